Context: an optimization exercise on an open-source flow, tuned for small area, a short achievable clock period and few clock cycles per item. The choices shown serve that exercise and are no tape-out recipe.
The RTL was checked by simulation tests, not by an equivalence proof against the original design.
Order is by start time. A run may have started before the one above it ended, and the first run may already hold edits.
Some runs may be left out. An edit can pass the tests and still lose a function that they never use.
Power figures rest on the tool's default switching activity, not on a simulated workload.

[design/flow/config.mk]
export PLATFORM = sky130hd
export DESIGN_NAME = multiplier32FP
export DESIGN_NICKNAME = multiplier32FP
export VERILOG_FILES = /design/flow/design.v
export SDC_FILE = /design/flow/constraint.sdc
export NUM_CORES = 4
export LEC_CHECK = 0
export CAP_MARGIN = 20
export CORE_MARGIN = 2
export CORE_UTILIZATION = 40
export PLACE_DENSITY = 0.6
export SLEW_MARGIN = 20
[design/flow/constraint.sdc]
create_clock -name core_clock -period 15.0 [get_ports {clk}]
set_input_delay 3.0000 -clock core_clock [delete_from_list [all_inputs] [get_ports {clk}]]
set_output_delay 3.0000 -clock core_clock [all_outputs]
set_load 0.01 [all_outputs]
[design/flow/design.v]
module multiplier32FP (
	input logic clk,		 
	input logic rst_n,		 
	input logic start_i,	 
	input logic [31:0] a_i,  
	input logic [31:0] b_i,  
	output logic done_o,			 
	output logic nan_o,				 
	output logic infinit_o,			 
	output logic overflow_o,		 
	output logic underflow_o,		 
	output logic [31:0] product_o	 
);	
	logic [31:0] a_i_ff, a_i_s;
	logic [31:0] b_i_ff, b_i_s;
	logic a_i_sign, b_i_sign, flagzero_a_ff, flagzero_b_ff, flagzero_a_s, flagzero_b_s, dirty_a, dirty_b, infinit_a, infinit_b;
	logic [7:0] a_i_exponent, b_i_exponent;
	logic signed [9:0] product_o_exponent_ff, product_o_exponent_s;
	logic [23:0] a_i_mantissa, b_i_mantissa;
	logic [47:0] product_o_mantissa_ff, product_o_mantissa_s;
	logic [31:0] product_o_ff;
	logic done_o_ff;
	logic nan_o_ff;
	logic infinit_o_ff;
	logic overflow_o_ff, underflow_o_ff;
	logic product_o_sign_ff, product_o_sign_s;
	logic norm_found;
	logic [4:0] norm_shift;
    typedef enum logic [2:0] {
    	IDLE,
    	EXPONENT,
        CHECK_INPUTS,
        MULTIPLY,
        CHECK_OVERFLOW_UNDERFLOW,
        DONE
    } state;
    state current_state, next_state;
    always_ff @(posedge clk or negedge rst_n) begin
        if (!rst_n) begin
            current_state <= IDLE;
        	product_o_exponent_s <= 9'h0;
        	product_o_mantissa_s <= 48'h0;
        	product_o_sign_s <= 1'b0;
        	product_o <= 32'h0;
        	overflow_o <= 1'b0;
        	done_o <= 1'b0;
        	nan_o <= 1'b0;
        	infinit_o <= 1'b0;
        	underflow_o <= 1'b0;
        	infinit_o <= 1'b0;
        	nan_o <= 1'b0;
        	done_o <= 1'b0;
        	product_o <= 32'h00000000;
        	flagzero_a_s <= 1'b0;
        	flagzero_b_s <= 1'b0;
        	a_i_s <= 32'b0;
        	b_i_s <= 32'b0;
        end else begin
            current_state <= next_state;
        	product_o_exponent_s <= product_o_exponent_ff;
        	product_o_mantissa_s <= product_o_mantissa_ff;
        	product_o_sign_s <= product_o_sign_ff;
        	flagzero_a_s <= flagzero_a_ff;
        	flagzero_b_s <= flagzero_b_ff;
        	product_o <= product_o_ff;
        	overflow_o <= overflow_o_ff;
        	underflow_o  <= underflow_o_ff;
        	done_o <= done_o_ff;
        	nan_o <= nan_o_ff;
        	infinit_o <= infinit_o_ff;  
        	a_i_s <= a_i_ff;
   			b_i_s <= b_i_ff;     	     	
        end
    end
    always_comb begin
        begin
        	next_state = current_state;
        	a_i_ff = a_i_s;
        	b_i_ff = b_i_s;
			a_i_sign = a_i_s[31];		 
			b_i_sign = b_i_s[31];		 
			a_i_exponent = a_i_ff[30:23];  
			b_i_exponent = b_i_ff[30:23];  
			a_i_mantissa = (a_i_exponent == 8'b0) ? {1'b0, a_i_s[22:0]} : {1'b1, a_i_s[22:0]};   
			b_i_mantissa = (b_i_exponent == 8'b0) ? {1'b0, b_i_s[22:0]} : {1'b1, b_i_s[22:0]};   
			done_o_ff = 1'b0;	
			product_o_exponent_ff = product_o_exponent_s;
        	product_o_mantissa_ff = product_o_mantissa_s;
        	product_o_sign_ff = product_o_sign_s ;
        	product_o_ff = product_o;
        	overflow_o_ff = overflow_o;
        	underflow_o_ff = underflow_o;
        	flagzero_a_ff = flagzero_a_s;
        	flagzero_b_ff = flagzero_b_s;
        	nan_o_ff = nan_o;
        	infinit_o_ff = infinit_o; 
        	dirty_a = 1'b0;
        	norm_found = 1'b0;
        	norm_shift = 5'd0;
        	dirty_b = 1'b0;
        	infinit_a = 1'b0;
        	infinit_b = 1'b0;
	        case (current_state)
	        	IDLE: begin
	        		if (start_i) begin
	                    next_state = EXPONENT;
	                    nan_o_ff = 1'b0;
	                    infinit_o_ff = 1'b0;
	                    overflow_o_ff = 1'b0;
	                    underflow_o_ff = 1'b0;
		                a_i_ff = a_i;
	        			b_i_ff = b_i;
	        		end
	            end
	            EXPONENT: begin
	            	dirty_a = (a_i_exponent == 8'b0000000) && (a_i_mantissa != 0);
	            	dirty_b = (b_i_exponent == 8'b0000000) && (b_i_mantissa != 0);
			 		flagzero_a_ff = (a_i_s[30:0] == 0);
			 		flagzero_b_ff = (b_i_s[30:0] == 0);
	            	if (!dirty_a && !dirty_b) begin
	            		product_o_exponent_ff = a_i_exponent + b_i_exponent - 127;  
	            		next_state = MULTIPLY;
	            	end else if (dirty_a && dirty_b) begin
	            		underflow_o_ff = 1'b1;
	            		product_o_ff = 32'h00000000;
	            		next_state = DONE;
	            	end else begin
	            		product_o_exponent_ff = a_i_exponent + b_i_exponent - 126;
	            		next_state = MULTIPLY;
	            	end
	            end
	            MULTIPLY: begin
	            	product_o_sign_ff = a_i_sign ^ b_i_sign;  
	                product_o_mantissa_ff = a_i_mantissa * b_i_mantissa;  
					product_o_exponent_ff = product_o_exponent_s + product_o_mantissa_ff[47];
					product_o_mantissa_ff = product_o_mantissa_ff >> product_o_mantissa_ff[47];
					if (product_o_mantissa_ff == 0) begin
						product_o_exponent_ff = 0;
						product_o_sign_ff = 0;
						next_state = CHECK_INPUTS;
					end else if (product_o_mantissa_ff[46] == '0 && product_o_exponent_ff > 0) begin
						 norm_found = 1'b0;
						 norm_shift = 5'd0;
						 for (int i = 24; i >= 1; i--) begin
			                if (product_o_mantissa_ff[46-i] == 1'b1) begin
			                  norm_found = 1'b1;
			                  norm_shift = i[4:0];
			                end
			             end
			             if (norm_found) begin
			               product_o_mantissa_ff = product_o_mantissa_ff << norm_shift ;
			               product_o_exponent_ff = product_o_exponent_ff - norm_shift ;
			             end
			        end
					if (product_o_exponent_ff >= -22 && product_o_exponent_ff <= 0) begin
						product_o_mantissa_ff = product_o_mantissa_ff >> (-product_o_exponent_ff + 1);
						product_o_exponent_ff = '0;
					end
	                next_state = CHECK_INPUTS;
	            end
	            CHECK_INPUTS: begin
	                nan_o_ff = ((a_i_exponent == 8'hFF && a_i_mantissa[22:0] != 0) ||
			 			(b_i_exponent == 8'hFF && b_i_mantissa[22:0] != 0));
             		infinit_o_ff = (product_o_exponent_s == 8'hFF && product_o_mantissa_s[45:23] == 0);
             		infinit_a = (a_i_exponent == 8'hFF && a_i_mantissa[22:0] == 0);
             		infinit_b = (b_i_exponent == 8'hFF && b_i_mantissa[22:0] == 0);
	                if (nan_o_ff) begin
	                	product_o_ff = 32'h00000000;
	                	next_state = DONE;
	                end else if ((infinit_a && flagzero_b_ff) || (flagzero_a_ff && infinit_b)) begin
	                	product_o_ff = 32'h00000000;
	                	next_state = DONE;
	                end else if ((infinit_a && !infinit_b) || (!infinit_a && infinit_b)) begin
	                	product_o_ff = {product_o_sign_s, 31'h7FFFFFFF};
	                	overflow_o_ff = 1'b1;
	                	next_state =DONE;
	                end else if (infinit_o_ff) begin
	                	product_o_exponent_ff = 8'hFF;
	                	product_o_mantissa_ff = 48'hFFFFFFFFFFFF;
	                	product_o_ff = {product_o_sign_s, product_o_exponent_ff[7:0], product_o_mantissa_ff[45:23]};
	                	next_state = DONE;
	                end else
	                	next_state = CHECK_OVERFLOW_UNDERFLOW;
	            end
	            CHECK_OVERFLOW_UNDERFLOW: begin
		                underflow_o_ff = ((product_o_exponent_s < 0) || ((product_o_exponent_s  == 0) && (product_o_mantissa_s[22:0] != 0) && (product_o_mantissa_s[45:23] == 0)));
		               	overflow_o_ff = ($signed(product_o_exponent_s) > 10'shFE);
		               	if (underflow_o_ff) begin
		               		if (product_o_mantissa_s[45:23] != 0 && product_o_exponent_s == 0) begin
								product_o_ff = {product_o_sign_s, product_o_exponent_s[7:0], product_o_mantissa_s[45:23]};
						 	end else begin
						 		product_o_ff = {product_o_sign_s, 31'h00000000};
		               		end
		               	end else if (overflow_o_ff) begin
		               		product_o_ff = {product_o_sign_s, 31'h7FFFFFFF};
		               	end	else begin
		               		product_o_ff = {product_o_sign_s, product_o_exponent_s[7:0], product_o_mantissa_s[45:23]};
		               	end
		               		next_state = DONE;
	            end            
	            DONE: begin
	                done_o_ff = 1'b1;
	                next_state = IDLE;
	            end
	        endcase
        end
    end
endmodule
[design/flow/run.sh]
#!/bin/bash
# synth_recipe.tcl (not shown) runs the flow's synth.tcl, then flattens the netlist and writes it again
# the make line also repeats each setting of config.mk as NAME=value (left out here)
make -C /OpenROAD-flow-scripts/flow DESIGN_CONFIG=/design/flow/config.mk WORK_HOME=/design/flow/orfs CLKGATE_MAP_FILE= SYNTH_SCRIPT=/design/flow/synth_recipe.tcl finish
==> impl_metrics.py, run 1 <==
metrics = {
    "clocking": {
        "cts-root-buf": "clkbuf_16",
        "cts_sinks": 163,
        "clkTransAtPathRegs_ns": 0.07,
        "cts_max_level": 4,
        "cts_buffers": 17,
        "clockBufferDepth": 2,
        "clock_latency_ns": 0.50,
        "cts_hold_buf": 0,
        "cts_tree": "done",
    },
    "global_route": {
        "grt_overflow": 0,
        "grt_max_degree": 86,
        "grt_pass1_vias": 36540,
        "grt_usage_pct": 31.52,
        "antenna_found_initial": 3,
        "grt_pass1_wl_um": 235400,
    },
    "sta": {
        "maxSlewViolCount": 0,
        "worstMarginPinSlew_ns": 1.226,
        "fin_skew_ns": 0.02039,
        "maxSlewHeadroom_pct": 16.12,
        "finalCritPeriodShare_pct": 95.55,
        "setup-violations-final": 0,
        "period_needed_ns": 14.33,
        "hold_ws_ns": 0.4870,
        "timing_hold_violations_final": 0,
        "rsz0062_at_grt": "yes",
        "fmax_mhz": 69.77,
    },
    "setup_path": {
        "endpoint_kind": "flip-flop",
        "crit_arrival_ns": 14.74,
        "cpMaxStageDelayCell": "fa_1",
        "path_max_fanout": 11,
        "worstSetupStartpointType": "flip-flop",
        "crit_top_cell": "fa_1",
        "crit_type": "reg2reg",
        "cp_num_buf_inv": 5,
        "path_delay_family": "simple AND/OR/NAND/NOR gates",
        "max_stage_delay_ns": 0.55,
        "r2r_slack_ns": 0.67,
        "cp.required_ns": 15.40,
    },
    "detailed_routing": {
        "first_iter_violations": 3901,
        "first_pass_iters": 6,
        "ant_nets": 0,
        "drc": 0,
        "wl_per_cell_um": 26.08,
        "wirelength_um": 154200,
        "num_vias": 36510,
        "via_per_inst": 6.176,
    },
    "floorplan": {
        "ioPinCount": 104,
        "floorplan.die.height_um": 311.9,
        "fp.dieArea_um2": 97250,
        "die_w_um": 311.9,
        "rows": 112,
        "initial_core_util_pct": 40.50,
        "core-area_um2": 93610,
    },
    "synth": {
        "synth_edf_count": 0,
        "yosysTopAreaCell": "fa_1",
        "yosys-top-cells-area": "fa_1 26%, dfrtp_1 11%, ha_1 6.6%",
        "syn_avg_cell_area_um2": 8.076,
        "syn-cell-area_um2": 37910,
        "synthCells": 4694,
        "synth_top_area_share_pct": 25.56,
        "ys_ff_latch": 163,
        "ys_seq_area_share_pct": 10.76,
        "yosysWarnings": 1,
        "yosysUniqueCellTypes": 122,
        "ys_async_sr_fraction_pct": 100.0,
        "synthFlopType": "dfrtp_1",
    },
    "final_layout": {
        "num-fill-cells": 9607,
        "area_delta_synth_final_pct": 8.324,
        "finalNetCount": 5396,
        "layout_common_cells": "635 x nand2_1, 547 x inv_1, 484 x fa_1, 259 x nor2_1, 237 x and2_1",
        "drive_above_1_share_pct": 10.09,
        "n_antenna_cell": 0,
        "final_common_cell": "nand2_1",
    },
    "placed_design": {
        "port_buffers": 103,
        "dpl.hpwl_um": 120800,
        "place.gp.congestion": 0.9986,
    },
    "worst_hold_path": {
        "hp-class": "reg2reg",
    },
    "status": {
        "status": "complete, no violations",
    },
    "job": {
        "maxCapViolations": 0,
    },
}
==> state kept, by name (all words and copies together), names as in the netlist, 3 cells and up <==
| signal | cells |
|---|---|
| product_o_mantissa_s | 46 |
| a_i_s | 32 |
| b_i_s | 32 |
| product_o | 32 |
| product_o_exponent_s | 10 |
| current_state | 3 |
==> through the flow <==
stage | setup slack (ns) | util (%) | TNS (ns) | std cells | instance area [µm²]
after global routing | -0.05635 | 43.87 | -0.07845 | 5912 | 41070
final | 0.6670 | 43.87 | 0 | 5912 | 41070
after detailed placement | 0.2917 | 43.02 | 0 | 5874 | 40270
after floorplan | 1.121 | - | 0 | 4694 | 37910
after global placement | 0.1931 | 43.02 | 0 | 5874 | 40270
after CTS | 0.2410 | 43.65 | 0 | 5906 | 40860
==> cells in the mapped netlist (16+ instances only) <==
library cell,count
o21ai_0,205
o22ai_1,34
buf_2,66
a21o_1,32
o211ai_1,59
and3_1,21
a311oi_1,17
nand3_1,105
clkbuf_1,222
buf_4,16
mux2i_1,67
inv_1,547
a211oi_1,41
a221oi_1,21
fa_1,484
a22oi_1,22
mux2_2,120
a31oi_1,43
o21a_1,32
o21ai_1,48
a21oi_1,232
or3_1,19
nand2_1,637
xnor2_1,51
nand2b_1,28
xor2_1,34
a2111oi_0,16
nor2_1,260
o31ai_1,21
nor3_1,103
nor4_1,50
o221ai_1,28
and2_1,237
o22a_1,16
ha_1,200
dfrtp_1,163
nand4_1,52
==> cell families after synthesis <==
kind of cell               Yosys count  share of synthesized area [%]
buffers and inverters              874                          9.132
muxes                              191                          5.548
adders and majority gates          684                          32.16
AOI/OAI and AO/OA                 1087                          19.89
xor gates and xnor gates            87                          2.086
DFF                                163                          10.76
and+or+nand+nor                   1608                          20.43
==> timing repair <==
| item | CTS | global route |
|---|---|---|
| setup buffers | 0 | 5 |
| endpoints found under the setup margin | 0 | 44 |
| hold endpoints to repair | 0 | 0 |
| resized for setup | 0 | 62 |
==> final timing paths <==
path	start	endpoint	depth (start not counted)
worst max-delay path	b_i_s[25]	product_o_mantissa_s[9]	51
worst min-delay path	nan_o	nan_o	1
worst max register to register	b_i_s[25]	product_o_mantissa_s[9]	51
worst min register to register	nan_o	nan_o	1
max in group asynchronous	rst_n	product_o_mantissa_s[38]	2
min in group asynchronous	rst_n	a_i_s[23]	1
==> area by class of cell <==
type	count	area [µm²]	area share, %
multi-input combinational	3657	30540	74.38
sequential	163	4121	10.04
timing repair buffer	252	2158	5.256
inverter	554	2079	5.064
tap	1254	1569	3.821
clock buffer	17	425.4	1.036
clock inverter	15	167.7	0.4083
==> per-layer routing <==
layer	global-route usage [%]	part of all wire, %	wire, µm	vias up
li1	-	-	-	16000
met1	43.14	42	65380	18300
met2	48.30	44	67870	1826
met3	6.469	8.8	13580	387
met4	13.30	4.8	7333	4
met5	0	0.018	27	-
Testbench counts, summed over its fixed seeds: cycles 19,200, ops 3,200.
Power of run 1 is not shown: default switching activity piles up to over one toggle a cycle in this logic, so the estimate is an artifact.
==> inputs of run 2 (changes only) <==
==> design/flow/design.v (replaced) <==
module multiplier32FP (
	input  logic        clk,
	input  logic        rst_n,
	input  logic        start_i,
	input  logic [31:0] a_i,
	input  logic [31:0] b_i,
	output logic        done_o,
	output logic        nan_o,
	output logic        infinit_o,
	output logic        overflow_o,
	output logic        underflow_o,
	output logic [31:0] product_o
);
	logic [7:0]  ea, eb;
	logic [22:0] fa, fb;
	logic        ea_nz, eb_nz, fa_nz, fb_nz, ea_max, eb_max;
	logic [23:0] ma, mb;
	logic        da, db;
	logic [22:0] fsub;
	logic [4:0]  t;
	logic signed [10:0] exp0, e0;
	logic [5:0]  v1;
	assign ea = a_i[30:23];
	assign eb = b_i[30:23];
	assign fa = a_i[22:0];
	assign fb = b_i[22:0];
	assign ea_nz = |ea;
	assign eb_nz = |eb;
	assign fa_nz = |fa;
	assign fb_nz = |fb;
	assign ea_max = &ea;
	assign eb_max = &eb;
	assign ma = {ea_nz, fa};
	assign mb = {eb_nz, fb};
	assign da = !ea_nz && fa_nz;
	assign db = !eb_nz && fb_nz;
	assign fsub = da ? fa : fb;
	always_comb begin
		t = 5'd0;
		if (da || db) begin
			t = 5'd23;
			for (int i = 0; i < 23; i++)
				if (fsub[i]) t = 5'(23 - i);
		end
	end
	assign exp0 = $signed({3'b0, ea}) + $signed({3'b0, eb}) - 11'sd127 + $signed({10'b0, da | db});
	assign e0   = exp0 - $signed({6'b0, t});
	logic low0;
	logic signed [10:0] vlow;
	assign low0 = (e0 <= 0);
	assign vlow = 11'sd24 - exp0;
	always_comb begin
		if (!low0)            v1 = 6'(5'd23 - t);
		else if (vlow > 11'sd63) v1 = 6'd63;
		else                  v1 = vlow[5:0];
	end
	logic [35:0] pl_r, ph_r;
	logic [5:0]  v_r;
	logic [7:0]  ef_r;
	logic        low0_r, sign_r, bd_r, nan_r, z_r, inf_op_r;
	logic        ge254_r, ge255_r, eq254_r, eq255_r;
	always_ff @(posedge clk) begin
		pl_r     <= ma * mb[11:0];
		ph_r     <= ma * mb[23:12];
		v_r      <= v1;
		low0_r   <= low0;
		ef_r     <= low0 ? 8'd0 : e0[7:0];
		sign_r   <= a_i[31] ^ b_i[31];
		bd_r     <= da && db;
		nan_r    <= (ea_max && fa_nz) || (eb_max && fb_nz);
		z_r      <= (!ea_nz && !fa_nz) || (!eb_nz && !fb_nz);
		inf_op_r <= (ea_max && !fa_nz) || (eb_max && !fb_nz);
		ge254_r  <= (e0 >= 11'sd254);
		ge255_r  <= (e0 >= 11'sd255);
		eq254_r  <= (e0 == 11'sd254);
		eq255_r  <= (e0 == 11'sd255);
	end
	always_ff @(posedge clk or negedge rst_n) begin
		if (!rst_n) done_o <= 1'b0;
		else        done_o <= start_i;
	end
	logic [47:0] p;
	logic [72:0] x;
	logic [24:0] q;
	logic        sel, wz, inf_f, ovf_n, unf_n;
	logic [22:0] w;
	logic [7:0]  e_field;
	assign p = {ph_r, 12'b0} + {12'b0, pl_r};
	assign x = {25'b0, p};
	assign q = 25'(x >> v_r);
	assign sel = q[24] && !low0_r;
	assign w = sel ? q[23:1] : q[22:0];
	assign e_field = low0_r ? {7'b0, q[23]} : ef_r + {7'b0, q[24]};
	assign wz = (w == 23'd0);
	assign inf_f = (q[24] ? eq254_r : eq255_r) && wz && !z_r;
	assign ovf_n = q[24] ? ge254_r : ge255_r;
	assign unf_n = low0_r && !q[23] && wz;
	always_comb begin
		product_o   = {sign_r, e_field, w};
		nan_o       = 1'b0;
		infinit_o   = 1'b0;
		overflow_o  = 1'b0;
		underflow_o = 1'b0;
		if (bd_r) begin
			product_o   = 32'h0;
			underflow_o = 1'b1;
		end else if (nan_r) begin
			product_o   = 32'h0;
			nan_o       = 1'b1;
			infinit_o   = inf_f;
		end else if (z_r) begin
			product_o   = 32'h0;
		end else if (inf_op_r || ovf_n) begin
			product_o   = {sign_r, 31'h7FFFFFFF};
			infinit_o   = inf_f;
			overflow_o  = inf_op_r || !inf_f;
		end else begin
			underflow_o = unf_n;
		end
	end
endmodule
==> impl_metrics.py, run 2 <==
metrics = {
    "status": {
        "status": "complete, no violations",
    },
    "global_route": {
        "grt_overflow": 0,
        "antenna_found_initial": 4,
        "grt_pass1_wl_um": 135400,
        "grt_max_degree": 62,
        "grt_usage_pct": 23.96,
        "grt_pass1_vias": 24520,
    },
    "placed_design": {
        "port_buffers": 103,
        "dpl.cell_count": 4314,
        "place.gp.congestion": 0.9241,
        "dpl.hpwl_um": 63800,
    },
    "detailed_routing": {
        "wl_per_cell_um": 19.08,
        "first_pass_iters": 5,
        "via_per_inst": 5.537,
        "drc": 0,
        "num_vias": 23990,
        "first_iter_violations": 1715,
        "wirelength_um": 82630,
        "ant_nets": 0,
    },
    "clocking": {
        "cts_tree": "done",
        "cts_buffers": 9,
        "cts_hold_buf": 0,
        "cts.repair.resized": 0,
        "cts_max_level": 3,
        "clkTransAtPathRegs_ns": 0.07,
        "cts-root-buf": "clkbuf_16",
        "clockBufferDepth": 2,
        "cts_sinks": 97,
        "cts_setup_buffers": 0,
    },
    "setup_path": {
        "path_delay_family": "compound AO/OA/AOI/OAI gates",
        "path_cells": "clkdlybuf4s50_1 > nand2_1 > fa_1 > inv_1 > ha_1 > fa_1 > inv_1 > fa_1 > fa_1 > inv_1 > ha_1 > o21ai_0 > a21boi_0 > o21ai_0 > a21oi_1 > o2111ai_1 > a21boi_0 > o21ai_0 > a311oi_1 > o31ai_1 > a31oi_1 > nand2_1 > o221ai_1 > xor2_1",
        "crit_type": "in2reg",
        "crit_arrival_ns": 10.10,
        "cp.required_ns": 15.31,
        "path_max_fanout": 26,
        "crit_top_cell": "fa_1",
        "cp_num_buf_inv": 4,
        "worstSetupStartpointType": "primary input",
        "cpMaxStageDelayCell": "clkdlybuf4s50_1",
        "max_stage_delay_ns": 1.17,
        "crit_start": "b_i[3]",
        "endpoint_kind": "flip-flop",
    },
    "job": {
        "maxCapViolations": 0,
    },
    "synth": {
        "synth-simple-area-share_pct": 20.41,
        "ys_ff_latch": 97,
        "synth_top_area_share_pct": 32.04,
        "syn-cell-area_um2": 27680,
        "synth_xor_xnor_area_share_pct": 3.286,
        "syn_avg_cell_area_um2": 8.080,
        "synthFlopType": "dfxtp_1",
        "ys_async_sr_fraction_pct": 1.031,
        "yosys.area_share.adder_pct": 41.03,
        "synthCells": 3426,
        "ys_seq_area_share_pct": 7.033,
        "muxShareOfSynthArea_pct": 3.087,
        "yosys-top-cells-area": "fa_1 32%, ha_1 9.0%, nand2_1 7.2%",
        "synth_top_family_by_area": "adder cells",
        "yosysTopAreaCell": "fa_1",
        "yosysMostFrequentCell": "nand2_1",
        "synth_compound_area_share_pct": 15.37,
        "synth_edf_count": 0,
        "yosysUniqueCellTypes": 106,
        "synthTopCellsByCount": "529 x nand2_1, 502 x inv_1, 443 x fa_1, 201 x and2_1, 199 x ha_1",
        "yosysWarnings": 1,
    },
    "floorplan": {
        "die_w_um": 267.1,
        "initial_core_util_pct": 40.36,
        "rows": 96,
        "floorplan.die.height_um": 267.1,
        "core-area_um2": 68590,
        "fp.dieArea_um2": 71330,
        "ioPinCount": 104,
    },
    "final_layout": {
        "area_delta_synth_final_pct": 7.792,
        "num-fill-cells": 6908,
        "finalNetCount": 4103,
        "drive_above_1_share_pct": 4.678,
        "post-route-util_pct": 43.51,
        "final_cells": 4332,
        "reg_top3": "ph_r: 36 flops, pl_r: 36 flops, ef_r: 8 flops",
        "layout_common_cells": "529 x nand2_1, 502 x inv_1, 443 x fa_1, 201 x and2_1, 199 x ha_1",
        "final_common_cell": "nand2_1",
    },
    "sta": {
        "finalCritPeriodShare_pct": 65.25,
        "timing_hold_violations_final": 0,
        "fmax_mhz": 102.2,
        "setup-violations-final": 0,
        "period_needed_ns": 9.788,
        "maxSlewViolCount": 0,
        "worstMarginPinSlew_ns": 1.063,
        "fin_setup_tns_ns": 0,
        "rsz0062_at_grt": "no",
        "hold_ws_ns": 2.749,
        "maxSlewHeadroom_pct": 28.92,
    },
    "worst_hold_path": {
        "hp-class": "in2async",
    },
}
-- run 2: per-stage QoR --
stage | setup WS, ns | area [µm²]
after global placement | 4.685 | 29510
final | 5.212 | 29840
after CTS | 5.274 | 29840
after detailed placement | 4.875 | 29520
after global routing | 4.699 | 29840
after floorplan | 6.186 | 27680
-- run 2: final cells by class --
type | count | area [µm²] | share of cell area (%)
repair buffers | 162 | 1466 | 4.914
inverters | 504 | 1892 | 6.340
clock buffers | 13 | 270.3 | 0.9057
well taps | 931 | 1165 | 3.904
multi-input cells | 2620 | 23040 | 77.23
flip-flops and latches | 97 | 1951 | 6.537
clock inverters | 3 | 46.29 | 0.1551
diodes | 2 | 5.005 | 0.01677
-- run 2: final timing paths --
kind / to / slack [ns] / depth (start not counted)
min in group core_clock: done_o / 3.06 / 1
max in group asynchronous: done_o / 12.15 / 1
min: done_o / 2.75 / 1
max: pl_r[34] / 5.21 / 24
-- run 2: kinds of logic after synthesis --
kind of cell / Yosys count
mux: 70
fa+ha+maj: 642
xor+xnor: 103
buf+inv: 709
flops: 97
compound gates: 622
simple gates: 1183
-- run 2: per-layer routing --
metal	GRT usage, %	wire (µm)	vias up
met1	32.08	36510	12020
met2	40.96	39790	714
met5	0	0	-
li1	-	-	11140
met3	2.197	3994	116
met4	7.455	2333	0
Testbench counts for the RTL of run 2, summed over its fixed seeds: cycles 3,200, ops 3,200.
Power of run 2 is not shown: the default activity estimate is doubtful for this run.
==> inputs of run 3 (changes only) <==
--- a/design/flow/config.mk
+++ b/design/flow/config.mk
@@ -5,6 +5,7 @@
 export SDC_FILE = /design/flow/constraint.sdc
 export NUM_CORES = 4
 export LEC_CHECK = 0
+export ABC_AREA = 1
 export CAP_MARGIN = 20
 export CORE_MARGIN = 2
 export CORE_UTILIZATION = 40
==> impl_metrics.py, run 3 <==
metrics = {
    "setup_path": {
        "cp.required_ns": 15.28,
        "crit_top_cell": "nand2_1",
        "crit_arrival_ns": 9.54,
        "endpoint_kind": "flip-flop",
        "path_max_fanout": 25,
        "cp_num_buf_inv": 5,
        "worstSetupPathDepth": 30,
        "critPathCapture": "pl_r[32]",
        "worstSetupStartpointType": "primary input",
        "crit_start": "b_i[4]",
        "max_stage_delay_ns": 1.23,
        "crit_type": "in2reg",
        "cpMaxStageDelayCell": "clkdlybuf4s50_1",
        "path_delay_family": "adder cells",
    },
    "sta": {
        "finalCritPeriodShare_pct": 61.73,
        "period_needed_ns": 9.259,
        "fin_setup_tns_ns": 0,
        "setup-violations-final": 0,
        "worstMarginPinSlew_ns": 1.144,
        "maxSlewViolCount": 0,
        "maxSlewHeadroom_pct": 23.50,
        "timing_hold_violations_final": 0,
        "fmax_mhz": 108.0,
        "rsz0062_at_grt": "no",
    },
    "synth": {
        "ys_ff_latch": 97,
        "yosysMostFrequentCell": "nand2_1",
        "synthTopCellsByCount": "1257 x nand2_1, 888 x inv_1, 443 x fa_1, 354 x nand3_1, 199 x ha_1",
        "yosys-top-cells-area": "fa_1 32%, nand2_1 17%, inv_1 12%",
        "ys_async_sr_fraction_pct": 1.031,
        "synthCells": 4097,
        "yosysUniqueCellTypes": 55,
        "syn_avg_cell_area_um2": 6.801,
        "synth_edf_count": 0,
        "synth_top_area_share_pct": 31.83,
        "yosysWarnings": 1,
        "syn-cell-area_um2": 27860,
        "ys_seq_area_share_pct": 6.987,
        "yosysTopAreaCell": "fa_1",
        "synthFlopType": "dfxtp_1",
    },
    "detailed_routing": {
        "wl_per_cell_um": 15.42,
        "drc": 0,
        "num_vias": 24660,
        "first_pass_iters": 6,
        "ant_nets": 0,
        "first_iter_violations": 1767,
        "wirelength_um": 77180,
        "via_per_inst": 4.928,
    },
    "clocking": {
        "cts_buffers": 9,
        "cts_setup_buffers": 0,
        "cts_max_level": 3,
        "clockBufferDepth": 2,
        "cts_sinks": 97,
        "clkTransAtPathRegs_ns": 0.08,
        "cts_tree": "done",
        "cts_hold_buf": 0,
        "cts-root-buf": "clkbuf_16",
        "cts.repair.resized": 0,
    },
    "placed_design": {
        "dpl_cell_area_um2": 29680,
        "port_buffers": 103,
        "dpl.hpwl_um": 61540,
        "place.gp.congestion": 0.9040,
    },
    "floorplan": {
        "core-area_um2": 68830,
        "floorplan.die.height_um": 267.9,
        "fp.dieArea_um2": 71780,
        "initial_core_util_pct": 40.48,
        "ioPinCount": 104,
        "rows": 96,
        "die_w_um": 267.9,
    },
    "global_route": {
        "grt_overflow": 0,
        "grt_pass1_wl_um": 129500,
        "grt_max_degree": 57,
        "grt_usage_pct": 22.57,
        "grt_pass1_vias": 24790,
        "antenna_found_initial": 1,
    },
    "final_layout": {
        "finalNetCount": 4776,
        "final_common_cell": "nand2_1",
        "reg_top3": "ph_r: 36 flops, pl_r: 36 flops, ef_r: 8 flops",
        "layout_common_cells": "1257 x nand2_1, 888 x inv_1, 443 x fa_1, 354 x nand3_1, 199 x ha_1",
        "area_delta_synth_final_pct": 7.544,
        "fin_area_um2": 29970,
        "drive_above_1_share_pct": 3.880,
    },
    "status": {
        "status": "complete, no violations",
    },
    "job": {
        "maxCapViolations": 0,
    },
    "worst_hold_path": {
        "hp-class": "in2async",
    },
}
==> run 3: cell types whose count changed in the layout (fill, tap and decap cells not counted), moves of 36 or more <==
cell,previous run,this run
inv_1,502,888
nand3_1,42,354
nand2_1,529,1257
mux2i_1,43,7
xnor2_1,70,31
and2_1,201,4
a21oi_1,159,122
nor3_1,55,11
==> run 3: worst min-delay path by stage <==
stage,startpoint,endpoint,depth (start not counted)
global route,rst_n,done_o,1
floorplan,rst_n,done_o,0
finish,rst_n,done_o,1
global placement,rst_n,done_o,1
detailed placement,rst_n,done_o,1
CTS,rst_n,done_o,1
==> run 3: area by class of cell <==
cell class	instances	area, µm²
fill	7208	38860
multi-input combinational	2901	21740
inverter	898	3371
sequential	97	1949
timing repair buffer	160	1449
tap	931	1165
clock buffer	11	252.7
clock inverter	5	38.79
antenna	1	2.502
==> run 3: kinds of logic after synthesis <==
kind of cell               count (synthesis)  share of synthesized area (%)
muxes                                      7                         0.2515
DFF                                       97                          6.987
AOI/OAI and AO/OA                        257                          5.025
xor gates and xnor gates                  92                          2.892
buffers and inverters                   1099                          15.00
and+or+nand+nor                         1903                          29.08
adders and majority gates                642                          40.77
==> run 3: routing by layer <==
metal	routed length (µm)	share of wire, %	up-vias	track usage [%]
li1	-	-	12190	-
met2	36530	47	563	38.43
met1	35130	46	11800	30.49
met3	3213	4.2	112	2.007
met4	2310	3.0	0	6.795
met5	0	0	-	0
==> run 3: through the flow <==
stage / std cells / worst slack (ns) / utilization (%) / hold slack, ns
2_1_floorplan: 4097 / 6.597 / - / 2.704
3_3_place_gp: 4987 / 5.451 / 43.12 / 3.149
3_5_place_dp: 4987 / 5.314 / 43.12 / 3.153
4_1_cts: 5003 / 5.749 / 43.54 / 2.714
5_1_grt: 5004 / 5.278 / 43.54 / 2.726
6_report: 5004 / 5.741 / 43.54 / 2.736
Power of run 3 is not shown: the default activity estimate is doubtful for this run.
## Run 4: large edit since run 3, in outline
design/flow/design.v: 121 -> 2802 lines; modules unchanged: 0
  multiplier32FP: edited, 121 -> 123 lines
  mul24_cs: new, 2679 lines, shown in part
==> module multiplier32FP as of run 4 <==
module multiplier32FP (
	input  logic        clk,
	input  logic        rst_n,
	input  logic        start_i,
	input  logic [31:0] a_i,
	input  logic [31:0] b_i,
	output logic        done_o,
	output logic        nan_o,
	output logic        infinit_o,
	output logic        overflow_o,
	output logic        underflow_o,
	output logic [31:0] product_o
);
	logic [7:0]  ea, eb;
	logic [22:0] fa, fb;
	logic        ea_nz, eb_nz, fa_nz, fb_nz, ea_max, eb_max;
	logic [23:0] ma, mb;
	logic        da, db;
	logic [22:0] fsub;
	logic [4:0]  t;
	logic signed [10:0] exp0;
	assign ea = a_i[30:23];
	assign eb = b_i[30:23];
	assign fa = a_i[22:0];
	assign fb = b_i[22:0];
	assign ea_nz = |ea;
	assign eb_nz = |eb;
	assign fa_nz = |fa;
	assign fb_nz = |fb;
	assign ea_max = &ea;
	assign eb_max = &eb;
	assign ma = {ea_nz, fa};
	assign mb = {eb_nz, fb};
	assign da = !ea_nz && fa_nz;
	assign db = !eb_nz && fb_nz;
	assign fsub = da ? fa : fb;
	always_comb begin
		t = 5'd0;
		if (da || db) begin
			t = 5'd23;
			for (int i = 0; i < 23; i++)
				if (fsub[i]) t = 5'(23 - i);
		end
	end
	assign exp0 = $signed({3'b0, ea}) + $signed({3'b0, eb}) - 11'sd127 + $signed({10'b0, da | db});
	logic [47:0] ms, mc, s_r, c_r;
	mul24_cs u_mul (.a(ma), .b(mb), .s(ms), .c(mc));
	logic signed [10:0] exp0_r;
	logic [4:0]  t_r;
	logic        sign_r, bd_r, nan_r, z_r, inf_op_r;
	always_ff @(posedge clk) begin
		s_r      <= ms;
		c_r      <= mc;
		exp0_r   <= exp0;
		t_r      <= t;
		sign_r   <= a_i[31] ^ b_i[31];
		bd_r     <= da && db;
		nan_r    <= (ea_max && fa_nz) || (eb_max && fb_nz);
		z_r      <= (!ea_nz && !fa_nz) || (!eb_nz && !fb_nz);
		inf_op_r <= (ea_max && !fa_nz) || (eb_max && !fb_nz);
	end
	always_ff @(posedge clk or negedge rst_n) begin
		if (!rst_n) done_o <= 1'b0;
		else        done_o <= start_i;
	end
	logic signed [10:0] e0, vlow;
	logic        low0;
	logic [5:0]  vsh;
	logic [7:0]  ef;
	logic        ge254, ge255, eq254, eq255;
	assign e0     = exp0_r - $signed({6'b0, t_r});
	assign low0   = (e0 <= 0);
	assign vlow   = 11'sd24 - exp0_r;
	always_comb begin
		if (!low0)               vsh = 6'(5'd23 - t_r);
		else if (vlow > 11'sd63) vsh = 6'd63;
		else                     vsh = vlow[5:0];
	end
	assign ef    = low0 ? 8'd0 : e0[7:0];
	assign ge254 = (e0 >= 11'sd254);
	assign ge255 = (e0 >= 11'sd255);
	assign eq254 = (e0 == 11'sd254);
	assign eq255 = (e0 == 11'sd255);
	logic [47:0] p;
	logic [72:0] x;
	logic [24:0] q;
	logic        sel, wz, inf_f, ovf_n, unf_n;
	logic [22:0] w;
	logic [7:0]  e_field;
	assign p = s_r + c_r;
	assign x = {25'b0, p};
	assign q = 25'(x >> vsh);
	assign sel = q[24] && !low0;
	assign w = sel ? q[23:1] : q[22:0];
	assign e_field = low0 ? {7'b0, q[23]} : ef + {7'b0, q[24]};
	assign wz = (w == 23'd0);
	assign inf_f = (q[24] ? eq254 : eq255) && wz && !z_r;
	assign ovf_n = q[24] ? ge254 : ge255;
	assign unf_n = low0 && !q[23] && wz;
	always_comb begin
		product_o   = {sign_r, e_field, w};
		nan_o       = 1'b0;
		infinit_o   = 1'b0;
		overflow_o  = 1'b0;
		underflow_o = 1'b0;
		if (bd_r) begin
			product_o   = 32'h0;
			underflow_o = 1'b1;
		end else if (nan_r) begin
			product_o   = 32'h0;
			nan_o       = 1'b1;
			infinit_o   = inf_f;
		end else if (z_r) begin
			product_o   = 32'h0;
		end else if (inf_op_r || ovf_n) begin
			product_o   = {sign_r, 31'h7FFFFFFF};
			infinit_o   = inf_f;
			overflow_o  = inf_op_r || !inf_f;
		end else begin
			underflow_o = unf_n;
		end
	end
endmodule
==> module mul24_cs as of run 4, first 133 of 2679 lines <==
module mul24_cs (
	input  logic [23:0] a,
	input  logic [23:0] b,
	output logic [47:0] s,
	output logic [47:0] c
);
	logic pp1;
	logic pp2;
	logic pp3;
	logic pp4;
	logic pp5;
	logic pp6;
	logic pp7;
	logic pp8;
	logic pp9;
	logic pp10;
	logic pp11;
	logic pp12;
	logic pp13;
	logic pp14;
	logic pp15;
	logic pp16;
	logic pp17;
	logic pp18;
	logic pp19;
	logic pp20;
	logic pp21;
	logic pp22;
	logic pp23;
	logic pp24;
	logic pp25;
	logic pp26;
	logic pp27;
	logic pp28;
	logic pp29;
	logic pp30;
	logic pp31;
	logic pp32;
	logic pp33;
	logic pp34;
	logic pp35;
	logic pp36;
	logic pp37;
	logic pp38;
	logic pp39;
	logic pp40;
	logic pp41;
	logic pp42;
	logic pp43;
	logic pp44;
	logic pp45;
	logic pp46;
	logic pp47;
	logic pp48;
	logic pp49;
	logic pp50;
	logic pp51;
	logic pp52;
	logic pp53;
	logic pp54;
	logic pp55;
	logic pp56;
	logic pp57;
	logic pp58;
	logic pp59;
	logic pp60;
	logic pp61;
	logic pp62;
	logic pp63;
	logic pp64;
	logic pp65;
	logic pp66;
	logic pp67;
	logic pp68;
	logic pp69;
	logic pp70;
	logic pp71;
	logic pp72;
	logic pp73;
	logic pp74;
	logic pp75;
	logic pp76;
	logic pp77;
	logic pp78;
	logic pp79;
	logic pp80;
	logic pp81;
	logic pp82;
	logic pp83;
	logic pp84;
	logic pp85;
	logic pp86;
	logic pp87;
	logic pp88;
	logic pp89;
	logic pp90;
	logic pp91;
	logic pp92;
	logic pp93;
	logic pp94;
	logic pp95;
	logic pp96;
	logic pp97;
	logic pp98;
	logic pp99;
	logic pp100;
	logic pp101;
	logic pp102;
	logic pp103;
	logic pp104;
	logic pp105;
	logic pp106;
	logic pp107;
	logic pp108;
	logic pp109;
	logic pp110;
	logic pp111;
	logic pp112;
	logic pp113;
	logic pp114;
	logic pp115;
	logic pp116;
	logic pp117;
	logic pp118;
	logic pp119;
	logic pp120;
	logic pp121;
	logic pp122;
	logic pp123;
	logic pp124;
	logic pp125;
	logic pp126;
	logic pp127;
--- a/design/flow/config.mk
+++ b/design/flow/config.mk
@@ -5,7 +5,6 @@
 export SDC_FILE = /design/flow/constraint.sdc
 export NUM_CORES = 4
 export LEC_CHECK = 0
-export ABC_AREA = 1
 export CAP_MARGIN = 20
 export CORE_MARGIN = 2
 export CORE_UTILIZATION = 40
==> impl_metrics.py, run 4 <==
metrics = {
    "status": {
        "status": "complete, no violations",
    },
    "clocking": {
        "cts_buffers": 17,
        "cts_setup_buffers": 0,
        "cts_max_level": 4,
        "cts_hold_buf": 0,
        "clkTransAtPathRegs_ns": 0.06,
        "clockBufferDepth": 2,
        "cts-root-buf": "clkbuf_16",
        "cts.repair.resized": 0,
        "cts_sinks": 115,
        "cts_tree": "done",
    },
    "synth": {
        "synthCells": 3176,
        "ys_ff_latch": 115,
        "yosysWarnings": 1,
        "synth_edf_count": 0,
        "ys_async_sr_fraction_pct": 0.8696,
        "ys_seq_area_share_pct": 8.586,
        "synthTopCellsByCount": "545 x inv_1, 536 x and2_1, 486 x fa_1, 235 x nand2_1, 153 x a21oi_1",
        "yosysMostFrequentCell": "inv_1",
        "yosysTopAreaCell": "fa_1",
        "yosysUniqueCellTypes": 96,
        "synth_top_area_share_pct": 36.20,
        "syn-cell-area_um2": 26870,
        "synthFlopType": "dfxtp_1",
        "syn_avg_cell_area_um2": 8.461,
        "yosys-top-cells-area": "fa_1 36%, and2_1 12%, dfxtp_1 8.5%",
    },
    "detailed_routing": {
        "first_pass_iters": 7,
        "wirelength_um": 87330,
        "num_vias": 22560,
        "via_per_inst": 5.536,
        "ant_nets": 0,
        "first_iter_violations": 1682,
        "drc": 0,
        "wl_per_cell_um": 21.43,
    },
    "final_layout": {
        "num-fill-cells": 6782,
        "top_register": "s_r",
        "largest_reg_flops": 47,
        "reg_top3": "s_r: 47 flops, c_r: 46 flops, exp0_r: 11 flops",
        "final_common_cell": "inv_1",
        "area_delta_synth_final_pct": 8.939,
        "finalNetCount": 3837,
        "drive_above_1_share_pct": 4.780,
        "layout_common_cells": "545 x inv_1, 536 x and2_1, 486 x fa_1, 235 x nand2_1, 153 x a21oi_1",
    },
    "sta": {
        "fmax_mhz": 96.68,
        "finalCritPeriodShare_pct": 68.95,
        "maxSlewHeadroom_pct": 24.15,
        "setup-violations-final": 0,
        "period_needed_ns": 10.34,
        "worstMarginPinSlew_ns": 1.123,
        "maxSlewViolCount": 0,
        "timing_hold_violations_final": 0,
        "fin_setup_tns_ns": 0,
        "rsz0062_at_grt": "no",
    },
    "global_route": {
        "antenna_found_initial": 4,
        "grt_overflow": 0,
        "grt_pass1_wl_um": 137500,
        "grt_pass1_vias": 23770,
        "grt_usage_pct": 25.64,
        "grt_max_degree": 62,
    },
    "setup_path": {
        "max_stage_delay_ns": 0.76,
        "crit_arrival_ns": 7.34,
        "path_cells": "inv_1 > ha_1 > fa_1 > nand2b_1 > a211oi_1 > nor3_1 > xnor2_1 > o21ai_2 > buf_4 > mux2_4 > nand3_1 > a21oi_1 > nor4_4 > nor4_1 > or3_1 > o21ai_0 > o22ai_2 > nand4_1 > nor4_1 > clkdlybuf4s50_1",
        "endpoint_kind": "primary output",
        "crit_type": "reg2out",
        "path_max_fanout": 61,
        "worstSetupStartpointType": "flip-flop",
        "cpMaxStageDelayCell": "mux2_4",
        "crit_top_cell": "nor4_1",
        "cp.required_ns": 12.00,
    },
    "job": {
        "maxCapViolations": 0,
    },
    "placed_design": {
        "dpl.hpwl_um": 62400,
        "port_buffers": 103,
        "place.gp.congestion": 1.015,
    },
    "worst_hold_path": {
        "hp-class": "in2async",
    },
    "floorplan": {
        "initial_core_util_pct": 40.23,
        "core-area_um2": 66800,
        "die_w_um": 263.2,
        "rows": 95,
        "fp.dieArea_um2": 69270,
        "floorplan.die.height_um": 263.2,
        "ioPinCount": 104,
    },
}
[run 4: critical path: cells and delay by family, from the launching register on]
kind            cells  cell delay, ns
compound gates      5            1.47
xor+xnor            1            0.49
fa+ha+maj           2            0.68
buf+inv             3            0.95
flops               1            0.42
mux                 1            0.76
simple gates        8            2.10
[run 4: area by class of cell]
type                            count  area, µm²  area share (%)
Antenna cell                        1      2.502        0.008548
Clock buffer                       18      439.2           1.500
Inverter                          545       2046           6.988
Timing Repair Buffer              156       1379           4.710
Multi-Input combinational cell   2353      21810           74.49
Sequential cell                   115       2307           7.881
Tap cell                          873       1092           3.731
Clock inverter                     14      201.4          0.6881
[run 4: logic make-up after synthesis]
logic type / share of synthesized area, %
simple gates: 23.45
fa+ha+maj: 40.67
xor+xnor: 2.021
buf+inv: 10.36
compound gates: 11.70
mux: 3.208
flops: 8.586
[run 4: worst paths after layout]
| path | startpoint | end | cells past startpoint |
|---|---|---|---|
| max in group asynchronous | rst_n | done_o | 1 |
| min in group core_clock | start_i | done_o | 1 |
| hold / removal | rst_n | done_o | 1 |
| setup / recovery | exp0_r[0] | infinit_o | 20 |
[run 4: layer usage]
layer	routed length (µm)	GRT usage [%]
met5	0	0
met4	3357	9.730
met3	5546	3.498
met2	41050	42.70
met1	37380	33.95
[run 4: per-stage QoR]
| step | cell area [µm²] | hold WS (ns) | instances | setup slack, ns | util, % |
|---|---|---|---|---|---|
| CTS | 29270 | 2.656 | 4074 | 4.688 | 43.82 |
| finish | 29280 | 2.690 | 4075 | 4.657 | 43.82 |
| global placement | 28630 | 3.149 | 4042 | 5.438 | 42.86 |
| detailed placement | 28630 | 3.151 | 4042 | 5.204 | 42.86 |
| floorplan | 26870 | 2.704 | 3176 | 7.230 | - |
| global route | 29280 | 2.683 | 4075 | 4.107 | 43.82 |
Testbench counts for the RTL of run 4, summed over its fixed seeds: cycles 3,200, ops 3,200.
Power of run 4 is not shown: the default activity estimate is doubtful for this run.
==> inputs of run 5 (changes only) <==
--- a/design/flow/config.mk
+++ b/design/flow/config.mk
@@ -5,6 +5,7 @@
 export SDC_FILE = /design/flow/constraint.sdc
 export NUM_CORES = 4
 export LEC_CHECK = 0
+export ABC_AREA = 1
 export CAP_MARGIN = 20
 export CORE_MARGIN = 2
 export CORE_UTILIZATION = 40
==> impl_metrics.py, run 5 <==
metrics = {
    "pwr": {
        "p_int_mw": 2.441,
        "p_clk_share_pct": 7.0,
        "p_leak_nw": 18.53,
        "combPwrFrac_pct": 83.8,
        "p_per_area_nw_per_um2": 184.8,
        "netSwitchingPower_mw": 3.199,
        "p_seq_share_pct": 9.2,
        "sw_frac_of_total_pct": 56.72,
        "max-vdd-ir-drop_mv": 0.1026,
    },
    "placed_design": {
        "dpl.hpwl_um": 66930,
        "port_buffers": 103,
        "post-place-ws_ns": 5.950,
        "dpl.cell_count": 5234,
        "place.gp.congestion": 0.9285,
    },
    "global_route": {
        "grt_usage_pct": 25.07,
        "grt_pass1_wl_um": 143000,
        "grt_overflow": 0,
        "grt_max_degree": 56,
        "antenna_found_initial": 6,
        "grt_pass1_vias": 26190,
    },
    "setup_path": {
        "crit_top_cell": "nand3_1",
        "endpoint_kind": "primary output",
        "crit_arrival_ns": 6.52,
        "cpMaxStageDelayCell": "clkdlybuf4s50_1",
        "worstSetupStartpointType": "flip-flop",
        "path_delay_family": "simple AND/OR/NAND/NOR gates",
        "worstSetupPathDepth": 33,
        "cp_num_buf_inv": 7,
        "max_stage_delay_ns": 0.58,
        "path_max_fanout": 55,
        "cp.required_ns": 12.00,
        "crit_type": "reg2out",
    },
    "floorplan": {
        "core-area_um2": 70030,
        "ioPinCount": 104,
        "initial_core_util_pct": 40.44,
        "die_w_um": 270.1,
        "rows": 97,
        "fp.dieArea_um2": 72950,
        "floorplan.die.height_um": 270.1,
    },
    "clocking": {
        "clkTransAtPathRegs_ns": 0.06,
        "cts.repair.resized": 0,
        "cts_sinks": 115,
        "cts_hold_buf": 0,
        "cts_tree": "done",
        "cts_max_level": 4,
        "cts_setup_buffers": 0,
        "cts-root-buf": "clkbuf_16",
        "cts_buffers": 17,
        "clockBufferDepth": 2,
    },
    "final_layout": {
        "reg_top3": "s_r: 47 flops, c_r: 46 flops, exp0_r: 11 flops",
        "final_common_cell": "nand2_1",
        "top_register": "s_r",
        "final_cells": 5268,
        "post-route-util_pct": 43.58,
        "drive_above_1_share_pct": 2.867,
        "num-fill-cells": 7407,
        "finalNetCount": 4962,
        "largest_reg_flops": 47,
        "area_delta_synth_final_pct": 7.749,
        "layout_common_cells": "1299 x nand2_1, 1258 x inv_1, 486 x fa_1, 365 x nand3_1, 198 x nor2_1",
    },
    "synth": {
        "synthTopCellsByCount": "1299 x nand2_1, 1258 x inv_1, 486 x fa_1, 365 x nand3_1, 200 x nor2_1",
        "ys_ff_latch": 115,
        "yosys-top-cells-area": "fa_1 34%, nand2_1 17%, inv_1 17%",
        "yosysMostFrequentCell": "nand2_1",
        "ys_seq_area_share_pct": 8.146,
        "yosysTopAreaCell": "fa_1",
        "synth_top_area_share_pct": 34.35,
        "syn-cell-area_um2": 28320,
        "ys_async_sr_fraction_pct": 0.8696,
        "yosysWarnings": 1,
        "synth_edf_count": 0,
        "synthCells": 4339,
        "synthFlopType": "dfxtp_1",
        "syn_avg_cell_area_um2": 6.527,
        "yosysUniqueCellTypes": 50,
    },
    "worst_hold_path": {
        "hp-class": "in2async",
    },
    "detailed_routing": {
        "first_pass_iters": 5,
        "drc": 0,
        "num_vias": 25660,
        "wirelength_um": 89280,
        "ant_nets": 0,
        "first_iter_violations": 1993,
        "via_per_inst": 4.871,
        "wl_per_cell_um": 16.95,
    },
    "sta": {
        "rsz0062_at_grt": "no",
        "period_needed_ns": 9.517,
        "worstMarginPinSlew_ns": 0.9763,
        "finalCritPeriodShare_pct": 63.44,
        "setup_slack_ns": 5.483,
        "setup-violations-final": 0,
        "fin_setup_tns_ns": 0,
        "maxSlewViolCount": 0,
        "fmax_mhz": 105.1,
        "timing_hold_violations_final": 0,
        "maxSlewHeadroom_pct": 34.91,
    },
    "job": {
        "maxCapViolations": 0,
    },
    "status": {
        "status": "complete, no violations",
    },
}
==> run 5: cell types whose count changed in the layout (fill, tap and decap cells not counted), moves of 71 or more <==
| cell | before | now |
|---|---|---|
| nand3_1 | 64 | 365 |
| nor2_1 | 127 | 198 |
| nand2_1 | 235 | 1299 |
| inv_1 | 545 | 1258 |
| and2_1 | 536 | 5 |
| a21oi_1 | 153 | 71 |
==> run 5: routing by layer <==
layer | GRT usage [%] | vias up | wire, µm
met4 | 7.880 | 2 | 2613
met5 | 0 | - | 19
met1 | 33.13 | 12300 | 38290
met3 | 3.192 | 157 | 6087
li1 | - | 12350 | -
met2 | 42.63 | 860 | 42270
==> run 5: logic make-up (layout without fill, tap and decap cells) <==
group / Yosys count / after routing / share of synthesized area (%)
AOI/OAI and AO/OA: 177 / 177 / 3.490
xor gates and xnor gates: 44 / 44 / 1.361
adders and majority gates: 582 / 582 / 38.59
buffers and inverters: 1453 / 1439 / 19.58
DFF: 115 / 115 / 8.146
other: 0 / 3 / 0
and+or+nand+nor: 1968 / 1968 / 28.83
==> run 5: worst max-delay path by stage <==
stage	start	slack, ns	endpoint
floorplan	a_i[24]	7.34	c_r[29]
global placement	exp0_r[0]	6.01	product_o[30]
detailed placement	exp0_r[0]	5.95	product_o[30]
CTS	exp0_r[0]	5.48	product_o[30]
global route	exp0_r[0]	4.90	product_o[30]
finish	exp0_r[0]	5.48	product_o[30]
==> run 5: metrics by stage <==
step                      instance area, µm²  hold slack (ns)  total power, mW
after global routing                   30510            2.679            6.302
after detailed placement               29940            3.151            5.188
after CTS                              30510            2.658            5.602
after global placement                 29940            3.148            5.166
final                                  30520            2.686            5.639
after floorplan                        28320            2.704            3.679
==> run 5: final cells by class <==
class / count / area [µm²] / area share (%)
clock buffer: 21 / 460.4 / 1.509
antenna: 3 / 7.507 / 0.02460
inverter: 1267 / 4756 / 15.58
timing repair buffer: 141 / 1226 / 4.018
clock inverter: 10 / 107.6 / 0.3526
multi-input combinational: 2771 / 20480 / 67.10
sequential: 115 / 2307 / 7.560
tap: 940 / 1176 / 3.854
==> run 5: power groups by stage <==
stage	Sequential, mW	Clock (mW)	Combinational [mW]
2_1_floorplan	0.509	0	3.17
3_3_place_gp	0.526	0	4.64
3_5_place_dp	0.528	0	4.66
4_1_cts	0.522	0.404	4.68
5_1_grt	0.531	0.413	5.36
6_report	0.520	0.395	4.72
==> inputs of run 6 (changes only) <==
==> design/flow/design.v (replaced) <==
module multiplier32FP (
	input  logic        clk,
	input  logic        rst_n,
	input  logic        start_i,
	input  logic [31:0] a_i,
	input  logic [31:0] b_i,
	output logic        done_o,
	output logic        nan_o,
	output logic        infinit_o,
	output logic        overflow_o,
	output logic        underflow_o,
	output logic [31:0] product_o
);
	logic [7:0]  ea, eb;
	logic [22:0] fa, fb;
	logic        ea_nz, eb_nz, fa_nz, fb_nz, ea_max, eb_max;
	logic [23:0] ma, mb;
	logic        da, db;
	logic [22:0] fsub;
	logic [4:0]  msb, k;
	logic [9:0]  sum3;
	logic [8:0]  esum;
	logic        low0;
	logic [5:0]  vsh;
	assign ea = a_i[30:23];
	assign eb = b_i[30:23];
	assign fa = a_i[22:0];
	assign fb = b_i[22:0];
	assign ea_nz = |ea;
	assign eb_nz = |eb;
	assign fa_nz = |fa;
	assign fb_nz = |fb;
	assign ea_max = &ea;
	assign eb_max = &eb;
	assign ma = {ea_nz, fa};
	assign mb = {eb_nz, fb};
	assign da = !ea_nz && fa_nz;
	assign db = !eb_nz && fb_nz;
	assign fsub = da ? fa : fb;
	always_comb begin
		msb = 5'd0;
		for (int i = 0; i < 23; i++)
			if (fsub[i]) msb = 5'(i);
	end
	assign k    = (da || db) ? msb : 5'd22;
	assign sum3 = {2'b0, ea} + {2'b0, eb} + {5'b0, k};
	assign low0 = (sum3 <= 10'd149);
	assign esum = {1'b0, ea} + {1'b0, eb} + {8'b0, da | db};
	always_comb begin
		if (!low0)              vsh = (da || db) ? {1'b0, msb} : 6'd23;
		else if (esum <= 9'd88) vsh = 6'd63;
		else                    vsh = 6'(9'd151 - esum);
	end
	logic [47:0] ms, mc, s_r, c_r;
	mul24_cs u_mul (.a(ma), .b(mb), .s(ms), .c(mc));
	logic [9:0]  sum3_r;
	logic [5:0]  vsh_r;
	logic        low0_r, sign_r, bd_r, nan_r, z_r, inf_op_r;
	always_ff @(posedge clk) begin
		s_r      <= ms;
		c_r      <= mc;
		sum3_r   <= sum3;
		vsh_r    <= vsh;
		low0_r   <= low0;
		sign_r   <= a_i[31] ^ b_i[31];
		bd_r     <= da && db;
		nan_r    <= (ea_max && fa_nz) || (eb_max && fb_nz);
		z_r      <= (!ea_nz && !fa_nz) || (!eb_nz && !fb_nz);
		inf_op_r <= (ea_max && !fa_nz) || (eb_max && !fb_nz);
	end
	always_ff @(posedge clk or negedge rst_n) begin
		if (!rst_n) done_o <= 1'b0;
		else        done_o <= start_i;
	end
	logic [7:0]  ef;
	logic        ge254, ge255, eq254, eq255;
	assign ef    = 8'(sum3_r - 10'd149);
	assign ge254 = (sum3_r >= 10'd403);
	assign ge255 = (sum3_r >= 10'd404);
	assign eq254 = (sum3_r == 10'd403);
	assign eq255 = (sum3_r == 10'd404);
	logic [47:0] p;
	logic [72:0] x;
	logic [24:0] q;
	logic        sel, wz, inf_f, ovf_n, unf_n;
	logic [22:0] w;
	logic [7:0]  e_field;
	assign p = s_r + c_r;
	assign x = {25'b0, p};
	assign q = 25'(x >> vsh_r);
	assign sel = q[24] && !low0_r;
	assign w = sel ? q[23:1] : q[22:0];
	assign e_field = low0_r ? {7'b0, q[23]} : ef + {7'b0, q[24]};
	assign wz = (w == 23'd0);
	assign inf_f = (q[24] ? eq254 : eq255) && wz && !z_r;
	assign ovf_n = q[24] ? ge254 : ge255;
	assign unf_n = low0_r && !q[23] && wz;
	always_comb begin
		product_o   = {sign_r, e_field, w};
		nan_o       = 1'b0;
		infinit_o   = 1'b0;
		overflow_o  = 1'b0;
		underflow_o = 1'b0;
		if (bd_r) begin
			product_o   = 32'h0;
			underflow_o = 1'b1;
		end else if (nan_r) begin
			product_o   = 32'h0;
			nan_o       = 1'b1;
			infinit_o   = inf_f;
		end else if (z_r) begin
			product_o   = 32'h0;
		end else if (inf_op_r || ovf_n) begin
			product_o   = {sign_r, 31'h7FFFFFFF};
			infinit_o   = inf_f;
			overflow_o  = inf_op_r || !inf_f;
		end else begin
			underflow_o = unf_n;
		end
	end
endmodule
module mul24_cs (
	input  logic [23:0] a,
	input  logic [23:0] b,
	output logic [47:0] s,
	output logic [47:0] c
);
	logic one1;
	logic two2;
	logic neg3;
	logic pp4;
	logic pp5;
	logic pp6;
	logic pp7;
	logic pp8;
	logic pp9;
	logic pp10;
	logic pp11;
	logic pp12;
	logic pp13;
	logic pp14;
	logic pp15;
	logic pp16;
	logic pp17;
	logic pp18;
	logic pp19;
	logic pp20;
	logic pp21;
	logic pp22;
	logic pp23;
	logic pp24;
	logic pp25;
	logic pp26;
	logic pp27;
	logic pp28;
	logic ns29;
	logic one30;
	logic two31;
	logic neg32;
	logic pp33;
	logic pp34;
	logic pp35;
	logic pp36;
	logic pp37;
	logic pp38;
	logic pp39;
	logic pp40;
	logic pp41;
	logic pp42;
	logic pp43;
	logic pp44;
	logic pp45;
	logic pp46;
	logic pp47;
	logic pp48;
	logic pp49;
	logic pp50;
	logic pp51;
	logic pp52;
	logic pp53;
	logic pp54;
	logic pp55;
	logic pp56;
	logic pp57;
	logic ns58;
	logic one59;
	logic two60;
	logic neg61;
	logic pp62;
	logic pp63;
	logic pp64;
	logic pp65;
	logic pp66;
	logic pp67;
	logic pp68;
	logic pp69;
	logic pp70;
	logic pp71;
	logic pp72;
	logic pp73;
	logic pp74;
	logic pp75;
	logic pp76;
	logic pp77;
	logic pp78;
	logic pp79;
	logic pp80;
	logic pp81;
	logic pp82;
	logic pp83;
	logic pp84;
	logic pp85;
	logic pp86;
	logic ns87;
	logic one88;
	logic two89;
	logic neg90;
	logic pp91;
	logic pp92;
	logic pp93;
	logic pp94;
	logic pp95;
	logic pp96;
	logic pp97;
	logic pp98;
	logic pp99;
	logic pp100;
	logic pp101;
	logic pp102;
	logic pp103;
	logic pp104;
	logic pp105;
	logic pp106;
	logic pp107;
	logic pp108;
	logic pp109;
	logic pp110;
	logic pp111;
	logic pp112;
	logic pp113;
	logic pp114;
	logic pp115;
	logic ns116;
	logic one117;
	logic two118;
	logic neg119;
	logic pp120;
	logic pp121;
	logic pp122;
	logic pp123;
	logic pp124;
	logic pp125;
	logic pp126;
	logic pp127;
	logic pp128;
	logic pp129;
	logic pp130;
	logic pp131;
	logic pp132;
	logic pp133;
	logic pp134;
	logic pp135;
	logic pp136;
	logic pp137;
	logic pp138;
	logic pp139;
	logic pp140;
	logic pp141;
	logic pp142;
	logic pp143;
	logic pp144;
	logic ns145;
	logic one146;
	logic two147;
	logic neg148;
	logic pp149;
	logic pp150;
	logic pp151;
	logic pp152;
	logic pp153;
	logic pp154;
	logic pp155;
	logic pp156;
	logic pp157;
	logic pp158;
	logic pp159;
	logic pp160;
	logic pp161;
	logic pp162;
	logic pp163;
	logic pp164;
	logic pp165;
	logic pp166;
	logic pp167;
	logic pp168;
	logic pp169;
	logic pp170;
	logic pp171;
	logic pp172;
	logic pp173;
	logic ns174;
	logic one175;
	logic two176;
	logic neg177;
	logic pp178;
	logic pp179;
	logic pp180;
	logic pp181;
	logic pp182;
	logic pp183;
	logic pp184;
	logic pp185;
	logic pp186;
	logic pp187;
	logic pp188;
	logic pp189;
	logic pp190;
	logic pp191;
	logic pp192;
	logic pp193;
	logic pp194;
	logic pp195;
	logic pp196;
	logic pp197;
	logic pp198;
	logic pp199;
	logic pp200;
	logic pp201;
	logic pp202;
	logic ns203;
	logic one204;
	logic two205;
	logic neg206;
	logic pp207;
	logic pp208;
	logic pp209;
	logic pp210;
	logic pp211;
	logic pp212;
	logic pp213;
	logic pp214;
	logic pp215;
	logic pp216;
	logic pp217;
	logic pp218;
	logic pp219;
	logic pp220;
	logic pp221;
	logic pp222;
	logic pp223;
	logic pp224;
	logic pp225;
	logic pp226;
	logic pp227;
	logic pp228;
	logic pp229;
	logic pp230;
	logic pp231;
	logic ns232;
	logic one233;
	logic two234;
	logic neg235;
	logic pp236;
	logic pp237;
	logic pp238;
	logic pp239;
	logic pp240;
	logic pp241;
	logic pp242;
	logic pp243;
	logic pp244;
	logic pp245;
	logic pp246;
	logic pp247;
	logic pp248;
	logic pp249;
	logic pp250;
	logic pp251;
	logic pp252;
	logic pp253;
	logic pp254;
	logic pp255;
	logic pp256;
	logic pp257;
	logic pp258;
	logic pp259;
	logic pp260;
	logic ns261;
	logic one262;
	logic two263;
	logic neg264;
	logic pp265;
	logic pp266;
	logic pp267;
	logic pp268;
	logic pp269;
	logic pp270;
	logic pp271;
	logic pp272;
	logic pp273;
	logic pp274;
	logic pp275;
	logic pp276;
	logic pp277;
	logic pp278;
	logic pp279;
	logic pp280;
	logic pp281;
	logic pp282;
	logic pp283;
	logic pp284;
	logic pp285;
	logic pp286;
	logic pp287;
	logic pp288;
	logic pp289;
	logic ns290;
	logic one291;
	logic two292;
	logic neg293;
	logic pp294;
	logic pp295;
	logic pp296;
	logic pp297;
	logic pp298;
	logic pp299;
	logic pp300;
	logic pp301;
	logic pp302;
	logic pp303;
	logic pp304;
	logic pp305;
	logic pp306;
	logic pp307;
	logic pp308;
	logic pp309;
	logic pp310;
	logic pp311;
	logic pp312;
	logic pp313;
	logic pp314;
	logic pp315;
	logic pp316;
	logic pp317;
	logic pp318;
	logic ns319;
	logic one320;
	logic two321;
	logic neg322;
	logic pp323;
	logic pp324;
	logic pp325;
	logic pp326;
	logic pp327;
	logic pp328;
	logic pp329;
	logic pp330;
	logic pp331;
	logic pp332;
	logic pp333;
	logic pp334;
	logic pp335;
	logic pp336;
	logic pp337;
	logic pp338;
	logic pp339;
	logic pp340;
	logic pp341;
	logic pp342;
	logic pp343;
	logic pp344;
	logic pp345;
	logic pp346;
	logic pp347;
	logic ns348;
	logic pp349;
	logic pp350;
	logic pp351;
	logic pp352;
	logic pp353;
	logic pp354;
	logic pp355;
	logic pp356;
	logic pp357;
	logic pp358;
	logic pp359;
	logic pp360;
	logic pp361;
	logic pp362;
	logic pp363;
	logic pp364;
	logic pp365;
	logic pp366;
	logic pp367;
	logic pp368;
	logic pp369;
	logic pp370;
	logic pp371;
	logic pp372;
	logic ci373;
	logic ci374;
	logic ci375;
	logic ci376;
	logic ci377;
	logic ci378;
	logic ci379;
	logic ci380;
	logic ci381;
	logic ci382;
	logic ci383;
	logic ci384;
	logic hs385;
	logic hc386;
	logic hs387;
	logic hc388;
	logic fs389;
	logic fc390;
	logic hs391;
	logic hc392;
	logic fs393;
	logic fc394;
	logic hs395;
	logic hc396;
	logic fs397;
	logic fc398;
	logic fs399;
	logic fc400;
	logic hs401;
	logic hc402;
	logic fs403;
	logic fc404;
	logic fs405;
	logic fc406;
	logic hs407;
	logic hc408;
	logic fs409;
	logic fc410;
	logic fs411;
	logic fc412;
	logic fs413;
	logic fc414;
	logic hs415;
	logic hc416;
	logic fs417;
	logic fc418;
	logic fs419;
	logic fc420;
	logic fs421;
	logic fc422;
	logic hs423;
	logic hc424;
	logic fs425;
	logic fc426;
	logic fs427;
	logic fc428;
	logic fs429;
	logic fc430;
	logic fs431;
	logic fc432;
	logic fs433;
	logic fc434;
	logic fs435;
	logic fc436;
	logic fs437;
	logic fc438;
	logic fs439;
	logic fc440;
	logic fs441;
	logic fc442;
	logic fs443;
	logic fc444;
	logic fs445;
	logic fc446;
	logic fs447;
	logic fc448;
	logic fs449;
	logic fc450;
	logic fs451;
	logic fc452;
	logic fs453;
	logic fc454;
	logic fs455;
	logic fc456;
	logic fs457;
	logic fc458;
	logic fs459;
	logic fc460;
	logic fs461;
	logic fc462;
	logic fs463;
	logic fc464;
	logic fs465;
	logic fc466;
	logic fs467;
	logic fc468;
	logic fs469;
	logic fc470;
	logic fs471;
	logic fc472;
	logic fs473;
	logic fc474;
	logic fs475;
	logic fc476;
	logic fs477;
	logic fc478;
	logic fs479;
	logic fc480;
	logic hs481;
	logic hc482;
	logic hs483;
	logic hc484;
	logic fs485;
	logic fc486;
	logic hs487;
	logic hc488;
	logic fs489;
	logic fc490;
	logic hs491;
	logic hc492;
	logic fs493;
	logic fc494;
	logic fs495;
	logic fc496;
	logic hs497;
	logic hc498;
	logic fs499;
	logic fc500;
	logic fs501;
	logic fc502;
	logic hs503;
	logic hc504;
	logic fs505;
	logic fc506;
	logic fs507;
	logic fc508;
	logic fs509;
	logic fc510;
	logic fs511;
	logic fc512;
	logic fs513;
	logic fc514;
	logic fs515;
	logic fc516;
	logic fs517;
	logic fc518;
	logic fs519;
	logic fc520;
	logic fs521;
	logic fc522;
	logic fs523;
	logic fc524;
	logic fs525;
	logic fc526;
	logic fs527;
	logic fc528;
	logic fs529;
	logic fc530;
	logic fs531;
	logic fc532;
	logic fs533;
	logic fc534;
	logic fs535;
	logic fc536;
	logic fs537;
	logic fc538;
	logic fs539;
	logic fc540;
	logic fs541;
	logic fc542;
	logic fs543;
	logic fc544;
	logic fs545;
	logic fc546;
	logic fs547;
	logic fc548;
	logic fs549;
	logic fc550;
	logic fs551;
	logic fc552;
	logic fs553;
	logic fc554;
	logic fs555;
	logic fc556;
	logic fs557;
	logic fc558;
	logic fs559;
	logic fc560;
	logic fs561;
	logic fc562;
	logic fs563;
	logic fc564;
	logic fs565;
	logic fc566;
	logic fs567;
	logic fc568;
	logic fs569;
	logic fc570;
	logic fs571;
	logic fc572;
	logic fs573;
	logic fc574;
	logic fs575;
	logic fc576;
	logic fs577;
	logic fc578;
	logic fs579;
	logic fc580;
	logic fs581;
	logic fc582;
	logic fs583;
	logic fc584;
	logic fs585;
	logic fc586;
	logic fs587;
	logic fc588;
	logic fs589;
	logic fc590;
	logic fs591;
	logic fc592;
	logic fs593;
	logic fc594;
	logic fs595;
	logic fc596;
	logic fs597;
	logic fc598;
	logic fs599;
	logic fc600;
	logic fs601;
	logic fc602;
	logic fs603;
	logic fc604;
	logic fs605;
	logic fc606;
	logic fs607;
	logic fc608;
	logic fs609;
	logic fc610;
	logic fs611;
	logic fc612;
	logic fs613;
	logic fc614;
	logic fs615;
	logic fc616;
	logic fs617;
	logic fc618;
	logic fs619;
	logic fc620;
	logic fs621;
	logic fc622;
	logic fs623;
	logic fc624;
	logic fs625;
	logic fc626;
	logic fs627;
	logic fc628;
	logic fs629;
	logic fc630;
	logic fs631;
	logic fc632;
	logic fs633;
	logic fc634;
	logic fs635;
	logic fc636;
	logic hs637;
	logic hc638;
	logic hs639;
	logic hc640;
	logic fs641;
	logic fc642;
	logic hs643;
	logic hc644;
	logic fs645;
	logic fc646;
	logic hs647;
	logic hc648;
	logic fs649;
	logic fc650;
	logic fs651;
	logic fc652;
	logic fs653;
	logic fc654;
	logic fs655;
	logic fc656;
	logic fs657;
	logic fc658;
	logic fs659;
	logic fc660;
	logic fs661;
	logic fc662;
	logic fs663;
	logic fc664;
	logic fs665;
	logic fc666;
	logic fs667;
	logic fc668;
	logic fs669;
	logic fc670;
	logic fs671;
	logic fc672;
	logic fs673;
	logic fc674;
	logic fs675;
	logic fc676;
	logic fs677;
	logic fc678;
	logic fs679;
	logic fc680;
	logic fs681;
	logic fc682;
	logic fs683;
	logic fc684;
	logic fs685;
	logic fc686;
	logic fs687;
	logic fc688;
	logic fs689;
	logic fc690;
	logic fs691;
	logic fc692;
	logic fs693;
	logic fc694;
	logic fs695;
	logic fc696;
	logic fs697;
	logic fc698;
	logic fs699;
	logic fc700;
	logic fs701;
	logic fc702;
	logic fs703;
	logic fc704;
	logic fs705;
	logic fc706;
	logic fs707;
	logic fc708;
	logic fs709;
	logic fc710;
	logic fs711;
	logic fc712;
	logic fs713;
	logic fc714;
	logic fs715;
	logic fc716;
	logic fs717;
	logic fc718;
	logic fs719;
	logic fc720;
	logic fs721;
	logic fc722;
	logic fs723;
	logic fc724;
	logic fs725;
	logic fc726;
	logic fs727;
	logic fc728;
	logic fs729;
	logic fc730;
	logic fs731;
	logic fc732;
	logic fs733;
	logic fc734;
	logic fs735;
	logic fc736;
	logic fs737;
	logic fc738;
	logic fs739;
	logic fc740;
	logic fs741;
	logic fc742;
	logic fs743;
	logic fc744;
	logic fs745;
	logic fc746;
	logic fs747;
	logic fc748;
	logic fs749;
	logic fc750;
	logic fs751;
	logic fc752;
	logic fs753;
	logic fc754;
	logic fs755;
	logic fc756;
	logic fs757;
	logic fc758;
	logic fs759;
	logic fc760;
	logic fs761;
	logic fc762;
	logic fs763;
	logic fc764;
	logic fs765;
	logic fc766;
	logic fs767;
	logic fc768;
	logic fs769;
	logic fc770;
	logic fs771;
	logic fc772;
	logic fs773;
	logic fc774;
	logic fs775;
	logic fc776;
	logic fs777;
	logic fc778;
	logic fs779;
	logic fc780;
	logic hs781;
	logic hc782;
	logic hs783;
	logic hc784;
	logic fs785;
	logic fc786;
	logic fs787;
	logic fc788;
	logic fs789;
	logic fc790;
	logic fs791;
	logic fc792;
	logic fs793;
	logic fc794;
	logic fs795;
	logic fc796;
	logic fs797;
	logic fc798;
	logic fs799;
	logic fc800;
	logic fs801;
	logic fc802;
	logic fs803;
	logic fc804;
	logic fs805;
	logic fc806;
	logic fs807;
	logic fc808;
	logic fs809;
	logic fc810;
	logic fs811;
	logic fc812;
	logic fs813;
	logic fc814;
	logic fs815;
	logic fc816;
	logic fs817;
	logic fc818;
	logic fs819;
	logic fc820;
	logic fs821;
	logic fc822;
	logic fs823;
	logic fc824;
	logic fs825;
	logic fc826;
	logic fs827;
	logic fc828;
	logic fs829;
	logic fc830;
	logic fs831;
	logic fc832;
	logic fs833;
	logic fc834;
	logic fs835;
	logic fc836;
	logic fs837;
	logic fc838;
	logic fs839;
	logic fc840;
	logic fs841;
	logic fc842;
	logic fs843;
	logic fc844;
	logic fs845;
	logic fc846;
	logic fs847;
	logic fc848;
	logic fs849;
	logic fc850;
	logic fs851;
	logic fc852;
	logic fs853;
	logic fc854;
	logic fs855;
	logic fc856;
	logic fs857;
	logic fc858;
	logic fs859;
	logic fc860;
	logic fs861;
	logic fc862;
	logic fs863;
	logic fc864;
	logic hs865;
	logic hc866;
	logic hs867;
	logic hc868;
	logic fs869;
	logic fc870;
	logic fs871;
	logic fc872;
	logic fs873;
	logic fc874;
	logic fs875;
	logic fc876;
	logic fs877;
	logic fc878;
	logic fs879;
	logic fc880;
	logic fs881;
	logic fc882;
	logic fs883;
	logic fc884;
	logic fs885;
	logic fc886;
	logic fs887;
	logic fc888;
	logic fs889;
	logic fc890;
	logic fs891;
	logic fc892;
	logic fs893;
	logic fc894;
	logic fs895;
	logic fc896;
	logic fs897;
	logic fc898;
	logic fs899;
	logic fc900;
	logic fs901;
	logic fc902;
	logic fs903;
	logic fc904;
	logic fs905;
	logic fc906;
	logic fs907;
	logic fc908;
	logic fs909;
	logic fc910;
	logic fs911;
	logic fc912;
	logic fs913;
	logic fc914;
	logic fs915;
	logic fc916;
	logic fs917;
	logic fc918;
	logic fs919;
	logic fc920;
	logic fs921;
	logic fc922;
	logic fs923;
	logic fc924;
	logic fs925;
	logic fc926;
	logic fs927;
	logic fc928;
	logic fs929;
	logic fc930;
	logic fs931;
	logic fc932;
	logic fs933;
	logic fc934;
	logic fs935;
	logic fc936;
	logic fs937;
	logic fc938;
	logic fs939;
	logic fc940;
	logic fs941;
	logic fc942;
	logic fs943;
	logic fc944;
	logic fs945;
	logic fc946;
	logic fs947;
	logic fc948;
	logic fs949;
	logic fc950;
	logic fs951;
	logic fc952;
	logic fs953;
	logic fc954;
	logic fs955;
	logic fc956;
	assign one1 = b[0] ^ 1'b0;
	assign two2 = (b[1] & ~b[0] & ~1'b0) | (~b[1] & b[0] & 1'b0);
	assign neg3 = b[1];
	booth_sel u_pp4 (.one(one1), .two(two2), .neg(neg3), .a0(a[0]), .a1(1'b0), .pp(pp4));
	booth_sel u_pp5 (.one(one1), .two(two2), .neg(neg3), .a0(a[1]), .a1(a[0]), .pp(pp5));
	booth_sel u_pp6 (.one(one1), .two(two2), .neg(neg3), .a0(a[2]), .a1(a[1]), .pp(pp6));
	booth_sel u_pp7 (.one(one1), .two(two2), .neg(neg3), .a0(a[3]), .a1(a[2]), .pp(pp7));
	booth_sel u_pp8 (.one(one1), .two(two2), .neg(neg3), .a0(a[4]), .a1(a[3]), .pp(pp8));
	booth_sel u_pp9 (.one(one1), .two(two2), .neg(neg3), .a0(a[5]), .a1(a[4]), .pp(pp9));
	booth_sel u_pp10 (.one(one1), .two(two2), .neg(neg3), .a0(a[6]), .a1(a[5]), .pp(pp10));
	booth_sel u_pp11 (.one(one1), .two(two2), .neg(neg3), .a0(a[7]), .a1(a[6]), .pp(pp11));
	booth_sel u_pp12 (.one(one1), .two(two2), .neg(neg3), .a0(a[8]), .a1(a[7]), .pp(pp12));
	booth_sel u_pp13 (.one(one1), .two(two2), .neg(neg3), .a0(a[9]), .a1(a[8]), .pp(pp13));
	booth_sel u_pp14 (.one(one1), .two(two2), .neg(neg3), .a0(a[10]), .a1(a[9]), .pp(pp14));
	booth_sel u_pp15 (.one(one1), .two(two2), .neg(neg3), .a0(a[11]), .a1(a[10]), .pp(pp15));
	booth_sel u_pp16 (.one(one1), .two(two2), .neg(neg3), .a0(a[12]), .a1(a[11]), .pp(pp16));
	booth_sel u_pp17 (.one(one1), .two(two2), .neg(neg3), .a0(a[13]), .a1(a[12]), .pp(pp17));
	booth_sel u_pp18 (.one(one1), .two(two2), .neg(neg3), .a0(a[14]), .a1(a[13]), .pp(pp18));
	booth_sel u_pp19 (.one(one1), .two(two2), .neg(neg3), .a0(a[15]), .a1(a[14]), .pp(pp19));
	booth_sel u_pp20 (.one(one1), .two(two2), .neg(neg3), .a0(a[16]), .a1(a[15]), .pp(pp20));
	booth_sel u_pp21 (.one(one1), .two(two2), .neg(neg3), .a0(a[17]), .a1(a[16]), .pp(pp21));
	booth_sel u_pp22 (.one(one1), .two(two2), .neg(neg3), .a0(a[18]), .a1(a[17]), .pp(pp22));
	booth_sel u_pp23 (.one(one1), .two(two2), .neg(neg3), .a0(a[19]), .a1(a[18]), .pp(pp23));
	booth_sel u_pp24 (.one(one1), .two(two2), .neg(neg3), .a0(a[20]), .a1(a[19]), .pp(pp24));
	booth_sel u_pp25 (.one(one1), .two(two2), .neg(neg3), .a0(a[21]), .a1(a[20]), .pp(pp25));
	booth_sel u_pp26 (.one(one1), .two(two2), .neg(neg3), .a0(a[22]), .a1(a[21]), .pp(pp26));
	booth_sel u_pp27 (.one(one1), .two(two2), .neg(neg3), .a0(a[23]), .a1(a[22]), .pp(pp27));
	booth_sel u_pp28 (.one(one1), .two(two2), .neg(neg3), .a0(1'b0), .a1(a[23]), .pp(pp28));
	assign ns29 = ~neg3;
	assign one30 = b[2] ^ b[1];
	assign two31 = (b[3] & ~b[2] & ~b[1]) | (~b[3] & b[2] & b[1]);
	assign neg32 = b[3];
	booth_sel u_pp33 (.one(one30), .two(two31), .neg(neg32), .a0(a[0]), .a1(1'b0), .pp(pp33));
	booth_sel u_pp34 (.one(one30), .two(two31), .neg(neg32), .a0(a[1]), .a1(a[0]), .pp(pp34));
	booth_sel u_pp35 (.one(one30), .two(two31), .neg(neg32), .a0(a[2]), .a1(a[1]), .pp(pp35));
	booth_sel u_pp36 (.one(one30), .two(two31), .neg(neg32), .a0(a[3]), .a1(a[2]), .pp(pp36));
	booth_sel u_pp37 (.one(one30), .two(two31), .neg(neg32), .a0(a[4]), .a1(a[3]), .pp(pp37));
	booth_sel u_pp38 (.one(one30), .two(two31), .neg(neg32), .a0(a[5]), .a1(a[4]), .pp(pp38));
	booth_sel u_pp39 (.one(one30), .two(two31), .neg(neg32), .a0(a[6]), .a1(a[5]), .pp(pp39));
	booth_sel u_pp40 (.one(one30), .two(two31), .neg(neg32), .a0(a[7]), .a1(a[6]), .pp(pp40));
	booth_sel u_pp41 (.one(one30), .two(two31), .neg(neg32), .a0(a[8]), .a1(a[7]), .pp(pp41));
	booth_sel u_pp42 (.one(one30), .two(two31), .neg(neg32), .a0(a[9]), .a1(a[8]), .pp(pp42));
	booth_sel u_pp43 (.one(one30), .two(two31), .neg(neg32), .a0(a[10]), .a1(a[9]), .pp(pp43));
	booth_sel u_pp44 (.one(one30), .two(two31), .neg(neg32), .a0(a[11]), .a1(a[10]), .pp(pp44));
	booth_sel u_pp45 (.one(one30), .two(two31), .neg(neg32), .a0(a[12]), .a1(a[11]), .pp(pp45));
	booth_sel u_pp46 (.one(one30), .two(two31), .neg(neg32), .a0(a[13]), .a1(a[12]), .pp(pp46));
	booth_sel u_pp47 (.one(one30), .two(two31), .neg(neg32), .a0(a[14]), .a1(a[13]), .pp(pp47));
	booth_sel u_pp48 (.one(one30), .two(two31), .neg(neg32), .a0(a[15]), .a1(a[14]), .pp(pp48));
	booth_sel u_pp49 (.one(one30), .two(two31), .neg(neg32), .a0(a[16]), .a1(a[15]), .pp(pp49));
	booth_sel u_pp50 (.one(one30), .two(two31), .neg(neg32), .a0(a[17]), .a1(a[16]), .pp(pp50));
	booth_sel u_pp51 (.one(one30), .two(two31), .neg(neg32), .a0(a[18]), .a1(a[17]), .pp(pp51));
	booth_sel u_pp52 (.one(one30), .two(two31), .neg(neg32), .a0(a[19]), .a1(a[18]), .pp(pp52));
	booth_sel u_pp53 (.one(one30), .two(two31), .neg(neg32), .a0(a[20]), .a1(a[19]), .pp(pp53));
	booth_sel u_pp54 (.one(one30), .two(two31), .neg(neg32), .a0(a[21]), .a1(a[20]), .pp(pp54));
	booth_sel u_pp55 (.one(one30), .two(two31), .neg(neg32), .a0(a[22]), .a1(a[21]), .pp(pp55));
	booth_sel u_pp56 (.one(one30), .two(two31), .neg(neg32), .a0(a[23]), .a1(a[22]), .pp(pp56));
	booth_sel u_pp57 (.one(one30), .two(two31), .neg(neg32), .a0(1'b0), .a1(a[23]), .pp(pp57));
	assign ns58 = ~neg32;
	assign one59 = b[4] ^ b[3];
	assign two60 = (b[5] & ~b[4] & ~b[3]) | (~b[5] & b[4] & b[3]);
	assign neg61 = b[5];
	booth_sel u_pp62 (.one(one59), .two(two60), .neg(neg61), .a0(a[0]), .a1(1'b0), .pp(pp62));
	booth_sel u_pp63 (.one(one59), .two(two60), .neg(neg61), .a0(a[1]), .a1(a[0]), .pp(pp63));
	booth_sel u_pp64 (.one(one59), .two(two60), .neg(neg61), .a0(a[2]), .a1(a[1]), .pp(pp64));
	booth_sel u_pp65 (.one(one59), .two(two60), .neg(neg61), .a0(a[3]), .a1(a[2]), .pp(pp65));
	booth_sel u_pp66 (.one(one59), .two(two60), .neg(neg61), .a0(a[4]), .a1(a[3]), .pp(pp66));
	booth_sel u_pp67 (.one(one59), .two(two60), .neg(neg61), .a0(a[5]), .a1(a[4]), .pp(pp67));
	booth_sel u_pp68 (.one(one59), .two(two60), .neg(neg61), .a0(a[6]), .a1(a[5]), .pp(pp68));
	booth_sel u_pp69 (.one(one59), .two(two60), .neg(neg61), .a0(a[7]), .a1(a[6]), .pp(pp69));
	booth_sel u_pp70 (.one(one59), .two(two60), .neg(neg61), .a0(a[8]), .a1(a[7]), .pp(pp70));
	booth_sel u_pp71 (.one(one59), .two(two60), .neg(neg61), .a0(a[9]), .a1(a[8]), .pp(pp71));
	booth_sel u_pp72 (.one(one59), .two(two60), .neg(neg61), .a0(a[10]), .a1(a[9]), .pp(pp72));
	booth_sel u_pp73 (.one(one59), .two(two60), .neg(neg61), .a0(a[11]), .a1(a[10]), .pp(pp73));
	booth_sel u_pp74 (.one(one59), .two(two60), .neg(neg61), .a0(a[12]), .a1(a[11]), .pp(pp74));
	booth_sel u_pp75 (.one(one59), .two(two60), .neg(neg61), .a0(a[13]), .a1(a[12]), .pp(pp75));
	booth_sel u_pp76 (.one(one59), .two(two60), .neg(neg61), .a0(a[14]), .a1(a[13]), .pp(pp76));
	booth_sel u_pp77 (.one(one59), .two(two60), .neg(neg61), .a0(a[15]), .a1(a[14]), .pp(pp77));
	booth_sel u_pp78 (.one(one59), .two(two60), .neg(neg61), .a0(a[16]), .a1(a[15]), .pp(pp78));
	booth_sel u_pp79 (.one(one59), .two(two60), .neg(neg61), .a0(a[17]), .a1(a[16]), .pp(pp79));
	booth_sel u_pp80 (.one(one59), .two(two60), .neg(neg61), .a0(a[18]), .a1(a[17]), .pp(pp80));
	booth_sel u_pp81 (.one(one59), .two(two60), .neg(neg61), .a0(a[19]), .a1(a[18]), .pp(pp81));
	booth_sel u_pp82 (.one(one59), .two(two60), .neg(neg61), .a0(a[20]), .a1(a[19]), .pp(pp82));
	booth_sel u_pp83 (.one(one59), .two(two60), .neg(neg61), .a0(a[21]), .a1(a[20]), .pp(pp83));
	booth_sel u_pp84 (.one(one59), .two(two60), .neg(neg61), .a0(a[22]), .a1(a[21]), .pp(pp84));
	booth_sel u_pp85 (.one(one59), .two(two60), .neg(neg61), .a0(a[23]), .a1(a[22]), .pp(pp85));
	booth_sel u_pp86 (.one(one59), .two(two60), .neg(neg61), .a0(1'b0), .a1(a[23]), .pp(pp86));
	assign ns87 = ~neg61;
	assign one88 = b[6] ^ b[5];
	assign two89 = (b[7] & ~b[6] & ~b[5]) | (~b[7] & b[6] & b[5]);
	assign neg90 = b[7];
	booth_sel u_pp91 (.one(one88), .two(two89), .neg(neg90), .a0(a[0]), .a1(1'b0), .pp(pp91));
	booth_sel u_pp92 (.one(one88), .two(two89), .neg(neg90), .a0(a[1]), .a1(a[0]), .pp(pp92));
	booth_sel u_pp93 (.one(one88), .two(two89), .neg(neg90), .a0(a[2]), .a1(a[1]), .pp(pp93));
	booth_sel u_pp94 (.one(one88), .two(two89), .neg(neg90), .a0(a[3]), .a1(a[2]), .pp(pp94));
	booth_sel u_pp95 (.one(one88), .two(two89), .neg(neg90), .a0(a[4]), .a1(a[3]), .pp(pp95));
	booth_sel u_pp96 (.one(one88), .two(two89), .neg(neg90), .a0(a[5]), .a1(a[4]), .pp(pp96));
	booth_sel u_pp97 (.one(one88), .two(two89), .neg(neg90), .a0(a[6]), .a1(a[5]), .pp(pp97));
	booth_sel u_pp98 (.one(one88), .two(two89), .neg(neg90), .a0(a[7]), .a1(a[6]), .pp(pp98));
	booth_sel u_pp99 (.one(one88), .two(two89), .neg(neg90), .a0(a[8]), .a1(a[7]), .pp(pp99));
	booth_sel u_pp100 (.one(one88), .two(two89), .neg(neg90), .a0(a[9]), .a1(a[8]), .pp(pp100));
	booth_sel u_pp101 (.one(one88), .two(two89), .neg(neg90), .a0(a[10]), .a1(a[9]), .pp(pp101));
	booth_sel u_pp102 (.one(one88), .two(two89), .neg(neg90), .a0(a[11]), .a1(a[10]), .pp(pp102));
	booth_sel u_pp103 (.one(one88), .two(two89), .neg(neg90), .a0(a[12]), .a1(a[11]), .pp(pp103));
	booth_sel u_pp104 (.one(one88), .two(two89), .neg(neg90), .a0(a[13]), .a1(a[12]), .pp(pp104));
	booth_sel u_pp105 (.one(one88), .two(two89), .neg(neg90), .a0(a[14]), .a1(a[13]), .pp(pp105));
	booth_sel u_pp106 (.one(one88), .two(two89), .neg(neg90), .a0(a[15]), .a1(a[14]), .pp(pp106));
	booth_sel u_pp107 (.one(one88), .two(two89), .neg(neg90), .a0(a[16]), .a1(a[15]), .pp(pp107));
	booth_sel u_pp108 (.one(one88), .two(two89), .neg(neg90), .a0(a[17]), .a1(a[16]), .pp(pp108));
	booth_sel u_pp109 (.one(one88), .two(two89), .neg(neg90), .a0(a[18]), .a1(a[17]), .pp(pp109));
	booth_sel u_pp110 (.one(one88), .two(two89), .neg(neg90), .a0(a[19]), .a1(a[18]), .pp(pp110));
	booth_sel u_pp111 (.one(one88), .two(two89), .neg(neg90), .a0(a[20]), .a1(a[19]), .pp(pp111));
	booth_sel u_pp112 (.one(one88), .two(two89), .neg(neg90), .a0(a[21]), .a1(a[20]), .pp(pp112));
	booth_sel u_pp113 (.one(one88), .two(two89), .neg(neg90), .a0(a[22]), .a1(a[21]), .pp(pp113));
	booth_sel u_pp114 (.one(one88), .two(two89), .neg(neg90), .a0(a[23]), .a1(a[22]), .pp(pp114));
	booth_sel u_pp115 (.one(one88), .two(two89), .neg(neg90), .a0(1'b0), .a1(a[23]), .pp(pp115));
	assign ns116 = ~neg90;
	assign one117 = b[8] ^ b[7];
	assign two118 = (b[9] & ~b[8] & ~b[7]) | (~b[9] & b[8] & b[7]);
	assign neg119 = b[9];
	booth_sel u_pp120 (.one(one117), .two(two118), .neg(neg119), .a0(a[0]), .a1(1'b0), .pp(pp120));
	booth_sel u_pp121 (.one(one117), .two(two118), .neg(neg119), .a0(a[1]), .a1(a[0]), .pp(pp121));
	booth_sel u_pp122 (.one(one117), .two(two118), .neg(neg119), .a0(a[2]), .a1(a[1]), .pp(pp122));
	booth_sel u_pp123 (.one(one117), .two(two118), .neg(neg119), .a0(a[3]), .a1(a[2]), .pp(pp123));
	booth_sel u_pp124 (.one(one117), .two(two118), .neg(neg119), .a0(a[4]), .a1(a[3]), .pp(pp124));
	booth_sel u_pp125 (.one(one117), .two(two118), .neg(neg119), .a0(a[5]), .a1(a[4]), .pp(pp125));
	booth_sel u_pp126 (.one(one117), .two(two118), .neg(neg119), .a0(a[6]), .a1(a[5]), .pp(pp126));
	booth_sel u_pp127 (.one(one117), .two(two118), .neg(neg119), .a0(a[7]), .a1(a[6]), .pp(pp127));
	booth_sel u_pp128 (.one(one117), .two(two118), .neg(neg119), .a0(a[8]), .a1(a[7]), .pp(pp128));
	booth_sel u_pp129 (.one(one117), .two(two118), .neg(neg119), .a0(a[9]), .a1(a[8]), .pp(pp129));
	booth_sel u_pp130 (.one(one117), .two(two118), .neg(neg119), .a0(a[10]), .a1(a[9]), .pp(pp130));
	booth_sel u_pp131 (.one(one117), .two(two118), .neg(neg119), .a0(a[11]), .a1(a[10]), .pp(pp131));
	booth_sel u_pp132 (.one(one117), .two(two118), .neg(neg119), .a0(a[12]), .a1(a[11]), .pp(pp132));
	booth_sel u_pp133 (.one(one117), .two(two118), .neg(neg119), .a0(a[13]), .a1(a[12]), .pp(pp133));
	booth_sel u_pp134 (.one(one117), .two(two118), .neg(neg119), .a0(a[14]), .a1(a[13]), .pp(pp134));
	booth_sel u_pp135 (.one(one117), .two(two118), .neg(neg119), .a0(a[15]), .a1(a[14]), .pp(pp135));
	booth_sel u_pp136 (.one(one117), .two(two118), .neg(neg119), .a0(a[16]), .a1(a[15]), .pp(pp136));
	booth_sel u_pp137 (.one(one117), .two(two118), .neg(neg119), .a0(a[17]), .a1(a[16]), .pp(pp137));
	booth_sel u_pp138 (.one(one117), .two(two118), .neg(neg119), .a0(a[18]), .a1(a[17]), .pp(pp138));
	booth_sel u_pp139 (.one(one117), .two(two118), .neg(neg119), .a0(a[19]), .a1(a[18]), .pp(pp139));
	booth_sel u_pp140 (.one(one117), .two(two118), .neg(neg119), .a0(a[20]), .a1(a[19]), .pp(pp140));
	booth_sel u_pp141 (.one(one117), .two(two118), .neg(neg119), .a0(a[21]), .a1(a[20]), .pp(pp141));
	booth_sel u_pp142 (.one(one117), .two(two118), .neg(neg119), .a0(a[22]), .a1(a[21]), .pp(pp142));
	booth_sel u_pp143 (.one(one117), .two(two118), .neg(neg119), .a0(a[23]), .a1(a[22]), .pp(pp143));
	booth_sel u_pp144 (.one(one117), .two(two118), .neg(neg119), .a0(1'b0), .a1(a[23]), .pp(pp144));
	assign ns145 = ~neg119;
	assign one146 = b[10] ^ b[9];
	assign two147 = (b[11] & ~b[10] & ~b[9]) | (~b[11] & b[10] & b[9]);
	assign neg148 = b[11];
	booth_sel u_pp149 (.one(one146), .two(two147), .neg(neg148), .a0(a[0]), .a1(1'b0), .pp(pp149));
	booth_sel u_pp150 (.one(one146), .two(two147), .neg(neg148), .a0(a[1]), .a1(a[0]), .pp(pp150));
	booth_sel u_pp151 (.one(one146), .two(two147), .neg(neg148), .a0(a[2]), .a1(a[1]), .pp(pp151));
	booth_sel u_pp152 (.one(one146), .two(two147), .neg(neg148), .a0(a[3]), .a1(a[2]), .pp(pp152));
	booth_sel u_pp153 (.one(one146), .two(two147), .neg(neg148), .a0(a[4]), .a1(a[3]), .pp(pp153));
	booth_sel u_pp154 (.one(one146), .two(two147), .neg(neg148), .a0(a[5]), .a1(a[4]), .pp(pp154));
	booth_sel u_pp155 (.one(one146), .two(two147), .neg(neg148), .a0(a[6]), .a1(a[5]), .pp(pp155));
	booth_sel u_pp156 (.one(one146), .two(two147), .neg(neg148), .a0(a[7]), .a1(a[6]), .pp(pp156));
	booth_sel u_pp157 (.one(one146), .two(two147), .neg(neg148), .a0(a[8]), .a1(a[7]), .pp(pp157));
	booth_sel u_pp158 (.one(one146), .two(two147), .neg(neg148), .a0(a[9]), .a1(a[8]), .pp(pp158));
	booth_sel u_pp159 (.one(one146), .two(two147), .neg(neg148), .a0(a[10]), .a1(a[9]), .pp(pp159));
	booth_sel u_pp160 (.one(one146), .two(two147), .neg(neg148), .a0(a[11]), .a1(a[10]), .pp(pp160));
	booth_sel u_pp161 (.one(one146), .two(two147), .neg(neg148), .a0(a[12]), .a1(a[11]), .pp(pp161));
	booth_sel u_pp162 (.one(one146), .two(two147), .neg(neg148), .a0(a[13]), .a1(a[12]), .pp(pp162));
	booth_sel u_pp163 (.one(one146), .two(two147), .neg(neg148), .a0(a[14]), .a1(a[13]), .pp(pp163));
	booth_sel u_pp164 (.one(one146), .two(two147), .neg(neg148), .a0(a[15]), .a1(a[14]), .pp(pp164));
	booth_sel u_pp165 (.one(one146), .two(two147), .neg(neg148), .a0(a[16]), .a1(a[15]), .pp(pp165));
	booth_sel u_pp166 (.one(one146), .two(two147), .neg(neg148), .a0(a[17]), .a1(a[16]), .pp(pp166));
	booth_sel u_pp167 (.one(one146), .two(two147), .neg(neg148), .a0(a[18]), .a1(a[17]), .pp(pp167));
	booth_sel u_pp168 (.one(one146), .two(two147), .neg(neg148), .a0(a[19]), .a1(a[18]), .pp(pp168));
	booth_sel u_pp169 (.one(one146), .two(two147), .neg(neg148), .a0(a[20]), .a1(a[19]), .pp(pp169));
	booth_sel u_pp170 (.one(one146), .two(two147), .neg(neg148), .a0(a[21]), .a1(a[20]), .pp(pp170));
	booth_sel u_pp171 (.one(one146), .two(two147), .neg(neg148), .a0(a[22]), .a1(a[21]), .pp(pp171));
	booth_sel u_pp172 (.one(one146), .two(two147), .neg(neg148), .a0(a[23]), .a1(a[22]), .pp(pp172));
	booth_sel u_pp173 (.one(one146), .two(two147), .neg(neg148), .a0(1'b0), .a1(a[23]), .pp(pp173));
	assign ns174 = ~neg148;
	assign one175 = b[12] ^ b[11];
	assign two176 = (b[13] & ~b[12] & ~b[11]) | (~b[13] & b[12] & b[11]);
	assign neg177 = b[13];
	booth_sel u_pp178 (.one(one175), .two(two176), .neg(neg177), .a0(a[0]), .a1(1'b0), .pp(pp178));
	booth_sel u_pp179 (.one(one175), .two(two176), .neg(neg177), .a0(a[1]), .a1(a[0]), .pp(pp179));
	booth_sel u_pp180 (.one(one175), .two(two176), .neg(neg177), .a0(a[2]), .a1(a[1]), .pp(pp180));
	booth_sel u_pp181 (.one(one175), .two(two176), .neg(neg177), .a0(a[3]), .a1(a[2]), .pp(pp181));
	booth_sel u_pp182 (.one(one175), .two(two176), .neg(neg177), .a0(a[4]), .a1(a[3]), .pp(pp182));
	booth_sel u_pp183 (.one(one175), .two(two176), .neg(neg177), .a0(a[5]), .a1(a[4]), .pp(pp183));
	booth_sel u_pp184 (.one(one175), .two(two176), .neg(neg177), .a0(a[6]), .a1(a[5]), .pp(pp184));
	booth_sel u_pp185 (.one(one175), .two(two176), .neg(neg177), .a0(a[7]), .a1(a[6]), .pp(pp185));
	booth_sel u_pp186 (.one(one175), .two(two176), .neg(neg177), .a0(a[8]), .a1(a[7]), .pp(pp186));
	booth_sel u_pp187 (.one(one175), .two(two176), .neg(neg177), .a0(a[9]), .a1(a[8]), .pp(pp187));
	booth_sel u_pp188 (.one(one175), .two(two176), .neg(neg177), .a0(a[10]), .a1(a[9]), .pp(pp188));
	booth_sel u_pp189 (.one(one175), .two(two176), .neg(neg177), .a0(a[11]), .a1(a[10]), .pp(pp189));
	booth_sel u_pp190 (.one(one175), .two(two176), .neg(neg177), .a0(a[12]), .a1(a[11]), .pp(pp190));
	booth_sel u_pp191 (.one(one175), .two(two176), .neg(neg177), .a0(a[13]), .a1(a[12]), .pp(pp191));
	booth_sel u_pp192 (.one(one175), .two(two176), .neg(neg177), .a0(a[14]), .a1(a[13]), .pp(pp192));
	booth_sel u_pp193 (.one(one175), .two(two176), .neg(neg177), .a0(a[15]), .a1(a[14]), .pp(pp193));
	booth_sel u_pp194 (.one(one175), .two(two176), .neg(neg177), .a0(a[16]), .a1(a[15]), .pp(pp194));
	booth_sel u_pp195 (.one(one175), .two(two176), .neg(neg177), .a0(a[17]), .a1(a[16]), .pp(pp195));
	booth_sel u_pp196 (.one(one175), .two(two176), .neg(neg177), .a0(a[18]), .a1(a[17]), .pp(pp196));
	booth_sel u_pp197 (.one(one175), .two(two176), .neg(neg177), .a0(a[19]), .a1(a[18]), .pp(pp197));
	booth_sel u_pp198 (.one(one175), .two(two176), .neg(neg177), .a0(a[20]), .a1(a[19]), .pp(pp198));
	booth_sel u_pp199 (.one(one175), .two(two176), .neg(neg177), .a0(a[21]), .a1(a[20]), .pp(pp199));
	booth_sel u_pp200 (.one(one175), .two(two176), .neg(neg177), .a0(a[22]), .a1(a[21]), .pp(pp200));
	booth_sel u_pp201 (.one(one175), .two(two176), .neg(neg177), .a0(a[23]), .a1(a[22]), .pp(pp201));
	booth_sel u_pp202 (.one(one175), .two(two176), .neg(neg177), .a0(1'b0), .a1(a[23]), .pp(pp202));
	assign ns203 = ~neg177;
	assign one204 = b[14] ^ b[13];
	assign two205 = (b[15] & ~b[14] & ~b[13]) | (~b[15] & b[14] & b[13]);
	assign neg206 = b[15];
	booth_sel u_pp207 (.one(one204), .two(two205), .neg(neg206), .a0(a[0]), .a1(1'b0), .pp(pp207));
	booth_sel u_pp208 (.one(one204), .two(two205), .neg(neg206), .a0(a[1]), .a1(a[0]), .pp(pp208));
	booth_sel u_pp209 (.one(one204), .two(two205), .neg(neg206), .a0(a[2]), .a1(a[1]), .pp(pp209));
	booth_sel u_pp210 (.one(one204), .two(two205), .neg(neg206), .a0(a[3]), .a1(a[2]), .pp(pp210));
	booth_sel u_pp211 (.one(one204), .two(two205), .neg(neg206), .a0(a[4]), .a1(a[3]), .pp(pp211));
	booth_sel u_pp212 (.one(one204), .two(two205), .neg(neg206), .a0(a[5]), .a1(a[4]), .pp(pp212));
	booth_sel u_pp213 (.one(one204), .two(two205), .neg(neg206), .a0(a[6]), .a1(a[5]), .pp(pp213));
	booth_sel u_pp214 (.one(one204), .two(two205), .neg(neg206), .a0(a[7]), .a1(a[6]), .pp(pp214));
	booth_sel u_pp215 (.one(one204), .two(two205), .neg(neg206), .a0(a[8]), .a1(a[7]), .pp(pp215));
	booth_sel u_pp216 (.one(one204), .two(two205), .neg(neg206), .a0(a[9]), .a1(a[8]), .pp(pp216));
	booth_sel u_pp217 (.one(one204), .two(two205), .neg(neg206), .a0(a[10]), .a1(a[9]), .pp(pp217));
	booth_sel u_pp218 (.one(one204), .two(two205), .neg(neg206), .a0(a[11]), .a1(a[10]), .pp(pp218));
	booth_sel u_pp219 (.one(one204), .two(two205), .neg(neg206), .a0(a[12]), .a1(a[11]), .pp(pp219));
	booth_sel u_pp220 (.one(one204), .two(two205), .neg(neg206), .a0(a[13]), .a1(a[12]), .pp(pp220));
	booth_sel u_pp221 (.one(one204), .two(two205), .neg(neg206), .a0(a[14]), .a1(a[13]), .pp(pp221));
	booth_sel u_pp222 (.one(one204), .two(two205), .neg(neg206), .a0(a[15]), .a1(a[14]), .pp(pp222));
	booth_sel u_pp223 (.one(one204), .two(two205), .neg(neg206), .a0(a[16]), .a1(a[15]), .pp(pp223));
	booth_sel u_pp224 (.one(one204), .two(two205), .neg(neg206), .a0(a[17]), .a1(a[16]), .pp(pp224));
	booth_sel u_pp225 (.one(one204), .two(two205), .neg(neg206), .a0(a[18]), .a1(a[17]), .pp(pp225));
	booth_sel u_pp226 (.one(one204), .two(two205), .neg(neg206), .a0(a[19]), .a1(a[18]), .pp(pp226));
	booth_sel u_pp227 (.one(one204), .two(two205), .neg(neg206), .a0(a[20]), .a1(a[19]), .pp(pp227));
	booth_sel u_pp228 (.one(one204), .two(two205), .neg(neg206), .a0(a[21]), .a1(a[20]), .pp(pp228));
	booth_sel u_pp229 (.one(one204), .two(two205), .neg(neg206), .a0(a[22]), .a1(a[21]), .pp(pp229));
	booth_sel u_pp230 (.one(one204), .two(two205), .neg(neg206), .a0(a[23]), .a1(a[22]), .pp(pp230));
	booth_sel u_pp231 (.one(one204), .two(two205), .neg(neg206), .a0(1'b0), .a1(a[23]), .pp(pp231));
	assign ns232 = ~neg206;
	assign one233 = b[16] ^ b[15];
	assign two234 = (b[17] & ~b[16] & ~b[15]) | (~b[17] & b[16] & b[15]);
	assign neg235 = b[17];
	booth_sel u_pp236 (.one(one233), .two(two234), .neg(neg235), .a0(a[0]), .a1(1'b0), .pp(pp236));
	booth_sel u_pp237 (.one(one233), .two(two234), .neg(neg235), .a0(a[1]), .a1(a[0]), .pp(pp237));
	booth_sel u_pp238 (.one(one233), .two(two234), .neg(neg235), .a0(a[2]), .a1(a[1]), .pp(pp238));
	booth_sel u_pp239 (.one(one233), .two(two234), .neg(neg235), .a0(a[3]), .a1(a[2]), .pp(pp239));
	booth_sel u_pp240 (.one(one233), .two(two234), .neg(neg235), .a0(a[4]), .a1(a[3]), .pp(pp240));
	booth_sel u_pp241 (.one(one233), .two(two234), .neg(neg235), .a0(a[5]), .a1(a[4]), .pp(pp241));
	booth_sel u_pp242 (.one(one233), .two(two234), .neg(neg235), .a0(a[6]), .a1(a[5]), .pp(pp242));
	booth_sel u_pp243 (.one(one233), .two(two234), .neg(neg235), .a0(a[7]), .a1(a[6]), .pp(pp243));
	booth_sel u_pp244 (.one(one233), .two(two234), .neg(neg235), .a0(a[8]), .a1(a[7]), .pp(pp244));
	booth_sel u_pp245 (.one(one233), .two(two234), .neg(neg235), .a0(a[9]), .a1(a[8]), .pp(pp245));
	booth_sel u_pp246 (.one(one233), .two(two234), .neg(neg235), .a0(a[10]), .a1(a[9]), .pp(pp246));
	booth_sel u_pp247 (.one(one233), .two(two234), .neg(neg235), .a0(a[11]), .a1(a[10]), .pp(pp247));
	booth_sel u_pp248 (.one(one233), .two(two234), .neg(neg235), .a0(a[12]), .a1(a[11]), .pp(pp248));
	booth_sel u_pp249 (.one(one233), .two(two234), .neg(neg235), .a0(a[13]), .a1(a[12]), .pp(pp249));
	booth_sel u_pp250 (.one(one233), .two(two234), .neg(neg235), .a0(a[14]), .a1(a[13]), .pp(pp250));
	booth_sel u_pp251 (.one(one233), .two(two234), .neg(neg235), .a0(a[15]), .a1(a[14]), .pp(pp251));
	booth_sel u_pp252 (.one(one233), .two(two234), .neg(neg235), .a0(a[16]), .a1(a[15]), .pp(pp252));
	booth_sel u_pp253 (.one(one233), .two(two234), .neg(neg235), .a0(a[17]), .a1(a[16]), .pp(pp253));
	booth_sel u_pp254 (.one(one233), .two(two234), .neg(neg235), .a0(a[18]), .a1(a[17]), .pp(pp254));
	booth_sel u_pp255 (.one(one233), .two(two234), .neg(neg235), .a0(a[19]), .a1(a[18]), .pp(pp255));
	booth_sel u_pp256 (.one(one233), .two(two234), .neg(neg235), .a0(a[20]), .a1(a[19]), .pp(pp256));
	booth_sel u_pp257 (.one(one233), .two(two234), .neg(neg235), .a0(a[21]), .a1(a[20]), .pp(pp257));
	booth_sel u_pp258 (.one(one233), .two(two234), .neg(neg235), .a0(a[22]), .a1(a[21]), .pp(pp258));
	booth_sel u_pp259 (.one(one233), .two(two234), .neg(neg235), .a0(a[23]), .a1(a[22]), .pp(pp259));
	booth_sel u_pp260 (.one(one233), .two(two234), .neg(neg235), .a0(1'b0), .a1(a[23]), .pp(pp260));
	assign ns261 = ~neg235;
	assign one262 = b[18] ^ b[17];
	assign two263 = (b[19] & ~b[18] & ~b[17]) | (~b[19] & b[18] & b[17]);
	assign neg264 = b[19];
	booth_sel u_pp265 (.one(one262), .two(two263), .neg(neg264), .a0(a[0]), .a1(1'b0), .pp(pp265));
	booth_sel u_pp266 (.one(one262), .two(two263), .neg(neg264), .a0(a[1]), .a1(a[0]), .pp(pp266));
	booth_sel u_pp267 (.one(one262), .two(two263), .neg(neg264), .a0(a[2]), .a1(a[1]), .pp(pp267));
	booth_sel u_pp268 (.one(one262), .two(two263), .neg(neg264), .a0(a[3]), .a1(a[2]), .pp(pp268));
	booth_sel u_pp269 (.one(one262), .two(two263), .neg(neg264), .a0(a[4]), .a1(a[3]), .pp(pp269));
	booth_sel u_pp270 (.one(one262), .two(two263), .neg(neg264), .a0(a[5]), .a1(a[4]), .pp(pp270));
	booth_sel u_pp271 (.one(one262), .two(two263), .neg(neg264), .a0(a[6]), .a1(a[5]), .pp(pp271));
	booth_sel u_pp272 (.one(one262), .two(two263), .neg(neg264), .a0(a[7]), .a1(a[6]), .pp(pp272));
	booth_sel u_pp273 (.one(one262), .two(two263), .neg(neg264), .a0(a[8]), .a1(a[7]), .pp(pp273));
	booth_sel u_pp274 (.one(one262), .two(two263), .neg(neg264), .a0(a[9]), .a1(a[8]), .pp(pp274));
	booth_sel u_pp275 (.one(one262), .two(two263), .neg(neg264), .a0(a[10]), .a1(a[9]), .pp(pp275));
	booth_sel u_pp276 (.one(one262), .two(two263), .neg(neg264), .a0(a[11]), .a1(a[10]), .pp(pp276));
	booth_sel u_pp277 (.one(one262), .two(two263), .neg(neg264), .a0(a[12]), .a1(a[11]), .pp(pp277));
	booth_sel u_pp278 (.one(one262), .two(two263), .neg(neg264), .a0(a[13]), .a1(a[12]), .pp(pp278));
	booth_sel u_pp279 (.one(one262), .two(two263), .neg(neg264), .a0(a[14]), .a1(a[13]), .pp(pp279));
	booth_sel u_pp280 (.one(one262), .two(two263), .neg(neg264), .a0(a[15]), .a1(a[14]), .pp(pp280));
	booth_sel u_pp281 (.one(one262), .two(two263), .neg(neg264), .a0(a[16]), .a1(a[15]), .pp(pp281));
	booth_sel u_pp282 (.one(one262), .two(two263), .neg(neg264), .a0(a[17]), .a1(a[16]), .pp(pp282));
	booth_sel u_pp283 (.one(one262), .two(two263), .neg(neg264), .a0(a[18]), .a1(a[17]), .pp(pp283));
	booth_sel u_pp284 (.one(one262), .two(two263), .neg(neg264), .a0(a[19]), .a1(a[18]), .pp(pp284));
	booth_sel u_pp285 (.one(one262), .two(two263), .neg(neg264), .a0(a[20]), .a1(a[19]), .pp(pp285));
	booth_sel u_pp286 (.one(one262), .two(two263), .neg(neg264), .a0(a[21]), .a1(a[20]), .pp(pp286));
	booth_sel u_pp287 (.one(one262), .two(two263), .neg(neg264), .a0(a[22]), .a1(a[21]), .pp(pp287));
	booth_sel u_pp288 (.one(one262), .two(two263), .neg(neg264), .a0(a[23]), .a1(a[22]), .pp(pp288));
	booth_sel u_pp289 (.one(one262), .two(two263), .neg(neg264), .a0(1'b0), .a1(a[23]), .pp(pp289));
	assign ns290 = ~neg264;
	assign one291 = b[20] ^ b[19];
	assign two292 = (b[21] & ~b[20] & ~b[19]) | (~b[21] & b[20] & b[19]);
	assign neg293 = b[21];
	booth_sel u_pp294 (.one(one291), .two(two292), .neg(neg293), .a0(a[0]), .a1(1'b0), .pp(pp294));
	booth_sel u_pp295 (.one(one291), .two(two292), .neg(neg293), .a0(a[1]), .a1(a[0]), .pp(pp295));
	booth_sel u_pp296 (.one(one291), .two(two292), .neg(neg293), .a0(a[2]), .a1(a[1]), .pp(pp296));
	booth_sel u_pp297 (.one(one291), .two(two292), .neg(neg293), .a0(a[3]), .a1(a[2]), .pp(pp297));
	booth_sel u_pp298 (.one(one291), .two(two292), .neg(neg293), .a0(a[4]), .a1(a[3]), .pp(pp298));
	booth_sel u_pp299 (.one(one291), .two(two292), .neg(neg293), .a0(a[5]), .a1(a[4]), .pp(pp299));
	booth_sel u_pp300 (.one(one291), .two(two292), .neg(neg293), .a0(a[6]), .a1(a[5]), .pp(pp300));
	booth_sel u_pp301 (.one(one291), .two(two292), .neg(neg293), .a0(a[7]), .a1(a[6]), .pp(pp301));
	booth_sel u_pp302 (.one(one291), .two(two292), .neg(neg293), .a0(a[8]), .a1(a[7]), .pp(pp302));
	booth_sel u_pp303 (.one(one291), .two(two292), .neg(neg293), .a0(a[9]), .a1(a[8]), .pp(pp303));
	booth_sel u_pp304 (.one(one291), .two(two292), .neg(neg293), .a0(a[10]), .a1(a[9]), .pp(pp304));
	booth_sel u_pp305 (.one(one291), .two(two292), .neg(neg293), .a0(a[11]), .a1(a[10]), .pp(pp305));
	booth_sel u_pp306 (.one(one291), .two(two292), .neg(neg293), .a0(a[12]), .a1(a[11]), .pp(pp306));
	booth_sel u_pp307 (.one(one291), .two(two292), .neg(neg293), .a0(a[13]), .a1(a[12]), .pp(pp307));
	booth_sel u_pp308 (.one(one291), .two(two292), .neg(neg293), .a0(a[14]), .a1(a[13]), .pp(pp308));
	booth_sel u_pp309 (.one(one291), .two(two292), .neg(neg293), .a0(a[15]), .a1(a[14]), .pp(pp309));
	booth_sel u_pp310 (.one(one291), .two(two292), .neg(neg293), .a0(a[16]), .a1(a[15]), .pp(pp310));
	booth_sel u_pp311 (.one(one291), .two(two292), .neg(neg293), .a0(a[17]), .a1(a[16]), .pp(pp311));
	booth_sel u_pp312 (.one(one291), .two(two292), .neg(neg293), .a0(a[18]), .a1(a[17]), .pp(pp312));
	booth_sel u_pp313 (.one(one291), .two(two292), .neg(neg293), .a0(a[19]), .a1(a[18]), .pp(pp313));
	booth_sel u_pp314 (.one(one291), .two(two292), .neg(neg293), .a0(a[20]), .a1(a[19]), .pp(pp314));
	booth_sel u_pp315 (.one(one291), .two(two292), .neg(neg293), .a0(a[21]), .a1(a[20]), .pp(pp315));
	booth_sel u_pp316 (.one(one291), .two(two292), .neg(neg293), .a0(a[22]), .a1(a[21]), .pp(pp316));
	booth_sel u_pp317 (.one(one291), .two(two292), .neg(neg293), .a0(a[23]), .a1(a[22]), .pp(pp317));
	booth_sel u_pp318 (.one(one291), .two(two292), .neg(neg293), .a0(1'b0), .a1(a[23]), .pp(pp318));
	assign ns319 = ~neg293;
	assign one320 = b[22] ^ b[21];
	assign two321 = (b[23] & ~b[22] & ~b[21]) | (~b[23] & b[22] & b[21]);
	assign neg322 = b[23];
	booth_sel u_pp323 (.one(one320), .two(two321), .neg(neg322), .a0(a[0]), .a1(1'b0), .pp(pp323));
	booth_sel u_pp324 (.one(one320), .two(two321), .neg(neg322), .a0(a[1]), .a1(a[0]), .pp(pp324));
	booth_sel u_pp325 (.one(one320), .two(two321), .neg(neg322), .a0(a[2]), .a1(a[1]), .pp(pp325));
	booth_sel u_pp326 (.one(one320), .two(two321), .neg(neg322), .a0(a[3]), .a1(a[2]), .pp(pp326));
	booth_sel u_pp327 (.one(one320), .two(two321), .neg(neg322), .a0(a[4]), .a1(a[3]), .pp(pp327));
	booth_sel u_pp328 (.one(one320), .two(two321), .neg(neg322), .a0(a[5]), .a1(a[4]), .pp(pp328));
	booth_sel u_pp329 (.one(one320), .two(two321), .neg(neg322), .a0(a[6]), .a1(a[5]), .pp(pp329));
	booth_sel u_pp330 (.one(one320), .two(two321), .neg(neg322), .a0(a[7]), .a1(a[6]), .pp(pp330));
	booth_sel u_pp331 (.one(one320), .two(two321), .neg(neg322), .a0(a[8]), .a1(a[7]), .pp(pp331));
	booth_sel u_pp332 (.one(one320), .two(two321), .neg(neg322), .a0(a[9]), .a1(a[8]), .pp(pp332));
	booth_sel u_pp333 (.one(one320), .two(two321), .neg(neg322), .a0(a[10]), .a1(a[9]), .pp(pp333));
	booth_sel u_pp334 (.one(one320), .two(two321), .neg(neg322), .a0(a[11]), .a1(a[10]), .pp(pp334));
	booth_sel u_pp335 (.one(one320), .two(two321), .neg(neg322), .a0(a[12]), .a1(a[11]), .pp(pp335));
	booth_sel u_pp336 (.one(one320), .two(two321), .neg(neg322), .a0(a[13]), .a1(a[12]), .pp(pp336));
	booth_sel u_pp337 (.one(one320), .two(two321), .neg(neg322), .a0(a[14]), .a1(a[13]), .pp(pp337));
	booth_sel u_pp338 (.one(one320), .two(two321), .neg(neg322), .a0(a[15]), .a1(a[14]), .pp(pp338));
	booth_sel u_pp339 (.one(one320), .two(two321), .neg(neg322), .a0(a[16]), .a1(a[15]), .pp(pp339));
	booth_sel u_pp340 (.one(one320), .two(two321), .neg(neg322), .a0(a[17]), .a1(a[16]), .pp(pp340));
	booth_sel u_pp341 (.one(one320), .two(two321), .neg(neg322), .a0(a[18]), .a1(a[17]), .pp(pp341));
	booth_sel u_pp342 (.one(one320), .two(two321), .neg(neg322), .a0(a[19]), .a1(a[18]), .pp(pp342));
	booth_sel u_pp343 (.one(one320), .two(two321), .neg(neg322), .a0(a[20]), .a1(a[19]), .pp(pp343));
	booth_sel u_pp344 (.one(one320), .two(two321), .neg(neg322), .a0(a[21]), .a1(a[20]), .pp(pp344));
	booth_sel u_pp345 (.one(one320), .two(two321), .neg(neg322), .a0(a[22]), .a1(a[21]), .pp(pp345));
	booth_sel u_pp346 (.one(one320), .two(two321), .neg(neg322), .a0(a[23]), .a1(a[22]), .pp(pp346));
	booth_sel u_pp347 (.one(one320), .two(two321), .neg(neg322), .a0(1'b0), .a1(a[23]), .pp(pp347));
	assign ns348 = ~neg322;
	assign pp349 = a[0] & b[23];
	assign pp350 = a[1] & b[23];
	assign pp351 = a[2] & b[23];
	assign pp352 = a[3] & b[23];
	assign pp353 = a[4] & b[23];
	assign pp354 = a[5] & b[23];
	assign pp355 = a[6] & b[23];
	assign pp356 = a[7] & b[23];
	assign pp357 = a[8] & b[23];
	assign pp358 = a[9] & b[23];
	assign pp359 = a[10] & b[23];
	assign pp360 = a[11] & b[23];
	assign pp361 = a[12] & b[23];
	assign pp362 = a[13] & b[23];
	assign pp363 = a[14] & b[23];
	assign pp364 = a[15] & b[23];
	assign pp365 = a[16] & b[23];
	assign pp366 = a[17] & b[23];
	assign pp367 = a[18] & b[23];
	assign pp368 = a[19] & b[23];
	assign pp369 = a[20] & b[23];
	assign pp370 = a[21] & b[23];
	assign pp371 = a[22] & b[23];
	assign pp372 = a[23] & b[23];
	assign ci373 = ~ns29;
	assign ci374 = ~pp57;
	assign ci375 = ~pp86;
	assign ci376 = ~pp115;
	assign ci377 = ~pp144;
	assign ci378 = ~pp173;
	assign ci379 = ~pp202;
	assign ci380 = ~pp231;
	assign ci381 = ~pp260;
	assign ci382 = ~pp289;
	assign ci383 = ~pp318;
	assign ci384 = ~pp347;
	ha_cell u_hs385 (.a(pp20), .b(pp47), .s(hs385), .co(hc386));
	ha_cell u_hs387 (.a(pp21), .b(pp48), .s(hs387), .co(hc388));
	fa_cell u_fs389 (.a(pp22), .b(pp49), .ci(pp76), .s(fs389), .co(fc390));
	ha_cell u_hs391 (.a(pp103), .b(pp130), .s(hs391), .co(hc392));
	fa_cell u_fs393 (.a(pp23), .b(pp50), .ci(pp77), .s(fs393), .co(fc394));
	ha_cell u_hs395 (.a(pp104), .b(pp131), .s(hs395), .co(hc396));
	fa_cell u_fs397 (.a(pp24), .b(pp51), .ci(pp78), .s(fs397), .co(fc398));
	fa_cell u_fs399 (.a(pp105), .b(pp132), .ci(pp159), .s(fs399), .co(fc400));
	ha_cell u_hs401 (.a(pp186), .b(pp213), .s(hs401), .co(hc402));
	fa_cell u_fs403 (.a(pp25), .b(pp52), .ci(pp79), .s(fs403), .co(fc404));
	fa_cell u_fs405 (.a(pp106), .b(pp133), .ci(pp160), .s(fs405), .co(fc406));
	ha_cell u_hs407 (.a(pp187), .b(pp214), .s(hs407), .co(hc408));
	fa_cell u_fs409 (.a(pp26), .b(pp53), .ci(pp80), .s(fs409), .co(fc410));
	fa_cell u_fs411 (.a(pp107), .b(pp134), .ci(pp161), .s(fs411), .co(fc412));
	fa_cell u_fs413 (.a(pp188), .b(pp215), .ci(pp242), .s(fs413), .co(fc414));
	ha_cell u_hs415 (.a(pp269), .b(pp296), .s(hs415), .co(hc416));
	fa_cell u_fs417 (.a(pp27), .b(pp54), .ci(pp81), .s(fs417), .co(fc418));
	fa_cell u_fs419 (.a(pp108), .b(pp135), .ci(pp162), .s(fs419), .co(fc420));
	fa_cell u_fs421 (.a(pp189), .b(pp216), .ci(pp243), .s(fs421), .co(fc422));
	ha_cell u_hs423 (.a(pp270), .b(pp297), .s(hs423), .co(hc424));
	fa_cell u_fs425 (.a(pp28), .b(pp55), .ci(pp82), .s(fs425), .co(fc426));
	fa_cell u_fs427 (.a(pp109), .b(pp136), .ci(pp163), .s(fs427), .co(fc428));
	fa_cell u_fs429 (.a(pp190), .b(pp217), .ci(pp244), .s(fs429), .co(fc430));
	fa_cell u_fs431 (.a(pp271), .b(pp298), .ci(pp325), .s(fs431), .co(fc432));
	fa_cell u_fs433 (.a(pp56), .b(pp83), .ci(pp110), .s(fs433), .co(fc434));
	fa_cell u_fs435 (.a(pp137), .b(pp164), .ci(pp191), .s(fs435), .co(fc436));
	fa_cell u_fs437 (.a(pp218), .b(pp245), .ci(pp272), .s(fs437), .co(fc438));
	fa_cell u_fs439 (.a(pp299), .b(pp326), .ci(pp350), .s(fs439), .co(fc440));
	fa_cell u_fs441 (.a(pp84), .b(pp111), .ci(pp138), .s(fs441), .co(fc442));
	fa_cell u_fs443 (.a(pp165), .b(pp192), .ci(pp219), .s(fs443), .co(fc444));
	fa_cell u_fs445 (.a(pp246), .b(pp273), .ci(pp300), .s(fs445), .co(fc446));
	fa_cell u_fs447 (.a(pp327), .b(pp351), .ci(ns29), .s(fs447), .co(fc448));
	fa_cell u_fs449 (.a(ns58), .b(pp85), .ci(pp112), .s(fs449), .co(fc450));
	fa_cell u_fs451 (.a(pp139), .b(pp166), .ci(pp193), .s(fs451), .co(fc452));
	fa_cell u_fs453 (.a(pp220), .b(pp247), .ci(pp274), .s(fs453), .co(fc454));
	fa_cell u_fs455 (.a(pp301), .b(pp328), .ci(pp352), .s(fs455), .co(fc456));
	fa_cell u_fs457 (.a(pp113), .b(pp140), .ci(pp167), .s(fs457), .co(fc458));
	fa_cell u_fs459 (.a(pp194), .b(pp221), .ci(pp248), .s(fs459), .co(fc460));
	fa_cell u_fs461 (.a(pp275), .b(pp302), .ci(pp329), .s(fs461), .co(fc462));
	fa_cell u_fs463 (.a(ns87), .b(pp114), .ci(pp141), .s(fs463), .co(fc464));
	fa_cell u_fs465 (.a(pp168), .b(pp195), .ci(pp222), .s(fs465), .co(fc466));
	fa_cell u_fs467 (.a(pp249), .b(pp276), .ci(pp303), .s(fs467), .co(fc468));
	fa_cell u_fs469 (.a(pp142), .b(pp169), .ci(pp196), .s(fs469), .co(fc470));
	fa_cell u_fs471 (.a(pp223), .b(pp250), .ci(pp277), .s(fs471), .co(fc472));
	fa_cell u_fs473 (.a(ns116), .b(pp143), .ci(pp170), .s(fs473), .co(fc474));
	fa_cell u_fs475 (.a(pp197), .b(pp224), .ci(pp251), .s(fs475), .co(fc476));
	fa_cell u_fs477 (.a(pp171), .b(pp198), .ci(pp225), .s(fs477), .co(fc478));
	fa_cell u_fs479 (.a(ns145), .b(pp172), .ci(pp199), .s(fs479), .co(fc480));
	ha_cell u_hs481 (.a(pp14), .b(pp41), .s(hs481), .co(hc482));
	ha_cell u_hs483 (.a(pp15), .b(pp42), .s(hs483), .co(hc484));
	fa_cell u_fs485 (.a(pp16), .b(pp43), .ci(pp70), .s(fs485), .co(fc486));
	ha_cell u_hs487 (.a(pp97), .b(pp124), .s(hs487), .co(hc488));
	fa_cell u_fs489 (.a(pp17), .b(pp44), .ci(pp71), .s(fs489), .co(fc490));
	ha_cell u_hs491 (.a(pp98), .b(pp125), .s(hs491), .co(hc492));
	fa_cell u_fs493 (.a(pp18), .b(pp45), .ci(pp72), .s(fs493), .co(fc494));
	fa_cell u_fs495 (.a(pp99), .b(pp126), .ci(pp153), .s(fs495), .co(fc496));
	ha_cell u_hs497 (.a(pp180), .b(pp207), .s(hs497), .co(hc498));
	fa_cell u_fs499 (.a(pp19), .b(pp46), .ci(pp73), .s(fs499), .co(fc500));
	fa_cell u_fs501 (.a(pp100), .b(pp127), .ci(pp154), .s(fs501), .co(fc502));
	ha_cell u_hs503 (.a(pp181), .b(pp208), .s(hs503), .co(hc504));
	fa_cell u_fs505 (.a(hs385), .b(pp74), .ci(pp101), .s(fs505), .co(fc506));
	fa_cell u_fs507 (.a(pp128), .b(pp155), .ci(pp182), .s(fs507), .co(fc508));
	fa_cell u_fs509 (.a(pp209), .b(pp236), .ci(neg235), .s(fs509), .co(fc510));
	fa_cell u_fs511 (.a(hc386), .b(hs387), .ci(pp75), .s(fs511), .co(fc512));
	fa_cell u_fs513 (.a(pp102), .b(pp129), .ci(pp156), .s(fs513), .co(fc514));
	fa_cell u_fs515 (.a(pp183), .b(pp210), .ci(pp237), .s(fs515), .co(fc516));
	fa_cell u_fs517 (.a(hc388), .b(fs389), .ci(hs391), .s(fs517), .co(fc518));
	fa_cell u_fs519 (.a(pp157), .b(pp184), .ci(pp211), .s(fs519), .co(fc520));
	fa_cell u_fs521 (.a(pp238), .b(pp265), .ci(neg264), .s(fs521), .co(fc522));
	fa_cell u_fs523 (.a(fc390), .b(hc392), .ci(fs393), .s(fs523), .co(fc524));
	fa_cell u_fs525 (.a(hs395), .b(pp158), .ci(pp185), .s(fs525), .co(fc526));
	fa_cell u_fs527 (.a(pp212), .b(pp239), .ci(pp266), .s(fs527), .co(fc528));
	fa_cell u_fs529 (.a(fc394), .b(hc396), .ci(fs397), .s(fs529), .co(fc530));
	fa_cell u_fs531 (.a(fs399), .b(hs401), .ci(pp240), .s(fs531), .co(fc532));
	fa_cell u_fs533 (.a(pp267), .b(pp294), .ci(neg293), .s(fs533), .co(fc534));
	fa_cell u_fs535 (.a(fc398), .b(fc400), .ci(hc402), .s(fs535), .co(fc536));
	fa_cell u_fs537 (.a(fs403), .b(fs405), .ci(hs407), .s(fs537), .co(fc538));
	fa_cell u_fs539 (.a(pp241), .b(pp268), .ci(pp295), .s(fs539), .co(fc540));
	fa_cell u_fs541 (.a(fc404), .b(fc406), .ci(hc408), .s(fs541), .co(fc542));
	fa_cell u_fs543 (.a(fs409), .b(fs411), .ci(fs413), .s(fs543), .co(fc544));
	fa_cell u_fs545 (.a(hs415), .b(pp323), .ci(neg322), .s(fs545), .co(fc546));
	fa_cell u_fs547 (.a(fc410), .b(fc412), .ci(fc414), .s(fs547), .co(fc548));
	fa_cell u_fs549 (.a(hc416), .b(fs417), .ci(fs419), .s(fs549), .co(fc550));
	fa_cell u_fs551 (.a(fs421), .b(hs423), .ci(pp324), .s(fs551), .co(fc552));
	fa_cell u_fs553 (.a(fc418), .b(fc420), .ci(fc422), .s(fs553), .co(fc554));
	fa_cell u_fs555 (.a(hc424), .b(fs425), .ci(fs427), .s(fs555), .co(fc556));
	fa_cell u_fs557 (.a(fs429), .b(fs431), .ci(pp349), .s(fs557), .co(fc558));
	fa_cell u_fs559 (.a(fc426), .b(fc428), .ci(fc430), .s(fs559), .co(fc560));
	fa_cell u_fs561 (.a(fc432), .b(fs433), .ci(fs435), .s(fs561), .co(fc562));
	fa_cell u_fs563 (.a(fs437), .b(fs439), .ci(ci373), .s(fs563), .co(fc564));
	fa_cell u_fs565 (.a(fc434), .b(fc436), .ci(fc438), .s(fs565), .co(fc566));
	fa_cell u_fs567 (.a(fc440), .b(fs441), .ci(fs443), .s(fs567), .co(fc568));
	fa_cell u_fs569 (.a(fs445), .b(fs447), .ci(ci374), .s(fs569), .co(fc570));
	fa_cell u_fs571 (.a(fc442), .b(fc444), .ci(fc446), .s(fs571), .co(fc572));
	fa_cell u_fs573 (.a(fc448), .b(fs449), .ci(fs451), .s(fs573), .co(fc574));
	fa_cell u_fs575 (.a(fs453), .b(fs455), .ci(pp57), .s(fs575), .co(fc576));
	fa_cell u_fs577 (.a(fc450), .b(fc452), .ci(fc454), .s(fs577), .co(fc578));
	fa_cell u_fs579 (.a(fc456), .b(fs457), .ci(fs459), .s(fs579), .co(fc580));
	fa_cell u_fs581 (.a(fs461), .b(pp353), .ci(ci375), .s(fs581), .co(fc582));
	fa_cell u_fs583 (.a(fc458), .b(fc460), .ci(fc462), .s(fs583), .co(fc584));
	fa_cell u_fs585 (.a(fs463), .b(fs465), .ci(fs467), .s(fs585), .co(fc586));
	fa_cell u_fs587 (.a(pp330), .b(pp354), .ci(pp86), .s(fs587), .co(fc588));
	fa_cell u_fs589 (.a(fc464), .b(fc466), .ci(fc468), .s(fs589), .co(fc590));
	fa_cell u_fs591 (.a(fs469), .b(fs471), .ci(pp304), .s(fs591), .co(fc592));
	fa_cell u_fs593 (.a(pp331), .b(pp355), .ci(ci376), .s(fs593), .co(fc594));
	fa_cell u_fs595 (.a(fc470), .b(fc472), .ci(fs473), .s(fs595), .co(fc596));
	fa_cell u_fs597 (.a(fs475), .b(pp278), .ci(pp305), .s(fs597), .co(fc598));
	fa_cell u_fs599 (.a(pp332), .b(pp356), .ci(pp115), .s(fs599), .co(fc600));
	fa_cell u_fs601 (.a(fc474), .b(fc476), .ci(fs477), .s(fs601), .co(fc602));
	fa_cell u_fs603 (.a(pp252), .b(pp279), .ci(pp306), .s(fs603), .co(fc604));
	fa_cell u_fs605 (.a(pp333), .b(pp357), .ci(ci377), .s(fs605), .co(fc606));
	fa_cell u_fs607 (.a(fc478), .b(fs479), .ci(pp226), .s(fs607), .co(fc608));
	fa_cell u_fs609 (.a(pp253), .b(pp280), .ci(pp307), .s(fs609), .co(fc610));
	fa_cell u_fs611 (.a(pp334), .b(pp358), .ci(pp144), .s(fs611), .co(fc612));
	fa_cell u_fs613 (.a(fc480), .b(pp200), .ci(pp227), .s(fs613), .co(fc614));
	fa_cell u_fs615 (.a(pp254), .b(pp281), .ci(pp308), .s(fs615), .co(fc616));
	fa_cell u_fs617 (.a(pp335), .b(pp359), .ci(ci378), .s(fs617), .co(fc618));
	fa_cell u_fs619 (.a(ns174), .b(pp201), .ci(pp228), .s(fs619), .co(fc620));
	fa_cell u_fs621 (.a(pp255), .b(pp282), .ci(pp309), .s(fs621), .co(fc622));
	fa_cell u_fs623 (.a(pp336), .b(pp360), .ci(pp173), .s(fs623), .co(fc624));
	fa_cell u_fs625 (.a(pp229), .b(pp256), .ci(pp283), .s(fs625), .co(fc626));
	fa_cell u_fs627 (.a(pp310), .b(pp337), .ci(pp361), .s(fs627), .co(fc628));
	fa_cell u_fs629 (.a(ns203), .b(pp230), .ci(pp257), .s(fs629), .co(fc630));
	fa_cell u_fs631 (.a(pp284), .b(pp311), .ci(pp338), .s(fs631), .co(fc632));
	fa_cell u_fs633 (.a(pp258), .b(pp285), .ci(pp312), .s(fs633), .co(fc634));
	fa_cell u_fs635 (.a(ns232), .b(pp259), .ci(pp286), .s(fs635), .co(fc636));
	ha_cell u_hs637 (.a(pp10), .b(pp37), .s(hs637), .co(hc638));
	ha_cell u_hs639 (.a(pp11), .b(pp38), .s(hs639), .co(hc640));
	fa_cell u_fs641 (.a(pp12), .b(pp39), .ci(pp66), .s(fs641), .co(fc642));
	ha_cell u_hs643 (.a(pp93), .b(pp120), .s(hs643), .co(hc644));
	fa_cell u_fs645 (.a(pp13), .b(pp40), .ci(pp67), .s(fs645), .co(fc646));
	ha_cell u_hs647 (.a(pp94), .b(pp121), .s(hs647), .co(hc648));
	fa_cell u_fs649 (.a(hs481), .b(pp68), .ci(pp95), .s(fs649), .co(fc650));
	fa_cell u_fs651 (.a(pp122), .b(pp149), .ci(neg148), .s(fs651), .co(fc652));
	fa_cell u_fs653 (.a(hc482), .b(hs483), .ci(pp69), .s(fs653), .co(fc654));
	fa_cell u_fs655 (.a(pp96), .b(pp123), .ci(pp150), .s(fs655), .co(fc656));
	fa_cell u_fs657 (.a(hc484), .b(fs485), .ci(hs487), .s(fs657), .co(fc658));
	fa_cell u_fs659 (.a(pp151), .b(pp178), .ci(neg177), .s(fs659), .co(fc660));
	fa_cell u_fs661 (.a(fc486), .b(hc488), .ci(fs489), .s(fs661), .co(fc662));
	fa_cell u_fs663 (.a(hs491), .b(pp152), .ci(pp179), .s(fs663), .co(fc664));
	fa_cell u_fs665 (.a(fc490), .b(hc492), .ci(fs493), .s(fs665), .co(fc666));
	fa_cell u_fs667 (.a(fs495), .b(hs497), .ci(neg206), .s(fs667), .co(fc668));
	fa_cell u_fs669 (.a(fc494), .b(fc496), .ci(hc498), .s(fs669), .co(fc670));
	fa_cell u_fs671 (.a(fs499), .b(fs501), .ci(hs503), .s(fs671), .co(fc672));
	fa_cell u_fs673 (.a(fc500), .b(fc502), .ci(hc504), .s(fs673), .co(fc674));
	fa_cell u_fs675 (.a(fs505), .b(fs507), .ci(fs509), .s(fs675), .co(fc676));
	fa_cell u_fs677 (.a(fc506), .b(fc508), .ci(fc510), .s(fs677), .co(fc678));
	fa_cell u_fs679 (.a(fs511), .b(fs513), .ci(fs515), .s(fs679), .co(fc680));
	fa_cell u_fs681 (.a(fc512), .b(fc514), .ci(fc516), .s(fs681), .co(fc682));
	fa_cell u_fs683 (.a(fs517), .b(fs519), .ci(fs521), .s(fs683), .co(fc684));
	fa_cell u_fs685 (.a(fc518), .b(fc520), .ci(fc522), .s(fs685), .co(fc686));
	fa_cell u_fs687 (.a(fs523), .b(fs525), .ci(fs527), .s(fs687), .co(fc688));
	fa_cell u_fs689 (.a(fc524), .b(fc526), .ci(fc528), .s(fs689), .co(fc690));
	fa_cell u_fs691 (.a(fs529), .b(fs531), .ci(fs533), .s(fs691), .co(fc692));
	fa_cell u_fs693 (.a(fc530), .b(fc532), .ci(fc534), .s(fs693), .co(fc694));
	fa_cell u_fs695 (.a(fs535), .b(fs537), .ci(fs539), .s(fs695), .co(fc696));
	fa_cell u_fs697 (.a(fc536), .b(fc538), .ci(fc540), .s(fs697), .co(fc698));
	fa_cell u_fs699 (.a(fs541), .b(fs543), .ci(fs545), .s(fs699), .co(fc700));
	fa_cell u_fs701 (.a(fc542), .b(fc544), .ci(fc546), .s(fs701), .co(fc702));
	fa_cell u_fs703 (.a(fs547), .b(fs549), .ci(fs551), .s(fs703), .co(fc704));
	fa_cell u_fs705 (.a(fc548), .b(fc550), .ci(fc552), .s(fs705), .co(fc706));
	fa_cell u_fs707 (.a(fs553), .b(fs555), .ci(fs557), .s(fs707), .co(fc708));
	fa_cell u_fs709 (.a(fc554), .b(fc556), .ci(fc558), .s(fs709), .co(fc710));
	fa_cell u_fs711 (.a(fs559), .b(fs561), .ci(fs563), .s(fs711), .co(fc712));
	fa_cell u_fs713 (.a(fc560), .b(fc562), .ci(fc564), .s(fs713), .co(fc714));
	fa_cell u_fs715 (.a(fs565), .b(fs567), .ci(fs569), .s(fs715), .co(fc716));
	fa_cell u_fs717 (.a(fc566), .b(fc568), .ci(fc570), .s(fs717), .co(fc718));
	fa_cell u_fs719 (.a(fs571), .b(fs573), .ci(fs575), .s(fs719), .co(fc720));
	fa_cell u_fs721 (.a(fc572), .b(fc574), .ci(fc576), .s(fs721), .co(fc722));
	fa_cell u_fs723 (.a(fs577), .b(fs579), .ci(fs581), .s(fs723), .co(fc724));
	fa_cell u_fs725 (.a(fc578), .b(fc580), .ci(fc582), .s(fs725), .co(fc726));
	fa_cell u_fs727 (.a(fs583), .b(fs585), .ci(fs587), .s(fs727), .co(fc728));
	fa_cell u_fs729 (.a(fc584), .b(fc586), .ci(fc588), .s(fs729), .co(fc730));
	fa_cell u_fs731 (.a(fs589), .b(fs591), .ci(fs593), .s(fs731), .co(fc732));
	fa_cell u_fs733 (.a(fc590), .b(fc592), .ci(fc594), .s(fs733), .co(fc734));
	fa_cell u_fs735 (.a(fs595), .b(fs597), .ci(fs599), .s(fs735), .co(fc736));
	fa_cell u_fs737 (.a(fc596), .b(fc598), .ci(fc600), .s(fs737), .co(fc738));
	fa_cell u_fs739 (.a(fs601), .b(fs603), .ci(fs605), .s(fs739), .co(fc740));
	fa_cell u_fs741 (.a(fc602), .b(fc604), .ci(fc606), .s(fs741), .co(fc742));
	fa_cell u_fs743 (.a(fs607), .b(fs609), .ci(fs611), .s(fs743), .co(fc744));
	fa_cell u_fs745 (.a(fc608), .b(fc610), .ci(fc612), .s(fs745), .co(fc746));
	fa_cell u_fs747 (.a(fs613), .b(fs615), .ci(fs617), .s(fs747), .co(fc748));
	fa_cell u_fs749 (.a(fc614), .b(fc616), .ci(fc618), .s(fs749), .co(fc750));
	fa_cell u_fs751 (.a(fs619), .b(fs621), .ci(fs623), .s(fs751), .co(fc752));
	fa_cell u_fs753 (.a(fc620), .b(fc622), .ci(fc624), .s(fs753), .co(fc754));
	fa_cell u_fs755 (.a(fs625), .b(fs627), .ci(ci379), .s(fs755), .co(fc756));
	fa_cell u_fs757 (.a(fc626), .b(fc628), .ci(fs629), .s(fs757), .co(fc758));
	fa_cell u_fs759 (.a(fs631), .b(pp362), .ci(pp202), .s(fs759), .co(fc760));
	fa_cell u_fs761 (.a(fc630), .b(fc632), .ci(fs633), .s(fs761), .co(fc762));
	fa_cell u_fs763 (.a(pp339), .b(pp363), .ci(ci380), .s(fs763), .co(fc764));
	fa_cell u_fs765 (.a(fc634), .b(fs635), .ci(pp313), .s(fs765), .co(fc766));
	fa_cell u_fs767 (.a(pp340), .b(pp364), .ci(pp231), .s(fs767), .co(fc768));
	fa_cell u_fs769 (.a(fc636), .b(pp287), .ci(pp314), .s(fs769), .co(fc770));
	fa_cell u_fs771 (.a(pp341), .b(pp365), .ci(ci381), .s(fs771), .co(fc772));
	fa_cell u_fs773 (.a(ns261), .b(pp288), .ci(pp315), .s(fs773), .co(fc774));
	fa_cell u_fs775 (.a(pp342), .b(pp366), .ci(pp260), .s(fs775), .co(fc776));
	fa_cell u_fs777 (.a(pp316), .b(pp343), .ci(pp367), .s(fs777), .co(fc778));
	fa_cell u_fs779 (.a(ns290), .b(pp317), .ci(pp344), .s(fs779), .co(fc780));
	ha_cell u_hs781 (.a(pp8), .b(pp35), .s(hs781), .co(hc782));
	ha_cell u_hs783 (.a(pp9), .b(pp36), .s(hs783), .co(hc784));
	fa_cell u_fs785 (.a(hs637), .b(pp64), .ci(pp91), .s(fs785), .co(fc786));
	fa_cell u_fs787 (.a(hc638), .b(hs639), .ci(pp65), .s(fs787), .co(fc788));
	fa_cell u_fs789 (.a(hc640), .b(fs641), .ci(hs643), .s(fs789), .co(fc790));
	fa_cell u_fs791 (.a(fc642), .b(hc644), .ci(fs645), .s(fs791), .co(fc792));
	fa_cell u_fs793 (.a(fc646), .b(hc648), .ci(fs649), .s(fs793), .co(fc794));
	fa_cell u_fs795 (.a(fc650), .b(fc652), .ci(fs653), .s(fs795), .co(fc796));
	fa_cell u_fs797 (.a(fc654), .b(fc656), .ci(fs657), .s(fs797), .co(fc798));
	fa_cell u_fs799 (.a(fc658), .b(fc660), .ci(fs661), .s(fs799), .co(fc800));
	fa_cell u_fs801 (.a(fc662), .b(fc664), .ci(fs665), .s(fs801), .co(fc802));
	fa_cell u_fs803 (.a(fc666), .b(fc668), .ci(fs669), .s(fs803), .co(fc804));
	fa_cell u_fs805 (.a(fc670), .b(fc672), .ci(fs673), .s(fs805), .co(fc806));
	fa_cell u_fs807 (.a(fc674), .b(fc676), .ci(fs677), .s(fs807), .co(fc808));
	fa_cell u_fs809 (.a(fc678), .b(fc680), .ci(fs681), .s(fs809), .co(fc810));
	fa_cell u_fs811 (.a(fc682), .b(fc684), .ci(fs685), .s(fs811), .co(fc812));
	fa_cell u_fs813 (.a(fc686), .b(fc688), .ci(fs689), .s(fs813), .co(fc814));
	fa_cell u_fs815 (.a(fc690), .b(fc692), .ci(fs693), .s(fs815), .co(fc816));
	fa_cell u_fs817 (.a(fc694), .b(fc696), .ci(fs697), .s(fs817), .co(fc818));
	fa_cell u_fs819 (.a(fc698), .b(fc700), .ci(fs701), .s(fs819), .co(fc820));
	fa_cell u_fs821 (.a(fc702), .b(fc704), .ci(fs705), .s(fs821), .co(fc822));
	fa_cell u_fs823 (.a(fc706), .b(fc708), .ci(fs709), .s(fs823), .co(fc824));
	fa_cell u_fs825 (.a(fc710), .b(fc712), .ci(fs713), .s(fs825), .co(fc826));
	fa_cell u_fs827 (.a(fc714), .b(fc716), .ci(fs717), .s(fs827), .co(fc828));
	fa_cell u_fs829 (.a(fc718), .b(fc720), .ci(fs721), .s(fs829), .co(fc830));
	fa_cell u_fs831 (.a(fc722), .b(fc724), .ci(fs725), .s(fs831), .co(fc832));
	fa_cell u_fs833 (.a(fc726), .b(fc728), .ci(fs729), .s(fs833), .co(fc834));
	fa_cell u_fs835 (.a(fc730), .b(fc732), .ci(fs733), .s(fs835), .co(fc836));
	fa_cell u_fs837 (.a(fc734), .b(fc736), .ci(fs737), .s(fs837), .co(fc838));
	fa_cell u_fs839 (.a(fc738), .b(fc740), .ci(fs741), .s(fs839), .co(fc840));
	fa_cell u_fs841 (.a(fc742), .b(fc744), .ci(fs745), .s(fs841), .co(fc842));
	fa_cell u_fs843 (.a(fc746), .b(fc748), .ci(fs749), .s(fs843), .co(fc844));
	fa_cell u_fs845 (.a(fc750), .b(fc752), .ci(fs753), .s(fs845), .co(fc846));
	fa_cell u_fs847 (.a(fc754), .b(fc756), .ci(fs757), .s(fs847), .co(fc848));
	fa_cell u_fs849 (.a(fc758), .b(fc760), .ci(fs761), .s(fs849), .co(fc850));
	fa_cell u_fs851 (.a(fc762), .b(fc764), .ci(fs765), .s(fs851), .co(fc852));
	fa_cell u_fs853 (.a(fc766), .b(fc768), .ci(fs769), .s(fs853), .co(fc854));
	fa_cell u_fs855 (.a(fc770), .b(fc772), .ci(fs773), .s(fs855), .co(fc856));
	fa_cell u_fs857 (.a(fc774), .b(fc776), .ci(fs777), .s(fs857), .co(fc858));
	fa_cell u_fs859 (.a(fc778), .b(fs779), .ci(pp368), .s(fs859), .co(fc860));
	fa_cell u_fs861 (.a(fc780), .b(pp345), .ci(pp369), .s(fs861), .co(fc862));
	fa_cell u_fs863 (.a(ns319), .b(pp346), .ci(pp370), .s(fs863), .co(fc864));
	ha_cell u_hs865 (.a(pp6), .b(pp33), .s(hs865), .co(hc866));
	ha_cell u_hs867 (.a(pp7), .b(pp34), .s(hs867), .co(hc868));
	fa_cell u_fs869 (.a(hs781), .b(pp62), .ci(neg61), .s(fs869), .co(fc870));
	fa_cell u_fs871 (.a(hc782), .b(hs783), .ci(pp63), .s(fs871), .co(fc872));
	fa_cell u_fs873 (.a(hc784), .b(fs785), .ci(neg90), .s(fs873), .co(fc874));
	fa_cell u_fs875 (.a(fc786), .b(fs787), .ci(pp92), .s(fs875), .co(fc876));
	fa_cell u_fs877 (.a(fc788), .b(fs789), .ci(neg119), .s(fs877), .co(fc878));
	fa_cell u_fs879 (.a(fc790), .b(fs791), .ci(hs647), .s(fs879), .co(fc880));
	fa_cell u_fs881 (.a(fc792), .b(fs793), .ci(fs651), .s(fs881), .co(fc882));
	fa_cell u_fs883 (.a(fc794), .b(fs795), .ci(fs655), .s(fs883), .co(fc884));
	fa_cell u_fs885 (.a(fc796), .b(fs797), .ci(fs659), .s(fs885), .co(fc886));
	fa_cell u_fs887 (.a(fc798), .b(fs799), .ci(fs663), .s(fs887), .co(fc888));
	fa_cell u_fs889 (.a(fc800), .b(fs801), .ci(fs667), .s(fs889), .co(fc890));
	fa_cell u_fs891 (.a(fc802), .b(fs803), .ci(fs671), .s(fs891), .co(fc892));
	fa_cell u_fs893 (.a(fc804), .b(fs805), .ci(fs675), .s(fs893), .co(fc894));
	fa_cell u_fs895 (.a(fc806), .b(fs807), .ci(fs679), .s(fs895), .co(fc896));
	fa_cell u_fs897 (.a(fc808), .b(fs809), .ci(fs683), .s(fs897), .co(fc898));
	fa_cell u_fs899 (.a(fc810), .b(fs811), .ci(fs687), .s(fs899), .co(fc900));
	fa_cell u_fs901 (.a(fc812), .b(fs813), .ci(fs691), .s(fs901), .co(fc902));
	fa_cell u_fs903 (.a(fc814), .b(fs815), .ci(fs695), .s(fs903), .co(fc904));
	fa_cell u_fs905 (.a(fc816), .b(fs817), .ci(fs699), .s(fs905), .co(fc906));
	fa_cell u_fs907 (.a(fc818), .b(fs819), .ci(fs703), .s(fs907), .co(fc908));
	fa_cell u_fs909 (.a(fc820), .b(fs821), .ci(fs707), .s(fs909), .co(fc910));
	fa_cell u_fs911 (.a(fc822), .b(fs823), .ci(fs711), .s(fs911), .co(fc912));
	fa_cell u_fs913 (.a(fc824), .b(fs825), .ci(fs715), .s(fs913), .co(fc914));
	fa_cell u_fs915 (.a(fc826), .b(fs827), .ci(fs719), .s(fs915), .co(fc916));
	fa_cell u_fs917 (.a(fc828), .b(fs829), .ci(fs723), .s(fs917), .co(fc918));
	fa_cell u_fs919 (.a(fc830), .b(fs831), .ci(fs727), .s(fs919), .co(fc920));
	fa_cell u_fs921 (.a(fc832), .b(fs833), .ci(fs731), .s(fs921), .co(fc922));
	fa_cell u_fs923 (.a(fc834), .b(fs835), .ci(fs735), .s(fs923), .co(fc924));
	fa_cell u_fs925 (.a(fc836), .b(fs837), .ci(fs739), .s(fs925), .co(fc926));
	fa_cell u_fs927 (.a(fc838), .b(fs839), .ci(fs743), .s(fs927), .co(fc928));
	fa_cell u_fs929 (.a(fc840), .b(fs841), .ci(fs747), .s(fs929), .co(fc930));
	fa_cell u_fs931 (.a(fc842), .b(fs843), .ci(fs751), .s(fs931), .co(fc932));
	fa_cell u_fs933 (.a(fc844), .b(fs845), .ci(fs755), .s(fs933), .co(fc934));
	fa_cell u_fs935 (.a(fc846), .b(fs847), .ci(fs759), .s(fs935), .co(fc936));
	fa_cell u_fs937 (.a(fc848), .b(fs849), .ci(fs763), .s(fs937), .co(fc938));
	fa_cell u_fs939 (.a(fc850), .b(fs851), .ci(fs767), .s(fs939), .co(fc940));
	fa_cell u_fs941 (.a(fc852), .b(fs853), .ci(fs771), .s(fs941), .co(fc942));
	fa_cell u_fs943 (.a(fc854), .b(fs855), .ci(fs775), .s(fs943), .co(fc944));
	fa_cell u_fs945 (.a(fc856), .b(fs857), .ci(ci382), .s(fs945), .co(fc946));
	fa_cell u_fs947 (.a(fc858), .b(fs859), .ci(pp289), .s(fs947), .co(fc948));
	fa_cell u_fs949 (.a(fc860), .b(fs861), .ci(ci383), .s(fs949), .co(fc950));
	fa_cell u_fs951 (.a(fc862), .b(fs863), .ci(pp318), .s(fs951), .co(fc952));
	fa_cell u_fs953 (.a(fc864), .b(pp371), .ci(ci384), .s(fs953), .co(fc954));
	fa_cell u_fs955 (.a(ns348), .b(pp372), .ci(pp347), .s(fs955), .co(fc956));
	assign s = {fc954, fc952, fc950, fc948, fc946, fc944, fc942, fc940, fc938, fc936, fc934, fc932, fc930, fc928, fc926, fc924, fc922, fc920, fc918, fc916, fc914, fc912, fc910, fc908, fc906, fc904, fc902, fc900, fc898, fc896, fc894, fc892, fc890, fc888, fc886, fc884, fc882, fc880, fc878, fc876, fc874, fc872, fc870, hc868, hc866, hs865, pp5, pp4};
	assign c = {fs955, fs953, fs951, fs949, fs947, fs945, fs943, fs941, fs939, fs937, fs935, fs933, fs931, fs929, fs927, fs925, fs923, fs921, fs919, fs917, fs915, fs913, fs911, fs909, fs907, fs905, fs903, fs901, fs899, fs897, fs895, fs893, fs891, fs889, fs887, fs885, fs883, fs881, fs879, fs877, fs875, fs873, fs871, fs869, hs867, neg32, 1'b0, neg3};
endmodule
module fa_cell (input logic a, b, ci, output logic s, co);
	assign s  = a ^ b ^ ci;
	assign co = (a & b) | (a & ci) | (b & ci);
endmodule
module booth_sel (input logic one, two, neg, a0, a1, output logic pp);
	assign pp = ((one & a0) | (two & a1)) ^ neg;
endmodule
module ha_cell (input logic a, b, output logic s, co);
	assign s  = a ^ b;
	assign co = a & b;
endmodule
--- a/design/flow/config.mk
+++ b/design/flow/config.mk
@@ -5,9 +5,9 @@
 export SDC_FILE = /design/flow/constraint.sdc
 export NUM_CORES = 4
 export LEC_CHECK = 0
-export ABC_AREA = 1
 export CAP_MARGIN = 20
 export CORE_MARGIN = 2
 export CORE_UTILIZATION = 40
 export PLACE_DENSITY = 0.6
 export SLEW_MARGIN = 20
+export SYNTH_HIERARCHICAL = 1
==> impl_metrics.py, run 6 <==
metrics = {
    "status": {
        "status": "complete, no violations",
    },
    "global_route": {
        "grt_max_degree": 55,
        "grt_pass1_wl_um": 137400,
        "grt_overflow": 0,
        "grt_usage_pct": 26.54,
        "antenna_found_initial": 1,
        "grt_pass1_vias": 22750,
    },
    "detailed_routing": {
        "wl_per_cell_um": 24.77,
        "num_vias": 22410,
        "first_iter_violations": 2252,
        "first_pass_iters": 6,
        "drc": 0,
        "wirelength_um": 88630,
        "ant_nets": 0,
        "via_per_inst": 6.264,
    },
    "clocking": {
        "cts_sinks": 119,
        "cts_tree": "done",
        "cts.repair.resized": 0,
        "cts_max_level": 4,
        "clockBufferDepth": 2,
        "cts_setup_buffers": 0,
        "cts-root-buf": "clkbuf_16",
        "cts_buffers": 17,
        "clkTransAtPathRegs_ns": 0.07,
        "cts_hold_buf": 0,
    },
    "synth": {
        "synth_edf_count": 0,
        "syn-cell-area_um2": 25410,
        "synthCells": 2691,
        "synth_top_area_share_pct": 21.67,
        "yosysTopAreaCell": "fa_1",
        "ys_ff_latch": 119,
        "synthFlopType": "dfxtp_1",
        "ys_seq_area_share_pct": 9.396,
        "yosysMostFrequentCell": "xnor2_1",
        "synthTopCellsByCount": "328 x xnor2_1, 301 x a22oi_2, 275 x fa_1, 165 x nand2_1, 161 x a21oi_1",
        "yosys-top-cells-area": "fa_1 22%, a22oi_2 15%, xnor2_1 11%",
        "syn_avg_cell_area_um2": 9.441,
        "yosysWarnings": 7,
        "yosysUniqueCellTypes": 114,
        "ys_async_sr_fraction_pct": 0.8403,
    },
    "sta": {
        "worstMarginPinSlew_ns": 1.156,
        "maxSlewHeadroom_pct": 22.95,
        "rsz0062_at_grt": "no",
        "period_needed_ns": 9.641,
        "finalCritPeriodShare_pct": 64.27,
        "fmax_mhz": 103.7,
        "setup_slack_ns": 5.359,
        "timing_hold_violations_final": 0,
        "setup-violations-final": 0,
        "maxSlewViolCount": 0,
        "fin_setup_tns_ns": 0,
    },
    "floorplan": {
        "floorplan.die.height_um": 256.0,
        "die_w_um": 256.0,
        "initial_core_util_pct": 40.35,
        "ioPinCount": 104,
        "core-area_um2": 62970,
        "rows": 92,
        "fp.dieArea_um2": 65550,
    },
    "setup_path": {
        "crit_type": "in2reg",
        "worstSetupStartpointType": "primary input",
        "cp.required_ns": 15.27,
        "crit_arrival_ns": 9.91,
        "endpoint_kind": "flip-flop",
        "path_max_fanout": 28,
    },
    "final_layout": {
        "reg_top3": "c_r: 48 flops, s_r: 48 flops, sum3_r: 10 flops",
        "drive_above_1_share_pct": 19.52,
        "finalNetCount": 3148,
        "area_delta_synth_final_pct": 9.500,
        "final_cells": 3578,
        "final_common_cell": "xnor2_1",
        "layout_common_cells": "328 x xnor2_1, 301 x a22oi_2, 275 x fa_1, 164 x nand2_1, 161 x a21oi_1",
    },
    "placed_design": {
        "dpl.cell_count": 3543,
        "place.gp.congestion": 0.9625,
        "dpl.hpwl_um": 66690,
        "post-place-ws_ns": 4.861,
        "port_buffers": 103,
    },
    "worst_hold_path": {
        "hp-class": "in2async",
    },
    "job": {
        "maxCapViolations": 0,
    },
}
run 6: changes by cell type after synthesis, moves of 211 or more:
cell | before | now
nand2_1 | 1299 | 165
nand3_1 | 365 | 33
fa_1 | 486 | 275
inv_1 | 1258 | 79
xnor2_1 | 19 | 328
a22oi_2 | 0 | 301
run 6: final timing paths:
path,depth (start not counted),slack [ns],end,start
worst max-delay path,28,5.36,vsh_r[0],a_i[14]
max in group asynchronous,1,12.20,done_o,rst_n
worst min-delay path,1,2.70,done_o,rst_n
min in group core_clock,1,3.01,done_o,start_i
run 6: area by class of cell:
class / instances / area [µm²]
repair buffers: 180 / 1582
fillers: 6038 / 35150
inverters: 82 / 307.8
well taps: 846 / 1059
clock buffers: 17 / 425.4
clock inverters: 14 / 152.6
diodes: 1 / 2.502
flip-flops and latches: 119 / 2389
multi-input cells: 2319 / 21900
run 6: per-layer routing:
layer | up-vias | track usage (%) | wire [µm] | share of wire, %
li1 | 9931 | - | - | -
met1 | 11200 | 35.73 | 38210 | 43
met2 | 1123 | 43.31 | 41240 | 47
met3 | 163 | 3.892 | 6325 | 7.1
met4 | 0 | 9.519 | 2851 | 3.2
met5 | - | 0 | 0 | 0
run 6: stage by stage:
| stage | utilization, % | cell area (µm²) | hold slack [ns] |
|---|---|---|---|
| floorplan | - | 25500 | 2.704 |
| global placement | 43.12 | 27150 | 3.148 |
| detailed placement | 43.13 | 27160 | 3.153 |
| CTS | 44.05 | 27740 | 2.676 |
| global route | 44.18 | 27820 | 2.689 |
| finish | 44.18 | 27820 | 2.705 |
run 6: Yosys stat by module (local to each module, per instance):
| module | area [µm²] | cells inside | times used | flip-flops and latches |
|---|---|---|---|---|
| fa_cell | 20.02 | 1 | 264 | 0 |
| booth_sel | 21.27 | 2 | 300 | 0 |
| ha_cell | 12.51 | 1 | 22 | 0 |
| mul24_cs | 1304 | 191 | 1 | 0 |
| multiplier32FP | 12160 | 1614 | 1 | 119 |
run 6: cells by family after synthesis:
family                     Yosys count  synth area share, %
other                                1              0.01476
adders and majority gates          362                25.95
AOI/OAI and AO/OA                  900                31.26
DFF                                119                9.396
buffers and inverters              277                5.806
xor gates and xnor gates           361                12.50
and+or+nand+nor                    603                11.98
muxes                               68                3.088
run 6: worst max-delay path, stage by stage:
cell and delay [ns]:
clkdlybuf4s50_1 0.40, buf_4 0.27, nor4_1 0.33, nand4_1 0.23
o21bai_4 0.62, o311ai_0 0.23, a21oi_1 0.21, o21bai_1 0.09
a21oi_1 0.16, o21bai_1 0.08, a21oi_1 0.18, nor2_1 0.06
nor2_1 0.11, nor2_1 0.06, o32ai_1 0.70, nor2_1 0.15
fa_1 0.45, ha_1 0.23, fa_1 0.41, a21o_1 0.20
a21oi_1 0.24, o21bai_1 0.09, a21oi_1 0.21, nor2_1 0.07
o21a_1 0.19, nor3b_2 0.61, nand2b_1 0.19, o221ai_1 0.12
Testbench counts for the RTL of run 6, summed over its fixed seeds: cycles 3,200, ops 3,200.
Power of run 6 is not shown: the default activity estimate is doubtful for this run.
==> inputs of run 7 (changes only) <==
==> design/flow/flow/run.sh (new file) <==
#!/bin/bash
# Own layout flow: the standard ORFS flow (standard.sh), unchanged except
# that the input and output ports are buffered with buf_4 cells instead of the
# default port-buffer choice. Each make step writes its own log under
# orfs/logs; the make output as a whole goes to standard.log.
set -euo pipefail
export BUFFER_PORTS_ARGS="-buffer_cell sky130_fd_sc_hd__buf_4"
bash standard.sh > standard.log 2>&1
==> design/flow/standard.sh (new file) <==
#!/bin/bash
# synth_recipe.tcl (not shown) runs the flow's synth.tcl, then flattens the netlist and writes it again
# the make line also repeats each setting of config.mk as NAME=value (left out here)
make -C /OpenROAD-flow-scripts/flow DESIGN_CONFIG=/design/flow/config.mk WORK_HOME=/design/flow/orfs CLKGATE_MAP_FILE= SYNTH_SCRIPT=/design/flow/synth_recipe.tcl "${@:-finish}"
removed: design/flow/run.sh
==> impl_metrics.py, run 7 <==
metrics = {
    "sta": {
        "fin_setup_tns_ns": 0,
        "maxSlewHeadroom_pct": 27.25,
        "maxSlewViolCount": 0,
        "rsz0062_at_grt": "no",
        "period_needed_ns": 9.309,
        "timing_hold_violations_final": 0,
        "hold_ws_ns": 2.328,
        "worstMarginPinSlew_ns": 1.081,
        "setup-violations-final": 0,
        "fmax_mhz": 107.4,
        "finalCritPeriodShare_pct": 62.06,
    },
    "setup_path": {
        "path_max_fanout": 28,
        "crit_start": "a_i[14]",
        "crit_arrival_ns": 9.58,
        "endpoint_kind": "flip-flop",
        "critPathCapture": "vsh_r[0]",
        "worstSetupStartpointType": "primary input",
        "crit_type": "in2reg",
        "cp.required_ns": 15.28,
    },
    "floorplan": {
        "floorplan.die.height_um": 256.0,
        "fp.dieArea_um2": 65550,
        "ioPinCount": 104,
        "initial_core_util_pct": 40.35,
        "die_w_um": 256.0,
        "rows": 92,
        "core-area_um2": 62970,
    },
    "detailed_routing": {
        "drc": 0,
        "first_iter_violations": 2320,
        "first_pass_iters": 6,
        "via_per_inst": 6.301,
        "wl_per_cell_um": 25.19,
        "wirelength_um": 89290,
        "ant_nets": 0,
        "num_vias": 22330,
    },
    "clocking": {
        "clockBufferDepth": 2,
        "cts_max_level": 4,
        "cts_hold_buf": 0,
        "cts.repair.resized": 0,
        "cts_tree": "done",
        "cts-root-buf": "clkbuf_16",
        "cts_buffers": 17,
        "clkTransAtPathRegs_ns": 0.06,
        "cts_setup_buffers": 0,
        "cts_sinks": 119,
    },
    "job": {
        "maxCapViolations": 0,
    },
    "placed_design": {
        "place.gp.congestion": 0.9596,
        "dpl.hpwl_um": 67730,
        "port_buffers": 103,
    },
    "global_route": {
        "grt_overflow": 0,
        "antenna_found_initial": 0,
        "grt_pass1_vias": 22570,
        "grt_max_degree": 56,
        "grt_pass1_wl_um": 138100,
        "grt_usage_pct": 26.75,
    },
    "synth": {
        "synthTopCellsByCount": "328 x xnor2_1, 301 x a22oi_2, 275 x fa_1, 165 x nand2_1, 161 x a21oi_1",
        "synthFlopType": "dfxtp_1",
        "syn-cell-area_um2": 25410,
        "synth_edf_count": 0,
        "ys_async_sr_fraction_pct": 0.8403,
        "yosysWarnings": 7,
        "syn_avg_cell_area_um2": 9.441,
        "yosys-top-cells-area": "fa_1 22%, a22oi_2 15%, xnor2_1 11%",
        "synth_top_area_share_pct": 21.67,
        "ys_seq_area_share_pct": 9.396,
        "ys_ff_latch": 119,
        "yosysTopAreaCell": "fa_1",
        "yosysMostFrequentCell": "xnor2_1",
        "synthCells": 2691,
        "yosysUniqueCellTypes": 114,
    },
    "final_layout": {
        "post-route-util_pct": 43.51,
        "area_delta_synth_final_pct": 7.820,
        "reg_top3": "c_r: 48 flops, s_r: 48 flops, sum3_r: 10 flops",
        "num-fill-cells": 6105,
        "final_common_cell": "xnor2_1",
        "finalNetCount": 3114,
        "n_antenna_cell": 0,
        "layout_common_cells": "328 x xnor2_1, 301 x a22oi_2, 275 x fa_1, 164 x nand2_1, 161 x a21oi_1",
        "drive_above_1_share_pct": 21.76,
    },
    "status": {
        "status": "complete, no violations",
    },
    "worst_hold_path": {
        "hp-class": "in2async",
    },
}
[run 7: kinds of logic (layout without fill, tap and decap cells)]
logic type	after synthesis	after routing	share of synthesized area, %
xor+xnor	361	361	12.50
compound gates	900	900	31.26
fa+ha+maj	362	362	25.95
mux	68	68	3.088
buf+inv	277	260	5.806
other cells	1	25	0.01476
flops	119	119	9.396
simple gates	603	603	11.98
[run 7: worst min-delay path by stage]
stage / slack (ns) / endpoint / start
global placement: 2.77 / done_o / rst_n
finish: 2.33 / done_o / rst_n
global route: 2.31 / done_o / rst_n
CTS: 2.30 / done_o / rst_n
floorplan: 2.70 / done_o / rst_n
detailed placement: 2.78 / done_o / rst_n
[run 7: modules after synthesis (local to each module, per instance)]
| module | cells inside | times used | flops+latches |
|---|---|---|---|
| multiplier32FP | 1614 | 1 | 119 |
| ha_cell | 1 | 22 | 0 |
| booth_sel | 2 | 300 | 0 |
| mul24_cs | 191 | 1 | 0 |
| fa_cell | 1 | 264 | 0 |
[run 7: stage by stage]
step	cell area [µm²]	cells	worst slack, ns
3_3_place_gp	26720	3509	5.483
6_report	27390	3544	5.691
5_1_grt	27390	3544	5.332
2_1_floorplan	25500	2715	5.516
3_5_place_dp	26720	3509	5.450
4_1_cts	27320	3541	5.846
[run 7: final cells by class]
| cell class | instances | area (µm²) | share of cell area, % |
|---|---|---|---|
| inverters | 82 | 307.8 | 1.124 |
| repair buffers | 146 | 1140 | 4.161 |
| flip-flops and latches | 119 | 2389 | 8.719 |
| clock inverters | 15 | 176.4 | 0.6440 |
| multi-input cells | 2319 | 21900 | 79.94 |
| well taps | 846 | 1059 | 3.864 |
| clock buffers | 17 | 425.4 | 1.553 |
[run 7: worst max-delay path, stage by stage]
cell and delay (ns):
buf_4 0.26, nor4_1 0.39, nand4_1 0.20, o21bai_2 0.88, o311ai_0 0.25, a21oi_1 0.19
o21bai_1 0.08, a21oi_1 0.17, o21bai_1 0.09, a21oi_1 0.19, nor2_1 0.05, nor2_1 0.12
nor2_1 0.05, o32ai_1 0.70, nor2_1 0.17, fa_1 0.42, ha_1 0.22, fa_1 0.40
a21o_1 0.19, a21oi_1 0.21, o21bai_1 0.09, a21oi_1 0.25, nor2_1 0.07, o21a_1 0.19
nor3b_1 0.24, buf_4 0.24, nand2b_1 0.13, o221ai_1 0.12
[run 7: metal layers]
| layer | wire length [µm] | GRT usage (%) |
|---|---|---|
| met4 | 2844 | 8.106 |
| met3 | 5985 | 2.684 |
| met5 | 0 | 0 |
| met1 | 39360 | 37.30 |
| met2 | 41090 | 43.69 |
Power of run 7 is not shown: the default activity estimate is doubtful for this run.
==> run 8: too many edits to list; what changed since run 7 <==
design/flow/design.v: 1767 -> 2426 lines; modules unchanged: 2
  multiplier32FP: edited, 121 -> 177 lines
  mul24_cs: edited, 1635 -> 2235 lines, shown in part
  ao22_cell: new, 3 lines
  xor_cell: new, 3 lines
  removed: booth_sel
==> module multiplier32FP as of run 8 <==
module multiplier32FP (
	input  logic        clk,
	input  logic        rst_n,
	input  logic        start_i,
	input  logic [31:0] a_i,
	input  logic [31:0] b_i,
	output logic        done_o,
	output logic        nan_o,
	output logic        infinit_o,
	output logic        overflow_o,
	output logic        underflow_o,
	output logic [31:0] product_o
);
	logic [7:0]  ea, eb;
	logic [22:0] fa, fb;
	logic        ea_nz, eb_nz, fa_nz, fb_nz, ea_max, eb_max;
	logic [23:0] ma, mb;
	logic        da, db, z, nan, inf_op, bd, rare;
	logic [22:0] fsub;
	logic [4:0]  msb;
	logic [8:0]  esum;
	assign ea = a_i[30:23];
	assign eb = b_i[30:23];
	assign fa = a_i[22:0];
	assign fb = b_i[22:0];
	assign ea_nz = |ea;
	assign eb_nz = |eb;
	assign fa_nz = |fa;
	assign fb_nz = |fb;
	assign ea_max = &ea;
	assign eb_max = &eb;
	assign ma = {ea_nz, fa};
	assign mb = {eb_nz, fb};
	assign da = !ea_nz && fa_nz;
	assign db = !eb_nz && fb_nz;
	assign z      = (!ea_nz && !fa_nz) || (!eb_nz && !fb_nz);
	assign nan    = (ea_max && fa_nz) || (eb_max && fb_nz);
	assign inf_op = (ea_max && !fa_nz) || (eb_max && !fb_nz);
	assign bd     = da && db;
	assign esum   = {1'b0, ea} + {1'b0, eb};
	assign fsub = da ? fa : fb;
	always_comb begin
		msb = 5'd0;
		for (int i = 0; i < 23; i++)
			if (fsub[i]) msb = 5'(i);
	end
	assign rare = !z && !bd &&
	              ((((da || db) || esum <= 9'd127) && !nan && !inf_op) ||
	               esum == 9'd381 || esum == 9'd382);
	logic [47:0] ms, mc, s_r, c_r;
	mul24_cs u_mul (.a(ma), .b(mb), .s(ms), .c(mc));
	logic [8:0]  esum_r;
	logic [4:0]  msb_r;
	logic        d_r, sign_r, bd_r, nan_r, z_r, inf_op_r;
	always_ff @(posedge clk) begin
		s_r      <= ms;
		c_r      <= mc;
		esum_r   <= esum;
		msb_r    <= msb;
		d_r      <= da || db;
		sign_r   <= a_i[31] ^ b_i[31];
		bd_r     <= bd;
		nan_r    <= nan;
		z_r      <= z;
		inf_op_r <= inf_op;
	end
	logic pend, rsel;
	always_ff @(posedge clk or negedge rst_n) begin
		if (!rst_n) begin
			pend   <= 1'b0;
			done_o <= 1'b0;
		end else begin
			pend   <= !pend && start_i && rare;
			done_o <= (!pend && start_i && !rare) || pend;
		end
	end
	always_ff @(posedge clk) rsel <= pend;
	logic [47:0] p;
	assign p = s_r + c_r;
	logic [7:0]  fe;
	logic [22:0] fw;
	logic [31:0] f_prod;
	logic        f_nan, f_ovf, f_unf;
	assign fe = p[47] ? 8'(esum_r - 9'd126) : 8'(esum_r - 9'd127);
	assign fw = p[47] ? p[46:24] : p[45:23];
	always_comb begin
		f_prod = {sign_r, fe, fw};
		f_nan  = 1'b0;
		f_ovf  = 1'b0;
		f_unf  = 1'b0;
		if (bd_r) begin
			f_prod = 32'h0;
			f_unf  = 1'b1;
		end else if (nan_r) begin
			f_prod = 32'h0;
			f_nan  = 1'b1;
		end else if (z_r) begin
			f_prod = 32'h0;
		end else if (inf_op_r || esum_r >= 9'd383) begin
			f_prod = {sign_r, 31'h7FFFFFFF};
			f_ovf  = 1'b1;
		end
	end
	logic [4:0]  k;
	logic [9:0]  sum3, esum1;
	logic        low0;
	logic [5:0]  vsh;
	logic [7:0]  ef;
	logic        ge254, ge255, eq254, eq255;
	assign k     = d_r ? msb_r : 5'd22;
	assign sum3  = {1'b0, esum_r} + {5'b0, k};
	assign low0  = (sum3 <= 10'd149);
	assign esum1 = {1'b0, esum_r} + {9'b0, d_r};
	always_comb begin
		if (!low0)                vsh = d_r ? {1'b0, msb_r} : 6'd23;
		else if (esum1 <= 10'd88) vsh = 6'd63;
		else                      vsh = 6'(10'd151 - esum1);
	end
	assign ef    = 8'(sum3 - 10'd149);
	assign ge254 = (sum3 >= 10'd403);
	assign ge255 = (sum3 >= 10'd404);
	assign eq254 = (sum3 == 10'd403);
	assign eq255 = (sum3 == 10'd404);
	logic [72:0] x;
	logic [24:0] q;
	logic        sel, wz, inf_f, ovf_n, unf_n;
	logic [22:0] w;
	logic [7:0]  e_field;
	logic [31:0] g_prod;
	logic        g_nan, g_inf, g_ovf, g_unf;
	assign x = {25'b0, p};
	assign q = 25'(x >> vsh);
	assign sel = q[24] && !low0;
	assign w = sel ? q[23:1] : q[22:0];
	assign e_field = low0 ? {7'b0, q[23]} : ef + {7'b0, q[24]};
	assign wz = (w == 23'd0);
	assign inf_f = (q[24] ? eq254 : eq255) && wz && !z_r;
	assign ovf_n = q[24] ? ge254 : ge255;
	assign unf_n = low0 && !q[23] && wz;
	always_comb begin
		g_prod = {sign_r, e_field, w};
		g_nan  = 1'b0;
		g_inf  = 1'b0;
		g_ovf  = 1'b0;
		g_unf  = 1'b0;
		if (bd_r) begin
			g_prod = 32'h0;
			g_unf  = 1'b1;
		end else if (nan_r) begin
			g_prod = 32'h0;
			g_nan  = 1'b1;
			g_inf  = inf_f;
		end else if (z_r) begin
			g_prod = 32'h0;
		end else if (inf_op_r || ovf_n) begin
			g_prod = {sign_r, 31'h7FFFFFFF};
			g_inf  = inf_f;
			g_ovf  = inf_op_r || !inf_f;
		end else begin
			g_unf  = unf_n;
		end
	end
	logic [31:0] r_prod;
	logic        r_nan, r_inf, r_ovf, r_unf;
	always_ff @(posedge clk) begin
		r_prod <= g_prod;
		r_nan  <= g_nan;
		r_inf  <= g_inf;
		r_ovf  <= g_ovf;
		r_unf  <= g_unf;
	end
	assign product_o   = rsel ? r_prod : f_prod;
	assign nan_o       = rsel ? r_nan  : f_nan;
	assign infinit_o   = rsel && r_inf;
	assign overflow_o  = rsel ? r_ovf  : f_ovf;
	assign underflow_o = rsel ? r_unf  : f_unf;
endmodule
==> module mul24_cs, changes in run 8, first 128 of 3295 lines <==
@@ -8,726 +8,726 @@
 	logic two2;
 	logic neg3;
 	logic pp4;
-	logic pp5;
+	logic pm5;
 	logic pp6;
-	logic pp7;
+	logic pm7;
 	logic pp8;
-	logic pp9;
+	logic pm9;
 	logic pp10;
-	logic pp11;
+	logic pm11;
 	logic pp12;
-	logic pp13;
+	logic pm13;
 	logic pp14;
-	logic pp15;
+	logic pm15;
 	logic pp16;
-	logic pp17;
+	logic pm17;
 	logic pp18;
-	logic pp19;
+	logic pm19;
 	logic pp20;
-	logic pp21;
+	logic pm21;
 	logic pp22;
-	logic pp23;
+	logic pm23;
 	logic pp24;
-	logic pp25;
+	logic pm25;
 	logic pp26;
-	logic pp27;
+	logic pm27;
 	logic pp28;
-	logic ns29;
-	logic one30;
-	logic two31;
-	logic neg32;
-	logic pp33;
+	logic pm29;
+	logic pp30;
+	logic pm31;
+	logic pp32;
+	logic pm33;
 	logic pp34;
-	logic pp35;
+	logic pm35;
 	logic pp36;
-	logic pp37;
+	logic pm37;
 	logic pp38;
-	logic pp39;
+	logic pm39;
 	logic pp40;
-	logic pp41;
+	logic pm41;
 	logic pp42;
-	logic pp43;
+	logic pm43;
 	logic pp44;
-	logic pp45;
+	logic pm45;
 	logic pp46;
-	logic pp47;
+	logic pm47;
 	logic pp48;
-	logic pp49;
+	logic pm49;
 	logic pp50;
-	logic pp51;
+	logic pm51;
 	logic pp52;
-	logic pp53;
-	logic pp54;
-	logic pp55;
-	logic pp56;
-	logic pp57;
-	logic ns58;
-	logic one59;
-	logic two60;
-	logic neg61;
+	logic pm53;
+	logic ns54;
+	logic one55;
+	logic two56;
+	logic neg57;
+	logic pp58;
+	logic pm59;
+	logic pp60;
+	logic pm61;
 	logic pp62;
-	logic pp63;
+	logic pm63;
 	logic pp64;
-	logic pp65;
+	logic pm65;
 	logic pp66;
-	logic pp67;
+	logic pm67;
 	logic pp68;
-	logic pp69;
+	logic pm69;
 	logic pp70;
-	logic pp71;
+	logic pm71;
 	logic pp72;
-	logic pp73;
+	logic pm73;
 	logic pp74;
-	logic pp75;
+	logic pm75;
 	logic pp76;
-	logic pp77;
+	logic pm77;
 	logic pp78;
-	logic pp79;
+	logic pm79;
 	logic pp80;
-	logic pp81;
+	logic pm81;
 	logic pp82;
-	logic pp83;
==> module ao22_cell as of run 8 <==
module ao22_cell (input logic a, b, c, d, output logic y);
	assign y = (a & b) | (c & d);
endmodule
==> module xor_cell as of run 8 <==
module xor_cell (input logic a, b, output logic y);
	assign y = a ^ b;
endmodule
==> impl_metrics.py, run 8 <==
metrics = {
    "setup_path": {
        "endpoint_kind": "primary output",
        "crit_top_cell": "a21oi_1",
        "worstSetupPathDepth": 15,
        "cpMaxStageDelayCell": "buf_4",
        "cp_num_buf_inv": 2,
        "reg2regPathDepth": 20,
        "cp.required_ns": 12.00,
        "path_max_fanout": 49,
        "max_stage_delay_ns": 0.50,
        "path_cells": "ha_1 > a21oi_1 > o21ai_0 > a21oi_1 > o221ai_1 > nor2_1 > a21oi_1 > o311ai_4 > buf_4 > mux2i_1 > nor3b_1 > xnor2_1 > nand2_1 > a22o_1 > buf_4",
        "crit_arrival_ns": 4.76,
        "path_delay_family": "compound AO/OA/AOI/OAI gates",
        "worstSetupStartpointType": "flip-flop",
        "crit_type": "reg2out",
    },
    "synth": {
        "yosysWarnings": 7,
        "synth_top_area_share_pct": 20.99,
        "synth_compound_area_share_pct": 27.08,
        "syn-cell-area_um2": 25460,
        "yosys.area_share.adder_pct": 25.37,
        "yosysUniqueCellTypes": 103,
        "yosys-top-cells-area": "fa_1 21%, dfxtp_1 12%, xor2_1 11%",
        "yosysMostFrequentCell": "xor2_1",
        "muxShareOfSynthArea_pct": 3.352,
        "ys_seq_area_share_pct": 12.23,
        "ys_async_sr_fraction_pct": 1.290,
        "synthCells": 2893,
        "yosysTopAreaCell": "fa_1",
        "synthTopCellsByCount": "333 x xor2_1, 307 x a22o_1, 267 x fa_1, 210 x nand2_1, 187 x a21oi_1",
        "synth_xor_xnor_area_share_pct": 13.17,
        "syn_avg_cell_area_um2": 8.801,
        "synthFlopType": "dfxtp_1",
        "ys_ff_latch": 155,
        "synth_top_family_by_area": "compound AO/OA/AOI/OAI gates",
        "synth_edf_count": 0,
        "synth-simple-area-share_pct": 13.09,
    },
    "sta": {
        "period_needed_ns": 7.756,
        "fmax_mhz": 128.9,
        "fin_skew_ns": 0.01653,
        "fin_setup_tns_ns": 0,
        "maxSlewViolCount": 0,
        "setup_slack_ns": 7.244,
        "maxSlewHeadroom_pct": 24.87,
        "hold_ws_ns": 0.4073,
        "worstMarginPinSlew_ns": 1.119,
        "rsz0062_at_grt": "no",
        "timing_hold_violations_final": 0,
        "finalCritPeriodShare_pct": 51.71,
        "setup-violations-final": 0,
    },
    "global_route": {
        "antenna_found_initial": 0,
        "grt_usage_pct": 27.83,
        "grt_pass1_wl_um": 143200,
        "grt_overflow": 0,
        "grt_pass1_vias": 24000,
        "grt_max_degree": 68,
    },
    "clocking": {
        "cts_hold_buf": 0,
        "cts_buffers": 17,
        "cts_tree": "done",
        "clock_latency_ns": 0.47,
        "cts_max_level": 4,
        "clkTransAtPathRegs_ns": 0.06,
        "clockBufferDepth": 2,
        "cts_setup_buffers": 0,
        "cts-root-buf": "clkbuf_16",
        "cts_sinks": 155,
        "cts.repair.resized": 0,
    },
    "floorplan": {
        "fp.dieArea_um2": 65680,
        "initial_core_util_pct": 40.44,
        "rows": 92,
        "ioPinCount": 104,
        "core-area_um2": 62970,
        "floorplan.die.height_um": 256.3,
        "die_w_um": 256.3,
    },
    "detailed_routing": {
        "num_vias": 23710,
        "ant_nets": 0,
        "first_iter_violations": 2142,
        "drc": 0,
        "wl_per_cell_um": 24.98,
        "wirelength_um": 93450,
        "via_per_inst": 6.338,
        "first_pass_iters": 9,
    },
    "final_layout": {
        "layout_common_cells": "322 x xor2_1, 307 x a22o_1, 267 x fa_1, 209 x nand2_1, 187 x a21oi_1",
        "num-fill-cells": 6227,
        "finalNetCount": 3305,
        "reg_top3": "c_r: 48 flops, s_r: 48 flops, r_prod: 32 flops",
        "area_delta_synth_final_pct": 7.406,
        "drive_above_1_share_pct": 9.706,
        "n_antenna_cell": 0,
        "regArea_um2": 3114,
        "final_common_cell": "xor2_1",
        "multiInputGateArea_um2": 21140,
    },
    "placed_design": {
        "post-place-ws_ns": 7.407,
        "place.gp.congestion": 1.005,
        "port_buffers": 103,
        "dpl.hpwl_um": 67580,
    },
    "worst_hold_path": {
        "whs_path_depth": 0,
        "hp-class": "reg2reg",
    },
    "status": {
        "status": "complete, no violations",
    },
    "job": {
        "maxCapViolations": 0,
    },
}
-- run 8: cell types whose count changed in the layout (fill, tap and decap cells not counted), sizes merged, moves of 13 or more --
cell   previous run  this run
xor2             31       333
a22oi           316        17
a22o              9       307
xnor2           330        49
o21ai           107       168
nand2           167       212
dfxtp           118       153
nor2            155       176
a21oi           168       188
nor3             48        68
a31oi            27        11
inv              83        67
mux2             10        25
nand3            33        46
-- run 8: worst reg2reg max path, stage by stage (launching register included) --
cell and delay [ns]:
dfxtp_1 0.61, nor2b_1 0.28, inv_1 0.16, fa_1 0.46, a21o_1 0.27, a21o_1 0.33, xor2_1 0.31, a22oi_1 0.16
o2111a_2 0.39, nor3_1 0.48, or2_2 0.20, buf_4 0.52, a211oi_1 0.14, o21ai_0 0.74, nand4_1 0.24, and3_1 0.53
nor2_1 0.26, or4b_1 0.45, a21oi_1 0.13, nand4_1 0.21, o41ai_1 0.41
-- run 8: area by class of cell --
class                      count  area share [%]
timing repair buffer         152           4.173
multi-input combinational   2493           77.32
clock buffer                  21           1.720
inverter                      63          0.8648
tap                          846           3.871
clock inverter                11          0.6634
sequential                   155           11.39
-- run 8: path summary, 6_finish.rpt --
path,to,slack (ns),start
setup reg to reg,r_unf,7.61,d_r
setup / recovery,product_o[27],7.24,s_r[14]
hold reg to reg,rsel,0.41,pend
hold / removal,rsel,0.41,pend
max in group asynchronous,done_o,12.61,rst_n
min in group asynchronous,pend,2.31,rst_n
-- run 8: per-module statistics from Yosys (local to each module, per instance) --
module | cell area, µm² | flip-flops and latches | cells inside
multiplier32FP | 13340 | 155 | 1816
mul24_cs | 1304 | 0 | 191
fa_cell | 20.02 | 0 | 1
ha_cell | 12.51 | 0 | 1
ao22_cell | 8.758 | 0 | 1
xor_cell | 8.758 | 0 | 1
-- run 8: routing by layer --
layer / track usage (%) / vias to the layer above / routed length (µm)
met2: 45.02 / 1378 / 42690
met3: 4.577 / 272 / 7885
met4: 13.50 / 0 / 4208
li1: - / 10440 / -
met5: 0 / - / 0
met1: 36.09 / 11620 / 38670
-- run 8: metrics by stage --
step | util, % | std cells | cell area, µm²
floorplan | - | 2917 | 25550
global placement | 42.38 | 3709 | 26680
detailed placement | 42.38 | 3709 | 26680
CTS | 43.41 | 3741 | 27340
global route | 43.43 | 3741 | 27350
finish | 43.43 | 3741 | 27350
-- run 8: logic make-up after synthesis --
family | Yosys count
adders and majority gates | 356
AOI/OAI and AO/OA | 957
muxes | 78
DFF | 155
buffers and inverters | 269
other | 1
xor gates and xnor gates | 382
and+or+nand+nor | 695
Testbench counts for the RTL of run 8, summed over its fixed seeds: cycles 3,216, ops 3,200.
Power of run 8 is not shown: the default activity estimate is doubtful for this run.
==> inputs of run 9 (changes only) <==
==> design/flow/run.sh (new file) <==
#!/bin/bash
# synth_recipe.tcl (not shown) runs the flow's synth.tcl, then flattens the netlist and writes it again
# the make line also repeats each setting of config.mk as NAME=value (left out here)
make -C /OpenROAD-flow-scripts/flow DESIGN_CONFIG=/design/flow/config.mk WORK_HOME=/design/flow/orfs CLKGATE_MAP_FILE= SYNTH_SCRIPT=/design/flow/synth_recipe.tcl finish
removed: design/flow/flow/run.sh
removed: design/flow/standard.sh
==> impl_metrics.py, run 9 <==
metrics = {
    "status": {
        "status": "complete, no violations",
    },
    "setup_path": {
        "worstSetupStartpointType": "flip-flop",
        "cp.required_ns": 12.00,
        "endpoint_kind": "primary output",
        "path_max_fanout": 49,
        "crit_arrival_ns": 5.09,
        "crit_type": "reg2out",
        "crit-reg2reg-launch": "d_r",
        "crit_start": "s_r[14]",
    },
    "sta": {
        "fmax_mhz": 123.6,
        "rsz0062_at_grt": "no",
        "timing_hold_violations_final": 0,
        "period_needed_ns": 8.091,
        "fin_skew_ns": 0.02135,
        "worstMarginPinSlew_ns": 1.064,
        "maxSlewHeadroom_pct": 28.53,
        "maxSlewViolCount": 0,
        "fin_setup_tns_ns": 0,
        "setup-violations-final": 0,
        "finalCritPeriodShare_pct": 53.94,
    },
    "floorplan": {
        "ioPinCount": 104,
        "initial_core_util_pct": 40.44,
        "die_w_um": 256.3,
        "floorplan.die.height_um": 256.3,
        "core-area_um2": 62970,
        "rows": 92,
        "fp.dieArea_um2": 65680,
    },
    "worst_hold_path": {
        "hp-class": "reg2reg",
        "min_from": "pend",
    },
    "global_route": {
        "grt_pass1_wl_um": 145300,
        "grt_pass1_vias": 24410,
        "grt_usage_pct": 28.29,
        "antenna_found_initial": 1,
        "grt_overflow": 0,
        "grt_max_degree": 68,
    },
    "clocking": {
        "clock_latency_ns": 0.47,
        "clkTransAtPathRegs_ns": 0.06,
        "cts-root-buf": "clkbuf_16",
        "cts_buffers": 17,
        "cts_sinks": 155,
        "cts_hold_buf": 0,
        "cts_tree": "done",
        "cts_max_level": 4,
        "cts_setup_buffers": 0,
        "clockBufferDepth": 2,
        "cts.repair.resized": 0,
    },
    "detailed_routing": {
        "topRoutingLayerUsed": "met4",
        "drc": 0,
        "wl_met2_um": 43610,
        "wl_per_cell_um": 25.02,
        "wl_met1_um": 39340,
        "first_iter_violations": 2280,
        "first_pass_iters": 7,
        "wirelength_um": 94330,
        "num_vias": 23710,
        "via_per_inst": 6.288,
        "ant_nets": 0,
        "wl_met3_um": 7813,
    },
    "synth": {
        "ys_seq_area_share_pct": 12.23,
        "syn_avg_cell_area_um2": 8.801,
        "yosysUniqueCellTypes": 103,
        "ys_async_sr_fraction_pct": 1.290,
        "synth_edf_count": 0,
        "synth_top_area_share_pct": 20.99,
        "yosys-top-cells-area": "fa_1 21%, dfxtp_1 12%, xor2_1 11%",
        "yosysWarnings": 7,
        "ys_ff_latch": 155,
        "syn-cell-area_um2": 25460,
        "yosysTopAreaCell": "fa_1",
        "synthTopCellsByCount": "333 x xor2_1, 307 x a22o_1, 267 x fa_1, 210 x nand2_1, 187 x a21oi_1",
        "synthCells": 2893,
        "yosysMostFrequentCell": "xor2_1",
        "synthFlopType": "dfxtp_1",
    },
    "job": {
        "maxCapViolations": 0,
    },
    "placed_design": {
        "place.gp.congestion": 0.9948,
        "dpl_cell_area_um2": 27130,
        "dpl.hpwl_um": 68490,
        "port_buffers": 103,
        "dpl.cell_count": 3739,
    },
    "final_layout": {
        "area_delta_synth_final_pct": 8.713,
        "final_cells": 3770,
        "finalNetCount": 3335,
        "fin_area_um2": 27680,
        "layout_common_cells": "322 x xor2_1, 307 x a22o_1, 267 x fa_1, 209 x nand2_1, 187 x a21oi_1",
        "final_common_cell": "xor2_1",
        "reg_top3": "c_r: 48 flops, s_r: 48 flops, r_prod: 32 flops",
        "drive_above_1_share_pct": 7.527,
    },
}
## run 9: cell counts after synthesis
No cell type changed its count.
## run 9: per-stage QoR
stage	worst slack, ns	hold slack [ns]	util (%)
after detailed placement	7.061	0.3899	43.09
after global placement	7.181	0.3847	43.07
after global routing	6.648	0.4202	43.96
final	6.909	0.3985	43.96
after CTS	6.973	0.4041	43.95
after floorplan	6.555	0.3699	-
## run 9: logic make-up (layout without fill, tap and decap cells)
kind of cell               after synthesis  after routing  synth area share, %
other                                    1             26              0.01473
muxes                                   78             78                3.351
adders and majority gates              356            356                25.37
AOI/OAI and AO/OA                      957            957                27.08
buffers and inverters                  269            275                5.701
and+or+nand+nor                        695            695                13.09
xor gates and xnor gates               382            382                13.17
DFF                                    155            155                12.23
## run 9: cell type report
type | instances | area [µm²]
clock buffer | 19 | 442.9
timing repair buffer | 182 | 1569
clock inverter | 11 | 97.59
fill | 6229 | 35290
inverter | 63 | 236.5
multi-input combinational | 2493 | 21160
sequential | 155 | 3117
antenna | 1 | 2.502
tap | 846 | 1059
## run 9: worst paths after layout
path / slack (ns) / to / depth (start not counted)
setup / recovery: 6.91 / product_o[28] / 15
hold / removal: 0.40 / rsel / 0
setup reg to reg: 7.26 / r_ovf / 20
hold reg to reg: 0.40 / rsel / 0
max in group asynchronous: 12.19 / done_o / 1
min in group asynchronous: 2.70 / pend / 1
## run 9: critical path: stages, from the launching register on
cell	delay [ns]
dfxtp_1	0.31
ha_1	0.39
a21oi_1	0.29
o21ai_0	0.16
a21oi_1	0.49
o221ai_1	0.28
nor2_1	0.41
a21oi_1	0.18
o311ai_4	0.09
buf_4	0.52
o21ai_0	0.29
nor2_1	0.18
xor2_1	0.16
o21ai_0	0.10
o21ai_0	0.17
clkdlybuf4s50_1	0.56
## run 9: metal layers
| layer | global-route usage, % | vias up |
|---|---|---|
| met3 | 5.190 | 244 |
| met4 | 12.77 | 0 |
| met2 | 46.04 | 1275 |
| met5 | 0 | - |
| met1 | 36.52 | 11670 |
| li1 | - | 10520 |
## run 9: Yosys stat by module, one instance, submodules excluded
module / flops+latches / cells inside / copies in the design / area [µm²]
fa_cell: 0 / 1 / 264 / 20.02
xor_cell: 0 / 1 / 300 / 8.758
mul24_cs: 0 / 191 / 1 / 1304
ha_cell: 0 / 1 / 22 / 12.51
multiplier32FP: 155 / 1816 / 1 / 13340
ao22_cell: 0 / 1 / 300 / 8.758
Power of run 9 is not shown: the default activity estimate is doubtful for this run.
==> inputs of run 10 (changes only) <==
==> design/flow/flow/run.sh (new file) <==
#!/bin/bash
# Own layout flow: the standard ORFS flow (standard.sh) with two changes:
#  - the input and output ports are buffered with buf_4 cells instead of the
#    default port-buffer choice;
#  - timing repair aims for 8 ns of setup slack (the clock period and the
#    constraints are unchanged; this only makes repair work on paths that
#    already meet them).
# Each make step writes its own log under orfs/logs; the make output as a
# whole goes to standard.log.
set -euo pipefail
export BUFFER_PORTS_ARGS="-buffer_cell sky130_fd_sc_hd__buf_4"
export SETUP_SLACK_MARGIN=8
bash standard.sh > standard.log 2>&1
==> design/flow/standard.sh (new file) <==
#!/bin/bash
# synth_recipe.tcl (not shown) runs the flow's synth.tcl, then flattens the netlist and writes it again
# the make line also repeats each setting of config.mk as NAME=value (left out here)
make -C /OpenROAD-flow-scripts/flow DESIGN_CONFIG=/design/flow/config.mk WORK_HOME=/design/flow/orfs CLKGATE_MAP_FILE= SYNTH_SCRIPT=/design/flow/synth_recipe.tcl "${@:-finish}"
removed: design/flow/run.sh
==> impl_metrics.py, run 10 <==
metrics = {
    "setup_path": {
        "reg2reg_to": "r_unf",
        "cpMaxStageDelayCell": "ha_1",
        "max_stage_delay_ns": 0.39,
        "crit_top_cell": "a21oi_2",
        "crit_arrival_ns": 3.89,
        "cp.required_ns": 12.00,
        "r2r_slack_ns": 8.25,
        "crit-reg2reg-launch": "d_r",
        "endpoint_kind": "primary output",
        "path_cells": "ha_1 > a21oi_1 > o21ai_0 > a21oi_2 > o221ai_4 > nor2_4 > a21oi_2 > o311ai_4 > buf_12 > mux2i_1 > nor3b_1 > xnor2_1 > nand2_1 > a22o_1 > buf_4",
        "crit_type": "reg2out",
        "worstSetupStartpointType": "flip-flop",
        "path_max_fanout": 25,
        "reg2regPathDepth": 21,
    },
    "floorplan": {
        "ioPinCount": 104,
        "die_w_um": 256.3,
        "floorplan.die.height_um": 256.3,
        "fp.dieArea_um2": 65680,
        "rows": 92,
        "core-area_um2": 62970,
        "initial_core_util_pct": 40.44,
    },
    "final_layout": {
        "area_delta_synth_final_pct": 9.219,
        "finalNetCount": 3325,
        "final_common_cell": "xor2_1",
        "layout_common_cells": "320 x xor2_1, 307 x a22o_1, 265 x fa_1, 209 x nand2_1, 184 x a21oi_1",
        "reg_top3": "c_r: 48 flops, s_r: 48 flops, r_prod: 32 flops",
        "drive_above_1_share_pct": 12.42,
    },
    "detailed_routing": {
        "ant_nets": 0,
        "wl_per_cell_um": 25.96,
        "drc": 0,
        "first_iter_violations": 2188,
        "first_pass_iters": 7,
        "wirelength_um": 97700,
        "via_per_inst": 6.354,
        "num_vias": 23910,
    },
    "worst_hold_path": {
        "hp-class": "reg2reg",
        "min_from": "pend",
        "whs_path_depth": 0,
        "hold_end": "rsel",
    },
    "synth": {
        "muxShareOfSynthArea_pct": 3.352,
        "yosysMostFrequentCell": "xor2_1",
        "ys_async_sr_fraction_pct": 1.290,
        "yosysUniqueCellTypes": 103,
        "synthFlopType": "dfxtp_1",
        "synth-simple-area-share_pct": 13.09,
        "syn_avg_cell_area_um2": 8.801,
        "ys_ff_latch": 155,
        "synth_compound_area_share_pct": 27.08,
        "synth_edf_count": 0,
        "yosysWarnings": 7,
        "syn-cell-area_um2": 25460,
        "yosys.area_share.adder_pct": 25.37,
        "synthTopCellsByCount": "333 x xor2_1, 307 x a22o_1, 267 x fa_1, 210 x nand2_1, 187 x a21oi_1",
        "synthCells": 2893,
        "synth_xor_xnor_area_share_pct": 13.17,
        "ys_seq_area_share_pct": 12.23,
        "synth_top_area_share_pct": 20.99,
        "yosys-top-cells-area": "fa_1 21%, dfxtp_1 12%, xor2_1 11%",
        "yosysTopAreaCell": "fa_1",
        "synth_top_family_by_area": "compound AO/OA/AOI/OAI gates",
    },
    "job": {
        "maxCapViolations": 0,
    },
    "clocking": {
        "cts_tree": "done",
        "clock_latency_ns": 0.47,
        "cts_sinks": 155,
        "clkTransAtPathRegs_ns": 0.07,
        "cts-root-buf": "clkbuf_16",
        "cts_hold_buf": 0,
        "cts_max_level": 4,
        "cts_buffers": 17,
        "clockBufferDepth": 2,
    },
    "sta": {
        "hold_ws_ns": 0.4081,
        "rsz0062_at_grt": "yes",
        "period_needed_ns": 6.890,
        "timing_hold_violations_final": 0,
        "maxSlewViolCount": 0,
        "fin_setup_tns_ns": 0,
        "finalCritPeriodShare_pct": 45.94,
        "setup-violations-final": 0,
        "fin_skew_ns": 0.02263,
        "fmax_mhz": 145.1,
        "worstMarginPinSlew_ns": 0.9904,
        "maxSlewHeadroom_pct": 33.73,
    },
    "global_route": {
        "grt_max_degree": 68,
        "grt_pass1_wl_um": 148800,
        "grt_pass1_vias": 24270,
        "grt_overflow": 0,
        "grt_usage_pct": 29.03,
        "antenna_found_initial": 3,
    },
    "status": {
        "status": "complete, no violations",
    },
    "placed_design": {
        "port_buffers": 103,
        "dpl.hpwl_um": 69200,
        "place.gp.congestion": 0.9584,
    },
}
-- run 10: cell counts after synthesis --
No cell type changed its count.
-- run 10: timing repair --
| action | in CTS | in global routing |
|---|---|---|
| setup endpoints to repair | 39 | 40 |
| gates resized for setup | 43 | 32 |
| pin swaps | 8 | 12 |
| cloned | 3 | 1 |
| setup buffers | 8 | 14 |
-- run 10: metrics by stage --
| stage | area, µm² | setup WS (ns) | utilization (%) | cells |
|---|---|---|---|---|
| 3_3_place_gp | 26700 | 7.569 | 42.41 | 3703 |
| 4_1_cts | 27550 | 7.966 | 43.76 | 3746 |
| 6_report | 27810 | 8.110 | 44.16 | 3763 |
| 2_1_floorplan | 25650 | 7.983 | - | 2917 |
| 5_1_grt | 27800 | 7.911 | 44.16 | 3761 |
| 3_5_place_dp | 26700 | 7.439 | 42.41 | 3703 |
-- run 10: logic make-up (layout without fill, tap and decap cells) --
| family | count (synthesis) | in the layout |
|---|---|---|
| buffers and inverters | 269 | 264 |
| flip-flops | 155 | 155 |
| AO/OA/AOI/OAI | 957 | 958 |
| adder cells (fa/ha/maj) | 356 | 356 |
| AND/OR/NAND/NOR | 695 | 697 |
| other | 1 | 27 |
| multiplexers | 78 | 78 |
| XOR/XNOR | 382 | 382 |
-- run 10: metal layers --
layer,track usage (%),routed length (µm),vias up
met5,0,11,-
met4,11.47,3611,2
met3,5.733,7819,249
met2,48.24,46250,1292
met1,37.00,40010,11870
li1,-,-,10500
-- run 10: area by class of cell --
cell class | count | area [µm²]
Antenna cell | 2 | 5.005
Clock buffer | 18 | 439.2
Clock inverter | 14 | 107.6
Fill cell | 6226 | 35160
Inverter | 63 | 236.5
Multi-Input combinational cell | 2496 | 21530
Sequential cell | 155 | 3115
Tap cell | 846 | 1059
Timing Repair Buffer | 169 | 1314
-- run 10: critical path: cells and delay by family, from the launching register on --
family,cells,cell delay [ns]
AO/OA/AOI/OAI,7,1.46
AND/OR/NAND/NOR,3,0.61
adder cells (fa/ha/maj),1,0.39
buffers and inverters,2,0.36
flip-flops,1,0.30
XOR/XNOR,1,0.16
multiplexers,1,0.14
-- run 10: per-module statistics from Yosys, one instance, submodules excluded --
module / cells inside / cell area (µm²) / copies in the design / flops+latches
ha_cell: 1 / 12.51 / 22 / 0
fa_cell: 1 / 20.02 / 264 / 0
mul24_cs: 191 / 1304 / 1 / 0
xor_cell: 1 / 8.758 / 300 / 0
multiplier32FP: 1816 / 13340 / 1 / 155
ao22_cell: 1 / 8.758 / 300 / 0
-- run 10: worst max-delay path by stage --
| stage | start | to | slack (ns) | depth (start not counted) |
|---|---|---|---|---|
| floorplan | b_i[26] | c_r[26] | 7.98 | 12 |
| global placement | b_i[28] | c_r[26] | 7.57 | 12 |
| detailed placement | b_i[26] | c_r[28] | 7.44 | 12 |
| CTS | s_r[28] | product_o[27] | 7.97 | 14 |
| global route | s_r[0] | product_o[4] | 7.91 | 13 |
| finish | s_r[14] | product_o[27] | 8.11 | 15 |
Power of run 10 is not shown: the default activity estimate is doubtful for this run.
==> inputs of run 11 (changes only) <==
==> design/flow/flow/run.sh (replaced) <==
#!/bin/bash
# Own layout flow: the standard ORFS flow (standard.sh) with two changes:
#  - the input and output ports are buffered with buf_4 cells instead of the
#    default port-buffer choice;
#  - timing repair aims for 9 ns of setup slack (the clock period and the
#    constraints are unchanged; this only makes repair work on paths that
#    already meet them).
# Each make step writes its own log under orfs/logs; the make output as a
# whole goes to standard.log.
set -euo pipefail
export BUFFER_PORTS_ARGS="-buffer_cell sky130_fd_sc_hd__buf_4"
export SETUP_SLACK_MARGIN=9
bash standard.sh > standard.log 2>&1
==> impl_metrics.py, run 11 <==
metrics = {
    "setup_path": {
        "crit_type": "reg2out",
        "max_stage_delay_ns": 0.56,
        "worstSetupStartpointType": "flip-flop",
        "endpoint_kind": "primary output",
        "r2r_slack_ns": 9.05,
        "cpMaxStageDelayCell": "or4_4",
        "path_max_fanout": 6,
        "path_cells": "ha_4 > nand4_1 > or4_4 > a211oi_4 > buf_6 > nor2_4 > a21oi_2 > o311ai_4 > buf_4 > buf_12 > buf_12 > buf_4 > o21ai_2 > a211oi_1 > a21o_1 > buf_4",
        "crit_top_cell": "buf_4",
        "crit_arrival_ns": 3.75,
        "cp.required_ns": 12.00,
    },
    "detailed_routing": {
        "drc": 0,
        "first_pass_iters": 8,
        "wirelength_um": 114800,
        "wl_per_cell_um": 28.64,
        "ant_nets": 0,
        "first_iter_violations": 2727,
        "num_vias": 25790,
        "via_per_inst": 6.434,
    },
    "global_route": {
        "grt_max_degree": 68,
        "antenna_found_initial": 3,
        "grt_overflow": 0,
        "grt_pass1_vias": 25260,
        "grt_pass1_wl_um": 165700,
        "grt_usage_pct": 33.46,
    },
    "synth": {
        "synth_edf_count": 0,
        "yosysTopAreaCell": "fa_1",
        "yosysWarnings": 7,
        "synth_top_area_share_pct": 20.99,
        "syn_avg_cell_area_um2": 8.801,
        "yosys-top-cells-area": "fa_1 21%, dfxtp_1 12%, xor2_1 11%",
        "synthTopCellsByCount": "333 x xor2_1, 307 x a22o_1, 267 x fa_1, 210 x nand2_1, 187 x a21oi_1",
        "synthFlopType": "dfxtp_1",
        "yosysMostFrequentCell": "xor2_1",
        "ys_seq_area_share_pct": 12.23,
        "ys_async_sr_fraction_pct": 1.290,
        "syn-cell-area_um2": 25460,
        "yosysUniqueCellTypes": 103,
        "ys_ff_latch": 155,
        "synthCells": 2893,
    },
    "floorplan": {
        "die_w_um": 256.3,
        "fp.dieArea_um2": 65680,
        "ioPinCount": 104,
        "initial_core_util_pct": 40.44,
        "floorplan.die.height_um": 256.3,
        "rows": 92,
        "core-area_um2": 62970,
    },
    "clocking": {
        "cts_tree": "done",
        "cts_buffers": 17,
        "cts-root-buf": "clkbuf_16",
        "clockBufferDepth": 2,
        "cts_sinks": 155,
        "clock_latency_ns": 0.51,
        "clkTransAtPathRegs_ns": 0.07,
        "cts_hold_buf": 0,
        "cts_max_level": 4,
    },
    "sta": {
        "fin_skew_ns": 0.02967,
        "maxSlewHeadroom_pct": 32.26,
        "setup_slack_ns": 8.248,
        "maxSlewViolCount": 0,
        "worstMarginPinSlew_ns": 1.016,
        "rsz0062_at_grt": "yes",
        "fmax_mhz": 148.1,
        "fin_setup_tns_ns": 0,
        "finalCritPeriodShare_pct": 45.01,
        "period_needed_ns": 6.752,
        "timing_hold_violations_final": 0,
        "setup-violations-final": 0,
    },
    "placed_design": {
        "port_buffers": 103,
        "post-place-ws_ns": 7.558,
        "place.gp.congestion": 0.9609,
        "dpl.hpwl_um": 70000,
    },
    "job": {
        "maxCapViolations": 0,
    },
    "worst_hold_path": {
        "hp-class": "reg2reg",
    },
    "final_layout": {
        "final_common_cell": "a22o_1",
        "reg_top3": "c_r: 48 flops, s_r: 48 flops, r_prod: 32 flops",
        "finalNetCount": 3570,
        "post-route-util_pct": 52.73,
        "area_delta_synth_final_pct": 30.40,
        "drive_above_1_share_pct": 30.41,
        "layout_common_cells": "304 x a22o_1, 299 x xor2_1, 282 x buf_4, 197 x nand2_1, 161 x nor2_1",
    },
    "status": {
        "status": "complete, no violations",
    },
}
-- run 11: cell types whose count changed in the layout (fill, tap and decap cells not counted), sizes merged, moves of 2 or more --
cell      delta
buf        +204
clkinv       -4
bufbuf       +9
clkbuf       +3
xor2        +10
clkinvlp     +2
o21ai       +13
nand2        +3
-- run 11: critical path, delay by kind of cell (launching register included) --
kind / cells / cell delay (ns)
flops: 1 / 0.33
buf+inv: 6 / 0.85
compound gates: 6 / 1.02
fa+ha+maj: 1 / 0.26
simple gates: 3 / 0.76
-- run 11: final timing paths --
| kind | start | to | depth (start not counted) |
|---|---|---|---|
| hold / removal | pend | rsel | 0 |
| hold reg to reg | pend | rsel | 0 |
| max in group asynchronous | rst_n | pend | 1 |
| setup reg to reg | msb_r[0] | r_ovf | 21 |
| setup / recovery | c_r[27] | product_o[2] | 16 |
| min in group asynchronous | rst_n | done_o | 1 |
-- run 11: cell families (layout without fill, tap and decap cells) --
family	Yosys count	in the layout	synth area share, %
adder cells (fa/ha/maj)	356	356	25.37
AND/OR/NAND/NOR	695	703	13.09
XOR/XNOR	382	392	13.17
buffers and inverters	269	480	5.701
other	1	27	0.01473
flip-flops	155	155	12.23
AO/OA/AOI/OAI	957	971	27.08
multiplexers	78	78	3.351
-- run 11: metrics by stage --
stage          std cells  instance area, µm²  hold WS [ns]
6_report            4008               33200        0.3931
4_1_cts             3932               31670        0.3970
3_3_place_gp        3687               27090        0.3861
2_1_floorplan       2917               26340        0.3699
5_1_grt             4006               33200        0.4202
3_5_place_dp        3687               27090        0.3885
-- run 11: modules after synthesis, one instance, submodules excluded --
module	area (µm²)	times used	flip-flops and latches	cells inside
ao22_cell	8.758	300	0	1
fa_cell	20.02	264	0	1
ha_cell	12.51	22	0	1
mul24_cs	1304	1	0	191
multiplier32FP	13340	1	155	1816
xor_cell	8.758	300	0	1
-- run 11: metal layers --
metal	GRT usage [%]	up-vias	share of wire [%]
met1	41.20	12660	38
met2	54.53	1653	46
li1	-	11050	-
met5	0	-	0.011
met3	7.177	424	9.3
met4	18.39	2	6.6
-- run 11: final cells by class --
cell class | instances | area, µm²
multi-input cells | 2525 | 24070
clock buffers | 18 | 429.2
well taps | 846 | 1059
clock inverters | 14 | 153.9
diodes | 2 | 5.005
inverters | 63 | 240.2
fillers | 5704 | 29760
repair buffers | 385 | 4104
flip-flops and latches | 155 | 3137
-- run 11: timing repair --
item | CTS | global route
pin swaps | 182 | 118
setup endpoints to repair | 133 | 107
gates resized for setup | 402 | 198
setup buffers | 169 | 67
cloned | 44 | 7
Power of run 11 is not shown: the default activity estimate is doubtful for this run.
==> inputs of run 12 (changes only) <==
--- a/design/flow/design.v
+++ b/design/flow/design.v
@@ -64,25 +64,16 @@
 		z_r      <= z;
 		inf_op_r <= inf_op;
 	end
-	logic pend, rsel;
-	always_ff @(posedge clk or negedge rst_n) begin
-		if (!rst_n) begin
-			pend   <= 1'b0;
-			done_o <= 1'b0;
-		end else begin
-			pend   <= !pend && start_i && rare;
-			done_o <= (!pend && start_i && !rare) || pend;
-		end
-	end
-	always_ff @(posedge clk) rsel <= pend;
 	logic [47:0] p;
 	assign p = s_r + c_r;
 	logic [7:0]  fe;
 	logic [22:0] fw;
 	logic [31:0] f_prod;
 	logic        f_nan, f_ovf, f_unf;
-	assign fe = p[47] ? 8'(esum_r - 9'd126) : 8'(esum_r - 9'd127);
-	assign fw = p[47] ? p[46:24] : p[45:23];
+	sel2 #(.N(31)) u_fsel (.s(p[47]),
+	                       .a({8'(esum_r - 9'd126), p[46:24]}),
+	                       .b({8'(esum_r - 9'd127), p[45:23]}),
+	                       .y({fe, fw}));
 	always_comb begin
 		f_prod = {sign_r, fe, fw};
 		f_nan  = 1'b0;
@@ -105,8 +96,6 @@
 	logic [9:0]  sum3, esum1;
 	logic        low0;
 	logic [5:0]  vsh;
-	logic [7:0]  ef;
-	logic        ge254, ge255, eq254, eq255;
 	assign k     = d_r ? msb_r : 5'd22;
 	assign sum3  = {1'b0, esum_r} + {5'b0, k};
 	assign low0  = (sum3 <= 10'd149);
@@ -116,64 +105,101 @@
 		else if (esum1 <= 10'd88) vsh = 6'd63;
 		else                      vsh = 6'(10'd151 - esum1);
 	end
-	assign ef    = 8'(sum3 - 10'd149);
-	assign ge254 = (sum3 >= 10'd403);
-	assign ge255 = (sum3 >= 10'd404);
-	assign eq254 = (sum3 == 10'd403);
-	assign eq255 = (sum3 == 10'd404);
-	logic [72:0] x;
+	logic [46:0] sh_load, sh_r;
+	logic [4:0]  cnt_load, cnt_r;
+	always_comb begin
+		if (vsh >= 6'd48) begin
+			sh_load  = 47'd0;
+			cnt_load = 5'd0;
+		end else if (vsh >= 6'd23) begin
+			sh_load  = {22'd0, p[47:23]};
+			cnt_load = 5'(vsh - 6'd23);
+		end else begin
+			sh_load  = p[46:0];
+			cnt_load = vsh[4:0];
+		end
+	end
+	logic pend, shifting, idle, gsel, gdone;
+	assign idle  = !pend && !shifting;
+	assign gdone = (pend && cnt_load == 5'd0) || (shifting && cnt_r == 5'd1);
+	always_ff @(posedge clk or negedge rst_n) begin
+		if (!rst_n) begin
+			pend     <= 1'b0;
+			shifting <= 1'b0;
+			done_o   <= 1'b0;
+		end else begin
+			pend     <= idle && start_i && rare;
+			shifting <= (pend && cnt_load != 5'd0) || (shifting && cnt_r != 5'd1);
+			done_o   <= (idle && start_i && !rare) || gdone;
+		end
+	end
+	logic [9:0]  g_sum3;
+	logic        g_sign, g_nan, g_inf_op;
+	always_ff @(posedge clk) begin
+		gsel  <= gdone;
+		sh_r  <= pend ? sh_load : {1'b0, sh_r[46:1]};
+		cnt_r <= pend ? cnt_load : cnt_r - 5'd1;
+		if (pend) begin
+			g_sum3   <= sum3;
+			g_sign   <= sign_r;
+			g_nan    <= nan_r;
+			g_inf_op <= inf_op_r;
+		end
+	end
+	logic        g_low0;
+	logic [7:0]  ef;
+	logic        ge254, ge255, eq254, eq255;
+	assign g_low0 = (g_sum3 <= 10'd149);
+	assign ef    = 8'(g_sum3 - 10'd149);
+	assign ge254 = (g_sum3 >= 10'd403);
+	assign ge255 = (g_sum3 >= 10'd404);
+	assign eq254 = (g_sum3 == 10'd403);
+	assign eq255 = (g_sum3 == 10'd404);
 	logic [24:0] q;
 	logic        sel, wz, inf_f, ovf_n, unf_n;
 	logic [22:0] w;
 	logic [7:0]  e_field;
 	logic [31:0] g_prod;
-	logic        g_nan, g_inf, g_ovf, g_unf;
-	assign x = {25'b0, p};
-	assign q = 25'(x >> vsh);
-	assign sel = q[24] && !low0;
+	logic        g_nan_o, g_inf, g_ovf, g_unf;
+	assign q = sh_r[24:0];
+	assign sel = q[24] && !g_low0;
 	assign w = sel ? q[23:1] : q[22:0];
-	assign e_field = low0 ? {7'b0, q[23]} : ef + {7'b0, q[24]};
+	assign e_field = g_low0 ? {7'b0, q[23]} : ef + {7'b0, q[24]};
 	assign wz = (w == 23'd0);
-	assign inf_f = (q[24] ? eq254 : eq255) && wz && !z_r;
+	assign inf_f = (q[24] ? eq254 : eq255) && wz;
 	assign ovf_n = q[24] ? ge254 : ge255;
-	assign unf_n = low0 && !q[23] && wz;
+	assign unf_n = g_low0 && !q[23] && wz;
 	always_comb begin
-		g_prod = {sign_r, e_field, w};
-		g_nan  = 1'b0;
-		g_inf  = 1'b0;
-		g_ovf  = 1'b0;
-		g_unf  = 1'b0;
-		if (bd_r) begin
-			g_prod = 32'h0;
-			g_unf  = 1'b1;
-		end else if (nan_r) begin
-			g_prod = 32'h0;
-			g_nan  = 1'b1;
-			g_inf  = inf_f;
-		end else if (z_r) begin
-			g_prod = 32'h0;
-		end else if (inf_op_r || ovf_n) begin
-			g_prod = {sign_r, 31'h7FFFFFFF};
-			g_inf  = inf_f;
-			g_ovf  = inf_op_r || !inf_f;
+		g_prod  = {g_sign, e_field, w};
+		g_nan_o = 1'b0;
+		g_inf   = 1'b0;
+		g_ovf   = 1'b0;
+		g_unf   = 1'b0;
+		if (g_nan) begin
+			g_prod  = 32'h0;
+			g_nan_o = 1'b1;
+			g_inf   = inf_f;
+		end else if (g_inf_op || ovf_n) begin
+			g_prod  = {g_sign, 31'h7FFFFFFF};
+			g_inf   = inf_f;
+			g_ovf   = g_inf_op || !inf_f;
 		end else begin
-			g_unf  = unf_n;
+			g_unf   = unf_n;
 		end
 	end
-	logic [31:0] r_prod;
-	logic        r_nan, r_inf, r_ovf, r_unf;
-	always_ff @(posedge clk) begin
-		r_prod <= g_prod;
-		r_nan  <= g_nan;
-		r_inf  <= g_inf;
-		r_ovf  <= g_ovf;
-		r_unf  <= g_unf;
-	end
-	assign product_o   = rsel ? r_prod : f_prod;
-	assign nan_o       = rsel ? r_nan  : f_nan;
-	assign infinit_o   = rsel && r_inf;
-	assign overflow_o  = rsel ? r_ovf  : f_ovf;
-	assign underflow_o = rsel ? r_unf  : f_unf;
+	assign product_o   = gsel ? g_prod  : f_prod;
+	assign nan_o       = gsel ? g_nan_o : f_nan;
+	assign infinit_o   = gsel && g_inf;
+	assign overflow_o  = gsel ? g_ovf   : f_ovf;
+	assign underflow_o = gsel ? g_unf   : f_unf;
+endmodule
+module sel2 #(parameter int N = 1) (
+	input  logic         s,
+	input  logic [N-1:0] a,
+	input  logic [N-1:0] b,
+	output logic [N-1:0] y
+);
+	assign y = s ? a : b;
 endmodule
 module mul24_cs (
 	input  logic [23:0] a,
@@ -2121,294 +2147,294 @@
 	assign ci682 = ~pp538;
 	assign ci683 = ~pp592;
 	assign ci684 = ~pp646;
-	ha_cell u_hs685 (.a(pp36), .b(pp86), .s(hs685), .co(hc686));
+	ha_cell u_hs685 (.a(neg435), .b(pp36), .s(hs685), .co(hc686));
 	ha_cell u_hs687 (.a(pp38), .b(pp88), .s(hs687), .co(hc688));
-	fa_cell u_fs689 (.a(pp40), .b(pp90), .ci(pp140), .s(fs689), .co(fc690));
-	ha_cell u_hs691 (.a(pp190), .b(pp240), .s(hs691), .co(hc692));
+	fa_cell u_fs689 (.a(neg489), .b(pp40), .ci(pp90), .s(fs689), .co(fc690));
+	ha_cell u_hs691 (.a(pp140), .b(pp190), .s(hs691), .co(hc692));
 	fa_cell u_fs693 (.a(pp42), .b(pp92), .ci(pp142), .s(fs693), .co(fc694));
 	ha_cell u_hs695 (.a(pp192), .b(pp242), .s(hs695), .co(hc696));
-	fa_cell u_fs697 (.a(pp44), .b(pp94), .ci(pp144), .s(fs697), .co(fc698));
-	fa_cell u_fs699 (.a(pp194), .b(pp244), .ci(pp294), .s(fs699), .co(fc700));
-	ha_cell u_hs701 (.a(pp344), .b(pp394), .s(hs701), .co(hc702));
+	fa_cell u_fs697 (.a(neg543), .b(pp44), .ci(pp94), .s(fs697), .co(fc698));
+	fa_cell u_fs699 (.a(pp144), .b(pp194), .ci(pp244), .s(fs699), .co(fc700));
+	ha_cell u_hs701 (.a(pp294), .b(pp344), .s(hs701), .co(hc702));
 	fa_cell u_fs703 (.a(pp46), .b(pp96), .ci(pp146), .s(fs703), .co(fc704));
 	fa_cell u_fs705 (.a(pp196), .b(pp246), .ci(pp296), .s(fs705), .co(fc706));
 	ha_cell u_hs707 (.a(pp346), .b(pp396), .s(hs707), .co(hc708));
-	fa_cell u_fs709 (.a(pp48), .b(pp98), .ci(pp148), .s(fs709), .co(fc710));
-	fa_cell u_fs711 (.a(pp198), .b(pp248), .ci(pp298), .s(fs711), .co(fc712));
-	fa_cell u_fs713 (.a(pp348), .b(pp398), .ci(pp448), .s(fs713), .co(fc714));
-	ha_cell u_hs715 (.a(pp498), .b(pp548), .s(hs715), .co(hc716));
+	fa_cell u_fs709 (.a(neg597), .b(pp48), .ci(pp98), .s(fs709), .co(fc710));
+	fa_cell u_fs711 (.a(pp148), .b(pp198), .ci(pp248), .s(fs711), .co(fc712));
+	fa_cell u_fs713 (.a(pp298), .b(pp348), .ci(pp398), .s(fs713), .co(fc714));
+	ha_cell u_hs715 (.a(pp448), .b(pp498), .s(hs715), .co(hc716));
 	fa_cell u_fs717 (.a(pp50), .b(pp100), .ci(pp150), .s(fs717), .co(fc718));
 	fa_cell u_fs719 (.a(pp200), .b(pp250), .ci(pp300), .s(fs719), .co(fc720));
 	fa_cell u_fs721 (.a(pp350), .b(pp400), .ci(pp450), .s(fs721), .co(fc722));
 	ha_cell u_hs723 (.a(pp500), .b(pp550), .s(hs723), .co(hc724));
-	fa_cell u_fs725 (.a(pp52), .b(pp102), .ci(pp152), .s(fs725), .co(fc726));
-	fa_cell u_fs727 (.a(pp202), .b(pp252), .ci(pp302), .s(fs727), .co(fc728));
-	fa_cell u_fs729 (.a(pp352), .b(pp402), .ci(pp452), .s(fs729), .co(fc730));
-	fa_cell u_fs731 (.a(pp502), .b(pp552), .ci(pp602), .s(fs731), .co(fc732));
-	fa_cell u_fs733 (.a(pp104), .b(pp154), .ci(pp204), .s(fs733), .co(fc734));
-	fa_cell u_fs735 (.a(pp254), .b(pp304), .ci(pp354), .s(fs735), .co(fc736));
-	fa_cell u_fs737 (.a(pp404), .b(pp454), .ci(pp504), .s(fs737), .co(fc738));
-	fa_cell u_fs739 (.a(pp554), .b(pp604), .ci(pp650), .s(fs739), .co(fc740));
-	fa_cell u_fs741 (.a(pp156), .b(pp206), .ci(pp256), .s(fs741), .co(fc742));
-	fa_cell u_fs743 (.a(pp306), .b(pp356), .ci(pp406), .s(fs743), .co(fc744));
-	fa_cell u_fs745 (.a(pp456), .b(pp506), .ci(pp556), .s(fs745), .co(fc746));
-	fa_cell u_fs747 (.a(pp606), .b(pp651), .ci(ns54), .s(fs747), .co(fc748));
-	fa_cell u_fs749 (.a(ns108), .b(pp158), .ci(pp208), .s(fs749), .co(fc750));
-	fa_cell u_fs751 (.a(pp258), .b(pp308), .ci(pp358), .s(fs751), .co(fc752));
-	fa_cell u_fs753 (.a(pp408), .b(pp458), .ci(pp508), .s(fs753), .co(fc754));
-	fa_cell u_fs755 (.a(pp558), .b(pp608), .ci(pp652), .s(fs755), .co(fc756));
-	fa_cell u_fs757 (.a(pp210), .b(pp260), .ci(pp310), .s(fs757), .co(fc758));
-	fa_cell u_fs759 (.a(pp360), .b(pp410), .ci(pp460), .s(fs759), .co(fc760));
-	fa_cell u_fs761 (.a(pp510), .b(pp560), .ci(pp610), .s(fs761), .co(fc762));
-	fa_cell u_fs763 (.a(ns162), .b(pp212), .ci(pp262), .s(fs763), .co(fc764));
-	fa_cell u_fs765 (.a(pp312), .b(pp362), .ci(pp412), .s(fs765), .co(fc766));
-	fa_cell u_fs767 (.a(pp462), .b(pp512), .ci(pp562), .s(fs767), .co(fc768));
-	fa_cell u_fs769 (.a(pp264), .b(pp314), .ci(pp364), .s(fs769), .co(fc770));
-	fa_cell u_fs771 (.a(pp414), .b(pp464), .ci(pp514), .s(fs771), .co(fc772));
-	fa_cell u_fs773 (.a(ns216), .b(pp266), .ci(pp316), .s(fs773), .co(fc774));
-	fa_cell u_fs775 (.a(pp366), .b(pp416), .ci(pp466), .s(fs775), .co(fc776));
-	fa_cell u_fs777 (.a(pp318), .b(pp368), .ci(pp418), .s(fs777), .co(fc778));
-	fa_cell u_fs779 (.a(ns270), .b(pp320), .ci(pp370), .s(fs779), .co(fc780));
-	ha_cell u_hs781 (.a(pp24), .b(pp74), .s(hs781), .co(hc782));
+	fa_cell u_fs725 (.a(pp649), .b(pp52), .ci(pp102), .s(fs725), .co(fc726));
+	fa_cell u_fs727 (.a(pp152), .b(pp202), .ci(pp252), .s(fs727), .co(fc728));
+	fa_cell u_fs729 (.a(pp302), .b(pp352), .ci(pp402), .s(fs729), .co(fc730));
+	fa_cell u_fs731 (.a(pp452), .b(pp502), .ci(pp552), .s(fs731), .co(fc732));
+	fa_cell u_fs733 (.a(pp650), .b(ci673), .ci(pp104), .s(fs733), .co(fc734));
+	fa_cell u_fs735 (.a(pp154), .b(pp204), .ci(pp254), .s(fs735), .co(fc736));
+	fa_cell u_fs737 (.a(pp304), .b(pp354), .ci(pp404), .s(fs737), .co(fc738));
+	fa_cell u_fs739 (.a(pp454), .b(pp504), .ci(pp554), .s(fs739), .co(fc740));
+	fa_cell u_fs741 (.a(pp651), .b(ns54), .ci(pp156), .s(fs741), .co(fc742));
+	fa_cell u_fs743 (.a(pp206), .b(pp256), .ci(pp306), .s(fs743), .co(fc744));
+	fa_cell u_fs745 (.a(pp356), .b(pp406), .ci(pp456), .s(fs745), .co(fc746));
+	fa_cell u_fs747 (.a(pp506), .b(pp556), .ci(ci674), .s(fs747), .co(fc748));
+	fa_cell u_fs749 (.a(pp652), .b(ns108), .ci(pp158), .s(fs749), .co(fc750));
+	fa_cell u_fs751 (.a(pp208), .b(pp258), .ci(pp308), .s(fs751), .co(fc752));
+	fa_cell u_fs753 (.a(pp358), .b(pp408), .ci(pp458), .s(fs753), .co(fc754));
+	fa_cell u_fs755 (.a(pp508), .b(pp558), .ci(pp106), .s(fs755), .co(fc756));
+	fa_cell u_fs757 (.a(pp653), .b(pp210), .ci(pp260), .s(fs757), .co(fc758));
+	fa_cell u_fs759 (.a(pp310), .b(pp360), .ci(pp410), .s(fs759), .co(fc760));
+	fa_cell u_fs761 (.a(pp460), .b(pp510), .ci(pp560), .s(fs761), .co(fc762));
+	fa_cell u_fs763 (.a(pp654), .b(ns162), .ci(pp212), .s(fs763), .co(fc764));
+	fa_cell u_fs765 (.a(pp262), .b(pp312), .ci(pp362), .s(fs765), .co(fc766));
+	fa_cell u_fs767 (.a(pp412), .b(pp462), .ci(pp512), .s(fs767), .co(fc768));
+	fa_cell u_fs769 (.a(pp655), .b(pp264), .ci(pp314), .s(fs769), .co(fc770));
+	fa_cell u_fs771 (.a(pp364), .b(pp414), .ci(pp464), .s(fs771), .co(fc772));
+	fa_cell u_fs773 (.a(pp656), .b(ns216), .ci(pp266), .s(fs773), .co(fc774));
+	fa_cell u_fs775 (.a(pp316), .b(pp366), .ci(pp416), .s(fs775), .co(fc776));
+	fa_cell u_fs777 (.a(pp657), .b(pp318), .ci(pp368), .s(fs777), .co(fc778));
+	fa_cell u_fs779 (.a(pp658), .b(ns270), .ci(pp320), .s(fs779), .co(fc780));
+	ha_cell u_hs781 (.a(neg273), .b(pp24), .s(hs781), .co(hc782));
 	ha_cell u_hs783 (.a(pp26), .b(pp76), .s(hs783), .co(hc784));
-	fa_cell u_fs785 (.a(pp28), .b(pp78), .ci(pp128), .s(fs785), .co(fc786));
-	ha_cell u_hs787 (.a(pp178), .b(pp228), .s(hs787), .co(hc788));
+	fa_cell u_fs785 (.a(neg327), .b(pp28), .ci(pp78), .s(fs785), .co(fc786));
+	ha_cell u_hs787 (.a(pp128), .b(pp178), .s(hs787), .co(hc788));
 	fa_cell u_fs789 (.a(pp30), .b(pp80), .ci(pp130), .s(fs789), .co(fc790));
 	ha_cell u_hs791 (.a(pp180), .b(pp230), .s(hs791), .co(hc792));
-	fa_cell u_fs793 (.a(pp32), .b(pp82), .ci(pp132), .s(fs793), .co(fc794));
-	fa_cell u_fs795 (.a(pp182), .b(pp232), .ci(pp282), .s(fs795), .co(fc796));
-	ha_cell u_hs797 (.a(pp332), .b(pp382), .s(hs797), .co(hc798));
+	fa_cell u_fs793 (.a(neg381), .b(pp32), .ci(pp82), .s(fs793), .co(fc794));
+	fa_cell u_fs795 (.a(pp132), .b(pp182), .ci(pp232), .s(fs795), .co(fc796));
+	ha_cell u_hs797 (.a(pp282), .b(pp332), .s(hs797), .co(hc798));
 	fa_cell u_fs799 (.a(pp34), .b(pp84), .ci(pp134), .s(fs799), .co(fc800));
 	fa_cell u_fs801 (.a(pp184), .b(pp234), .ci(pp284), .s(fs801), .co(fc802));
 	ha_cell u_hs803 (.a(pp334), .b(pp384), .s(hs803), .co(hc804));
-	fa_cell u_fs805 (.a(hs685), .b(pp136), .ci(pp186), .s(fs805), .co(fc806));
+	fa_cell u_fs805 (.a(pp86), .b(pp136), .ci(pp186), .s(fs805), .co(fc806));
 	fa_cell u_fs807 (.a(pp236), .b(pp286), .ci(pp336), .s(fs807), .co(fc808));
-	fa_cell u_fs809 (.a(pp386), .b(pp436), .ci(neg435), .s(fs809), .co(fc810));
-	fa_cell u_fs811 (.a(hc686), .b(hs687), .ci(pp138), .s(fs811), .co(fc812));
-	fa_cell u_fs813 (.a(pp188), .b(pp238), .ci(pp288), .s(fs813), .co(fc814));
-	fa_cell u_fs815 (.a(pp338), .b(pp388), .ci(pp438), .s(fs815), .co(fc816));
-	fa_cell u_fs817 (.a(hc688), .b(fs689), .ci(hs691), .s(fs817), .co(fc818));
-	fa_cell u_fs819 (.a(pp290), .b(pp340), .ci(pp390), .s(fs819), .co(fc820));
-	fa_cell u_fs821 (.a(pp440), .b(pp490), .ci(neg489), .s(fs821), .co(fc822));
-	fa_cell u_fs823 (.a(fc690), .b(hc692), .ci(fs693), .s(fs823), .co(fc824));
-	fa_cell u_fs825 (.a(hs695), .b(pp292), .ci(pp342), .s(fs825), .co(fc826));
-	fa_cell u_fs827 (.a(pp392), .b(pp442), .ci(pp492), .s(fs827), .co(fc828));
-	fa_cell u_fs829 (.a(fc694), .b(hc696), .ci(fs697), .s(fs829), .co(fc830));
-	fa_cell u_fs831 (.a(fs699), .b(hs701), .ci(pp444), .s(fs831), .co(fc832));
-	fa_cell u_fs833 (.a(pp494), .b(pp544), .ci(neg543), .s(fs833), .co(fc834));
-	fa_cell u_fs835 (.a(fc698), .b(fc700), .ci(hc702), .s(fs835), .co(fc836));
-	fa_cell u_fs837 (.a(fs703), .b(fs705), .ci(hs707), .s(fs837), .co(fc838));
-	fa_cell u_fs839 (.a(pp446), .b(pp496), .ci(pp546), .s(fs839), .co(fc840));
-	fa_cell u_fs841 (.a(fc704), .b(fc706), .ci(hc708), .s(fs841), .co(fc842));
-	fa_cell u_fs843 (.a(fs709), .b(fs711), .ci(fs713), .s(fs843), .co(fc844));
-	fa_cell u_fs845 (.a(hs715), .b(pp598), .ci(neg597), .s(fs845), .co(fc846));
-	fa_cell u_fs847 (.a(fc710), .b(fc712), .ci(fc714), .s(fs847), .co(fc848));
-	fa_cell u_fs849 (.a(hc716), .b(fs717), .ci(fs719), .s(fs849), .co(fc850));
-	fa_cell u_fs851 (.a(fs721), .b(hs723), .ci(pp600), .s(fs851), .co(fc852));
-	fa_cell u_fs853 (.a(fc718), .b(fc720), .ci(fc722), .s(fs853), .co(fc854));
-	fa_cell u_fs855 (.a(hc724), .b(fs725), .ci(fs727), .s(fs855), .co(fc856));
-	fa_cell u_fs857 (.a(fs729), .b(fs731), .ci(pp649), .s(fs857), .co(fc858));
+	fa_cell u_fs809 (.a(pp386), .b(pp436), .ci(hs685), .s(fs809), .co(fc810));
+	fa_cell u_fs811 (.a(pp138), .b(pp188), .ci(pp238), .s(fs811), .co(fc812));
+	fa_cell u_fs813 (.a(pp288), .b(pp338), .ci(pp388), .s(fs813), .co(fc814));
+	fa_cell u_fs815 (.a(pp438), .b(hc686), .ci(hs687), .s(fs815), .co(fc816));
+	fa_cell u_fs817 (.a(pp240), .b(pp290), .ci(pp340), .s(fs817), .co(fc818));
+	fa_cell u_fs819 (.a(pp390), .b(pp440), .ci(pp490), .s(fs819), .co(fc820));
+	fa_cell u_fs821 (.a(hc688), .b(hs691), .ci(fs689), .s(fs821), .co(fc822));
+	fa_cell u_fs823 (.a(pp292), .b(pp342), .ci(pp392), .s(fs823), .co(fc824));
+	fa_cell u_fs825 (.a(pp442), .b(pp492), .ci(hc692), .s(fs825), .co(fc826));
+	fa_cell u_fs827 (.a(hs695), .b(fc690), .ci(fs693), .s(fs827), .co(fc828));
+	fa_cell u_fs829 (.a(pp394), .b(pp444), .ci(pp494), .s(fs829), .co(fc830));
+	fa_cell u_fs831 (.a(pp544), .b(hc696), .ci(hs701), .s(fs831), .co(fc832));
+	fa_cell u_fs833 (.a(fc694), .b(fs697), .ci(fs699), .s(fs833), .co(fc834));
+	fa_cell u_fs835 (.a(pp446), .b(pp496), .ci(pp546), .s(fs835), .co(fc836));
+	fa_cell u_fs837 (.a(hc702), .b(hs707), .ci(fc698), .s(fs837), .co(fc838));
+	fa_cell u_fs839 (.a(fc700), .b(fs703), .ci(fs705), .s(fs839), .co(fc840));
+	fa_cell u_fs841 (.a(pp548), .b(hc708), .ci(hs715), .s(fs841), .co(fc842));
+	fa_cell u_fs843 (.a(fc704), .b(fc706), .ci(fs709), .s(fs843), .co(fc844));
+	fa_cell u_fs845 (.a(fs711), .b(fs713), .ci(pp598), .s(fs845), .co(fc846));
+	fa_cell u_fs847 (.a(hc716), .b(hs723), .ci(fc710), .s(fs847), .co(fc848));
+	fa_cell u_fs849 (.a(fc712), .b(fc714), .ci(fs717), .s(fs849), .co(fc850));
+	fa_cell u_fs851 (.a(fs719), .b(fs721), .ci(pp600), .s(fs851), .co(fc852));
+	fa_cell u_fs853 (.a(hc724), .b(fc718), .ci(fc720), .s(fs853), .co(fc854));
+	fa_cell u_fs855 (.a(fc722), .b(fs725), .ci(fs727), .s(fs855), .co(fc856));
+	fa_cell u_fs857 (.a(fs729), .b(fs731), .ci(pp602), .s(fs857), .co(fc858));
 	fa_cell u_fs859 (.a(fc726), .b(fc728), .ci(fc730), .s(fs859), .co(fc860));
 	fa_cell u_fs861 (.a(fc732), .b(fs733), .ci(fs735), .s(fs861), .co(fc862));
-	fa_cell u_fs863 (.a(fs737), .b(fs739), .ci(ci673), .s(fs863), .co(fc864));
+	fa_cell u_fs863 (.a(fs737), .b(fs739), .ci(pp604), .s(fs863), .co(fc864));
 	fa_cell u_fs865 (.a(fc734), .b(fc736), .ci(fc738), .s(fs865), .co(fc866));
 	fa_cell u_fs867 (.a(fc740), .b(fs741), .ci(fs743), .s(fs867), .co(fc868));
-	fa_cell u_fs869 (.a(fs745), .b(fs747), .ci(ci674), .s(fs869), .co(fc870));
+	fa_cell u_fs869 (.a(fs745), .b(pp606), .ci(fs747), .s(fs869), .co(fc870));
 	fa_cell u_fs871 (.a(fc742), .b(fc744), .ci(fc746), .s(fs871), .co(fc872));
-	fa_cell u_fs873 (.a(fc748), .b(fs749), .ci(fs751), .s(fs873), .co(fc874));
-	fa_cell u_fs875 (.a(fs753), .b(fs755), .ci(pp106), .s(fs875), .co(fc876));
-	fa_cell u_fs877 (.a(fc750), .b(fc752), .ci(fc754), .s(fs877), .co(fc878));
-	fa_cell u_fs879 (.a(fc756), .b(fs757), .ci(fs759), .s(fs879), .co(fc880));
-	fa_cell u_fs881 (.a(fs761), .b(pp653), .ci(ci675), .s(fs881), .co(fc882));
-	fa_cell u_fs883 (.a(fc758), .b(fc760), .ci(fc762), .s(fs883), .co(fc884));
-	fa_cell u_fs885 (.a(fs763), .b(fs765), .ci(fs767), .s(fs885), .co(fc886));
-	fa_cell u_fs887 (.a(pp612), .b(pp654), .ci(pp160), .s(fs887), .co(fc888));
-	fa_cell u_fs889 (.a(fc764), .b(fc766), .ci(fc768), .s(fs889), .co(fc890));
-	fa_cell u_fs891 (.a(fs769), .b(fs771), .ci(pp564), .s(fs891), .co(fc892));
-	fa_cell u_fs893 (.a(pp614), .b(pp655), .ci(ci676), .s(fs893), .co(fc894));
-	fa_cell u_fs895 (.a(fc770), .b(fc772), .ci(fs773), .s(fs895), .co(fc896));
-	fa_cell u_fs897 (.a(fs775), .b(pp516), .ci(pp566), .s(fs897), .co(fc898));
-	fa_cell u_fs899 (.a(pp616), .b(pp656), .ci(pp214), .s(fs899), .co(fc900));
-	fa_cell u_fs901 (.a(fc774), .b(fc776), .ci(fs777), .s(fs901), .co(fc902));
-	fa_cell u_fs903 (.a(pp468), .b(pp518), .ci(pp568), .s(fs903), .co(fc904));
-	fa_cell u_fs905 (.a(pp618), .b(pp657), .ci(ci677), .s(fs905), .co(fc906));
-	fa_cell u_fs907 (.a(fc778), .b(fs779), .ci(pp420), .s(fs907), .co(fc908));
-	fa_cell u_fs909 (.a(pp470), .b(pp520), .ci(pp570), .s(fs909), .co(fc910));
-	fa_cell u_fs911 (.a(pp620), .b(pp658), .ci(pp268), .s(fs911), .co(fc912));
-	fa_cell u_fs913 (.a(fc780), .b(pp372), .ci(pp422), .s(fs913), .co(fc914));
+	fa_cell u_fs873 (.a(fs749), .b(fs751), .ci(fs753), .s(fs873), .co(fc874));
+	fa_cell u_fs875 (.a(fs755), .b(pp608), .ci(fc748), .s(fs875), .co(fc876));
+	fa_cell u_fs877 (.a(ci675), .b(fc750), .ci(fc752), .s(fs877), .co(fc878));
+	fa_cell u_fs879 (.a(fc754), .b(fc756), .ci(fs757), .s(fs879), .co(fc880));
+	fa_cell u_fs881 (.a(fs759), .b(fs761), .ci(pp610), .s(fs881), .co(fc882));
+	fa_cell u_fs883 (.a(pp562), .b(pp160), .ci(fc758), .s(fs883), .co(fc884));
+	fa_cell u_fs885 (.a(fc760), .b(fc762), .ci(fs763), .s(fs885), .co(fc886));
+	fa_cell u_fs887 (.a(fs765), .b(fs767), .ci(pp612), .s(fs887), .co(fc888));
+	fa_cell u_fs889 (.a(pp514), .b(pp564), .ci(ci676), .s(fs889), .co(fc890));
+	fa_cell u_fs891 (.a(fc764), .b(fc766), .ci(fc768), .s(fs891), .co(fc892));
+	fa_cell u_fs893 (.a(fs769), .b(fs771), .ci(pp614), .s(fs893), .co(fc894));
+	fa_cell u_fs895 (.a(pp466), .b(pp516), .ci(pp566), .s(fs895), .co(fc896));
+	fa_cell u_fs897 (.a(pp214), .b(fc770), .ci(fc772), .s(fs897), .co(fc898));
+	fa_cell u_fs899 (.a(fs773), .b(fs775), .ci(pp616), .s(fs899), .co(fc900));
+	fa_cell u_fs901 (.a(pp418), .b(pp468), .ci(pp518), .s(fs901), .co(fc902));
+	fa_cell u_fs903 (.a(pp568), .b(ci677), .ci(fc774), .s(fs903), .co(fc904));
+	fa_cell u_fs905 (.a(fc776), .b(fs777), .ci(pp618), .s(fs905), .co(fc906));
+	fa_cell u_fs907 (.a(pp370), .b(pp420), .ci(pp470), .s(fs907), .co(fc908));
+	fa_cell u_fs909 (.a(pp520), .b(pp570), .ci(pp268), .s(fs909), .co(fc910));
+	fa_cell u_fs911 (.a(fc778), .b(fs779), .ci(pp620), .s(fs911), .co(fc912));
+	fa_cell u_fs913 (.a(pp659), .b(pp372), .ci(pp422), .s(fs913), .co(fc914));
 	fa_cell u_fs915 (.a(pp472), .b(pp522), .ci(pp572), .s(fs915), .co(fc916));
-	fa_cell u_fs917 (.a(pp622), .b(pp659), .ci(ci678), .s(fs917), .co(fc918));
-	fa_cell u_fs919 (.a(ns324), .b(pp374), .ci(pp424), .s(fs919), .co(fc920));
-	fa_cell u_fs921 (.a(pp474), .b(pp524), .ci(pp574), .s(fs921), .co(fc922));
-	fa_cell u_fs923 (.a(pp624), .b(pp660), .ci(pp322), .s(fs923), .co(fc924));
-	fa_cell u_fs925 (.a(pp426), .b(pp476), .ci(pp526), .s(fs925), .co(fc926));
-	fa_cell u_fs927 (.a(pp576), .b(pp626), .ci(pp661), .s(fs927), .co(fc928));
-	fa_cell u_fs929 (.a(ns378), .b(pp428), .ci(pp478), .s(fs929), .co(fc930));
-	fa_cell u_fs931 (.a(pp528), .b(pp578), .ci(pp628), .s(fs931), .co(fc932));
-	fa_cell u_fs933 (.a(pp480), .b(pp530), .ci(pp580), .s(fs933), .co(fc934));
-	fa_cell u_fs935 (.a(ns432), .b(pp482), .ci(pp532), .s(fs935), .co(fc936));
-	ha_cell u_hs937 (.a(pp16), .b(pp66), .s(hs937), .co(hc938));
+	fa_cell u_fs917 (.a(ci678), .b(fc780), .ci(pp622), .s(fs917), .co(fc918));
+	fa_cell u_fs919 (.a(pp660), .b(ns324), .ci(pp374), .s(fs919), .co(fc920));
+	fa_cell u_fs921 (.a(pp424), .b(pp474), .ci(pp524), .s(fs921), .co(fc922));
+	fa_cell u_fs923 (.a(pp574), .b(pp322), .ci(pp624), .s(fs923), .co(fc924));
+	fa_cell u_fs925 (.a(pp661), .b(pp426), .ci(pp476), .s(fs925), .co(fc926));
+	fa_cell u_fs927 (.a(pp526), .b(pp576), .ci(ci679), .s(fs927), .co(fc928));
+	fa_cell u_fs929 (.a(pp662), .b(ns378), .ci(pp428), .s(fs929), .co(fc930));
+	fa_cell u_fs931 (.a(pp478), .b(pp528), .ci(pp578), .s(fs931), .co(fc932));
+	fa_cell u_fs933 (.a(pp663), .b(pp480), .ci(pp530), .s(fs933), .co(fc934));
+	fa_cell u_fs935 (.a(pp664), .b(ns432), .ci(pp482), .s(fs935), .co(fc936));
+	ha_cell u_hs937 (.a(neg165), .b(pp16), .s(hs937), .co(hc938));
 	ha_cell u_hs939 (.a(pp18), .b(pp68), .s(hs939), .co(hc940));
-	fa_cell u_fs941 (.a(pp20), .b(pp70), .ci(pp120), .s(fs941), .co(fc942));
-	ha_cell u_hs943 (.a(pp170), .b(pp220), .s(hs943), .co(hc944));
+	fa_cell u_fs941 (.a(neg219), .b(pp20), .ci(pp70), .s(fs941), .co(fc942));
+	ha_cell u_hs943 (.a(pp120), .b(pp170), .s(hs943), .co(hc944));
 	fa_cell u_fs945 (.a(pp22), .b(pp72), .ci(pp122), .s(fs945), .co(fc946));
 	ha_cell u_hs947 (.a(pp172), .b(pp222), .s(hs947), .co(hc948));
-	fa_cell u_fs949 (.a(hs781), .b(pp124), .ci(pp174), .s(fs949), .co(fc950));
-	fa_cell u_fs951 (.a(pp224), .b(pp274), .ci(neg273), .s(fs951), .co(fc952));
-	fa_cell u_fs953 (.a(hc782), .b(hs783), .ci(pp126), .s(fs953), .co(fc954));
-	fa_cell u_fs955 (.a(pp176), .b(pp226), .ci(pp276), .s(fs955), .co(fc956));
-	fa_cell u_fs957 (.a(hc784), .b(fs785), .ci(hs787), .s(fs957), .co(fc958));
-	fa_cell u_fs959 (.a(pp278), .b(pp328), .ci(neg327), .s(fs959), .co(fc960));
-	fa_cell u_fs961 (.a(fc786), .b(hc788), .ci(fs789), .s(fs961), .co(fc962));
-	fa_cell u_fs963 (.a(hs791), .b(pp280), .ci(pp330), .s(fs963), .co(fc964));
-	fa_cell u_fs965 (.a(fc790), .b(hc792), .ci(fs793), .s(fs965), .co(fc966));
-	fa_cell u_fs967 (.a(fs795), .b(hs797), .ci(neg381), .s(fs967), .co(fc968));
-	fa_cell u_fs969 (.a(fc794), .b(fc796), .ci(hc798), .s(fs969), .co(fc970));
-	fa_cell u_fs971 (.a(fs799), .b(fs801), .ci(hs803), .s(fs971), .co(fc972));
-	fa_cell u_fs973 (.a(fc800), .b(fc802), .ci(hc804), .s(fs973), .co(fc974));
+	fa_cell u_fs949 (.a(pp74), .b(pp124), .ci(pp174), .s(fs949), .co(fc950));
+	fa_cell u_fs951 (.a(pp224), .b(pp274), .ci(hs781), .s(fs951), .co(fc952));
+	fa_cell u_fs953 (.a(pp126), .b(pp176), .ci(pp226), .s(fs953), .co(fc954));
+	fa_cell u_fs955 (.a(pp276), .b(hc782), .ci(hs783), .s(fs955), .co(fc956));
+	fa_cell u_fs957 (.a(pp228), .b(pp278), .ci(pp328), .s(fs957), .co(fc958));
+	fa_cell u_fs959 (.a(hc784), .b(hs787), .ci(fs785), .s(fs959), .co(fc960));
+	fa_cell u_fs961 (.a(pp280), .b(pp330), .ci(hc788), .s(fs961), .co(fc962));
+	fa_cell u_fs963 (.a(hs791), .b(fc786), .ci(fs789), .s(fs963), .co(fc964));
+	fa_cell u_fs965 (.a(pp382), .b(hc792), .ci(hs797), .s(fs965), .co(fc966));
+	fa_cell u_fs967 (.a(fc790), .b(fs793), .ci(fs795), .s(fs967), .co(fc968));
+	fa_cell u_fs969 (.a(hc798), .b(hs803), .ci(fc794), .s(fs969), .co(fc970));
+	fa_cell u_fs971 (.a(fc796), .b(fs799), .ci(fs801), .s(fs971), .co(fc972));
+	fa_cell u_fs973 (.a(hc804), .b(fc800), .ci(fc802), .s(fs973), .co(fc974));
 	fa_cell u_fs975 (.a(fs805), .b(fs807), .ci(fs809), .s(fs975), .co(fc976));
-	fa_cell u_fs977 (.a(fc806), .b(fc808), .ci(fc810), .s(fs977), .co(fc978));
-	fa_cell u_fs979 (.a(fs811), .b(fs813), .ci(fs815), .s(fs979), .co(fc980));
-	fa_cell u_fs981 (.a(fc812), .b(fc814), .ci(fc816), .s(fs981), .co(fc982));
-	fa_cell u_fs983 (.a(fs817), .b(fs819), .ci(fs821), .s(fs983), .co(fc984));
-	fa_cell u_fs985 (.a(fc818), .b(fc820), .ci(fc822), .s(fs985), .co(fc986));
-	fa_cell u_fs987 (.a(fs823), .b(fs825), .ci(fs827), .s(fs987), .co(fc988));
-	fa_cell u_fs989 (.a(fc824), .b(fc826), .ci(fc828), .s(fs989), .co(fc990));
-	fa_cell u_fs991 (.a(fs829), .b(fs831), .ci(fs833), .s(fs991), .co(fc992));
-	fa_cell u_fs993 (.a(fc830), .b(fc832), .ci(fc834), .s(fs993), .co(fc994));
-	fa_cell u_fs995 (.a(fs835), .b(fs837), .ci(fs839), .s(fs995), .co(fc996));
-	fa_cell u_fs997 (.a(fc836), .b(fc838), .ci(fc840), .s(fs997), .co(fc998));
-	fa_cell u_fs999 (.a(fs841), .b(fs843), .ci(fs845), .s(fs999), .co(fc1000));
-	fa_cell u_fs1001 (.a(fc842), .b(fc844), .ci(fc846), .s(fs1001), .co(fc1002));
-	fa_cell u_fs1003 (.a(fs847), .b(fs849), .ci(fs851), .s(fs1003), .co(fc1004));
-	fa_cell u_fs1005 (.a(fc848), .b(fc850), .ci(fc852), .s(fs1005), .co(fc1006));
-	fa_cell u_fs1007 (.a(fs853), .b(fs855), .ci(fs857), .s(fs1007), .co(fc1008));
-	fa_cell u_fs1009 (.a(fc854), .b(fc856), .ci(fc858), .s(fs1009), .co(fc1010));
-	fa_cell u_fs1011 (.a(fs859), .b(fs861), .ci(fs863), .s(fs1011), .co(fc1012));
-	fa_cell u_fs1013 (.a(fc860), .b(fc862), .ci(fc864), .s(fs1013), .co(fc1014));
-	fa_cell u_fs1015 (.a(fs865), .b(fs867), .ci(fs869), .s(fs1015), .co(fc1016));
-	fa_cell u_fs1017 (.a(fc866), .b(fc868), .ci(fc870), .s(fs1017), .co(fc1018));
-	fa_cell u_fs1019 (.a(fs871), .b(fs873), .ci(fs875), .s(fs1019), .co(fc1020));
-	fa_cell u_fs1021 (.a(fc872), .b(fc874), .ci(fc876), .s(fs1021), .co(fc1022));
-	fa_cell u_fs1023 (.a(fs877), .b(fs879), .ci(fs881), .s(fs1023), .co(fc1024));
-	fa_cell u_fs1025 (.a(fc878), .b(fc880), .ci(fc882), .s(fs1025), .co(fc1026));
-	fa_cell u_fs1027 (.a(fs883), .b(fs885), .ci(fs887), .s(fs1027), .co(fc1028));
-	fa_cell u_fs1029 (.a(fc884), .b(fc886), .ci(fc888), .s(fs1029), .co(fc1030));
-	fa_cell u_fs1031 (.a(fs889), .b(fs891), .ci(fs893), .s(fs1031), .co(fc1032));
-	fa_cell u_fs1033 (.a(fc890), .b(fc892), .ci(fc894), .s(fs1033), .co(fc1034));
-	fa_cell u_fs1035 (.a(fs895), .b(fs897), .ci(fs899), .s(fs1035), .co(fc1036));
-	fa_cell u_fs1037 (.a(fc896), .b(fc898), .ci(fc900), .s(fs1037), .co(fc1038));
-	fa_cell u_fs1039 (.a(fs901), .b(fs903), .ci(fs905), .s(fs1039), .co(fc1040));
-	fa_cell u_fs1041 (.a(fc902), .b(fc904), .ci(fc906), .s(fs1041), .co(fc1042));
-	fa_cell u_fs1043 (.a(fs907), .b(fs909), .ci(fs911), .s(fs1043), .co(fc1044));
-	fa_cell u_fs1045 (.a(fc908), .b(fc910), .ci(fc912), .s(fs1045), .co(fc1046));
-	fa_cell u_fs1047 (.a(fs913), .b(fs915), .ci(fs917), .s(fs1047), .co(fc1048));
-	fa_cell u_fs1049 (.a(fc914), .b(fc916), .ci(fc918), .s(fs1049), .co(fc1050));
-	fa_cell u_fs1051 (.a(fs919), .b(fs921), .ci(fs923), .s(fs1051), .co(fc1052));
-	fa_cell u_fs1053 (.a(fc920), .b(fc922), .ci(fc924), .s(fs1053), .co(fc1054));
-	fa_cell u_fs1055 (.a(fs925), .b(fs927), .ci(ci679), .s(fs1055), .co(fc1056));
-	fa_cell u_fs1057 (.a(fc926), .b(fc928), .ci(fs929), .s(fs1057), .co(fc1058));
-	fa_cell u_fs1059 (.a(fs931), .b(pp662), .ci(pp376), .s(fs1059), .co(fc1060));
-	fa_cell u_fs1061 (.a(fc930), .b(fc932), .ci(fs933), .s(fs1061), .co(fc1062));
-	fa_cell u_fs1063 (.a(pp630), .b(pp663), .ci(ci680), .s(fs1063), .co(fc1064));
-	fa_cell u_fs1065 (.a(fc934), .b(fs935), .ci(pp582), .s(fs1065), .co(fc1066));
-	fa_cell u_fs1067 (.a(pp632), .b(pp664), .ci(pp430), .s(fs1067), .co(fc1068));
-	fa_cell u_fs1069 (.a(fc936), .b(pp534), .ci(pp584), .s(fs1069), .co(fc1070));
-	fa_cell u_fs1071 (.a(pp634), .b(pp665), .ci(ci681), .s(fs1071), .co(fc1072));
-	fa_cell u_fs1073 (.a(ns486), .b(pp536), .ci(pp586), .s(fs1073), .co(fc1074));
-	fa_cell u_fs1075 (.a(pp636), .b(pp666), .ci(pp484), .s(fs1075), .co(fc1076));
-	fa_cell u_fs1077 (.a(pp588), .b(pp638), .ci(pp667), .s(fs1077), .co(fc1078));
-	fa_cell u_fs1079 (.a(ns540), .b(pp590), .ci(pp640), .s(fs1079), .co(fc1080));
-	ha_cell u_hs1081 (.a(pp12), .b(pp62), .s(hs1081), .co(hc1082));
+	fa_cell u_fs977 (.a(fc806), .b(fc808), .ci(fs811), .s(fs977), .co(fc978));
+	fa_cell u_fs979 (.a(fs813), .b(fc810), .ci(fs815), .s(fs979), .co(fc980));
+	fa_cell u_fs981 (.a(fc812), .b(fc814), .ci(fs817), .s(fs981), .co(fc982));
+	fa_cell u_fs983 (.a(fs819), .b(fc816), .ci(fs821), .s(fs983), .co(fc984));
+	fa_cell u_fs985 (.a(fc818), .b(fc820), .ci(fs823), .s(fs985), .co(fc986));
+	fa_cell u_fs987 (.a(fs825), .b(fc822), .ci(fs827), .s(fs987), .co(fc988));
+	fa_cell u_fs989 (.a(fc824), .b(fs829), .ci(fc826), .s(fs989), .co(fc990));
+	fa_cell u_fs991 (.a(fs831), .b(fc828), .ci(fs833), .s(fs991), .co(fc992));
+	fa_cell u_fs993 (.a(fc830), .b(fs835), .ci(fc832), .s(fs993), .co(fc994));
+	fa_cell u_fs995 (.a(fs837), .b(fc834), .ci(fs839), .s(fs995), .co(fc996));
+	fa_cell u_fs997 (.a(fc836), .b(fs841), .ci(fc838), .s(fs997), .co(fc998));
+	fa_cell u_fs999 (.a(fc840), .b(fs843), .ci(fs845), .s(fs999), .co(fc1000));
+	fa_cell u_fs1001 (.a(fc842), .b(fs847), .ci(fc844), .s(fs1001), .co(fc1002));
+	fa_cell u_fs1003 (.a(fc846), .b(fs849), .ci(fs851), .s(fs1003), .co(fc1004));
+	fa_cell u_fs1005 (.a(fc848), .b(fs853), .ci(fc850), .s(fs1005), .co(fc1006));
+	fa_cell u_fs1007 (.a(fc852), .b(fs855), .ci(fs857), .s(fs1007), .co(fc1008));
+	fa_cell u_fs1009 (.a(fc854), .b(fs859), .ci(fc856), .s(fs1009), .co(fc1010));
+	fa_cell u_fs1011 (.a(fc858), .b(fs861), .ci(fs863), .s(fs1011), .co(fc1012));
+	fa_cell u_fs1013 (.a(fc860), .b(fs865), .ci(fc862), .s(fs1013), .co(fc1014));
+	fa_cell u_fs1015 (.a(fc864), .b(fs867), .ci(fs869), .s(fs1015), .co(fc1016));
+	fa_cell u_fs1017 (.a(fc866), .b(fs871), .ci(fc868), .s(fs1017), .co(fc1018));
+	fa_cell u_fs1019 (.a(fs873), .b(fc870), .ci(fs875), .s(fs1019), .co(fc1020));
+	fa_cell u_fs1021 (.a(fc872), .b(fs877), .ci(fc874), .s(fs1021), .co(fc1022));
+	fa_cell u_fs1023 (.a(fc876), .b(fs879), .ci(fs881), .s(fs1023), .co(fc1024));
+	fa_cell u_fs1025 (.a(fc878), .b(fs883), .ci(fc880), .s(fs1025), .co(fc1026));
+	fa_cell u_fs1027 (.a(fc882), .b(fs885), .ci(fs887), .s(fs1027), .co(fc1028));
+	fa_cell u_fs1029 (.a(fs889), .b(fc884), .ci(fs891), .s(fs1029), .co(fc1030));
+	fa_cell u_fs1031 (.a(fc886), .b(fc888), .ci(fs893), .s(fs1031), .co(fc1032));
+	fa_cell u_fs1033 (.a(fs895), .b(fc890), .ci(fc892), .s(fs1033), .co(fc1034));
+	fa_cell u_fs1035 (.a(fs897), .b(fc894), .ci(fs899), .s(fs1035), .co(fc1036));
+	fa_cell u_fs1037 (.a(fc896), .b(fs901), .ci(fc898), .s(fs1037), .co(fc1038));
+	fa_cell u_fs1039 (.a(fs903), .b(fc900), .ci(fs905), .s(fs1039), .co(fc1040));
+	fa_cell u_fs1041 (.a(fc902), .b(fs907), .ci(fs909), .s(fs1041), .co(fc1042));
+	fa_cell u_fs1043 (.a(fc904), .b(fc906), .ci(fs911), .s(fs1043), .co(fc1044));
+	fa_cell u_fs1045 (.a(fc908), .b(fc910), .ci(fs913), .s(fs1045), .co(fc1046));
+	fa_cell u_fs1047 (.a(fs915), .b(fc912), .ci(fs917), .s(fs1047), .co(fc1048));
+	fa_cell u_fs1049 (.a(fc914), .b(fc916), .ci(fs919), .s(fs1049), .co(fc1050));
+	fa_cell u_fs1051 (.a(fs921), .b(fc918), .ci(fs923), .s(fs1051), .co(fc1052));
+	fa_cell u_fs1053 (.a(fc920), .b(fc922), .ci(fs925), .s(fs1053), .co(fc1054));
+	fa_cell u_fs1055 (.a(pp626), .b(fs927), .ci(fc924), .s(fs1055), .co(fc1056));
+	fa_cell u_fs1057 (.a(pp376), .b(fc926), .ci(fs929), .s(fs1057), .co(fc1058));
+	fa_cell u_fs1059 (.a(fs931), .b(pp628), .ci(fc928), .s(fs1059), .co(fc1060));
+	fa_cell u_fs1061 (.a(pp580), .b(ci680), .ci(fc930), .s(fs1061), .co(fc1062));
+	fa_cell u_fs1063 (.a(fc932), .b(fs933), .ci(pp630), .s(fs1063), .co(fc1064));
+	fa_cell u_fs1065 (.a(pp532), .b(pp582), .ci(pp430), .s(fs1065), .co(fc1066));
+	fa_cell u_fs1067 (.a(fc934), .b(fs935), .ci(pp632), .s(fs1067), .co(fc1068));
+	fa_cell u_fs1069 (.a(pp665), .b(pp534), .ci(pp584), .s(fs1069), .co(fc1070));
+	fa_cell u_fs1071 (.a(ci681), .b(fc936), .ci(pp634), .s(fs1071), .co(fc1072));
+	fa_cell u_fs1073 (.a(pp666), .b(ns486), .ci(pp536), .s(fs1073), .co(fc1074));
+	fa_cell u_fs1075 (.a(pp586), .b(pp484), .ci(pp636), .s(fs1075), .co(fc1076));
+	fa_cell u_fs1077 (.a(pp667), .b(pp588), .ci(ci682), .s(fs1077), .co(fc1078));
+	fa_cell u_fs1079 (.a(pp668), .b(ns540), .ci(pp590), .s(fs1079), .co(fc1080));
+	ha_cell u_hs1081 (.a(neg111), .b(pp12), .s(hs1081), .co(hc1082));
 	ha_cell u_hs1083 (.a(pp14), .b(pp64), .s(hs1083), .co(hc1084));
-	fa_cell u_fs1085 (.a(hs937), .b(pp116), .ci(pp166), .s(fs1085), .co(fc1086));
-	fa_cell u_fs1087 (.a(hc938), .b(hs939), .ci(pp118), .s(fs1087), .co(fc1088));
-	fa_cell u_fs1089 (.a(hc940), .b(fs941), .ci(hs943), .s(fs1089), .co(fc1090));
-	fa_cell u_fs1091 (.a(fc942), .b(hc944), .ci(fs945), .s(fs1091), .co(fc1092));
-	fa_cell u_fs1093 (.a(fc946), .b(hc948), .ci(fs949), .s(fs1093), .co(fc1094));
-	fa_cell u_fs1095 (.a(fc950), .b(fc952), .ci(fs953), .s(fs1095), .co(fc1096));
-	fa_cell u_fs1097 (.a(fc954), .b(fc956), .ci(fs957), .s(fs1097), .co(fc1098));
-	fa_cell u_fs1099 (.a(fc958), .b(fc960), .ci(fs961), .s(fs1099), .co(fc1100));
-	fa_cell u_fs1101 (.a(fc962), .b(fc964), .ci(fs965), .s(fs1101), .co(fc1102));
-	fa_cell u_fs1103 (.a(fc966), .b(fc968), .ci(fs969), .s(fs1103), .co(fc1104));
-	fa_cell u_fs1105 (.a(fc970), .b(fc972), .ci(fs973), .s(fs1105), .co(fc1106));
-	fa_cell u_fs1107 (.a(fc974), .b(fc976), .ci(fs977), .s(fs1107), .co(fc1108));
-	fa_cell u_fs1109 (.a(fc978), .b(fc980), .ci(fs981), .s(fs1109), .co(fc1110));
-	fa_cell u_fs1111 (.a(fc982), .b(fc984), .ci(fs985), .s(fs1111), .co(fc1112));
-	fa_cell u_fs1113 (.a(fc986), .b(fc988), .ci(fs989), .s(fs1113), .co(fc1114));
-	fa_cell u_fs1115 (.a(fc990), .b(fc992), .ci(fs993), .s(fs1115), .co(fc1116));
-	fa_cell u_fs1117 (.a(fc994), .b(fc996), .ci(fs997), .s(fs1117), .co(fc1118));
+	fa_cell u_fs1085 (.a(pp66), .b(pp116), .ci(pp166), .s(fs1085), .co(fc1086));
+	fa_cell u_fs1087 (.a(pp118), .b(pp168), .ci(hc938), .s(fs1087), .co(fc1088));
+	fa_cell u_fs1089 (.a(pp220), .b(hc940), .ci(hs943), .s(fs1089), .co(fc1090));
+	fa_cell u_fs1091 (.a(hc944), .b(hs947), .ci(fc942), .s(fs1091), .co(fc1092));
+	fa_cell u_fs1093 (.a(hc948), .b(fc946), .ci(fs949), .s(fs1093), .co(fc1094));
+	fa_cell u_fs1095 (.a(fc950), .b(fs953), .ci(fc952), .s(fs1095), .co(fc1096));
+	fa_cell u_fs1097 (.a(fc954), .b(fs957), .ci(fc956), .s(fs1097), .co(fc1098));
+	fa_cell u_fs1099 (.a(fc958), .b(fs961), .ci(fc960), .s(fs1099), .co(fc1100));
+	fa_cell u_fs1101 (.a(fc962), .b(fs965), .ci(fc964), .s(fs1101), .co(fc1102));
+	fa_cell u_fs1103 (.a(fc966), .b(fs969), .ci(fc968), .s(fs1103), .co(fc1104));
+	fa_cell u_fs1105 (.a(fc970), .b(fs973), .ci(fc972), .s(fs1105), .co(fc1106));
+	fa_cell u_fs1107 (.a(fc974), .b(fs977), .ci(fc976), .s(fs1107), .co(fc1108));
+	fa_cell u_fs1109 (.a(fc978), .b(fs981), .ci(fc980), .s(fs1109), .co(fc1110));
+	fa_cell u_fs1111 (.a(fc982), .b(fs985), .ci(fc984), .s(fs1111), .co(fc1112));
+	fa_cell u_fs1113 (.a(fc986), .b(fs989), .ci(fc988), .s(fs1113), .co(fc1114));
+	fa_cell u_fs1115 (.a(fc990), .b(fs993), .ci(fc992), .s(fs1115), .co(fc1116));
+	fa_cell u_fs1117 (.a(fc994), .b(fs997), .ci(fc996), .s(fs1117), .co(fc1118));
 	fa_cell u_fs1119 (.a(fc998), .b(fc1000), .ci(fs1001), .s(fs1119), .co(fc1120));
 	fa_cell u_fs1121 (.a(fc1002), .b(fc1004), .ci(fs1005), .s(fs1121), .co(fc1122));
 	fa_cell u_fs1123 (.a(fc1006), .b(fc1008), .ci(fs1009), .s(fs1123), .co(fc1124));
 	fa_cell u_fs1125 (.a(fc1010), .b(fc1012), .ci(fs1013), .s(fs1125), .co(fc1126));
-	fa_cell u_fs1127 (.a(fc1014), .b(fc1016), .ci(fs1017), .s(fs1127), .co(fc1128));
-	fa_cell u_fs1129 (.a(fc1018), .b(fc1020), .ci(fs1021), .s(fs1129), .co(fc1130));
+	fa_cell u_fs1127 (.a(fc1014), .b(fs1017), .ci(fc1016), .s(fs1127), .co(fc1128));
+	fa_cell u_fs1129 (.a(fc1018), .b(fs1021), .ci(fc1020), .s(fs1129), .co(fc1130));
 	fa_cell u_fs1131 (.a(fc1022), .b(fc1024), .ci(fs1025), .s(fs1131), .co(fc1132));
-	fa_cell u_fs1133 (.a(fc1026), .b(fc1028), .ci(fs1029), .s(fs1133), .co(fc1134));
-	fa_cell u_fs1135 (.a(fc1030), .b(fc1032), .ci(fs1033), .s(fs1135), .co(fc1136));
-	fa_cell u_fs1137 (.a(fc1034), .b(fc1036), .ci(fs1037), .s(fs1137), .co(fc1138));
-	fa_cell u_fs1139 (.a(fc1038), .b(fc1040), .ci(fs1041), .s(fs1139), .co(fc1140));
-	fa_cell u_fs1141 (.a(fc1042), .b(fc1044), .ci(fs1045), .s(fs1141), .co(fc1142));
-	fa_cell u_fs1143 (.a(fc1046), .b(fc1048), .ci(fs1049), .s(fs1143), .co(fc1144));
-	fa_cell u_fs1145 (.a(fc1050), .b(fc1052), .ci(fs1053), .s(fs1145), .co(fc1146));
-	fa_cell u_fs1147 (.a(fc1054), .b(fc1056), .ci(fs1057), .s(fs1147), .co(fc1148));
-	fa_cell u_fs1149 (.a(fc1058), .b(fc1060), .ci(fs1061), .s(fs1149), .co(fc1150));
-	fa_cell u_fs1151 (.a(fc1062), .b(fc1064), .ci(fs1065), .s(fs1151), .co(fc1152));
-	fa_cell u_fs1153 (.a(fc1066), .b(fc1068), .ci(fs1069), .s(fs1153), .co(fc1154));
-	fa_cell u_fs1155 (.a(fc1070), .b(fc1072), .ci(fs1073), .s(fs1155), .co(fc1156));
-	fa_cell u_fs1157 (.a(fc1074), .b(fc1076), .ci(fs1077), .s(fs1157), .co(fc1158));
-	fa_cell u_fs1159 (.a(fc1078), .b(fs1079), .ci(pp668), .s(fs1159), .co(fc1160));
-	fa_cell u_fs1161 (.a(fc1080), .b(pp642), .ci(pp669), .s(fs1161), .co(fc1162));
-	fa_cell u_fs1163 (.a(ns594), .b(pp644), .ci(pp670), .s(fs1163), .co(fc1164));
-	ha_cell u_hs1165 (.a(pp8), .b(pp58), .s(hs1165), .co(hc1166));
+	fa_cell u_fs1133 (.a(fc1026), .b(fs1029), .ci(fc1028), .s(fs1133), .co(fc1134));
+	fa_cell u_fs1135 (.a(fc1030), .b(fs1033), .ci(fc1032), .s(fs1135), .co(fc1136));
+	fa_cell u_fs1137 (.a(fc1034), .b(fs1037), .ci(fc1036), .s(fs1137), .co(fc1138));
+	fa_cell u_fs1139 (.a(fs1041), .b(fc1038), .ci(fc1040), .s(fs1139), .co(fc1140));
+	fa_cell u_fs1141 (.a(fc1042), .b(fs1045), .ci(fc1044), .s(fs1141), .co(fc1142));
+	fa_cell u_fs1143 (.a(fc1046), .b(fs1049), .ci(fc1048), .s(fs1143), .co(fc1144));
+	fa_cell u_fs1145 (.a(fc1050), .b(fs1053), .ci(fc1052), .s(fs1145), .co(fc1146));
+	fa_cell u_fs1147 (.a(fc1054), .b(fs1057), .ci(fs1059), .s(fs1147), .co(fc1148));
+	fa_cell u_fs1149 (.a(fs1061), .b(fc1058), .ci(fc1060), .s(fs1149), .co(fc1150));
+	fa_cell u_fs1151 (.a(fs1065), .b(fc1062), .ci(fc1064), .s(fs1151), .co(fc1152));
+	fa_cell u_fs1153 (.a(fc1066), .b(fs1069), .ci(fc1068), .s(fs1153), .co(fc1154));
+	fa_cell u_fs1155 (.a(fc1070), .b(fs1073), .ci(fc1072), .s(fs1155), .co(fc1156));
+	fa_cell u_fs1157 (.a(fc1074), .b(pp638), .ci(fs1077), .s(fs1157), .co(fc1158));
+	fa_cell u_fs1159 (.a(pp538), .b(fs1079), .ci(pp640), .s(fs1159), .co(fc1160));
+	fa_cell u_fs1161 (.a(pp669), .b(ci683), .ci(fc1080), .s(fs1161), .co(fc1162));
+	fa_cell u_fs1163 (.a(pp670), .b(ns594), .ci(pp592), .s(fs1163), .co(fc1164));
+	ha_cell u_hs1165 (.a(neg57), .b(pp8), .s(hs1165), .co(hc1166));
 	ha_cell u_hs1167 (.a(pp10), .b(pp60), .s(hs1167), .co(hc1168));
-	fa_cell u_fs1169 (.a(hs1081), .b(pp112), .ci(neg111), .s(fs1169), .co(fc1170));
-	fa_cell u_fs1171 (.a(hc1082), .b(hs1083), .ci(pp114), .s(fs1171), .co(fc1172));
-	fa_cell u_fs1173 (.a(hc1084), .b(fs1085), .ci(neg165), .s(fs1173), .co(fc1174));
-	fa_cell u_fs1175 (.a(fc1086), .b(fs1087), .ci(pp168), .s(fs1175), .co(fc1176));
-	fa_cell u_fs1177 (.a(fc1088), .b(fs1089), .ci(neg219), .s(fs1177), .co(fc1178));
-	fa_cell u_fs1179 (.a(fc1090), .b(fs1091), .ci(hs947), .s(fs1179), .co(fc1180));
-	fa_cell u_fs1181 (.a(fc1092), .b(fs1093), .ci(fs951), .s(fs1181), .co(fc1182));
-	fa_cell u_fs1183 (.a(fc1094), .b(fs1095), .ci(fs955), .s(fs1183), .co(fc1184));
-	fa_cell u_fs1185 (.a(fc1096), .b(fs1097), .ci(fs959), .s(fs1185), .co(fc1186));
-	fa_cell u_fs1187 (.a(fc1098), .b(fs1099), .ci(fs963), .s(fs1187), .co(fc1188));
-	fa_cell u_fs1189 (.a(fc1100), .b(fs1101), .ci(fs967), .s(fs1189), .co(fc1190));
-	fa_cell u_fs1191 (.a(fc1102), .b(fs1103), .ci(fs971), .s(fs1191), .co(fc1192));
-	fa_cell u_fs1193 (.a(fc1104), .b(fs1105), .ci(fs975), .s(fs1193), .co(fc1194));
-	fa_cell u_fs1195 (.a(fc1106), .b(fs1107), .ci(fs979), .s(fs1195), .co(fc1196));
-	fa_cell u_fs1197 (.a(fc1108), .b(fs1109), .ci(fs983), .s(fs1197), .co(fc1198));
-	fa_cell u_fs1199 (.a(fc1110), .b(fs1111), .ci(fs987), .s(fs1199), .co(fc1200));
-	fa_cell u_fs1201 (.a(fc1112), .b(fs1113), .ci(fs991), .s(fs1201), .co(fc1202));
-	fa_cell u_fs1203 (.a(fc1114), .b(fs1115), .ci(fs995), .s(fs1203), .co(fc1204));
-	fa_cell u_fs1205 (.a(fc1116), .b(fs1117), .ci(fs999), .s(fs1205), .co(fc1206));
-	fa_cell u_fs1207 (.a(fc1118), .b(fs1119), .ci(fs1003), .s(fs1207), .co(fc1208));
-	fa_cell u_fs1209 (.a(fc1120), .b(fs1121), .ci(fs1007), .s(fs1209), .co(fc1210));
-	fa_cell u_fs1211 (.a(fc1122), .b(fs1123), .ci(fs1011), .s(fs1211), .co(fc1212));
-	fa_cell u_fs1213 (.a(fc1124), .b(fs1125), .ci(fs1015), .s(fs1213), .co(fc1214));
-	fa_cell u_fs1215 (.a(fc1126), .b(fs1127), .ci(fs1019), .s(fs1215), .co(fc1216));
-	fa_cell u_fs1217 (.a(fc1128), .b(fs1129), .ci(fs1023), .s(fs1217), .co(fc1218));
-	fa_cell u_fs1219 (.a(fc1130), .b(fs1131), .ci(fs1027), .s(fs1219), .co(fc1220));
-	fa_cell u_fs1221 (.a(fc1132), .b(fs1133), .ci(fs1031), .s(fs1221), .co(fc1222));
-	fa_cell u_fs1223 (.a(fc1134), .b(fs1135), .ci(fs1035), .s(fs1223), .co(fc1224));
-	fa_cell u_fs1225 (.a(fc1136), .b(fs1137), .ci(fs1039), .s(fs1225), .co(fc1226));
-	fa_cell u_fs1227 (.a(fc1138), .b(fs1139), .ci(fs1043), .s(fs1227), .co(fc1228));
-	fa_cell u_fs1229 (.a(fc1140), .b(fs1141), .ci(fs1047), .s(fs1229), .co(fc1230));
-	fa_cell u_fs1231 (.a(fc1142), .b(fs1143), .ci(fs1051), .s(fs1231), .co(fc1232));
-	fa_cell u_fs1233 (.a(fc1144), .b(fs1145), .ci(fs1055), .s(fs1233), .co(fc1234));
-	fa_cell u_fs1235 (.a(fc1146), .b(fs1147), .ci(fs1059), .s(fs1235), .co(fc1236));
-	fa_cell u_fs1237 (.a(fc1148), .b(fs1149), .ci(fs1063), .s(fs1237), .co(fc1238));
-	fa_cell u_fs1239 (.a(fc1150), .b(fs1151), .ci(fs1067), .s(fs1239), .co(fc1240));
-	fa_cell u_fs1241 (.a(fc1152), .b(fs1153), .ci(fs1071), .s(fs1241), .co(fc1242));
-	fa_cell u_fs1243 (.a(fc1154), .b(fs1155), .ci(fs1075), .s(fs1243), .co(fc1244));
-	fa_cell u_fs1245 (.a(fc1156), .b(fs1157), .ci(ci682), .s(fs1245), .co(fc1246));
-	fa_cell u_fs1247 (.a(fc1158), .b(fs1159), .ci(pp538), .s(fs1247), .co(fc1248));
-	fa_cell u_fs1249 (.a(fc1160), .b(fs1161), .ci(ci683), .s(fs1249), .co(fc1250));
-	fa_cell u_fs1251 (.a(fc1162), .b(fs1163), .ci(pp592), .s(fs1251), .co(fc1252));
-	fa_cell u_fs1253 (.a(fc1164), .b(pp671), .ci(ci684), .s(fs1253), .co(fc1254));
-	fa_cell u_fs1255 (.a(ns648), .b(pp672), .ci(pp646), .s(fs1255), .co(fc1256));
-	assign s = {fc1254, fc1252, fc1250, fc1248, fc1246, fc1244, fc1242, fc1240, fc1238, fc1236, fc1234, fc1232, fc1230, fc1228, fc1226, fc1224, fc1222, fc1220, fc1218, fc1216, fc1214, fc1212, fc1210, fc1208, fc1206, fc1204, fc1202, fc1200, fc1198, fc1196, fc1194, fc1192, fc1190, fc1188, fc1186, fc1184, fc1182, fc1180, fc1178, fc1176, fc1174, fc1172, fc1170, hc1168, hc1166, hs1165, pp6, pp4};
-	assign c = {fs1255, fs1253, fs1251, fs1249, fs1247, fs1245, fs1243, fs1241, fs1239, fs1237, fs1235, fs1233, fs1231, fs1229, fs1227, fs1225, fs1223, fs1221, fs1219, fs1217, fs1215, fs1213, fs1211, fs1209, fs1207, fs1205, fs1203, fs1201, fs1199, fs1197, fs1195, fs1193, fs1191, fs1189, fs1187, fs1185, fs1183, fs1181, fs1179, fs1177, fs1175, fs1173, fs1171, fs1169, hs1167, neg57, 1'b0, neg3};
+	fa_cell u_fs1169 (.a(pp62), .b(pp112), .ci(hs1081), .s(fs1169), .co(fc1170));
+	fa_cell u_fs1171 (.a(pp114), .b(hc1082), .ci(hs1083), .s(fs1171), .co(fc1172));
+	fa_cell u_fs1173 (.a(hc1084), .b(hs937), .ci(fs1085), .s(fs1173), .co(fc1174));
+	fa_cell u_fs1175 (.a(hs939), .b(fc1086), .ci(fs1087), .s(fs1175), .co(fc1176));
+	fa_cell u_fs1177 (.a(fs941), .b(fc1088), .ci(fs1089), .s(fs1177), .co(fc1178));
+	fa_cell u_fs1179 (.a(fs945), .b(fc1090), .ci(fs1091), .s(fs1179), .co(fc1180));
+	fa_cell u_fs1181 (.a(fs951), .b(fc1092), .ci(fs1093), .s(fs1181), .co(fc1182));
+	fa_cell u_fs1183 (.a(fs955), .b(fc1094), .ci(fs1095), .s(fs1183), .co(fc1184));
+	fa_cell u_fs1185 (.a(fs959), .b(fc1096), .ci(fs1097), .s(fs1185), .co(fc1186));
+	fa_cell u_fs1187 (.a(fs963), .b(fc1098), .ci(fs1099), .s(fs1187), .co(fc1188));
+	fa_cell u_fs1189 (.a(fs967), .b(fc1100), .ci(fs1101), .s(fs1189), .co(fc1190));
+	fa_cell u_fs1191 (.a(fs971), .b(fc1102), .ci(fs1103), .s(fs1191), .co(fc1192));
+	fa_cell u_fs1193 (.a(fs975), .b(fc1104), .ci(fs1105), .s(fs1193), .co(fc1194));
+	fa_cell u_fs1195 (.a(fs979), .b(fc1106), .ci(fs1107), .s(fs1195), .co(fc1196));
+	fa_cell u_fs1197 (.a(fs983), .b(fc1108), .ci(fs1109), .s(fs1197), .co(fc1198));
+	fa_cell u_fs1199 (.a(fs987), .b(fc1110), .ci(fs1111), .s(fs1199), .co(fc1200));
+	fa_cell u_fs1201 (.a(fs991), .b(fc1112), .ci(fs1113), .s(fs1201), .co(fc1202));
+	fa_cell u_fs1203 (.a(fs995), .b(fc1114), .ci(fs1115), .s(fs1203), .co(fc1204));
+	fa_cell u_fs1205 (.a(fs999), .b(fc1116), .ci(fs1117), .s(fs1205), .co(fc1206));
+	fa_cell u_fs1207 (.a(fs1003), .b(fc1118), .ci(fs1119), .s(fs1207), .co(fc1208));
+	fa_cell u_fs1209 (.a(fs1007), .b(fc1120), .ci(fs1121), .s(fs1209), .co(fc1210));
+	fa_cell u_fs1211 (.a(fs1011), .b(fc1122), .ci(fs1123), .s(fs1211), .co(fc1212));
+	fa_cell u_fs1213 (.a(fs1015), .b(fc1124), .ci(fs1125), .s(fs1213), .co(fc1214));
+	fa_cell u_fs1215 (.a(fs1019), .b(fc1126), .ci(fs1127), .s(fs1215), .co(fc1216));
+	fa_cell u_fs1217 (.a(fs1023), .b(fc1128), .ci(fs1129), .s(fs1217), .co(fc1218));
+	fa_cell u_fs1219 (.a(fs1027), .b(fc1130), .ci(fs1131), .s(fs1219), .co(fc1220));
+	fa_cell u_fs1221 (.a(fs1031), .b(fc1132), .ci(fs1133), .s(fs1221), .co(fc1222));
+	fa_cell u_fs1223 (.a(fs1035), .b(fc1134), .ci(fs1135), .s(fs1223), .co(fc1224));
+	fa_cell u_fs1225 (.a(fs1039), .b(fc1136), .ci(fs1137), .s(fs1225), .co(fc1226));
+	fa_cell u_fs1227 (.a(fs1043), .b(fc1138), .ci(fs1139), .s(fs1227), .co(fc1228));
+	fa_cell u_fs1229 (.a(fs1047), .b(fc1140), .ci(fs1141), .s(fs1229), .co(fc1230));
+	fa_cell u_fs1231 (.a(fs1051), .b(fc1142), .ci(fs1143), .s(fs1231), .co(fc1232));
+	fa_cell u_fs1233 (.a(fs1055), .b(fc1144), .ci(fs1145), .s(fs1233), .co(fc1234));
+	fa_cell u_fs1235 (.a(fc1056), .b(fs1147), .ci(fc1146), .s(fs1235), .co(fc1236));
+	fa_cell u_fs1237 (.a(fs1063), .b(fc1148), .ci(fs1149), .s(fs1237), .co(fc1238));
+	fa_cell u_fs1239 (.a(fs1067), .b(fc1150), .ci(fs1151), .s(fs1239), .co(fc1240));
+	fa_cell u_fs1241 (.a(fs1071), .b(fc1152), .ci(fs1153), .s(fs1241), .co(fc1242));
+	fa_cell u_fs1243 (.a(fs1075), .b(fc1154), .ci(fs1155), .s(fs1243), .co(fc1244));
+	fa_cell u_fs1245 (.a(fc1076), .b(fs1157), .ci(fc1156), .s(fs1245), .co(fc1246));
+	fa_cell u_fs1247 (.a(fc1078), .b(fs1159), .ci(fc1158), .s(fs1247), .co(fc1248));
+	fa_cell u_fs1249 (.a(pp642), .b(fs1161), .ci(fc1160), .s(fs1249), .co(fc1250));
+	fa_cell u_fs1251 (.a(fs1163), .b(pp644), .ci(fc1162), .s(fs1251), .co(fc1252));
+	fa_cell u_fs1253 (.a(pp671), .b(fc1164), .ci(ci684), .s(fs1253), .co(fc1254));
+	fa_cell u_fs1255 (.a(pp672), .b(ns648), .ci(pp646), .s(fs1255), .co(fc1256));
+	assign s = {fc1254, fc1252, fc1250, fc1248, fc1246, fc1244, fc1242, fc1240, fc1238, fc1236, fc1234, fc1232, fc1230, fc1228, fc1226, fc1224, fc1222, fc1220, fc1218, fc1216, fc1214, fc1212, fc1210, fc1208, fc1206, fc1204, fc1202, fc1200, fc1198, fc1196, fc1194, fc1192, fc1190, fc1188, fc1186, fc1184, fc1182, fc1180, fc1178, fc1176, fc1174, fc1172, fc1170, hc1168, hc1166, hs1165, pp6, neg3};
+	assign c = {fs1255, fs1253, fs1251, fs1249, fs1247, fs1245, fs1243, fs1241, fs1239, fs1237, fs1235, fs1233, fs1231, fs1229, fs1227, fs1225, fs1223, fs1221, fs1219, fs1217, fs1215, fs1213, fs1211, fs1209, fs1207, fs1205, fs1203, fs1201, fs1199, fs1197, fs1195, fs1193, fs1191, fs1189, fs1187, fs1185, fs1183, fs1181, fs1179, fs1177, fs1175, fs1173, fs1171, fs1169, hs1167, pp58, 1'b0, pp4};
 endmodule
 module fa_cell (input logic a, b, ci, output logic s, co);
 	assign s  = a ^ b ^ ci;
==> design/flow/flow/run.sh (replaced) <==
#!/bin/bash
# Own layout flow: the standard ORFS flow (standard.sh) with two changes:
#  - the input and output ports are buffered with buf_4 cells instead of the
#    default port-buffer choice;
#  - timing repair aims for 8 ns of setup slack (the clock period and the
#    constraints are unchanged; this only makes repair work on paths that
#    already meet them).
# Each make step writes its own log under orfs/logs; the make output as a
# whole goes to standard.log.
set -euo pipefail
export BUFFER_PORTS_ARGS="-buffer_cell sky130_fd_sc_hd__buf_4"
export SETUP_SLACK_MARGIN=8
bash standard.sh > standard.log 2>&1
==> impl_metrics.py, run 12 <==
metrics = {
    "detailed_routing": {
        "wl_met1_um": 33600,
        "first_iter_violations": 1930,
        "first_pass_iters": 6,
        "via_per_inst": 6.081,
        "wl_met2_um": 36280,
        "ant_nets": 0,
        "topRoutingLayerUsed": "met5",
        "drc": 0,
        "num_vias": 19380,
        "wirelength_um": 78770,
        "wl_per_cell_um": 24.72,
        "wl_met3_um": 6825,
    },
    "floorplan": {
        "initial_core_util_pct": 40.43,
        "fp.dieArea_um2": 60150,
        "die_w_um": 245.3,
        "core-area_um2": 57590,
        "rows": 88,
        "floorplan.die.height_um": 245.3,
        "ioPinCount": 104,
    },
    "clocking": {
        "cts_sinks": 185,
        "clkTransAtPathRegs_ns": 0.08,
        "cts_tree": "done",
        "cts-root-buf": "clkbuf_16",
        "cts_max_level": 4,
        "clockBufferDepth": 2,
        "clock_latency_ns": 0.50,
        "cts_buffers": 17,
    },
    "synth": {
        "ys_seq_area_share_pct": 16.53,
        "synthTopCellsByCount": "344 x xor2_1, 316 x a22o_1, 267 x fa_1, 169 x dfxtp_1, 115 x a21oi_1",
        "muxShareOfSynthArea_pct": 3.316,
        "synth_top_area_share_pct": 22.96,
        "yosysWarnings": 9,
        "syn_avg_cell_area_um2": 9.887,
        "yosysMostFrequentCell": "xor2_1",
        "synth_edf_count": 13,
        "syn-cell-area_um2": 23280,
        "synth_compound_area_share_pct": 22.89,
        "synth-simple-area-share_pct": 9.071,
        "yosys.area_share.adder_pct": 28.00,
        "yosysUniqueCellTypes": 85,
        "synthFlopType": "dfxtp_1",
        "yosys-top-cells-area": "fa_1 23%, dfxtp_1 15%, xor2_1 13%",
        "yosysTopAreaCell": "fa_1",
        "ys_async_sr_fraction_pct": 1.622,
        "synth_xor_xnor_area_share_pct": 14.62,
        "ys_ff_latch": 185,
        "synthCells": 2355,
        "synth_top_family_by_area": "adder cells",
    },
    "final_layout": {
        "fin_area_um2": 25880,
        "layout_common_cells": "333 x xor2_1, 316 x a22o_1, 266 x fa_1, 160 x dfxtp_1, 150 x buf_4",
        "drive_above_1_share_pct": 14.13,
        "reg_top3": "c_r: 48 flops, s_r: 48 flops, sh_r: 47 flops",
        "finalNetCount": 2834,
        "final_cells": 3186,
        "final_common_cell": "xor2_1",
        "area_delta_synth_final_pct": 11.16,
    },
    "worst_hold_path": {
        "hp-class": "reg2reg",
        "min_from": "sh_r[35]",
    },
    "global_route": {
        "grt_pass1_vias": 19780,
        "grt_max_degree": 40,
        "grt_pass1_wl_um": 119900,
        "antenna_found_initial": 2,
        "grt_overflow": 0,
        "grt_usage_pct": 26.05,
    },
    "sta": {
        "finalCritPeriodShare_pct": 45.88,
        "fin_skew_ns": 0.02287,
        "maxSlewHeadroom_pct": 29.05,
        "maxSlewViolCount": 0,
        "setup-violations-final": 0,
        "hold_ws_ns": 0.4423,
        "fmax_mhz": 145.3,
        "worstMarginPinSlew_ns": 1.056,
        "timing_hold_violations_final": 0,
        "rsz0062_at_grt": "yes",
        "fin_setup_tns_ns": 0,
        "period_needed_ns": 6.883,
    },
    "setup_path": {
        "endpoint_kind": "primary output",
        "path_max_fanout": 5,
        "crit-reg2reg-launch": "d_r",
        "cp.required_ns": 12.00,
        "crit_arrival_ns": 3.88,
        "crit_start": "s_r[0]",
        "crit_type": "reg2out",
        "worstSetupStartpointType": "flip-flop",
    },
    "job": {
        "maxCapViolations": 0,
    },
    "placed_design": {
        "dpl_cell_area_um2": 24510,
        "port_buffers": 103,
        "place.gp.congestion": 0.9267,
        "dpl.cell_count": 3134,
        "dpl.hpwl_um": 54090,
    },
    "status": {
        "status": "complete, no violations",
    },
}
## run 12: cell types whose count changed after synthesis, moves of 14 or more
| cell | before | now |
|---|---|---|
| nand2_1 | 210 | 89 |
| nor3_1 | 67 | 28 |
| a211oi_1 | 35 | 12 |
| dfxtp_1 | 153 | 169 |
| a22oi_1 | 17 | 3 |
| a21oi_1 | 187 | 115 |
| o21ai_0 | 161 | 96 |
| nor2_1 | 175 | 81 |
| inv_1 | 61 | 89 |
| clkbuf_1 | 69 | 30 |
| buf_2 | 26 | 9 |
| nand4_1 | 37 | 20 |
## run 12: cell type report
cell class	instances	area, µm²
fill	5416	31700
tap	765	957.2
inverter	89	334.1
clock inverter	15	220.2
clock buffer	17	425.4
antenna	1	2.502
timing repair buffer	154	1210
sequential	185	3862
multi-input combinational	1960	18870
## run 12: path summary, 6_finish.rpt
path / cells past startpoint / slack [ns] / end
min in group asynchronous: 1 / 2.28 / shifting
max in group asynchronous: 1 / 12.61 / pend
max: 15 / 8.12 / product_o[18]
max reg2reg: 17 / 9.43 / sh_r[22]
min reg2reg: 1 / 0.44 / sh_r[34]
min: 1 / 0.44 / sh_r[34]
## run 12: stage by stage
stage / util [%] / setup slack (ns)
after floorplan: - / 8.015
after global placement: 42.56 / 7.670
after detailed placement: 42.56 / 7.559
after CTS: 44.04 / 8.002
after global routing: 44.94 / 7.933
final: 44.95 / 8.117
## run 12: modules after synthesis, one instance, submodules excluded, excerpt
module | area [µm²] | copies in the design | flip-flops and latches | cells inside
xor_cell | 8.758 | 300 | 0 | 1
multiplier32FP | 10780 | 1 | 185 | 1244
mul24_cs | 1304 | 1 | 0 | 191
ao22_cell | 8.758 | 300 | 0 | 1
ha_cell | 12.51 | 22 | 0 | 1
fa_cell | 20.02 | 264 | 0 | 1
## run 12: cell families (layout without fill, tap and decap cells)
family / Yosys count / count (layout)
AO/OA/AOI/OAI: 709 / 709
other: 1 / 26
multiplexers: 72 / 72
flip-flops: 185 / 185
XOR/XNOR: 387 / 387
adder cells (fa/ha/maj): 361 / 361
buffers and inverters: 234 / 275
AND/OR/NAND/NOR: 406 / 406
## run 12: what timing repair did
item / in CTS / in global routing
gates resized for setup: 41 / 87
gates cloned: 1 / 1
hold buffers: 0 / 0
buffers inserted: 6 / 11
pin swaps: 8 / 20
endpoints found under the setup margin: 31 / 45
## run 12: metal layers
metal	vias up	GRT usage, %
met4	2	7.568
met2	982	42.13
met1	9704	34.99
met5	-	0
met3	141	5.500
li1	8546	-
## run 12: worst max-delay path, cell delays in order (launching register included)
cell and delay [ns]:
dfxtp_1 0.32, ha_1 0.25, fa_2 0.28, nand3_1 0.10, a21oi_2 0.22, o21ai_2 0.11
a211oi_1 0.23, buf_4 0.19, o21a_1 0.18, o21ai_0 0.13, and2_1 0.18, xnor2_1 0.54
mux2_2 0.28, a21oi_1 0.06, o21ai_0 0.15, buf_4 0.17
Testbench counts for the RTL of run 12, summed over its fixed seeds: cycles 3,321, ops 3,200.
Power of run 12 is not shown: the default activity estimate is doubtful for this run.
==> inputs of run 13 (changes only) <==
==> design/flow/flow/run.sh (replaced) <==
#!/bin/bash
# Own layout flow: the standard ORFS flow (standard.sh) with two changes:
#  - the input and output ports are buffered with buf_4 cells instead of the
#    default port-buffer choice;
#  - timing repair aims for 7.5 ns of setup slack (the clock period and the
#    constraints are unchanged; this only makes repair work on paths that
#    already meet them).
# Each make step writes its own log under orfs/logs; the make output as a
# whole goes to standard.log.
set -euo pipefail
export BUFFER_PORTS_ARGS="-buffer_cell sky130_fd_sc_hd__buf_4"
export SETUP_SLACK_MARGIN=7.5
bash standard.sh > standard.log 2>&1
==> impl_metrics.py, run 13 <==
metrics = {
    "status": {
        "status": "complete, no violations",
    },
    "worst_hold_path": {
        "hp-class": "reg2reg",
        "min_from": "sh_r[26]",
    },
    "synth": {
        "synth_top_area_share_pct": 22.96,
        "yosysWarnings": 9,
        "syn_avg_cell_area_um2": 9.887,
        "yosysTopAreaCell": "fa_1",
        "yosysUniqueCellTypes": 85,
        "synth_edf_count": 13,
        "ys_ff_latch": 185,
        "synthTopCellsByCount": "344 x xor2_1, 316 x a22o_1, 267 x fa_1, 169 x dfxtp_1, 115 x a21oi_1",
        "syn-cell-area_um2": 23280,
        "yosys-top-cells-area": "fa_1 23%, dfxtp_1 15%, xor2_1 13%",
        "ys_async_sr_fraction_pct": 1.622,
        "synthFlopType": "dfxtp_1",
        "ys_seq_area_share_pct": 16.53,
        "synthCells": 2355,
        "yosysMostFrequentCell": "xor2_1",
    },
    "sta": {
        "timing_hold_violations_final": 0,
        "fin_setup_tns_ns": 0,
        "period_needed_ns": 7.330,
        "setup-violations-final": 0,
        "maxSlewHeadroom_pct": 29.55,
        "rsz0062_at_grt": "no",
        "maxSlewViolCount": 0,
        "setup_slack_ns": 7.670,
        "fin_skew_ns": 0.01771,
        "finalCritPeriodShare_pct": 48.86,
        "worstMarginPinSlew_ns": 1.057,
        "fmax_mhz": 136.4,
    },
    "floorplan": {
        "die_w_um": 245.3,
        "fp.dieArea_um2": 60150,
        "rows": 88,
        "floorplan.die.height_um": 245.3,
        "ioPinCount": 104,
        "initial_core_util_pct": 40.43,
        "core-area_um2": 57590,
    },
    "final_layout": {
        "num-fill-cells": 5514,
        "finalNetCount": 2816,
        "regArea_um2": 3849,
        "area_delta_synth_final_pct": 8.136,
        "final_cells": 3167,
        "layout_common_cells": "332 x xor2_1, 316 x a22o_1, 267 x fa_1, 169 x dfxtp_1, 135 x buf_4",
        "reg_top3": "c_r: 48 flops, s_r: 48 flops, sh_r: 47 flops",
        "drive_above_1_share_pct": 10.74,
        "n_antenna_cell": 0,
        "multiInputGateArea_um2": 18410,
        "final_common_cell": "xor2_1",
    },
    "clocking": {
        "clock_latency_ns": 0.49,
        "cts_max_level": 4,
        "cts_tree": "done",
        "cts_sinks": 185,
        "cts-root-buf": "clkbuf_16",
        "cts_hold_buf": 0,
        "clkTransAtPathRegs_ns": 0.08,
        "clockBufferDepth": 2,
        "cts_buffers": 17,
    },
    "global_route": {
        "grt_pass1_vias": 19550,
        "grt_usage_pct": 26.00,
        "grt_max_degree": 57,
        "use_met3_pct": 4.876,
        "top_usage_layer": "met2",
        "grt_overflow": 0,
        "antenna_found_initial": 4,
        "grt_pass1_wl_um": 119600,
        "use_met2_pct": 41.08,
        "grt_util_met1_pct": 35.28,
    },
    "setup_path": {
        "crit-reg2reg-launch": "d_r",
        "cpMaxStageDelayCell": "a2111oi_1",
        "crit_type": "reg2out",
        "max_stage_delay_ns": 0.51,
        "path_delay_family": "compound AO/OA/AOI/OAI gates",
        "cp.required_ns": 12.00,
        "path_cells": "ha_1 > a2111oi_1 > o21ai_2 > a21o_1 > a41oi_2 > o211ai_1 > nand3_1 > a21oi_1 > nor3_2 > inv_1 > mux2_2 > a21oi_1 > o21ai_0 > buf_4",
        "cp_num_buf_inv": 2,
        "crit_top_cell": "a21oi_1",
        "crit_arrival_ns": 4.33,
        "worstSetupStartpointType": "flip-flop",
        "endpoint_kind": "primary output",
        "path_max_fanout": 6,
        "crit_start": "s_r[6]",
    },
    "detailed_routing": {
        "ant_nets": 0,
        "drc": 0,
        "num_vias": 19330,
        "wirelength_um": 78030,
        "wl_per_cell_um": 24.64,
        "first_iter_violations": 1968,
        "via_per_inst": 6.104,
        "first_pass_iters": 6,
    },
    "placed_design": {
        "dpl.hpwl_um": 54530,
        "port_buffers": 103,
        "dpl.cell_count": 3135,
        "place.gp.congestion": 0.8795,
        "post-place-ws_ns": 7.631,
    },
    "job": {
        "maxCapViolations": 0,
    },
}
run 13: cell type report:
type | count | share of cell area, %
multi-input cells | 1960 | 73.14
well taps | 765 | 3.802
clock buffers | 18 | 1.744
clock inverters | 14 | 0.6013
repair buffers | 136 | 4.105
inverters | 89 | 1.327
flip-flops and latches | 185 | 15.29
run 13: final timing paths:
path                                  to  slack, ns  cells past startpoint
setup / recovery           product_o[17]       7.67                     14
max in group asynchronous           pend      12.61                      1
hold / removal                  sh_r[25]       0.44                      2
setup reg to reg                sh_r[22]       9.48                     17
hold reg to reg                 sh_r[25]       0.44                      2
min in group asynchronous         done_o       2.29                      1
run 13: modules after synthesis, one instance, submodules excluded, a selection:
module          cells inside  flip-flops and latches
multiplier32FP          1244                     185
mul24_cs                 191                       0
fa_cell                    1                       0
ha_cell                    1                       0
ao22_cell                  1                       0
xor_cell                   1                       0
run 13: timing repair:
action                     in CTS  in global routing
pin swaps                       0                  1
setup buffers                   0                  0
resized for setup               7                 11
setup endpoints to repair      31                 31
run 13: per-stage QoR:
| step | util [%] | hold slack, ns | cell area, µm² |
|---|---|---|---|
| after floorplan | - | 0.4071 | 23380 |
| after global placement | 42.56 | 0.4163 | 24510 |
| after detailed placement | 42.56 | 0.4192 | 24510 |
| after CTS | 43.63 | 0.4332 | 25130 |
| after global routing | 43.72 | 0.4572 | 25180 |
| final | 43.72 | 0.4362 | 25180 |
run 13: routing by layer:
metal | vias to the layer above | wire (µm)
met1 | 9695 | 33730
li1 | 8518 | -
met4 | 4 | 2556
met5 | - | 27
met2 | 936 | 35210
met3 | 179 | 6501
run 13: cells by family after synthesis:
| logic type | share of synthesized area (%) |
|---|---|
| AO/OA/AOI/OAI | 22.89 |
| XOR/XNOR | 14.62 |
| adder cells (fa/ha/maj) | 28.00 |
| buffers and inverters | 5.562 |
| flip-flops | 16.53 |
| multiplexers | 3.316 |
| other | 0.01611 |
| AND/OR/NAND/NOR | 9.071 |
run 13: tightest hold or removal path: stages (launching register included):
cell     delay [ns]
dfxtp_1        0.30
inv_1          0.04
o21ai_0        0.06
Power of run 13 is not shown: the default activity estimate is doubtful for this run.
==> inputs of run 14 (changes only) <==
==> design/flow/flow/run.sh (replaced) <==
#!/bin/bash
# Own layout flow: the standard ORFS flow (standard.sh) with two changes:
#  - the input and output ports are buffered with buf_4 cells instead of the
#    default port-buffer choice;
#  - timing repair aims for 8 ns of setup slack (the clock period and the
#    constraints are unchanged; this only makes repair work on paths that
#    already meet them).
# Each make step writes its own log under orfs/logs; the make output as a
# whole goes to standard.log.
set -euo pipefail
export BUFFER_PORTS_ARGS="-buffer_cell sky130_fd_sc_hd__buf_4"
export SETUP_SLACK_MARGIN=8
bash standard.sh > standard.log 2>&1
--- a/design/flow/config.mk
+++ b/design/flow/config.mk
@@ -7,7 +7,7 @@
 export LEC_CHECK = 0
 export CAP_MARGIN = 20
 export CORE_MARGIN = 2
-export CORE_UTILIZATION = 40
-export PLACE_DENSITY = 0.6
+export CORE_UTILIZATION = 55
+export PLACE_DENSITY = 0.72
 export SLEW_MARGIN = 20
 export SYNTH_HIERARCHICAL = 1
==> impl_metrics.py, run 14 <==
metrics = {
    "global_route": {
        "grt_max_degree": 57,
        "grt_pass1_wl_um": 112000,
        "antenna_found_initial": 0,
        "grt_overflow": 0,
        "grt_pass1_vias": 19340,
        "grt_usage_pct": 32.73,
    },
    "detailed_routing": {
        "first_pass_iters": 8,
        "drc": 0,
        "num_vias": 19390,
        "first_iter_violations": 2032,
        "via_per_inst": 6.571,
        "wirelength_um": 72270,
        "wl_per_cell_um": 24.50,
        "ant_nets": 0,
    },
    "sta": {
        "timing_hold_violations_final": 0,
        "maxSlewViolCount": 0,
        "maxSlewHeadroom_pct": 32.60,
        "worstMarginPinSlew_ns": 1.011,
        "finalCritPeriodShare_pct": 45.96,
        "fmax_mhz": 145.1,
        "rsz0062_at_grt": "yes",
        "period_needed_ns": 6.894,
        "hold_ws_ns": 0.4381,
        "setup-violations-final": 0,
        "fin_skew_ns": 0.01428,
        "fin_setup_tns_ns": 0,
    },
    "setup_path": {
        "path_max_fanout": 16,
        "crit_top_cell": "buf_4",
        "path_cells": "ha_4 > a21oi_2 > nand2_1 > a221oi_4 > o21ai_4 > a2111oi_4 > a211oi_2 > a211oi_4 > buf_4 > clkbuf_16 > mux2_2 > a21oi_1 > o21ai_0 > buf_4",
        "crit-reg2reg-launch": "d_r",
        "path_delay_family": "compound AO/OA/AOI/OAI gates",
        "crit_start": "c_r[33]",
        "max_stage_delay_ns": 0.45,
        "crit_type": "reg2out",
        "cpMaxStageDelayCell": "dfxtp_1",
        "cp_num_buf_inv": 3,
        "cp.required_ns": 12.00,
        "crit_arrival_ns": 3.89,
        "endpoint_kind": "primary output",
        "worstSetupStartpointType": "flip-flop",
    },
    "synth": {
        "yosysMostFrequentCell": "xor2_1",
        "yosys-top-cells-area": "fa_1 23%, dfxtp_1 15%, xor2_1 13%",
        "synth_edf_count": 13,
        "syn_avg_cell_area_um2": 9.887,
        "synthTopCellsByCount": "344 x xor2_1, 316 x a22o_1, 267 x fa_1, 169 x dfxtp_1, 115 x a21oi_1",
        "yosysTopAreaCell": "fa_1",
        "synthCells": 2355,
        "syn-cell-area_um2": 23280,
        "ys_ff_latch": 185,
        "synthFlopType": "dfxtp_1",
        "yosysWarnings": 9,
        "yosysUniqueCellTypes": 85,
        "ys_seq_area_share_pct": 16.53,
        "ys_async_sr_fraction_pct": 1.622,
        "synth_top_area_share_pct": 22.96,
    },
    "clocking": {
        "cts_hold_buf": 0,
        "clockBufferDepth": 2,
        "cts-root-buf": "clkbuf_16",
        "cts_buffers": 17,
        "cts_tree": "done",
        "cts_sinks": 185,
        "clkTransAtPathRegs_ns": 0.07,
        "cts_max_level": 4,
        "clock_latency_ns": 0.46,
    },
    "final_layout": {
        "final_cells": 2950,
        "reg_top3": "c_r: 48 flops, s_r: 48 flops, sh_r: 47 flops",
        "fin_area_um2": 25250,
        "drive_above_1_share_pct": 12.32,
        "layout_common_cells": "333 x xor2_1, 316 x a22o_1, 266 x fa_1, 168 x dfxtp_1, 142 x buf_4",
        "area_delta_synth_final_pct": 8.431,
        "finalNetCount": 2824,
        "final_common_cell": "xor2_1",
    },
    "status": {
        "status": "complete, no violations",
    },
    "floorplan": {
        "rows": 75,
        "die_w_um": 209.8,
        "floorplan.die.height_um": 209.8,
        "fp.dieArea_um2": 44000,
        "initial_core_util_pct": 55.63,
        "core-area_um2": 41850,
        "ioPinCount": 104,
    },
    "placed_design": {
        "dpl_cell_area_um2": 24200,
        "port_buffers": 103,
        "dpl.cell_count": 2905,
        "place.gp.congestion": 0.9706,
        "dpl.hpwl_um": 50900,
    },
    "worst_hold_path": {
        "min_from": "sh_r[28]",
        "hp-class": "reg2reg",
    },
    "job": {
        "maxCapViolations": 0,
    },
}
[run 14: Yosys stat by module, one instance, submodules excluded, a selection]
| module | area (µm²) | copies in the design |
|---|---|---|
| xor_cell | 8.758 | 300 |
| multiplier32FP | 10780 | 1 |
| ha_cell | 12.51 | 22 |
| mul24_cs | 1304 | 1 |
| fa_cell | 20.02 | 264 |
| ao22_cell | 8.758 | 300 |
[run 14: per-layer routing]
layer  global-route usage (%)  part of all wire (%)  wire (µm)
met5                        0                     0          0
met4                    12.18                   2.8       2053
met3                    7.347                    10       7316
met2                    51.16                    45      32860
met1                    44.58                    42      30040
[run 14: cells by family (layout without fill, tap and decap cells)]
group / after synthesis / after routing / share of synthesized area, %
AOI/OAI and AO/OA: 709 / 709 / 22.89
xor gates and xnor gates: 387 / 387 / 14.62
adders and majority gates: 361 / 361 / 28.00
buffers and inverters: 234 / 265 / 5.562
DFF: 185 / 185 / 16.53
muxes: 72 / 72 / 3.316
other: 1 / 26 / 0.01611
and+or+nand+nor: 406 / 406 / 9.071
[run 14: worst reg2reg max path, delay by kind of cell (launching register included)]
kind / cells / cell delay (ns)
XOR/XNOR: 1 / 0.29
buffers and inverters: 2 / 0.33
AND/OR/NAND/NOR: 3 / 1.16
flip-flops: 1 / 0.59
AO/OA/AOI/OAI: 7 / 1.79
multiplexers: 2 / 0.51
adder cells (fa/ha/maj): 2 / 0.75
[run 14: final cells by class]
cell class              count  area [µm²]
fillers                  3564       16610
diodes                      1       2.502
inverters                  89       334.1
multi-input cells        1960       18700
flip-flops and latches    185        3850
clock inverters            13       133.9
well taps                 539       674.4
clock buffers              19       442.9
repair buffers            144        1111
[run 14: worst paths after layout]
kind	end	slack, ns	cells past startpoint
worst max-delay path	product_o[22]	8.11	14
worst min-delay path	sh_r[27]	0.44	1
worst max register to register	sh_r[22]	9.54	17
worst min register to register	sh_r[27]	0.44	1
max in group asynchronous	pend	12.57	1
min in group asynchronous	shifting	2.33	1
[run 14: repair_timing]
item,in CTS,in global routing
gates cloned,0,1
hold endpoints to repair,0,0
endpoints found under the setup margin,31,40
pin swaps,2,15
setup buffers,1,10
resized for setup,19,55
[run 14: per-stage QoR]
stage,worst slack [ns],util [%]
after floorplan,8.015,-
after global placement,7.764,57.82
after detailed placement,7.638,57.82
after CTS,7.974,59.39
after global routing,7.944,60.32
final,8.106,60.32
Power of run 14 is not shown: the default activity estimate is doubtful for this run.
--- run 15: outline of the changes from run 14 ---
design/flow/design.v: 2452 -> 2480 lines; modules unchanged: 6
  mul24_cs: edited, 2235 -> 2259 lines, shown in part
  booth_enc: new, 4 lines
==> module mul24_cs, changes in run 15, first 118 of 2673 lines <==
@@ -7,8 +7,8 @@
 	logic one1;
 	logic two2;
 	logic neg3;
-	logic pp4;
-	logic pm5;
+	logic one4;
+	logic two5;
 	logic pp6;
 	logic pm7;
 	logic pp8;
@@ -57,14 +57,14 @@
 	logic pm51;
 	logic pp52;
 	logic pm53;
-	logic ns54;
-	logic one55;
-	logic two56;
-	logic neg57;
-	logic pp58;
-	logic pm59;
-	logic pp60;
-	logic pm61;
+	logic pp54;
+	logic pm55;
+	logic ns56;
+	logic one57;
+	logic two58;
+	logic neg59;
+	logic one60;
+	logic two61;
 	logic pp62;
 	logic pm63;
 	logic pp64;
@@ -111,16 +111,16 @@
 	logic pm105;
 	logic pp106;
 	logic pm107;
-	logic ns108;
-	logic one109;
-	logic two110;
-	logic neg111;
-	logic pp112;
-	logic pm113;
-	logic pp114;
-	logic pm115;
-	logic pp116;
-	logic pm117;
+	logic pp108;
+	logic pm109;
+	logic pp110;
+	logic pm111;
+	logic ns112;
+	logic one113;
+	logic two114;
+	logic neg115;
+	logic one116;
+	logic two117;
 	logic pp118;
 	logic pm119;
 	logic pp120;
@@ -165,18 +165,18 @@
 	logic pm159;
 	logic pp160;
 	logic pm161;
-	logic ns162;
-	logic one163;
-	logic two164;
-	logic neg165;
+	logic pp162;
+	logic pm163;
+	logic pp164;
+	logic pm165;
 	logic pp166;
 	logic pm167;
-	logic pp168;
-	logic pm169;
-	logic pp170;
-	logic pm171;
-	logic pp172;
-	logic pm173;
+	logic ns168;
+	logic one169;
+	logic two170;
+	logic neg171;
+	logic one172;
+	logic two173;
 	logic pp174;
 	logic pm175;
 	logic pp176;
@@ -219,20 +219,20 @@
 	logic pm213;
 	logic pp214;
 	logic pm215;
-	logic ns216;
-	logic one217;
-	logic two218;
-	logic neg219;
+	logic pp216;
+	logic pm217;
+	logic pp218;
+	logic pm219;
 	logic pp220;
 	logic pm221;
 	logic pp222;
 	logic pm223;
-	logic pp224;
-	logic pm225;
-	logic pp226;
-	logic pm227;
-	logic pp228;
-	logic pm229;
+	logic ns224;
+	logic one225;
+	logic two226;
+	logic neg227;
+	logic one228;
+	logic two229;
==> module booth_enc as of run 15 <==
module booth_enc (input logic b2, b1, b0, output logic one, two);
	assign one = b1 ^ b0;
	assign two = (b2 & ~b1 & ~b0) | (~b2 & b1 & b0);
endmodule
--- a/design/flow/config.mk
+++ b/design/flow/config.mk
@@ -7,7 +7,7 @@
 export LEC_CHECK = 0
 export CAP_MARGIN = 20
 export CORE_MARGIN = 2
-export CORE_UTILIZATION = 55
-export PLACE_DENSITY = 0.72
+export CORE_UTILIZATION = 40
+export PLACE_DENSITY = 0.6
 export SLEW_MARGIN = 20
 export SYNTH_HIERARCHICAL = 1
==> impl_metrics.py, run 15 <==
metrics = {
    "synth": {
        "synth_top_family_by_area": "adder cells",
        "muxShareOfSynthArea_pct": 3.288,
        "ys_seq_area_share_pct": 16.34,
        "ys_async_sr_fraction_pct": 1.622,
        "syn_avg_cell_area_um2": 9.963,
        "syn-cell-area_um2": 23550,
        "ys_ff_latch": 185,
        "yosysMostFrequentCell": "xor2_1",
        "synth-simple-area-share_pct": 8.595,
        "yosys.area_share.adder_pct": 27.53,
        "yosysUniqueCellTypes": 83,
        "synthCells": 2364,
        "synth_xor_xnor_area_share_pct": 15.28,
        "yosys-top-cells-area": "fa_1 23%, dfxtp_1 14%, xor2_1 13%",
        "synth_compound_area_share_pct": 23.51,
        "synthFlopType": "dfxtp_1",
        "yosysTopAreaCell": "fa_1",
        "synthTopCellsByCount": "363 x xor2_1, 319 x a22o_1, 267 x fa_1, 169 x dfxtp_1, 118 x a21oi_1",
        "synth_top_area_share_pct": 22.69,
        "synth_edf_count": 13,
        "yosysWarnings": 9,
    },
    "detailed_routing": {
        "first_iter_violations": 2024,
        "via_per_inst": 5.995,
        "first_pass_iters": 6,
        "ant_nets": 0,
        "wirelength_um": 77310,
        "num_vias": 19120,
        "wl_per_cell_um": 24.24,
        "drc": 0,
    },
    "sta": {
        "period_needed_ns": 7.073,
        "maxSlewViolCount": 0,
        "worstMarginPinSlew_ns": 1.066,
        "fin_setup_tns_ns": 0,
        "fmax_mhz": 141.4,
        "fin_skew_ns": 0.01180,
        "setup-violations-final": 0,
        "rsz0062_at_grt": "yes",
        "finalCritPeriodShare_pct": 47.15,
        "maxSlewHeadroom_pct": 28.68,
        "timing_hold_violations_final": 0,
    },
    "setup_path": {
        "path_max_fanout": 3,
        "worstSetupStartpointType": "flip-flop",
        "endpoint_kind": "primary output",
        "path_cells": "ha_4 > fa_2 > a21o_1 > a221o_1 > a22o_1 > o211a_1 > o211ai_1 > o21ai_2 > a21o_1 > a21oi_2 > xor2_2 > inv_2 > mux2_4 > a21oi_2 > o21ai_1 > buf_4",
        "crit_type": "reg2out",
        "crit_arrival_ns": 4.07,
        "cp.required_ns": 12.00,
        "max_stage_delay_ns": 0.34,
        "cpMaxStageDelayCell": "dfxtp_2",
    },
    "clocking": {
        "cts_max_level": 4,
        "cts_hold_buf": 0,
        "cts_tree": "done",
        "clock_latency_ns": 0.45,
        "clockBufferDepth": 2,
        "cts_sinks": 185,
        "cts-root-buf": "clkbuf_16",
        "cts_buffers": 17,
        "clkTransAtPathRegs_ns": 0.07,
    },
    "placed_design": {
        "dpl.hpwl_um": 54490,
        "dpl.cell_count": 3134,
        "dpl_cell_area_um2": 24570,
        "port_buffers": 103,
        "place.gp.congestion": 0.9362,
    },
    "final_layout": {
        "final_common_cell": "xor2_1",
        "layout_common_cells": "352 x xor2_1, 319 x a22o_1, 266 x fa_1, 167 x dfxtp_1, 138 x buf_4",
        "drive_above_1_share_pct": 13.87,
        "area_delta_synth_final_pct": 9.445,
        "finalNetCount": 2834,
        "reg_top3": "c_r: 48 flops, s_r: 48 flops, sh_r: 47 flops",
        "post-route-util_pct": 44.51,
        "fin_area_um2": 25780,
        "final_cells": 3189,
    },
    "floorplan": {
        "floorplan.die.height_um": 246.7,
        "initial_core_util_pct": 40.67,
        "fp.dieArea_um2": 60840,
        "ioPinCount": 104,
        "die_w_um": 246.7,
        "rows": 88,
        "core-area_um2": 57920,
    },
    "global_route": {
        "grt_usage_pct": 25.16,
        "grt_max_degree": 57,
        "grt_pass1_vias": 19680,
        "antenna_found_initial": 2,
        "grt_overflow": 0,
        "grt_pass1_wl_um": 117700,
    },
    "worst_hold_path": {
        "hp-class": "reg2reg",
    },
    "status": {
        "status": "complete, no violations",
    },
    "job": {
        "maxCapViolations": 0,
    },
}
-- run 15: final timing paths --
path                            slack (ns)             to     start  cells past startpoint
worst min-delay path                  0.42       sh_r[31]  sh_r[32]                      1
worst min register to register        0.42       sh_r[31]  sh_r[32]                      1
max in group asynchronous            12.57           pend     rst_n                      1
worst max-delay path                  7.93  product_o[18]    s_r[0]                     16
worst max register to register        9.78       sh_r[23]       d_r                     18
min in group asynchronous             2.33         done_o     rst_n                      1
-- run 15: worst max-delay path, delay by kind of cell (launching register included) --
kind / cells / cell delay, ns
xor+xnor: 1 / 0.24
mux: 1 / 0.27
flops: 1 / 0.34
buf+inv: 2 / 0.25
fa+ha+maj: 2 / 0.49
compound gates: 10 / 2.04
-- run 15: kinds of logic (layout without fill, tap and decap cells) --
| kind of cell | after synthesis | count (layout) |
|---|---|---|
| compound gates | 709 | 709 |
| xor+xnor | 411 | 411 |
| simple gates | 405 | 405 |
| fa+ha+maj | 358 | 358 |
| buf+inv | 223 | 251 |
| flops | 185 | 185 |
| mux | 72 | 72 |
| other cells | 1 | 33 |
-- run 15: area by class of cell --
type                            count  area (µm²)
Tap cell                          765       957.2
Fill cell                        5606       32140
Timing Repair Buffer              146        1166
Multi-Input combinational cell   1986       18990
Clock inverter                     13       102.6
Clock buffer                       19       432.9
Sequential cell                   185        3851
Inverter                           73       274.0
Antenna cell                        2       5.005
-- run 15: per-module statistics from Yosys (local to each module, per instance), a selection --
| module | flops+latches | cells | area [µm²] |
|---|---|---|---|
| mul24_cs | 0 | 146 | 997.2 |
| ha_cell | 0 | 1 | 12.51 |
| booth_enc | 0 | 4 | 31.28 |
| xor_cell | 0 | 1 | 8.758 |
| ao22_cell | 0 | 1 | 8.758 |
| fa_cell | 0 | 1 | 20.02 |
| multiplier32FP | 185 | 1202 | 10610 |
-- run 15: repair_timing --
| action | in CTS | in global routing |
|---|---|---|
| pin swaps | 14 | 17 |
| gates cloned | 0 | 3 |
| setup endpoints to repair | 33 | 53 |
| gates resized for setup | 36 | 55 |
| buffers inserted | 9 | 8 |
-- run 15: routing by layer --
layer / track usage (%) / part of all wire (%)
met3: 4.178 / 7.6
met1: 34.20 / 44
met2: 40.03 / 45
met4: 9.621 / 3.5
met5: 0 / 0.016
-- run 15: stage by stage --
stage | setup slack (ns) | hold slack [ns]
after floorplan | 8.018 | 0.4061
after global placement | 7.537 | 0.4129
after detailed placement | 7.511 | 0.4162
after CTS | 7.791 | 0.4311
after global routing | 7.754 | 0.4376
final | 7.927 | 0.4231
Testbench counts for the RTL of run 15, summed over its fixed seeds: cycles 3,321, ops 3,200.
Power of run 15 is not shown: the default activity estimate is doubtful for this run.
## Run 16: large edit since run 15, in outline
design/flow/design.v: 2480 -> 3043 lines; modules unchanged: 5
  multiplier32FP: edited, 195 -> 195 lines
  add48: new, 555 lines, not shown
  pg_grey: new, 3 lines
  pg_black: new, 4 lines
  mul24_cs: edited, 2259 -> 2259 lines, shown in part
  booth_enc: edited, 4 -> 5 lines
==> module multiplier32FP, changes in run 16 <==
@@ -65,7 +65,7 @@
 		inf_op_r <= inf_op;
 	end
 	logic [47:0] p;
-	assign p = s_r + c_r;
+	add48 u_add (.a(s_r), .b(c_r), .s(p));
 	logic [7:0]  fe;
 	logic [22:0] fw;
 	logic [31:0] f_prod;
==> module pg_grey as of run 16 <==
module pg_grey (input logic gh, ph, gl, output logic g);
	assign g = gh | (ph & gl);
endmodule
==> module pg_black as of run 16 <==
module pg_black (input logic gh, ph, gl, pl, output logic g, p);
	assign g = gh | (ph & gl);
	assign p = ph & pl;
endmodule
==> module mul24_cs, changes in run 16, first 127 of 3110 lines <==
@@ -9,64 +9,64 @@
 	logic neg3;
 	logic one4;
 	logic two5;
-	logic pp6;
-	logic pm7;
-	logic pp8;
-	logic pm9;
-	logic pp10;
-	logic pm11;
-	logic pp12;
-	logic pm13;
-	logic pp14;
-	logic pm15;
-	logic pp16;
-	logic pm17;
-	logic pp18;
-	logic pm19;
-	logic pp20;
-	logic pm21;
-	logic pp22;
-	logic pm23;
-	logic pp24;
-	logic pm25;
-	logic pp26;
-	logic pm27;
-	logic pp28;
-	logic pm29;
-	logic pp30;
-	logic pm31;
-	logic pp32;
-	logic pm33;
-	logic pp34;
-	logic pm35;
-	logic pp36;
-	logic pm37;
-	logic pp38;
-	logic pm39;
-	logic pp40;
-	logic pm41;
-	logic pp42;
-	logic pm43;
-	logic pp44;
-	logic pm45;
-	logic pp46;
-	logic pm47;
-	logic pp48;
-	logic pm49;
-	logic pp50;
-	logic pm51;
-	logic pp52;
-	logic pm53;
-	logic pp54;
-	logic pm55;
-	logic ns56;
-	logic one57;
-	logic two58;
-	logic neg59;
-	logic one60;
-	logic two61;
-	logic pp62;
-	logic pm63;
+	logic neg6;
+	logic pp7;
+	logic pm8;
+	logic pp9;
+	logic pm10;
+	logic pp11;
+	logic pm12;
+	logic pp13;
+	logic pm14;
+	logic pp15;
+	logic pm16;
+	logic pp17;
+	logic pm18;
+	logic pp19;
+	logic pm20;
+	logic pp21;
+	logic pm22;
+	logic pp23;
+	logic pm24;
+	logic pp25;
+	logic pm26;
+	logic pp27;
+	logic pm28;
+	logic pp29;
+	logic pm30;
+	logic pp31;
+	logic pm32;
+	logic pp33;
+	logic pm34;
+	logic pp35;
+	logic pm36;
+	logic pp37;
+	logic pm38;
+	logic pp39;
+	logic pm40;
+	logic pp41;
+	logic pm42;
+	logic pp43;
+	logic pm44;
+	logic pp45;
+	logic pm46;
+	logic pp47;
+	logic pm48;
+	logic pp49;
+	logic pm50;
+	logic pp51;
+	logic pm52;
+	logic pp53;
+	logic pm54;
+	logic pp55;
+	logic pm56;
+	logic ns57;
+	logic one58;
+	logic two59;
+	logic neg60;
+	logic one61;
+	logic two62;
+	logic neg63;
 	logic pp64;
 	logic pm65;
 	logic pp66;
@@ -115,72 +115,72 @@
 	logic pm109;
 	logic pp110;
 	logic pm111;
==> module booth_enc as of run 16 <==
module booth_enc (input logic b2, b1, b0, output logic one, two, neg);
	assign one = b1 ^ b0;
	assign two = (b2 & ~b1 & ~b0) | (~b2 & b1 & b0);
	assign neg = b2;
endmodule
--- a/design/flow/config.mk
+++ b/design/flow/config.mk
@@ -7,7 +7,7 @@
 export LEC_CHECK = 0
 export CAP_MARGIN = 20
 export CORE_MARGIN = 2
-export CORE_UTILIZATION = 40
-export PLACE_DENSITY = 0.6
+export CORE_UTILIZATION = 55
+export PLACE_DENSITY = 0.72
 export SLEW_MARGIN = 20
 export SYNTH_HIERARCHICAL = 1
==> impl_metrics.py, run 16 <==
metrics = {
    "placed_design": {
        "post-place-ws_ns": 7.573,
        "place.gp.congestion": 0.9781,
        "dpl.hpwl_um": 51220,
        "port_buffers": 103,
        "dpl_cell_area_um2": 24330,
    },
    "sta": {
        "maxSlewViolCount": 0,
        "setup-violations-final": 0,
        "timing_hold_violations_final": 0,
        "setup_slack_ns": 8.076,
        "maxSlewHeadroom_pct": 23.76,
        "fin_setup_tns_ns": 0,
        "fin_skew_ns": 0.01482,
        "fmax_mhz": 144.4,
        "finalCritPeriodShare_pct": 46.16,
        "rsz0062_at_grt": "yes",
        "period_needed_ns": 6.924,
        "worstMarginPinSlew_ns": 1.140,
    },
    "final_layout": {
        "finalNetCount": 2768,
        "regArea_um2": 3850,
        "final_common_cell": "xor2_1",
        "multiInputGateArea_um2": 18720,
        "area_delta_synth_final_pct": 5.700,
        "layout_common_cells": "374 x xor2_1, 302 x a22o_1, 266 x fa_1, 169 x dfxtp_1, 132 x a21o_1",
        "reg_top3": "c_r: 48 flops, s_r: 48 flops, sh_r: 47 flops",
        "n_antenna_cell": 0,
        "num-fill-cells": 3702,
        "fin_area_um2": 25130,
        "drive_above_1_share_pct": 10.78,
        "post-route-util_pct": 58.60,
    },
    "synth": {
        "ys_seq_area_share_pct": 16.19,
        "synth_edf_count": 13,
        "synthTopCellsByCount": "388 x xor2_1, 302 x a22o_1, 266 x fa_1, 169 x dfxtp_1, 134 x a21o_1",
        "synth_top_area_share_pct": 22.40,
        "synthCells": 2347,
        "yosysMostFrequentCell": "xor2_1",
        "ys_async_sr_fraction_pct": 1.622,
        "syn-cell-area_um2": 23780,
        "ys_ff_latch": 185,
        "synthFlopType": "dfxtp_1",
        "syn_avg_cell_area_um2": 10.13,
        "yosys-top-cells-area": "fa_1 22%, xor2_1 14%, dfxtp_1 14%",
        "yosysUniqueCellTypes": 72,
        "yosysTopAreaCell": "fa_1",
        "yosysWarnings": 9,
    },
    "floorplan": {
        "floorplan.die.height_um": 211.9,
        "fp.dieArea_um2": 44910,
        "initial_core_util_pct": 55.44,
        "rows": 76,
        "core-area_um2": 42890,
        "die_w_um": 211.9,
        "ioPinCount": 104,
    },
    "setup_path": {
        "crit-reg2reg-launch": "d_r",
        "r2r_slack_ns": 9.35,
        "worstSetupStartpointType": "flip-flop",
        "crit_type": "reg2out",
        "reg2regPathDepth": 20,
        "endpoint_kind": "primary output",
        "path_max_fanout": 16,
        "crit_arrival_ns": 3.92,
        "reg2reg_to": "sh_r[15]",
        "critPathCapture": "product_o[27]",
        "crit_start": "c_r[23]",
        "cp.required_ns": 12.00,
    },
    "pwr": {
        "max-vdd-ir-drop_mv": 0.2091,
        "p_per_area_nw_per_um2": 230.2,
        "p_leak_nw": 11.11,
    },
    "clocking": {
        "cts_tree": "done",
        "clock_latency_ns": 0.45,
        "clockBufferDepth": 2,
        "cts_buffers": 17,
        "cts_sinks": 185,
        "clkTransAtPathRegs_ns": 0.08,
        "cts-root-buf": "clkbuf_16",
        "cts_max_level": 4,
        "cts_hold_buf": 0,
    },
    "global_route": {
        "antenna_found_initial": 1,
        "grt_overflow": 0,
        "grt_pass1_vias": 18610,
        "grt_max_degree": 72,
        "grt_usage_pct": 30.97,
        "grt_pass1_wl_um": 107100,
    },
    "detailed_routing": {
        "first_iter_violations": 1775,
        "topRoutingLayerUsed": "met4",
        "drc": 0,
        "num_vias": 18500,
        "wl_met1_um": 30070,
        "ant_nets": 0,
        "via_per_inst": 6.291,
        "wl_met3_um": 4878,
        "wirelength_um": 69020,
        "wl_per_cell_um": 23.47,
        "first_pass_iters": 6,
        "wl_met2_um": 31120,
    },
    "status": {
        "status": "complete, no violations",
    },
    "worst_hold_path": {
        "hp-class": "reg2reg",
    },
    "job": {
        "maxCapViolations": 0,
    },
}
run 16: cell count changes in the layout (fill, tap and decap cells not counted), sizes merged, moves of 18 or more:
cell and delta:
a21o +93, and2 +78, a21oi -63, nor2 -50, nand2 -41, buf -30, xor2 +26, xnor2 -23
mux2i +18
run 16: repair_timing:
| action | in CTS | in global routing |
|---|---|---|
| gates cloned | 0 | 1 |
| resized for setup | 1 | 16 |
| buffers inserted | 0 | 1 |
| pin swaps | 0 | 1 |
| endpoints found under the setup margin | 1 | 52 |
run 16: area by class of cell:
class	instances	area share [%]
multi-input combinational	1942	74.49
sequential	185	15.32
timing repair buffer	115	3.605
tap	585	2.913
clock buffer	19	1.763
inverter	82	1.225
clock inverter	13	0.6871
run 16: power by group:
group | internal, mW | switching [mW]
Combinational | 1.98 | 2.45
Sequential | 0.752 | 0.127
Clock | 0.259 | 0.217
Total | 2.99 | 2.80
run 16: worst min path at each step:
stage / start / endpoint / slack, ns / cells past startpoint
2_1_floorplan: sh_r[26] / sh_r[25] / 0.41 / 2
3_3_place_gp: sh_r[42] / sh_r[41] / 0.41 / 2
3_5_place_dp: sh_r[34] / sh_r[33] / 0.42 / 2
4_1_cts: sh_r[44] / sh_r[43] / 0.42 / 2
5_1_grt: sh_r[32] / sh_r[31] / 0.44 / 2
6_report: sh_r[44] / sh_r[43] / 0.42 / 2
run 16: through the flow:
step	hold slack (ns)	power [mW]	std cells
5_1_grt	0.4405	6.275	2941
3_3_place_gp	0.4097	5.085	2907
3_5_place_dp	0.4180	5.206	2907
2_1_floorplan	0.4073	4.680	2377
6_report	0.4219	5.786	2941
4_1_cts	0.4233	5.704	2939
run 16: logic make-up (layout without fill, tap and decap cells):
logic type | Yosys count | after routing | share of synthesized area, %
flops | 185 | 185 | 16.19
fa+ha+maj | 358 | 358 | 27.24
simple gates | 375 | 375 | 8.747
compound gates | 679 | 679 | 22.50
mux | 85 | 85 | 3.779
buf+inv | 250 | 229 | 6.247
other cells | 1 | 31 | 0.01577
xor+xnor | 414 | 414 | 15.28
run 16: metal layers:
| metal | vias to the layer above | global-route usage (%) |
|---|---|---|
| met4 | 0 | 14.01 |
| met1 | 9297 | 43.30 |
| li1 | 8245 | - |
| met5 | - | 0 |
| met2 | 809 | 47.30 |
| met3 | 151 | 4.881 |
run 16: worst max-delay path: stages (launching register included):
cell and delay (ns):
dfxtp_1 0.34, ha_1 0.35, a21o_1 0.21, a21o_1 0.20, a21o_1 0.20, a21o_1 0.17, a21o_1 0.18, a21o_4 0.21
a21o_1 0.20, xor2_4 0.21, buf_12 0.15, clkbuf_16 0.18, mux2_2 0.38, a221o_1 0.32, buf_4 0.15
run 16: per-module statistics from Yosys, one instance, submodules excluded, a selection:
module / flops+latches / cells / area, µm²
pg_grey: 0 / 1 / 7.507
add48: 0 / 1 / 7.507
mul24_cs: 0 / 146 / 1006
pg_black: 0 / 2 / 13.76
multiplier32FP: 185 / 851 / 8119
ha_cell: 0 / 1 / 12.51
xor_cell: 0 / 1 / 8.758
fa_cell: 0 / 1 / 20.02
ao22_cell: 0 / 1 / 8.758
booth_enc: 0 / 5 / 38.79
Testbench counts for the RTL of run 16, summed over its fixed seeds: cycles 3,321, ops 3,200.
==> inputs of run 17 (changes only) <==
==> design/flow/flow/run.sh (replaced) <==
#!/bin/bash
# Own layout flow: the standard ORFS flow (standard.sh) with two changes:
#  - the input and output ports are buffered with buf_4 cells instead of the
#    default port-buffer choice;
#  - timing repair aims for 8.5 ns of setup slack (the clock period and the
#    constraints are unchanged; this only makes repair work on paths that
#    already meet them).
# Each make step writes its own log under orfs/logs; the make output as a
# whole goes to standard.log.
set -euo pipefail
export BUFFER_PORTS_ARGS="-buffer_cell sky130_fd_sc_hd__buf_4"
export SETUP_SLACK_MARGIN=8.5
bash standard.sh > standard.log 2>&1
==> impl_metrics.py, run 17 <==
metrics = {
    "setup_path": {
        "critPathCapture": "product_o[14]",
        "r2r_slack_ns": 9.27,
        "path_cells": "ha_4 > a21o_1 > a21o_1 > a21o_1 > a21o_1 > a21o_1 > a21o_4 > a21o_1 > xor2_4 > buf_12 > buf_12 > buf_16 > mux2_4 > a21oi_1 > o21ai_1 > buf_4",
        "crit_type": "reg2out",
        "endpoint_kind": "primary output",
        "cp_num_buf_inv": 4,
        "worstSetupPathDepth": 16,
        "crit_start": "s_r[35]",
        "worstSetupStartpointType": "flip-flop",
        "reg2reg_to": "sh_r[22]",
        "path_delay_family": "compound AO/OA/AOI/OAI gates",
        "max_stage_delay_ns": 0.34,
        "path_max_fanout": 8,
        "cp.required_ns": 12.00,
        "reg2regPathDepth": 20,
        "crit_arrival_ns": 3.70,
        "cpMaxStageDelayCell": "dfxtp_2",
        "crit_top_cell": "a21o_1",
        "crit-reg2reg-launch": "d_r",
    },
    "clocking": {
        "cts_max_level": 4,
        "cts_sinks": 185,
        "cts_tree": "done",
        "cts_hold_buf": 0,
        "clkTransAtPathRegs_ns": 0.08,
        "cts_buffers": 17,
        "cts-root-buf": "clkbuf_16",
        "clock_latency_ns": 0.46,
        "clockBufferDepth": 2,
    },
    "synth": {
        "ys_seq_area_share_pct": 16.19,
        "synthTopCellsByCount": "388 x xor2_1, 302 x a22o_1, 266 x fa_1, 169 x dfxtp_1, 134 x a21o_1",
        "yosysMostFrequentCell": "xor2_1",
        "yosysWarnings": 9,
        "ys_async_sr_fraction_pct": 1.622,
        "yosysTopAreaCell": "fa_1",
        "syn_avg_cell_area_um2": 10.13,
        "ys_ff_latch": 185,
        "yosys-top-cells-area": "fa_1 22%, xor2_1 14%, dfxtp_1 14%",
        "synth_edf_count": 13,
        "synthCells": 2347,
        "synthFlopType": "dfxtp_1",
        "yosysUniqueCellTypes": 72,
        "syn-cell-area_um2": 23780,
        "synth_top_area_share_pct": 22.40,
    },
    "placed_design": {
        "dpl.cell_count": 2905,
        "place.gp.congestion": 0.9428,
        "port_buffers": 103,
        "dpl_cell_area_um2": 24380,
        "post-place-ws_ns": 7.573,
        "dpl.hpwl_um": 50970,
    },
    "sta": {
        "hold_ws_ns": 0.4184,
        "fin_setup_tns_ns": 0,
        "worstMarginPinSlew_ns": 1.073,
        "rsz0062_at_grt": "yes",
        "maxSlewHeadroom_pct": 28.45,
        "fin_skew_ns": 0.01968,
        "maxSlewViolCount": 0,
        "setup-violations-final": 0,
        "timing_hold_violations_final": 0,
        "fmax_mhz": 149.3,
        "period_needed_ns": 6.696,
        "setup_slack_ns": 8.304,
        "finalCritPeriodShare_pct": 44.64,
    },
    "final_layout": {
        "reg_top3": "c_r: 48 flops, s_r: 48 flops, sh_r: 47 flops",
        "final_cells": 2981,
        "final_common_cell": "xor2_1",
        "area_delta_synth_final_pct": 11.91,
        "fin_area_um2": 26610,
        "num-fill-cells": 3533,
        "finalNetCount": 2809,
        "multiInputGateArea_um2": 19670,
        "n_antenna_cell": 0,
        "layout_common_cells": "364 x xor2_1, 302 x a22o_1, 264 x fa_1, 134 x dfxtp_1, 129 x a21o_1",
        "regArea_um2": 3899,
        "post-route-util_pct": 62.04,
        "drive_above_1_share_pct": 16.74,
    },
    "pwr": {
        "p_int_mw": 3.302,
        "p_clk_share_pct": 7.1,
        "p_per_area_nw_per_um2": 234.7,
        "netSwitchingPower_mw": 2.943,
        "total_power_mw": 6.244,
        "sw_frac_of_total_pct": 47.12,
        "max-vdd-ir-drop_mv": 0.1675,
        "combPwrFrac_pct": 77.9,
        "p_seq_share_pct": 15.0,
        "p_leak_nw": 11.49,
    },
    "floorplan": {
        "ioPinCount": 104,
        "die_w_um": 211.9,
        "floorplan.die.height_um": 211.9,
        "fp.dieArea_um2": 44910,
        "core-area_um2": 42890,
        "rows": 76,
        "initial_core_util_pct": 55.44,
    },
    "detailed_routing": {
        "via_per_inst": 6.359,
        "ant_nets": 0,
        "first_pass_iters": 6,
        "num_vias": 18960,
        "first_iter_violations": 1897,
        "wl_per_cell_um": 23.76,
        "wirelength_um": 70830,
        "drc": 0,
    },
    "global_route": {
        "grt_pass1_vias": 19140,
        "grt_usage_pct": 31.89,
        "grt_max_degree": 72,
        "antenna_found_initial": 0,
        "grt_overflow": 0,
        "grt_pass1_wl_um": 109900,
    },
    "job": {
        "maxCapViolations": 0,
    },
    "status": {
        "status": "complete, no violations",
    },
    "worst_hold_path": {
        "hp-class": "reg2reg",
    },
}
-- run 17: cell counts after synthesis --
No cell type changed its count.
-- run 17: worst min path at each step --
stage          endpoint  slack, ns  depth (start not counted)     start
4_1_cts        sh_r[40]       0.42                          2  sh_r[41]
3_5_place_dp   sh_r[38]       0.42                          2  sh_r[39]
3_3_place_gp   sh_r[40]       0.41                          2  sh_r[41]
6_report       sh_r[40]       0.42                          2  sh_r[41]
2_1_floorplan  sh_r[25]       0.41                          2  sh_r[26]
5_1_grt        sh_r[36]       0.44                          2  sh_r[37]
-- run 17: layout make-up --
type / instances / area share (%)
multi-input cells: 1944 / 73.92
flip-flops and latches: 185 / 14.65
repair buffers: 154 / 5.356
well taps: 585 / 2.751
clock buffers: 18 / 1.651
inverters: 82 / 1.157
clock inverters: 13 / 0.5079
-- run 17: logic make-up (layout without fill, tap and decap cells) --
logic type | after synthesis | after routing | synth area share [%]
other cells | 1 | 31 | 0.01577
mux | 85 | 85 | 3.779
xor+xnor | 414 | 414 | 15.28
simple gates | 375 | 376 | 8.747
fa+ha+maj | 358 | 358 | 27.24
buf+inv | 250 | 267 | 6.247
flops | 185 | 185 | 16.19
compound gates | 679 | 680 | 22.50
-- run 17: power by group through the flow --
stage          sequential [mW]  combinational, mW  clock, mW
3_5_place_dp             0.881               4.32          0
2_1_floorplan            0.828               3.86          0
4_1_cts                  0.929               4.74      0.448
3_3_place_gp             0.880               4.20          0
5_1_grt                  0.954               5.32      0.471
6_report                 0.936               4.87      0.443
-- run 17: per-layer routing --
layer	global-route usage, %	vias to the layer above	wire length [µm]
met5	0	-	0
met4	12.65	0	2582
li1	-	8338	-
met3	6.245	143	5784
met2	50.68	926	32880
met1	42.84	9548	29590
-- run 17: worst reg2reg max path, cell delays in order (launching register included) --
cell      delay, ns
dfxtp_1        0.54
and2_1         0.23
ha_1           0.18
inv_1          0.06
fa_1           0.39
nand2b_1       0.19
a21oi_1        0.21
a31oi_1        0.21
nor2_1         0.21
nor2_1         0.07
o22ai_2        0.63
mux2_2         0.43
ha_1           0.31
nand2_1        0.12
nand3b_1       0.09
o22ai_1        0.24
o211ai_1       0.22
mux2i_4        0.22
buf_4          0.58
mux2i_1        0.37
o22ai_1        0.10
-- run 17: modules after synthesis, one instance, submodules excluded, a selection --
module | area, µm² | times used | cells
booth_enc | 38.79 | 24 | 5
pg_black | 13.76 | 84 | 2
mul24_cs | 1006 | 1 | 146
add48 | 7.507 | 1 | 1
pg_grey | 7.507 | 46 | 1
xor_cell | 8.758 | 347 | 1
multiplier32FP | 8119 | 1 | 851
ao22_cell | 8.758 | 300 | 1
ha_cell | 12.51 | 70 | 1
fa_cell | 20.02 | 264 | 1
-- run 17: repair_timing --
| action | CTS | global route |
|---|---|---|
| endpoints found under the setup margin | 73 | 66 |
| pin swaps | 33 | 11 |
| gates cloned | 5 | 0 |
| resized for setup | 166 | 65 |
| setup buffers | 22 | 18 |
==> inputs of run 18 (changes only) <==
==> design/flow/flow/run.sh (replaced) <==
#!/bin/bash
# Own layout flow: the standard ORFS flow (standard.sh) with two changes:
#  - the input and output ports are buffered with buf_4 cells instead of the
#    default port-buffer choice;
#  - timing repair aims for 8.8 ns of setup slack (the clock period and the
#    constraints are unchanged; this only makes repair work on paths that
#    already meet them).
# Each make step writes its own log under orfs/logs; the make output as a
# whole goes to standard.log.
set -euo pipefail
export BUFFER_PORTS_ARGS="-buffer_cell sky130_fd_sc_hd__buf_4"
export SETUP_SLACK_MARGIN=8.8
bash standard.sh > standard.log 2>&1
==> impl_metrics.py, run 18 <==
metrics = {
    "status": {
        "status": "complete, no violations",
    },
    "clocking": {
        "cts_buffers": 17,
        "cts-root-buf": "clkbuf_16",
        "clockBufferDepth": 2,
        "cts_tree": "done",
        "cts_sinks": 185,
        "cts_hold_buf": 0,
        "clock_latency_ns": 0.45,
        "clkTransAtPathRegs_ns": 0.07,
        "cts_max_level": 4,
    },
    "placed_design": {
        "post-place-ws_ns": 7.803,
        "dpl.hpwl_um": 50830,
        "place.gp.congestion": 0.9378,
        "port_buffers": 103,
        "dpl_cell_area_um2": 24690,
    },
    "pwr": {
        "p_leak_nw": 11.95,
        "p_per_area_nw_per_um2": 231.5,
        "max-vdd-ir-drop_mv": 0.2020,
    },
    "synth": {
        "syn_avg_cell_area_um2": 10.13,
        "yosysUniqueCellTypes": 72,
        "ys_ff_latch": 185,
        "ys_seq_area_share_pct": 16.19,
        "yosysWarnings": 9,
        "yosysTopAreaCell": "fa_1",
        "synth_edf_count": 13,
        "ys_async_sr_fraction_pct": 1.622,
        "yosysMostFrequentCell": "xor2_1",
        "yosys-top-cells-area": "fa_1 22%, xor2_1 14%, dfxtp_1 14%",
        "synthFlopType": "dfxtp_1",
        "synthTopCellsByCount": "388 x xor2_1, 302 x a22o_1, 266 x fa_1, 169 x dfxtp_1, 134 x a21o_1",
        "synthCells": 2347,
        "syn-cell-area_um2": 23780,
        "synth_top_area_share_pct": 22.40,
    },
    "final_layout": {
        "area_delta_synth_final_pct": 17.36,
        "post-route-util_pct": 65.06,
        "multiInputGateArea_um2": 20310,
        "finalNetCount": 2856,
        "n_antenna_cell": 0,
        "regArea_um2": 3891,
        "layout_common_cells": "336 x xor2_1, 299 x a22o_1, 216 x fa_1, 155 x buf_4, 142 x dfxtp_1",
        "num-fill-cells": 3284,
        "drive_above_1_share_pct": 21.81,
        "reg_top3": "c_r: 48 flops, s_r: 48 flops, sh_r: 47 flops",
        "final_common_cell": "xor2_1",
        "fin_area_um2": 27900,
    },
    "floorplan": {
        "core-area_um2": 42890,
        "fp.dieArea_um2": 44910,
        "die_w_um": 211.9,
        "floorplan.die.height_um": 211.9,
        "initial_core_util_pct": 55.44,
        "ioPinCount": 104,
        "rows": 76,
    },
    "job": {
        "maxCapViolations": 0,
    },
    "setup_path": {
        "crit_arrival_ns": 3.68,
        "path_max_fanout": 8,
        "cp.required_ns": 12.00,
        "crit_type": "reg2out",
        "reg2regPathDepth": 20,
        "crit-reg2reg-launch": "d_r",
        "r2r_slack_ns": 9.18,
        "endpoint_kind": "primary output",
        "worstSetupStartpointType": "flip-flop",
        "reg2reg_to": "sh_r[24]",
    },
    "global_route": {
        "antenna_found_initial": 0,
        "grt_max_degree": 73,
        "use_met2_pct": 50.84,
        "grt_util_met1_pct": 44.55,
        "use_met3_pct": 4.228,
        "grt_pass1_vias": 19270,
        "grt_pass1_wl_um": 111000,
        "grt_overflow": 0,
        "grt_usage_pct": 32.13,
        "top_usage_layer": "met2",
    },
    "sta": {
        "fin_setup_tns_ns": 0,
        "fin_skew_ns": 0.01190,
        "hold_ws_ns": 0.4149,
        "worstMarginPinSlew_ns": 0.9549,
        "timing_hold_violations_final": 0,
        "fmax_mhz": 149.6,
        "rsz0062_at_grt": "yes",
        "finalCritPeriodShare_pct": 44.56,
        "setup_slack_ns": 8.317,
        "period_needed_ns": 6.683,
        "setup-violations-final": 0,
        "maxSlewHeadroom_pct": 35.75,
        "maxSlewViolCount": 0,
    },
    "detailed_routing": {
        "wirelength_um": 74830,
        "num_vias": 19480,
        "via_per_inst": 6.430,
        "drc": 0,
        "ant_nets": 0,
        "wl_per_cell_um": 24.70,
        "first_iter_violations": 1978,
        "first_pass_iters": 6,
    },
    "worst_hold_path": {
        "hp-class": "reg2reg",
        "whs_path_depth": 2,
        "hold_end": "sh_r[38]",
        "min_from": "sh_r[39]",
    },
}
## run 18: metal layers
layer	part of all wire, %	vias to the layer above
met5	0	-
met4	3.8	0
met3	8.9	183
met2	47	1072
met1	41	9788
li1	-	8433
## run 18: power by group
part	switching [mW]	total (mW)	internal, mW
clock	0.211	0.442	0.232
combinational	2.64	5.08	2.44
sequential	0.174	0.938	0.764
## run 18: worst max-delay path, cell delays in order, from the launching register on
cell	delay, ns
dfxtp_2	0.33
ha_4	0.25
and2_1	0.19
and2_1	0.20
a21o_4	0.26
a21o_4	0.24
a21o_1	0.20
a21o_1	0.21
xor2_4	0.29
buf_12	0.17
buf_16	0.15
mux2_4	0.32
a211o_1	0.27
buf_6	0.13
## run 18: cell families after synthesis
logic type      after synthesis  synth area share (%)
mux                          85                 3.779
other cells                   1               0.01577
buf+inv                     250                 6.247
compound gates              679                 22.50
simple gates                375                 8.747
xor+xnor                    414                 15.28
fa+ha+maj                   358                 27.24
flops                       185                 16.19
## run 18: stage by stage
step                cells  power, mW
floorplan            2377      4.736
global placement     2905      5.203
detailed placement   2905      5.325
CTS                  2991      6.135
global route         3029      6.960
finish               3029      6.460
## run 18: worst max path at each step
stage | startpoint | to | slack (ns) | cells past startpoint
5_1_grt | s_r[37] | product_o[8] | 8.20 | 15
4_1_cts | c_r[17] | product_o[15] | 8.30 | 14
3_5_place_dp | b_i[17] | s_r[29] | 7.80 | 10
2_1_floorplan | a_i[25] | c_r[28] | 8.59 | 10
6_report | s_r[5] | product_o[24] | 8.32 | 13
3_3_place_gp | b_i[17] | c_r[30] | 7.85 | 10
## run 18: layout make-up
cell class                      instances  area share, %
Clock inverter                         12         0.3587
Timing Repair Buffer                  197          7.484
Inverter                               82          1.103
Sequential cell                       185          13.95
Clock buffer                           20          1.677
Tap cell                              585          2.623
Multi-Input combinational cell       1948          72.81
## run 18: Yosys stat by module (local to each module, per instance), a selection
| module | cells | times used |
|---|---|---|
| fa_cell | 1 | 264 |
| ao22_cell | 1 | 300 |
| pg_grey | 1 | 46 |
| multiplier32FP | 851 | 1 |
| booth_enc | 5 | 24 |
| add48 | 1 | 1 |
| mul24_cs | 146 | 1 |
## run 18: timing repair
item,CTS,global route
cloned,9,11
gates resized for setup,155,123
pin swaps,34,46
setup buffers,45,27
endpoints found under the setup margin,87,103
==> inputs of run 19 (changes only) <==
==> design/flow/flow/run.sh (replaced) <==
#!/bin/bash
# Own layout flow: the standard ORFS flow (standard.sh) with two changes:
#  - the input and output ports are buffered with buf_4 cells instead of the
#    default port-buffer choice;
#  - timing repair aims for 8 ns of setup slack (the clock period and the
#    constraints are unchanged; this only makes repair work on paths that
#    already meet them).
# Each make step writes its own log under orfs/logs; the make output as a
# whole goes to standard.log.
set -euo pipefail
export BUFFER_PORTS_ARGS="-buffer_cell sky130_fd_sc_hd__buf_4"
export SETUP_SLACK_MARGIN=8
bash standard.sh > standard.log 2>&1
==> design/flow/config.mk (replaced) <==
export PLATFORM = sky130hd
export DESIGN_NAME = multiplier32FP
export DESIGN_NICKNAME = multiplier32FP
export VERILOG_FILES = /design/flow/design.v
export SDC_FILE = /design/flow/constraint.sdc
export NUM_CORES = 4
export LEC_CHECK = 0
export CAP_MARGIN = 0
export CORE_MARGIN = 2
export CORE_UTILIZATION = 60
export PLACE_DENSITY = 0.75
export SLEW_MARGIN = 0
export SYNTH_HIERARCHICAL = 1
==> impl_metrics.py, run 19 <==
metrics = {
    "status": {
        "status": "complete, no violations",
    },
    "pwr": {
        "p_leak_nw": 11.09,
        "max-vdd-ir-drop_mv": 0.1241,
        "p_per_area_nw_per_um2": 230.9,
        "total_power_mw": 5.773,
    },
    "synth": {
        "yosys.area_share.adder_pct": 27.24,
        "muxShareOfSynthArea_pct": 3.779,
        "synth_top_area_share_pct": 22.40,
        "synth_top_family_by_area": "adder cells",
        "syn_avg_cell_area_um2": 10.13,
        "synth_compound_area_share_pct": 22.50,
        "syn-cell-area_um2": 23780,
        "synth-simple-area-share_pct": 8.746,
        "ys_ff_latch": 185,
        "yosysTopAreaCell": "fa_1",
        "yosysUniqueCellTypes": 72,
        "synthFlopType": "dfxtp_1",
        "ys_seq_area_share_pct": 16.19,
        "ys_async_sr_fraction_pct": 1.622,
        "yosys-top-cells-area": "fa_1 22%, xor2_1 14%, dfxtp_1 14%",
        "synth_xor_xnor_area_share_pct": 15.28,
        "yosysMostFrequentCell": "xor2_1",
        "synthCells": 2347,
        "synth_edf_count": 13,
        "yosysWarnings": 9,
        "synthTopCellsByCount": "388 x xor2_1, 302 x a22o_1, 266 x fa_1, 169 x dfxtp_1, 134 x a21o_1",
    },
    "clocking": {
        "cts-root-buf": "clkbuf_16",
        "cts_hold_buf": 0,
        "cts_tree": "done",
        "cts_buffers": 17,
        "clkTransAtPathRegs_ns": 0.08,
        "clock_latency_ns": 0.45,
        "cts_max_level": 4,
        "cts_sinks": 185,
        "clockBufferDepth": 2,
    },
    "detailed_routing": {
        "wirelength_um": 69060,
        "wl_per_cell_um": 24.04,
        "first_iter_violations": 1846,
        "first_pass_iters": 5,
        "num_vias": 18740,
        "ant_nets": 0,
        "drc": 0,
        "via_per_inst": 6.523,
    },
    "setup_path": {
        "path_max_fanout": 40,
        "crit_arrival_ns": 7.28,
        "cp.required_ns": 15.33,
        "worstSetupStartpointType": "primary input",
        "crit_type": "in2reg",
        "reg2regPathDepth": 20,
        "crit-reg2reg-launch": "d_r",
        "endpoint_kind": "flip-flop",
        "reg2reg_to": "sh_r[24]",
        "r2r_slack_ns": 9.29,
    },
    "floorplan": {
        "floorplan.die.height_um": 203.1,
        "fp.dieArea_um2": 41230,
        "ioPinCount": 104,
        "core-area_um2": 38920,
        "initial_core_util_pct": 61.09,
        "rows": 72,
        "die_w_um": 203.1,
    },
    "sta": {
        "setup-violations-final": 0,
        "maxSlewHeadroom_pct": 5.566,
        "maxSlewViolCount": 0,
        "period_needed_ns": 6.948,
        "timing_hold_violations_final": 0,
        "rsz0062_at_grt": "yes",
        "finalCritPeriodShare_pct": 46.32,
        "fmax_mhz": 143.9,
        "worstMarginPinSlew_ns": 1.412,
        "fin_skew_ns": 0.01626,
        "fin_setup_tns_ns": 0,
    },
    "final_layout": {
        "final_common_cell": "xor2_1",
        "area_delta_synth_final_pct": 5.141,
        "layout_common_cells": "377 x xor2_1, 302 x a22o_1, 266 x fa_1, 169 x dfxtp_1, 133 x a21o_1",
        "drive_above_1_share_pct": 10.57,
        "finalNetCount": 2767,
        "n_antenna_cell": 0,
        "final_cells": 2873,
        "reg_top3": "c_r: 48 flops, s_r: 48 flops, sh_r: 47 flops",
    },
    "global_route": {
        "grt_max_degree": 73,
        "grt_pass1_wl_um": 107400,
        "grt_usage_pct": 33.37,
        "antenna_found_initial": 1,
        "grt_pass1_vias": 19130,
        "grt_overflow": 0,
    },
    "placed_design": {
        "dpl.cell_count": 2839,
        "dpl.hpwl_um": 50970,
        "port_buffers": 103,
        "place.gp.congestion": 0.9758,
    },
    "job": {
        "maxCapViolations": 0,
    },
    "worst_hold_path": {
        "hp-class": "reg2reg",
        "hold_end": "sh_r[28]",
        "min_from": "sh_r[29]",
        "whs_path_depth": 2,
    },
}
-- run 19: critical path, stage by stage --
cell	delay (ns)
buf_4	0.52
nand2_1	0.14
o22ai_2	0.49
a22o_1	0.23
xor2_1	0.39
inv_1	0.11
fa_1	0.58
fa_1	0.45
fa_1	0.40
fa_1	0.52
fa_1	0.43
-- run 19: metrics by stage --
stage	hold WS (ns)	setup slack, ns	area [µm²]	utilization, %
6_report	0.4262	8.052	25000	64.23
5_1_grt	0.4403	7.993	25000	64.23
4_1_cts	0.4277	8.034	24860	63.88
3_5_place_dp	0.4179	7.491	24230	62.26
3_3_place_gp	0.4094	7.595	24230	62.26
2_1_floorplan	0.4073	8.275	23890	-
-- run 19: cell families (layout without fill, tap and decap cells) --
group / count (synthesis) / count (layout)
AOI/OAI and AO/OA: 679 / 679
xor gates and xnor gates: 414 / 414
adders and majority gates: 358 / 358
buffers and inverters: 250 / 228
DFF: 185 / 185
muxes: 85 / 85
other: 1 / 31
and+or+nand+nor: 375 / 375
-- run 19: worst max path at each step --
| stage | start | endpoint | slack (ns) | cells past startpoint |
|---|---|---|---|---|
| floorplan | a_i[24] | c_r[24] | 8.28 | 10 |
| global placement | b_i[19] | c_r[29] | 7.60 | 9 |
| detailed placement | b_i[19] | c_r[29] | 7.49 | 9 |
| CTS | b_i[13] | c_r[27] | 8.03 | 9 |
| global route | b_i[1] | c_r[27] | 7.99 | 11 |
| finish | b_i[1] | c_r[27] | 8.05 | 11 |
-- run 19: Yosys stat by module (local to each module, per instance), excerpt --
module / copies in the design / flops+latches
pg_grey: 46 / 0
xor_cell: 347 / 0
booth_enc: 24 / 0
fa_cell: 264 / 0
mul24_cs: 1 / 0
pg_black: 84 / 0
ha_cell: 70 / 0
multiplier32FP: 1 / 185
add48: 1 / 0
ao22_cell: 300 / 0
-- run 19: layer usage --
layer	wire (µm)	global-route usage (%)
met2	31860	53.41
met1	29280	45.23
met4	2331	12.72
met3	5532	5.907
met5	50	0
-- run 19: repair_timing --
action / in CTS / in global routing
pin swaps: 0 / 1
cloned: 0 / 1
endpoints found under the setup margin: 11 / 49
setup buffers: 0 / 1
gates resized for setup: 3 / 14
-- run 19: layout make-up --
cell class | count | area (µm²)
Clock buffer | 17 | 425.4
Multi-Input combinational cell | 1942 | 18680
Clock inverter | 15 | 187.7
Sequential cell | 185 | 3850
Inverter | 82 | 307.8
Fill cell | 3229 | 13920
Timing Repair Buffer | 114 | 902.1
Tap cell | 518 | 648.1
-- run 19: where the power goes --
part           internal (mW)  switching [mW]
combinational           1.98            2.45
sequential             0.753           0.121
clock                  0.253           0.215
## Run 20: large edit since run 19, in outline
design/flow/design.v: 3043 -> 3014 lines; modules unchanged: 9
  mul24_cs: edited, 2259 -> 2235 lines, shown in part
  removed: booth_enc
==> module mul24_cs, changes in run 20, first 127 of 3240 lines <==
@@ -7,66 +7,66 @@
 	logic one1;
 	logic two2;
 	logic neg3;
-	logic one4;
-	logic two5;
-	logic neg6;
-	logic pp7;
-	logic pm8;
-	logic pp9;
-	logic pm10;
-	logic pp11;
-	logic pm12;
-	logic pp13;
-	logic pm14;
-	logic pp15;
-	logic pm16;
-	logic pp17;
-	logic pm18;
-	logic pp19;
-	logic pm20;
-	logic pp21;
-	logic pm22;
-	logic pp23;
-	logic pm24;
-	logic pp25;
-	logic pm26;
-	logic pp27;
-	logic pm28;
-	logic pp29;
-	logic pm30;
-	logic pp31;
-	logic pm32;
-	logic pp33;
-	logic pm34;
-	logic pp35;
-	logic pm36;
-	logic pp37;
-	logic pm38;
-	logic pp39;
-	logic pm40;
-	logic pp41;
-	logic pm42;
-	logic pp43;
-	logic pm44;
-	logic pp45;
-	logic pm46;
-	logic pp47;
-	logic pm48;
-	logic pp49;
-	logic pm50;
-	logic pp51;
-	logic pm52;
-	logic pp53;
-	logic pm54;
-	logic pp55;
-	logic pm56;
-	logic ns57;
-	logic one58;
-	logic two59;
-	logic neg60;
-	logic one61;
-	logic two62;
-	logic neg63;
+	logic pp4;
+	logic pm5;
+	logic pp6;
+	logic pm7;
+	logic pp8;
+	logic pm9;
+	logic pp10;
+	logic pm11;
+	logic pp12;
+	logic pm13;
+	logic pp14;
+	logic pm15;
+	logic pp16;
+	logic pm17;
+	logic pp18;
+	logic pm19;
+	logic pp20;
+	logic pm21;
+	logic pp22;
+	logic pm23;
+	logic pp24;
+	logic pm25;
+	logic pp26;
+	logic pm27;
+	logic pp28;
+	logic pm29;
+	logic pp30;
+	logic pm31;
+	logic pp32;
+	logic pm33;
+	logic pp34;
+	logic pm35;
+	logic pp36;
+	logic pm37;
+	logic pp38;
+	logic pm39;
+	logic pp40;
+	logic pm41;
+	logic pp42;
+	logic pm43;
+	logic pp44;
+	logic pm45;
+	logic pp46;
+	logic pm47;
+	logic pp48;
+	logic pm49;
+	logic pp50;
+	logic pm51;
+	logic pp52;
+	logic pm53;
+	logic ns54;
+	logic one55;
+	logic two56;
+	logic neg57;
+	logic pp58;
+	logic pm59;
+	logic pp60;
+	logic pm61;
+	logic pp62;
+	logic pm63;
 	logic pp64;
 	logic pm65;
 	logic pp66;
==> impl_metrics.py, run 20 <==
metrics = {
    "status": {
        "status": "complete, no violations",
    },
    "sta": {
        "fin_setup_tns_ns": 0,
        "rsz0062_at_grt": "yes",
        "maxSlewHeadroom_pct": 31.59,
        "period_needed_ns": 6.930,
        "finalCritPeriodShare_pct": 46.20,
        "hold_ws_ns": 0.4309,
        "worstMarginPinSlew_ns": 1.026,
        "setup_slack_ns": 8.070,
        "maxSlewViolCount": 0,
        "fin_skew_ns": 0.01403,
        "fmax_mhz": 144.3,
        "timing_hold_violations_final": 0,
        "setup-violations-final": 0,
    },
    "job": {
        "maxCapViolations": 0,
    },
    "pwr": {
        "p_leak_nw": 11.08,
        "sw_frac_of_total_pct": 49.12,
        "p_clk_share_pct": 7.4,
        "p_per_area_nw_per_um2": 235.9,
        "total_power_mw": 5.852,
        "p_seq_share_pct": 15.0,
        "p_int_mw": 2.978,
        "netSwitchingPower_mw": 2.875,
        "combPwrFrac_pct": 77.6,
        "max-vdd-ir-drop_mv": 0.1444,
    },
    "setup_path": {
        "reg2regPathDepth": 17,
        "endpoint_kind": "primary output",
        "worstSetupStartpointType": "flip-flop",
        "crit_top_cell": "a21o_1",
        "crit_arrival_ns": 3.93,
        "max_stage_delay_ns": 0.38,
        "path_max_fanout": 16,
        "cpMaxStageDelayCell": "ha_1",
        "crit_type": "reg2out",
        "path_cells": "ha_1 > a21o_1 > a21o_1 > a21o_1 > a21o_1 > a21o_1 > a21o_1 > a21o_1 > xor2_4 > buf_12 > mux2_2 > a221o_1 > buf_4",
        "cp_num_buf_inv": 2,
        "cp.required_ns": 12.00,
        "worstSetupPathDepth": 13,
        "path_delay_family": "compound AO/OA/AOI/OAI gates",
    },
    "worst_hold_path": {
        "whs_path_depth": 2,
        "hp-class": "reg2reg",
    },
    "global_route": {
        "grt_max_degree": 73,
        "grt_pass1_vias": 19170,
        "grt_overflow": 0,
        "grt_pass1_wl_um": 114100,
        "grt_usage_pct": 36.71,
        "antenna_found_initial": 0,
    },
    "final_layout": {
        "n_antenna_cell": 0,
        "finalNetCount": 2744,
        "drive_above_1_share_pct": 10.43,
        "final_cells": 2847,
        "reg_top3": "c_r: 48 flops, s_r: 48 flops, sh_r: 47 flops",
        "fin_area_um2": 24800,
        "layout_common_cells": "361 x xor2_1, 303 x a22o_1, 266 x fa_1, 169 x dfxtp_1, 138 x a21o_1",
        "final_common_cell": "xor2_1",
        "post-route-util_pct": 64.48,
        "num-fill-cells": 3155,
        "area_delta_synth_final_pct": 6.713,
    },
    "clocking": {
        "clock_latency_ns": 0.45,
        "cts_buffers": 17,
        "cts-root-buf": "clkbuf_16",
        "clkTransAtPathRegs_ns": 0.07,
        "cts_max_level": 4,
        "cts_hold_buf": 0,
        "clockBufferDepth": 2,
        "cts_tree": "done",
        "cts_sinks": 185,
    },
    "placed_design": {
        "dpl.cell_count": 2815,
        "dpl.hpwl_um": 51020,
        "port_buffers": 103,
        "place.gp.congestion": 0.9422,
        "dpl_cell_area_um2": 24140,
        "post-place-ws_ns": 7.448,
    },
    "floorplan": {
        "core-area_um2": 38470,
        "die_w_um": 200.8,
        "fp.dieArea_um2": 40330,
        "rows": 72,
        "initial_core_util_pct": 60.42,
        "floorplan.die.height_um": 200.8,
        "ioPinCount": 104,
    },
    "detailed_routing": {
        "via_per_inst": 6.684,
        "wl_per_cell_um": 26.11,
        "first_pass_iters": 5,
        "ant_nets": 0,
        "num_vias": 19030,
        "first_iter_violations": 1888,
        "wirelength_um": 74340,
        "drc": 0,
    },
    "synth": {
        "synthCells": 2286,
        "yosys-top-cells-area": "fa_1 23%, dfxtp_1 15%, xor2_1 14%",
        "yosysMostFrequentCell": "xor2_1",
        "ys_seq_area_share_pct": 16.56,
        "yosysWarnings": 9,
        "yosysUniqueCellTypes": 76,
        "syn-cell-area_um2": 23240,
        "synth_edf_count": 13,
        "syn_avg_cell_area_um2": 10.17,
        "yosysTopAreaCell": "fa_1",
        "ys_async_sr_fraction_pct": 1.622,
        "synthTopCellsByCount": "373 x xor2_1, 303 x a22o_1, 266 x fa_1, 169 x dfxtp_1, 138 x a21o_1",
        "synth_top_area_share_pct": 22.91,
        "ys_ff_latch": 185,
        "synthFlopType": "dfxtp_1",
    },
}
[run 20: changes by cell type in the layout (fill, tap and decap cells not counted), sizes merged, moves of 6 or more]
cell    previous run  this run
o21ai             67        81
nand3b             5        12
nor2              44        58
conb              31        25
xor2             389       374
a21oi             56        64
nand2             60        31
nand2b            35        20
o22ai             38         7
buf              113       130
[run 20: timing repair]
action | CTS | global route
gates cloned | 1 | 0
pin swaps | 1 | 1
gates resized for setup | 7 | 3
setup endpoints to repair | 36 | 24
setup buffers | 1 | 1
[run 20: kinds of logic (layout without fill, tap and decap cells)]
| family | count (synthesis) | after routing | share of synthesized area [%] |
|---|---|---|---|
| other | 1 | 25 | 0.01613 |
| flip-flops | 185 | 185 | 16.56 |
| XOR/XNOR | 397 | 398 | 14.96 |
| AND/OR/NAND/NOR | 355 | 355 | 8.602 |
| buffers and inverters | 220 | 238 | 5.399 |
| AO/OA/AOI/OAI | 681 | 681 | 22.59 |
| multiplexers | 88 | 88 | 3.973 |
| adder cells (fa/ha/maj) | 359 | 359 | 27.91 |
[run 20: path summary, 6_finish.rpt]
kind,startpoint,endpoint,slack [ns]
hold / removal,sh_r[44],sh_r[43],0.43
hold reg to reg,sh_r[44],sh_r[43],0.43
setup reg to reg,d_r,sh_r[14],9.32
max in group asynchronous,rst_n,pend,12.56
min in group asynchronous,rst_n,shifting,2.33
setup / recovery,s_r[15],product_o[23],8.07
[run 20: layout make-up]
type                            count  area, µm²  area share (%)
Clock buffer                       20      446.7           1.801
Clock inverter                      9      92.59          0.3733
Sequential cell                   185       3850           15.52
Tap cell                          518      648.1           2.613
Inverter                           79      296.5           1.196
Multi-Input combinational cell   1906      18470           74.46
Timing Repair Buffer              130       1001           4.036
[run 20: worst register-to-register path, cell delays in order (launching register included)]
cell,delay [ns]
dfxtp_1,0.65
nand2b_1,0.26
fa_1,0.49
a21o_1,0.21
o21ai_1,0.18
xnor2_1,0.20
o2111ai_1,0.24
a41oi_4,0.63
a31oi_1,0.25
ha_1,0.39
a211oi_1,0.35
o211ai_1,0.20
nand2_1,0.14
o211ai_1,0.18
mux2i_4,0.22
buf_4,0.56
mux2i_1,0.32
o22ai_1,0.09
[run 20: routing by layer]
layer	GRT usage, %	vias up	share of wire (%)
li1	-	8176	-
met1	49.39	9408	40
met2	57.65	1221	45
met3	7.906	225	11
met4	15.42	0	3.9
met5	0	-	0
[run 20: power by group through the flow]
stage,registers [mW],logic (mW),clock network [mW]
2_1_floorplan,0.824,3.78,0
3_3_place_gp,0.878,4.27,0
3_5_place_dp,0.881,4.39,0
4_1_cts,0.871,4.44,0.436
5_1_grt,0.891,4.90,0.453
6_report,0.878,4.54,0.431
[run 20: Yosys stat by module, one instance, submodules excluded, a selection]
module,flip-flops and latches,times used,cells inside
add48,0,1,1
ao22_cell,0,300,1
fa_cell,0,264,1
ha_cell,0,70,1
mul24_cs,0,1,191
multiplier32FP,185,1,865
pg_black,0,84,2
pg_grey,0,46,1
xor_cell,0,347,1
Testbench counts for the RTL of run 20, summed over its fixed seeds: cycles 3,321, ops 3,200.
==> inputs of run 21 (changes only) <==
==> design/flow/design.v: back to that of run 16 <==
==> design/flow/flow/run.sh (replaced) <==
#!/bin/bash
# Own layout flow: the standard ORFS flow (standard.sh) with two changes:
#  - the input and output ports are buffered with buf_4 cells instead of the
#    default port-buffer choice;
#  - timing repair aims for 8.2 ns of setup slack (the clock period and the
#    constraints are unchanged; this only makes repair work on paths that
#    already meet them).
# Each make step writes its own log under orfs/logs; the make output as a
# whole goes to standard.log.
set -euo pipefail
export BUFFER_PORTS_ARGS="-buffer_cell sky130_fd_sc_hd__buf_4"
export SETUP_SLACK_MARGIN=8.2
bash standard.sh > standard.log 2>&1
==> impl_metrics.py, run 21 <==
metrics = {
    "status": {
        "status": "complete, no violations",
    },
    "clocking": {
        "clock_latency_ns": 0.45,
        "cts_max_level": 4,
        "cts_hold_buf": 0,
        "cts_tree": "done",
        "cts-root-buf": "clkbuf_16",
        "cts_buffers": 17,
        "clkTransAtPathRegs_ns": 0.08,
        "clockBufferDepth": 2,
        "cts_sinks": 185,
    },
    "final_layout": {
        "fin_area_um2": 25500,
        "post-route-util_pct": 65.53,
        "drive_above_1_share_pct": 12.48,
        "reg_top3": "c_r: 48 flops, s_r: 48 flops, sh_r: 47 flops",
        "final_common_cell": "xor2_1",
        "area_delta_synth_final_pct": 7.263,
        "num-fill-cells": 3166,
        "finalNetCount": 2768,
        "layout_common_cells": "372 x xor2_1, 302 x a22o_1, 266 x fa_1, 160 x dfxtp_1, 131 x a21o_1",
    },
    "sta": {
        "maxSlewHeadroom_pct": 5.715,
        "fin_setup_tns_ns": 0,
        "period_needed_ns": 6.734,
        "worstMarginPinSlew_ns": 1.409,
        "finalCritPeriodShare_pct": 44.90,
        "setup-violations-final": 0,
        "timing_hold_violations_final": 0,
        "setup_slack_ns": 8.266,
        "rsz0062_at_grt": "yes",
        "fin_skew_ns": 0.01664,
        "maxSlewViolCount": 0,
        "fmax_mhz": 148.5,
    },
    "setup_path": {
        "cp.required_ns": 12.00,
        "worstSetupStartpointType": "flip-flop",
        "endpoint_kind": "primary output",
        "path_max_fanout": 8,
        "crit_type": "reg2out",
        "crit_arrival_ns": 3.73,
    },
    "global_route": {
        "grt_usage_pct": 33.55,
        "grt_pass1_vias": 19150,
        "grt_overflow": 0,
        "antenna_found_initial": 2,
        "grt_max_degree": 73,
        "grt_pass1_wl_um": 107900,
    },
    "placed_design": {
        "place.gp.congestion": 0.9758,
        "port_buffers": 103,
        "dpl_cell_area_um2": 24230,
        "post-place-ws_ns": 7.491,
        "dpl.hpwl_um": 50970,
    },
    "detailed_routing": {
        "wl_per_cell_um": 24.39,
        "via_per_inst": 6.570,
        "wl_met3_um": 5799,
        "wl_met2_um": 32680,
        "topRoutingLayerUsed": "met4",
        "drc": 0,
        "ant_nets": 0,
        "first_iter_violations": 1931,
        "wirelength_um": 70110,
        "wl_met1_um": 29250,
        "first_pass_iters": 5,
        "num_vias": 18890,
    },
    "synth": {
        "syn-cell-area_um2": 23780,
        "synthTopCellsByCount": "388 x xor2_1, 302 x a22o_1, 266 x fa_1, 169 x dfxtp_1, 134 x a21o_1",
        "yosysTopAreaCell": "fa_1",
        "synthCells": 2347,
        "yosys-top-cells-area": "fa_1 22%, xor2_1 14%, dfxtp_1 14%",
        "synthFlopType": "dfxtp_1",
        "yosysMostFrequentCell": "xor2_1",
        "syn_avg_cell_area_um2": 10.13,
        "ys_seq_area_share_pct": 16.19,
        "yosysUniqueCellTypes": 72,
        "ys_ff_latch": 185,
        "ys_async_sr_fraction_pct": 1.622,
        "yosysWarnings": 9,
        "synth_top_area_share_pct": 22.40,
        "synth_edf_count": 13,
    },
    "floorplan": {
        "die_w_um": 203.1,
        "fp.dieArea_um2": 41230,
        "core-area_um2": 38920,
        "ioPinCount": 104,
        "floorplan.die.height_um": 203.1,
        "initial_core_util_pct": 61.09,
        "rows": 72,
    },
    "job": {
        "maxCapViolations": 0,
    },
    "pwr": {
        "p_per_area_nw_per_um2": 233.7,
        "p_leak_nw": 11.12,
        "total_power_mw": 5.961,
        "max-vdd-ir-drop_mv": 0.1339,
    },
    "worst_hold_path": {
        "hp-class": "reg2reg",
    },
}
[run 21: cell count changes after synthesis, sizes merged, moves of 5 or more]
| cell | before | now |
|---|---|---|
| nand2 | 31 | 60 |
| and3 | 9 | 4 |
| o21ai | 81 | 67 |
| buf | 120 | 148 |
| a21oi | 64 | 56 |
| a211oi | 6 | 1 |
| o22ai | 7 | 38 |
| nand2b | 20 | 35 |
| xor2 | 373 | 389 |
| nor2 | 58 | 44 |
| nand3b | 12 | 5 |
[run 21: cells by family after synthesis]
group | Yosys count | synth area share, %
AND/OR/NAND/NOR | 375 | 8.747
other | 1 | 0.01577
AO/OA/AOI/OAI | 679 | 22.50
adder cells (fa/ha/maj) | 358 | 27.24
buffers and inverters | 250 | 6.247
XOR/XNOR | 414 | 15.28
multiplexers | 85 | 3.779
flip-flops | 185 | 16.19
[run 21: per-layer routing]
metal,track usage [%],up-vias
met1,45.29,9535
met5,0,-
met2,53.38,939
met4,13.53,0
met3,6.212,157
li1,-,8259
[run 21: timing repair]
action | 4_1_cts | 5_1_grt
gates resized for setup | 38 | 56
endpoints found under the setup margin | 54 | 59
gates cloned | 1 | 1
setup buffers | 1 | 0
hold endpoints to repair | 0 | 0
pin swaps | 2 | 1
[run 21: cell type report]
class                   count  area [µm²]  share of cell area (%)
clock inverters            15       187.7                  0.7359
repair buffers            115       955.9                   3.748
flip-flops and latches    185        3861                   15.14
clock buffers              17       425.4                   1.668
diodes                      1       2.502                0.009813
well taps                 518       648.1                   2.541
multi-input cells        1942       19110                   74.95
inverters                  82       307.8                   1.207
[run 21: final timing paths]
kind / from / endpoint / slack (ns) / depth (start not counted)
min in group asynchronous: rst_n / done_o / 2.33 / 1
worst max-delay path: c_r[31] / product_o[28] / 8.27 / 14
worst max register to register: d_r / sh_r[24] / 9.28 / 20
worst min register to register: sh_r[41] / sh_r[40] / 0.43 / 2
worst min-delay path: sh_r[41] / sh_r[40] / 0.43 / 2
max in group asynchronous: rst_n / pend / 12.56 / 1
[run 21: critical path, cell delays in order (launching register included)]
cell       delay, ns
dfxtp_1         0.41
ha_4            0.23
a21o_1          0.18
a21o_1          0.21
a21o_1          0.20
a21o_1          0.18
a21o_1          0.15
a21o_4          0.21
a21o_1          0.20
xor2_4          0.16
buf_12          0.15
clkbuf_16       0.16
mux2_2          0.35
a221o_1         0.32
buf_4           0.15
[run 21: Yosys stat by module (local to each module, per instance), a selection]
module          flops+latches  copies in the design  cell area [µm²]
ao22_cell                   0                   300            8.758
ha_cell                     0                    70            12.51
fa_cell                     0                   264            20.02
pg_grey                     0                    46            7.507
xor_cell                    0                   347            8.758
booth_enc                   0                    24            38.79
multiplier32FP            185                     1             8119
mul24_cs                    0                     1             1006
add48                       0                     1            7.507
pg_black                    0                    84            13.76
[run 21: per-stage QoR]
stage | cells | hold slack (ns)
2_1_floorplan | 2377 | 0.4073
3_3_place_gp | 2839 | 0.4094
3_5_place_dp | 2839 | 0.4179
4_1_cts | 2873 | 0.4277
5_1_grt | 2875 | 0.4403
6_report | 2875 | 0.4261
[run 21: report_power, final]
part           leakage, nW  switching (mW)  total, mW  internal [mW]
Sequential            1.57           0.159      0.915          0.756
Clock                0.288           0.217      0.469          0.253
Combinational         9.25            2.48       4.58           2.10
Testbench counts for the RTL of run 21, summed over its fixed seeds: cycles 3,321, ops 3,200.
==> inputs of run 22 (changes only) <==
==> design/flow/design.v: back to that of run 20 <==
==> impl_metrics.py, run 22 <==
metrics = {
    "status": {
        "status": "complete, no violations",
    },
    "final_layout": {
        "reg_top3": "c_r: 48 flops, s_r: 48 flops, sh_r: 47 flops",
        "area_delta_synth_final_pct": 10.13,
        "drive_above_1_share_pct": 13.27,
        "n_antenna_cell": 0,
        "layout_common_cells": "360 x xor2_1, 303 x a22o_1, 266 x fa_1, 158 x dfxtp_1, 133 x a21o_1",
        "final_common_cell": "xor2_1",
        "finalNetCount": 2755,
    },
    "sta": {
        "timing_hold_violations_final": 0,
        "maxSlewViolCount": 0,
        "period_needed_ns": 6.778,
        "worstMarginPinSlew_ns": 1.097,
        "finalCritPeriodShare_pct": 45.18,
        "fin_setup_tns_ns": 0,
        "fmax_mhz": 147.5,
        "fin_skew_ns": 0.01271,
        "rsz0062_at_grt": "yes",
        "setup-violations-final": 0,
        "maxSlewHeadroom_pct": 26.74,
    },
    "setup_path": {
        "path_max_fanout": 35,
        "max_stage_delay_ns": 0.58,
        "crit_type": "in2reg",
        "path_cells": "clkbuf_8 > nand2b_1 > o21ai_4 > buf_6 > a22o_1 > xor2_1 > inv_1 > fa_1 > fa_1 > fa_1 > fa_1 > fa_1",
        "endpoint_kind": "flip-flop",
        "worstSetupStartpointType": "primary input",
        "crit_arrival_ns": 7.11,
        "cp.required_ns": 15.33,
        "crit_top_cell": "fa_1",
        "cp_num_buf_inv": 3,
        "cpMaxStageDelayCell": "fa_1",
        "path_delay_family": "adder cells",
    },
    "global_route": {
        "grt_usage_pct": 37.57,
        "grt_pass1_wl_um": 117000,
        "grt_overflow": 0,
        "grt_pass1_vias": 19520,
        "antenna_found_initial": 0,
        "grt_max_degree": 73,
    },
    "synth": {
        "yosysMostFrequentCell": "xor2_1",
        "yosysTopAreaCell": "fa_1",
        "yosysWarnings": 9,
        "ys_seq_area_share_pct": 16.56,
        "synthCells": 2286,
        "synthTopCellsByCount": "373 x xor2_1, 303 x a22o_1, 266 x fa_1, 169 x dfxtp_1, 138 x a21o_1",
        "syn_avg_cell_area_um2": 10.17,
        "synthFlopType": "dfxtp_1",
        "synth_edf_count": 13,
        "synth_top_area_share_pct": 22.91,
        "ys_async_sr_fraction_pct": 1.622,
        "yosys-top-cells-area": "fa_1 23%, dfxtp_1 15%, xor2_1 14%",
        "ys_ff_latch": 185,
        "syn-cell-area_um2": 23240,
        "yosysUniqueCellTypes": 76,
    },
    "clocking": {
        "cts_sinks": 185,
        "cts-root-buf": "clkbuf_16",
        "clkTransAtPathRegs_ns": 0.08,
        "clockBufferDepth": 2,
        "cts_tree": "done",
        "cts_buffers": 17,
        "cts_max_level": 4,
        "clock_latency_ns": 0.45,
    },
    "placed_design": {
        "place.gp.congestion": 0.9420,
        "port_buffers": 103,
        "dpl.hpwl_um": 50930,
    },
    "detailed_routing": {
        "wl_per_cell_um": 26.83,
        "num_vias": 19440,
        "drc": 0,
        "wirelength_um": 76770,
        "first_pass_iters": 6,
        "first_iter_violations": 1930,
        "ant_nets": 0,
        "via_per_inst": 6.795,
    },
    "floorplan": {
        "floorplan.die.height_um": 200.8,
        "fp.dieArea_um2": 40330,
        "core-area_um2": 38470,
        "die_w_um": 200.8,
        "initial_core_util_pct": 60.42,
        "ioPinCount": 104,
        "rows": 72,
    },
    "pwr": {
        "p_per_area_nw_per_um2": 237.5,
        "p_leak_nw": 11.23,
        "max-vdd-ir-drop_mv": 0.1190,
        "total_power_mw": 6.079,
    },
    "job": {
        "maxCapViolations": 0,
    },
    "worst_hold_path": {
        "hp-class": "reg2reg",
    },
}
==> run 22: cell types whose count changed after synthesis, moves of 9 or more <==
cell	previous run	this run
o21ai_0	44	79
nand2b_1	35	20
and2_1	93	102
buf_4	124	99
o22ai_2	25	0
xor2_1	388	373
nand2_1	59	30
nor2_1	44	58
o21ai_1	23	2
==> run 22: power by group <==
part / total [mW] / leakage (nW) / internal [mW] / switching (mW)
sequential: 0.912 / 1.57 / 0.752 / 0.160
clock: 0.438 / 0.270 / 0.228 / 0.211
combinational: 4.73 / 9.40 / 2.13 / 2.60
==> run 22: final timing paths <==
kind / start / end / slack, ns / cells after the start
max in group asynchronous: rst_n / pend / 12.57 / 1
setup / recovery: b_i[3] / c_r[27] / 8.22 / 12
hold / removal: sh_r[36] / sh_r[35] / 0.44 / 2
hold reg to reg: sh_r[36] / sh_r[35] / 0.44 / 2
min in group asynchronous: rst_n / pend / 2.33 / 1
setup reg to reg: d_r / done_o / 9.03 / 18
==> run 22: stage by stage <==
stage	hold WS, ns	std cells	instance area [µm²]	util, %	worst slack (ns)
2_1_floorplan	0.4082	2310	23470	-	8.298
3_5_place_dp	0.4325	2809	24160	62.81	7.215
4_1_cts	0.4395	2858	25080	65.19	8.195
3_3_place_gp	0.4193	2808	24130	62.73	7.274
5_1_grt	0.4594	2861	25600	66.55	8.127
6_report	0.4388	2861	25600	66.55	8.222
==> run 22: worst register-to-register path, delay by kind of cell (launching register included) <==
family          cells  cell delay, ns
mux                 1            0.20
buf+inv             1            0.57
simple gates        2            0.41
flops               1            0.65
compound gates     11            2.90
xor+xnor            1            0.21
fa+ha+maj           2            0.88
==> run 22: final cells by class <==
| cell class | count | area [µm²] |
|---|---|---|
| inverter | 79 | 296.5 |
| timing repair buffer | 134 | 1179 |
| fill | 3052 | 12870 |
| clock buffer | 20 | 457.9 |
| sequential | 185 | 3864 |
| multi-input combinational | 1913 | 19050 |
| tap | 518 | 648.1 |
| clock inverter | 12 | 107.6 |
==> run 22: cells by family (layout without fill, tap and decap cells) <==
family / Yosys count / after routing / synth area share, %
xor+xnor: 397 / 398 / 14.96
simple gates: 355 / 355 / 8.602
buf+inv: 220 / 245 / 5.399
mux: 88 / 88 / 3.973
fa+ha+maj: 359 / 359 / 27.91
compound gates: 681 / 688 / 22.59
flops: 185 / 185 / 16.56
other cells: 1 / 25 / 0.01613
==> run 22: what timing repair did <==
item | CTS | global route
gates resized for setup | 19 | 77
pin swaps | 9 | 8
setup buffers | 9 | 2
setup endpoints to repair | 77 | 73
gates cloned | 8 | 1
hold buffers | 0 | 0
==> run 22: per-module statistics from Yosys (local to each module, per instance), excerpt <==
| module | cell area (µm²) | flops+latches | copies in the design |
|---|---|---|---|
| mul24_cs | 1304 | 0 | 1 |
| pg_black | 13.76 | 0 | 84 |
| fa_cell | 20.02 | 0 | 264 |
| ao22_cell | 8.758 | 0 | 300 |
| xor_cell | 8.758 | 0 | 347 |
| ha_cell | 12.51 | 0 | 70 |
| pg_grey | 7.507 | 0 | 46 |
| multiplier32FP | 8220 | 185 | 1 |
| add48 | 7.507 | 0 | 1 |
==> run 22: routing by layer <==
metal / track usage [%] / vias to the layer above / wire (µm)
met2: 58.94 / 1313 / 34670
met3: 9.919 / 262 / 8844
met5: 0 / - / 0
li1: - / 8212 / -
met1: 50.04 / 9653 / 30240
met4: 14.23 / 0 / 3015
Testbench counts for the RTL of run 22, summed over its fixed seeds: cycles 3,321, ops 3,200.
==> inputs of run 23 (changes only) <==
==> design/flow/run.sh (new file) <==
#!/bin/bash
# synth_recipe.tcl (not shown) runs the flow's synth.tcl, then flattens the netlist and writes it again
# the make line also repeats each setting of config.mk as NAME=value (left out here)
make -C /OpenROAD-flow-scripts/flow DESIGN_CONFIG=/design/flow/config.mk WORK_HOME=/design/flow/orfs CLKGATE_MAP_FILE= SYNTH_SCRIPT=/design/flow/synth_recipe.tcl finish
--- a/design/flow/config.mk
+++ b/design/flow/config.mk
@@ -9,5 +9,6 @@
 export CORE_MARGIN = 2
 export CORE_UTILIZATION = 60
 export PLACE_DENSITY = 0.75
+export SETUP_SLACK_MARGIN = 5
 export SLEW_MARGIN = 0
 export SYNTH_HIERARCHICAL = 1
removed: design/flow/flow/run.sh
removed: design/flow/standard.sh
==> impl_metrics.py, run 23 <==
metrics = {
    "status": {
        "status": "complete, no violations",
    },
    "floorplan": {
        "initial_core_util_pct": 60.42,
        "ioPinCount": 104,
        "die_w_um": 200.8,
        "fp.dieArea_um2": 40330,
        "floorplan.die.height_um": 200.8,
        "rows": 72,
        "core-area_um2": 38470,
    },
    "setup_path": {
        "r2r_slack_ns": 9.21,
        "cp.required_ns": 12.00,
        "cp_num_buf_inv": 1,
        "crit_type": "reg2out",
        "path_max_fanout": 32,
        "crit-reg2reg-launch": "d_r",
        "reg2reg_to": "sh_r[14]",
        "crit_top_cell": "a21o_1",
        "endpoint_kind": "primary output",
        "path_cells": "ha_1 > a21o_1 > a21o_1 > a21o_1 > a21o_1 > a21o_1 > a21o_1 > a21o_1 > xor2_4 > mux2_2 > a221o_1 > clkdlybuf4s50_1",
        "crit_arrival_ns": 4.85,
        "max_stage_delay_ns": 0.87,
        "reg2regPathDepth": 17,
        "path_delay_family": "compound AO/OA/AOI/OAI gates",
        "cpMaxStageDelayCell": "xor2_4",
        "worstSetupStartpointType": "flip-flop",
    },
    "final_layout": {
        "area_delta_synth_final_pct": 8.823,
        "final_common_cell": "xor2_1",
        "drive_above_1_share_pct": 7.868,
        "fin_area_um2": 25290,
        "n_antenna_cell": 0,
        "finalNetCount": 2776,
        "reg_top3": "c_r: 48 flops, s_r: 48 flops, sh_r: 47 flops",
        "multiInputGateArea_um2": 18460,
        "regArea_um2": 3850,
        "layout_common_cells": "361 x xor2_1, 303 x a22o_1, 266 x fa_1, 169 x dfxtp_1, 138 x a21o_1",
        "num-fill-cells": 3156,
    },
    "placed_design": {
        "place.gp.congestion": 0.9449,
        "dpl_cell_area_um2": 24680,
        "dpl.hpwl_um": 50650,
        "port_buffers": 103,
        "post-place-ws_ns": 7.133,
    },
    "synth": {
        "ys_seq_area_share_pct": 16.56,
        "syn_avg_cell_area_um2": 10.17,
        "yosysMostFrequentCell": "xor2_1",
        "yosysUniqueCellTypes": 76,
        "synthCells": 2286,
        "yosysTopAreaCell": "fa_1",
        "synthTopCellsByCount": "373 x xor2_1, 303 x a22o_1, 266 x fa_1, 169 x dfxtp_1, 138 x a21o_1",
        "ys_async_sr_fraction_pct": 1.622,
        "synthFlopType": "dfxtp_1",
        "ys_ff_latch": 185,
        "yosys-top-cells-area": "fa_1 23%, dfxtp_1 15%, xor2_1 14%",
        "yosysWarnings": 9,
        "synth_top_area_share_pct": 22.91,
        "syn-cell-area_um2": 23240,
        "synth_edf_count": 13,
    },
    "clocking": {
        "cts_tree": "done",
        "clockBufferDepth": 2,
        "cts.repair.resized": 0,
        "cts_sinks": 185,
        "clock_latency_ns": 0.44,
        "cts-root-buf": "clkbuf_16",
        "clkTransAtPathRegs_ns": 0.07,
        "cts_max_level": 4,
        "cts_setup_buffers": 0,
        "cts_buffers": 17,
        "cts_hold_buf": 0,
    },
    "sta": {
        "period_needed_ns": 7.847,
        "maxSlewHeadroom_pct": 26.94,
        "finalCritPeriodShare_pct": 52.31,
        "setup-violations-final": 0,
        "setup_slack_ns": 7.153,
        "rsz0062_at_grt": "no",
        "fin_skew_ns": 0.01194,
        "worstMarginPinSlew_ns": 1.094,
        "fin_setup_tns_ns": 0,
        "fmax_mhz": 127.4,
        "maxSlewViolCount": 0,
        "timing_hold_violations_final": 0,
    },
    "detailed_routing": {
        "via_per_inst": 6.682,
        "first_pass_iters": 5,
        "wirelength_um": 73990,
        "num_vias": 19260,
        "wl_per_cell_um": 25.67,
        "ant_nets": 0,
        "drc": 0,
        "first_iter_violations": 1967,
    },
    "worst_hold_path": {
        "hold_end": "sh_r[24]",
        "min_from": "sh_r[25]",
        "hp-class": "reg2reg",
        "whs_path_depth": 1,
    },
    "pwr": {
        "p_per_area_nw_per_um2": 237.0,
        "total_power_mw": 5.994,
        "max-vdd-ir-drop_mv": 0.1453,
        "p_leak_nw": 11.18,
    },
    "global_route": {
        "grt_pass1_wl_um": 113700,
        "antenna_found_initial": 0,
        "grt_max_degree": 73,
        "grt_usage_pct": 36.39,
        "grt_overflow": 0,
        "grt_pass1_vias": 19880,
    },
    "job": {
        "maxCapViolations": 0,
    },
}
[run 23: Yosys stat by module, one instance, submodules excluded, excerpt]
module          copies in the design  flops+latches  area, µm²
add48                              1              0      7.507
fa_cell                          264              0      20.02
multiplier32FP                     1            185       8220
pg_black                          84              0      13.76
pg_grey                           46              0      7.507
xor_cell                         347              0      8.758
[run 23: cell families after synthesis]
group | after synthesis | synth area share, %
AO/OA/AOI/OAI | 681 | 22.59
XOR/XNOR | 397 | 14.96
adder cells (fa/ha/maj) | 359 | 27.91
buffers and inverters | 220 | 5.399
flip-flops | 185 | 16.56
multiplexers | 88 | 3.973
other | 1 | 0.01613
AND/OR/NAND/NOR | 355 | 8.602
[run 23: routing by layer]
layer  share of wire (%)  global-route usage [%]
met4                 4.2                   16.19
met1                  40                   47.67
met3                  10                   6.981
met5                   0                       0
met2                  46                   58.89
[run 23: final cells by class]
| class | count | area share [%] |
|---|---|---|
| clock buffers | 20 | 1.805 |
| clock inverters | 12 | 0.6332 |
| inverters | 79 | 1.172 |
| multi-input cells | 1905 | 72.99 |
| flip-flops and latches | 185 | 15.22 |
| well taps | 518 | 2.562 |
| repair buffers | 163 | 5.619 |
[run 23: worst max-delay path by stage]
stage            start       endpoint  slack (ns)  depth (start not counted)
3_3_place_gp   b_i[24]        c_r[29]        7.36                         13
2_1_floorplan  b_i[27]        c_r[24]        7.06                         11
4_1_cts        s_r[15]  product_o[29]        7.19                         12
6_report       s_r[15]  product_o[29]        7.15                         12
5_1_grt        s_r[15]  product_o[29]        7.05                         12
3_5_place_dp   b_i[24]        c_r[26]        7.13                         13
[run 23: where the power goes]
part | total (mW) | switching, mW | internal (mW)
Sequential | 0.864 | 0.116 | 0.748
Combinational | 4.65 | 2.58 | 2.07
Clock | 0.476 | 0.202 | 0.274
Total | 5.99 | 2.90 | 3.09
[run 23: per-stage QoR]
stage                     hold WS [ns]  utilization (%)  cells
after floorplan                 0.4082                -   2310
after global placement          0.4179            64.15   2850
after detailed placement        0.4200            64.15   2850
after CTS                       0.4329            65.76   2882
after global routing            0.4454            65.76   2882
final                           0.4336            65.76   2882
==> inputs of run 24 (changes only) <==
==> design/flow/flow/run.sh (new file) <==
#!/bin/bash
# Own layout flow: the standard ORFS flow (standard.sh) with two changes:
#  - the input and output ports are buffered with buf_2 cells instead of the
#    default port-buffer choice;
#  - timing repair aims for 8 ns of setup slack (the clock period and the
#    constraints are unchanged; this only makes repair work on paths that
#    already meet them).
# Each make step writes its own log under orfs/logs; the make output as a
# whole goes to standard.log.
set -euo pipefail
export BUFFER_PORTS_ARGS="-buffer_cell sky130_fd_sc_hd__buf_2"
export SETUP_SLACK_MARGIN=8
bash standard.sh > standard.log 2>&1
==> design/flow/standard.sh (new file) <==
#!/bin/bash
# synth_recipe.tcl (not shown) runs the flow's synth.tcl, then flattens the netlist and writes it again
# the make line also repeats each setting of config.mk as NAME=value (left out here)
make -C /OpenROAD-flow-scripts/flow DESIGN_CONFIG=/design/flow/config.mk WORK_HOME=/design/flow/orfs CLKGATE_MAP_FILE= SYNTH_SCRIPT=/design/flow/synth_recipe.tcl "${@:-finish}"
--- a/design/flow/config.mk
+++ b/design/flow/config.mk
@@ -9,6 +9,5 @@
 export CORE_MARGIN = 2
 export CORE_UTILIZATION = 60
 export PLACE_DENSITY = 0.75
-export SETUP_SLACK_MARGIN = 5
 export SLEW_MARGIN = 0
 export SYNTH_HIERARCHICAL = 1
removed: design/flow/run.sh
==> impl_metrics.py, run 24 <==
metrics = {
    "floorplan": {
        "ioPinCount": 104,
        "floorplan.die.height_um": 200.8,
        "core-area_um2": 38470,
        "fp.dieArea_um2": 40330,
        "rows": 72,
        "initial_core_util_pct": 60.42,
        "die_w_um": 200.8,
    },
    "placed_design": {
        "port_buffers": 103,
        "dpl.cell_count": 2830,
        "dpl.hpwl_um": 51060,
        "place.gp.congestion": 0.9213,
    },
    "final_layout": {
        "finalNetCount": 2766,
        "final_common_cell": "xor2_1",
        "reg_top3": "c_r: 48 flops, s_r: 48 flops, sh_r: 47 flops",
        "area_delta_synth_final_pct": 7.090,
        "drive_above_1_share_pct": 11.55,
        "layout_common_cells": "361 x xor2_1, 303 x a22o_1, 266 x fa_1, 169 x dfxtp_1, 137 x a21o_1",
        "n_antenna_cell": 0,
        "final_cells": 2872,
        "post-route-util_pct": 64.71,
    },
    "sta": {
        "period_needed_ns": 6.903,
        "maxSlewViolCount": 0,
        "fin_setup_tns_ns": 0,
        "fmax_mhz": 144.9,
        "rsz0062_at_grt": "no",
        "fin_skew_ns": 0.008265,
        "maxSlewHeadroom_pct": 32.48,
        "worstMarginPinSlew_ns": 1.013,
        "setup-violations-final": 0,
        "hold_ws_ns": 0.4373,
        "finalCritPeriodShare_pct": 46.02,
        "timing_hold_violations_final": 0,
    },
    "setup_path": {
        "reg2regPathDepth": 18,
        "endpoint_kind": "flip-flop",
        "worstSetupStartpointType": "primary input",
        "cpMaxStageDelayCell": "nor4_1",
        "crit_arrival_ns": 7.22,
        "crit_type": "in2reg",
        "max_stage_delay_ns": 0.55,
        "path_cells": "buf_2 > nor4_1 > nand2_2 > buf_4 > nand3b_1 > o21ai_4 > a22o_1 > xor2_1 > fa_1 > fa_1 > fa_1 > fa_1",
        "crit_top_cell": "fa_1",
        "cp.required_ns": 15.32,
        "path_max_fanout": 55,
    },
    "synth": {
        "yosysWarnings": 9,
        "ys_seq_area_share_pct": 16.56,
        "synthFlopType": "dfxtp_1",
        "syn-cell-area_um2": 23240,
        "yosysTopAreaCell": "fa_1",
        "ys_ff_latch": 185,
        "yosysMostFrequentCell": "xor2_1",
        "yosys-top-cells-area": "fa_1 23%, dfxtp_1 15%, xor2_1 14%",
        "ys_async_sr_fraction_pct": 1.622,
        "synthCells": 2286,
        "synth_top_area_share_pct": 22.91,
        "synthTopCellsByCount": "373 x xor2_1, 303 x a22o_1, 266 x fa_1, 169 x dfxtp_1, 138 x a21o_1",
        "synth_edf_count": 13,
        "yosysUniqueCellTypes": 76,
        "syn_avg_cell_area_um2": 10.17,
    },
    "detailed_routing": {
        "via_per_inst": 6.651,
        "first_pass_iters": 6,
        "wl_per_cell_um": 26.27,
        "wirelength_um": 75440,
        "num_vias": 19100,
        "drc": 0,
        "first_iter_violations": 1991,
        "ant_nets": 0,
    },
    "clocking": {
        "cts_hold_buf": 0,
        "clkTransAtPathRegs_ns": 0.07,
        "clockBufferDepth": 2,
        "cts_sinks": 185,
        "cts-root-buf": "clkbuf_16",
        "cts_tree": "done",
        "cts_max_level": 4,
        "clock_latency_ns": 0.43,
        "cts_buffers": 17,
    },
    "job": {
        "maxCapViolations": 0,
    },
    "pwr": {
        "combPwrFrac_pct": 76.9,
        "netSwitchingPower_mw": 2.880,
        "sw_frac_of_total_pct": 49.44,
        "max-vdd-ir-drop_mv": 0.1232,
        "p_leak_nw": 11.14,
        "p_clk_share_pct": 8.2,
        "p_per_area_nw_per_um2": 234.0,
        "total_power_mw": 5.824,
        "p_seq_share_pct": 15.0,
        "p_int_mw": 2.945,
    },
    "worst_hold_path": {
        "hp-class": "reg2reg",
        "whs_path_depth": 2,
    },
    "global_route": {
        "antenna_found_initial": 1,
        "grt_pass1_vias": 19550,
        "grt_pass1_wl_um": 115500,
        "grt_max_degree": 73,
        "grt_overflow": 0,
        "grt_usage_pct": 37.11,
    },
    "status": {
        "status": "complete, no violations",
    },
}
-- run 24: repair_timing --
| item | in CTS | in global routing |
|---|---|---|
| pin swaps | 2 | 2 |
| setup buffers | 6 | 0 |
| gates cloned | 2 | 2 |
| endpoints found under the setup margin | 38 | 51 |
| resized for setup | 6 | 11 |
-- run 24: metrics by stage --
| stage | instance area [µm²] | setup WS [ns] |
|---|---|---|
| finish | 24890 | 8.097 |
| detailed placement | 24060 | 7.442 |
| floorplan | 23340 | 8.015 |
| global placement | 24060 | 7.536 |
| global route | 24890 | 8.021 |
| CTS | 24810 | 8.027 |
-- run 24: worst paths after layout --
path	end	start	slack, ns
max in group asynchronous	pend	rst_n	12.54
max	c_r[29]	b_i[24]	8.10
min reg2reg	sh_r[43]	sh_r[44]	0.44
max reg2reg	done_o	d_r	8.91
min in group asynchronous	pend	rst_n	2.35
min	sh_r[43]	sh_r[44]	0.44
-- run 24: final cells by class --
class	count	area, µm²
timing repair inverter	1	5.005
clock buffer	19	442.9
fill	3166	13580
multi-input combinational	1908	18560
timing repair buffer	149	900.9
inverter	79	300.3
sequential	185	3850
clock inverter	13	180.2
tap	518	648.1
-- run 24: critical path: cells and delay by family --
family                   cells  cell delay (ns)
buffers and inverters        2             0.48
AND/OR/NAND/NOR              3             1.07
XOR/XNOR                     1             0.24
adder cells (fa/ha/maj)      4             1.85
AO/OA/AOI/OAI                2             0.53
-- run 24: power by group through the flow --
stage / Combinational [mW] / Sequential (mW) / Clock [mW]
2_1_floorplan: 3.78 / 0.824 / 0
3_3_place_gp: 4.18 / 0.872 / 0
3_5_place_dp: 4.31 / 0.875 / 0
4_1_cts: 4.38 / 0.866 / 0.483
5_1_grt: 4.85 / 0.886 / 0.502
6_report: 4.48 / 0.871 / 0.477
-- run 24: logic make-up (layout without fill, tap and decap cells) --
| family | Yosys count | after routing | synth area share (%) |
|---|---|---|---|
| simple gates | 355 | 355 | 8.602 |
| other cells | 1 | 25 | 0.01613 |
| fa+ha+maj | 359 | 359 | 27.91 |
| buf+inv | 220 | 261 | 5.399 |
| compound gates | 681 | 682 | 22.59 |
| xor+xnor | 397 | 399 | 14.96 |
| flops | 185 | 185 | 16.56 |
| mux | 88 | 88 | 3.973 |
-- run 24: Yosys stat by module, one instance, submodules excluded, a selection --
module	times used	flip-flops and latches	cell area, µm²	cells
pg_grey	46	0	7.507	1
pg_black	84	0	13.76	2
multiplier32FP	1	185	8220	865
add48	1	0	7.507	1
ha_cell	70	0	12.51	1
mul24_cs	1	0	1304	191
-- run 24: per-layer routing --
layer	up-vias	wire [µm]	global-route usage, %
li1	8249	-	-
met4	0	3091	15.00
met3	238	7691	8.133
met2	1183	34400	59.42
met5	-	0	0
met1	9432	30260	49.10
==> inputs of run 25 (changes only) <==
==> design/flow/flow/run.sh (replaced) <==
#!/bin/bash
# Own layout flow: the standard ORFS flow (standard.sh) with two changes:
#  - the input and output ports are buffered with buf_4 cells instead of the
#    default port-buffer choice;
#  - timing repair aims for 8 ns of setup slack (the clock period and the
#    constraints are unchanged; this only makes repair work on paths that
#    already meet them).
# Each make step writes its own log under orfs/logs; the make output as a
# whole goes to standard.log.
set -euo pipefail
export BUFFER_PORTS_ARGS="-buffer_cell sky130_fd_sc_hd__buf_4"
export SETUP_SLACK_MARGIN=8
bash standard.sh > standard.log 2>&1
--- a/design/flow/config.mk
+++ b/design/flow/config.mk
@@ -7,7 +7,8 @@
 export LEC_CHECK = 0
 export CAP_MARGIN = 0
 export CORE_MARGIN = 2
-export CORE_UTILIZATION = 60
-export PLACE_DENSITY = 0.75
+export CORE_UTILIZATION = 65
+export GPL_TIMING_DRIVEN = 1
+export PLACE_DENSITY = 0.78
 export SLEW_MARGIN = 0
 export SYNTH_HIERARCHICAL = 1
==> impl_metrics.py, run 25 <==
metrics = {
    "synth": {
        "synth_top_area_share_pct": 22.91,
        "synth_edf_count": 13,
        "yosysUniqueCellTypes": 76,
        "syn_avg_cell_area_um2": 10.17,
        "yosysMostFrequentCell": "xor2_1",
        "ys_seq_area_share_pct": 16.56,
        "yosysTopAreaCell": "fa_1",
        "ys_async_sr_fraction_pct": 1.622,
        "yosysWarnings": 9,
        "synthFlopType": "dfxtp_1",
        "synthCells": 2286,
        "syn-cell-area_um2": 23240,
        "ys_ff_latch": 185,
        "synthTopCellsByCount": "373 x xor2_1, 303 x a22o_1, 266 x fa_1, 169 x dfxtp_1, 138 x a21o_1",
        "yosys-top-cells-area": "fa_1 23%, dfxtp_1 15%, xor2_1 14%",
    },
    "worst_hold_path": {
        "whs_path_depth": 2,
        "hp-class": "reg2reg",
    },
    "setup_path": {
        "endpoint_kind": "flip-flop",
        "worstSetupStartpointType": "primary input",
        "max_stage_delay_ns": 0.84,
        "reg2regPathDepth": 17,
        "cp_num_buf_inv": 1,
        "crit_top_cell": "fa_1",
        "crit_type": "in2reg",
        "cpMaxStageDelayCell": "xor2_4",
        "path_max_fanout": 35,
        "cp.required_ns": 15.32,
        "worstSetupPathDepth": 9,
        "crit_arrival_ns": 7.25,
        "path_delay_family": "adder cells",
        "path_cells": "buf_4 > xor2_4 > a22o_1 > xor2_1 > fa_1 > fa_1 > fa_1 > fa_1 > fa_1",
    },
    "sta": {
        "timing_hold_violations_final": 0,
        "setup-violations-final": 0,
        "worstMarginPinSlew_ns": 1.021,
        "fmax_mhz": 144.2,
        "maxSlewHeadroom_pct": 31.92,
        "finalCritPeriodShare_pct": 46.23,
        "hold_ws_ns": 0.4374,
        "maxSlewViolCount": 0,
        "rsz0062_at_grt": "yes",
        "setup_slack_ns": 8.065,
        "fin_skew_ns": 0.008210,
        "period_needed_ns": 6.935,
        "fin_setup_tns_ns": 0,
    },
    "final_layout": {
        "reg_top3": "c_r: 48 flops, s_r: 48 flops, sh_r: 47 flops",
        "drive_above_1_share_pct": 10.74,
        "regArea_um2": 3850,
        "num-fill-cells": 2755,
        "final_cells": 2798,
        "layout_common_cells": "361 x xor2_1, 303 x a22o_1, 266 x fa_1, 169 x dfxtp_1, 136 x a21o_1",
        "multiInputGateArea_um2": 18480,
        "fin_area_um2": 24850,
        "post-route-util_pct": 70.19,
        "area_delta_synth_final_pct": 6.895,
        "final_common_cell": "xor2_1",
        "finalNetCount": 2748,
    },
    "clocking": {
        "clock_latency_ns": 0.44,
        "cts-root-buf": "clkbuf_16",
        "cts_tree": "done",
        "cts_hold_buf": 0,
        "cts_sinks": 185,
        "clkTransAtPathRegs_ns": 0.07,
        "cts_buffers": 17,
        "cts_max_level": 4,
        "clockBufferDepth": 2,
    },
    "detailed_routing": {
        "ant_nets": 0,
        "wl_per_cell_um": 25.94,
        "wirelength_um": 72590,
        "num_vias": 19150,
        "drc": 0,
        "first_iter_violations": 1905,
        "first_pass_iters": 8,
        "via_per_inst": 6.844,
    },
    "global_route": {
        "grt_pass1_wl_um": 110900,
        "grt_max_degree": 73,
        "grt_pass1_vias": 19690,
        "grt_overflow": 0,
        "grt_usage_pct": 39.13,
        "antenna_found_initial": 1,
    },
    "placed_design": {
        "dpl.hpwl_um": 48820,
        "dpl.cell_count": 2756,
        "place.gp.congestion": 0.9475,
        "post-place-ws_ns": 7.473,
        "port_buffers": 103,
        "dpl_cell_area_um2": 24090,
    },
    "floorplan": {
        "fp.dieArea_um2": 37290,
        "core-area_um2": 35400,
        "die_w_um": 193.1,
        "rows": 69,
        "floorplan.die.height_um": 193.1,
        "ioPinCount": 104,
        "initial_core_util_pct": 65.67,
    },
    "pwr": {
        "max-vdd-ir-drop_mv": 0.3276,
        "combPwrFrac_pct": 77.8,
        "p_clk_share_pct": 7.8,
        "p_per_area_nw_per_um2": 237.8,
        "total_power_mw": 5.909,
        "p_leak_nw": 11.12,
        "netSwitchingPower_mw": 2.891,
        "sw_frac_of_total_pct": 48.93,
        "p_int_mw": 3.018,
        "p_seq_share_pct": 14.5,
    },
    "job": {
        "maxCapViolations": 0,
    },
    "status": {
        "status": "complete, no violations",
    },
}
## run 25: power by group through the flow
stage / clock [mW] / combinational, mW / sequential (mW)
after floorplan: 0 / 3.78 / 0.824
after global placement: 0 / 4.23 / 0.858
after detailed placement: 0 / 4.39 / 0.861
after CTS: 0.463 / 4.46 / 0.853
after global routing: 0.480 / 4.94 / 0.874
final: 0.458 / 4.60 / 0.855
## run 25: metal layers
| layer | share of wire (%) | global-route usage (%) |
|---|---|---|
| met5 | 0 | 0 |
| met4 | 4.4 | 17.51 |
| met3 | 11 | 9.339 |
| met2 | 46 | 64.05 |
| met1 | 38 | 49.39 |
## run 25: tightest hold or removal path, stage by stage, from the launching register on
cell and delay, ns:
dfxtp_1 0.30, inv_1 0.04, o21ai_0 0.05
## run 25: cell type report
class / instances / share of cell area, %
multi-input cells: 1906 / 74.39
repair buffers: 133 / 4.185
well taps: 461 / 2.321
clock inverters: 15 / 0.6597
flip-flops and latches: 185 / 15.50
inverters: 79 / 1.209
repair inverters: 1 / 0.02014
diodes: 1 / 0.01007
clock buffers: 17 / 1.712
## run 25: cell families (layout without fill, tap and decap cells)
family	count (synthesis)	count (layout)	share of synthesized area, %
compound gates	681	681	22.59
xor+xnor	397	398	14.96
fa+ha+maj	359	359	27.91
buf+inv	220	245	5.399
flops	185	185	16.56
mux	88	88	3.973
other cells	1	26	0.01613
simple gates	355	355	8.602
## run 25: what timing repair did
| item | 4_1_cts | 5_1_grt |
|---|---|---|
| pin swaps | 2 | 1 |
| resized for setup | 4 | 7 |
| gates cloned | 1 | 1 |
| buffers inserted | 4 | 2 |
| setup endpoints to repair | 36 | 33 |
| hold endpoints to repair | 0 | 0 |
## run 25: final timing paths
kind,slack (ns),from,to
setup / recovery,8.07,b_i[17],c_r[27]
hold / removal,0.44,sh_r[26],sh_r[25]
setup reg to reg,9.17,d_r,sh_r[14]
hold reg to reg,0.44,sh_r[26],sh_r[25]
max in group asynchronous,12.57,rst_n,pend
min in group asynchronous,2.33,rst_n,pend
## run 25: per-module statistics from Yosys, one instance, submodules excluded, excerpt
| module | flops+latches | cells |
|---|---|---|
| add48 | 0 | 1 |
| ao22_cell | 0 | 1 |
| fa_cell | 0 | 1 |
| ha_cell | 0 | 1 |
| mul24_cs | 0 | 191 |
| multiplier32FP | 185 | 865 |
| pg_black | 0 | 2 |
| pg_grey | 0 | 1 |
| xor_cell | 0 | 1 |

static timing again, ports no longer ideal:
In the flow no input, the clock included, has a driving cell. The finished layouts below were timed again as built, in two steps. Step 1: set_driving_cell puts a clkbuf_16 on clk and a buf_2 on each other input, an assumption about the parent block. Step 2 adds t to the input delays and takes it off the output delays; t is the mean of the earliest and latest rising clock arrival at the registers after step 1. Input paths then give back, and output paths get back, about the clock's delay inside the block. Three values: ideal ports, drivers, drivers and shift; two values: the first two.
run | shift t [ns] | slack for setup (ns) | latest minus earliest clock arrival (ns) | worst data-port slew with drivers (ns)
run 1 | 0.549 | 0.667 / 0.667 / 0.667 | 0.021 / 0.020 | 0.09
run 2 | 0.432 | 5.212 / 5.248 / 4.816 | 0.018 / 0.018 | 0.09
run 3 | 0.450 | 5.741 / 5.770 / 5.320 | 0.014 / 0.014 | 0.08
run 4 | 0.500 | 4.657 / 4.602 / 5.102 | 0.015 / 0.016 | 0.05
run 5 | 0.492 | 5.483 / 5.430 / 5.922 | 0.016 / 0.016 | 0.15
run 6 | 0.478 | 5.359 / 5.390 / 4.912 | 0.018 / 0.018 | 0.05
run 7 | 0.481 | 5.691 / 5.726 / 5.245 | 0.014 / 0.014 | 0.04
run 8 | 0.518 | 7.244 / 7.185 / 7.364 | 0.017 / 0.017 | 0.04
run 9 | 0.526 | 6.909 / 6.847 / 6.976 | 0.023 / 0.023 | 0.04
run 10 | 0.511 | 8.110 / 8.057 / 7.634 | 0.024 / 0.024 | 0.04
run 11 | 0.554 | 8.248 / 8.194 / 8.059 | 0.029 / 0.030 | 0.26
run 12 | 0.544 | 8.117 / 8.061 / 7.640 | 0.023 / 0.023 | 0.05
run 13 | 0.548 | 7.670 / 7.608 / 7.552 | 0.021 / 0.021 | 0.04
run 14 | 0.497 | 8.106 / 8.057 / 7.693 | 0.015 / 0.014 | 0.05
run 15 | 0.498 | 7.927 / 7.872 / 7.571 | 0.012 / 0.012 | 0.04
run 16 | 0.498 | 8.076 / 8.024 / 7.609 | 0.015 / 0.015 | 0.04
run 17 | 0.504 | 8.304 / 8.249 / 8.068 | 0.019 / 0.019 | 0.07
run 18 | 0.489 | 8.317 / 8.274 / 8.157 | 0.013 / 0.012 | 0.24
run 19 | 0.486 | 8.052 / 8.060 / 7.574 | 0.022 / 0.022 | 0.05
run 20 | 0.492 | 8.070 / 8.017 / 7.611 | 0.017 / 0.016 | 0.07
run 21 | 0.486 | 8.266 / 8.222 / 7.809 | 0.019 / 0.019 | 0.06
run 22 | 0.487 | 8.222 / 8.180 / 7.749 | 0.014 / 0.015 | 0.04
run 23 | 0.498 | 7.153 / 7.094 / 7.048 | 0.012 / 0.011 | 0.04
run 24 | 0.479 | 8.097 / 8.093 / 7.645 | 0.010 / 0.010 | 0.04
run 25 | 0.491 | 8.065 / 8.045 / 7.601 | 0.009 / 0.010 | 0.04
After both steps setup and hold are still met in every run listed. For run 19, which loses most, drivers alone change the setup slack by +0.008 ns; drivers and shift together by -0.478 ns.
